This is an optimization exercise on Yosys and OpenROAD, whose aim is small area, not a production implementation.
RTL that was checked went through simulation tests only; none was proved equivalent to the original.
Order is by start time. A run may have started before the one above it ended, and the first run may already hold edits.
Some runs may be left out. An edit can pass the tests and still lose a function that they never use.
Only the layout flow was run in run 2; the RTL was not checked for function there.
Power and IR drop assume default switching activity.

**flow/config.mk**
```make
export PLATFORM = sky130hd
export DESIGN_NAME = E6_VGA
export DESIGN_NICKNAME = E6_VGA
export VERILOG_FILES = /design/flow/design.v
export SDC_FILE = /design/flow/constraint.sdc
export NUM_CORES = 8
export LEC_CHECK = 0
export CAP_MARGIN = 20
export CORE_MARGIN = 2
export CORE_UTILIZATION = 40
export SLEW_MARGIN = 20
```
**flow/constraint.sdc**
```tcl
create_clock -name core_clock -period 12.0 [get_ports {CLK}]
set_input_delay 2.4000 -clock core_clock [delete_from_list [all_inputs] [get_ports {CLK}]]
set_output_delay 2.4000 -clock core_clock [all_outputs]
set_load 0.01 [all_outputs]
```
**flow/design.v**
```verilog
module E6_VGA (
	input						RST_N					,
	input						CLK						,
	output						VGA_HSYNC				,
	output						VGA_VSYNC				,
	output			[ 7:0]		VGA_R					,
	output			[ 7:0]		VGA_G					,
	output			[ 7:0]		VGA_B					,
	output						VGA_SYNC_N				,
	output						VGA_BLANK_N				,
	input						k						,
	input						k1						,
	input						k2						,
	input						remin					,
	input						rehour					,
	input						key1_N					,
	input						key2_N					,
	input			[ 1:0]		fast					,
	output						LED_hourly				,
	output						LED_alarm				,
	output			[41:0]		DigitalTube_out
);
	function [6:0] inc60;	 
		input [6:0] v;
		begin
			if (v[3:0] == 4'd9) inc60 = {(v[6:4] == 3'd5) ? 3'd0 : v[6:4] + 3'd1, 4'd0};
			else                inc60 = {v[6:4], v[3:0] + 4'd1};
		end
	endfunction
	function [6:0] dec60;
		input [6:0] v;
		begin
			if (v[3:0] == 4'd0) dec60 = {(v[6:4] == 3'd0) ? 3'd5 : v[6:4] - 3'd1, 4'd9};
			else                dec60 = {v[6:4], v[3:0] - 4'd1};
		end
	endfunction
	function [5:0] inc24;	 
		input [5:0] v;
		begin
			if (v == 6'h23)          inc24 = 6'h00;
			else if (v[3:0] == 4'd9) inc24 = {v[5:4] + 2'd1, 4'd0};
			else                     inc24 = {v[5:4], v[3:0] + 4'd1};
		end
	endfunction
	function [5:0] dec24;
		input [5:0] v;
		begin
			if (v == 6'h00)          dec24 = 6'h23;
			else if (v[3:0] == 4'd0) dec24 = {v[5:4] - 2'd1, 4'd9};
			else                     dec24 = {v[5:4], v[3:0] - 4'd1};
		end
	endfunction
	function [6:0] seg7;	 
		input [3:0] n;
		begin
			case (n)
				4'd0:    seg7 = 7'b1000000;
				4'd1:    seg7 = 7'b1111001;
				4'd2:    seg7 = 7'b0100100;
				4'd3:    seg7 = 7'b0110000;
				4'd4:    seg7 = 7'b0011001;
				4'd5:    seg7 = 7'b0010010;
				4'd6:    seg7 = 7'b0000010;
				4'd7:    seg7 = 7'b1111000;
				4'd9:    seg7 = 7'b0010000;
				4'd15:   seg7 = 7'b1111111;
				default: seg7 = 7'b0000000;
			endcase
		end
	endfunction
	function [3:0] c3to4;
		input [2:0] c;
		begin
			c3to4 = (c == 3'd7) ? 4'd15 : (c == 3'd6) ? 4'd8 : {1'b0, c};
		end
	endfunction
	function glyph;
		input [13:0] a;	 
		begin
			case (a)
		14'd85: glyph = 1'b1;
		14'd86: glyph = 1'b1;
		14'd87: glyph = 1'b1;
		14'd88: glyph = 1'b1;
		14'd89: glyph = 1'b1;
		14'd90: glyph = 1'b1;
		14'd91: glyph = 1'b1;
		14'd100: glyph = 1'b1;
		14'd101: glyph = 1'b1;
		14'd102: glyph = 1'b1;
		14'd103: glyph = 1'b1;
		14'd104: glyph = 1'b1;
		14'd105: glyph = 1'b1;
		14'd106: glyph = 1'b1;
		14'd107: glyph = 1'b1;
		14'd108: glyph = 1'b1;
		14'd115: glyph = 1'b1;
		14'd116: glyph = 1'b1;
		14'd117: glyph = 1'b1;
		14'd118: glyph = 1'b1;
		14'd122: glyph = 1'b1;
		14'd123: glyph = 1'b1;
		14'd124: glyph = 1'b1;
		14'd125: glyph = 1'b1;
		14'd131: glyph = 1'b1;
		14'd132: glyph = 1'b1;
		14'd133: glyph = 1'b1;
		14'd139: glyph = 1'b1;
		14'd140: glyph = 1'b1;
		14'd141: glyph = 1'b1;
		14'd146: glyph = 1'b1;
		14'd147: glyph = 1'b1;
		14'd148: glyph = 1'b1;
		14'd156: glyph = 1'b1;
		14'd157: glyph = 1'b1;
		14'd158: glyph = 1'b1;
		14'd162: glyph = 1'b1;
		14'd163: glyph = 1'b1;
		14'd164: glyph = 1'b1;
		14'd172: glyph = 1'b1;
		14'd173: glyph = 1'b1;
		14'd174: glyph = 1'b1;
		14'd178: glyph = 1'b1;
		14'd179: glyph = 1'b1;
		14'd180: glyph = 1'b1;
		14'd189: glyph = 1'b1;
		14'd190: glyph = 1'b1;
		14'd193: glyph = 1'b1;
		14'd194: glyph = 1'b1;
		14'd195: glyph = 1'b1;
		14'd205: glyph = 1'b1;
		14'd206: glyph = 1'b1;
		14'd209: glyph = 1'b1;
		14'd210: glyph = 1'b1;
		14'd211: glyph = 1'b1;
		14'd221: glyph = 1'b1;
		14'd222: glyph = 1'b1;
		14'd223: glyph = 1'b1;
		14'd225: glyph = 1'b1;
		14'd226: glyph = 1'b1;
		14'd227: glyph = 1'b1;
		14'd237: glyph = 1'b1;
		14'd238: glyph = 1'b1;
		14'd239: glyph = 1'b1;
		14'd241: glyph = 1'b1;
		14'd242: glyph = 1'b1;
		14'd243: glyph = 1'b1;
		14'd253: glyph = 1'b1;
		14'd254: glyph = 1'b1;
		14'd255: glyph = 1'b1;
		14'd257: glyph = 1'b1;
		14'd258: glyph = 1'b1;
		14'd259: glyph = 1'b1;
		14'd269: glyph = 1'b1;
		14'd270: glyph = 1'b1;
		14'd271: glyph = 1'b1;
		14'd273: glyph = 1'b1;
		14'd274: glyph = 1'b1;
		14'd275: glyph = 1'b1;
		14'd285: glyph = 1'b1;
		14'd286: glyph = 1'b1;
		14'd287: glyph = 1'b1;
		14'd289: glyph = 1'b1;
		14'd290: glyph = 1'b1;
		14'd291: glyph = 1'b1;
		14'd301: glyph = 1'b1;
		14'd302: glyph = 1'b1;
		14'd303: glyph = 1'b1;
		14'd305: glyph = 1'b1;
		14'd306: glyph = 1'b1;
		14'd307: glyph = 1'b1;
		14'd317: glyph = 1'b1;
		14'd318: glyph = 1'b1;
		14'd319: glyph = 1'b1;
		14'd321: glyph = 1'b1;
		14'd322: glyph = 1'b1;
		14'd323: glyph = 1'b1;
		14'd333: glyph = 1'b1;
		14'd334: glyph = 1'b1;
		14'd338: glyph = 1'b1;
		14'd339: glyph = 1'b1;
		14'd340: glyph = 1'b1;
		14'd349: glyph = 1'b1;
		14'd350: glyph = 1'b1;
		14'd354: glyph = 1'b1;
		14'd355: glyph = 1'b1;
		14'd356: glyph = 1'b1;
		14'd364: glyph = 1'b1;
		14'd365: glyph = 1'b1;
		14'd366: glyph = 1'b1;
		14'd370: glyph = 1'b1;
		14'd371: glyph = 1'b1;
		14'd372: glyph = 1'b1;
		14'd380: glyph = 1'b1;
		14'd381: glyph = 1'b1;
		14'd382: glyph = 1'b1;
		14'd387: glyph = 1'b1;
		14'd388: glyph = 1'b1;
		14'd389: glyph = 1'b1;
		14'd395: glyph = 1'b1;
		14'd396: glyph = 1'b1;
		14'd397: glyph = 1'b1;
		14'd403: glyph = 1'b1;
		14'd404: glyph = 1'b1;
		14'd405: glyph = 1'b1;
		14'd406: glyph = 1'b1;
		14'd410: glyph = 1'b1;
		14'd411: glyph = 1'b1;
		14'd412: glyph = 1'b1;
		14'd413: glyph = 1'b1;
		14'd420: glyph = 1'b1;
		14'd421: glyph = 1'b1;
		14'd422: glyph = 1'b1;
		14'd423: glyph = 1'b1;
		14'd424: glyph = 1'b1;
		14'd425: glyph = 1'b1;
		14'd426: glyph = 1'b1;
		14'd427: glyph = 1'b1;
		14'd428: glyph = 1'b1;
		14'd437: glyph = 1'b1;
		14'd438: glyph = 1'b1;
		14'd439: glyph = 1'b1;
		14'd440: glyph = 1'b1;
		14'd441: glyph = 1'b1;
		14'd442: glyph = 1'b1;
		14'd443: glyph = 1'b1;
		14'd456: glyph = 1'b1;
		14'd457: glyph = 1'b1;
		14'd600: glyph = 1'b1;
		14'd601: glyph = 1'b1;
		14'd615: glyph = 1'b1;
		14'd616: glyph = 1'b1;
		14'd617: glyph = 1'b1;
		14'd630: glyph = 1'b1;
		14'd631: glyph = 1'b1;
		14'd632: glyph = 1'b1;
		14'd633: glyph = 1'b1;
		14'd645: glyph = 1'b1;
		14'd646: glyph = 1'b1;
		14'd647: glyph = 1'b1;
		14'd648: glyph = 1'b1;
		14'd649: glyph = 1'b1;
		14'd660: glyph = 1'b1;
		14'd661: glyph = 1'b1;
		14'd662: glyph = 1'b1;
		14'd664: glyph = 1'b1;
		14'd665: glyph = 1'b1;
		14'd675: glyph = 1'b1;
		14'd676: glyph = 1'b1;
		14'd677: glyph = 1'b1;
		14'd680: glyph = 1'b1;
		14'd681: glyph = 1'b1;
		14'd691: glyph = 1'b1;
		14'd692: glyph = 1'b1;
		14'd696: glyph = 1'b1;
		14'd697: glyph = 1'b1;
		14'd707: glyph = 1'b1;
		14'd712: glyph = 1'b1;
		14'd713: glyph = 1'b1;
		14'd728: glyph = 1'b1;
		14'd729: glyph = 1'b1;
		14'd744: glyph = 1'b1;
		14'd745: glyph = 1'b1;
		14'd760: glyph = 1'b1;
		14'd761: glyph = 1'b1;
		14'd776: glyph = 1'b1;
		14'd777: glyph = 1'b1;
		14'd792: glyph = 1'b1;
		14'd793: glyph = 1'b1;
		14'd808: glyph = 1'b1;
		14'd809: glyph = 1'b1;
		14'd824: glyph = 1'b1;
		14'd825: glyph = 1'b1;
		14'd840: glyph = 1'b1;
		14'd841: glyph = 1'b1;
		14'd856: glyph = 1'b1;
		14'd857: glyph = 1'b1;
		14'd872: glyph = 1'b1;
		14'd873: glyph = 1'b1;
		14'd888: glyph = 1'b1;
		14'd889: glyph = 1'b1;
		14'd904: glyph = 1'b1;
		14'd905: glyph = 1'b1;
		14'd920: glyph = 1'b1;
		14'd921: glyph = 1'b1;
		14'd936: glyph = 1'b1;
		14'd937: glyph = 1'b1;
		14'd952: glyph = 1'b1;
		14'd953: glyph = 1'b1;
		14'd1096: glyph = 1'b1;
		14'd1097: glyph = 1'b1;
		14'd1109: glyph = 1'b1;
		14'd1110: glyph = 1'b1;
		14'd1111: glyph = 1'b1;
		14'd1112: glyph = 1'b1;
		14'd1113: glyph = 1'b1;
		14'd1114: glyph = 1'b1;
		14'd1115: glyph = 1'b1;
		14'd1116: glyph = 1'b1;
		14'd1123: glyph = 1'b1;
		14'd1124: glyph = 1'b1;
		14'd1125: glyph = 1'b1;
		14'd1126: glyph = 1'b1;
		14'd1127: glyph = 1'b1;
		14'd1128: glyph = 1'b1;
		14'd1129: glyph = 1'b1;
		14'd1130: glyph = 1'b1;
		14'd1131: glyph = 1'b1;
		14'd1132: glyph = 1'b1;
		14'd1133: glyph = 1'b1;
		14'd1139: glyph = 1'b1;
		14'd1140: glyph = 1'b1;
		14'd1141: glyph = 1'b1;
		14'd1142: glyph = 1'b1;
		14'd1146: glyph = 1'b1;
		14'd1147: glyph = 1'b1;
		14'd1148: glyph = 1'b1;
		14'd1149: glyph = 1'b1;
		14'd1154: glyph = 1'b1;
		14'd1155: glyph = 1'b1;
		14'd1156: glyph = 1'b1;
		14'd1164: glyph = 1'b1;
		14'd1165: glyph = 1'b1;
		14'd1166: glyph = 1'b1;
		14'd1170: glyph = 1'b1;
		14'd1171: glyph = 1'b1;
		14'd1180: glyph = 1'b1;
		14'd1181: glyph = 1'b1;
		14'd1182: glyph = 1'b1;
		14'd1185: glyph = 1'b1;
		14'd1186: glyph = 1'b1;
		14'd1187: glyph = 1'b1;
		14'd1196: glyph = 1'b1;
		14'd1197: glyph = 1'b1;
		14'd1198: glyph = 1'b1;
		14'd1212: glyph = 1'b1;
		14'd1213: glyph = 1'b1;
		14'd1214: glyph = 1'b1;
		14'd1228: glyph = 1'b1;
		14'd1229: glyph = 1'b1;
		14'd1230: glyph = 1'b1;
		14'd1244: glyph = 1'b1;
		14'd1245: glyph = 1'b1;
		14'd1246: glyph = 1'b1;
		14'd1259: glyph = 1'b1;
		14'd1260: glyph = 1'b1;
		14'd1261: glyph = 1'b1;
		14'd1274: glyph = 1'b1;
		14'd1275: glyph = 1'b1;
		14'd1276: glyph = 1'b1;
		14'd1277: glyph = 1'b1;
		14'd1290: glyph = 1'b1;
		14'd1291: glyph = 1'b1;
		14'd1292: glyph = 1'b1;
		14'd1305: glyph = 1'b1;
		14'd1306: glyph = 1'b1;
		14'd1307: glyph = 1'b1;
		14'd1320: glyph = 1'b1;
		14'd1321: glyph = 1'b1;
		14'd1322: glyph = 1'b1;
		14'd1323: glyph = 1'b1;
		14'd1336: glyph = 1'b1;
		14'd1337: glyph = 1'b1;
		14'd1338: glyph = 1'b1;
		14'd1351: glyph = 1'b1;
		14'd1352: glyph = 1'b1;
		14'd1353: glyph = 1'b1;
		14'd1366: glyph = 1'b1;
		14'd1367: glyph = 1'b1;
		14'd1368: glyph = 1'b1;
		14'd1381: glyph = 1'b1;
		14'd1382: glyph = 1'b1;
		14'd1383: glyph = 1'b1;
		14'd1396: glyph = 1'b1;
		14'd1397: glyph = 1'b1;
		14'd1398: glyph = 1'b1;
		14'd1399: glyph = 1'b1;
		14'd1411: glyph = 1'b1;
		14'd1412: glyph = 1'b1;
		14'd1413: glyph = 1'b1;
		14'd1414: glyph = 1'b1;
		14'd1426: glyph = 1'b1;
		14'd1427: glyph = 1'b1;
		14'd1428: glyph = 1'b1;
		14'd1429: glyph = 1'b1;
		14'd1442: glyph = 1'b1;
		14'd1443: glyph = 1'b1;
		14'd1444: glyph = 1'b1;
		14'd1445: glyph = 1'b1;
		14'd1446: glyph = 1'b1;
		14'd1447: glyph = 1'b1;
		14'd1448: glyph = 1'b1;
		14'd1449: glyph = 1'b1;
		14'd1450: glyph = 1'b1;
		14'd1451: glyph = 1'b1;
		14'd1452: glyph = 1'b1;
		14'd1453: glyph = 1'b1;
		14'd1454: glyph = 1'b1;
		14'd1458: glyph = 1'b1;
		14'd1459: glyph = 1'b1;
		14'd1460: glyph = 1'b1;
		14'd1461: glyph = 1'b1;
		14'd1462: glyph = 1'b1;
		14'd1463: glyph = 1'b1;
		14'd1464: glyph = 1'b1;
		14'd1465: glyph = 1'b1;
		14'd1466: glyph = 1'b1;
		14'd1467: glyph = 1'b1;
		14'd1468: glyph = 1'b1;
		14'd1469: glyph = 1'b1;
		14'd1470: glyph = 1'b1;
		14'd1621: glyph = 1'b1;
		14'd1622: glyph = 1'b1;
		14'd1623: glyph = 1'b1;
		14'd1624: glyph = 1'b1;
		14'd1625: glyph = 1'b1;
		14'd1626: glyph = 1'b1;
		14'd1627: glyph = 1'b1;
		14'd1628: glyph = 1'b1;
		14'd1636: glyph = 1'b1;
		14'd1637: glyph = 1'b1;
		14'd1638: glyph = 1'b1;
		14'd1639: glyph = 1'b1;
		14'd1640: glyph = 1'b1;
		14'd1641: glyph = 1'b1;
		14'd1642: glyph = 1'b1;
		14'd1643: glyph = 1'b1;
		14'd1644: glyph = 1'b1;
		14'd1645: glyph = 1'b1;
		14'd1651: glyph = 1'b1;
		14'd1652: glyph = 1'b1;
		14'd1653: glyph = 1'b1;
		14'd1654: glyph = 1'b1;
		14'd1659: glyph = 1'b1;
		14'd1660: glyph = 1'b1;
		14'd1661: glyph = 1'b1;
		14'd1667: glyph = 1'b1;
		14'd1668: glyph = 1'b1;
		14'd1676: glyph = 1'b1;
		14'd1677: glyph = 1'b1;
		14'd1678: glyph = 1'b1;
		14'd1682: glyph = 1'b1;
		14'd1683: glyph = 1'b1;
		14'd1684: glyph = 1'b1;
		14'd1692: glyph = 1'b1;
		14'd1693: glyph = 1'b1;
		14'd1694: glyph = 1'b1;
		14'd1698: glyph = 1'b1;
		14'd1699: glyph = 1'b1;
		14'd1708: glyph = 1'b1;
		14'd1709: glyph = 1'b1;
		14'd1710: glyph = 1'b1;
		14'd1724: glyph = 1'b1;
		14'd1725: glyph = 1'b1;
		14'd1726: glyph = 1'b1;
		14'd1740: glyph = 1'b1;
		14'd1741: glyph = 1'b1;
		14'd1742: glyph = 1'b1;
		14'd1755: glyph = 1'b1;
		14'd1756: glyph = 1'b1;
		14'd1757: glyph = 1'b1;
		14'd1770: glyph = 1'b1;
		14'd1771: glyph = 1'b1;
		14'd1772: glyph = 1'b1;
		14'd1783: glyph = 1'b1;
		14'd1784: glyph = 1'b1;
		14'd1785: glyph = 1'b1;
		14'd1786: glyph = 1'b1;
		14'd1787: glyph = 1'b1;
		14'd1799: glyph = 1'b1;
		14'd1800: glyph = 1'b1;
		14'd1801: glyph = 1'b1;
		14'd1802: glyph = 1'b1;
		14'd1803: glyph = 1'b1;
		14'd1804: glyph = 1'b1;
		14'd1818: glyph = 1'b1;
		14'd1819: glyph = 1'b1;
		14'd1820: glyph = 1'b1;
		14'd1821: glyph = 1'b1;
		14'd1835: glyph = 1'b1;
		14'd1836: glyph = 1'b1;
		14'd1837: glyph = 1'b1;
		14'd1838: glyph = 1'b1;
		14'd1852: glyph = 1'b1;
		14'd1853: glyph = 1'b1;
		14'd1854: glyph = 1'b1;
		14'd1868: glyph = 1'b1;
		14'd1869: glyph = 1'b1;
		14'd1870: glyph = 1'b1;
		14'd1885: glyph = 1'b1;
		14'd1886: glyph = 1'b1;
		14'd1889: glyph = 1'b1;
		14'd1890: glyph = 1'b1;
		14'd1891: glyph = 1'b1;
		14'd1901: glyph = 1'b1;
		14'd1902: glyph = 1'b1;
		14'd1906: glyph = 1'b1;
		14'd1907: glyph = 1'b1;
		14'd1908: glyph = 1'b1;
		14'd1916: glyph = 1'b1;
		14'd1917: glyph = 1'b1;
		14'd1918: glyph = 1'b1;
		14'd1922: glyph = 1'b1;
		14'd1923: glyph = 1'b1;
		14'd1924: glyph = 1'b1;
		14'd1932: glyph = 1'b1;
		14'd1933: glyph = 1'b1;
		14'd1934: glyph = 1'b1;
		14'd1939: glyph = 1'b1;
		14'd1940: glyph = 1'b1;
		14'd1941: glyph = 1'b1;
		14'd1942: glyph = 1'b1;
		14'd1946: glyph = 1'b1;
		14'd1947: glyph = 1'b1;
		14'd1948: glyph = 1'b1;
		14'd1949: glyph = 1'b1;
		14'd1955: glyph = 1'b1;
		14'd1956: glyph = 1'b1;
		14'd1957: glyph = 1'b1;
		14'd1958: glyph = 1'b1;
		14'd1959: glyph = 1'b1;
		14'd1960: glyph = 1'b1;
		14'd1961: glyph = 1'b1;
		14'd1962: glyph = 1'b1;
		14'd1963: glyph = 1'b1;
		14'd1964: glyph = 1'b1;
		14'd1965: glyph = 1'b1;
		14'd1973: glyph = 1'b1;
		14'd1974: glyph = 1'b1;
		14'd1975: glyph = 1'b1;
		14'd1976: glyph = 1'b1;
		14'd1977: glyph = 1'b1;
		14'd1978: glyph = 1'b1;
		14'd1979: glyph = 1'b1;
		14'd1992: glyph = 1'b1;
		14'd2139: glyph = 1'b1;
		14'd2140: glyph = 1'b1;
		14'd2141: glyph = 1'b1;
		14'd2154: glyph = 1'b1;
		14'd2155: glyph = 1'b1;
		14'd2156: glyph = 1'b1;
		14'd2157: glyph = 1'b1;
		14'd2170: glyph = 1'b1;
		14'd2171: glyph = 1'b1;
		14'd2172: glyph = 1'b1;
		14'd2173: glyph = 1'b1;
		14'd2185: glyph = 1'b1;
		14'd2186: glyph = 1'b1;
		14'd2187: glyph = 1'b1;
		14'd2188: glyph = 1'b1;
		14'd2189: glyph = 1'b1;
		14'd2200: glyph = 1'b1;
		14'd2201: glyph = 1'b1;
		14'd2202: glyph = 1'b1;
		14'd2203: glyph = 1'b1;
		14'd2204: glyph = 1'b1;
		14'd2205: glyph = 1'b1;
		14'd2215: glyph = 1'b1;
		14'd2216: glyph = 1'b1;
		14'd2217: glyph = 1'b1;
		14'd2219: glyph = 1'b1;
		14'd2220: glyph = 1'b1;
		14'd2221: glyph = 1'b1;
		14'd2231: glyph = 1'b1;
		14'd2232: glyph = 1'b1;
		14'd2233: glyph = 1'b1;
		14'd2235: glyph = 1'b1;
		14'd2236: glyph = 1'b1;
		14'd2237: glyph = 1'b1;
		14'd2246: glyph = 1'b1;
		14'd2247: glyph = 1'b1;
		14'd2248: glyph = 1'b1;
		14'd2251: glyph = 1'b1;
		14'd2252: glyph = 1'b1;
		14'd2253: glyph = 1'b1;
		14'd2261: glyph = 1'b1;
		14'd2262: glyph = 1'b1;
		14'd2263: glyph = 1'b1;
		14'd2267: glyph = 1'b1;
		14'd2268: glyph = 1'b1;
		14'd2269: glyph = 1'b1;
		14'd2277: glyph = 1'b1;
		14'd2278: glyph = 1'b1;
		14'd2279: glyph = 1'b1;
		14'd2283: glyph = 1'b1;
		14'd2284: glyph = 1'b1;
		14'd2285: glyph = 1'b1;
		14'd2292: glyph = 1'b1;
		14'd2293: glyph = 1'b1;
		14'd2294: glyph = 1'b1;
		14'd2299: glyph = 1'b1;
		14'd2300: glyph = 1'b1;
		14'd2301: glyph = 1'b1;
		14'd2307: glyph = 1'b1;
		14'd2308: glyph = 1'b1;
		14'd2309: glyph = 1'b1;
		14'd2315: glyph = 1'b1;
		14'd2316: glyph = 1'b1;
		14'd2317: glyph = 1'b1;
		14'd2323: glyph = 1'b1;
		14'd2324: glyph = 1'b1;
		14'd2325: glyph = 1'b1;
		14'd2331: glyph = 1'b1;
		14'd2332: glyph = 1'b1;
		14'd2333: glyph = 1'b1;
		14'd2338: glyph = 1'b1;
		14'd2339: glyph = 1'b1;
		14'd2340: glyph = 1'b1;
		14'd2347: glyph = 1'b1;
		14'd2348: glyph = 1'b1;
		14'd2349: glyph = 1'b1;
		14'd2353: glyph = 1'b1;
		14'd2354: glyph = 1'b1;
		14'd2355: glyph = 1'b1;
		14'd2363: glyph = 1'b1;
		14'd2364: glyph = 1'b1;
		14'd2365: glyph = 1'b1;
		14'd2369: glyph = 1'b1;
		14'd2370: glyph = 1'b1;
		14'd2379: glyph = 1'b1;
		14'd2380: glyph = 1'b1;
		14'd2381: glyph = 1'b1;
		14'd2384: glyph = 1'b1;
		14'd2385: glyph = 1'b1;
		14'd2386: glyph = 1'b1;
		14'd2387: glyph = 1'b1;
		14'd2388: glyph = 1'b1;
		14'd2389: glyph = 1'b1;
		14'd2390: glyph = 1'b1;
		14'd2391: glyph = 1'b1;
		14'd2392: glyph = 1'b1;
		14'd2393: glyph = 1'b1;
		14'd2394: glyph = 1'b1;
		14'd2395: glyph = 1'b1;
		14'd2396: glyph = 1'b1;
		14'd2397: glyph = 1'b1;
		14'd2398: glyph = 1'b1;
		14'd2399: glyph = 1'b1;
		14'd2400: glyph = 1'b1;
		14'd2401: glyph = 1'b1;
		14'd2402: glyph = 1'b1;
		14'd2403: glyph = 1'b1;
		14'd2404: glyph = 1'b1;
		14'd2405: glyph = 1'b1;
		14'd2406: glyph = 1'b1;
		14'd2407: glyph = 1'b1;
		14'd2408: glyph = 1'b1;
		14'd2409: glyph = 1'b1;
		14'd2410: glyph = 1'b1;
		14'd2411: glyph = 1'b1;
		14'd2412: glyph = 1'b1;
		14'd2413: glyph = 1'b1;
		14'd2414: glyph = 1'b1;
		14'd2415: glyph = 1'b1;
		14'd2427: glyph = 1'b1;
		14'd2428: glyph = 1'b1;
		14'd2429: glyph = 1'b1;
		14'd2443: glyph = 1'b1;
		14'd2444: glyph = 1'b1;
		14'd2445: glyph = 1'b1;
		14'd2459: glyph = 1'b1;
		14'd2460: glyph = 1'b1;
		14'd2461: glyph = 1'b1;
		14'd2475: glyph = 1'b1;
		14'd2476: glyph = 1'b1;
		14'd2477: glyph = 1'b1;
		14'd2491: glyph = 1'b1;
		14'd2492: glyph = 1'b1;
		14'd2493: glyph = 1'b1;
		14'd2644: glyph = 1'b1;
		14'd2645: glyph = 1'b1;
		14'd2646: glyph = 1'b1;
		14'd2647: glyph = 1'b1;
		14'd2648: glyph = 1'b1;
		14'd2649: glyph = 1'b1;
		14'd2650: glyph = 1'b1;
		14'd2651: glyph = 1'b1;
		14'd2652: glyph = 1'b1;
		14'd2653: glyph = 1'b1;
		14'd2654: glyph = 1'b1;
		14'd2660: glyph = 1'b1;
		14'd2661: glyph = 1'b1;
		14'd2662: glyph = 1'b1;
		14'd2663: glyph = 1'b1;
		14'd2664: glyph = 1'b1;
		14'd2665: glyph = 1'b1;
		14'd2666: glyph = 1'b1;
		14'd2667: glyph = 1'b1;
		14'd2668: glyph = 1'b1;
		14'd2669: glyph = 1'b1;
		14'd2670: glyph = 1'b1;
		14'd2675: glyph = 1'b1;
		14'd2676: glyph = 1'b1;
		14'd2677: glyph = 1'b1;
		14'd2678: glyph = 1'b1;
		14'd2679: glyph = 1'b1;
		14'd2680: glyph = 1'b1;
		14'd2681: glyph = 1'b1;
		14'd2682: glyph = 1'b1;
		14'd2683: glyph = 1'b1;
		14'd2684: glyph = 1'b1;
		14'd2685: glyph = 1'b1;
		14'd2686: glyph = 1'b1;
		14'd2691: glyph = 1'b1;
		14'd2692: glyph = 1'b1;
		14'd2693: glyph = 1'b1;
		14'd2707: glyph = 1'b1;
		14'd2708: glyph = 1'b1;
		14'd2723: glyph = 1'b1;
		14'd2724: glyph = 1'b1;
		14'd2738: glyph = 1'b1;
		14'd2739: glyph = 1'b1;
		14'd2740: glyph = 1'b1;
		14'd2754: glyph = 1'b1;
		14'd2755: glyph = 1'b1;
		14'd2756: glyph = 1'b1;
		14'd2770: glyph = 1'b1;
		14'd2771: glyph = 1'b1;
		14'd2772: glyph = 1'b1;
		14'd2773: glyph = 1'b1;
		14'd2774: glyph = 1'b1;
		14'd2775: glyph = 1'b1;
		14'd2776: glyph = 1'b1;
		14'd2777: glyph = 1'b1;
		14'd2778: glyph = 1'b1;
		14'd2779: glyph = 1'b1;
		14'd2786: glyph = 1'b1;
		14'd2787: glyph = 1'b1;
		14'd2788: glyph = 1'b1;
		14'd2789: glyph = 1'b1;
		14'd2790: glyph = 1'b1;
		14'd2791: glyph = 1'b1;
		14'd2792: glyph = 1'b1;
		14'd2793: glyph = 1'b1;
		14'd2794: glyph = 1'b1;
		14'd2795: glyph = 1'b1;
		14'd2796: glyph = 1'b1;
		14'd2802: glyph = 1'b1;
		14'd2803: glyph = 1'b1;
		14'd2804: glyph = 1'b1;
		14'd2810: glyph = 1'b1;
		14'd2811: glyph = 1'b1;
		14'd2812: glyph = 1'b1;
		14'd2813: glyph = 1'b1;
		14'd2817: glyph = 1'b1;
		14'd2818: glyph = 1'b1;
		14'd2819: glyph = 1'b1;
		14'd2827: glyph = 1'b1;
		14'd2828: glyph = 1'b1;
		14'd2829: glyph = 1'b1;
		14'd2830: glyph = 1'b1;
		14'd2844: glyph = 1'b1;
		14'd2845: glyph = 1'b1;
		14'd2846: glyph = 1'b1;
		14'd2860: glyph = 1'b1;
		14'd2861: glyph = 1'b1;
		14'd2862: glyph = 1'b1;
		14'd2877: glyph = 1'b1;
		14'd2878: glyph = 1'b1;
		14'd2879: glyph = 1'b1;
		14'd2893: glyph = 1'b1;
		14'd2894: glyph = 1'b1;
		14'd2895: glyph = 1'b1;
		14'd2909: glyph = 1'b1;
		14'd2910: glyph = 1'b1;
		14'd2913: glyph = 1'b1;
		14'd2914: glyph = 1'b1;
		14'd2924: glyph = 1'b1;
		14'd2925: glyph = 1'b1;
		14'd2926: glyph = 1'b1;
		14'd2929: glyph = 1'b1;
		14'd2930: glyph = 1'b1;
		14'd2931: glyph = 1'b1;
		14'd2940: glyph = 1'b1;
		14'd2941: glyph = 1'b1;
		14'd2942: glyph = 1'b1;
		14'd2945: glyph = 1'b1;
		14'd2946: glyph = 1'b1;
		14'd2947: glyph = 1'b1;
		14'd2955: glyph = 1'b1;
		14'd2956: glyph = 1'b1;
		14'd2957: glyph = 1'b1;
		14'd2958: glyph = 1'b1;
		14'd2962: glyph = 1'b1;
		14'd2963: glyph = 1'b1;
		14'd2964: glyph = 1'b1;
		14'd2970: glyph = 1'b1;
		14'd2971: glyph = 1'b1;
		14'd2972: glyph = 1'b1;
		14'd2973: glyph = 1'b1;
		14'd2978: glyph = 1'b1;
		14'd2979: glyph = 1'b1;
		14'd2980: glyph = 1'b1;
		14'd2981: glyph = 1'b1;
		14'd2982: glyph = 1'b1;
		14'd2983: glyph = 1'b1;
		14'd2984: glyph = 1'b1;
		14'd2985: glyph = 1'b1;
		14'd2986: glyph = 1'b1;
		14'd2987: glyph = 1'b1;
		14'd2988: glyph = 1'b1;
		14'd2996: glyph = 1'b1;
		14'd2997: glyph = 1'b1;
		14'd2998: glyph = 1'b1;
		14'd2999: glyph = 1'b1;
		14'd3000: glyph = 1'b1;
		14'd3001: glyph = 1'b1;
		14'd3002: glyph = 1'b1;
		14'd3003: glyph = 1'b1;
		14'd3014: glyph = 1'b1;
		14'd3015: glyph = 1'b1;
		14'd3016: glyph = 1'b1;
		14'd3161: glyph = 1'b1;
		14'd3162: glyph = 1'b1;
		14'd3163: glyph = 1'b1;
		14'd3176: glyph = 1'b1;
		14'd3177: glyph = 1'b1;
		14'd3178: glyph = 1'b1;
		14'd3179: glyph = 1'b1;
		14'd3192: glyph = 1'b1;
		14'd3193: glyph = 1'b1;
		14'd3194: glyph = 1'b1;
		14'd3207: glyph = 1'b1;
		14'd3208: glyph = 1'b1;
		14'd3209: glyph = 1'b1;
		14'd3222: glyph = 1'b1;
		14'd3223: glyph = 1'b1;
		14'd3224: glyph = 1'b1;
		14'd3225: glyph = 1'b1;
		14'd3238: glyph = 1'b1;
		14'd3239: glyph = 1'b1;
		14'd3240: glyph = 1'b1;
		14'd3253: glyph = 1'b1;
		14'd3254: glyph = 1'b1;
		14'd3255: glyph = 1'b1;
		14'd3269: glyph = 1'b1;
		14'd3270: glyph = 1'b1;
		14'd3271: glyph = 1'b1;
		14'd3284: glyph = 1'b1;
		14'd3285: glyph = 1'b1;
		14'd3286: glyph = 1'b1;
		14'd3288: glyph = 1'b1;
		14'd3289: glyph = 1'b1;
		14'd3290: glyph = 1'b1;
		14'd3291: glyph = 1'b1;
		14'd3299: glyph = 1'b1;
		14'd3300: glyph = 1'b1;
		14'd3301: glyph = 1'b1;
		14'd3302: glyph = 1'b1;
		14'd3303: glyph = 1'b1;
		14'd3304: glyph = 1'b1;
		14'd3305: glyph = 1'b1;
		14'd3306: glyph = 1'b1;
		14'd3307: glyph = 1'b1;
		14'd3308: glyph = 1'b1;
		14'd3309: glyph = 1'b1;
		14'd3315: glyph = 1'b1;
		14'd3316: glyph = 1'b1;
		14'd3317: glyph = 1'b1;
		14'd3318: glyph = 1'b1;
		14'd3319: glyph = 1'b1;
		14'd3320: glyph = 1'b1;
		14'd3321: glyph = 1'b1;
		14'd3322: glyph = 1'b1;
		14'd3323: glyph = 1'b1;
		14'd3324: glyph = 1'b1;
		14'd3325: glyph = 1'b1;
		14'd3326: glyph = 1'b1;
		14'd3330: glyph = 1'b1;
		14'd3331: glyph = 1'b1;
		14'd3332: glyph = 1'b1;
		14'd3333: glyph = 1'b1;
		14'd3340: glyph = 1'b1;
		14'd3341: glyph = 1'b1;
		14'd3342: glyph = 1'b1;
		14'd3343: glyph = 1'b1;
		14'd3346: glyph = 1'b1;
		14'd3347: glyph = 1'b1;
		14'd3348: glyph = 1'b1;
		14'd3357: glyph = 1'b1;
		14'd3358: glyph = 1'b1;
		14'd3359: glyph = 1'b1;
		14'd3362: glyph = 1'b1;
		14'd3363: glyph = 1'b1;
		14'd3364: glyph = 1'b1;
		14'd3373: glyph = 1'b1;
		14'd3374: glyph = 1'b1;
		14'd3375: glyph = 1'b1;
		14'd3377: glyph = 1'b1;
		14'd3378: glyph = 1'b1;
		14'd3379: glyph = 1'b1;
		14'd3390: glyph = 1'b1;
		14'd3391: glyph = 1'b1;
		14'd3393: glyph = 1'b1;
		14'd3394: glyph = 1'b1;
		14'd3395: glyph = 1'b1;
		14'd3406: glyph = 1'b1;
		14'd3407: glyph = 1'b1;
		14'd3409: glyph = 1'b1;
		14'd3410: glyph = 1'b1;
		14'd3411: glyph = 1'b1;
		14'd3422: glyph = 1'b1;
		14'd3423: glyph = 1'b1;
		14'd3426: glyph = 1'b1;
		14'd3427: glyph = 1'b1;
		14'd3437: glyph = 1'b1;
		14'd3438: glyph = 1'b1;
		14'd3439: glyph = 1'b1;
		14'd3442: glyph = 1'b1;
		14'd3443: glyph = 1'b1;
		14'd3444: glyph = 1'b1;
		14'd3453: glyph = 1'b1;
		14'd3454: glyph = 1'b1;
		14'd3455: glyph = 1'b1;
		14'd3458: glyph = 1'b1;
		14'd3459: glyph = 1'b1;
		14'd3460: glyph = 1'b1;
		14'd3469: glyph = 1'b1;
		14'd3470: glyph = 1'b1;
		14'd3471: glyph = 1'b1;
		14'd3475: glyph = 1'b1;
		14'd3476: glyph = 1'b1;
		14'd3477: glyph = 1'b1;
		14'd3478: glyph = 1'b1;
		14'd3483: glyph = 1'b1;
		14'd3484: glyph = 1'b1;
		14'd3485: glyph = 1'b1;
		14'd3486: glyph = 1'b1;
		14'd3491: glyph = 1'b1;
		14'd3492: glyph = 1'b1;
		14'd3493: glyph = 1'b1;
		14'd3494: glyph = 1'b1;
		14'd3495: glyph = 1'b1;
		14'd3496: glyph = 1'b1;
		14'd3497: glyph = 1'b1;
		14'd3498: glyph = 1'b1;
		14'd3499: glyph = 1'b1;
		14'd3500: glyph = 1'b1;
		14'd3501: glyph = 1'b1;
		14'd3509: glyph = 1'b1;
		14'd3510: glyph = 1'b1;
		14'd3511: glyph = 1'b1;
		14'd3512: glyph = 1'b1;
		14'd3513: glyph = 1'b1;
		14'd3514: glyph = 1'b1;
		14'd3515: glyph = 1'b1;
		14'd3516: glyph = 1'b1;
		14'd3528: glyph = 1'b1;
		14'd3529: glyph = 1'b1;
		14'd3665: glyph = 1'b1;
		14'd3666: glyph = 1'b1;
		14'd3667: glyph = 1'b1;
		14'd3668: glyph = 1'b1;
		14'd3669: glyph = 1'b1;
		14'd3670: glyph = 1'b1;
		14'd3671: glyph = 1'b1;
		14'd3672: glyph = 1'b1;
		14'd3673: glyph = 1'b1;
		14'd3674: glyph = 1'b1;
		14'd3675: glyph = 1'b1;
		14'd3676: glyph = 1'b1;
		14'd3677: glyph = 1'b1;
		14'd3678: glyph = 1'b1;
		14'd3679: glyph = 1'b1;
		14'd3681: glyph = 1'b1;
		14'd3682: glyph = 1'b1;
		14'd3683: glyph = 1'b1;
		14'd3684: glyph = 1'b1;
		14'd3685: glyph = 1'b1;
		14'd3686: glyph = 1'b1;
		14'd3687: glyph = 1'b1;
		14'd3688: glyph = 1'b1;
		14'd3689: glyph = 1'b1;
		14'd3690: glyph = 1'b1;
		14'd3691: glyph = 1'b1;
		14'd3692: glyph = 1'b1;
		14'd3693: glyph = 1'b1;
		14'd3694: glyph = 1'b1;
		14'd3695: glyph = 1'b1;
		14'd3697: glyph = 1'b1;
		14'd3698: glyph = 1'b1;
		14'd3699: glyph = 1'b1;
		14'd3700: glyph = 1'b1;
		14'd3701: glyph = 1'b1;
		14'd3702: glyph = 1'b1;
		14'd3703: glyph = 1'b1;
		14'd3704: glyph = 1'b1;
		14'd3705: glyph = 1'b1;
		14'd3706: glyph = 1'b1;
		14'd3707: glyph = 1'b1;
		14'd3708: glyph = 1'b1;
		14'd3709: glyph = 1'b1;
		14'd3710: glyph = 1'b1;
		14'd3711: glyph = 1'b1;
		14'd3725: glyph = 1'b1;
		14'd3726: glyph = 1'b1;
		14'd3740: glyph = 1'b1;
		14'd3741: glyph = 1'b1;
		14'd3742: glyph = 1'b1;
		14'd3756: glyph = 1'b1;
		14'd3757: glyph = 1'b1;
		14'd3771: glyph = 1'b1;
		14'd3772: glyph = 1'b1;
		14'd3773: glyph = 1'b1;
		14'd3787: glyph = 1'b1;
		14'd3788: glyph = 1'b1;
		14'd3802: glyph = 1'b1;
		14'd3803: glyph = 1'b1;
		14'd3804: glyph = 1'b1;
		14'd3818: glyph = 1'b1;
		14'd3819: glyph = 1'b1;
		14'd3833: glyph = 1'b1;
		14'd3834: glyph = 1'b1;
		14'd3835: glyph = 1'b1;
		14'd3849: glyph = 1'b1;
		14'd3850: glyph = 1'b1;
		14'd3864: glyph = 1'b1;
		14'd3865: glyph = 1'b1;
		14'd3866: glyph = 1'b1;
		14'd3880: glyph = 1'b1;
		14'd3881: glyph = 1'b1;
		14'd3882: glyph = 1'b1;
		14'd3895: glyph = 1'b1;
		14'd3896: glyph = 1'b1;
		14'd3897: glyph = 1'b1;
		14'd3911: glyph = 1'b1;
		14'd3912: glyph = 1'b1;
		14'd3913: glyph = 1'b1;
		14'd3927: glyph = 1'b1;
		14'd3928: glyph = 1'b1;
		14'd3942: glyph = 1'b1;
		14'd3943: glyph = 1'b1;
		14'd3944: glyph = 1'b1;
		14'd3958: glyph = 1'b1;
		14'd3959: glyph = 1'b1;
		14'd3960: glyph = 1'b1;
		14'd3974: glyph = 1'b1;
		14'd3975: glyph = 1'b1;
		14'd3976: glyph = 1'b1;
		14'd3989: glyph = 1'b1;
		14'd3990: glyph = 1'b1;
		14'd3991: glyph = 1'b1;
		14'd4005: glyph = 1'b1;
		14'd4006: glyph = 1'b1;
		14'd4007: glyph = 1'b1;
		14'd4021: glyph = 1'b1;
		14'd4022: glyph = 1'b1;
		14'd4023: glyph = 1'b1;
		14'd4181: glyph = 1'b1;
		14'd4182: glyph = 1'b1;
		14'd4183: glyph = 1'b1;
		14'd4184: glyph = 1'b1;
		14'd4185: glyph = 1'b1;
		14'd4186: glyph = 1'b1;
		14'd4187: glyph = 1'b1;
		14'd4195: glyph = 1'b1;
		14'd4196: glyph = 1'b1;
		14'd4197: glyph = 1'b1;
		14'd4198: glyph = 1'b1;
		14'd4199: glyph = 1'b1;
		14'd4200: glyph = 1'b1;
		14'd4201: glyph = 1'b1;
		14'd4202: glyph = 1'b1;
		14'd4203: glyph = 1'b1;
		14'd4204: glyph = 1'b1;
		14'd4211: glyph = 1'b1;
		14'd4212: glyph = 1'b1;
		14'd4213: glyph = 1'b1;
		14'd4218: glyph = 1'b1;
		14'd4219: glyph = 1'b1;
		14'd4220: glyph = 1'b1;
		14'd4221: glyph = 1'b1;
		14'd4226: glyph = 1'b1;
		14'd4227: glyph = 1'b1;
		14'd4228: glyph = 1'b1;
		14'd4236: glyph = 1'b1;
		14'd4237: glyph = 1'b1;
		14'd4238: glyph = 1'b1;
		14'd4242: glyph = 1'b1;
		14'd4243: glyph = 1'b1;
		14'd4252: glyph = 1'b1;
		14'd4253: glyph = 1'b1;
		14'd4254: glyph = 1'b1;
		14'd4258: glyph = 1'b1;
		14'd4259: glyph = 1'b1;
		14'd4268: glyph = 1'b1;
		14'd4269: glyph = 1'b1;
		14'd4270: glyph = 1'b1;
		14'd4274: glyph = 1'b1;
		14'd4275: glyph = 1'b1;
		14'd4284: glyph = 1'b1;
		14'd4285: glyph = 1'b1;
		14'd4286: glyph = 1'b1;
		14'd4290: glyph = 1'b1;
		14'd4291: glyph = 1'b1;
		14'd4292: glyph = 1'b1;
		14'd4300: glyph = 1'b1;
		14'd4301: glyph = 1'b1;
		14'd4302: glyph = 1'b1;
		14'd4306: glyph = 1'b1;
		14'd4307: glyph = 1'b1;
		14'd4308: glyph = 1'b1;
		14'd4315: glyph = 1'b1;
		14'd4316: glyph = 1'b1;
		14'd4317: glyph = 1'b1;
		14'd4323: glyph = 1'b1;
		14'd4324: glyph = 1'b1;
		14'd4325: glyph = 1'b1;
		14'd4326: glyph = 1'b1;
		14'd4327: glyph = 1'b1;
		14'd4328: glyph = 1'b1;
		14'd4329: glyph = 1'b1;
		14'd4330: glyph = 1'b1;
		14'd4331: glyph = 1'b1;
		14'd4332: glyph = 1'b1;
		14'd4340: glyph = 1'b1;
		14'd4341: glyph = 1'b1;
		14'd4342: glyph = 1'b1;
		14'd4343: glyph = 1'b1;
		14'd4344: glyph = 1'b1;
		14'd4345: glyph = 1'b1;
		14'd4346: glyph = 1'b1;
		14'd4347: glyph = 1'b1;
		14'd4355: glyph = 1'b1;
		14'd4356: glyph = 1'b1;
		14'd4357: glyph = 1'b1;
		14'd4358: glyph = 1'b1;
		14'd4359: glyph = 1'b1;
		14'd4360: glyph = 1'b1;
		14'd4361: glyph = 1'b1;
		14'd4362: glyph = 1'b1;
		14'd4363: glyph = 1'b1;
		14'd4364: glyph = 1'b1;
		14'd4370: glyph = 1'b1;
		14'd4371: glyph = 1'b1;
		14'd4372: glyph = 1'b1;
		14'd4373: glyph = 1'b1;
		14'd4374: glyph = 1'b1;
		14'd4378: glyph = 1'b1;
		14'd4379: glyph = 1'b1;
		14'd4380: glyph = 1'b1;
		14'd4381: glyph = 1'b1;
		14'd4386: glyph = 1'b1;
		14'd4387: glyph = 1'b1;
		14'd4388: glyph = 1'b1;
		14'd4396: glyph = 1'b1;
		14'd4397: glyph = 1'b1;
		14'd4398: glyph = 1'b1;
		14'd4401: glyph = 1'b1;
		14'd4402: glyph = 1'b1;
		14'd4403: glyph = 1'b1;
		14'd4412: glyph = 1'b1;
		14'd4413: glyph = 1'b1;
		14'd4414: glyph = 1'b1;
		14'd4417: glyph = 1'b1;
		14'd4418: glyph = 1'b1;
		14'd4419: glyph = 1'b1;
		14'd4429: glyph = 1'b1;
		14'd4430: glyph = 1'b1;
		14'd4431: glyph = 1'b1;
		14'd4433: glyph = 1'b1;
		14'd4434: glyph = 1'b1;
		14'd4435: glyph = 1'b1;
		14'd4445: glyph = 1'b1;
		14'd4446: glyph = 1'b1;
		14'd4447: glyph = 1'b1;
		14'd4449: glyph = 1'b1;
		14'd4450: glyph = 1'b1;
		14'd4451: glyph = 1'b1;
		14'd4461: glyph = 1'b1;
		14'd4462: glyph = 1'b1;
		14'd4463: glyph = 1'b1;
		14'd4465: glyph = 1'b1;
		14'd4466: glyph = 1'b1;
		14'd4467: glyph = 1'b1;
		14'd4477: glyph = 1'b1;
		14'd4478: glyph = 1'b1;
		14'd4479: glyph = 1'b1;
		14'd4481: glyph = 1'b1;
		14'd4482: glyph = 1'b1;
		14'd4483: glyph = 1'b1;
		14'd4492: glyph = 1'b1;
		14'd4493: glyph = 1'b1;
		14'd4494: glyph = 1'b1;
		14'd4498: glyph = 1'b1;
		14'd4499: glyph = 1'b1;
		14'd4500: glyph = 1'b1;
		14'd4501: glyph = 1'b1;
		14'd4507: glyph = 1'b1;
		14'd4508: glyph = 1'b1;
		14'd4509: glyph = 1'b1;
		14'd4510: glyph = 1'b1;
		14'd4514: glyph = 1'b1;
		14'd4515: glyph = 1'b1;
		14'd4516: glyph = 1'b1;
		14'd4517: glyph = 1'b1;
		14'd4518: glyph = 1'b1;
		14'd4519: glyph = 1'b1;
		14'd4520: glyph = 1'b1;
		14'd4521: glyph = 1'b1;
		14'd4522: glyph = 1'b1;
		14'd4523: glyph = 1'b1;
		14'd4524: glyph = 1'b1;
		14'd4525: glyph = 1'b1;
		14'd4532: glyph = 1'b1;
		14'd4533: glyph = 1'b1;
		14'd4534: glyph = 1'b1;
		14'd4535: glyph = 1'b1;
		14'd4536: glyph = 1'b1;
		14'd4537: glyph = 1'b1;
		14'd4538: glyph = 1'b1;
		14'd4539: glyph = 1'b1;
		14'd4540: glyph = 1'b1;
		14'd4551: glyph = 1'b1;
		14'd4552: glyph = 1'b1;
		14'd4553: glyph = 1'b1;
		14'd4692: glyph = 1'b1;
		14'd4693: glyph = 1'b1;
		14'd4694: glyph = 1'b1;
		14'd4695: glyph = 1'b1;
		14'd4696: glyph = 1'b1;
		14'd4697: glyph = 1'b1;
		14'd4698: glyph = 1'b1;
		14'd4699: glyph = 1'b1;
		14'd4707: glyph = 1'b1;
		14'd4708: glyph = 1'b1;
		14'd4709: glyph = 1'b1;
		14'd4710: glyph = 1'b1;
		14'd4711: glyph = 1'b1;
		14'd4712: glyph = 1'b1;
		14'd4713: glyph = 1'b1;
		14'd4714: glyph = 1'b1;
		14'd4715: glyph = 1'b1;
		14'd4716: glyph = 1'b1;
		14'd4722: glyph = 1'b1;
		14'd4723: glyph = 1'b1;
		14'd4724: glyph = 1'b1;
		14'd4725: glyph = 1'b1;
		14'd4726: glyph = 1'b1;
		14'd4730: glyph = 1'b1;
		14'd4731: glyph = 1'b1;
		14'd4732: glyph = 1'b1;
		14'd4733: glyph = 1'b1;
		14'd4738: glyph = 1'b1;
		14'd4739: glyph = 1'b1;
		14'd4740: glyph = 1'b1;
		14'd4747: glyph = 1'b1;
		14'd4748: glyph = 1'b1;
		14'd4749: glyph = 1'b1;
		14'd4750: glyph = 1'b1;
		14'd4753: glyph = 1'b1;
		14'd4754: glyph = 1'b1;
		14'd4755: glyph = 1'b1;
		14'd4764: glyph = 1'b1;
		14'd4765: glyph = 1'b1;
		14'd4766: glyph = 1'b1;
		14'd4769: glyph = 1'b1;
		14'd4770: glyph = 1'b1;
		14'd4771: glyph = 1'b1;
		14'd4780: glyph = 1'b1;
		14'd4781: glyph = 1'b1;
		14'd4782: glyph = 1'b1;
		14'd4785: glyph = 1'b1;
		14'd4786: glyph = 1'b1;
		14'd4787: glyph = 1'b1;
		14'd4796: glyph = 1'b1;
		14'd4797: glyph = 1'b1;
		14'd4798: glyph = 1'b1;
		14'd4801: glyph = 1'b1;
		14'd4802: glyph = 1'b1;
		14'd4803: glyph = 1'b1;
		14'd4812: glyph = 1'b1;
		14'd4813: glyph = 1'b1;
		14'd4814: glyph = 1'b1;
		14'd4817: glyph = 1'b1;
		14'd4818: glyph = 1'b1;
		14'd4819: glyph = 1'b1;
		14'd4828: glyph = 1'b1;
		14'd4829: glyph = 1'b1;
		14'd4830: glyph = 1'b1;
		14'd4833: glyph = 1'b1;
		14'd4834: glyph = 1'b1;
		14'd4835: glyph = 1'b1;
		14'd4844: glyph = 1'b1;
		14'd4845: glyph = 1'b1;
		14'd4846: glyph = 1'b1;
		14'd4849: glyph = 1'b1;
		14'd4850: glyph = 1'b1;
		14'd4851: glyph = 1'b1;
		14'd4859: glyph = 1'b1;
		14'd4860: glyph = 1'b1;
		14'd4861: glyph = 1'b1;
		14'd4862: glyph = 1'b1;
		14'd4866: glyph = 1'b1;
		14'd4867: glyph = 1'b1;
		14'd4868: glyph = 1'b1;
		14'd4874: glyph = 1'b1;
		14'd4875: glyph = 1'b1;
		14'd4876: glyph = 1'b1;
		14'd4877: glyph = 1'b1;
		14'd4882: glyph = 1'b1;
		14'd4883: glyph = 1'b1;
		14'd4884: glyph = 1'b1;
		14'd4885: glyph = 1'b1;
		14'd4886: glyph = 1'b1;
		14'd4887: glyph = 1'b1;
		14'd4888: glyph = 1'b1;
		14'd4889: glyph = 1'b1;
		14'd4890: glyph = 1'b1;
		14'd4891: glyph = 1'b1;
		14'd4892: glyph = 1'b1;
		14'd4893: glyph = 1'b1;
		14'd4900: glyph = 1'b1;
		14'd4901: glyph = 1'b1;
		14'd4902: glyph = 1'b1;
		14'd4903: glyph = 1'b1;
		14'd4904: glyph = 1'b1;
		14'd4905: glyph = 1'b1;
		14'd4906: glyph = 1'b1;
		14'd4907: glyph = 1'b1;
		14'd4908: glyph = 1'b1;
		14'd4918: glyph = 1'b1;
		14'd4919: glyph = 1'b1;
		14'd4920: glyph = 1'b1;
		14'd4921: glyph = 1'b1;
		14'd4922: glyph = 1'b1;
		14'd4923: glyph = 1'b1;
		14'd4924: glyph = 1'b1;
		14'd4937: glyph = 1'b1;
		14'd4938: glyph = 1'b1;
		14'd4939: glyph = 1'b1;
		14'd4952: glyph = 1'b1;
		14'd4953: glyph = 1'b1;
		14'd4954: glyph = 1'b1;
		14'd4955: glyph = 1'b1;
		14'd4968: glyph = 1'b1;
		14'd4969: glyph = 1'b1;
		14'd4970: glyph = 1'b1;
		14'd4983: glyph = 1'b1;
		14'd4984: glyph = 1'b1;
		14'd4985: glyph = 1'b1;
		14'd4999: glyph = 1'b1;
		14'd5000: glyph = 1'b1;
		14'd5001: glyph = 1'b1;
		14'd5014: glyph = 1'b1;
		14'd5015: glyph = 1'b1;
		14'd5016: glyph = 1'b1;
		14'd5030: glyph = 1'b1;
		14'd5031: glyph = 1'b1;
		14'd5032: glyph = 1'b1;
		14'd5045: glyph = 1'b1;
		14'd5046: glyph = 1'b1;
		14'd5047: glyph = 1'b1;
		14'd5060: glyph = 1'b1;
		14'd5061: glyph = 1'b1;
		14'd5062: glyph = 1'b1;
		14'd8407: glyph = 1'b1;
		14'd8408: glyph = 1'b1;
		14'd8409: glyph = 1'b1;
		14'd8423: glyph = 1'b1;
		14'd8424: glyph = 1'b1;
		14'd8425: glyph = 1'b1;
		14'd8439: glyph = 1'b1;
		14'd8440: glyph = 1'b1;
		14'd8441: glyph = 1'b1;
		14'd8599: glyph = 1'b1;
		14'd8600: glyph = 1'b1;
		14'd8601: glyph = 1'b1;
		14'd8615: glyph = 1'b1;
		14'd8616: glyph = 1'b1;
		14'd8617: glyph = 1'b1;
		14'd8631: glyph = 1'b1;
		14'd8632: glyph = 1'b1;
		14'd8633: glyph = 1'b1;
		14'd8768: glyph = 1'b1;
		14'd8769: glyph = 1'b1;
		14'd8770: glyph = 1'b1;
		14'd8771: glyph = 1'b1;
		14'd8772: glyph = 1'b1;
		14'd8773: glyph = 1'b1;
		14'd8774: glyph = 1'b1;
		14'd8775: glyph = 1'b1;
		14'd8776: glyph = 1'b1;
		14'd8777: glyph = 1'b1;
		14'd8778: glyph = 1'b1;
		14'd8784: glyph = 1'b1;
		14'd8785: glyph = 1'b1;
		14'd8786: glyph = 1'b1;
		14'd8787: glyph = 1'b1;
		14'd8788: glyph = 1'b1;
		14'd8789: glyph = 1'b1;
		14'd8790: glyph = 1'b1;
		14'd8791: glyph = 1'b1;
		14'd8792: glyph = 1'b1;
		14'd8793: glyph = 1'b1;
		14'd8794: glyph = 1'b1;
		14'd8800: glyph = 1'b1;
		14'd8801: glyph = 1'b1;
		14'd8808: glyph = 1'b1;
		14'd8809: glyph = 1'b1;
		14'd8810: glyph = 1'b1;
		14'd8816: glyph = 1'b1;
		14'd8817: glyph = 1'b1;
		14'd8824: glyph = 1'b1;
		14'd8825: glyph = 1'b1;
		14'd8826: glyph = 1'b1;
		14'd8832: glyph = 1'b1;
		14'd8833: glyph = 1'b1;
		14'd8840: glyph = 1'b1;
		14'd8841: glyph = 1'b1;
		14'd8842: glyph = 1'b1;
		14'd8844: glyph = 1'b1;
		14'd8845: glyph = 1'b1;
		14'd8846: glyph = 1'b1;
		14'd8847: glyph = 1'b1;
		14'd8848: glyph = 1'b1;
		14'd8849: glyph = 1'b1;
		14'd8856: glyph = 1'b1;
		14'd8857: glyph = 1'b1;
		14'd8858: glyph = 1'b1;
		14'd8860: glyph = 1'b1;
		14'd8861: glyph = 1'b1;
		14'd8862: glyph = 1'b1;
		14'd8863: glyph = 1'b1;
		14'd8864: glyph = 1'b1;
		14'd8865: glyph = 1'b1;
		14'd8872: glyph = 1'b1;
		14'd8873: glyph = 1'b1;
		14'd8874: glyph = 1'b1;
		14'd8876: glyph = 1'b1;
		14'd8877: glyph = 1'b1;
		14'd8880: glyph = 1'b1;
		14'd8881: glyph = 1'b1;
		14'd8888: glyph = 1'b1;
		14'd8889: glyph = 1'b1;
		14'd8890: glyph = 1'b1;
		14'd8896: glyph = 1'b1;
		14'd8897: glyph = 1'b1;
		14'd8904: glyph = 1'b1;
		14'd8905: glyph = 1'b1;
		14'd8906: glyph = 1'b1;
		14'd8912: glyph = 1'b1;
		14'd8913: glyph = 1'b1;
		14'd8914: glyph = 1'b1;
		14'd8915: glyph = 1'b1;
		14'd8916: glyph = 1'b1;
		14'd8917: glyph = 1'b1;
		14'd8918: glyph = 1'b1;
		14'd8919: glyph = 1'b1;
		14'd8920: glyph = 1'b1;
		14'd8921: glyph = 1'b1;
		14'd8922: glyph = 1'b1;
		14'd8928: glyph = 1'b1;
		14'd8929: glyph = 1'b1;
		14'd8930: glyph = 1'b1;
		14'd8931: glyph = 1'b1;
		14'd8932: glyph = 1'b1;
		14'd8933: glyph = 1'b1;
		14'd8934: glyph = 1'b1;
		14'd8935: glyph = 1'b1;
		14'd8936: glyph = 1'b1;
		14'd8937: glyph = 1'b1;
		14'd8938: glyph = 1'b1;
		14'd8944: glyph = 1'b1;
		14'd8945: glyph = 1'b1;
		14'd8952: glyph = 1'b1;
		14'd8953: glyph = 1'b1;
		14'd8954: glyph = 1'b1;
		14'd8958: glyph = 1'b1;
		14'd8959: glyph = 1'b1;
		14'd8960: glyph = 1'b1;
		14'd8961: glyph = 1'b1;
		14'd8968: glyph = 1'b1;
		14'd8969: glyph = 1'b1;
		14'd8970: glyph = 1'b1;
		14'd8975: glyph = 1'b1;
		14'd8976: glyph = 1'b1;
		14'd8977: glyph = 1'b1;
		14'd8984: glyph = 1'b1;
		14'd8985: glyph = 1'b1;
		14'd8986: glyph = 1'b1;
		14'd8991: glyph = 1'b1;
		14'd8992: glyph = 1'b1;
		14'd8993: glyph = 1'b1;
		14'd9000: glyph = 1'b1;
		14'd9001: glyph = 1'b1;
		14'd9002: glyph = 1'b1;
		14'd9008: glyph = 1'b1;
		14'd9009: glyph = 1'b1;
		14'd9016: glyph = 1'b1;
		14'd9017: glyph = 1'b1;
		14'd9018: glyph = 1'b1;
		14'd9024: glyph = 1'b1;
		14'd9025: glyph = 1'b1;
		14'd9032: glyph = 1'b1;
		14'd9033: glyph = 1'b1;
		14'd9034: glyph = 1'b1;
		14'd9040: glyph = 1'b1;
		14'd9041: glyph = 1'b1;
		14'd9048: glyph = 1'b1;
		14'd9049: glyph = 1'b1;
		14'd9050: glyph = 1'b1;
		14'd9056: glyph = 1'b1;
		14'd9057: glyph = 1'b1;
		14'd9058: glyph = 1'b1;
		14'd9059: glyph = 1'b1;
		14'd9060: glyph = 1'b1;
		14'd9061: glyph = 1'b1;
		14'd9062: glyph = 1'b1;
		14'd9063: glyph = 1'b1;
		14'd9064: glyph = 1'b1;
		14'd9065: glyph = 1'b1;
		14'd9066: glyph = 1'b1;
		14'd9072: glyph = 1'b1;
		14'd9073: glyph = 1'b1;
		14'd9074: glyph = 1'b1;
		14'd9075: glyph = 1'b1;
		14'd9076: glyph = 1'b1;
		14'd9077: glyph = 1'b1;
		14'd9078: glyph = 1'b1;
		14'd9079: glyph = 1'b1;
		14'd9080: glyph = 1'b1;
		14'd9081: glyph = 1'b1;
		14'd9082: glyph = 1'b1;
		14'd9088: glyph = 1'b1;
		14'd9089: glyph = 1'b1;
		14'd9096: glyph = 1'b1;
		14'd9097: glyph = 1'b1;
		14'd9098: glyph = 1'b1;
		14'd9104: glyph = 1'b1;
		14'd9105: glyph = 1'b1;
		14'd9112: glyph = 1'b1;
		14'd9113: glyph = 1'b1;
		14'd9114: glyph = 1'b1;
		14'd9120: glyph = 1'b1;
		14'd9121: glyph = 1'b1;
		14'd9128: glyph = 1'b1;
		14'd9129: glyph = 1'b1;
		14'd9130: glyph = 1'b1;
		14'd9136: glyph = 1'b1;
		14'd9137: glyph = 1'b1;
		14'd9152: glyph = 1'b1;
		14'd9153: glyph = 1'b1;
		14'd9224: glyph = 1'b1;
		14'd9225: glyph = 1'b1;
		14'd9226: glyph = 1'b1;
		14'd9240: glyph = 1'b1;
		14'd9241: glyph = 1'b1;
		14'd9256: glyph = 1'b1;
		14'd9257: glyph = 1'b1;
		14'd9272: glyph = 1'b1;
		14'd9273: glyph = 1'b1;
		14'd9288: glyph = 1'b1;
		14'd9289: glyph = 1'b1;
		14'd9304: glyph = 1'b1;
		14'd9305: glyph = 1'b1;
		14'd9320: glyph = 1'b1;
		14'd9321: glyph = 1'b1;
		14'd9336: glyph = 1'b1;
		14'd9337: glyph = 1'b1;
		14'd9344: glyph = 1'b1;
		14'd9345: glyph = 1'b1;
		14'd9346: glyph = 1'b1;
		14'd9347: glyph = 1'b1;
		14'd9348: glyph = 1'b1;
		14'd9349: glyph = 1'b1;
		14'd9350: glyph = 1'b1;
		14'd9351: glyph = 1'b1;
		14'd9352: glyph = 1'b1;
		14'd9353: glyph = 1'b1;
		14'd9354: glyph = 1'b1;
		14'd9355: glyph = 1'b1;
		14'd9356: glyph = 1'b1;
		14'd9357: glyph = 1'b1;
		14'd9358: glyph = 1'b1;
		14'd9360: glyph = 1'b1;
		14'd9361: glyph = 1'b1;
		14'd9362: glyph = 1'b1;
		14'd9363: glyph = 1'b1;
		14'd9364: glyph = 1'b1;
		14'd9365: glyph = 1'b1;
		14'd9366: glyph = 1'b1;
		14'd9367: glyph = 1'b1;
		14'd9368: glyph = 1'b1;
		14'd9369: glyph = 1'b1;
		14'd9370: glyph = 1'b1;
		14'd9371: glyph = 1'b1;
		14'd9372: glyph = 1'b1;
		14'd9373: glyph = 1'b1;
		14'd9374: glyph = 1'b1;
		14'd9384: glyph = 1'b1;
		14'd9385: glyph = 1'b1;
		14'd9390: glyph = 1'b1;
		14'd9400: glyph = 1'b1;
		14'd9401: glyph = 1'b1;
		14'd9416: glyph = 1'b1;
		14'd9417: glyph = 1'b1;
		14'd9432: glyph = 1'b1;
		14'd9433: glyph = 1'b1;
		14'd9440: glyph = 1'b1;
		14'd9448: glyph = 1'b1;
		14'd9449: glyph = 1'b1;
		14'd9456: glyph = 1'b1;
		14'd9464: glyph = 1'b1;
		14'd9465: glyph = 1'b1;
		14'd9472: glyph = 1'b1;
		14'd9473: glyph = 1'b1;
		14'd9480: glyph = 1'b1;
		14'd9481: glyph = 1'b1;
		14'd9488: glyph = 1'b1;
		14'd9489: glyph = 1'b1;
		14'd9496: glyph = 1'b1;
		14'd9497: glyph = 1'b1;
		14'd9504: glyph = 1'b1;
		14'd9505: glyph = 1'b1;
		14'd9506: glyph = 1'b1;
		14'd9512: glyph = 1'b1;
		14'd9513: glyph = 1'b1;
		14'd9520: glyph = 1'b1;
		14'd9521: glyph = 1'b1;
		14'd9522: glyph = 1'b1;
		14'd9528: glyph = 1'b1;
		14'd9529: glyph = 1'b1;
		14'd9537: glyph = 1'b1;
		14'd9538: glyph = 1'b1;
		14'd9544: glyph = 1'b1;
		14'd9545: glyph = 1'b1;
		14'd9560: glyph = 1'b1;
		14'd9561: glyph = 1'b1;
		14'd9576: glyph = 1'b1;
		14'd9577: glyph = 1'b1;
		14'd9592: glyph = 1'b1;
		14'd9593: glyph = 1'b1;
		14'd9608: glyph = 1'b1;
		14'd9609: glyph = 1'b1;
		14'd9624: glyph = 1'b1;
		14'd9625: glyph = 1'b1;
		14'd9640: glyph = 1'b1;
		14'd9641: glyph = 1'b1;
		14'd9656: glyph = 1'b1;
		14'd9657: glyph = 1'b1;
		14'd9671: glyph = 1'b1;
		14'd9672: glyph = 1'b1;
		14'd9673: glyph = 1'b1;
		14'd9683: glyph = 1'b1;
		14'd9684: glyph = 1'b1;
		14'd9685: glyph = 1'b1;
		14'd9686: glyph = 1'b1;
		14'd9687: glyph = 1'b1;
		14'd9688: glyph = 1'b1;
		14'd9689: glyph = 1'b1;
		14'd9700: glyph = 1'b1;
		14'd9701: glyph = 1'b1;
		14'd9702: glyph = 1'b1;
		14'd9703: glyph = 1'b1;
		14'd9704: glyph = 1'b1;
		14'd9705: glyph = 1'b1;
		14'd9716: glyph = 1'b1;
		14'd9717: glyph = 1'b1;
		14'd9718: glyph = 1'b1;
		14'd9719: glyph = 1'b1;
		14'd9733: glyph = 1'b1;
		14'd9747: glyph = 1'b1;
		14'd9748: glyph = 1'b1;
		14'd9749: glyph = 1'b1;
		14'd9750: glyph = 1'b1;
		14'd9764: glyph = 1'b1;
		14'd9765: glyph = 1'b1;
		14'd9766: glyph = 1'b1;
		14'd9767: glyph = 1'b1;
		14'd9772: glyph = 1'b1;
		14'd9773: glyph = 1'b1;
		14'd9774: glyph = 1'b1;
		14'd9775: glyph = 1'b1;
		14'd9781: glyph = 1'b1;
		14'd9782: glyph = 1'b1;
		14'd9783: glyph = 1'b1;
		14'd9784: glyph = 1'b1;
		14'd9788: glyph = 1'b1;
		14'd9789: glyph = 1'b1;
		14'd9790: glyph = 1'b1;
		14'd9791: glyph = 1'b1;
		14'd9798: glyph = 1'b1;
		14'd9799: glyph = 1'b1;
		14'd9800: glyph = 1'b1;
		14'd9815: glyph = 1'b1;
		14'd9822: glyph = 1'b1;
		14'd9837: glyph = 1'b1;
		14'd9838: glyph = 1'b1;
		14'd9839: glyph = 1'b1;
		14'd9841: glyph = 1'b1;
		14'd9842: glyph = 1'b1;
		14'd9843: glyph = 1'b1;
		14'd9854: glyph = 1'b1;
		14'd9855: glyph = 1'b1;
		14'd9857: glyph = 1'b1;
		14'd9858: glyph = 1'b1;
		14'd9859: glyph = 1'b1;
		14'd9871: glyph = 1'b1;
		14'd9873: glyph = 1'b1;
		14'd9874: glyph = 1'b1;
		14'd9875: glyph = 1'b1;
		14'd9889: glyph = 1'b1;
		14'd9890: glyph = 1'b1;
		14'd9891: glyph = 1'b1;
		14'd9895: glyph = 1'b1;
		14'd9896: glyph = 1'b1;
		14'd9897: glyph = 1'b1;
		14'd9898: glyph = 1'b1;
		14'd9899: glyph = 1'b1;
		14'd9900: glyph = 1'b1;
		14'd9901: glyph = 1'b1;
		14'd9902: glyph = 1'b1;
		14'd9903: glyph = 1'b1;
		14'd9905: glyph = 1'b1;
		14'd9906: glyph = 1'b1;
		14'd9907: glyph = 1'b1;
		14'd9911: glyph = 1'b1;
		14'd9912: glyph = 1'b1;
		14'd9913: glyph = 1'b1;
		14'd9914: glyph = 1'b1;
		14'd9915: glyph = 1'b1;
		14'd9916: glyph = 1'b1;
		14'd9917: glyph = 1'b1;
		14'd9918: glyph = 1'b1;
		14'd9919: glyph = 1'b1;
		14'd9921: glyph = 1'b1;
		14'd9922: glyph = 1'b1;
		14'd9923: glyph = 1'b1;
		14'd9934: glyph = 1'b1;
		14'd9935: glyph = 1'b1;
		14'd9937: glyph = 1'b1;
		14'd9938: glyph = 1'b1;
		14'd9939: glyph = 1'b1;
		14'd9950: glyph = 1'b1;
		14'd9951: glyph = 1'b1;
		14'd9953: glyph = 1'b1;
		14'd9954: glyph = 1'b1;
		14'd9955: glyph = 1'b1;
		14'd9966: glyph = 1'b1;
		14'd9967: glyph = 1'b1;
		14'd9969: glyph = 1'b1;
		14'd9970: glyph = 1'b1;
		14'd9971: glyph = 1'b1;
		14'd9982: glyph = 1'b1;
		14'd9983: glyph = 1'b1;
		14'd9985: glyph = 1'b1;
		14'd9986: glyph = 1'b1;
		14'd9987: glyph = 1'b1;
		14'd9991: glyph = 1'b1;
		14'd9992: glyph = 1'b1;
		14'd9993: glyph = 1'b1;
		14'd9994: glyph = 1'b1;
		14'd9995: glyph = 1'b1;
		14'd9996: glyph = 1'b1;
		14'd9997: glyph = 1'b1;
		14'd9998: glyph = 1'b1;
		14'd9999: glyph = 1'b1;
		14'd10001: glyph = 1'b1;
		14'd10002: glyph = 1'b1;
		14'd10003: glyph = 1'b1;
		14'd10007: glyph = 1'b1;
		14'd10008: glyph = 1'b1;
		14'd10009: glyph = 1'b1;
		14'd10010: glyph = 1'b1;
		14'd10011: glyph = 1'b1;
		14'd10012: glyph = 1'b1;
		14'd10013: glyph = 1'b1;
		14'd10014: glyph = 1'b1;
		14'd10015: glyph = 1'b1;
		14'd10017: glyph = 1'b1;
		14'd10018: glyph = 1'b1;
		14'd10019: glyph = 1'b1;
		14'd10023: glyph = 1'b1;
		14'd10024: glyph = 1'b1;
		14'd10025: glyph = 1'b1;
		14'd10030: glyph = 1'b1;
		14'd10031: glyph = 1'b1;
		14'd10033: glyph = 1'b1;
		14'd10034: glyph = 1'b1;
		14'd10035: glyph = 1'b1;
		14'd10039: glyph = 1'b1;
		14'd10040: glyph = 1'b1;
		14'd10041: glyph = 1'b1;
		14'd10046: glyph = 1'b1;
		14'd10047: glyph = 1'b1;
		14'd10049: glyph = 1'b1;
		14'd10050: glyph = 1'b1;
		14'd10051: glyph = 1'b1;
		14'd10055: glyph = 1'b1;
		14'd10056: glyph = 1'b1;
		14'd10057: glyph = 1'b1;
		14'd10062: glyph = 1'b1;
		14'd10063: glyph = 1'b1;
		14'd10065: glyph = 1'b1;
		14'd10066: glyph = 1'b1;
		14'd10067: glyph = 1'b1;
		14'd10071: glyph = 1'b1;
		14'd10072: glyph = 1'b1;
		14'd10073: glyph = 1'b1;
		14'd10078: glyph = 1'b1;
		14'd10079: glyph = 1'b1;
		14'd10081: glyph = 1'b1;
		14'd10082: glyph = 1'b1;
		14'd10083: glyph = 1'b1;
		14'd10087: glyph = 1'b1;
		14'd10088: glyph = 1'b1;
		14'd10089: glyph = 1'b1;
		14'd10094: glyph = 1'b1;
		14'd10095: glyph = 1'b1;
		14'd10097: glyph = 1'b1;
		14'd10098: glyph = 1'b1;
		14'd10099: glyph = 1'b1;
		14'd10103: glyph = 1'b1;
		14'd10104: glyph = 1'b1;
		14'd10105: glyph = 1'b1;
		14'd10110: glyph = 1'b1;
		14'd10111: glyph = 1'b1;
		14'd10113: glyph = 1'b1;
		14'd10114: glyph = 1'b1;
		14'd10115: glyph = 1'b1;
		14'd10119: glyph = 1'b1;
		14'd10120: glyph = 1'b1;
		14'd10121: glyph = 1'b1;
		14'd10126: glyph = 1'b1;
		14'd10127: glyph = 1'b1;
		14'd10129: glyph = 1'b1;
		14'd10130: glyph = 1'b1;
		14'd10131: glyph = 1'b1;
		14'd10135: glyph = 1'b1;
		14'd10136: glyph = 1'b1;
		14'd10137: glyph = 1'b1;
		14'd10142: glyph = 1'b1;
		14'd10143: glyph = 1'b1;
		14'd10145: glyph = 1'b1;
		14'd10146: glyph = 1'b1;
		14'd10147: glyph = 1'b1;
		14'd10151: glyph = 1'b1;
		14'd10152: glyph = 1'b1;
		14'd10153: glyph = 1'b1;
		14'd10158: glyph = 1'b1;
		14'd10159: glyph = 1'b1;
		14'd10161: glyph = 1'b1;
		14'd10162: glyph = 1'b1;
		14'd10163: glyph = 1'b1;
		14'd10174: glyph = 1'b1;
		14'd10175: glyph = 1'b1;
		14'd10177: glyph = 1'b1;
		14'd10178: glyph = 1'b1;
		14'd10179: glyph = 1'b1;
		14'd10190: glyph = 1'b1;
		14'd10191: glyph = 1'b1;
		14'd10193: glyph = 1'b1;
		14'd10194: glyph = 1'b1;
		14'd10195: glyph = 1'b1;
		14'd10206: glyph = 1'b1;
		14'd10207: glyph = 1'b1;
		14'd10209: glyph = 1'b1;
		14'd10210: glyph = 1'b1;
		14'd10211: glyph = 1'b1;
		14'd10225: glyph = 1'b1;
		14'd10226: glyph = 1'b1;
		14'd10227: glyph = 1'b1;
		14'd10272: glyph = 1'b1;
		14'd10273: glyph = 1'b1;
		14'd10274: glyph = 1'b1;
		14'd10275: glyph = 1'b1;
		14'd10276: glyph = 1'b1;
		14'd10277: glyph = 1'b1;
		14'd10278: glyph = 1'b1;
		14'd10279: glyph = 1'b1;
		14'd10280: glyph = 1'b1;
		14'd10281: glyph = 1'b1;
		14'd10282: glyph = 1'b1;
		14'd10283: glyph = 1'b1;
		14'd10284: glyph = 1'b1;
		14'd10285: glyph = 1'b1;
		14'd10288: glyph = 1'b1;
		14'd10289: glyph = 1'b1;
		14'd10290: glyph = 1'b1;
		14'd10291: glyph = 1'b1;
		14'd10292: glyph = 1'b1;
		14'd10293: glyph = 1'b1;
		14'd10294: glyph = 1'b1;
		14'd10295: glyph = 1'b1;
		14'd10296: glyph = 1'b1;
		14'd10297: glyph = 1'b1;
		14'd10298: glyph = 1'b1;
		14'd10299: glyph = 1'b1;
		14'd10300: glyph = 1'b1;
		14'd10301: glyph = 1'b1;
		14'd10316: glyph = 1'b1;
		14'd10317: glyph = 1'b1;
		14'd10332: glyph = 1'b1;
		14'd10333: glyph = 1'b1;
		14'd10348: glyph = 1'b1;
		14'd10349: glyph = 1'b1;
		14'd10352: glyph = 1'b1;
		14'd10364: glyph = 1'b1;
		14'd10365: glyph = 1'b1;
		14'd10368: glyph = 1'b1;
		14'd10380: glyph = 1'b1;
		14'd10381: glyph = 1'b1;
		14'd10396: glyph = 1'b1;
		14'd10397: glyph = 1'b1;
		14'd10400: glyph = 1'b1;
		14'd10401: glyph = 1'b1;
		14'd10402: glyph = 1'b1;
		14'd10403: glyph = 1'b1;
		14'd10404: glyph = 1'b1;
		14'd10405: glyph = 1'b1;
		14'd10406: glyph = 1'b1;
		14'd10407: glyph = 1'b1;
		14'd10408: glyph = 1'b1;
		14'd10412: glyph = 1'b1;
		14'd10413: glyph = 1'b1;
		14'd10416: glyph = 1'b1;
		14'd10417: glyph = 1'b1;
		14'd10418: glyph = 1'b1;
		14'd10419: glyph = 1'b1;
		14'd10420: glyph = 1'b1;
		14'd10421: glyph = 1'b1;
		14'd10422: glyph = 1'b1;
		14'd10423: glyph = 1'b1;
		14'd10424: glyph = 1'b1;
		14'd10428: glyph = 1'b1;
		14'd10429: glyph = 1'b1;
		14'd10432: glyph = 1'b1;
		14'd10444: glyph = 1'b1;
		14'd10445: glyph = 1'b1;
		14'd10448: glyph = 1'b1;
		14'd10460: glyph = 1'b1;
		14'd10461: glyph = 1'b1;
		14'd10464: glyph = 1'b1;
		14'd10476: glyph = 1'b1;
		14'd10477: glyph = 1'b1;
		14'd10480: glyph = 1'b1;
		14'd10492: glyph = 1'b1;
		14'd10493: glyph = 1'b1;
		14'd10496: glyph = 1'b1;
		14'd10497: glyph = 1'b1;
		14'd10498: glyph = 1'b1;
		14'd10499: glyph = 1'b1;
		14'd10500: glyph = 1'b1;
		14'd10501: glyph = 1'b1;
		14'd10502: glyph = 1'b1;
		14'd10503: glyph = 1'b1;
		14'd10508: glyph = 1'b1;
		14'd10509: glyph = 1'b1;
		14'd10512: glyph = 1'b1;
		14'd10513: glyph = 1'b1;
		14'd10514: glyph = 1'b1;
		14'd10515: glyph = 1'b1;
		14'd10516: glyph = 1'b1;
		14'd10517: glyph = 1'b1;
		14'd10518: glyph = 1'b1;
		14'd10519: glyph = 1'b1;
		14'd10524: glyph = 1'b1;
		14'd10525: glyph = 1'b1;
		14'd10528: glyph = 1'b1;
		14'd10533: glyph = 1'b1;
		14'd10534: glyph = 1'b1;
		14'd10535: glyph = 1'b1;
		14'd10540: glyph = 1'b1;
		14'd10541: glyph = 1'b1;
		14'd10544: glyph = 1'b1;
		14'd10549: glyph = 1'b1;
		14'd10550: glyph = 1'b1;
		14'd10551: glyph = 1'b1;
		14'd10556: glyph = 1'b1;
		14'd10557: glyph = 1'b1;
		14'd10560: glyph = 1'b1;
		14'd10565: glyph = 1'b1;
		14'd10566: glyph = 1'b1;
		14'd10567: glyph = 1'b1;
		14'd10572: glyph = 1'b1;
		14'd10573: glyph = 1'b1;
		14'd10576: glyph = 1'b1;
		14'd10581: glyph = 1'b1;
		14'd10582: glyph = 1'b1;
		14'd10583: glyph = 1'b1;
		14'd10588: glyph = 1'b1;
		14'd10589: glyph = 1'b1;
		14'd10592: glyph = 1'b1;
		14'd10597: glyph = 1'b1;
		14'd10598: glyph = 1'b1;
		14'd10599: glyph = 1'b1;
		14'd10604: glyph = 1'b1;
		14'd10605: glyph = 1'b1;
		14'd10608: glyph = 1'b1;
		14'd10613: glyph = 1'b1;
		14'd10614: glyph = 1'b1;
		14'd10615: glyph = 1'b1;
		14'd10620: glyph = 1'b1;
		14'd10621: glyph = 1'b1;
		14'd10624: glyph = 1'b1;
		14'd10627: glyph = 1'b1;
		14'd10628: glyph = 1'b1;
		14'd10629: glyph = 1'b1;
		14'd10630: glyph = 1'b1;
		14'd10631: glyph = 1'b1;
		14'd10636: glyph = 1'b1;
		14'd10637: glyph = 1'b1;
		14'd10640: glyph = 1'b1;
		14'd10643: glyph = 1'b1;
		14'd10644: glyph = 1'b1;
		14'd10645: glyph = 1'b1;
		14'd10646: glyph = 1'b1;
		14'd10647: glyph = 1'b1;
		14'd10652: glyph = 1'b1;
		14'd10653: glyph = 1'b1;
		14'd10656: glyph = 1'b1;
		14'd10660: glyph = 1'b1;
		14'd10661: glyph = 1'b1;
		14'd10668: glyph = 1'b1;
		14'd10669: glyph = 1'b1;
		14'd10672: glyph = 1'b1;
		14'd10684: glyph = 1'b1;
		14'd10685: glyph = 1'b1;
		14'd10688: glyph = 1'b1;
		14'd10699: glyph = 1'b1;
		14'd10700: glyph = 1'b1;
		14'd10701: glyph = 1'b1;
		14'd10704: glyph = 1'b1;
		14'd10711: glyph = 1'b1;
		14'd10712: glyph = 1'b1;
		14'd10713: glyph = 1'b1;
		14'd10714: glyph = 1'b1;
		14'd10715: glyph = 1'b1;
		14'd10716: glyph = 1'b1;
		14'd10717: glyph = 1'b1;
		14'd10728: glyph = 1'b1;
		14'd10729: glyph = 1'b1;
		14'd10730: glyph = 1'b1;
		14'd10731: glyph = 1'b1;
		14'd10732: glyph = 1'b1;
		14'd10733: glyph = 1'b1;
		14'd10744: glyph = 1'b1;
		14'd10745: glyph = 1'b1;
		14'd10746: glyph = 1'b1;
		14'd10747: glyph = 1'b1;
		14'd10773: glyph = 1'b1;
		14'd10789: glyph = 1'b1;
		14'd10790: glyph = 1'b1;
		14'd10791: glyph = 1'b1;
		14'd10804: glyph = 1'b1;
		14'd10805: glyph = 1'b1;
		14'd10806: glyph = 1'b1;
		14'd10807: glyph = 1'b1;
		14'd10820: glyph = 1'b1;
		14'd10821: glyph = 1'b1;
		14'd10822: glyph = 1'b1;
		14'd10836: glyph = 1'b1;
		14'd10837: glyph = 1'b1;
		14'd10838: glyph = 1'b1;
		14'd10851: glyph = 1'b1;
		14'd10852: glyph = 1'b1;
		14'd10853: glyph = 1'b1;
		14'd10854: glyph = 1'b1;
		14'd10855: glyph = 1'b1;
		14'd10856: glyph = 1'b1;
		14'd10857: glyph = 1'b1;
		14'd10858: glyph = 1'b1;
		14'd10859: glyph = 1'b1;
		14'd10866: glyph = 1'b1;
		14'd10867: glyph = 1'b1;
		14'd10868: glyph = 1'b1;
		14'd10869: glyph = 1'b1;
		14'd10870: glyph = 1'b1;
		14'd10871: glyph = 1'b1;
		14'd10872: glyph = 1'b1;
		14'd10873: glyph = 1'b1;
		14'd10874: glyph = 1'b1;
		14'd10875: glyph = 1'b1;
		14'd10882: glyph = 1'b1;
		14'd10883: glyph = 1'b1;
		14'd10884: glyph = 1'b1;
		14'd10893: glyph = 1'b1;
		14'd10894: glyph = 1'b1;
		14'd10895: glyph = 1'b1;
		14'd10897: glyph = 1'b1;
		14'd10898: glyph = 1'b1;
		14'd10899: glyph = 1'b1;
		14'd10910: glyph = 1'b1;
		14'd10911: glyph = 1'b1;
		14'd10912: glyph = 1'b1;
		14'd10913: glyph = 1'b1;
		14'd10914: glyph = 1'b1;
		14'd10915: glyph = 1'b1;
		14'd10926: glyph = 1'b1;
		14'd10927: glyph = 1'b1;
		14'd10928: glyph = 1'b1;
		14'd10929: glyph = 1'b1;
		14'd10930: glyph = 1'b1;
		14'd10942: glyph = 1'b1;
		14'd10943: glyph = 1'b1;
		14'd10944: glyph = 1'b1;
		14'd10945: glyph = 1'b1;
		14'd10947: glyph = 1'b1;
		14'd10948: glyph = 1'b1;
		14'd10949: glyph = 1'b1;
		14'd10950: glyph = 1'b1;
		14'd10951: glyph = 1'b1;
		14'd10952: glyph = 1'b1;
		14'd10953: glyph = 1'b1;
		14'd10954: glyph = 1'b1;
		14'd10958: glyph = 1'b1;
		14'd10959: glyph = 1'b1;
		14'd10963: glyph = 1'b1;
		14'd10964: glyph = 1'b1;
		14'd10965: glyph = 1'b1;
		14'd10966: glyph = 1'b1;
		14'd10967: glyph = 1'b1;
		14'd10968: glyph = 1'b1;
		14'd10969: glyph = 1'b1;
		14'd10970: glyph = 1'b1;
		14'd10974: glyph = 1'b1;
		14'd10975: glyph = 1'b1;
		14'd10981: glyph = 1'b1;
		14'd10982: glyph = 1'b1;
		14'd10983: glyph = 1'b1;
		14'd10990: glyph = 1'b1;
		14'd10991: glyph = 1'b1;
		14'd10997: glyph = 1'b1;
		14'd10998: glyph = 1'b1;
		14'd10999: glyph = 1'b1;
		14'd11006: glyph = 1'b1;
		14'd11007: glyph = 1'b1;
		14'd11013: glyph = 1'b1;
		14'd11014: glyph = 1'b1;
		14'd11015: glyph = 1'b1;
		14'd11022: glyph = 1'b1;
		14'd11023: glyph = 1'b1;
		14'd11029: glyph = 1'b1;
		14'd11030: glyph = 1'b1;
		14'd11031: glyph = 1'b1;
		14'd11038: glyph = 1'b1;
		14'd11039: glyph = 1'b1;
		14'd11041: glyph = 1'b1;
		14'd11042: glyph = 1'b1;
		14'd11043: glyph = 1'b1;
		14'd11044: glyph = 1'b1;
		14'd11045: glyph = 1'b1;
		14'd11046: glyph = 1'b1;
		14'd11047: glyph = 1'b1;
		14'd11048: glyph = 1'b1;
		14'd11049: glyph = 1'b1;
		14'd11050: glyph = 1'b1;
		14'd11051: glyph = 1'b1;
		14'd11054: glyph = 1'b1;
		14'd11055: glyph = 1'b1;
		14'd11057: glyph = 1'b1;
		14'd11058: glyph = 1'b1;
		14'd11059: glyph = 1'b1;
		14'd11060: glyph = 1'b1;
		14'd11061: glyph = 1'b1;
		14'd11062: glyph = 1'b1;
		14'd11063: glyph = 1'b1;
		14'd11064: glyph = 1'b1;
		14'd11065: glyph = 1'b1;
		14'd11066: glyph = 1'b1;
		14'd11067: glyph = 1'b1;
		14'd11070: glyph = 1'b1;
		14'd11071: glyph = 1'b1;
		14'd11077: glyph = 1'b1;
		14'd11078: glyph = 1'b1;
		14'd11079: glyph = 1'b1;
		14'd11086: glyph = 1'b1;
		14'd11087: glyph = 1'b1;
		14'd11093: glyph = 1'b1;
		14'd11094: glyph = 1'b1;
		14'd11095: glyph = 1'b1;
		14'd11102: glyph = 1'b1;
		14'd11103: glyph = 1'b1;
		14'd11109: glyph = 1'b1;
		14'd11110: glyph = 1'b1;
		14'd11111: glyph = 1'b1;
		14'd11118: glyph = 1'b1;
		14'd11119: glyph = 1'b1;
		14'd11125: glyph = 1'b1;
		14'd11126: glyph = 1'b1;
		14'd11127: glyph = 1'b1;
		14'd11133: glyph = 1'b1;
		14'd11134: glyph = 1'b1;
		14'd11135: glyph = 1'b1;
		14'd11141: glyph = 1'b1;
		14'd11142: glyph = 1'b1;
		14'd11143: glyph = 1'b1;
		14'd11146: glyph = 1'b1;
		14'd11157: glyph = 1'b1;
		14'd11158: glyph = 1'b1;
		14'd11159: glyph = 1'b1;
		14'd11161: glyph = 1'b1;
		14'd11162: glyph = 1'b1;
		14'd11163: glyph = 1'b1;
		14'd11173: glyph = 1'b1;
		14'd11174: glyph = 1'b1;
		14'd11175: glyph = 1'b1;
		14'd11176: glyph = 1'b1;
		14'd11177: glyph = 1'b1;
		14'd11178: glyph = 1'b1;
		14'd11179: glyph = 1'b1;
		14'd11189: glyph = 1'b1;
		14'd11190: glyph = 1'b1;
		14'd11191: glyph = 1'b1;
		14'd11192: glyph = 1'b1;
		14'd11193: glyph = 1'b1;
		14'd11194: glyph = 1'b1;
		14'd11204: glyph = 1'b1;
		14'd11205: glyph = 1'b1;
		14'd11206: glyph = 1'b1;
		14'd11207: glyph = 1'b1;
		14'd11208: glyph = 1'b1;
		14'd11220: glyph = 1'b1;
		14'd11221: glyph = 1'b1;
		14'd11222: glyph = 1'b1;
		14'd11223: glyph = 1'b1;
		14'd11237: glyph = 1'b1;
		14'd11238: glyph = 1'b1;
		14'd11284: glyph = 1'b1;
		14'd11285: glyph = 1'b1;
		14'd11286: glyph = 1'b1;
		14'd11300: glyph = 1'b1;
		14'd11301: glyph = 1'b1;
		14'd11302: glyph = 1'b1;
		14'd11316: glyph = 1'b1;
		14'd11317: glyph = 1'b1;
		14'd11318: glyph = 1'b1;
		14'd11332: glyph = 1'b1;
		14'd11333: glyph = 1'b1;
		14'd11334: glyph = 1'b1;
		14'd11348: glyph = 1'b1;
		14'd11349: glyph = 1'b1;
		14'd11350: glyph = 1'b1;
		14'd11364: glyph = 1'b1;
		14'd11365: glyph = 1'b1;
		14'd11366: glyph = 1'b1;
		14'd11380: glyph = 1'b1;
		14'd11381: glyph = 1'b1;
		14'd11382: glyph = 1'b1;
		14'd11392: glyph = 1'b1;
		14'd11393: glyph = 1'b1;
		14'd11394: glyph = 1'b1;
		14'd11395: glyph = 1'b1;
		14'd11396: glyph = 1'b1;
		14'd11397: glyph = 1'b1;
		14'd11398: glyph = 1'b1;
		14'd11399: glyph = 1'b1;
		14'd11400: glyph = 1'b1;
		14'd11401: glyph = 1'b1;
		14'd11402: glyph = 1'b1;
		14'd11403: glyph = 1'b1;
		14'd11404: glyph = 1'b1;
		14'd11405: glyph = 1'b1;
		14'd11408: glyph = 1'b1;
		14'd11409: glyph = 1'b1;
		14'd11410: glyph = 1'b1;
		14'd11411: glyph = 1'b1;
		14'd11412: glyph = 1'b1;
		14'd11413: glyph = 1'b1;
		14'd11414: glyph = 1'b1;
		14'd11415: glyph = 1'b1;
		14'd11416: glyph = 1'b1;
		14'd11417: glyph = 1'b1;
		14'd11418: glyph = 1'b1;
		14'd11419: glyph = 1'b1;
		14'd11420: glyph = 1'b1;
		14'd11421: glyph = 1'b1;
		14'd11428: glyph = 1'b1;
		14'd11429: glyph = 1'b1;
		14'd11430: glyph = 1'b1;
		14'd11435: glyph = 1'b1;
		14'd11436: glyph = 1'b1;
		14'd11437: glyph = 1'b1;
		14'd11444: glyph = 1'b1;
		14'd11445: glyph = 1'b1;
		14'd11446: glyph = 1'b1;
		14'd11451: glyph = 1'b1;
		14'd11452: glyph = 1'b1;
		14'd11453: glyph = 1'b1;
		14'd11460: glyph = 1'b1;
		14'd11461: glyph = 1'b1;
		14'd11462: glyph = 1'b1;
		14'd11467: glyph = 1'b1;
		14'd11468: glyph = 1'b1;
		14'd11469: glyph = 1'b1;
		14'd11476: glyph = 1'b1;
		14'd11477: glyph = 1'b1;
		14'd11478: glyph = 1'b1;
		14'd11483: glyph = 1'b1;
		14'd11484: glyph = 1'b1;
		14'd11485: glyph = 1'b1;
		14'd11492: glyph = 1'b1;
		14'd11493: glyph = 1'b1;
		14'd11494: glyph = 1'b1;
		14'd11499: glyph = 1'b1;
		14'd11500: glyph = 1'b1;
		14'd11501: glyph = 1'b1;
		14'd11508: glyph = 1'b1;
		14'd11509: glyph = 1'b1;
		14'd11510: glyph = 1'b1;
		14'd11515: glyph = 1'b1;
		14'd11516: glyph = 1'b1;
		14'd11517: glyph = 1'b1;
		14'd11524: glyph = 1'b1;
		14'd11525: glyph = 1'b1;
		14'd11526: glyph = 1'b1;
		14'd11531: glyph = 1'b1;
		14'd11532: glyph = 1'b1;
		14'd11533: glyph = 1'b1;
		14'd11540: glyph = 1'b1;
		14'd11541: glyph = 1'b1;
		14'd11542: glyph = 1'b1;
		14'd11547: glyph = 1'b1;
		14'd11548: glyph = 1'b1;
		14'd11549: glyph = 1'b1;
		14'd11556: glyph = 1'b1;
		14'd11557: glyph = 1'b1;
		14'd11558: glyph = 1'b1;
		14'd11563: glyph = 1'b1;
		14'd11564: glyph = 1'b1;
		14'd11565: glyph = 1'b1;
		14'd11568: glyph = 1'b1;
		14'd11569: glyph = 1'b1;
		14'd11570: glyph = 1'b1;
		14'd11571: glyph = 1'b1;
		14'd11572: glyph = 1'b1;
		14'd11573: glyph = 1'b1;
		14'd11574: glyph = 1'b1;
		14'd11575: glyph = 1'b1;
		14'd11576: glyph = 1'b1;
		14'd11577: glyph = 1'b1;
		14'd11578: glyph = 1'b1;
		14'd11579: glyph = 1'b1;
		14'd11580: glyph = 1'b1;
		14'd11581: glyph = 1'b1;
		14'd11584: glyph = 1'b1;
		14'd11585: glyph = 1'b1;
		14'd11586: glyph = 1'b1;
		14'd11587: glyph = 1'b1;
		14'd11588: glyph = 1'b1;
		14'd11589: glyph = 1'b1;
		14'd11590: glyph = 1'b1;
		14'd11591: glyph = 1'b1;
		14'd11592: glyph = 1'b1;
		14'd11593: glyph = 1'b1;
		14'd11594: glyph = 1'b1;
		14'd11595: glyph = 1'b1;
		14'd11596: glyph = 1'b1;
		14'd11597: glyph = 1'b1;
		14'd11604: glyph = 1'b1;
		14'd11605: glyph = 1'b1;
		14'd11606: glyph = 1'b1;
		14'd11611: glyph = 1'b1;
		14'd11612: glyph = 1'b1;
		14'd11613: glyph = 1'b1;
		14'd11620: glyph = 1'b1;
		14'd11621: glyph = 1'b1;
		14'd11622: glyph = 1'b1;
		14'd11627: glyph = 1'b1;
		14'd11628: glyph = 1'b1;
		14'd11629: glyph = 1'b1;
		14'd11636: glyph = 1'b1;
		14'd11637: glyph = 1'b1;
		14'd11638: glyph = 1'b1;
		14'd11643: glyph = 1'b1;
		14'd11644: glyph = 1'b1;
		14'd11645: glyph = 1'b1;
		14'd11652: glyph = 1'b1;
		14'd11653: glyph = 1'b1;
		14'd11654: glyph = 1'b1;
		14'd11668: glyph = 1'b1;
		14'd11669: glyph = 1'b1;
		14'd11670: glyph = 1'b1;
		14'd11684: glyph = 1'b1;
		14'd11685: glyph = 1'b1;
		14'd11686: glyph = 1'b1;
		14'd11700: glyph = 1'b1;
		14'd11701: glyph = 1'b1;
		14'd11702: glyph = 1'b1;
		14'd11716: glyph = 1'b1;
		14'd11717: glyph = 1'b1;
		14'd11718: glyph = 1'b1;
		14'd11732: glyph = 1'b1;
		14'd11733: glyph = 1'b1;
		14'd11734: glyph = 1'b1;
		14'd11748: glyph = 1'b1;
		14'd11749: glyph = 1'b1;
		14'd11750: glyph = 1'b1;
		14'd11764: glyph = 1'b1;
		14'd11765: glyph = 1'b1;
		14'd11766: glyph = 1'b1;
				default: glyph = 1'b0;
			endcase
		end
	endfunction
	reg			[14:0]		dcnt;
	reg						dclk;
	wire ge0 = dcnt[14] & dcnt[13] & dcnt[8] & dcnt[7] & dcnt[5] & dcnt[3];
	wire ge1 = (|dcnt[14:9]) | (dcnt[8] & dcnt[7] & (dcnt[6] | dcnt[5]));
	wire ge2 = (|dcnt[14:3]) | (dcnt[2] & dcnt[1]);
	wire ge  = (fast == 2'd0) ? ge0 : (fast == 2'd1) ? ge1 : ge2;
	wire tick = ge & ~dclk;
	always @(posedge CLK or negedge RST_N) begin
		if (!RST_N) begin
			dcnt <= 15'd0;
			dclk <= 1'b0;
		end else if (ge) begin
			dcnt <= 15'd0;
			dclk <= ~dclk;
		end else begin
			dcnt <= dcnt + 15'd1;
		end
	end
	reg			[22:0]		tcnt;
	reg						twk;
	wire tend = tcnt[22] & tcnt[19] & tcnt[18] & tcnt[14] & tcnt[11] & tcnt[9] & tcnt[8] & tcnt[6];
	always @(posedge CLK or negedge RST_N) begin
		if (!RST_N) begin
			tcnt <= 23'd0;
			twk  <= 1'b1;
		end else if (tend) begin
			tcnt <= 23'd0;
			twk  <= ~twk;
		end else begin
			tcnt <= tcnt + 23'd1;
		end
	end
	reg			[7:0]		kc1, kc2;
	reg						p1, p2;
	wire kend1 = kc1[7] & kc1[6] & kc1[3];
	wire kend2 = kc2[7] & kc2[6] & kc2[3];
	always @(posedge CLK or negedge RST_N) begin
		if (!RST_N) begin
			kc1 <= 8'd0; p1 <= 1'b0;
			kc2 <= 8'd0; p2 <= 1'b0;
		end else if (tick) begin
			if (kend1) begin kc1 <= 8'd0; p1 <= 1'b1; end
			else begin p1 <= 1'b0; kc1 <= key1_N ? 8'd0 : kc1 + 8'd1; end
			if (kend2) begin kc2 <= 8'd0; p2 <= 1'b1; end
			else begin p2 <= 1'b0; kc2 <= key2_N ? 8'd0 : kc2 + 8'd1; end
		end
	end
	wire v_sw = k2;
	wire v_al = ~k2 & k;
	wire v_ck = ~k2 & ~k;
	reg			[9:0]		c_ms;
	reg			[6:0]		c_sec, c_min;
	reg			[5:0]		c_hour;
	reg						g_dir, g_h, g_m;
	reg						f_dir, f_h, f_m;
	wire c_norm  = ~g_dir & ~g_h & ~g_m;
	wire c_ms999 = c_ms[9] & c_ms[8] & c_ms[7] & c_ms[6] & c_ms[5] & c_ms[2] & c_ms[1] & c_ms[0];
	wire c_sec59 = c_sec[6] & c_sec[4] & c_sec[3] & c_sec[0];
	wire c_min59 = c_min[6] & c_min[4] & c_min[3] & c_min[0];
	wire c_min0  = (c_min == 7'd0);
	wire c_secinc  = c_norm & c_ms999;
	wire c_mininc  = (c_secinc & c_sec59) | (g_m & ~g_dir);
	wire c_mindec  = g_m & g_dir;
	wire c_hourinc = (c_secinc & c_sec59 & c_min59) | (~g_dir & (g_h | (g_m & c_min59)));
	wire c_hourdec = g_dir & (g_h | (g_m & c_min0));
	wire [9:0] s_ms   = c_norm ? (c_ms999 ? 10'd0 : c_ms + 10'd1) : c_ms;
	wire [6:0] s_sec  = c_secinc ? inc60(c_sec) : c_sec;
	wire [6:0] s_min  = c_mininc ? inc60(c_min) : c_mindec ? dec60(c_min) : c_min;
	wire [5:0] s_hour = c_hourinc ? inc24(c_hour) : c_hourdec ? dec24(c_hour) : c_hour;
	always @(posedge CLK or negedge RST_N) begin
		if (!RST_N) begin
			c_ms <= 10'd0; c_sec <= 7'd0; c_min <= 7'd0; c_hour <= 6'd0;
			g_dir <= 1'b1; g_h <= 1'b0; g_m <= 1'b0;
			f_dir <= 1'b0; f_h <= 1'b0; f_m <= 1'b0;
		end else if (tick) begin
			c_ms <= s_ms; c_sec <= s_sec; c_min <= s_min; c_hour <= s_hour;
			g_dir <= f_dir; g_h <= f_h; g_m <= f_m;
			if (v_ck) begin
				f_dir <= p2 & ~p1 & (rehour | remin);
				f_h   <= (p1 ^ p2) & rehour;
				f_m   <= (p1 ^ p2) & remin;
			end
		end
	end
	wire hourly = (s_min == 7'h59) & (s_sec[6:4] == 3'd5) & (s_sec[3:0] >= 4'd7);
	assign LED_hourly = hourly;
	reg			[6:0]		a_min;
	reg			[5:0]		a_hour;
	wire a_min59 = a_min[6] & a_min[4] & a_min[3] & a_min[0];
	wire a_min0  = (a_min == 7'd0);
	always @(posedge CLK or negedge RST_N) begin
		if (!RST_N) begin
			a_min <= 7'd0; a_hour <= 6'd0;
		end else if (tick & v_al) begin
			if (p1 & ~p2) begin
				if (remin) a_min <= inc60(a_min);
				if (rehour | (remin & a_min59)) a_hour <= inc24(a_hour);
			end else if (p2 & ~p1) begin
				if (remin) a_min <= dec60(a_min);
				if (rehour | (remin & a_min0)) a_hour <= dec24(a_hour);
			end
		end
	end
	wire alarm = k1 & (s_min == a_min) & (s_hour == a_hour);
	assign LED_alarm = alarm;
	reg			[3:0]		w_c2, w_c1, w_c0;
	reg			[6:0]		w_sec, w_min;
	reg			[5:0]		w_hour;
	reg						w_g;
	reg						w_en, w_rstn;
	wire w_c0_9 = w_c0[3] & w_c0[0];
	wire w_c1_9 = w_c1[3] & w_c1[0];
	wire w_c2_9 = w_c2[3] & w_c2[0];
	wire w_ms999 = w_c0_9 & w_c1_9 & w_c2_9;
	wire w_sec59 = w_sec[6] & w_sec[4] & w_sec[3] & w_sec[0];
	wire w_min59 = w_min[6] & w_min[4] & w_min[3] & w_min[0];
	always @(posedge CLK or negedge RST_N) begin
		if (!RST_N) begin
			w_c2 <= 4'd0; w_c1 <= 4'd0; w_c0 <= 4'd0;
			w_sec <= 7'd0; w_min <= 7'd0; w_hour <= 6'd0;
			w_g <= 1'b0;
		end else if (!w_rstn) begin
			w_c2 <= 4'd0; w_c1 <= 4'd0; w_c0 <= 4'd0;
			w_sec <= 7'd0; w_min <= 7'd0; w_hour <= 6'd0;
			w_g <= 1'b0;
		end else if (tick) begin
			w_g <= w_en;
			if (w_g) begin
				w_c0 <= w_c0_9 ? 4'd0 : w_c0 + 4'd1;
				if (w_c0_9) w_c1 <= w_c1_9 ? 4'd0 : w_c1 + 4'd1;
				if (w_c0_9 & w_c1_9) w_c2 <= w_c2_9 ? 4'd0 : w_c2 + 4'd1;
				if (w_ms999) w_sec <= inc60(w_sec);
				if (w_ms999 & w_sec59) w_min <= inc60(w_min);
				if (w_ms999 & w_sec59 & w_min59) w_hour <= inc24(w_hour);
			end
		end
	end
	always @(posedge CLK or negedge RST_N) begin
		if (!RST_N) begin
			w_en <= 1'b0; w_rstn <= 1'b0;
		end else if (tick & v_sw) begin
			case ({p2, p1})
				2'b01:   begin w_en <= ~w_en; w_rstn <= 1'b1; end
				2'b10:   begin w_en <= 1'b0;  w_rstn <= 1'b0; end
				2'b11:   begin w_en <= ~w_en; w_rstn <= 1'b0; end
				default: begin                w_rstn <= 1'b1; end
			endcase
		end
	end
	wire w_hz = (w_hour == 6'd0);
	wire [3:0] d0 = v_ck ? c_sec[3:0]        : v_al ? 4'd0               : w_hz ? w_c1              : w_sec[3:0];
	wire [3:0] d1 = v_ck ? {1'b0,c_sec[6:4]} : v_al ? 4'd0               : w_hz ? w_c2              : {1'b0,w_sec[6:4]};
	wire [3:0] d2 = v_ck ? c_min[3:0]        : v_al ? a_min[3:0]         : w_hz ? w_sec[3:0]        : w_min[3:0];
	wire [2:0] d3 = v_ck ? c_min[6:4]        : v_al ? a_min[6:4]         : w_hz ? w_sec[6:4]        : w_min[6:4];
	wire [3:0] d4 = v_ck ? c_hour[3:0]       : v_al ? a_hour[3:0]        : w_hz ? w_min[3:0]        : w_hour[3:0];
	wire [2:0] d5 = v_ck ? {1'b0,c_hour[5:4]}: v_al ? {1'b0,a_hour[5:4]} : w_hz ? w_min[6:4]        : {1'b0,w_hour[5:4]};
	reg						en01, en23, en45;
	reg			[3:0]		tc0, tc1, tc2, tc4;
	reg			[2:0]		tc3, tc5;
	always @(posedge CLK or negedge RST_N) begin
		if (!RST_N) begin
			en01 <= 1'b1; en23 <= 1'b1; en45 <= 1'b1;
			tc0 <= 4'd8; tc1 <= 4'd8; tc2 <= 4'd8; tc4 <= 4'd8;
			tc3 <= 3'd6; tc5 <= 3'd6;
		end else begin
			en01 <= ~v_al;
			en23 <= ~(~v_sw & remin) | twk;
			en45 <= ~(~v_sw & rehour) | twk;
			tc0 <= en01 ? d0 : 4'd15;
			tc1 <= en01 ? d1 : 4'd15;
			tc2 <= en23 ? d2 : 4'd15;
			tc3 <= en23 ? d3 : 3'd7;
			tc4 <= en45 ? d4 : 4'd15;
			tc5 <= en45 ? d5 : 3'd7;
		end
	end
	assign DigitalTube_out = {seg7(c3to4(tc5)), seg7(tc4), seg7(c3to4(tc3)), seg7(tc2), seg7(tc1), seg7(tc0)};
	reg			[10:0]		hc;
	reg			[9:0]		vc;
	wire hc_end = hc[10] & hc[8] & (&hc[5:0]);				 
	wire hc_v   = (hc == 11'd1048);
	wire vc_end = vc[9] & vc[8] & vc[5] & vc[2] & vc[0];	 
	always @(posedge CLK or negedge RST_N) begin
		if (!RST_N) begin
			hc <= 11'd1048;
			vc <= 10'd786;
		end else begin
			hc <= hc_end ? 11'd0 : hc + 11'd1;
			if (hc_v) vc <= vc_end ? 10'd0 : vc + 10'd1;
		end
	end
	wire hs = ~((hc >= 11'd1049) & (hc <= 11'd1184));
	wire vs = ~((vc >= 10'd787) & (vc <= 10'd792));
	assign VGA_HSYNC   = hs;
	assign VGA_VSYNC   = vs;
	assign VGA_SYNC_N  = 1'b0;
	assign VGA_BLANK_N = hs & vs;
	wire act = (vc >= 10'd16) & (vc <= 10'd783);
	wire pe  = act & (hc >= 11'd1) & (hc <= 11'd1024);
	wire lastpix  = hc[10];
	wire lastline = vc[9] & vc[8] & (&vc[3:0]);				 
	function [10:0] hnext;
		input [10:0] x;
		begin
			if (&x[7:1]) hnext = {(x[10:8] == 3'd5) ? 3'd0 : x[10:8] + 3'd1, 8'd0};
			else         hnext = {x[10:8], x[7:0] + 8'd1};
		end
	endfunction
	reg			[20:0]		cc;
	reg			[10:0]		hu, hu1, hc_c;
	wire cc_end = cc[20] & cc[19] & cc[18] & cc[17] & cc[15] & cc[10] & cc[7];
	always @(posedge CLK or negedge RST_N) begin
		if (!RST_N) begin
			cc <= 21'd0; hu <= 11'd0; hu1 <= 11'd0; hc_c <= 11'd0;
		end else if (pe) begin
			if (cc_end) begin cc <= 21'd0; hu <= hnext(hu); end
			else cc <= cc + 21'd1;
			if (lastpix) begin
				hc_c <= lastline ? hu : hu1;
				if (lastline) hu1 <= hu;
			end else begin
				hc_c <= hnext(hc_c);
			end
		end
	end
	wire [6:0] xb = hc[10:4];
	wire band_d = (vc[9:5] == 5'd12);
	wire band_i = (vc[9:5] == 5'd10);
	reg  [4:0] gid;
	always @* begin
		gid = 5'd31;
		if (band_d) begin
			case (xb)
				7'd36: gid = {1'b0, c3to4(tc5)};
				7'd37: gid = {1'b0, tc4};
				7'd38: gid = 5'd16;
				7'd39: gid = {1'b0, c3to4(tc3)};
				7'd40: gid = {1'b0, tc2};
				7'd41: gid = 5'd16;
				7'd42: gid = {1'b0, tc1};
				7'd43: gid = {1'b0, tc0};
				default: gid = 5'd31;
			endcase
		end else if (band_i) begin
			case (xb)
				7'd35: gid = 5'd17;
				7'd36: gid = 5'd18;
				7'd37: gid = 5'd21;
				7'd38: gid = 5'd22;
				7'd41: gid = 5'd19;
				7'd42: gid = 5'd20;
				7'd43: gid = 5'd21;
				7'd44: gid = 5'd22;
				default: gid = 5'd31;
			endcase
		end
	end
	wire gcov = glyph({gid, vc[4:0], hc[3:0]});
	reg						white, inv, hourly_d, alarm_d;
	wire img_inv = band_i & (((xb <= 7'd38) & hourly_d) | ((xb >= 7'd41) & alarm_d));
	always @(posedge CLK or negedge RST_N) begin
		if (!RST_N) begin
			white <= 1'b0; inv <= 1'b0; hourly_d <= 1'b0; alarm_d <= 1'b0;
		end else begin
			white <= gcov & ~img_inv;
			inv   <= gcov & img_inv;
			hourly_d <= hourly;
			alarm_d  <= alarm;
		end
	end
	wire [2:0] cs = hc_c[10:8];
	wire [7:0] co = hc_c[7:0];
	wire       co0 = (co == 8'd0);
	wire [2:0] cs_p3 = (cs >= 3'd3) ? cs - 3'd3 : cs + 3'd3;
	wire [2:0] cs_p2 = (cs >= 3'd4) ? cs - 3'd4 : cs + 3'd2;
	wire [2:0] qs = inv ? (co0 ? cs_p2 : cs_p3) : cs;
	wire [7:0] qo = inv ? (co0 ? 8'd254 : co - 8'd1) : co;
	reg [7:0] wr, wg, wb;
	always @* begin
		case (qs)
			3'd0:    begin wr = 8'hff; wg = qo;    wb = 8'h00; end
			3'd1:    begin wr = ~qo;   wg = 8'hff; wb = 8'h00; end
			3'd2:    begin wr = 8'h00; wg = 8'hff; wb = qo;    end
			3'd3:    begin wr = 8'h00; wg = ~qo;   wb = 8'hff; end
			3'd4:    begin wr = qo;    wg = 8'h00; wb = 8'hff; end
			default: begin wr = 8'hff; wg = 8'h00; wb = ~qo;   end
		endcase
	end
	assign VGA_R = pe ? (white ? 8'hff : wr) : 8'h00;
	assign VGA_G = pe ? (white ? 8'hff : wg) : 8'h00;
	assign VGA_B = pe ? (white ? 8'hff : wb) : 8'h00;
endmodule
```
**flow/run.sh**
```bash
#!/bin/bash
# synth_recipe.tcl (not shown) runs the flow's synth.tcl, then flattens the netlist and writes it again
# the make line also repeats each setting of config.mk as NAME=value (left out here)
make -C /OpenROAD-flow-scripts/flow DESIGN_CONFIG=/design/flow/config.mk WORK_HOME=/design/flow/orfs CLKGATE_MAP_FILE= SYNTH_SCRIPT=/design/flow/synth_recipe.tcl finish
```
==> flow_summary.yaml, run 1 <==
run_status:
  status: "complete, no violations"
floorplanning:
  die_w_um: 240
  die_h_um: 240
  core_sq_mm: 0.0551
  die_area_sq_mm: 0.0576
  io_pins: 83
  std_cell_rows: 86
  initial_core_util_pct: 40.4
synthesis:
  yosysSeqAreaShare_pct: 27.8
  synth_ff_type: "dfrtp_1"
  synth_edf_count: 0
  synth_cell_types: 101
  synth_warnings: 1
  synthCells: 2987
  avgSynthCellArea_sq_um: 7.45
  synthesis.area_sq_mm: 0.0223
  ys_seq_elements: 246
  synth_nets: 3081
  synthArstFlopShare_pct: 100
global_route:
  grt_pass1_vias: 23559
  grt_util_all_layers_pct: 39.2
  antenna_found_initial: 8
  grt_start_max_net_pins: 170
  grt_first_pass_wirelength_mm: 165
  grt_overflow: 0
detailed_routing:
  drt_pass1_iterations: 9
  vias_per_cell: 6.85
  drtAntennaViolNets: 0
  wl_per_cell_um: 31.0
  wl_mm: 115
  via_count: 25434
  drc: 0
  drt_iter0_markers: 3616
sta:
  max_freq_ghz: 0.144
  rsz0062_at_grt: "no"
  min_period_ns: 6.97
  fin_skew_ns: 0.0241
  relSlewSlack_pct: 8.53
  worst_slew_pin_slew_ns: 1.36
  finalSetupTns_ns: 0
  fin_crit_sh_pct: 58.1
  holdWs_ns: 0.468
  finalHoldViolations: 0
  report.final.slew_viol_count: 0
  worst_slack_ns: 5.03
  finalSetupViolations: 0
clock_network:
  hold_buffers: 0
  cts-resized-gates: 0
  clock-sinks: 246
  path_clk_slew_ns: 0.06
  clk-insertion-delay-late_ns: 0.58
  cts-root-buf: "clkbuf_16"
  clockBufferDepth: 3
  post_cts_buffers: 0
  cts_tree: "yes"
  htreeDepth: 1
  numCtsBuffers: 29
pwr:
  power_density_mw_per_mm2: 105
  peakVddDrop_mv: 0.127
  pwr-share-seq_pct: 40.4
  combPwrFrac_pct: 24.4
  p_int_mw: 1.73
  swShare_pct: 33.3
  p_sw_mw: 0.865
  finalPower_mw: 2.60
  clock_power_share_pct: 35.2
  leakage_nw: 9.83
setup_path:
  crit_required_ns: 9.60
  cp-start-kind: "register"
  crit_path_end_kind: "output port"
  cp_data_arrival_time_ns: 4.57
  crit_chain: "or3_4, nor4_1, o21ai_0, a2111oi_0, o2111ai_1, nor4b_1, clkdlybuf4s50_1"
  critPathKind: "reg2out"
  cp_slowest_stage_delay_ns: 0.74
  crit_path_max_fanout: 6
  crit_slowest_cell: "a2111oi_0"
finish:
  most-common-layout-cells: "363 x nand2_1, 261 x nor2_1, 261 x o21ai_0"
  final_common_cell: "nand2_1"
  layout-drive-gt1-share_pct: 8.59
  final_nets: 3029
  areaGrowthSynthToFinish_pct: 11.2
  final_cell_area_sq_mm: 0.0248
  final_util_pct: 44.9
  fin_cells: 3711
placed_design:
  gp_congestion: 1.10
  placed_cell_area_sq_mm: 0.0237
  hpwl_mm: 79.8
  place_inst: 3651
  port_buffers: 81
  place_ws_ns: 5.24
hold_path:
  hold_path.class: "reg2reg"
run:
  drv_cap: 0
final timing paths:
check | depth (start not counted) | to | start | slack [ns]
min | 2 | vc[9]$_DFFE_PN1N_ | vc[9]$_DFFE_PN1N_ | 0.47
min reg2reg | 2 | vc[9]$_DFFE_PN1N_ | vc[9]$_DFFE_PN1N_ | 0.47
max | 7 | LED_hourly | g_h$_DFFE_PN0P_ | 5.03
min in group asynchronous | 1 | hu[4]$_DFFE_PN0P_ | RST_N | 1.79
max in group asynchronous | 2 | hc[2]$_DFF_PN0_ | RST_N | 8.74
max reg2reg | 11 | white$_DFF_PN0_ | hc[0]$_DFF_PN0_ | 6.68
state kept, by name, summed over array words and instances, names as in the netlist, 8 cells and up:
name and flops:
dcnt 15, kc2 8, cc 21, tcnt 23, vc 10, kc1 8
hc_c 11, hc 11, hu1 11, c_ms 10, hu 11
kinds of logic (layout without fill, tap and decap cells):
logic type	count (synthesis)	in the layout	share of synthesized area, %
DFF	246	246	27.8
other	1	6	0.0168
AOI/OAI and AO/OA	904	904	26.2
buffers and inverters	322	293	5.68
and+or+nand+nor	1274	1274	28.7
adders and majority gates	84	84	4.71
muxes	65	65	3.37
xor gates and xnor gates	91	91	3.58
worst max-delay path, delay by kind of cell (launching register included):
kind	cells	cell delay, ns
AO/OA/AOI/OAI	3	1.10
flip-flops	1	0.44
buffers and inverters	1	0.68
AND/OR/NAND/NOR	3	1.77
cell usage after synthesis, drive strengths merged (16+ instances only):
cell type / instances / area, sq um
nand2: 363 / 1360
nor2: 272 / 1030
o21ai: 263 / 1320
dfrtp: 226 / 5660
a21oi: 203 / 1020
clkbuf: 175 / 657
nand3: 132 / 661
nor3: 99 / 495
ha: 83 / 1040
inv: 82 / 308
buf: 63 / 293
nand4: 55 / 344
xor2: 48 / 420
nor2b: 46 / 288
o22ai: 44 / 282
xnor2: 43 / 377
a31oi: 42 / 263
nand2b: 42 / 263
o31ai: 40 / 300
and2: 36 / 225
and3: 31 / 194
mux2i: 31 / 323
mux2: 30 / 338
nor4: 30 / 200
or3: 30 / 193
a211oi: 26 / 195
o211ai: 24 / 180
a22oi: 23 / 178
a21boi: 21 / 158
a22o: 21 / 185
dfstp: 20 / 526
nand3b: 19 / 146
or2: 19 / 119
a21o: 17 / 135
nor3b: 17 / 128
o2111ai: 17 / 149
a2111oi: 16 / 146
o32ai: 16 / 140
or4: 16 / 124
metal layers:
metal	up-vias	part of all wire, %	GRT usage, %
li1	10867	-	-
met1	12403	39	50.2
met2	1681	42	58.1
met3	473	11	12.4
met4	10	6.8	21.7
met5	-	0.13	1.56
power by group through the flow:
stage	Combinational [mW]	Sequential [mW]	Clock, mW
2_1_floorplan	0.474	0.990	0
3_3_place_gp	0.603	1.05	0
3_5_place_dp	0.623	1.06	0
4_1_cts	0.628	1.05	0.931
5_1_grt	0.708	1.06	0.966
6_report	0.635	1.05	0.914
final cells by class:
cell class | count | area, sq um
Clock inverter | 11 | 174
Fill cell | 5594 | 30300
Multi-Input combinational cell | 2419 | 14900
Clock buffer | 43 | 818
Timing Repair Buffer | 155 | 1430
Tap cell | 748 | 936
Sequential cell | 246 | 6180
Inverter | 84 | 315
Antenna cell | 5 | 12.5
==> run 2: changes to the inputs <==
==> flow/design.v (replaced) <==
module E6_VGA (
	input						RST_N					,
	input						CLK						,
	output						VGA_HSYNC				,
	output						VGA_VSYNC				,
	output			[ 7:0]		VGA_R					,
	output			[ 7:0]		VGA_G					,
	output			[ 7:0]		VGA_B					,
	output						VGA_SYNC_N				,
	output						VGA_BLANK_N				,
	input						k						,
	input						k1						,
	input						k2						,
	input						remin					,
	input						rehour					,
	input						key1_N					,
	input						key2_N					,
	input			[ 1:0]		fast					,
	output						LED_hourly				,
	output						LED_alarm				,
	output			[41:0]		DigitalTube_out
);
	function [6:0] inc60;	 
		input [6:0] v;
		begin
			if (v[3:0] == 4'd9) inc60 = {(v[6:4] == 3'd5) ? 3'd0 : v[6:4] + 3'd1, 4'd0};
			else                inc60 = {v[6:4], v[3:0] + 4'd1};
		end
	endfunction
	function [6:0] dec60;
		input [6:0] v;
		begin
			if (v[3:0] == 4'd0) dec60 = {(v[6:4] == 3'd0) ? 3'd5 : v[6:4] - 3'd1, 4'd9};
			else                dec60 = {v[6:4], v[3:0] - 4'd1};
		end
	endfunction
	function [5:0] inc24;	 
		input [5:0] v;
		begin
			if (v == 6'h23)          inc24 = 6'h00;
			else if (v[3:0] == 4'd9) inc24 = {v[5:4] + 2'd1, 4'd0};
			else                     inc24 = {v[5:4], v[3:0] + 4'd1};
		end
	endfunction
	function [5:0] dec24;
		input [5:0] v;
		begin
			if (v == 6'h00)          dec24 = 6'h23;
			else if (v[3:0] == 4'd0) dec24 = {v[5:4] - 2'd1, 4'd9};
			else                     dec24 = {v[5:4], v[3:0] - 4'd1};
		end
	endfunction
	function [6:0] seg7;	 
		input [3:0] n;
		begin
			case (n)
				4'd0:    seg7 = 7'b1000000;
				4'd1:    seg7 = 7'b1111001;
				4'd2:    seg7 = 7'b0100100;
				4'd3:    seg7 = 7'b0110000;
				4'd4:    seg7 = 7'b0011001;
				4'd5:    seg7 = 7'b0010010;
				4'd6:    seg7 = 7'b0000010;
				4'd7:    seg7 = 7'b1111000;
				4'd9:    seg7 = 7'b0010000;
				4'd15:   seg7 = 7'b1111111;
				default: seg7 = 7'b0000000;
			endcase
		end
	endfunction
	function [3:0] c3to4;
		input [2:0] c;
		begin
			c3to4 = (c == 3'd7) ? 4'd15 : (c == 3'd6) ? 4'd8 : {1'b0, c};
		end
	endfunction
	reg			[14:0]		dcnt;
	reg						dclk;
	wire ge0 = dcnt[14] & dcnt[13] & dcnt[8] & dcnt[7] & dcnt[5] & dcnt[3];
	wire ge1 = (|dcnt[14:9]) | (dcnt[8] & dcnt[7] & (dcnt[6] | dcnt[5]));
	wire ge2 = (|dcnt[14:3]) | (dcnt[2] & dcnt[1]);
	wire ge  = (fast == 2'd0) ? ge0 : (fast == 2'd1) ? ge1 : ge2;
	wire tick = ge & ~dclk;
	always @(posedge CLK or negedge RST_N) begin
		if (!RST_N) begin
			dcnt <= 15'd0;
			dclk <= 1'b0;
		end else if (ge) begin
			dcnt <= 15'd0;
			dclk <= ~dclk;
		end else begin
			dcnt <= dcnt + 15'd1;
		end
	end
	reg			[22:0]		tcnt;
	reg						twk;
	wire tend = tcnt[22] & tcnt[19] & tcnt[18] & tcnt[14] & tcnt[11] & tcnt[9] & tcnt[8] & tcnt[6];
	always @(posedge CLK or negedge RST_N) begin
		if (!RST_N) begin
			tcnt <= 23'd0;
			twk  <= 1'b1;
		end else if (tend) begin
			tcnt <= 23'd0;
			twk  <= ~twk;
		end else begin
			tcnt <= tcnt + 23'd1;
		end
	end
	reg			[7:0]		kc1, kc2;
	reg						p1, p2;
	wire kend1 = kc1[7] & kc1[6] & kc1[3];
	wire kend2 = kc2[7] & kc2[6] & kc2[3];
	always @(posedge CLK or negedge RST_N) begin
		if (!RST_N) begin
			kc1 <= 8'd0; p1 <= 1'b0;
			kc2 <= 8'd0; p2 <= 1'b0;
		end else if (tick) begin
			if (kend1) begin kc1 <= 8'd0; p1 <= 1'b1; end
			else begin p1 <= 1'b0; kc1 <= key1_N ? 8'd0 : kc1 + 8'd1; end
			if (kend2) begin kc2 <= 8'd0; p2 <= 1'b1; end
			else begin p2 <= 1'b0; kc2 <= key2_N ? 8'd0 : kc2 + 8'd1; end
		end
	end
	wire v_sw = k2;
	wire v_al = ~k2 & k;
	wire v_ck = ~k2 & ~k;
	reg			[9:0]		c_ms;
	reg			[6:0]		c_sec, c_min;
	reg			[5:0]		c_hour;
	reg						g_dir, g_h, g_m;
	reg						f_dir, f_h, f_m;
	wire c_norm  = ~g_dir & ~g_h & ~g_m;
	wire c_ms999 = c_ms[9] & c_ms[8] & c_ms[7] & c_ms[6] & c_ms[5] & c_ms[2] & c_ms[1] & c_ms[0];
	wire c_sec59 = c_sec[6] & c_sec[4] & c_sec[3] & c_sec[0];
	wire c_min59 = c_min[6] & c_min[4] & c_min[3] & c_min[0];
	wire c_min0  = (c_min == 7'd0);
	wire c_secinc  = c_norm & c_ms999;
	wire c_mininc  = (c_secinc & c_sec59) | (g_m & ~g_dir);
	wire c_mindec  = g_m & g_dir;
	wire c_hourinc = (c_secinc & c_sec59 & c_min59) | (~g_dir & (g_h | (g_m & c_min59)));
	wire c_hourdec = g_dir & (g_h | (g_m & c_min0));
	wire [9:0] s_ms   = c_norm ? (c_ms999 ? 10'd0 : c_ms + 10'd1) : c_ms;
	wire [6:0] s_sec  = c_secinc ? inc60(c_sec) : c_sec;
	wire [6:0] s_min  = c_mininc ? inc60(c_min) : c_mindec ? dec60(c_min) : c_min;
	wire [5:0] s_hour = c_hourinc ? inc24(c_hour) : c_hourdec ? dec24(c_hour) : c_hour;
	always @(posedge CLK or negedge RST_N) begin
		if (!RST_N) begin
			c_ms <= 10'd0; c_sec <= 7'd0; c_min <= 7'd0; c_hour <= 6'd0;
			g_dir <= 1'b1; g_h <= 1'b0; g_m <= 1'b0;
			f_dir <= 1'b0; f_h <= 1'b0; f_m <= 1'b0;
		end else if (tick) begin
			c_ms <= s_ms; c_sec <= s_sec; c_min <= s_min; c_hour <= s_hour;
			g_dir <= f_dir; g_h <= f_h; g_m <= f_m;
			if (v_ck) begin
				f_dir <= p2 & ~p1 & (rehour | remin);
				f_h   <= (p1 ^ p2) & rehour;
				f_m   <= (p1 ^ p2) & remin;
			end
		end
	end
	wire hourly = (s_min == 7'h59) & (s_sec[6:4] == 3'd5) & (s_sec[3:0] >= 4'd7);
	assign LED_hourly = hourly;
	reg			[6:0]		a_min;
	reg			[5:0]		a_hour;
	wire a_min59 = a_min[6] & a_min[4] & a_min[3] & a_min[0];
	wire a_min0  = (a_min == 7'd0);
	always @(posedge CLK or negedge RST_N) begin
		if (!RST_N) begin
			a_min <= 7'd0; a_hour <= 6'd0;
		end else if (tick & v_al) begin
			if (p1 & ~p2) begin
				if (remin) a_min <= inc60(a_min);
				if (rehour | (remin & a_min59)) a_hour <= inc24(a_hour);
			end else if (p2 & ~p1) begin
				if (remin) a_min <= dec60(a_min);
				if (rehour | (remin & a_min0)) a_hour <= dec24(a_hour);
			end
		end
	end
	wire alarm = k1 & (s_min == a_min) & (s_hour == a_hour);
	assign LED_alarm = alarm;
	reg			[3:0]		w_c2, w_c1, w_c0;
	reg			[6:0]		w_sec, w_min;
	reg			[5:0]		w_hour;
	reg						w_g;
	reg						w_en, w_rstn;
	wire w_c0_9 = w_c0[3] & w_c0[0];
	wire w_c1_9 = w_c1[3] & w_c1[0];
	wire w_c2_9 = w_c2[3] & w_c2[0];
	wire w_ms999 = w_c0_9 & w_c1_9 & w_c2_9;
	wire w_sec59 = w_sec[6] & w_sec[4] & w_sec[3] & w_sec[0];
	wire w_min59 = w_min[6] & w_min[4] & w_min[3] & w_min[0];
	always @(posedge CLK or negedge RST_N) begin
		if (!RST_N) begin
			w_c2 <= 4'd0; w_c1 <= 4'd0; w_c0 <= 4'd0;
			w_sec <= 7'd0; w_min <= 7'd0; w_hour <= 6'd0;
			w_g <= 1'b0;
		end else if (!w_rstn) begin
			w_c2 <= 4'd0; w_c1 <= 4'd0; w_c0 <= 4'd0;
			w_sec <= 7'd0; w_min <= 7'd0; w_hour <= 6'd0;
			w_g <= 1'b0;
		end else if (tick) begin
			w_g <= w_en;
			if (w_g) begin
				w_c0 <= w_c0_9 ? 4'd0 : w_c0 + 4'd1;
				if (w_c0_9) w_c1 <= w_c1_9 ? 4'd0 : w_c1 + 4'd1;
				if (w_c0_9 & w_c1_9) w_c2 <= w_c2_9 ? 4'd0 : w_c2 + 4'd1;
				if (w_ms999) w_sec <= inc60(w_sec);
				if (w_ms999 & w_sec59) w_min <= inc60(w_min);
				if (w_ms999 & w_sec59 & w_min59) w_hour <= inc24(w_hour);
			end
		end
	end
	always @(posedge CLK or negedge RST_N) begin
		if (!RST_N) begin
			w_en <= 1'b0; w_rstn <= 1'b0;
		end else if (tick & v_sw) begin
			case ({p2, p1})
				2'b01:   begin w_en <= ~w_en; w_rstn <= 1'b1; end
				2'b10:   begin w_en <= 1'b0;  w_rstn <= 1'b0; end
				2'b11:   begin w_en <= ~w_en; w_rstn <= 1'b0; end
				default: begin                w_rstn <= 1'b1; end
			endcase
		end
	end
	wire w_hz = (w_hour == 6'd0);
	wire [3:0] d0 = v_ck ? c_sec[3:0]        : v_al ? 4'd0               : w_hz ? w_c1              : w_sec[3:0];
	wire [3:0] d1 = v_ck ? {1'b0,c_sec[6:4]} : v_al ? 4'd0               : w_hz ? w_c2              : {1'b0,w_sec[6:4]};
	wire [3:0] d2 = v_ck ? c_min[3:0]        : v_al ? a_min[3:0]         : w_hz ? w_sec[3:0]        : w_min[3:0];
	wire [2:0] d3 = v_ck ? c_min[6:4]        : v_al ? a_min[6:4]         : w_hz ? w_sec[6:4]        : w_min[6:4];
	wire [3:0] d4 = v_ck ? c_hour[3:0]       : v_al ? a_hour[3:0]        : w_hz ? w_min[3:0]        : w_hour[3:0];
	wire [2:0] d5 = v_ck ? {1'b0,c_hour[5:4]}: v_al ? {1'b0,a_hour[5:4]} : w_hz ? w_min[6:4]        : {1'b0,w_hour[5:4]};
	reg						en01, en23, en45;
	reg			[3:0]		tc0, tc1, tc2, tc4;
	reg			[2:0]		tc3, tc5;
	always @(posedge CLK or negedge RST_N) begin
		if (!RST_N) begin
			en01 <= 1'b1; en23 <= 1'b1; en45 <= 1'b1;
			tc0 <= 4'd8; tc1 <= 4'd8; tc2 <= 4'd8; tc4 <= 4'd8;
			tc3 <= 3'd6; tc5 <= 3'd6;
		end else begin
			en01 <= ~v_al;
			en23 <= ~(~v_sw & remin) | twk;
			en45 <= ~(~v_sw & rehour) | twk;
			tc0 <= en01 ? d0 : 4'd15;
			tc1 <= en01 ? d1 : 4'd15;
			tc2 <= en23 ? d2 : 4'd15;
			tc3 <= en23 ? d3 : 3'd7;
			tc4 <= en45 ? d4 : 4'd15;
			tc5 <= en45 ? d5 : 3'd7;
		end
	end
	assign DigitalTube_out = {seg7(c3to4(tc5)), seg7(tc4), seg7(c3to4(tc3)), seg7(tc2), seg7(tc1), seg7(tc0)};
	reg			[10:0]		hc;
	reg			[9:0]		vc;
	wire hc_end = hc[10] & hc[8] & (&hc[5:0]);				 
	wire hc_v   = (hc == 11'd1048);
	wire vc_end = vc[9] & vc[8] & vc[5] & vc[2] & vc[0];	 
	always @(posedge CLK or negedge RST_N) begin
		if (!RST_N) begin
			hc <= 11'd1048;
			vc <= 10'd786;
		end else begin
			hc <= hc_end ? 11'd0 : hc + 11'd1;
			if (hc_v) vc <= vc_end ? 10'd0 : vc + 10'd1;
		end
	end
	wire hs = ~((hc >= 11'd1049) & (hc <= 11'd1184));
	wire vs = ~((vc >= 10'd787) & (vc <= 10'd792));
	assign VGA_HSYNC   = hs;
	assign VGA_VSYNC   = vs;
	assign VGA_SYNC_N  = 1'b0;
	assign VGA_BLANK_N = hs & vs;
	wire act = (vc >= 10'd16) & (vc <= 10'd783);
	wire pe  = act & (hc >= 11'd1) & (hc <= 11'd1024);
	wire lastpix  = hc[10];
	wire lastline = vc[9] & vc[8] & (&vc[3:0]);				 
	function [10:0] hnext;
		input [10:0] x;
		begin
			if (&x[7:1]) hnext = {(x[10:8] == 3'd5) ? 3'd0 : x[10:8] + 3'd1, 8'd0};
			else         hnext = {x[10:8], x[7:0] + 8'd1};
		end
	endfunction
	reg			[20:0]		cc;
	reg			[10:0]		hu, hu1, hc_c;
	wire cc_end = cc[20] & cc[19] & cc[18] & cc[17] & cc[15] & cc[10] & cc[7];
	always @(posedge CLK or negedge RST_N) begin
		if (!RST_N) begin
			cc <= 21'd0; hu <= 11'd0; hu1 <= 11'd0; hc_c <= 11'd0;
		end else if (pe) begin
			if (cc_end) begin cc <= 21'd0; hu <= hnext(hu); end
			else cc <= cc + 21'd1;
			if (lastpix) begin
				hc_c <= lastline ? hu : hu1;
				if (lastline) hu1 <= hu;
			end else begin
				hc_c <= hnext(hc_c);
			end
		end
	end
	wire [6:0] xb = hc[10:4];
	wire band_d = (vc[9:5] == 5'd12);
	wire band_i = (vc[9:5] == 5'd10);
	function [15:0] wgl;
		input [9:0] a;
		begin
			case (a)
				10'd5: wgl = 16'b0000111111100000;
				10'd6: wgl = 16'b0001111111110000;
				10'd7: wgl = 16'b0011110001111000;
				10'd8: wgl = 16'b0011100000111000;
				10'd9: wgl = 16'b0111000000011100;
				10'd10: wgl = 16'b0111000000011100;
				10'd11: wgl = 16'b0110000000011100;
				10'd12: wgl = 16'b0110000000001110;
				10'd13: wgl = 16'b1110000000001110;
				10'd14: wgl = 16'b1110000000001110;
				10'd15: wgl = 16'b1110000000001110;
				10'd16: wgl = 16'b1110000000001110;
				10'd17: wgl = 16'b1110000000001110;
				10'd18: wgl = 16'b1110000000001110;
				10'd19: wgl = 16'b1110000000001110;
				10'd20: wgl = 16'b0110000000001110;
				10'd21: wgl = 16'b0110000000011100;
				10'd22: wgl = 16'b0111000000011100;
				10'd23: wgl = 16'b0111000000011100;
				10'd24: wgl = 16'b0011100000111000;
				10'd25: wgl = 16'b0011110001111000;
				10'd26: wgl = 16'b0001111111110000;
				10'd27: wgl = 16'b0000111111100000;
				10'd28: wgl = 16'b0000001100000000;
				10'd37: wgl = 16'b0000001100000000;
				10'd38: wgl = 16'b0000001110000000;
				10'd39: wgl = 16'b0000001111000000;
				10'd40: wgl = 16'b0000001111100000;
				10'd41: wgl = 16'b0000001101110000;
				10'd42: wgl = 16'b0000001100111000;
				10'd43: wgl = 16'b0000001100011000;
				10'd44: wgl = 16'b0000001100001000;
				10'd45: wgl = 16'b0000001100000000;
				10'd46: wgl = 16'b0000001100000000;
				10'd47: wgl = 16'b0000001100000000;
				10'd48: wgl = 16'b0000001100000000;
				10'd49: wgl = 16'b0000001100000000;
				10'd50: wgl = 16'b0000001100000000;
				10'd51: wgl = 16'b0000001100000000;
				10'd52: wgl = 16'b0000001100000000;
				10'd53: wgl = 16'b0000001100000000;
				10'd54: wgl = 16'b0000001100000000;
				10'd55: wgl = 16'b0000001100000000;
				10'd56: wgl = 16'b0000001100000000;
				10'd57: wgl = 16'b0000001100000000;
				10'd58: wgl = 16'b0000001100000000;
				10'd59: wgl = 16'b0000001100000000;
				10'd68: wgl = 16'b0000001100000000;
				10'd69: wgl = 16'b0001111111100000;
				10'd70: wgl = 16'b0011111111111000;
				10'd71: wgl = 16'b0011110001111000;
				10'd72: wgl = 16'b0111000000011100;
				10'd73: wgl = 16'b0111000000001100;
				10'd74: wgl = 16'b0111000000001110;
				10'd75: wgl = 16'b0111000000000000;
				10'd76: wgl = 16'b0111000000000000;
				10'd77: wgl = 16'b0111000000000000;
				10'd78: wgl = 16'b0011100000000000;
				10'd79: wgl = 16'b0011110000000000;
				10'd80: wgl = 16'b0001110000000000;
				10'd81: wgl = 16'b0000111000000000;
				10'd82: wgl = 16'b0000111100000000;
				10'd83: wgl = 16'b0000011100000000;
				10'd84: wgl = 16'b0000001110000000;
				10'd85: wgl = 16'b0000000111000000;
				10'd86: wgl = 16'b0000000011100000;
				10'd87: wgl = 16'b0000000011110000;
				10'd88: wgl = 16'b0000000001111000;
				10'd89: wgl = 16'b0000000000111100;
				10'd90: wgl = 16'b0111111111111100;
				10'd91: wgl = 16'b0111111111111100;
				10'd101: wgl = 16'b0001111111100000;
				10'd102: wgl = 16'b0011111111110000;
				10'd103: wgl = 16'b0011100001111000;
				10'd104: wgl = 16'b0111000000011000;
				10'd105: wgl = 16'b0111000000011100;
				10'd106: wgl = 16'b0111000000001100;
				10'd107: wgl = 16'b0111000000000000;
				10'd108: wgl = 16'b0111000000000000;
				10'd109: wgl = 16'b0011100000000000;
				10'd110: wgl = 16'b0001110000000000;
				10'd111: wgl = 16'b0000111110000000;
				10'd112: wgl = 16'b0001111110000000;
				10'd113: wgl = 16'b0011110000000000;
				10'd114: wgl = 16'b0111100000000000;
				10'd115: wgl = 16'b0111000000000000;
				10'd116: wgl = 16'b0111000000000000;
				10'd117: wgl = 16'b0110000000000000;
				10'd118: wgl = 16'b0110000000001110;
				10'd119: wgl = 16'b0111000000011100;
				10'd120: wgl = 16'b0111000000011100;
				10'd121: wgl = 16'b0011110001111000;
				10'd122: wgl = 16'b0011111111111000;
				10'd123: wgl = 16'b0000111111100000;
				10'd124: wgl = 16'b0000000100000000;
				10'd133: wgl = 16'b0011100000000000;
				10'd134: wgl = 16'b0011110000000000;
				10'd135: wgl = 16'b0011110000000000;
				10'd136: wgl = 16'b0011111000000000;
				10'd137: wgl = 16'b0011111100000000;
				10'd138: wgl = 16'b0011101110000000;
				10'd139: wgl = 16'b0011101110000000;
				10'd140: wgl = 16'b0011100111000000;
				10'd141: wgl = 16'b0011100011100000;
				10'd142: wgl = 16'b0011100011100000;
				10'd143: wgl = 16'b0011100001110000;
				10'd144: wgl = 16'b0011100000111000;
				10'd145: wgl = 16'b0011100000111000;
				10'd146: wgl = 16'b0011100000011100;
				10'd147: wgl = 16'b0011100000001110;
				10'd148: wgl = 16'b0011100000000110;
				10'd149: wgl = 16'b1111111111111111;
				10'd150: wgl = 16'b1111111111111111;
				10'd151: wgl = 16'b0011100000000000;
				10'd152: wgl = 16'b0011100000000000;
				10'd153: wgl = 16'b0011100000000000;
				10'd154: wgl = 16'b0011100000000000;
				10'd155: wgl = 16'b0011100000000000;
				10'd165: wgl = 16'b0111111111110000;
				10'd166: wgl = 16'b0111111111110000;
				10'd167: wgl = 16'b0111111111111000;
				10'd168: wgl = 16'b0000000000111000;
				10'd169: wgl = 16'b0000000000011000;
				10'd170: wgl = 16'b0000000000011000;
				10'd171: wgl = 16'b0000000000011100;
				10'd172: wgl = 16'b0000000000011100;
				10'd173: wgl = 16'b0000111111111100;
				10'd174: wgl = 16'b0001111111111100;
				10'd175: wgl = 16'b0011110000011100;
				10'd176: wgl = 16'b0111100000001110;
				10'd177: wgl = 16'b0111000000000000;
				10'd178: wgl = 16'b0111000000000000;
				10'd179: wgl = 16'b1110000000000000;
				10'd180: wgl = 16'b1110000000000000;
				10'd181: wgl = 16'b0110000000000000;
				10'd182: wgl = 16'b0111000000000110;
				10'd183: wgl = 16'b0111000000001110;
				10'd184: wgl = 16'b0111100000001110;
				10'd185: wgl = 16'b0011110000011100;
				10'd186: wgl = 16'b0001111111111100;
				10'd187: wgl = 16'b0000111111110000;
				10'd188: wgl = 16'b0000000111000000;
				10'd197: wgl = 16'b0000111000000000;
				10'd198: wgl = 16'b0000111100000000;
				10'd199: wgl = 16'b0000011100000000;
				10'd200: wgl = 16'b0000001110000000;
				10'd201: wgl = 16'b0000001111000000;
				10'd202: wgl = 16'b0000000111000000;
				10'd203: wgl = 16'b0000000011100000;
				10'd204: wgl = 16'b0000000011100000;
				10'd205: wgl = 16'b0000111101110000;
				10'd206: wgl = 16'b0011111111111000;
				10'd207: wgl = 16'b0111111111111000;
				10'd208: wgl = 16'b1111000000111100;
				10'd209: wgl = 16'b1110000000011100;
				10'd210: wgl = 16'b1110000000011100;
				10'd211: wgl = 16'b1100000000001110;
				10'd212: wgl = 16'b1100000000001110;
				10'd213: wgl = 16'b1100000000001110;
				10'd214: wgl = 16'b1110000000001100;
				10'd215: wgl = 16'b1110000000011100;
				10'd216: wgl = 16'b1110000000011100;
				10'd217: wgl = 16'b0111100001111000;
				10'd218: wgl = 16'b0011111111111000;
				10'd219: wgl = 16'b0001111111100000;
				10'd220: wgl = 16'b0000001100000000;
				10'd229: wgl = 16'b1111111111111110;
				10'd230: wgl = 16'b1111111111111110;
				10'd231: wgl = 16'b1111111111111110;
				10'd232: wgl = 16'b0110000000000000;
				10'd233: wgl = 16'b0111000000000000;
				10'd234: wgl = 16'b0011000000000000;
				10'd235: wgl = 16'b0011100000000000;
				10'd236: wgl = 16'b0001100000000000;
				10'd237: wgl = 16'b0001110000000000;
				10'd238: wgl = 16'b0000110000000000;
				10'd239: wgl = 16'b0000111000000000;
				10'd240: wgl = 16'b0000011000000000;
				10'd241: wgl = 16'b0000011100000000;
				10'd242: wgl = 16'b0000011100000000;
				10'd243: wgl = 16'b0000001110000000;
				10'd244: wgl = 16'b0000001110000000;
				10'd245: wgl = 16'b0000000110000000;
				10'd246: wgl = 16'b0000000111000000;
				10'd247: wgl = 16'b0000000111000000;
				10'd248: wgl = 16'b0000000111000000;
				10'd249: wgl = 16'b0000000011100000;
				10'd250: wgl = 16'b0000000011100000;
				10'd251: wgl = 16'b0000000011100000;
				10'd261: wgl = 16'b0000111111100000;
				10'd262: wgl = 16'b0001111111111000;
				10'd263: wgl = 16'b0011110000111000;
				10'd264: wgl = 16'b0111000000011100;
				10'd265: wgl = 16'b0111000000001100;
				10'd266: wgl = 16'b0111000000001100;
				10'd267: wgl = 16'b0111000000001100;
				10'd268: wgl = 16'b0111000000011100;
				10'd269: wgl = 16'b0011100000011100;
				10'd270: wgl = 16'b0001111111111000;
				10'd271: wgl = 16'b0000111111110000;
				10'd272: wgl = 16'b0001111111111000;
				10'd273: wgl = 16'b0011110001111100;
				10'd274: wgl = 16'b0111000000011100;
				10'd275: wgl = 16'b0111000000001110;
				10'd276: wgl = 16'b1110000000001110;
				10'd277: wgl = 16'b1110000000001110;
				10'd278: wgl = 16'b1110000000001110;
				10'd279: wgl = 16'b1110000000001110;
				10'd280: wgl = 16'b0111000000001110;
				10'd281: wgl = 16'b0111100000111100;
				10'd282: wgl = 16'b0011111111111100;
				10'd283: wgl = 16'b0001111111110000;
				10'd284: wgl = 16'b0000001110000000;
				10'd293: wgl = 16'b0000111111110000;
				10'd294: wgl = 16'b0001111111111000;
				10'd295: wgl = 16'b0011110001111100;
				10'd296: wgl = 16'b0111100000011100;
				10'd297: wgl = 16'b0111000000001110;
				10'd298: wgl = 16'b0111000000001110;
				10'd299: wgl = 16'b0111000000001110;
				10'd300: wgl = 16'b0111000000001110;
				10'd301: wgl = 16'b0111000000001110;
				10'd302: wgl = 16'b0111000000001110;
				10'd303: wgl = 16'b0111100000001110;
				10'd304: wgl = 16'b0011110000011100;
				10'd305: wgl = 16'b0011111111111100;
				10'd306: wgl = 16'b0001111111110000;
				10'd307: wgl = 16'b0001111111000000;
				10'd308: wgl = 16'b0000111000000000;
				10'd309: wgl = 16'b0000111100000000;
				10'd310: wgl = 16'b0000011100000000;
				10'd311: wgl = 16'b0000001110000000;
				10'd312: wgl = 16'b0000001110000000;
				10'd313: wgl = 16'b0000000111000000;
				10'd314: wgl = 16'b0000000111000000;
				10'd315: wgl = 16'b0000000011100000;
				10'd316: wgl = 16'b0000000001110000;
				10'd525: wgl = 16'b0000001110000000;
				10'd526: wgl = 16'b0000001110000000;
				10'd527: wgl = 16'b0000001110000000;
				10'd537: wgl = 16'b0000001110000000;
				10'd538: wgl = 16'b0000001110000000;
				10'd539: wgl = 16'b0000001110000000;
				10'd548: wgl = 16'b0000011111111111;
				10'd549: wgl = 16'b0000011111111111;
				10'd550: wgl = 16'b0000011100000011;
				10'd551: wgl = 16'b0000011100000011;
				10'd552: wgl = 16'b1111011100000011;
				10'd553: wgl = 16'b1111011100000011;
				10'd554: wgl = 16'b0011011100000011;
				10'd555: wgl = 16'b0000011100000011;
				10'd556: wgl = 16'b0000011100000011;
				10'd557: wgl = 16'b0000011111111111;
				10'd558: wgl = 16'b0000011111111111;
				10'd559: wgl = 16'b1100011100000011;
				10'd560: wgl = 16'b1000011100000011;
				10'd561: wgl = 16'b1000011100000011;
				10'd562: wgl = 16'b0000011100000011;
				10'd563: wgl = 16'b0000011100000011;
				10'd564: wgl = 16'b0000011100000011;
				10'd565: wgl = 16'b0000011100000011;
				10'd566: wgl = 16'b0000011111111111;
				10'd567: wgl = 16'b0000011111111111;
				10'd568: wgl = 16'b0000011100000011;
				10'd569: wgl = 16'b0000011100000011;
				10'd570: wgl = 16'b0000011100000011;
				10'd571: wgl = 16'b0000000000000011;
				10'd572: wgl = 16'b0000000000000011;
				10'd576: wgl = 16'b0000011100000000;
				10'd577: wgl = 16'b0000001100000000;
				10'd578: wgl = 16'b0000001100000000;
				10'd579: wgl = 16'b0000001100000000;
				10'd580: wgl = 16'b0000001100000000;
				10'd581: wgl = 16'b0000001100000000;
				10'd582: wgl = 16'b0000001100000000;
				10'd583: wgl = 16'b0000001100000000;
				10'd584: wgl = 16'b0111111111111111;
				10'd585: wgl = 16'b0111111111111111;
				10'd586: wgl = 16'b0100001100000000;
				10'd587: wgl = 16'b0000001100000000;
				10'd588: wgl = 16'b0000001100000000;
				10'd589: wgl = 16'b0000001100000000;
				10'd590: wgl = 16'b0000001100000001;
				10'd591: wgl = 16'b0000001100000001;
				10'd592: wgl = 16'b0000001100000011;
				10'd593: wgl = 16'b0000001100000011;
				10'd594: wgl = 16'b0000001100000111;
				10'd595: wgl = 16'b0000001100000111;
				10'd596: wgl = 16'b0000001100000110;
				10'd597: wgl = 16'b0000001100000000;
				10'd598: wgl = 16'b0000001100000000;
				10'd599: wgl = 16'b0000001100000000;
				10'd600: wgl = 16'b0000001100000000;
				10'd601: wgl = 16'b0000001100000000;
				10'd602: wgl = 16'b0000001100000000;
				10'd603: wgl = 16'b0000001100000000;
				10'd604: wgl = 16'b0000001110000000;
				10'd605: wgl = 16'b0000001111111000;
				10'd606: wgl = 16'b0000001111110000;
				10'd607: wgl = 16'b0000000011110000;
				10'd608: wgl = 16'b0000000000100000;
				10'd609: wgl = 16'b0000000001111000;
				10'd610: wgl = 16'b1111000011110000;
				10'd611: wgl = 16'b1111000111100000;
				10'd612: wgl = 16'b0000000111000000;
				10'd613: wgl = 16'b0100000010000000;
				10'd614: wgl = 16'b1110000000000000;
				10'd615: wgl = 16'b1100000000001110;
				10'd616: wgl = 16'b1000000000001110;
				10'd617: wgl = 16'b0000000000001110;
				10'd618: wgl = 16'b1111111110001110;
				10'd619: wgl = 16'b1111111110001110;
				10'd620: wgl = 16'b1100000000001110;
				10'd621: wgl = 16'b1100000000001110;
				10'd622: wgl = 16'b1100000000001110;
				10'd623: wgl = 16'b1100000000001110;
				10'd624: wgl = 16'b1111111110001110;
				10'd625: wgl = 16'b1111111110001110;
				10'd626: wgl = 16'b1100001110001110;
				10'd627: wgl = 16'b1100001110001110;
				10'd628: wgl = 16'b1100001110001110;
				10'd629: wgl = 16'b1100001110001110;
				10'd630: wgl = 16'b1100001110001110;
				10'd631: wgl = 16'b1100001110001110;
				10'd632: wgl = 16'b1100001110001110;
				10'd633: wgl = 16'b1100001110001110;
				10'd634: wgl = 16'b1100001110001110;
				10'd635: wgl = 16'b1100000000001110;
				10'd636: wgl = 16'b1100000000001110;
				10'd637: wgl = 16'b1100000000001110;
				10'd638: wgl = 16'b0000000000001110;
				10'd639: wgl = 16'b0000000000001110;
				10'd642: wgl = 16'b0011111111111111;
				10'd643: wgl = 16'b0011111111111111;
				10'd644: wgl = 16'b0011000000000000;
				10'd645: wgl = 16'b0011000000000000;
				10'd646: wgl = 16'b0011000000000000;
				10'd647: wgl = 16'b0011000000000001;
				10'd648: wgl = 16'b0011000000000001;
				10'd649: wgl = 16'b0011000000000000;
				10'd650: wgl = 16'b0011000111111111;
				10'd651: wgl = 16'b0011000111111111;
				10'd652: wgl = 16'b0011000000000001;
				10'd653: wgl = 16'b0011000000000001;
				10'd654: wgl = 16'b0011000000000001;
				10'd655: wgl = 16'b0011000000000001;
				10'd656: wgl = 16'b0011000011111111;
				10'd657: wgl = 16'b0011000011111111;
				10'd658: wgl = 16'b0011000011100001;
				10'd659: wgl = 16'b0011000011100001;
				10'd660: wgl = 16'b0011000011100001;
				10'd661: wgl = 16'b0011000011100001;
				10'd662: wgl = 16'b0011000011100001;
				10'd663: wgl = 16'b0011000011100001;
				10'd664: wgl = 16'b0011000011111001;
				10'd665: wgl = 16'b0011000011111001;
				10'd666: wgl = 16'b0011000000110001;
				10'd667: wgl = 16'b0011000000000001;
				10'd668: wgl = 16'b0011100000000001;
				10'd669: wgl = 16'b0011111110000001;
				10'd670: wgl = 16'b0011111100000000;
				10'd671: wgl = 16'b0000111100000000;
				10'd673: wgl = 16'b0000000000100000;
				10'd674: wgl = 16'b0000000011100000;
				10'd675: wgl = 16'b0000000011110000;
				10'd676: wgl = 16'b0000000001110000;
				10'd677: wgl = 16'b0000000001110000;
				10'd678: wgl = 16'b0000111111111000;
				10'd679: wgl = 16'b0000111111111100;
				10'd680: wgl = 16'b1110000000011100;
				10'd681: wgl = 16'b1100000000001110;
				10'd682: wgl = 16'b1100000000001111;
				10'd683: wgl = 16'b1100000000000111;
				10'd684: wgl = 16'b1100011111111011;
				10'd685: wgl = 16'b1100011111111000;
				10'd686: wgl = 16'b1100000011100000;
				10'd687: wgl = 16'b1100000011100000;
				10'd688: wgl = 16'b1100000011100000;
				10'd689: wgl = 16'b1100000011100000;
				10'd690: wgl = 16'b1100111111111110;
				10'd691: wgl = 16'b1100111111111110;
				10'd692: wgl = 16'b1100000011100000;
				10'd693: wgl = 16'b1100000011100000;
				10'd694: wgl = 16'b1100000011100000;
				10'd695: wgl = 16'b1110000011100000;
				10'd696: wgl = 16'b0000010011100000;
				10'd697: wgl = 16'b0000111011100000;
				10'd698: wgl = 16'b0000111111100000;
				10'd699: wgl = 16'b0000011111100000;
				10'd700: wgl = 16'b0000000111110000;
				10'd701: wgl = 16'b0000000011110000;
				10'd702: wgl = 16'b0000000001100000;
				10'd705: wgl = 16'b0000000001110000;
				10'd706: wgl = 16'b0000000001110000;
				10'd707: wgl = 16'b0000000001110000;
				10'd708: wgl = 16'b0000000001110000;
				10'd709: wgl = 16'b0000000001110000;
				10'd710: wgl = 16'b0000000001110000;
				10'd711: wgl = 16'b0000000001110000;
				10'd712: wgl = 16'b0011111111111111;
				10'd713: wgl = 16'b0011111111111111;
				10'd714: wgl = 16'b0011100001110000;
				10'd715: wgl = 16'b0011100001110000;
				10'd716: wgl = 16'b0011100001110000;
				10'd717: wgl = 16'b0011100001110000;
				10'd718: wgl = 16'b0011100001110000;
				10'd719: wgl = 16'b0011100001110000;
				10'd720: wgl = 16'b0011100001110000;
				10'd721: wgl = 16'b0011100001110000;
				10'd722: wgl = 16'b0011100001110000;
				10'd723: wgl = 16'b0011111111111111;
				10'd724: wgl = 16'b0011111111111111;
				10'd725: wgl = 16'b0011100001110000;
				10'd726: wgl = 16'b0011100001110000;
				10'd727: wgl = 16'b0011100001110000;
				10'd728: wgl = 16'b0000000001110000;
				10'd729: wgl = 16'b0000000001110000;
				10'd730: wgl = 16'b0000000001110000;
				10'd731: wgl = 16'b0000000001110000;
				10'd732: wgl = 16'b0000000001110000;
				10'd733: wgl = 16'b0000000001110000;
				10'd734: wgl = 16'b0000000001110000;
				10'd735: wgl = 16'b0000000001110000;
				default: wgl = 16'd0;
			endcase
		end
	endfunction
	reg  [3:0] dsel;
	always @* begin
		case (xb[2:0])
			3'd4:    dsel = c3to4(tc5);
			3'd5:    dsel = tc4;
			3'd7:    dsel = c3to4(tc3);
			3'd0:    dsel = tc2;
			3'd2:    dsel = tc1;
			3'd3:    dsel = tc0;
			default: dsel = 4'd15;
		endcase
	end
	wire in_d = band_d & (xb >= 7'd36) & (xb <= 7'd43);
	wire is_colon = (xb == 7'd38) | (xb == 7'd41);
	wire in_i = band_i & (((xb >= 7'd35) & (xb <= 7'd38)) | ((xb >= 7'd41) & (xb <= 7'd44)));
	reg  [2:0] isel;
	always @* begin
		case (xb[3:0])
			4'd3:    isel = 3'd0;
			4'd4:    isel = 3'd1;
			4'd9:    isel = 3'd2;
			4'd10:   isel = 3'd3;
			4'd5:    isel = 3'd4;
			4'd11:   isel = 3'd4;
			default: isel = 3'd5;
		endcase
	end
	wire [4:0] gid = in_d ? (is_colon ? 5'd16 : {1'b0, dsel}) : in_i ? 5'd17 + {2'b00, isel} : 5'd31;
	wire [15:0] gw = wgl({gid, vc[4:0]});
	wire gcov = gw[hc[3:0]];
	reg						white, inv, hourly_d, alarm_d;
	wire img_inv = band_i & (((xb <= 7'd38) & hourly_d) | ((xb >= 7'd41) & alarm_d));
	always @(posedge CLK or negedge RST_N) begin
		if (!RST_N) begin
			white <= 1'b0; inv <= 1'b0; hourly_d <= 1'b0; alarm_d <= 1'b0;
		end else begin
			white <= gcov & ~img_inv;
			inv   <= gcov & img_inv;
			hourly_d <= hourly;
			alarm_d  <= alarm;
		end
	end
	wire [2:0] cs = hc_c[10:8];
	wire [7:0] co = hc_c[7:0];
	wire       co0 = (co == 8'd0);
	wire [2:0] cs_p3 = (cs >= 3'd3) ? cs - 3'd3 : cs + 3'd3;
	wire [2:0] cs_p2 = (cs >= 3'd4) ? cs - 3'd4 : cs + 3'd2;
	wire [2:0] qs = inv ? (co0 ? cs_p2 : cs_p3) : cs;
	wire [7:0] qo = inv ? (co0 ? 8'd254 : co - 8'd1) : co;
	reg [7:0] wr, wg, wb;
	always @* begin
		case (qs)
			3'd0:    begin wr = 8'hff; wg = qo;    wb = 8'h00; end
			3'd1:    begin wr = ~qo;   wg = 8'hff; wb = 8'h00; end
			3'd2:    begin wr = 8'h00; wg = 8'hff; wb = qo;    end
			3'd3:    begin wr = 8'h00; wg = ~qo;   wb = 8'hff; end
			3'd4:    begin wr = qo;    wg = 8'h00; wb = 8'hff; end
			default: begin wr = 8'hff; wg = 8'h00; wb = ~qo;   end
		endcase
	end
	assign VGA_R = pe ? (white ? 8'hff : wr) : 8'h00;
	assign VGA_G = pe ? (white ? 8'hff : wg) : 8'h00;
	assign VGA_B = pe ? (white ? 8'hff : wb) : 8'h00;
endmodule
==> flow/flow/run.sh (new file) <==
#!/bin/bash
# Layout flow: the standard synthesis, then the combinational logic of its
# netlist is re-mapped with an area-oriented ABC script (registers, their
# names and cell types are kept as the standard synthesis made them), checked
# for equivalence with the standard netlist, and the rest of the standard flow
# (floorplan to finish) lays it out. Each tool's output goes to its own log.
set -uo pipefail
W=$PWD
F=$W/flow
R=$W/orfs/results/${FLOW_PLATFORM}/E6_VGA/base
LIB=$FLOW_HOME/platforms/${FLOW_PLATFORM}/lib/sky130_fd_sc_hd__tt_025C_1v80.lib

YOSYS=yosys
command -v yosys > /dev/null 2>&1 || YOSYS=$FLOW_HOME/../tools/install/yosys/bin/yosys
ABC=yosys-abc
command -v yosys-abc > /dev/null 2>&1 || ABC=$FLOW_HOME/../tools/install/yosys/bin/yosys-abc

# 1. standard synthesis
bash standard.sh synth > $W/log_synth.txt 2>&1 || { echo "standard synthesis failed"; exit 1; }
cp $R/1_2_yosys.v $W/std_1_2_yosys.v

# 2. re-map the combinational logic
export REMAP_IN=$W/std_1_2_yosys.v
export REMAP_OUT=$W/remapped.v
export REMAP_LIB=$LIB
export REMAP_ABC=$F/area.abc
export REMAP_TMP=$W
export REMAP_SEQ="$(grep -oE 'sky130_fd_sc_hd__(df|edf|sdf|dl|sdl)[a-z0-9_]*' $REMAP_IN | sort -u | tr '\n' ' ')"
export REMAP_DONTUSE="$(sed -n '/DONT_USE_CELLS += /,/^#/p' $FLOW_HOME/platforms/${FLOW_PLATFORM}/config.mk | grep -oE 'sky130_fd_sc_hd__[a-z0-9_]+' | tr '\n' ' ')"

ok=0
if $YOSYS -c $F/remap.tcl > $W/log_remap.txt 2>&1 && [[ -s $REMAP_OUT ]]; then
  if $YOSYS -c $F/eqcheck.tcl > $W/log_eqcheck.txt 2>&1; then
    $ABC -c "cec -n $W/gold.blif $W/gate.blif" > $W/log_cec.txt 2>&1
    if grep -q "Networks are equivalent" $W/log_cec.txt; then
      ok=1
    fi
  fi
fi

if [[ $ok == 1 ]]; then
  echo "re-mapped netlist is equivalent; using it"
  cp $REMAP_OUT $R/1_2_yosys.v
  rm -f $R/1_synth.odb $R/1_synth.sdc
else
  echo "re-mapping failed or not proven equivalent; keeping the standard netlist"
fi

# 3. the rest of the standard flow
bash standard.sh BUFFER_PORTS_ARGS="-buffer_cell sky130_fd_sc_hd__buf_1" finish > $W/log_finish.txt 2>&1 || { echo "layout failed"; tail -30 $W/log_finish.txt; exit 1; }
echo "done"
==> flow/flow/area.abc (new file) <==
strash
dc2
balance -l; resub -K 6 -l; rewrite -l; resub -K 6 -N 2 -l; refactor -l; resub -K 8 -l; balance -l; resub -K 8 -N 2 -l; rewrite -l; resub -K 10 -l; rewrite -z -l; resub -K 10 -N 2 -l; balance -l; resub -K 12 -l; refactor -z -l; resub -K 12 -N 2 -l; rewrite -z -l; balance -l
balance -l; resub -K 6 -l; rewrite -l; resub -K 6 -N 2 -l; refactor -l; resub -K 8 -l; balance -l; resub -K 8 -N 2 -l; rewrite -l; resub -K 10 -l; rewrite -z -l; resub -K 10 -N 2 -l; balance -l; resub -K 12 -l; refactor -z -l; resub -K 12 -N 2 -l; rewrite -z -l; balance -l
dch -f
amap
topo
==> flow/flow/eqcheck.tcl (new file) <==
# Check that the re-mapped netlist is equivalent to the standard synthesis
# netlist, registers paired by name (ABC cec on the flattened netlists).
yosys -import
set lib $::env(REMAP_LIB)
set tmp $::env(REMAP_TMP)
foreach {which file} [list gold $::env(REMAP_IN) gate $::env(REMAP_OUT)] {
  design -reset
  read_liberty -overwrite -ignore_miss_func -ignore_miss_data_latch $lib
  read_verilog $file
  hierarchy -top E6_VGA
  flatten
  yosys rename -hide w:* x:* %d
  opt_clean -purge
  async2sync
  dffunmap
  opt_clean -purge
  write_blif -gates $tmp/$which.blif
}
==> flow/flow/remap.tcl (new file) <==
# Re-map the combinational logic of the standard synthesis netlist with a
# stronger area-oriented ABC script. Registers (their instances, names and
# cell types) are kept exactly as the standard synthesis made them.
# env: REMAP_IN, REMAP_OUT, REMAP_LIB, REMAP_ABC, REMAP_DONTUSE
yosys -import
set lib $::env(REMAP_LIB)
set du {}
foreach c $::env(REMAP_DONTUSE) { lappend du -dont_use $c }
read_liberty -overwrite -ignore_miss_func -ignore_miss_data_latch $lib
read_verilog $::env(REMAP_IN)
hierarchy -top E6_VGA
# keep every sequential cell as an instance
setattr -mod -set keep_hierarchy 1 {*}$::env(REMAP_SEQ)
flatten
opt_clean -purge
select -module E6_VGA
opt -full
abc -liberty $lib {*}$du -script $::env(REMAP_ABC)
opt_clean -purge
hilomap -singleton -hicell sky130_fd_sc_hd__conb_1 HI -locell sky130_fd_sc_hd__conb_1 LO
splitnets
opt_clean -purge
insbuf -buf sky130_fd_sc_hd__buf_4 A X
opt_clean -purge
select -clear
read_liberty -lib -overwrite -ignore_miss_func -ignore_miss_data_latch $lib
tee -o $::env(REMAP_OUT).stat stat -top E6_VGA -liberty $lib
write_verilog -noattr -noexpr -nohex -nodec -selected $::env(REMAP_OUT)
==> flow/standard.sh (new file) <==
#!/bin/bash
# synth_recipe.tcl (not shown) runs the flow's synth.tcl, then flattens the netlist and writes it again
# the make line also repeats each setting of config.mk as NAME=value (left out here)
make -C /OpenROAD-flow-scripts/flow DESIGN_CONFIG=/design/flow/config.mk WORK_HOME=/design/flow/orfs CLKGATE_MAP_FILE= SYNTH_SCRIPT=/design/flow/synth_recipe.tcl "${@:-finish}"
--- a/flow/config.mk
+++ b/flow/config.mk
@@ -10,2 +10,4 @@
 export CORE_UTILIZATION = 40
+export CTS_BUF_LIST = sky130_fd_sc_hd__clkbuf_4
 export SLEW_MARGIN = 20
+export SYNTH_MEMORY_MAX_BITS = 65536
removed: flow/run.sh
==> run 2 against run 1 <==
Against the previous run: still clean on timing, DRC and antenna; combinational power is 7.1% lower; fmax is 17% lower; count of clock-buffer cells in the layout is 57 higher; flip-flop and latch count stayed put; sequential power hardly changed; power is 7.5% lower; clock power is 13% lower; critical path depth is 9 higher; register-to-register slack worse by 1.8 ns; critical path type unchanged; critical endpoint is now LED_alarm.
==> flow_summary.yaml, run 2 <==
clock_network:
  cts_tree: "yes"
  cts-resized-gates: 0
  path_clk_slew_ns: 0.06
  cts-root-buf: "clkbuf_4"
  htreeDepth: 3
  numCtsBuffers: 71
  hold_buffers: 0
  clockBufferDepth: 3
  clock-sinks: 246
  clk-insertion-delay-late_ns: 0.76
  post_cts_buffers: 0
setup_path:
  cpMostUsedCell: "nor2_1"
  critPathKind: "reg2out"
  crit_path_end_kind: "output port"
  rrSetupSlack_ns: 4.92
  cp-start-kind: "register"
  crit_required_ns: 9.60
  crit_path_max_fanout: 6
  r2r_end: "white$_DFF_PN0_"
  cp-startpoint: "g_m$_DFFE_PN0P_"
  cp_slowest_stage_delay_ns: 0.81
  r2r-start: "hc[6]$_DFF_PN0_"
  crit_chain: "clkinv_1, nand3_1, or2_0, or4_1, nor2_1, a31oi_1, nor2_1, nand3_1, o32ai_1, clkinv_1, nor2_1, a31oi_1, a221o_1, or4_1, nor4_1, buf_1"
  cp_data_arrival_time_ns: 6.01
  r2r_cells: 20
  crit_slowest_cell: "o32ai_1"
finish:
  largest_reg_flops: 23
  largestRegisters: "tcnt x23, cc x21, dcnt x15"
  areaGrowthSynthToFinish_pct: 13.4
  final_cell_area_sq_mm: 0.0180
  final_common_cell: "nor2_1"
  final_nets: 2371
  layout-drive-gt1-share_pct: 7.01
  most-common-layout-cells: "541 x nor2_1, 296 x clkinv_1, 226 x dfrtp_1"
  largest-register: "tcnt"
sta:
  finalHoldViolations: 0
  worst_slew_pin_slew_ns: 1.11
  rsz0062_at_grt: "no"
  min_period_ns: 8.41
  finalSetupViolations: 0
  fin_skew_ns: 0.0515
  finalSetupTns_ns: 0
  fin_crit_sh_pct: 70.1
  max_freq_ghz: 0.119
  relSlewSlack_pct: 25.5
  holdWs_ns: 0.478
  report.final.slew_viol_count: 0
detailed_routing:
  via_count: 17540
  vias_per_cell: 5.99
  drt_iter0_markers: 1747
  wl_per_cell_um: 21.6
  drt_pass1_iterations: 8
  wl_mm: 63.3
  drtAntennaViolNets: 0
  drc: 0
global_route:
  grt_overflow: 0
  grt_first_pass_wirelength_mm: 97.9
  grt_pass1_vias: 16944
  grt_util_all_layers_pct: 30.9
  antenna_found_initial: 2
  grt_start_max_net_pins: 78
pwr:
  p_sw_mw: 0.860
  p_int_mw: 1.54
  pwr-share-seq_pct: 42.5
  clock_power_share_pct: 33.0
  power_density_mw_per_mm2: 134
  leakage_nw: 6.93
  swShare_pct: 35.8
  peakVddDrop_mv: 0.140
  combPwrFrac_pct: 24.5
floorplanning:
  die_h_um: 203
  io_pins: 83
  die_area_sq_mm: 0.0412
  std_cell_rows: 72
  die_w_um: 203
  initial_core_util_pct: 40.7
  core_sq_mm: 0.0389
hold_path:
  whs_path_depth: 1
  hp-start: "dcnt[0]$_DFF_PN0_"
  hold_path.class: "reg2reg"
  holdPathEnd: "dcnt[0]$_DFF_PN0_"
synthesis:
  synth_warnings: 1
  synth_nets: 2187
  synthesis.area_sq_mm: 0.0158
  avgSynthCellArea_sq_um: 7.28
  synthCells: 2176
placed_design:
  gp_congestion: 1.04
  hpwl_mm: 48.2
  placed_cell_area_sq_mm: 0.0171
  port_buffers: 81
run:
  drv_cap: 0
run_status:
  status: "complete, no violations"
[run 2: power groups by stage]
stage | Sequential (mW) | Clock, mW | Combinational [mW]
after floorplan | 1.00 | 0 | 0.408
after global placement | 1.03 | 0 | 0.587
after detailed placement | 1.03 | 0 | 0.590
after CTS | 1.02 | 0.827 | 0.591
after global routing | 1.03 | 0.876 | 0.666
final | 1.02 | 0.793 | 0.590
[run 2: routing by layer]
layer	wire, um	track usage [%]	up-vias
met1	26700	40.0	8312
met5	13	0	-
met2	28800	48.5	776
met3	4660	6.68	190
li1	-	-	8260
met4	3150	16.2	2
[run 2: per-stage QoR]
step / worst slack (ns) / util (%) / std cells / power, mW
2_1_floorplan: 4.67 / - / 2176 / 1.41
3_3_place_gp: 4.52 / 43.8 / 2805 / 1.62
3_5_place_dp: 4.41 / 43.8 / 2805 / 1.62
4_1_cts: 3.56 / 46.1 / 2929 / 2.44
5_1_grt: 3.12 / 46.2 / 2930 / 2.58
6_report: 3.59 / 46.2 / 2930 / 2.40
[run 2: cell type report]
| class | count | area (sq um) |
|---|---|---|
| fillers | 4058 | 20900 |
| multi-input cells | 1646 | 8630 |
| repair buffers | 113 | 548 |
| diodes | 1 | 2.50 |
| clock buffers | 100 | 751 |
| clock inverters | 24 | 153 |
| inverters | 282 | 1060 |
| well taps | 518 | 648 |
| flip-flops and latches | 246 | 6180 |
[run 2: worst max-delay path by stage]
stage | endpoint | slack (ns) | cells after the start
after floorplan | w_hour[5]$_DFFE_PN0P_ | 4.67 | 21
after CTS | LED_alarm | 3.56 | 16
after global placement | LED_alarm | 4.52 | 16
after global routing | LED_alarm | 3.12 | 16
after detailed placement | LED_alarm | 4.41 | 16
final | LED_alarm | 3.59 | 16
[run 2: worst max-delay path: cells and delay by family, from the launching register on]
family                 cells  cell delay [ns]
DFF                        1             0.40
buffers and inverters      3             0.71
AOI/OAI and AO/OA          4             1.47
and+or+nand+nor            9             2.69
==> run 3: changes to the inputs <==
--- a/flow/design.v
+++ b/flow/design.v
@@ -96,3 +96,3 @@
 	reg						twk;
-	wire tend = tcnt[22] & tcnt[19] & tcnt[18] & tcnt[14] & tcnt[11] & tcnt[9] & tcnt[8] & tcnt[6];
+	wire tend = (tcnt == 23'd4272211);
 	always @(posedge CLK or negedge RST_N) begin
@@ -105,3 +105,3 @@
 		end else begin
-			tcnt <= tcnt + 23'd1;
+			tcnt <= {tcnt[21:0], ~(tcnt[22] ^ tcnt[17])};
 		end
@@ -110,4 +110,4 @@
 	reg						p1, p2;
-	wire kend1 = kc1[7] & kc1[6] & kc1[3];
-	wire kend2 = kc2[7] & kc2[6] & kc2[3];
+	wire kend1 = (kc1 == 8'd11);
+	wire kend2 = (kc2 == 8'd11);
 	always @(posedge CLK or negedge RST_N) begin
@@ -118,5 +118,5 @@
 			if (kend1) begin kc1 <= 8'd0; p1 <= 1'b1; end
-			else begin p1 <= 1'b0; kc1 <= key1_N ? 8'd0 : kc1 + 8'd1; end
+			else begin p1 <= 1'b0; kc1 <= key1_N ? 8'd0 : {kc1[6:0], ~(kc1[7] ^ kc1[5] ^ kc1[4] ^ kc1[3])}; end
 			if (kend2) begin kc2 <= 8'd0; p2 <= 1'b1; end
-			else begin p2 <= 1'b0; kc2 <= key2_N ? 8'd0 : kc2 + 8'd1; end
+			else begin p2 <= 1'b0; kc2 <= key2_N ? 8'd0 : {kc2[6:0], ~(kc2[7] ^ kc2[5] ^ kc2[4] ^ kc2[3])}; end
 		end
@@ -132,3 +132,3 @@
 	wire c_norm  = ~g_dir & ~g_h & ~g_m;
-	wire c_ms999 = c_ms[9] & c_ms[8] & c_ms[7] & c_ms[6] & c_ms[5] & c_ms[2] & c_ms[1] & c_ms[0];
+	wire c_ms999 = (c_ms == 10'd690);
 	wire c_sec59 = c_sec[6] & c_sec[4] & c_sec[3] & c_sec[0];
@@ -141,3 +141,3 @@
 	wire c_hourdec = g_dir & (g_h | (g_m & c_min0));
-	wire [9:0] s_ms   = c_norm ? (c_ms999 ? 10'd0 : c_ms + 10'd1) : c_ms;
+	wire [9:0] s_ms   = c_norm ? (c_ms999 ? 10'd0 : {c_ms[8:0], ~(c_ms[9] ^ c_ms[6])}) : c_ms;
 	wire [6:0] s_sec  = c_secinc ? inc60(c_sec) : c_sec;
@@ -285,3 +285,4 @@
 	reg			[20:0]		cc;
-	reg			[10:0]		hu, hu1, hc_c;
+	reg			[10:0]		hu, hu1;
+	reg			[10:0]		hc_c;	 
 	wire cc_end = cc[20] & cc[19] & cc[18] & cc[17] & cc[15] & cc[10] & cc[7];
@@ -289,3 +290,3 @@
 		if (!RST_N) begin
-			cc <= 21'd0; hu <= 11'd0; hu1 <= 11'd0; hc_c <= 11'd0;
+			cc <= 21'd0; hu <= 11'd0; hu1 <= 11'd0;
 		end else if (pe) begin
@@ -293,10 +294,9 @@
 			else cc <= cc + 21'd1;
-			if (lastpix) begin
-				hc_c <= lastline ? hu : hu1;
-				if (lastline) hu1 <= hu;
-			end else begin
-				hc_c <= hnext(hc_c);
-			end
+			if (lastpix & lastline) hu1 <= hu;
 		end
 	end
+	always @(posedge CLK) begin
+		if (hc == 11'd0) hc_c <= hu1;
+		else if (pe) hc_c <= hnext(hc_c);
+	end
 	wire [6:0] xb = hc[10:4];
@@ -767,11 +767,7 @@
 	wire img_inv = band_i & (((xb <= 7'd38) & hourly_d) | ((xb >= 7'd41) & alarm_d));
-	always @(posedge CLK or negedge RST_N) begin
-		if (!RST_N) begin
-			white <= 1'b0; inv <= 1'b0; hourly_d <= 1'b0; alarm_d <= 1'b0;
-		end else begin
-			white <= gcov & ~img_inv;
-			inv   <= gcov & img_inv;
-			hourly_d <= hourly;
-			alarm_d  <= alarm;
-		end
+	always @(posedge CLK) begin
+		white <= gcov & ~img_inv;
+		inv   <= gcov & img_inv;
+		hourly_d <= hourly;
+		alarm_d  <= alarm;
 	end
--- a/flow/flow/run.sh
+++ b/flow/flow/run.sh
@@ -48,4 +48,11 @@
 
-# 3. the rest of the standard flow
-bash standard.sh BUFFER_PORTS_ARGS="-buffer_cell sky130_fd_sc_hd__buf_1" finish > $W/log_finish.txt 2>&1 || { echo "layout failed"; tail -30 $W/log_finish.txt; exit 1; }
+# 3. the rest of the standard flow, with the make settings listed in
+#    flow/make_args (one VAR=value per line)
+ARGS=()
+if [[ -f $F/make_args ]]; then
+  while IFS= read -r line; do
+    [[ -n "$line" && "${line:0:1}" != "#" ]] && ARGS+=("$line")
+  done < $F/make_args
+fi
+bash standard.sh "${ARGS[@]}" finish > $W/log_finish.txt 2>&1 || { echo "layout failed"; tail -30 $W/log_finish.txt; exit 1; }
 echo "done"
==> flow/flow/make_args (new file) <==
BUFFER_PORTS_ARGS=-buffer_cell sky130_fd_sc_hd__buf_1
CTS_ARGS=-sink_clustering_enable -repair_clock_nets -buf_list sky130_fd_sc_hd__clkbuf_8 -sink_clustering_size 15 -sink_clustering_max_diameter 60 -dont_use_dummy_load
--- a/flow/config.mk
+++ b/flow/config.mk
@@ -7,7 +7,7 @@
 export LEC_CHECK = 0
-export CAP_MARGIN = 20
+export CAP_MARGIN = 0
 export CORE_MARGIN = 2
 export CORE_UTILIZATION = 40
-export CTS_BUF_LIST = sky130_fd_sc_hd__clkbuf_4
-export SLEW_MARGIN = 20
+export GPL_TIMING_DRIVEN = 0
+export SLEW_MARGIN = 0
 export SYNTH_MEMORY_MAX_BITS = 65536
==> run 3 against run 2 <==
Against the previous run: die area down 2.2%; fmax decreased by 6.6%; synthesized cell count fell by 4.0%; register-to-register slack worse by 1.0 ns; combinational power grew 21%; final cell count fell by 6.8%; clock power fell by about 40%; largest power group unchanged.
==> flow_summary.yaml, run 3 <==
detailed_routing:
  via_count: 16456
  drtAntennaViolNets: 0
  vias_per_cell: 6.03
  drt_pass1_iterations: 5
  wl_per_cell_um: 22.0
  wl_mm: 60.2
  drt_iter0_markers: 1386
  drc: 0
placed_design:
  gp_congestion: 0.992
  place_inst: 2701
  port_buffers: 81
  hpwl_mm: 46.3
  placed_cell_area_sq_mm: 0.0167
clock_network:
  hold_buffers: 0
  clk-insertion-delay-late_ns: 0.60
  clock-sinks: 246
  cts_tree: "yes"
  numCtsBuffers: 27
  path_clk_slew_ns: 0.09
  cts-root-buf: "clkbuf_8"
  htreeDepth: 1
  cts-resized-gates: 0
  clockBufferDepth: 3
  post_cts_buffers: 0
finish:
  final_nets: 2224
  final_common_cell: "nor2_1"
  areaGrowthSynthToFinish_pct: 10.4
  most-common-layout-cells: "487 x nor2_1, 295 x clkinv_1, 211 x dfrtp_1"
  largest_reg_flops: 23
  final_cell_area_sq_mm: 0.0171
  largest-register: "tcnt"
  largestRegisters: "tcnt x23, cc x21, dcnt x15"
  fin_cells: 2730
  layout-drive-gt1-share_pct: 3.17
  final_util_pct: 44.5
setup_path:
  cp-start-kind: "register"
  worst-path-stages: 18
  rrSetupSlack_ns: 3.87
  r2r_cells: 22
  cp-startpoint: "c_ms[5]$_DFFE_PN0P_"
  crit_required_ns: 9.60
  endpoint: "LED_alarm"
  crit_path_end_kind: "output port"
  crit_chain: "clkinv_1, or4_1, or4_1, or3_1, o41ai_1, nand2_1, nor2_1, clkinv_1, o22ai_1, a211oi_1, nor3_1, clkinv_1, a21oi_1, o221ai_1, a2111oi_0, o211ai_1, nor4_1, buf_1"
  critPathKind: "reg2out"
  critical-path-top-delay-family: "simple AND/OR/NAND/NOR gates"
  crit_buf_inv: 4
  cp_slowest_stage_delay_ns: 0.70
  r2r_end: "white$_DFF_P_"
  cp_data_arrival_time_ns: 6.61
  r2r-start: "hc[8]$_DFF_PN0_"
  crit_slowest_cell: "nor4_1"
  cpMostUsedCell: "clkinv_1"
  crit_path_max_fanout: 7
synthesis:
  avgSynthCellArea_sq_um: 7.42
  synthCells: 2090
  synth_warnings: 1
  synth_nets: 2101
  synthesis.area_sq_mm: 0.0155
sta:
  finalSetupTns_ns: 0
  max_freq_ghz: 0.111
  worst_slew_pin_slew_ns: 1.39
  rsz0062_at_grt: "no"
  fin_crit_sh_pct: 75.1
  fin_skew_ns: 0.0845
  finalSetupViolations: 0
  finalHoldViolations: 0
  relSlewSlack_pct: 7.04
  report.final.slew_viol_count: 0
  min_period_ns: 9.01
floorplanning:
  die_w_um: 201
  core_sq_mm: 0.0385
  initial_core_util_pct: 40.3
  die_area_sq_mm: 0.0403
  std_cell_rows: 72
  io_pins: 83
  die_h_um: 201
pwr:
  peakVddDrop_mv: 0.122
  leakage_nw: 6.24
  finalPower_mw: 2.27
  power_density_mw_per_mm2: 133
global_route:
  grt_first_pass_wirelength_mm: 92.9
  grt_overflow: 0
  grt_util_all_layers_pct: 29.6
  antenna_found_initial: 1
  grt_start_max_net_pins: 52
  grt_pass1_vias: 15903
run:
  drv_cap: 0
hold_path:
  hold_path.class: "reg2reg"
run_status:
  status: "complete, no violations"
run 3: worst reg2reg max path, stage by stage (launching register included):
cell and delay, ns:
dfrtp_1 0.43, clkinv_1 0.10, nand3_1 0.16, or4_1 0.44, nor4_1 0.84, clkinv_1 0.28
o21ai_0 0.33, clkinv_1 0.21, nor3_2 0.65, clkinv_1 0.86, nor2_1 0.68, clkinv_1 0.40
a21oi_1 0.38, o21ai_0 0.16, a21oi_1 0.16, nor3_1 0.07, a2111oi_0 0.65, a21oi_1 0.23
nor4b_1 0.47, nor2_1 0.09, or2_0 0.21, nand2b_1 0.10, nor2b_1 0.08
run 3: worst min path at each step:
| stage | from | end | slack, ns | cells after the start |
|---|---|---|---|---|
| after global routing | tcnt[9]$_DFF_PN0_ | tcnt[10]$_DFF_PN0_ | 0.40 | 0 |
| after floorplan | tcnt[3]$_DFF_PN0_ | tcnt[4]$_DFF_PN0_ | 0.35 | 0 |
| final | tcnt[20]$_DFF_PN0_ | tcnt[21]$_DFF_PN0_ | 0.38 | 0 |
| after global placement | tcnt[7]$_DFF_PN0_ | tcnt[8]$_DFF_PN0_ | 0.35 | 0 |
| after detailed placement | tcnt[20]$_DFF_PN0_ | tcnt[21]$_DFF_PN0_ | 0.35 | 0 |
| after CTS | tcnt[20]$_DFF_PN0_ | tcnt[21]$_DFF_PN0_ | 0.38 | 0 |
run 3: power by group:
| part | switching, mW | total, mW | leakage, nW | internal, mW |
|---|---|---|---|---|
| Sequential | 0.125 | 1.08 | 3.01 | 0.955 |
| Combinational | 0.473 | 0.711 | 3.03 | 0.238 |
| Clock | 0.279 | 0.477 | 0.194 | 0.198 |
run 3: layout make-up:
| cell class | instances | area, sq um |
|---|---|---|
| Antenna cell | 1 | 2.50 |
| Buffer | 2 | 7.51 |
| Clock buffer | 27 | 372 |
| Fill cell | 3980 | 21400 |
| Inverter | 296 | 1110 |
| Multi-Input combinational cell | 1546 | 8220 |
| Sequential cell | 246 | 6220 |
| Tap cell | 518 | 648 |
| Timing Repair Buffer | 94 | 542 |
run 3: metal layers:
layer	track usage, %	vias to the layer above	share of wire (%)
met3	5.44	164	7.4
met5	0	-	0.022
met2	47.8	678	45
met1	38.3	7835	42
met4	14.3	2	5.2
li1	-	7777	-
run 3: per-stage QoR:
step                setup slack, ns  hold WS (ns)
floorplan                      4.87         0.345
global placement              -3.09         0.355
detailed placement             3.90         0.352
CTS                            3.15         0.376
global route                   2.59         0.399
finish                         2.99         0.380
==> run 4: changes to the inputs <==
==> flow/design.v (replaced) <==
module E6_glyph_rom (
	input  [4:0]  g,
	input  [4:0]  r,
	output [15:0] w
);
wire new_n27, new_n28, new_n29, new_n30, new_n31, new_n32, new_n33,
    new_n34, new_n35, new_n36, new_n37, new_n38, new_n39, new_n40, new_n41,
    new_n42, new_n43, new_n44, new_n45, new_n46, new_n47, new_n48, new_n49,
    new_n50, new_n51, new_n52, new_n53, new_n54, new_n55, new_n56, new_n57,
    new_n58, new_n59, new_n60, new_n61, new_n62, new_n63, new_n64, new_n65,
    new_n66, new_n67, new_n68, new_n69, new_n70, new_n71, new_n72, new_n73,
    new_n74, new_n75, new_n76, new_n77, new_n78, new_n79, new_n80, new_n81,
    new_n82, new_n83, new_n84, new_n85, new_n86, new_n87, new_n88, new_n89,
    new_n90, new_n92, new_n93, new_n94, new_n95, new_n96, new_n97, new_n98,
    new_n99, new_n100, new_n101, new_n102, new_n103, new_n104, new_n105,
    new_n106, new_n107, new_n108, new_n109, new_n110, new_n111, new_n112,
    new_n113, new_n114, new_n115, new_n116, new_n117, new_n118, new_n119,
    new_n120, new_n121, new_n122, new_n123, new_n124, new_n125, new_n126,
    new_n127, new_n128, new_n129, new_n130, new_n131, new_n132, new_n133,
    new_n134, new_n135, new_n136, new_n137, new_n138, new_n139, new_n140,
    new_n141, new_n142, new_n143, new_n144, new_n145, new_n146, new_n147,
    new_n148, new_n149, new_n150, new_n151, new_n152, new_n153, new_n154,
    new_n155, new_n156, new_n157, new_n158, new_n159, new_n160, new_n161,
    new_n162, new_n163, new_n164, new_n165, new_n166, new_n167, new_n168,
    new_n169, new_n170, new_n171, new_n172, new_n173, new_n174, new_n175,
    new_n176, new_n177, new_n178, new_n179, new_n180, new_n181, new_n182,
    new_n184, new_n185, new_n186, new_n187, new_n188, new_n189, new_n190,
    new_n191, new_n192, new_n193, new_n194, new_n195, new_n196, new_n197,
    new_n198, new_n199, new_n200, new_n201, new_n202, new_n203, new_n204,
    new_n205, new_n206, new_n207, new_n208, new_n209, new_n210, new_n211,
    new_n212, new_n213, new_n214, new_n215, new_n216, new_n217, new_n218,
    new_n219, new_n220, new_n221, new_n222, new_n223, new_n224, new_n225,
    new_n226, new_n227, new_n228, new_n229, new_n230, new_n231, new_n232,
    new_n233, new_n234, new_n235, new_n236, new_n237, new_n238, new_n239,
    new_n240, new_n241, new_n242, new_n243, new_n244, new_n245, new_n246,
    new_n247, new_n248, new_n249, new_n250, new_n251, new_n252, new_n253,
    new_n254, new_n255, new_n256, new_n257, new_n258, new_n259, new_n260,
    new_n261, new_n262, new_n263, new_n264, new_n265, new_n266, new_n267,
    new_n268, new_n269, new_n270, new_n271, new_n273, new_n274, new_n275,
    new_n276, new_n277, new_n278, new_n279, new_n280, new_n281, new_n282,
    new_n283, new_n284, new_n285, new_n286, new_n287, new_n288, new_n289,
    new_n290, new_n291, new_n292, new_n293, new_n294, new_n295, new_n296,
    new_n297, new_n298, new_n299, new_n300, new_n301, new_n302, new_n303,
    new_n304, new_n305, new_n307, new_n308, new_n309, new_n310, new_n311,
    new_n312, new_n313, new_n314, new_n315, new_n316, new_n317, new_n318,
    new_n319, new_n320, new_n321, new_n322, new_n323, new_n324, new_n325,
    new_n326, new_n327, new_n328, new_n329, new_n330, new_n331, new_n332,
    new_n333, new_n334, new_n335, new_n336, new_n337, new_n338, new_n339,
    new_n340, new_n341, new_n342, new_n343, new_n344, new_n345, new_n346,
    new_n347, new_n348, new_n349, new_n350, new_n351, new_n352, new_n353,
    new_n354, new_n355, new_n356, new_n357, new_n358, new_n359, new_n360,
    new_n361, new_n362, new_n363, new_n364, new_n365, new_n366, new_n367,
    new_n368, new_n369, new_n370, new_n371, new_n372, new_n373, new_n374,
    new_n375, new_n376, new_n377, new_n379, new_n380, new_n381, new_n382,
    new_n383, new_n384, new_n385, new_n386, new_n387, new_n388, new_n389,
    new_n390, new_n391, new_n392, new_n393, new_n394, new_n395, new_n396,
    new_n397, new_n398, new_n399, new_n400, new_n401, new_n402, new_n403,
    new_n404, new_n405, new_n406, new_n407, new_n408, new_n409, new_n410,
    new_n411, new_n413, new_n414, new_n415, new_n416, new_n417, new_n418,
    new_n419, new_n420, new_n421, new_n422, new_n423, new_n424, new_n425,
    new_n426, new_n427, new_n428, new_n429, new_n430, new_n431, new_n432,
    new_n433, new_n434, new_n435, new_n436, new_n437, new_n438, new_n439,
    new_n440, new_n441, new_n442, new_n443, new_n444, new_n445, new_n446,
    new_n447, new_n448, new_n449, new_n450, new_n452, new_n453, new_n454,
    new_n455, new_n456, new_n457, new_n458, new_n459, new_n460, new_n461,
    new_n462, new_n463, new_n464, new_n465, new_n466, new_n467, new_n468,
    new_n469, new_n470, new_n471, new_n472, new_n473, new_n474, new_n475,
    new_n476, new_n477, new_n478, new_n479, new_n480, new_n481, new_n482,
    new_n483, new_n484, new_n485, new_n486, new_n487, new_n488, new_n489,
    new_n490, new_n491, new_n492, new_n493, new_n494, new_n495, new_n496,
    new_n497, new_n498, new_n499, new_n500, new_n501, new_n502, new_n503,
    new_n504, new_n505, new_n506, new_n507, new_n508, new_n509, new_n510,
    new_n511, new_n512, new_n513, new_n514, new_n516, new_n517, new_n518,
    new_n519, new_n520, new_n521, new_n522, new_n523, new_n524, new_n525,
    new_n526, new_n527, new_n528, new_n529, new_n530, new_n531, new_n532,
    new_n533, new_n534, new_n535, new_n536, new_n537, new_n538, new_n539,
    new_n540, new_n541, new_n542, new_n543, new_n544, new_n545, new_n546,
    new_n547, new_n548, new_n550, new_n551, new_n552, new_n553, new_n554,
    new_n555, new_n556, new_n557, new_n558, new_n559, new_n560, new_n561,
    new_n562, new_n563, new_n564, new_n565, new_n566, new_n567, new_n568,
    new_n569, new_n570, new_n572, new_n573, new_n574, new_n575, new_n576,
    new_n577, new_n578, new_n579, new_n580, new_n581, new_n582, new_n583,
    new_n584, new_n585, new_n586, new_n587, new_n588, new_n589, new_n590,
    new_n591, new_n592, new_n593, new_n594, new_n595, new_n596, new_n597,
    new_n598, new_n599, new_n600, new_n601, new_n602, new_n603, new_n604,
    new_n605, new_n606, new_n607, new_n608, new_n609, new_n610, new_n611,
    new_n612, new_n613, new_n614, new_n615, new_n616, new_n617, new_n618,
    new_n619, new_n620, new_n621, new_n622, new_n624, new_n625, new_n626,
    new_n627, new_n628, new_n629, new_n630, new_n631, new_n632, new_n633,
    new_n634, new_n635, new_n636, new_n637, new_n638, new_n640, new_n641,
    new_n642, new_n643, new_n644, new_n645, new_n646, new_n647, new_n648,
    new_n649, new_n650, new_n651, new_n652, new_n653, new_n654, new_n655,
    new_n656, new_n657, new_n658, new_n659, new_n660, new_n661, new_n662,
    new_n663, new_n664, new_n665, new_n666, new_n667, new_n668, new_n670,
    new_n671, new_n672, new_n673, new_n674, new_n675, new_n676, new_n677,
    new_n678, new_n679, new_n680, new_n681, new_n682, new_n683, new_n684,
    new_n685, new_n686, new_n687, new_n688, new_n690, new_n691, new_n692,
    new_n693, new_n694, new_n695, new_n696, new_n697, new_n698, new_n699,
    new_n700, new_n701, new_n702, new_n703, new_n704, new_n705, new_n706,
    new_n707, new_n708, new_n709, new_n710, new_n711, new_n712, new_n713,
    new_n714, new_n715, new_n717, new_n718, new_n719, new_n720, new_n721,
    new_n722, new_n723, new_n724, new_n725, new_n726, new_n727, new_n728,
    new_n729, new_n730, new_n731, new_n732, new_n733, new_n734, new_n735,
    new_n736, new_n737, new_n738, new_n739, new_n740, new_n741;
  assign new_n27 = ~g[1] & g[2];
  assign new_n28 = ~r[1] & ~r[2];
  assign new_n29 = ~r[0] & ~r[1];
  assign new_n30 = r[2] & ~new_n29;
  assign new_n31 = r[3] & ~r[4];
  assign new_n32 = ~new_n30 & new_n31;
  assign new_n33 = ~new_n28 & new_n32;
  assign new_n34 = r[0] & r[1];
  assign new_n35 = r[2] & ~new_n34;
  assign new_n36 = r[2] & r[4];
  assign new_n37 = ~g[0] & r[1];
  assign new_n38 = ~new_n36 & new_n37;
  assign new_n39 = ~new_n35 & new_n38;
  assign new_n40 = ~g[0] & r[4];
  assign new_n41 = r[1] & r[3];
  assign new_n42 = new_n40 & ~new_n41;
  assign new_n43 = ~new_n39 & ~new_n42;
  assign new_n44 = ~g[0] & new_n31;
  assign new_n45 = r[2] & new_n44;
  assign new_n46 = ~r[0] & new_n44;
  assign new_n47 = ~new_n45 & ~new_n46;
  assign new_n48 = new_n43 & new_n47;
  assign new_n49 = ~new_n33 & new_n48;
  assign new_n50 = new_n27 & new_n49;
  assign new_n51 = ~new_n29 & ~new_n34;
  assign new_n52 = new_n36 & new_n51;
  assign new_n53 = ~g[0] & ~r[3];
  assign new_n54 = new_n52 & new_n53;
  assign new_n55 = ~g[4] & ~new_n54;
  assign new_n56 = ~r[2] & ~r[4];
  assign new_n57 = ~r[3] & new_n56;
  assign new_n58 = r[3] & new_n36;
  assign new_n59 = ~new_n57 & ~new_n58;
  assign new_n60 = g[0] & ~g[1];
  assign new_n61 = new_n59 & new_n60;
  assign new_n62 = ~g[1] & ~g[2];
  assign new_n63 = g[0] & r[3];
  assign new_n64 = new_n29 & new_n63;
  assign new_n65 = new_n36 & new_n64;
  assign new_n66 = new_n62 & ~new_n65;
  assign new_n67 = ~new_n61 & new_n66;
  assign new_n68 = ~g[3] & ~new_n67;
  assign new_n69 = ~new_n55 & new_n68;
  assign new_n70 = g[1] & ~g[2];
  assign new_n71 = ~r[3] & ~r[4];
  assign new_n72 = r[1] & r[2];
  assign new_n73 = ~new_n28 & ~new_n72;
  assign new_n74 = ~r[4] & ~new_n73;
  assign new_n75 = ~r[2] & ~r[3];
  assign new_n76 = ~new_n74 & ~new_n75;
  assign new_n77 = ~new_n71 & ~new_n76;
  assign new_n78 = new_n70 & ~new_n77;
  assign new_n79 = g[0] & g[1];
  assign new_n80 = ~r[3] & r[4];
  assign new_n81 = ~r[2] & ~new_n34;
  assign new_n82 = ~new_n30 & ~new_n81;
  assign new_n83 = new_n80 & new_n82;
  assign new_n84 = g[1] & g[2];
  assign new_n85 = new_n28 & new_n31;
  assign new_n86 = new_n84 & ~new_n85;
  assign new_n87 = ~new_n83 & new_n86;
  assign new_n88 = ~new_n79 & ~new_n87;
  assign new_n89 = ~new_n78 & new_n88;
  assign new_n90 = new_n69 & new_n89;
  assign w[0] = ~new_n50 & new_n90;
  assign new_n92 = ~g[3] & g[4];
  assign new_n93 = g[2] & ~new_n88;
  assign new_n94 = new_n92 & ~new_n93;
  assign new_n95 = r[4] & new_n28;
  assign new_n96 = ~g[0] & ~g[1];
  assign new_n97 = r[1] & new_n56;
  assign new_n98 = new_n96 & ~new_n97;
  assign new_n99 = ~new_n95 & new_n98;
  assign new_n100 = new_n94 & ~new_n99;
  assign new_n101 = ~r[3] & new_n40;
  assign new_n102 = ~new_n30 & new_n101;
  assign new_n103 = r[2] & new_n34;
  assign new_n104 = new_n71 & ~new_n103;
  assign new_n105 = ~g[0] & ~new_n85;
  assign new_n106 = ~new_n104 & ~new_n105;
  assign new_n107 = new_n70 & ~new_n106;
  assign new_n108 = ~new_n40 & ~new_n107;
  assign new_n109 = ~new_n102 & ~new_n108;
  assign new_n110 = new_n36 & new_n53;
  assign new_n111 = ~new_n32 & ~new_n110;
  assign new_n112 = ~new_n29 & ~new_n111;
  assign new_n113 = r[1] & new_n80;
  assign new_n114 = ~r[2] & new_n113;
  assign new_n115 = g[2] & ~new_n114;
  assign new_n116 = ~new_n112 & new_n115;
  assign new_n117 = new_n49 & new_n116;
  assign new_n118 = ~new_n67 & ~new_n117;
  assign new_n119 = ~new_n109 & new_n118;
  assign new_n120 = new_n100 & new_n119;
  assign new_n121 = ~r[2] & new_n29;
  assign new_n122 = ~r[4] & new_n63;
  assign new_n123 = ~new_n121 & new_n122;
  assign new_n124 = new_n40 & new_n121;
  assign new_n125 = ~new_n123 & ~new_n124;
  assign new_n126 = ~new_n101 & new_n125;
  assign new_n127 = new_n80 & new_n81;
  assign new_n128 = g[3] & ~g[4];
  assign new_n129 = new_n62 & new_n128;
  assign new_n130 = ~new_n127 & new_n129;
  assign new_n131 = ~new_n126 & new_n130;
  assign new_n132 = ~new_n120 & ~new_n131;
  assign new_n133 = ~g[3] & ~g[4];
  assign new_n134 = ~r[3] & new_n72;
  assign new_n135 = r[3] & r[4];
  assign new_n136 = ~r[2] & new_n135;
  assign new_n137 = ~r[4] & new_n30;
  assign new_n138 = ~r[3] & new_n137;
  assign new_n139 = ~new_n136 & ~new_n138;
  assign new_n140 = ~new_n134 & new_n139;
  assign new_n141 = g[0] & ~new_n140;
  assign new_n142 = ~r[2] & ~new_n29;
  assign new_n143 = ~g[0] & r[3];
  assign new_n144 = new_n142 & new_n143;
  assign new_n145 = ~new_n141 & ~new_n144;
  assign new_n146 = g[1] & ~new_n145;
  assign new_n147 = ~new_n45 & ~new_n146;
  assign new_n148 = g[0] & ~r[3];
  assign new_n149 = new_n137 & new_n148;
  assign new_n150 = g[2] & ~new_n149;
  assign new_n151 = ~new_n102 & ~new_n150;
  assign new_n152 = new_n147 & new_n151;
  assign new_n153 = new_n133 & ~new_n152;
  assign new_n154 = ~new_n28 & ~new_n103;
  assign new_n155 = new_n101 & new_n154;
  assign new_n156 = r[3] & new_n81;
  assign new_n157 = ~new_n134 & ~new_n156;
  assign new_n158 = r[4] & new_n121;
  assign new_n159 = ~new_n31 & ~new_n158;
  assign new_n160 = new_n157 & new_n159;
  assign new_n161 = ~r[4] & ~new_n157;
  assign new_n162 = new_n60 & ~new_n161;
  assign new_n163 = ~new_n160 & new_n162;
  assign new_n164 = ~new_n155 & ~new_n163;
  assign new_n165 = g[1] & r[1];
  assign new_n166 = new_n36 & ~new_n165;
  assign new_n167 = ~r[2] & r[4];
  assign new_n168 = g[0] & new_n167;
  assign new_n169 = ~new_n29 & new_n168;
  assign new_n170 = r[3] & new_n169;
  assign new_n171 = new_n51 & new_n101;
  assign new_n172 = ~new_n122 & ~new_n171;
  assign new_n173 = ~new_n170 & new_n172;
  assign new_n174 = ~new_n166 & ~new_n173;
  assign new_n175 = ~new_n164 & ~new_n174;
  assign new_n176 = new_n150 & ~new_n175;
  assign new_n177 = ~new_n36 & ~new_n56;
  assign new_n178 = ~r[0] & r[1];
  assign new_n179 = ~new_n177 & new_n178;
  assign new_n180 = new_n70 & ~new_n179;
  assign new_n181 = ~new_n176 & ~new_n180;
  assign new_n182 = new_n153 & new_n181;
  assign w[1] = ~new_n132 | new_n182;
  assign new_n184 = g[0] & g[2];
  assign new_n185 = ~g[0] & ~g[2];
  assign new_n186 = ~new_n184 & ~new_n185;
  assign new_n187 = ~r[2] & ~new_n31;
  assign new_n188 = ~new_n113 & new_n187;
  assign new_n189 = ~new_n186 & new_n188;
  assign new_n190 = ~new_n34 & new_n137;
  assign new_n191 = r[3] & new_n190;
  assign new_n192 = g[0] & r[2];
  assign new_n193 = ~r[1] & new_n71;
  assign new_n194 = ~new_n113 & ~new_n193;
  assign new_n195 = new_n192 & ~new_n194;
  assign new_n196 = new_n62 & ~new_n195;
  assign new_n197 = ~new_n191 & new_n196;
  assign new_n198 = ~new_n189 & ~new_n197;
  assign new_n199 = new_n100 & new_n198;
  assign new_n200 = ~new_n109 & new_n199;
  assign new_n201 = r[4] & ~new_n28;
  assign new_n202 = new_n29 & new_n56;
  assign new_n203 = ~new_n71 & ~new_n135;
  assign new_n204 = ~g[1] & new_n203;
  assign new_n205 = ~g[0] & new_n204;
  assign new_n206 = ~new_n202 & new_n205;
  assign new_n207 = ~g[2] & ~new_n206;
  assign new_n208 = g[1] & new_n56;
  assign new_n209 = new_n29 & ~new_n143;
  assign new_n210 = r[0] & ~r[1];
  assign new_n211 = new_n143 & new_n210;
  assign new_n212 = ~new_n209 & ~new_n211;
  assign new_n213 = new_n208 & new_n212;
  assign new_n214 = ~new_n146 & ~new_n213;
  assign new_n215 = ~new_n40 & ~new_n113;
  assign new_n216 = r[3] & new_n29;
  assign new_n217 = new_n31 & ~new_n34;
  assign new_n218 = ~new_n216 & ~new_n217;
  assign new_n219 = new_n215 & new_n218;
  assign new_n220 = ~new_n214 & ~new_n219;
  assign new_n221 = new_n207 & ~new_n220;
  assign new_n222 = g[0] & ~new_n34;
  assign new_n223 = new_n71 & new_n72;
  assign new_n224 = ~new_n222 & new_n223;
  assign new_n225 = ~new_n156 & ~new_n224;
  assign new_n226 = new_n221 & new_n225;
  assign new_n227 = new_n201 & new_n226;
  assign new_n228 = ~new_n56 & ~new_n82;
  assign new_n229 = g[1] & ~new_n58;
  assign new_n230 = ~new_n52 & new_n229;
  assign new_n231 = r[2] & new_n71;
  assign new_n232 = g[0] & ~new_n231;
  assign new_n233 = new_n230 & ~new_n232;
  assign new_n234 = new_n228 & new_n233;
  assign new_n235 = ~new_n71 & new_n234;
  assign new_n236 = new_n44 & new_n103;
  assign new_n237 = ~new_n235 & ~new_n236;
  assign new_n238 = r[4] & new_n63;
  assign new_n239 = new_n71 & ~new_n72;
  assign new_n240 = new_n129 & ~new_n239;
  assign new_n241 = ~new_n238 & new_n240;
  assign new_n242 = new_n237 & new_n241;
  assign new_n243 = ~new_n227 & new_n242;
  assign new_n244 = g[0] & new_n80;
  assign new_n245 = ~r[2] & new_n143;
  assign new_n246 = ~new_n244 & ~new_n245;
  assign new_n247 = ~new_n223 & new_n246;
  assign new_n248 = ~r[1] & r[3];
  assign new_n249 = r[1] & new_n148;
  assign new_n250 = ~new_n248 & ~new_n249;
  assign new_n251 = ~new_n45 & ~new_n95;
  assign new_n252 = new_n250 & ~new_n251;
  assign new_n253 = new_n247 & new_n252;
  assign new_n254 = ~new_n71 & ~new_n253;
  assign new_n255 = ~r[0] & ~new_n254;
  assign new_n256 = new_n243 & ~new_n255;
  assign new_n257 = ~g[0] & new_n71;
  assign new_n258 = new_n256 & ~new_n257;
  assign new_n259 = ~new_n200 & ~new_n258;
  assign new_n260 = g[2] & new_n192;
  assign new_n261 = ~new_n224 & new_n260;
  assign new_n262 = ~new_n259 & ~new_n261;
  assign new_n263 = ~new_n54 & new_n150;
  assign new_n264 = ~new_n80 & ~new_n158;
  assign new_n265 = ~new_n79 & ~new_n96;
  assign new_n266 = ~new_n264 & new_n265;
  assign new_n267 = new_n263 & ~new_n266;
  assign new_n268 = ~new_n60 & ~new_n267;
  assign new_n269 = new_n164 & ~new_n268;
  assign new_n270 = new_n133 & ~new_n269;
  assign new_n271 = ~new_n221 & new_n270;
  assign w[2] = new_n262 | new_n271;
  assign new_n273 = ~new_n35 & ~new_n157;
  assign new_n274 = new_n159 & ~new_n273;
  assign new_n275 = new_n60 & ~new_n274;
  assign new_n276 = ~g[2] & new_n49;
  assign new_n277 = new_n275 & ~new_n276;
  assign new_n278 = ~new_n139 & new_n154;
  assign new_n279 = ~new_n192 & new_n216;
  assign new_n280 = new_n36 & new_n279;
  assign new_n281 = ~new_n244 & ~new_n280;
  assign new_n282 = ~new_n278 & new_n281;
  assign new_n283 = ~new_n275 & new_n282;
  assign new_n284 = ~g[1] & ~new_n283;
  assign new_n285 = ~r[4] & ~new_n41;
  assign new_n286 = new_n234 & ~new_n285;
  assign new_n287 = new_n40 & new_n75;
  assign new_n288 = new_n267 & ~new_n287;
  assign new_n289 = ~new_n286 & new_n288;
  assign new_n290 = ~new_n284 & ~new_n289;
  assign new_n291 = ~new_n226 & new_n290;
  assign new_n292 = ~new_n277 & ~new_n291;
  assign new_n293 = new_n133 & ~new_n292;
  assign new_n294 = ~new_n59 & new_n210;
  assign new_n295 = new_n107 & ~new_n294;
  assign new_n296 = g[0] & ~new_n177;
  assign new_n297 = ~new_n53 & ~new_n135;
  assign new_n298 = new_n250 & new_n297;
  assign new_n299 = ~new_n296 & ~new_n298;
  assign new_n300 = ~new_n95 & new_n299;
  assign new_n301 = new_n184 & ~new_n300;
  assign new_n302 = ~new_n81 & new_n301;
  assign new_n303 = ~new_n295 & ~new_n302;
  assign new_n304 = new_n199 & new_n303;
  assign new_n305 = ~new_n243 & ~new_n304;
  assign w[3] = new_n293 | ~new_n305;
  assign new_n307 = ~new_n57 & new_n79;
  assign new_n308 = new_n30 & new_n135;
  assign new_n309 = new_n105 & ~new_n308;
  assign new_n310 = ~g[2] & new_n92;
  assign new_n311 = ~new_n309 & new_n310;
  assign new_n312 = ~new_n197 & new_n311;
  assign new_n313 = ~new_n307 & new_n312;
  assign new_n314 = new_n142 & ~new_n201;
  assign new_n315 = ~new_n34 & ~new_n208;
  assign new_n316 = new_n314 & new_n315;
  assign new_n317 = new_n34 & new_n208;
  assign new_n318 = ~new_n316 & ~new_n317;
  assign new_n319 = ~new_n214 & new_n318;
  assign new_n320 = ~r[4] & new_n29;
  assign new_n321 = g[1] & new_n320;
  assign new_n322 = ~new_n121 & ~new_n321;
  assign new_n323 = new_n214 & new_n322;
  assign new_n324 = ~new_n319 & ~new_n323;
  assign new_n325 = new_n313 & ~new_n324;
  assign new_n326 = new_n273 & ~new_n314;
  assign new_n327 = new_n28 & new_n63;
  assign new_n328 = new_n143 & new_n167;
  assign new_n329 = ~new_n223 & ~new_n328;
  assign new_n330 = ~new_n327 & new_n329;
  assign new_n331 = ~new_n326 & new_n330;
  assign new_n332 = g[1] & ~new_n331;
  assign new_n333 = ~g[1] & new_n112;
  assign new_n334 = new_n96 & ~new_n157;
  assign new_n335 = ~g[2] & ~new_n334;
  assign new_n336 = ~new_n333 & new_n335;
  assign new_n337 = ~new_n332 & new_n336;
  assign new_n338 = ~g[1] & ~new_n173;
  assign new_n339 = new_n80 & new_n121;
  assign new_n340 = ~g[0] & new_n339;
  assign new_n341 = new_n150 & ~new_n340;
  assign new_n342 = ~new_n338 & new_n341;
  assign new_n343 = new_n237 & new_n342;
  assign new_n344 = new_n133 & ~new_n343;
  assign new_n345 = ~new_n337 & new_n344;
  assign new_n346 = new_n71 & new_n121;
  assign new_n347 = g[2] & ~new_n79;
  assign new_n348 = new_n92 & new_n347;
  assign new_n349 = ~new_n346 & new_n348;
  assign new_n350 = ~new_n75 & ~new_n248;
  assign new_n351 = ~new_n81 & ~new_n350;
  assign new_n352 = new_n232 & ~new_n320;
  assign new_n353 = ~new_n351 & new_n352;
  assign new_n354 = ~new_n99 & ~new_n353;
  assign new_n355 = ~new_n29 & ~new_n139;
  assign new_n356 = ~r[0] & new_n168;
  assign new_n357 = ~new_n65 & ~new_n356;
  assign new_n358 = ~new_n252 & new_n357;
  assign new_n359 = ~new_n355 & new_n358;
  assign new_n360 = ~r[0] & ~r[2];
  assign new_n361 = new_n349 & new_n360;
  assign new_n362 = ~new_n129 & ~new_n361;
  assign new_n363 = ~new_n163 & ~new_n362;
  assign new_n364 = ~new_n359 & new_n363;
  assign new_n365 = ~new_n354 & ~new_n364;
  assign new_n366 = new_n349 & ~new_n365;
  assign new_n367 = ~new_n45 & ~new_n127;
  assign new_n368 = ~new_n29 & new_n328;
  assign new_n369 = r[3] & new_n202;
  assign new_n370 = ~new_n368 & ~new_n369;
  assign new_n371 = new_n367 & new_n370;
  assign new_n372 = ~new_n65 & ~new_n223;
  assign new_n373 = ~new_n149 & new_n372;
  assign new_n374 = new_n371 & new_n373;
  assign new_n375 = new_n129 & ~new_n374;
  assign new_n376 = ~new_n366 & ~new_n375;
  assign new_n377 = ~new_n345 & new_n376;
  assign w[4] = new_n325 | ~new_n377;
  assign new_n379 = new_n63 & new_n202;
  assign new_n380 = new_n41 & new_n168;
  assign new_n381 = ~new_n379 & ~new_n380;
  assign new_n382 = ~new_n191 & new_n381;
  assign new_n383 = new_n263 & new_n382;
  assign new_n384 = ~new_n253 & new_n383;
  assign new_n385 = new_n139 & ~new_n369;
  assign new_n386 = new_n96 & ~new_n385;
  assign new_n387 = new_n31 & new_n81;
  assign new_n388 = new_n60 & new_n387;
  assign new_n389 = ~new_n27 & ~new_n388;
  assign new_n390 = ~new_n386 & new_n389;
  assign new_n391 = ~new_n384 & ~new_n390;
  assign new_n392 = ~g[0] & g[2];
  assign new_n393 = new_n140 & ~new_n392;
  assign new_n394 = new_n31 & ~new_n81;
  assign new_n395 = ~new_n29 & new_n135;
  assign new_n396 = g[0] & ~r[4];
  assign new_n397 = ~new_n185 & ~new_n396;
  assign new_n398 = ~new_n395 & new_n397;
  assign new_n399 = ~new_n394 & new_n398;
  assign new_n400 = ~new_n340 & new_n399;
  assign new_n401 = new_n229 & ~new_n400;
  assign new_n402 = ~new_n393 & new_n401;
  assign new_n403 = ~new_n391 & ~new_n402;
  assign new_n404 = new_n133 & ~new_n403;
  assign new_n405 = ~new_n80 & new_n99;
  assign new_n406 = ~new_n35 & ~new_n177;
  assign new_n407 = new_n63 & new_n406;
  assign new_n408 = new_n349 & ~new_n407;
  assign new_n409 = ~new_n405 & new_n408;
  assign new_n410 = ~new_n313 & ~new_n409;
  assign new_n411 = ~new_n364 & new_n410;
  assign w[5] = new_n404 | ~new_n411;
  assign new_n413 = ~g[1] & new_n383;
  assign new_n414 = g[0] & ~new_n137;
  assign new_n415 = ~new_n105 & ~new_n414;
  assign new_n416 = new_n27 & ~new_n223;
  assign new_n417 = ~new_n54 & new_n416;
  assign new_n418 = ~new_n170 & new_n417;
  assign new_n419 = ~new_n415 & new_n418;
  assign new_n420 = ~new_n413 & ~new_n419;
  assign new_n421 = ~new_n65 & ~new_n420;
  assign new_n422 = ~new_n84 & ~new_n421;
  assign new_n423 = new_n147 & ~new_n422;
  assign new_n424 = g[1] & new_n34;
  assign new_n425 = ~new_n265 & ~new_n424;
  assign new_n426 = new_n355 & new_n425;
  assign new_n427 = ~g[2] & ~new_n426;
  assign new_n428 = r[2] & new_n53;
  assign new_n429 = ~new_n136 & ~new_n428;
  assign new_n430 = g[1] & ~new_n429;
  assign new_n431 = ~new_n224 & ~new_n430;
  assign new_n432 = new_n212 & ~new_n431;
  assign new_n433 = new_n60 & new_n85;
  assign new_n434 = ~new_n432 & ~new_n433;
  assign new_n435 = new_n427 & new_n434;
  assign new_n436 = new_n133 & ~new_n435;
  assign new_n437 = ~new_n423 & new_n436;
  assign new_n438 = ~new_n30 & new_n71;
  assign new_n439 = ~new_n121 & new_n438;
  assign new_n440 = new_n79 & ~new_n439;
  assign new_n441 = new_n312 & ~new_n440;
  assign new_n442 = new_n28 & new_n396;
  assign new_n443 = ~new_n65 & ~new_n169;
  assign new_n444 = ~new_n149 & new_n443;
  assign new_n445 = ~new_n253 & new_n444;
  assign new_n446 = ~new_n278 & new_n445;
  assign new_n447 = new_n129 & ~new_n446;
  assign new_n448 = ~new_n409 & ~new_n447;
  assign new_n449 = ~new_n442 & ~new_n448;
  assign new_n450 = ~new_n441 & ~new_n449;
  assign w[6] = new_n437 | ~new_n450;
  assign new_n452 = g[0] & new_n127;
  assign new_n453 = ~new_n396 & ~new_n452;
  assign new_n454 = ~r[1] & new_n453;
  assign new_n455 = new_n234 & new_n454;
  assign new_n456 = ~new_n234 & ~new_n453;
  assign new_n457 = ~r[4] & new_n154;
  assign new_n458 = ~g[1] & ~new_n457;
  assign new_n459 = ~new_n53 & new_n59;
  assign new_n460 = ~new_n458 & new_n459;
  assign new_n461 = ~new_n456 & new_n460;
  assign new_n462 = ~new_n455 & new_n461;
  assign new_n463 = ~new_n422 & ~new_n462;
  assign new_n464 = new_n63 & ~new_n154;
  assign new_n465 = ~new_n158 & ~new_n464;
  assign new_n466 = ~new_n137 & ~new_n452;
  assign new_n467 = ~new_n465 & ~new_n466;
  assign new_n468 = ~new_n278 & ~new_n467;
  assign new_n469 = g[1] & new_n110;
  assign new_n470 = new_n34 & new_n135;
  assign new_n471 = new_n61 & ~new_n470;
  assign new_n472 = ~g[2] & ~new_n471;
  assign new_n473 = ~new_n469 & new_n472;
  assign new_n474 = new_n468 & new_n473;
  assign new_n475 = ~g[2] & new_n60;
  assign new_n476 = ~new_n223 & new_n475;
  assign new_n477 = ~new_n202 & new_n476;
  assign new_n478 = new_n133 & ~new_n477;
  assign new_n479 = ~new_n474 & new_n478;
  assign new_n480 = ~new_n463 & new_n479;
  assign new_n481 = g[2] & ~new_n299;
  assign new_n482 = g[2] & new_n98;
  assign new_n483 = ~new_n308 & new_n482;
  assign new_n484 = new_n94 & ~new_n483;
  assign new_n485 = ~new_n481 & new_n484;
  assign new_n486 = ~new_n29 & new_n143;
  assign new_n487 = new_n177 & new_n486;
  assign new_n488 = new_n197 & ~new_n487;
  assign new_n489 = r[2] & r[3];
  assign new_n490 = ~new_n470 & ~new_n489;
  assign new_n491 = ~new_n105 & new_n490;
  assign new_n492 = new_n36 & new_n41;
  assign new_n493 = ~g[1] & new_n492;
  assign new_n494 = ~new_n79 & ~new_n229;
  assign new_n495 = ~new_n493 & new_n494;
  assign new_n496 = ~new_n491 & ~new_n495;
  assign new_n497 = new_n74 & new_n79;
  assign new_n498 = ~new_n496 & ~new_n497;
  assign new_n499 = ~new_n488 & new_n498;
  assign new_n500 = new_n485 & new_n499;
  assign new_n501 = r[1] & new_n135;
  assign new_n502 = ~new_n193 & ~new_n501;
  assign new_n503 = new_n409 & new_n502;
  assign new_n504 = new_n94 & new_n503;
  assign new_n505 = new_n29 & new_n148;
  assign new_n506 = r[1] & new_n45;
  assign new_n507 = ~new_n168 & ~new_n339;
  assign new_n508 = ~new_n506 & new_n507;
  assign new_n509 = new_n282 & new_n508;
  assign new_n510 = new_n129 & ~new_n509;
  assign new_n511 = ~new_n505 & new_n510;
  assign new_n512 = ~new_n52 & new_n511;
  assign new_n513 = ~new_n504 & ~new_n512;
  assign new_n514 = ~new_n500 & new_n513;
  assign w[7] = new_n480 | ~new_n514;
  assign new_n516 = ~new_n65 & new_n301;
  assign new_n517 = new_n484 & ~new_n516;
  assign new_n518 = ~new_n511 & ~new_n517;
  assign new_n519 = ~new_n285 & ~new_n489;
  assign new_n520 = g[0] & ~new_n519;
  assign new_n521 = ~g[1] & ~new_n129;
  assign new_n522 = ~new_n470 & ~new_n521;
  assign new_n523 = ~new_n520 & new_n522;
  assign new_n524 = ~new_n487 & ~new_n523;
  assign new_n525 = new_n472 & new_n524;
  assign new_n526 = g[1] & ~r[3];
  assign new_n527 = new_n82 & new_n526;
  assign new_n528 = new_n525 & ~new_n527;
  assign new_n529 = ~new_n518 & ~new_n528;
  assign new_n530 = ~g[1] & ~new_n31;
  assign new_n531 = g[1] & new_n44;
  assign new_n532 = ~new_n279 & ~new_n531;
  assign new_n533 = ~new_n149 & new_n532;
  assign new_n534 = new_n247 & new_n533;
  assign new_n535 = ~new_n530 & ~new_n534;
  assign new_n536 = ~new_n324 & new_n535;
  assign new_n537 = ~new_n422 & ~new_n536;
  assign new_n538 = new_n29 & new_n428;
  assign new_n539 = new_n37 & new_n167;
  assign new_n540 = new_n70 & ~new_n539;
  assign new_n541 = ~new_n538 & new_n540;
  assign new_n542 = new_n468 & new_n541;
  assign new_n543 = ~new_n65 & new_n542;
  assign new_n544 = ~new_n175 & new_n543;
  assign new_n545 = new_n62 & new_n283;
  assign new_n546 = new_n133 & ~new_n545;
  assign new_n547 = ~new_n544 & new_n546;
  assign new_n548 = ~new_n537 & new_n547;
  assign w[8] = new_n529 | new_n548;
  assign new_n550 = new_n360 & new_n518;
  assign new_n551 = new_n173 & new_n510;
  assign new_n552 = ~new_n485 & ~new_n551;
  assign new_n553 = ~new_n525 & ~new_n552;
  assign new_n554 = ~new_n550 & new_n553;
  assign new_n555 = new_n101 & new_n142;
  assign new_n556 = new_n542 & ~new_n555;
  assign new_n557 = new_n546 & ~new_n556;
  assign new_n558 = ~r[3] & ~new_n36;
  assign new_n559 = ~new_n29 & ~new_n558;
  assign new_n560 = ~new_n283 & ~new_n559;
  assign new_n561 = ~new_n85 & ~new_n137;
  assign new_n562 = ~new_n222 & ~new_n561;
  assign new_n563 = r[3] & new_n539;
  assign new_n564 = new_n84 & ~new_n563;
  assign new_n565 = ~new_n562 & new_n564;
  assign new_n566 = ~new_n560 & new_n565;
  assign new_n567 = new_n56 & new_n143;
  assign new_n568 = ~new_n420 & ~new_n567;
  assign new_n569 = ~new_n566 & ~new_n568;
  assign new_n570 = new_n557 & new_n569;
  assign w[9] = new_n554 | new_n570;
  assign new_n572 = new_n51 & new_n135;
  assign new_n573 = new_n184 & ~new_n572;
  assign new_n574 = new_n35 & new_n63;
  assign new_n575 = ~new_n573 & ~new_n574;
  assign new_n576 = ~new_n304 & ~new_n575;
  assign new_n577 = ~new_n56 & ~new_n175;
  assign new_n578 = ~new_n29 & ~new_n577;
  assign new_n579 = new_n29 & ~new_n80;
  assign new_n580 = ~new_n63 & ~new_n579;
  assign new_n581 = ~new_n122 & ~new_n580;
  assign new_n582 = ~g[0] & new_n113;
  assign new_n583 = new_n36 & new_n185;
  assign new_n584 = new_n129 & ~new_n583;
  assign new_n585 = ~new_n582 & new_n584;
  assign new_n586 = ~new_n581 & new_n585;
  assign new_n587 = ~new_n578 & new_n586;
  assign new_n588 = new_n133 & new_n386;
  assign new_n589 = g[1] & ~new_n203;
  assign new_n590 = ~new_n193 & ~new_n204;
  assign new_n591 = ~new_n589 & new_n590;
  assign new_n592 = ~new_n244 & ~new_n591;
  assign new_n593 = new_n56 & ~new_n442;
  assign new_n594 = ~r[1] & new_n168;
  assign new_n595 = ~new_n593 & ~new_n594;
  assign new_n596 = g[1] & ~new_n37;
  assign new_n597 = ~new_n595 & new_n596;
  assign new_n598 = ~g[2] & ~new_n597;
  assign new_n599 = new_n92 & ~new_n598;
  assign new_n600 = ~new_n592 & new_n599;
  assign new_n601 = ~new_n386 & new_n600;
  assign new_n602 = ~new_n588 & ~new_n601;
  assign new_n603 = ~new_n587 & new_n602;
  assign new_n604 = ~new_n576 & ~new_n603;
  assign new_n605 = new_n321 & new_n593;
  assign new_n606 = new_n472 & ~new_n605;
  assign new_n607 = ~new_n604 & new_n606;
  assign new_n608 = new_n485 & ~new_n607;
  assign new_n609 = g[1] & new_n177;
  assign new_n610 = ~new_n579 & new_n609;
  assign new_n611 = ~new_n46 & new_n250;
  assign new_n612 = new_n610 & new_n611;
  assign new_n613 = new_n427 & ~new_n612;
  assign new_n614 = new_n466 & new_n564;
  assign new_n615 = new_n133 & ~new_n614;
  assign new_n616 = ~new_n419 & new_n615;
  assign new_n617 = ~new_n613 & new_n616;
  assign new_n618 = ~r[1] & new_n143;
  assign new_n619 = ~new_n406 & ~new_n618;
  assign new_n620 = new_n580 & new_n619;
  assign new_n621 = new_n585 & new_n620;
  assign new_n622 = ~new_n617 & ~new_n621;
  assign w[10] = new_n608 | ~new_n622;
  assign new_n624 = ~new_n205 & ~new_n368;
  assign new_n625 = ~new_n506 & new_n624;
  assign new_n626 = new_n150 & new_n625;
  assign new_n627 = ~new_n136 & ~new_n158;
  assign new_n628 = ~g[1] & ~new_n627;
  assign new_n629 = ~new_n79 & ~new_n103;
  assign new_n630 = new_n394 & ~new_n629;
  assign new_n631 = ~new_n190 & ~new_n630;
  assign new_n632 = ~new_n628 & new_n631;
  assign new_n633 = new_n626 & new_n632;
  assign new_n634 = ~new_n83 & ~new_n618;
  assign new_n635 = new_n610 & new_n634;
  assign new_n636 = ~g[2] & ~new_n635;
  assign new_n637 = new_n133 & ~new_n636;
  assign new_n638 = ~new_n633 & new_n637;
  assign w[11] = new_n604 | new_n638;
  assign new_n640 = ~new_n77 & new_n140;
  assign new_n641 = new_n228 & ~new_n640;
  assign new_n642 = g[1] & ~new_n125;
  assign new_n643 = ~new_n641 & new_n642;
  assign new_n644 = ~g[1] & new_n641;
  assign new_n645 = ~new_n340 & new_n626;
  assign new_n646 = ~new_n644 & new_n645;
  assign new_n647 = ~new_n643 & new_n646;
  assign new_n648 = ~new_n42 & ~new_n438;
  assign new_n649 = ~new_n339 & ~new_n648;
  assign new_n650 = g[0] & new_n41;
  assign new_n651 = ~new_n490 & new_n650;
  assign new_n652 = r[0] & new_n651;
  assign new_n653 = new_n230 & ~new_n652;
  assign new_n654 = ~new_n649 & new_n653;
  assign new_n655 = new_n335 & ~new_n654;
  assign new_n656 = new_n133 & ~new_n655;
  assign new_n657 = ~new_n647 & new_n656;
  assign new_n658 = ~new_n36 & new_n242;
  assign new_n659 = ~new_n388 & new_n598;
  assign new_n660 = ~g[1] & ~new_n103;
  assign new_n661 = new_n135 & ~new_n660;
  assign new_n662 = ~new_n28 & ~new_n84;
  assign new_n663 = new_n71 & ~new_n662;
  assign new_n664 = new_n92 & ~new_n184;
  assign new_n665 = ~new_n663 & new_n664;
  assign new_n666 = ~new_n661 & new_n665;
  assign new_n667 = ~new_n659 & new_n666;
  assign new_n668 = ~new_n658 & ~new_n667;
  assign w[12] = new_n657 | ~new_n668;
  assign new_n670 = ~new_n184 & ~new_n464;
  assign new_n671 = new_n204 & ~new_n670;
  assign new_n672 = r[1] & ~new_n229;
  assign new_n673 = g[0] & ~new_n193;
  assign new_n674 = ~g[1] & ~new_n75;
  assign new_n675 = new_n56 & new_n210;
  assign new_n676 = ~new_n674 & ~new_n675;
  assign new_n677 = new_n673 & new_n676;
  assign new_n678 = ~new_n672 & new_n677;
  assign new_n679 = ~new_n671 & ~new_n678;
  assign new_n680 = new_n94 & ~new_n679;
  assign new_n681 = ~new_n153 & ~new_n583;
  assign new_n682 = new_n60 & new_n83;
  assign new_n683 = ~new_n70 & new_n268;
  assign new_n684 = ~new_n682 & ~new_n683;
  assign new_n685 = r[2] & new_n488;
  assign new_n686 = new_n132 & new_n685;
  assign new_n687 = ~new_n684 & ~new_n686;
  assign new_n688 = ~new_n681 & new_n687;
  assign w[15] = new_n680 | new_n688;
  assign new_n690 = ~new_n120 & ~new_n331;
  assign new_n691 = w[15] & new_n690;
  assign new_n692 = new_n103 & new_n284;
  assign new_n693 = ~g[1] & ~new_n122;
  assign new_n694 = new_n29 & new_n71;
  assign new_n695 = ~new_n650 & ~new_n694;
  assign new_n696 = new_n693 & new_n695;
  assign new_n697 = ~g[2] & ~new_n42;
  assign new_n698 = ~new_n193 & new_n697;
  assign new_n699 = ~new_n339 & new_n698;
  assign new_n700 = ~new_n651 & new_n699;
  assign new_n701 = ~new_n696 & ~new_n700;
  assign new_n702 = new_n59 & ~new_n701;
  assign new_n703 = new_n72 & new_n101;
  assign new_n704 = new_n63 & new_n208;
  assign new_n705 = ~new_n703 & ~new_n704;
  assign new_n706 = ~new_n149 & new_n705;
  assign new_n707 = ~new_n286 & new_n706;
  assign new_n708 = ~new_n702 & new_n707;
  assign new_n709 = ~new_n692 & new_n708;
  assign new_n710 = g[2] & ~new_n709;
  assign new_n711 = ~new_n284 & new_n702;
  assign new_n712 = ~new_n710 & ~new_n711;
  assign new_n713 = new_n133 & ~new_n712;
  assign new_n714 = ~new_n667 & ~new_n713;
  assign new_n715 = ~new_n256 & new_n714;
  assign w[13] = new_n691 | ~new_n715;
  assign new_n717 = ~g[0] & new_n137;
  assign new_n718 = ~new_n621 & ~new_n717;
  assign new_n719 = new_n243 & new_n718;
  assign new_n720 = r[0] & new_n286;
  assign new_n721 = new_n79 & new_n85;
  assign new_n722 = new_n267 & ~new_n721;
  assign new_n723 = ~new_n720 & new_n722;
  assign new_n724 = ~new_n28 & ~new_n246;
  assign new_n725 = ~r[4] & new_n618;
  assign new_n726 = ~r[2] & new_n64;
  assign new_n727 = ~new_n32 & ~new_n726;
  assign new_n728 = ~new_n725 & new_n727;
  assign new_n729 = ~new_n724 & new_n728;
  assign new_n730 = g[1] & ~new_n729;
  assign new_n731 = new_n207 & ~new_n730;
  assign new_n732 = new_n133 & ~new_n731;
  assign new_n733 = ~new_n723 & new_n732;
  assign new_n734 = ~g[0] & ~new_n387;
  assign new_n735 = new_n70 & ~new_n442;
  assign new_n736 = ~new_n492 & ~new_n694;
  assign new_n737 = new_n735 & new_n736;
  assign new_n738 = ~new_n734 & new_n737;
  assign new_n739 = ~new_n671 & ~new_n738;
  assign new_n740 = new_n92 & ~new_n739;
  assign new_n741 = ~new_n733 & ~new_n740;
  assign w[14] = new_n719 | ~new_n741;
endmodule
module E6_VGA (
	input						RST_N					,
	input						CLK						,
	output						VGA_HSYNC				,
	output						VGA_VSYNC				,
	output			[ 7:0]		VGA_R					,
	output			[ 7:0]		VGA_G					,
	output			[ 7:0]		VGA_B					,
	output						VGA_SYNC_N				,
	output						VGA_BLANK_N				,
	input						k						,
	input						k1						,
	input						k2						,
	input						remin					,
	input						rehour					,
	input						key1_N					,
	input						key2_N					,
	input			[ 1:0]		fast					,
	output						LED_hourly				,
	output						LED_alarm				,
	output			[41:0]		DigitalTube_out
);
	function [6:0] inc60;	 
		input [6:0] v;
		begin
			if (v[3:0] == 4'd9) inc60 = {(v[6:4] == 3'd5) ? 3'd0 : v[6:4] + 3'd1, 4'd0};
			else                inc60 = {v[6:4], v[3:0] + 4'd1};
		end
	endfunction
	function [6:0] dec60;
		input [6:0] v;
		begin
			if (v[3:0] == 4'd0) dec60 = {(v[6:4] == 3'd0) ? 3'd5 : v[6:4] - 3'd1, 4'd9};
			else                dec60 = {v[6:4], v[3:0] - 4'd1};
		end
	endfunction
	function [5:0] inc24;	 
		input [5:0] v;
		begin
			if (v == 6'h23)          inc24 = 6'h00;
			else if (v[3:0] == 4'd9) inc24 = {v[5:4] + 2'd1, 4'd0};
			else                     inc24 = {v[5:4], v[3:0] + 4'd1};
		end
	endfunction
	function [5:0] dec24;
		input [5:0] v;
		begin
			if (v == 6'h00)          dec24 = 6'h23;
			else if (v[3:0] == 4'd0) dec24 = {v[5:4] - 2'd1, 4'd9};
			else                     dec24 = {v[5:4], v[3:0] - 4'd1};
		end
	endfunction
	function [6:0] seg7;	 
		input [3:0] n;
		begin
			case (n)
				4'd0:    seg7 = 7'b1000000;
				4'd1:    seg7 = 7'b1111001;
				4'd2:    seg7 = 7'b0100100;
				4'd3:    seg7 = 7'b0110000;
				4'd4:    seg7 = 7'b0011001;
				4'd5:    seg7 = 7'b0010010;
				4'd6:    seg7 = 7'b0000010;
				4'd7:    seg7 = 7'b1111000;
				4'd9:    seg7 = 7'b0010000;
				4'd15:   seg7 = 7'b1111111;
				default: seg7 = 7'b0000000;
			endcase
		end
	endfunction
	function [3:0] c3to4;
		input [2:0] c;
		begin
			c3to4 = (c == 3'd7) ? 4'd15 : (c == 3'd6) ? 4'd8 : {1'b0, c};
		end
	endfunction
	reg			[14:0]		dcnt;
	reg						dclk;
	wire ge0 = dcnt[14] & dcnt[13] & dcnt[8] & dcnt[7] & dcnt[5] & dcnt[3];
	wire ge1 = (|dcnt[14:9]) | (dcnt[8] & dcnt[7] & (dcnt[6] | dcnt[5]));
	wire ge2 = (|dcnt[14:3]) | (dcnt[2] & dcnt[1]);
	wire ge  = (fast == 2'd0) ? ge0 : (fast == 2'd1) ? ge1 : ge2;
	wire tick = ge & ~dclk;
	always @(posedge CLK or negedge RST_N) begin
		if (!RST_N) begin
			dcnt <= 15'd0;
			dclk <= 1'b0;
		end else if (ge) begin
			dcnt <= 15'd0;
			dclk <= ~dclk;
		end else begin
			dcnt <= dcnt + 15'd1;
		end
	end
	reg			[22:0]		tcnt;
	reg						twk;
	wire tend = (tcnt == 23'd4272211);
	always @(posedge CLK or negedge RST_N) begin
		if (!RST_N) begin
			tcnt <= 23'd0;
			twk  <= 1'b1;
		end else if (tend) begin
			tcnt <= 23'd0;
			twk  <= ~twk;
		end else begin
			tcnt <= {tcnt[21:0], ~(tcnt[22] ^ tcnt[17])};
		end
	end
	reg			[7:0]		kc1, kc2;
	reg						p1, p2;
	wire kend1 = (kc1 == 8'd11);
	wire kend2 = (kc2 == 8'd11);
	always @(posedge CLK or negedge RST_N) begin
		if (!RST_N) begin
			kc1 <= 8'd0; p1 <= 1'b0;
			kc2 <= 8'd0; p2 <= 1'b0;
		end else if (tick) begin
			if (kend1) begin kc1 <= 8'd0; p1 <= 1'b1; end
			else begin p1 <= 1'b0; kc1 <= key1_N ? 8'd0 : {kc1[6:0], ~(kc1[7] ^ kc1[5] ^ kc1[4] ^ kc1[3])}; end
			if (kend2) begin kc2 <= 8'd0; p2 <= 1'b1; end
			else begin p2 <= 1'b0; kc2 <= key2_N ? 8'd0 : {kc2[6:0], ~(kc2[7] ^ kc2[5] ^ kc2[4] ^ kc2[3])}; end
		end
	end
	wire v_sw = k2;
	wire v_al = ~k2 & k;
	wire v_ck = ~k2 & ~k;
	reg			[9:0]		c_ms;
	reg			[6:0]		c_sec, c_min;
	reg			[5:0]		c_hour;
	reg						g_dir, g_h, g_m;
	reg						f_dir, f_h, f_m;
	wire c_norm  = ~g_dir & ~g_h & ~g_m;
	wire c_ms999 = (c_ms == 10'd690);
	wire c_sec59 = c_sec[6] & c_sec[4] & c_sec[3] & c_sec[0];
	wire c_min59 = c_min[6] & c_min[4] & c_min[3] & c_min[0];
	wire c_min0  = (c_min == 7'd0);
	wire c_secinc  = c_norm & c_ms999;
	wire c_mininc  = (c_secinc & c_sec59) | (g_m & ~g_dir);
	wire c_mindec  = g_m & g_dir;
	wire c_hourinc = (c_secinc & c_sec59 & c_min59) | (~g_dir & (g_h | (g_m & c_min59)));
	wire c_hourdec = g_dir & (g_h | (g_m & c_min0));
	wire [9:0] s_ms   = c_norm ? (c_ms999 ? 10'd0 : {c_ms[8:0], ~(c_ms[9] ^ c_ms[6])}) : c_ms;
	wire [6:0] s_sec  = c_secinc ? inc60(c_sec) : c_sec;
	wire [6:0] s_min  = c_mininc ? inc60(c_min) : c_mindec ? dec60(c_min) : c_min;
	wire [5:0] s_hour = c_hourinc ? inc24(c_hour) : c_hourdec ? dec24(c_hour) : c_hour;
	always @(posedge CLK or negedge RST_N) begin
		if (!RST_N) begin
			c_ms <= 10'd0; c_sec <= 7'd0; c_min <= 7'd0; c_hour <= 6'd0;
			g_dir <= 1'b1; g_h <= 1'b0; g_m <= 1'b0;
			f_dir <= 1'b0; f_h <= 1'b0; f_m <= 1'b0;
		end else if (tick) begin
			c_ms <= s_ms; c_sec <= s_sec; c_min <= s_min; c_hour <= s_hour;
			g_dir <= f_dir; g_h <= f_h; g_m <= f_m;
			if (v_ck) begin
				f_dir <= p2 & ~p1 & (rehour | remin);
				f_h   <= (p1 ^ p2) & rehour;
				f_m   <= (p1 ^ p2) & remin;
			end
		end
	end
	wire hourly = (s_min == 7'h59) & (s_sec[6:4] == 3'd5) & (s_sec[3:0] >= 4'd7);
	assign LED_hourly = hourly;
	reg			[6:0]		a_min;
	reg			[5:0]		a_hour;
	wire a_min59 = a_min[6] & a_min[4] & a_min[3] & a_min[0];
	wire a_min0  = (a_min == 7'd0);
	always @(posedge CLK or negedge RST_N) begin
		if (!RST_N) begin
			a_min <= 7'd0; a_hour <= 6'd0;
		end else if (tick & v_al) begin
			if (p1 & ~p2) begin
				if (remin) a_min <= inc60(a_min);
				if (rehour | (remin & a_min59)) a_hour <= inc24(a_hour);
			end else if (p2 & ~p1) begin
				if (remin) a_min <= dec60(a_min);
				if (rehour | (remin & a_min0)) a_hour <= dec24(a_hour);
			end
		end
	end
	wire alarm = k1 & (s_min == a_min) & (s_hour == a_hour);
	assign LED_alarm = alarm;
	reg			[3:0]		w_c2, w_c1, w_c0;
	reg			[6:0]		w_sec, w_min;
	reg			[5:0]		w_hour;
	reg						w_g;
	reg						w_en, w_rstn;
	wire w_c0_9 = w_c0[3] & w_c0[0];
	wire w_c1_9 = w_c1[3] & w_c1[0];
	wire w_c2_9 = w_c2[3] & w_c2[0];
	wire w_ms999 = w_c0_9 & w_c1_9 & w_c2_9;
	wire w_sec59 = w_sec[6] & w_sec[4] & w_sec[3] & w_sec[0];
	wire w_min59 = w_min[6] & w_min[4] & w_min[3] & w_min[0];
	always @(posedge CLK or negedge RST_N) begin
		if (!RST_N) begin
			w_c2 <= 4'd0; w_c1 <= 4'd0; w_c0 <= 4'd0;
			w_sec <= 7'd0; w_min <= 7'd0; w_hour <= 6'd0;
			w_g <= 1'b0;
		end else if (!w_rstn) begin
			w_c2 <= 4'd0; w_c1 <= 4'd0; w_c0 <= 4'd0;
			w_sec <= 7'd0; w_min <= 7'd0; w_hour <= 6'd0;
			w_g <= 1'b0;
		end else if (tick) begin
			w_g <= w_en;
			if (w_g) begin
				w_c0 <= w_c0_9 ? 4'd0 : w_c0 + 4'd1;
				if (w_c0_9) w_c1 <= w_c1_9 ? 4'd0 : w_c1 + 4'd1;
				if (w_c0_9 & w_c1_9) w_c2 <= w_c2_9 ? 4'd0 : w_c2 + 4'd1;
				if (w_ms999) w_sec <= inc60(w_sec);
				if (w_ms999 & w_sec59) w_min <= inc60(w_min);
				if (w_ms999 & w_sec59 & w_min59) w_hour <= inc24(w_hour);
			end
		end
	end
	always @(posedge CLK or negedge RST_N) begin
		if (!RST_N) begin
			w_en <= 1'b0; w_rstn <= 1'b0;
		end else if (tick & v_sw) begin
			case ({p2, p1})
				2'b01:   begin w_en <= ~w_en; w_rstn <= 1'b1; end
				2'b10:   begin w_en <= 1'b0;  w_rstn <= 1'b0; end
				2'b11:   begin w_en <= ~w_en; w_rstn <= 1'b0; end
				default: begin                w_rstn <= 1'b1; end
			endcase
		end
	end
	wire w_hz = (w_hour == 6'd0);
	wire [3:0] d0 = v_ck ? c_sec[3:0]        : v_al ? 4'd0               : w_hz ? w_c1              : w_sec[3:0];
	wire [3:0] d1 = v_ck ? {1'b0,c_sec[6:4]} : v_al ? 4'd0               : w_hz ? w_c2              : {1'b0,w_sec[6:4]};
	wire [3:0] d2 = v_ck ? c_min[3:0]        : v_al ? a_min[3:0]         : w_hz ? w_sec[3:0]        : w_min[3:0];
	wire [2:0] d3 = v_ck ? c_min[6:4]        : v_al ? a_min[6:4]         : w_hz ? w_sec[6:4]        : w_min[6:4];
	wire [3:0] d4 = v_ck ? c_hour[3:0]       : v_al ? a_hour[3:0]        : w_hz ? w_min[3:0]        : w_hour[3:0];
	wire [2:0] d5 = v_ck ? {1'b0,c_hour[5:4]}: v_al ? {1'b0,a_hour[5:4]} : w_hz ? w_min[6:4]        : {1'b0,w_hour[5:4]};
	reg						en01, en23, en45;
	reg			[3:0]		tc0, tc1, tc2, tc4;
	reg			[2:0]		tc3, tc5;
	always @(posedge CLK or negedge RST_N) begin
		if (!RST_N) begin
			en01 <= 1'b1; en23 <= 1'b1; en45 <= 1'b1;
			tc0 <= 4'd8; tc1 <= 4'd8; tc2 <= 4'd8; tc4 <= 4'd8;
			tc3 <= 3'd6; tc5 <= 3'd6;
		end else begin
			en01 <= ~v_al;
			en23 <= ~(~v_sw & remin) | twk;
			en45 <= ~(~v_sw & rehour) | twk;
			tc0 <= en01 ? d0 : 4'd15;
			tc1 <= en01 ? d1 : 4'd15;
			tc2 <= en23 ? d2 : 4'd15;
			tc3 <= en23 ? d3 : 3'd7;
			tc4 <= en45 ? d4 : 4'd15;
			tc5 <= en45 ? d5 : 3'd7;
		end
	end
	assign DigitalTube_out = {seg7(c3to4(tc5)), seg7(tc4), seg7(c3to4(tc3)), seg7(tc2), seg7(tc1), seg7(tc0)};
	reg			[10:0]		hc;
	reg			[9:0]		vc;
	wire hc_end = hc[10] & hc[8] & (&hc[5:0]);				 
	wire hc_v   = (hc == 11'd1048);
	wire vc_end = vc[9] & vc[8] & vc[5] & vc[2] & vc[0];	 
	always @(posedge CLK or negedge RST_N) begin
		if (!RST_N) begin
			hc <= 11'd1048;
			vc <= 10'd786;
		end else begin
			hc <= hc_end ? 11'd0 : hc + 11'd1;
			if (hc_v) vc <= vc_end ? 10'd0 : vc + 10'd1;
		end
	end
	wire hs = ~((hc >= 11'd1049) & (hc <= 11'd1184));
	wire vs = ~((vc >= 10'd787) & (vc <= 10'd792));
	assign VGA_HSYNC   = hs;
	assign VGA_VSYNC   = vs;
	assign VGA_SYNC_N  = 1'b0;
	assign VGA_BLANK_N = hs & vs;
	wire act = (vc >= 10'd16) & (vc <= 10'd783);
	wire pe  = act & (hc >= 11'd1) & (hc <= 11'd1024);
	wire lastpix  = hc[10];
	wire lastline = vc[9] & vc[8] & (&vc[3:0]);				 
	function [10:0] hnext;
		input [10:0] x;
		begin
			if (&x[7:1]) hnext = {(x[10:8] == 3'd5) ? 3'd0 : x[10:8] + 3'd1, 8'd0};
			else         hnext = {x[10:8], x[7:0] + 8'd1};
		end
	endfunction
	reg			[20:0]		cc;
	reg			[10:0]		hu, hu1;
	reg			[10:0]		hc_c;	 
	wire cc_end = cc[20] & cc[19] & cc[18] & cc[17] & cc[15] & cc[10] & cc[7];
	always @(posedge CLK or negedge RST_N) begin
		if (!RST_N) begin
			cc <= 21'd0; hu <= 11'd0; hu1 <= 11'd0;
		end else if (pe) begin
			if (cc_end) begin cc <= 21'd0; hu <= hnext(hu); end
			else cc <= cc + 21'd1;
			if (lastpix & lastline) hu1 <= hu;
		end
	end
	always @(posedge CLK) begin
		if (hc == 11'd0) hc_c <= hu1;
		else if (pe) hc_c <= hnext(hc_c);
	end
	wire [6:0] xb = hc[10:4];
	wire band_d = (vc[9:5] == 5'd12);
	wire band_i = (vc[9:5] == 5'd10);
	reg  [3:0] dsel;
	always @* begin
		case (xb[2:0])
			3'd4:    dsel = c3to4(tc5);
			3'd5:    dsel = tc4;
			3'd7:    dsel = c3to4(tc3);
			3'd0:    dsel = tc2;
			3'd2:    dsel = tc1;
			3'd3:    dsel = tc0;
			default: dsel = 4'd15;
		endcase
	end
	wire in_d = band_d & (xb >= 7'd36) & (xb <= 7'd43);
	wire is_colon = (xb == 7'd38) | (xb == 7'd41);
	wire in_i = band_i & (((xb >= 7'd35) & (xb <= 7'd38)) | ((xb >= 7'd41) & (xb <= 7'd44)));
	reg  [2:0] isel;
	always @* begin
		case (xb[3:0])
			4'd3:    isel = 3'd0;
			4'd4:    isel = 3'd1;
			4'd9:    isel = 3'd2;
			4'd10:   isel = 3'd3;
			4'd5:    isel = 3'd4;
			4'd11:   isel = 3'd4;
			default: isel = 3'd5;
		endcase
	end
	wire [4:0] gid = in_d ? (is_colon ? 5'd16 : {1'b0, dsel}) : in_i ? 5'd17 + {2'b00, isel} : 5'd31;
	wire [15:0] gw;
	E6_glyph_rom u_glyph (.g(gid), .r(vc[4:0]), .w(gw));
	wire gcov = gw[hc[3:0]];
	reg						white, inv, hourly_d, alarm_d;
	wire img_inv = band_i & (((xb <= 7'd38) & hourly_d) | ((xb >= 7'd41) & alarm_d));
	always @(posedge CLK) begin
		white <= gcov & ~img_inv;
		inv   <= gcov & img_inv;
		hourly_d <= hourly;
		alarm_d  <= alarm;
	end
	wire [2:0] cs = hc_c[10:8];
	wire [7:0] co = hc_c[7:0];
	wire       co0 = (co == 8'd0);
	wire [2:0] cs_p3 = (cs >= 3'd3) ? cs - 3'd3 : cs + 3'd3;
	wire [2:0] cs_p2 = (cs >= 3'd4) ? cs - 3'd4 : cs + 3'd2;
	wire [2:0] qs = inv ? (co0 ? cs_p2 : cs_p3) : cs;
	wire [7:0] qo = inv ? (co0 ? 8'd254 : co - 8'd1) : co;
	reg [7:0] wr, wg, wb;
	always @* begin
		case (qs)
			3'd0:    begin wr = 8'hff; wg = qo;    wb = 8'h00; end
			3'd1:    begin wr = ~qo;   wg = 8'hff; wb = 8'h00; end
			3'd2:    begin wr = 8'h00; wg = 8'hff; wb = qo;    end
			3'd3:    begin wr = 8'h00; wg = ~qo;   wb = 8'hff; end
			3'd4:    begin wr = qo;    wg = 8'h00; wb = 8'hff; end
			default: begin wr = 8'hff; wg = 8'h00; wb = ~qo;   end
		endcase
	end
	assign VGA_R = pe ? (white ? 8'hff : wr) : 8'h00;
	assign VGA_G = pe ? (white ? 8'hff : wg) : 8'h00;
	assign VGA_B = pe ? (white ? 8'hff : wb) : 8'h00;
endmodule
--- a/flow/flow/area.abc
+++ b/flow/flow/area.abc
@@ -5,3 +5,3 @@
 dch -f
-amap
+amap -F 20 -A 40
 topo
==> run 4 against run 3 <==
Against the previous run: sequential share of layout area increased by 1.4 points; critical path depth is 6 higher; via count down 3.4%; global-route usage decreased by 0.98 points; flip-flop and latch count unchanged; final cell count down 5.3%; first-iteration DRC count grew 5.9%; clock power down 6.1%; wire length fell by 7.3%; sequential power hardly changed; utilization shrank 0.33 points; the layout now fails its checks (max-capacitance violations); highest routed layer unchanged; design area fell by 3.7%.
==> flow_summary.yaml, run 4 <==
run_status:
  status: "complete, but fails checks"
  so.violations: "max-capacitance violations"
sta:
  worst_slew_pin_slew_ns: 1.59
  holdWs_ns: 0.378
  max_freq_ghz: 0.108
  rsz0062_at_grt: "no"
  finalSetupTns_ns: 0
  fin_skew_ns: 0.0765
  finalSetupViolations: 0
  finalHoldViolations: 0
  relSlewSlack_pct: -6.09
  fin_crit_sh_pct: 76.9
  min_period_ns: 9.23
  report.final.slew_viol_count: 4
detailed_routing:
  drtAntennaViolNets: 0
  via_count: 15892
  drc: 0
  drt_pass1_iterations: 6
  wl_mm: 55.8
  vias_per_cell: 6.15
  drt_iter0_markers: 1468
  wl_per_cell_um: 21.6
run:
  drv_cap: 1
setup_path:
  crit_path_max_fanout: 19
  crit_path_end_kind: "register"
  cp-start-kind: "register"
  critPathKind: "reg2reg"
  cp_data_arrival_time_ns: 9.64
  crit_required_ns: 12.42
floorplanning:
  io_pins: 83
  core_sq_mm: 0.0373
  initial_core_util_pct: 40.3
  die_w_um: 198
  std_cell_rows: 71
  die_area_sq_mm: 0.0392
  die_h_um: 198
pwr:
  p_int_mw: 1.38
  p_sw_mw: 0.870
  finalPower_mw: 2.25
  peakVddDrop_mv: 0.118
  swShare_pct: 38.6
  clock_power_share_pct: 19.9
  leakage_nw: 6.03
  power_density_mw_per_mm2: 137
  pwr-share-seq_pct: 48.1
  combPwrFrac_pct: 32.1
clock_network:
  path_clk_slew_ns: 0.09
  clockBufferDepth: 3
  post_cts_buffers: 0
  htreeDepth: 1
  cts-root-buf: "clkbuf_8"
  cts_tree: "yes"
  numCtsBuffers: 24
  clock-sinks: 246
  clk-insertion-delay-late_ns: 0.58
  hold_buffers: 0
  cts-resized-gates: 0
global_route:
  grt_util_all_layers_pct: 28.6
  grt_pass1_vias: 15190
  grt_start_max_net_pins: 42
  antenna_found_initial: 2
  grt_first_pass_wirelength_mm: 86.7
  grt_overflow: 0
placed_design:
  hpwl_mm: 42.0
  place_inst: 2561
  port_buffers: 81
  gp_congestion: 1.04
finish:
  areaGrowthSynthToFinish_pct: 9.56
  largest_reg_flops: 23
  antenna_cells: 0
  largest-register: "tcnt"
  layout-drive-gt1-share_pct: 2.98
  largestRegisters: "tcnt x23, cc x21, dcnt x15"
  final_nets: 2124
  fin_cells: 2585
  final_common_cell: "nor2_1"
  fillers: 3847
  most-common-layout-cells: "358 x nor2_1, 310 x clkinv_1, 232 x o21ai_0"
synthesis:
  synth_nets: 2006
  synthCells: 1995
  avgSynthCellArea_sq_um: 7.54
  synthesis.area_sq_mm: 0.0150
  synth_warnings: 1
hold_path:
  hold_path.class: "reg2reg"
## run 4: metal layers
| layer | up-vias | share of wire, % | global-route usage (%) |
|---|---|---|---|
| met1 | 7418 | 41 | 37.3 |
| met5 | - | 0.014 | 0 |
| met3 | 212 | 8.6 | 4.51 |
| li1 | 7464 | - | - |
| met4 | 2 | 5.9 | 15.2 |
| met2 | 796 | 45 | 45.7 |
## run 4: layout make-up
type,count,area (sq um),share of cell area [%]
multi-input cells,1437,7690,46.6
repair buffers,92,482,2.92
inverters,310,1160,7.06
well taps,474,593,3.60
clock buffers,24,330,2.00
flip-flops and latches,246,6220,37.7
plain buffers,2,7.51,0.0456
## run 4: worst paths after layout
kind                       slack [ns]  cells after the start                    end          startpoint
max reg2reg                      2.77                     24            inv$_DFF_P_     hc[6]$_DFF_PN0_
min reg2reg                      0.38                      0     tcnt[20]$_DFF_PN0_  tcnt[19]$_DFF_PN0_
max in group asynchronous        8.80                      5  w_hour[0]$_DFFE_PN0P_               RST_N
min                              0.38                      0     tcnt[20]$_DFF_PN0_  tcnt[19]$_DFF_PN0_
max                              2.77                     24            inv$_DFF_P_     hc[6]$_DFF_PN0_
min in group asynchronous        1.79                      1     cc[19]$_DFFE_PN0P_               RST_N
## run 4: power by group through the flow
stage | Sequential (mW) | Combinational (mW) | Clock, mW
6_report | 1.08 | 0.723 | 0.448
4_1_cts | 1.08 | 0.721 | 0.470
5_1_grt | 1.10 | 0.812 | 0.501
3_5_place_dp | 1.10 | 0.718 | 0
3_3_place_gp | 1.10 | 0.695 | 0
2_1_floorplan | 1.06 | 0.514 | 0
## run 4: critical path, stage by stage (launching register included)
cell	delay (ns)
dfrtp_1	0.60
clkinv_1	0.44
nor2_1	0.40
nor3_1	0.11
o2111ai_1	0.21
nor2_1	0.17
a21oi_1	1.09
clkinv_1	0.83
nor2_2	0.47
buf_8	0.23
clkinv_1	0.52
nor2_1	0.88
nand2_1	0.46
o21ai_0	0.57
clkinv_1	0.18
o21ai_0	0.28
clkinv_1	0.31
o22ai_1	0.25
o21ai_0	0.13
a31oi_1	0.21
o311ai_0	0.15
o32ai_1	0.12
nor2b_1	0.14
nor2b_1	0.18
nor3_1	0.09
## run 4: per-stage QoR
stage / cell area [sq um] / util [%] / setup slack [ns]
final: 16500 / 44.2 / 2.77
after detailed placement: 16100 / 43.3 / 3.47
after floorplan: 15000 / - / 4.34
after global routing: 16500 / 44.2 / 2.34
after global placement: 15900 / 42.7 / -2.92
after CTS: 16500 / 44.2 / 3.37
==> run 5: changes to the inputs <==
--- a/flow/flow/run.sh
+++ b/flow/flow/run.sh
@@ -21,7 +21,7 @@
 
-# 2. re-map the combinational logic
+# 2. re-map the combinational logic: several ABC runs with different seeds for
+#    its &deepsyn search run side by side; the smallest result that is proven
+#    equivalent to the standard netlist is used
 export REMAP_IN=$W/std_1_2_yosys.v
-export REMAP_OUT=$W/remapped.v
 export REMAP_LIB=$LIB
-export REMAP_ABC=$F/area.abc
 export REMAP_TMP=$W
@@ -29,15 +29,26 @@
 export REMAP_DONTUSE="$(sed -n '/DONT_USE_CELLS += /,/^#/p' $FLOW_HOME/platforms/${FLOW_PLATFORM}/config.mk | grep -oE 'sky130_fd_sc_hd__[a-z0-9_]+' | tr '\n' ' ')"
+SEEDS=$(cat $F/remap_seeds 2>/dev/null || echo "1")
+DEEP_T=$(cat $F/remap_seconds 2>/dev/null || echo "600")
+for S in $SEEDS; do
+  sed -e "s/@SEED@/$S/" -e "s/@TIME@/$DEEP_T/" $F/area.abc > $W/area_$S.abc
+  REMAP_ABC=$W/area_$S.abc REMAP_OUT=$W/remapped_$S.v $YOSYS -c $F/remap.tcl > $W/log_remap_$S.txt 2>&1 &
+done
+wait
 
 ok=0
-if $YOSYS -c $F/remap.tcl > $W/log_remap.txt 2>&1 && [[ -s $REMAP_OUT ]]; then
-  if $YOSYS -c $F/eqcheck.tcl > $W/log_eqcheck.txt 2>&1; then
-    $ABC -c "cec -n $W/gold.blif $W/gate.blif" > $W/log_cec.txt 2>&1
-    if grep -q "Networks are equivalent" $W/log_cec.txt; then
+for S in $(for S in $SEEDS; do a=$(grep -s "Chip area" $W/remapped_$S.v.stat | awk '{print $NF}'); [[ -n "$a" ]] && echo "$a $S"; done | sort -g | awk '{print $2}'); do
+  echo "seed $S: area $(grep "Chip area" $W/remapped_$S.v.stat | awk '{print $NF}')"
+  export REMAP_OUT=$W/remapped_$S.v
+  if $YOSYS -c $F/eqcheck.tcl > $W/log_eqcheck_$S.txt 2>&1; then
+    $ABC -c "cec -n $W/gold.blif $W/gate.blif" > $W/log_cec_$S.txt 2>&1
+    if grep -q "Networks are equivalent" $W/log_cec_$S.txt; then
       ok=1
+      break
     fi
   fi
-fi
+  echo "seed $S: not proven equivalent"
+done
 
 if [[ $ok == 1 ]]; then
-  echo "re-mapped netlist is equivalent; using it"
+  echo "re-mapped netlist (seed $S) is equivalent; using it"
   cp $REMAP_OUT $R/1_2_yosys.v
--- a/flow/flow/area.abc
+++ b/flow/flow/area.abc
@@ -4,2 +4,5 @@
 balance -l; resub -K 6 -l; rewrite -l; resub -K 6 -N 2 -l; refactor -l; resub -K 8 -l; balance -l; resub -K 8 -N 2 -l; rewrite -l; resub -K 10 -l; rewrite -z -l; resub -K 10 -N 2 -l; balance -l; resub -K 12 -l; refactor -z -l; resub -K 12 -N 2 -l; rewrite -z -l; balance -l
+&get -n
+&deepsyn -T @TIME@ -S @SEED@
+&put
 dch -f
==> flow/flow/remap_seconds (new file) <==
1200
==> flow/flow/remap_seeds (new file) <==
1 2 3 4 5 6
==> run 5 against run 4 <==
Against the previous run: now clean on timing, DRC and antenna; critical path depth shrank 1; synthesized cell count shrank 6.5%; die area shrank 3.7%; global-route usage shrank 0.66 points; register-to-register slack gained 0.02 ns; first-iteration DRC count shrank 9.6%; final cell count shrank 5.6%; power shrank 11%; critical endpoint is now white$_DFF_P_.
==> flow_summary.yaml, run 5 <==
run_status:
  status: "complete, no violations"
sta:
  finalSetupViolations: 0
  max_freq_ghz: 0.109
  finalHoldViolations: 0
  fin_crit_sh_pct: 76.7
  relSlewSlack_pct: 13.9
  worst_slew_pin_slew_ns: 1.28
  worst_slack_ns: 2.79
  finalSetupTns_ns: 0
  rsz0062_at_grt: "no"
  min_period_ns: 9.21
  fin_skew_ns: 0.0397
  report.final.slew_viol_count: 0
setup_path:
  crit_slowest_cell: "nor2_1"
  cp_data_arrival_time_ns: 9.64
  crit_path_end_kind: "register"
  critPathKind: "reg2reg"
  crit_buf_inv: 5
  crit_required_ns: 12.44
  critical-path-top-delay-family: "simple AND/OR/NAND/NOR gates"
  crit_path_max_fanout: 12
  crit_chain: "clkinv_1, nor2_1, clkinv_1, o22ai_1, nor2_1, clkinv_1, o22ai_1, o21ai_1, clkinv_1, nor2_1, clkinv_1, nor2_1, o21ai_0, nand2_1, a21oi_1, nor3_1, o21ai_0, o21bai_1, o2111a_1, or4_1, o221ai_1, nor2_1, nor2b_1"
  cp_slowest_stage_delay_ns: 1.07
  cp-start-kind: "register"
synthesis:
  synth_warnings: 1
  synth_nets: 1876
  synthesis.area_sq_mm: 0.0145
  avgSynthCellArea_sq_um: 7.76
  synthCells: 1865
detailed_routing:
  drc: 0
  wl_per_cell_um: 21.7
  drt_iter0_markers: 1327
  wl_mm: 53.1
  drt_pass1_iterations: 6
  via_count: 14841
  drtAntennaViolNets: 0
  vias_per_cell: 6.08
pwr:
  pwr-share-seq_pct: 52.5
  peakVddDrop_mv: 0.170
  swShare_pct: 35.7
  p_sw_mw: 0.717
  combPwrFrac_pct: 26.5
  power_density_mw_per_mm2: 126
  clock_power_share_pct: 21.0
  leakage_nw: 5.85
  p_int_mw: 1.29
floorplanning:
  initial_core_util_pct: 40.7
  io_pins: 83
  std_cell_rows: 69
  die_w_um: 194
  core_sq_mm: 0.0356
  die_area_sq_mm: 0.0377
  die_h_um: 194
finish:
  largest-register: "tcnt"
  largestRegisters: "tcnt x23, cc x21, dcnt x15"
  final_common_cell: "nor2_1"
  final_cell_area_sq_mm: 0.0159
  fin_cells: 2441
  final_util_pct: 44.6
  most-common-layout-cells: "354 x nor2_1, 305 x clkinv_1, 211 x dfrtp_1"
  largest_reg_flops: 23
  layout-drive-gt1-share_pct: 3.03
  final_nets: 1993
  areaGrowthSynthToFinish_pct: 9.63
  antenna_cells: 0
placed_design:
  gp_congestion: 0.989
  hpwl_mm: 41.5
  place_inst: 2419
  place_ws_ns: 3.33
  port_buffers: 81
  placed_cell_area_sq_mm: 0.0156
global_route:
  grt_start_max_net_pins: 42
  antenna_found_initial: 1
  grt_util_all_layers_pct: 27.9
  grt_pass1_vias: 14133
  grt_overflow: 0
  grt_first_pass_wirelength_mm: 82.7
clock_network:
  clock-sinks: 246
  post_cts_buffers: 0
  clk-insertion-delay-late_ns: 0.55
  hold_buffers: 0
  cts-root-buf: "clkbuf_8"
  cts_tree: "yes"
  cts-resized-gates: 0
  path_clk_slew_ns: 0.09
  numCtsBuffers: 22
  clockBufferDepth: 3
  htreeDepth: 1
hold_path:
  hold_path.class: "reg2reg"
run:
  drv_cap: 0
[run 5: power by group through the flow]
stage,clock network (mW),registers (mW),logic [mW]
6_report,0.421,1.05,0.531
5_1_grt,0.473,1.07,0.601
4_1_cts,0.444,1.05,0.530
3_5_place_dp,0,1.07,0.527
3_3_place_gp,0,1.06,0.511
2_1_floorplan,0,1.03,0.382
[run 5: stage by stage]
| step | power (mW) | hold WS, ns |
|---|---|---|
| finish | 2.01 | 0.373 |
| global route | 2.14 | 0.385 |
| CTS | 2.02 | 0.378 |
| detailed placement | 1.59 | 0.357 |
| global placement | 1.58 | 0.351 |
| floorplan | 1.41 | 0.346 |
[run 5: final timing paths]
check	from	end	slack, ns	cells past startpoint
worst max-delay path	hc[4]$_DFF_PN1_	white$_DFF_P_	2.79	23
worst max register to register	hc[4]$_DFF_PN1_	white$_DFF_P_	2.79	23
max in group asynchronous	RST_N	hc[3]$_DFF_PN1_	9.35	3
worst min register to register	tcnt[15]$_DFF_PN0_	tcnt[16]$_DFF_PN0_	0.37	0
worst min-delay path	tcnt[15]$_DFF_PN0_	tcnt[16]$_DFF_PN0_	0.37	0
min in group asynchronous	RST_N	kc1[1]$_DFFE_PN0P_	1.75	1
[run 5: layer usage]
layer  vias up  part of all wire, %  track usage, %
met4         0                  5.2            12.6
met1      7056                   41            35.8
li1       6994                    -               -
met5         -                    0               0
met3       159                  7.0            4.07
met2       632                   47            46.8
[run 5: worst register-to-register path, delay by kind of cell (launching register included)]
kind | cells | cell delay [ns]
flops | 1 | 0.69
buf+inv | 5 | 2.00
simple gates | 9 | 3.84
compound gates | 9 | 2.56
[run 5: layout make-up]
type	count	area, sq um
timing repair buffer	93	487
clock buffer	22	303
sequential	246	6220
inverter	305	1140
multi-input combinational	1312	7130
buffer	2	7.51
fill	3638	19700
tap	461	577
==> run 6: changes to the inputs <==
--- a/flow/flow/run.sh
+++ b/flow/flow/run.sh
@@ -21,7 +21,7 @@
 
-# 2. re-map the combinational logic: several ABC runs with different seeds for
-#    its &deepsyn search run side by side; the smallest result that is proven
-#    equivalent to the standard netlist is used
+# 2. re-map the combinational logic
 export REMAP_IN=$W/std_1_2_yosys.v
+export REMAP_OUT=$W/remapped.v
 export REMAP_LIB=$LIB
+export REMAP_ABC=$F/area.abc
 export REMAP_TMP=$W
@@ -29,26 +29,15 @@
 export REMAP_DONTUSE="$(sed -n '/DONT_USE_CELLS += /,/^#/p' $FLOW_HOME/platforms/${FLOW_PLATFORM}/config.mk | grep -oE 'sky130_fd_sc_hd__[a-z0-9_]+' | tr '\n' ' ')"
-SEEDS=$(cat $F/remap_seeds 2>/dev/null || echo "1")
-DEEP_T=$(cat $F/remap_seconds 2>/dev/null || echo "600")
-for S in $SEEDS; do
-  sed -e "s/@SEED@/$S/" -e "s/@TIME@/$DEEP_T/" $F/area.abc > $W/area_$S.abc
-  REMAP_ABC=$W/area_$S.abc REMAP_OUT=$W/remapped_$S.v $YOSYS -c $F/remap.tcl > $W/log_remap_$S.txt 2>&1 &
-done
-wait
 
 ok=0
-for S in $(for S in $SEEDS; do a=$(grep -s "Chip area" $W/remapped_$S.v.stat | awk '{print $NF}'); [[ -n "$a" ]] && echo "$a $S"; done | sort -g | awk '{print $2}'); do
-  echo "seed $S: area $(grep "Chip area" $W/remapped_$S.v.stat | awk '{print $NF}')"
-  export REMAP_OUT=$W/remapped_$S.v
-  if $YOSYS -c $F/eqcheck.tcl > $W/log_eqcheck_$S.txt 2>&1; then
-    $ABC -c "cec -n $W/gold.blif $W/gate.blif" > $W/log_cec_$S.txt 2>&1
-    if grep -q "Networks are equivalent" $W/log_cec_$S.txt; then
+if $YOSYS -c $F/remap.tcl > $W/log_remap.txt 2>&1 && [[ -s $REMAP_OUT ]]; then
+  if $YOSYS -c $F/eqcheck.tcl > $W/log_eqcheck.txt 2>&1; then
+    $ABC -c "cec -n $W/gold.blif $W/gate.blif" > $W/log_cec.txt 2>&1
+    if grep -q "Networks are equivalent" $W/log_cec.txt; then
       ok=1
-      break
     fi
   fi
-  echo "seed $S: not proven equivalent"
-done
+fi
 
 if [[ $ok == 1 ]]; then
-  echo "re-mapped netlist (seed $S) is equivalent; using it"
+  echo "re-mapped netlist is equivalent; using it"
   cp $REMAP_OUT $R/1_2_yosys.v
--- a/flow/flow/area.abc
+++ b/flow/flow/area.abc
@@ -4,5 +4,2 @@
 balance -l; resub -K 6 -l; rewrite -l; resub -K 6 -N 2 -l; refactor -l; resub -K 8 -l; balance -l; resub -K 8 -N 2 -l; rewrite -l; resub -K 10 -l; rewrite -z -l; resub -K 10 -N 2 -l; balance -l; resub -K 12 -l; refactor -z -l; resub -K 12 -N 2 -l; rewrite -z -l; balance -l
-&get -n
-&deepsyn -T @TIME@ -S @SEED@
-&put
 dch -f
--- a/flow/config.mk
+++ b/flow/config.mk
@@ -7,3 +7,3 @@
 export LEC_CHECK = 0
-export CAP_MARGIN = 0
+export CAP_MARGIN = 20
 export CORE_MARGIN = 2
@@ -11,3 +11,3 @@
 export GPL_TIMING_DRIVEN = 0
-export SLEW_MARGIN = 0
+export SLEW_MARGIN = 20
 export SYNTH_MEMORY_MAX_BITS = 65536
removed: flow/flow/remap_seconds
removed: flow/flow/remap_seeds
==> run 6 against run 5 <==
Against the previous run: still clean on timing, DRC and antenna; wire length rose by 5.3%; area after synthesis grew 4.0%; global-route usage rose by 0.68 points; fmax increased by 5.5%; critical path depth grew 1; first-iteration DRC count grew 7.8%; clock skew up 0.059 ns; final cell count increased by 6.2%; non-clock buffer count is 6 higher; sequential share of layout area down 1.8 points; die area is 3.9% higher; synthesized cell count up 7.0%; largest cell class unchanged; highest routed layer is now met5.
==> flow_summary.yaml, run 6 <==
run_status:
  status: "complete, no violations"
clock_network:
  cts-root-buf: "clkbuf_8"
  htreeDepth: 1
  clockBufferDepth: 3
  clock-sinks: 246
  cts-resized-gates: 0
  cts_tree: "yes"
  post_cts_buffers: 0
  clk-insertion-delay-late_ns: 0.59
  numCtsBuffers: 23
  hold_buffers: 0
  path_clk_slew_ns: 0.09
sta:
  worst_slew_pin_slew_ns: 1.18
  fin_skew_ns: 0.0986
  finalHoldViolations: 0
  max_freq_ghz: 0.115
  relSlewSlack_pct: 19.0
  holdWs_ns: 0.371
  report.final.slew_viol_count: 0
  finalSetupTns_ns: 0
  fin_crit_sh_pct: 72.7
  rsz0062_at_grt: "no"
  min_period_ns: 8.73
  finalSetupViolations: 0
pwr:
  finalPower_mw: 2.25
  power_density_mw_per_mm2: 136
  leakage_nw: 6.08
  peakVddDrop_mv: 0.122
detailed_routing:
  drtAntennaViolNets: 0
  wl_per_cell_um: 21.6
  drc: 0
  drt_pass1_iterations: 6
  vias_per_cell: 6.14
  drt_iter0_markers: 1430
  via_count: 15924
  wl_mm: 55.9
floorplanning:
  io_pins: 83
  die_w_um: 198
  die_area_sq_mm: 0.0392
  initial_core_util_pct: 40.3
  std_cell_rows: 71
  core_sq_mm: 0.0373
  die_h_um: 198
finish:
  final_common_cell: "nor2_1"
  largestRegisters: "tcnt x23, cc x21, dcnt x15"
  largest-register: "tcnt"
  final_util_pct: 44.5
  areaGrowthSynthToFinish_pct: 10.4
  most-common-layout-cells: "356 x nor2_1, 310 x clkinv_1, 231 x o21ai_0"
  largest_reg_flops: 23
  fin_cells: 2592
  final_nets: 2130
  layout-drive-gt1-share_pct: 3.50
global_route:
  grt_util_all_layers_pct: 28.6
  grt_pass1_vias: 15226
  antenna_found_initial: 2
  grt_first_pass_wirelength_mm: 86.6
  grt_start_max_net_pins: 35
  grt_overflow: 0
setup_path:
  crit_path_max_fanout: 15
  cp_slowest_stage_delay_ns: 0.89
  critical-path-top-delay-family: "simple AND/OR/NAND/NOR gates"
  crit_buf_inv: 6
  crit_path_end_kind: "register"
  cpMostUsedCell: "clkinv_1"
  critPathKind: "reg2reg"
  cp_data_arrival_time_ns: 9.19
  cp-start-kind: "register"
  crit_required_ns: 12.46
  crit_slowest_cell: "nor2_1"
  crit_chain: "clkinv_1, nor2_1, nor3_1, o2111ai_1, nor2_1, a21oi_2, clkinv_1, nor2_2, buf_8, clkinv_1, nor2_1, nand2_1, o21ai_0, clkinv_1, o21ai_0, clkinv_1, o22ai_1, o21ai_0, a31oi_1, o311ai_0, o32ai_1, nor2b_1, nor2b_1, nor3_1"
placed_design:
  port_buffers: 81
  hpwl_mm: 42.3
  place_inst: 2568
  gp_congestion: 1.04
hold_path:
  hold_path.class: "reg2reg"
synthesis:
  synth_nets: 2006
  synth_warnings: 1
  synthCells: 1995
  synthesis.area_sq_mm: 0.0150
  avgSynthCellArea_sq_um: 7.54
run:
  drv_cap: 0
==> run 6: worst reg2reg max path, delay by kind of cell, from the launching register on <==
family,cells,cell delay [ns]
compound gates,9,2.68
buf+inv,6,2.30
flops,1,0.59
simple gates,9,3.04
==> run 6: layer usage <==
layer  track usage [%]  wire (um)  share of wire (%)  vias to the layer above
met5                 0         11              0.020                        -
met4              13.2       2720                4.9                        2
met3              4.67       4460                8.0                      181
met2              47.0      25600                 46                      699
met1              37.0      23100                 41                     7565
li1                  -          -                  -                     7477
==> run 6: where the power goes <==
part / switching, mW / leakage, nW / internal [mW]
registers: 0.127 / 3.01 / 0.958
clock network: 0.268 / 0.165 / 0.171
logic: 0.477 / 2.90 / 0.253
total: 0.872 / 6.08 / 1.38
==> run 6: worst paths after layout <==
path / startpoint / end / slack, ns / cells past startpoint
setup / recovery: hc[6]$_DFF_PN0_ / inv$_DFF_P_ / 3.27 / 24
hold / removal: tcnt[3]$_DFF_PN0_ / tcnt[4]$_DFF_PN0_ / 0.37 / 0
setup reg to reg: hc[6]$_DFF_PN0_ / inv$_DFF_P_ / 3.27 / 24
hold reg to reg: tcnt[3]$_DFF_PN0_ / tcnt[4]$_DFF_PN0_ / 0.37 / 0
max in group asynchronous: RST_N / tcnt[20]$_DFF_PN0_ / 8.87 / 6
min in group asynchronous: RST_N / cc[17]$_DFFE_PN0P_ / 1.70 / 1
==> run 6: layout make-up <==
cell class                      count  area [sq um]
Antenna cell                        1          2.50
Buffer                              2          7.51
Clock buffer                       23           317
Fill cell                        3806         20700
Inverter                          310          1160
Multi-Input combinational cell   1437          7700
Sequential cell                   246          6220
Tap cell                          474           593
Timing Repair Buffer               99           601
==> run 6: metrics by stage <==
stage	setup slack [ns]	instance area, sq um
final	3.27	16600
after CTS	3.73	16600
after global placement	-2.92	15900
after detailed placement	3.77	16300
after global routing	2.91	16600
after floorplan	4.34	15000
==> run 7: changes to the inputs <==
--- a/flow/flow/run.sh
+++ b/flow/flow/run.sh
@@ -21,7 +21,7 @@
 
-# 2. re-map the combinational logic
+# 2. re-map the combinational logic: several ABC runs with different seeds for
+#    its &deepsyn search run side by side; the smallest result that is proven
+#    equivalent to the standard netlist is used
 export REMAP_IN=$W/std_1_2_yosys.v
-export REMAP_OUT=$W/remapped.v
 export REMAP_LIB=$LIB
-export REMAP_ABC=$F/area.abc
 export REMAP_TMP=$W
@@ -29,15 +29,26 @@
 export REMAP_DONTUSE="$(sed -n '/DONT_USE_CELLS += /,/^#/p' $FLOW_HOME/platforms/${FLOW_PLATFORM}/config.mk | grep -oE 'sky130_fd_sc_hd__[a-z0-9_]+' | tr '\n' ' ')"
+SEEDS=$(cat $F/remap_seeds 2>/dev/null || echo "1")
+DEEP_T=$(cat $F/remap_seconds 2>/dev/null || echo "600")
+for S in $SEEDS; do
+  sed -e "s/@SEED@/$S/" -e "s/@TIME@/$DEEP_T/" $F/area.abc > $W/area_$S.abc
+  REMAP_ABC=$W/area_$S.abc REMAP_OUT=$W/remapped_$S.v $YOSYS -c $F/remap.tcl > $W/log_remap_$S.txt 2>&1 &
+done
+wait
 
 ok=0
-if $YOSYS -c $F/remap.tcl > $W/log_remap.txt 2>&1 && [[ -s $REMAP_OUT ]]; then
-  if $YOSYS -c $F/eqcheck.tcl > $W/log_eqcheck.txt 2>&1; then
-    $ABC -c "cec -n $W/gold.blif $W/gate.blif" > $W/log_cec.txt 2>&1
-    if grep -q "Networks are equivalent" $W/log_cec.txt; then
+for S in $(for S in $SEEDS; do a=$(grep -s "Chip area" $W/remapped_$S.v.stat | awk '{print $NF}'); [[ -n "$a" ]] && echo "$a $S"; done | sort -g | awk '{print $2}'); do
+  echo "seed $S: area $(grep "Chip area" $W/remapped_$S.v.stat | awk '{print $NF}')"
+  export REMAP_OUT=$W/remapped_$S.v
+  if $YOSYS -c $F/eqcheck.tcl > $W/log_eqcheck_$S.txt 2>&1; then
+    $ABC -c "cec -n $W/gold.blif $W/gate.blif" > $W/log_cec_$S.txt 2>&1
+    if grep -q "Networks are equivalent" $W/log_cec_$S.txt; then
       ok=1
+      break
     fi
   fi
-fi
+  echo "seed $S: not proven equivalent"
+done
 
 if [[ $ok == 1 ]]; then
-  echo "re-mapped netlist is equivalent; using it"
+  echo "re-mapped netlist (seed $S) is equivalent; using it"
   cp $REMAP_OUT $R/1_2_yosys.v
--- a/flow/flow/area.abc
+++ b/flow/flow/area.abc
@@ -4,2 +4,5 @@
 balance -l; resub -K 6 -l; rewrite -l; resub -K 6 -N 2 -l; refactor -l; resub -K 8 -l; balance -l; resub -K 8 -N 2 -l; rewrite -l; resub -K 10 -l; rewrite -z -l; resub -K 10 -N 2 -l; balance -l; resub -K 12 -l; refactor -z -l; resub -K 12 -N 2 -l; rewrite -z -l; balance -l
+&get -n
+&deepsyn -T @TIME@ -S @SEED@
+&put
 dch -f
==> flow/flow/remap_seconds (new file) <==
1200
==> flow/flow/remap_seeds (new file) <==
1 2 3 4
==> run 7 against run 6 <==
Against the previous run: still clean on timing, DRC and antenna; setup slack better by 0.10 ns; worst hold slack better by 0.0025 ns; combinational power down 27%; highest routed layer is now met4; wire length down 5.4%.
==> flow_summary.yaml, run 7 <==
setup_path:
  critPathKind: "reg2reg"
  crit_required_ns: 12.44
  cp_slowest_stage_delay_ns: 1.03
  crit_chain: "clkinv_1, nor2_1, clkinv_1, o22ai_1, nor2_1, clkinv_1, o22ai_1, o21ai_1, buf_4, clkinv_1, nor2_1, clkinv_1, nor2_1, o21ai_0, nand2_1, a21oi_1, nor3_1, o21ai_0, o21bai_1, o2111a_1, or4_1, o221ai_1, nor2_1, nor2b_1"
  crit_path_end_kind: "register"
  cp-start-kind: "register"
  crit_path_max_fanout: 12
  crit_slowest_cell: "nor2_1"
  cp_data_arrival_time_ns: 9.07
clock_network:
  cts-resized-gates: 0
  path_clk_slew_ns: 0.09
  clk-insertion-delay-late_ns: 0.57
  cts_tree: "yes"
  post_cts_buffers: 0
  clock-sinks: 246
  hold_buffers: 0
  htreeDepth: 1
  clockBufferDepth: 3
  cts-root-buf: "clkbuf_8"
  numCtsBuffers: 24
pwr:
  leakage_nw: 5.88
  p_sw_mw: 0.725
  power_density_mw_per_mm2: 127
  finalPower_mw: 2.03
  clock_power_share_pct: 21.7
  swShare_pct: 35.7
  p_int_mw: 1.30
  combPwrFrac_pct: 26.3
  pwr-share-seq_pct: 52.0
  peakVddDrop_mv: 0.137
finish:
  largestRegisters: "tcnt x23, cc x21, dcnt x15"
  layout-drive-gt1-share_pct: 3.38
  areaGrowthSynthToFinish_pct: 10.1
  antenna_cells: 0
  final_util_pct: 44.8
  final_common_cell: "nor2_1"
  largest-register: "tcnt"
  most-common-layout-cells: "353 x nor2_1, 305 x clkinv_1, 211 x dfrtp_1"
  largest_reg_flops: 23
  final_nets: 1997
  final_cell_area_sq_mm: 0.0159
synthesis:
  synth_warnings: 1
  synth_nets: 1876
  synthCells: 1865
  avgSynthCellArea_sq_um: 7.76
  synthesis.area_sq_mm: 0.0145
sta:
  relSlewSlack_pct: 19.5
  finalSetupTns_ns: 0
  worst_slew_pin_slew_ns: 1.20
  rsz0062_at_grt: "no"
  fin_skew_ns: 0.0414
  fin_crit_sh_pct: 71.9
  worst_slack_ns: 3.37
  finalSetupViolations: 0
  finalHoldViolations: 0
  max_freq_ghz: 0.116
  min_period_ns: 8.63
  report.final.slew_viol_count: 0
detailed_routing:
  drc: 0
  drt_pass1_iterations: 6
  via_count: 14800
  drtAntennaViolNets: 0
  wl_mm: 52.9
  wl_per_cell_um: 21.6
  vias_per_cell: 6.05
  drt_iter0_markers: 1286
placed_design:
  placed_cell_area_sq_mm: 0.0156
  port_buffers: 81
  gp_congestion: 0.989
  hpwl_mm: 41.4
  place_ws_ns: 3.53
global_route:
  grt_start_max_net_pins: 36
  grt_pass1_vias: 14292
  grt_overflow: 0
  grt_first_pass_wirelength_mm: 82.7
  antenna_found_initial: 0
  grt_util_all_layers_pct: 27.9
run_status:
  status: "complete, no violations"
run:
  drv_cap: 0
floorplanning:
  initial_core_util_pct: 40.7
  die_w_um: 194
  die_area_sq_mm: 0.0377
  core_sq_mm: 0.0356
  io_pins: 83
  std_cell_rows: 69
  die_h_um: 194
hold_path:
  hold_path.class: "reg2reg"
run 7: area by class of cell:
class | instances | area (sq um)
multi-input cells | 1312 | 7140
repair buffers | 95 | 514
fillers | 3646 | 19600
flip-flops and latches | 246 | 6220
plain buffers | 2 | 7.51
well taps | 461 | 577
inverters | 305 | 1140
clock buffers | 24 | 330
run 7: routing by layer:
metal | part of all wire, % | vias to the layer above | global-route usage (%)
met3 | 6.5 | 169 | 3.25
met2 | 47 | 603 | 46.6
met1 | 41 | 7029 | 35.7
met5 | 0 | - | 0
met4 | 6.0 | 0 | 14.5
li1 | - | 6999 | -
run 7: path summary, 6_finish.rpt:
| kind | end | start | slack (ns) | depth (start not counted) |
|---|---|---|---|---|
| hold reg to reg | tcnt[16]$_DFF_PN0_ | tcnt[15]$_DFF_PN0_ | 0.37 | 0 |
| max in group asynchronous | vc[1]$_DFFE_PN1N_ | RST_N | 9.28 | 4 |
| min in group asynchronous | kc1[0]$_DFFE_PN0P_ | RST_N | 1.72 | 1 |
| setup / recovery | white$_DFF_P_ | hc[4]$_DFF_PN1_ | 3.37 | 24 |
| hold / removal | tcnt[16]$_DFF_PN0_ | tcnt[15]$_DFF_PN0_ | 0.37 | 0 |
| setup reg to reg | white$_DFF_P_ | hc[4]$_DFF_PN1_ | 3.37 | 24 |
run 7: worst max-delay path: cells and delay by family, from the launching register on:
kind | cells | cell delay, ns
compound gates | 9 | 2.16
buf+inv | 6 | 1.89
flops | 1 | 0.66
simple gates | 9 | 3.79
run 7: stage by stage:
stage	std cells	hold slack, ns
after floorplan	1865	0.346
after global placement	2407	0.351
after detailed placement	2420	0.355
after CTS	2444	0.378
after global routing	2445	0.389
final	2445	0.374
run 7: power groups by stage:
| stage | logic, mW | registers, mW | clock network, mW |
|---|---|---|---|
| after floorplan | 0.382 | 1.03 | 0 |
| final | 0.533 | 1.06 | 0.440 |
| after global placement | 0.511 | 1.06 | 0 |
| after global routing | 0.606 | 1.07 | 0.493 |
| after CTS | 0.530 | 1.05 | 0.462 |
| after detailed placement | 0.527 | 1.07 | 0 |
==> run 8: changes to the inputs <==
--- a/flow/design.v
+++ b/flow/design.v
@@ -1106,3 +1106,4 @@
 	reg			[20:0]		cc;
-	reg			[10:0]		hu, hu1;
+	reg			[10:0]		hu1;
+	reg						hw;
 	reg			[10:0]		hc_c;	 
@@ -1111,7 +1112,12 @@
 		if (!RST_N) begin
-			cc <= 21'd0; hu <= 11'd0; hu1 <= 11'd0;
+			cc <= 21'd0; hu1 <= 11'd0; hw <= 1'b0;
 		end else if (pe) begin
-			if (cc_end) begin cc <= 21'd0; hu <= hnext(hu); end
-			else cc <= cc + 21'd1;
-			if (lastpix & lastline) hu1 <= hu;
+			if (cc_end) cc <= 21'd0;
+			else        cc <= cc + 21'd1;
+			if (lastpix & lastline) begin
+				if (hw) hu1 <= hnext(hu1);
+				hw <= cc_end;
+			end else if (cc_end) begin
+				hw <= 1'b1;
+			end
 		end
==> run 8 against run 7 <==
Against the previous run: via count is 0.22% higher; synthesized cell count fell by 0.27%; clock skew is 0.047 ns higher; highest routed layer unchanged.
==> flow_summary.yaml, run 8 <==
clock_network:
  clock-sinks: 236
  path_clk_slew_ns: 0.10
  clk-insertion-delay-late_ns: 0.57
  cts_tree: "yes"
  clockBufferDepth: 3
  cts-root-buf: "clkbuf_8"
  numCtsBuffers: 23
  htreeDepth: 1
  cts-resized-gates: 0
  hold_buffers: 0
  post_cts_buffers: 0
finish:
  antenna_cells: 0
  final_common_cell: "nor2_1"
  largest_reg_flops: 23
  most-common-layout-cells: "368 x nor2_1, 294 x clkinv_1, 201 x dfrtp_1"
  largestRegisters: "tcnt x23, cc x21, dcnt x15"
  final_nets: 1989
  areaGrowthSynthToFinish_pct: 10.4
  largest-register: "tcnt"
  layout-drive-gt1-share_pct: 3.29
  fillers: 3659
sta:
  min_period_ns: 8.00
  finalHoldViolations: 0
  rsz0062_at_grt: "no"
  relSlewSlack_pct: 21.7
  max_freq_ghz: 0.125
  fin_skew_ns: 0.0889
  holdWs_ns: 0.369
  finalSetupViolations: 0
  fin_crit_sh_pct: 66.7
  report.final.slew_viol_count: 0
  worst_slew_pin_slew_ns: 1.16
placed_design:
  hpwl_mm: 43.1
  gp_congestion: 1.02
  port_buffers: 81
detailed_routing:
  drt_iter0_markers: 1242
  wl_mm: 55.8
  drt_pass1_iterations: 6
  drtAntennaViolNets: 0
  vias_per_cell: 6.09
  drc: 0
  via_count: 14833
  wl_per_cell_um: 22.9
setup_path:
  crit_path_max_fanout: 15
  cp_data_arrival_time_ns: 8.48
  cp-start-kind: "register"
  crit_path_end_kind: "register"
  critPathKind: "reg2reg"
  crit_required_ns: 12.47
floorplanning:
  die_h_um: 193
  die_w_um: 193
  die_area_sq_mm: 0.0371
  core_sq_mm: 0.0353
  initial_core_util_pct: 40.3
  std_cell_rows: 69
  io_pins: 83
synthesis:
  avgSynthCellArea_sq_um: 7.64
  synth_warnings: 1
  synthesis.area_sq_mm: 0.0142
  synthCells: 1860
  synth_nets: 1871
global_route:
  grt_busiest_layer: "met2"
  grt_util_all_layers_pct: 30.0
  grt_overflow: 0
  met1_usage_pct: 37.7
  met3_usage_pct: 4.56
  grt_first_pass_wirelength_mm: 83.7
  antenna_found_initial: 0
  grt_start_max_net_pins: 35
  grt_pass1_vias: 13959
  grt_use_met2_pct: 50.2
hold_path:
  hold_path.class: "reg2reg"
pwr:
  peakVddDrop_mv: 0.127
  leakage_nw: 5.80
  power_density_mw_per_mm2: 136
  finalPower_mw: 2.13
run_status:
  status: "complete, no violations"
run:
  drv_cap: 0
## run 8: path summary, 6_finish.rpt
| path | startpoint | to | slack (ns) | depth (start not counted) |
|---|---|---|---|---|
| worst max-delay path | vc[2]$_DFFE_PN0N_ | white$_DFF_P_ | 4.00 | 20 |
| worst min-delay path | tcnt[21]$_DFF_PN0_ | tcnt[22]$_DFF_PN0_ | 0.37 | 0 |
| worst max register to register | vc[2]$_DFFE_PN0N_ | white$_DFF_P_ | 4.00 | 20 |
| worst min register to register | tcnt[21]$_DFF_PN0_ | tcnt[22]$_DFF_PN0_ | 0.37 | 0 |
| max in group asynchronous | RST_N | en23$_DFF_PN1_ | 8.92 | 5 |
| min in group asynchronous | RST_N | hu1[4]$_DFFE_PN0P_ | 1.75 | 1 |
## run 8: layout make-up
class / count / area, sq um / area share (%)
Multi-Input combinational cell: 1328 / 7220 / 46.0
Tap cell: 461 / 577 / 3.67
Inverter: 294 / 1100 / 7.03
Clock buffer: 23 / 317 / 2.02
Timing Repair Buffer: 93 / 510 / 3.25
Sequential cell: 236 / 5970 / 38.0
Buffer: 2 / 7.51 / 0.0478
## run 8: power by group
part,leakage [nW],internal [mW],switching (mW),total [mW]
logic,2.75,0.224,0.425,0.649
registers,2.89,0.917,0.139,1.06
clock network,0.165,0.171,0.258,0.429
## run 8: metal layers
metal | wire [um] | part of all wire (%)
met2 | 26100 | 47
met3 | 3510 | 6.3
met1 | 23100 | 41
met4 | 3150 | 5.6
met5 | 0 | 0
## run 8: per-stage QoR
step                      worst slack, ns  setup TNS [ns]  util [%]  std cells  cell area [sq um]
after global placement              -2.22         -441.95      42.8       2402              15100
after floorplan                      4.77               0         -       1860              14200
final                                4.00               0      44.5       2437              15700
after CTS                            4.05               0      44.4       2437              15700
after global routing                 3.46               0      44.5       2437              15700
after detailed placement             4.20               0      43.5       2414              15400
## run 8: critical path, cell delays in order, from the launching register on
cell	delay [ns]
dfrtp_1	0.81
clkinv_1	0.77
nor2_1	0.43
clkinv_1	0.49
nor2_1	0.67
clkinv_1	0.45
o21ai_0	1.01
clkinv_1	0.30
o21ai_0	0.23
a21boi_0	0.50
nor2_1	0.11
o21ai_0	0.50
o221ai_1	0.18
a222oi_1	0.42
clkinv_1	0.13
a31oi_1	0.33
nor2_1	0.06
o21bai_1	0.16
nand3_1	0.08
nand2b_1	0.12
nor2b_1	0.14
==> run 9: changes to the inputs <==
==> flow/flow/remap_seconds (replaced) <==
5400
==> flow/flow/remap_seeds (replaced) <==
1 2 3 4 5 6
==> run 9 against run 8 <==
Against the previous run: largest cell class unchanged; count of clock-buffer cells in the layout decreased by 1; combinational power decreased by 0.6%; flip-flop and latch count unchanged; sequential share of layout area increased by 0.17 points; worst hold slack about the same; register-to-register slack improved by 0.24 ns; global-route usage decreased by 2.6 points.
==> flow_summary.yaml, run 9 <==
run_status:
  status: "complete, no violations"
setup_path:
  critPathKind: "reg2out"
  cp-start-kind: "register"
  crit_path_end_kind: "output port"
  crit_path_max_fanout: 5
  cp_data_arrival_time_ns: 5.87
  crit_required_ns: 9.60
finish:
  final_common_cell: "nor2_1"
  most-common-layout-cells: "344 x nor2_1, 308 x clkinv_1, 201 x dfrtp_1"
  largest-register: "tcnt"
  layout-drive-gt1-share_pct: 2.92
  final_nets: 1965
  largest_reg_flops: 23
  areaGrowthSynthToFinish_pct: 10.1
  largestRegisters: "tcnt x23, cc x21, dcnt x15"
global_route:
  grt_overflow: 0
  grt_start_max_net_pins: 33
  grt_util_all_layers_pct: 27.4
  antenna_found_initial: 0
  grt_pass1_vias: 13851
  grt_first_pass_wirelength_mm: 78.4
clock_network:
  path_clk_slew_ns: 0.10
  hold_buffers: 0
  clk-insertion-delay-late_ns: 0.58
  cts-resized-gates: 0
  htreeDepth: 1
  cts-root-buf: "clkbuf_8"
  numCtsBuffers: 22
  clock-sinks: 236
  clockBufferDepth: 3
  cts_tree: "yes"
  post_cts_buffers: 0
sta:
  min_period_ns: 8.27
  fin_crit_sh_pct: 68.9
  finalSetupTns_ns: 0
  finalSetupViolations: 0
  max_freq_ghz: 0.121
  report.final.slew_viol_count: 0
  worst_slack_ns: 3.73
  relSlewSlack_pct: 24.1
  finalHoldViolations: 0
  fin_skew_ns: 0.0743
  worst_slew_pin_slew_ns: 1.14
  rsz0062_at_grt: "no"
  holdWs_ns: 0.368
detailed_routing:
  drt_iter0_markers: 1395
  wl_mm: 50.9
  drc: 0
  via_count: 14635
  vias_per_cell: 6.08
  wl_per_cell_um: 21.1
  drt_pass1_iterations: 9
  drtAntennaViolNets: 0
pwr:
  finalPower_mw: 2.12
  peakVddDrop_mv: 0.122
  combPwrFrac_pct: 30.5
  leakage_nw: 5.71
  pwr-share-seq_pct: 49.9
  clock_power_share_pct: 19.6
  p_sw_mw: 0.802
  swShare_pct: 37.9
  power_density_mw_per_mm2: 135
  p_int_mw: 1.31
floorplanning:
  core_sq_mm: 0.0347
  die_h_um: 192
  io_pins: 83
  die_area_sq_mm: 0.0370
  std_cell_rows: 68
  die_w_um: 192
  initial_core_util_pct: 40.9
synthesis:
  synthesis.area_sq_mm: 0.0142
  synth_nets: 1850
  synth_warnings: 1
  avgSynthCellArea_sq_um: 7.72
  synthCells: 1839
placed_design:
  port_buffers: 81
  hpwl_mm: 39.9
  gp_congestion: 1.05
  place_ws_ns: 4.31
hold_path:
  hold_path.class: "reg2reg"
run:
  drv_cap: 0
-- run 9: power by group through the flow --
| stage | Sequential (mW) | Clock, mW | Combinational (mW) |
|---|---|---|---|
| detailed placement | 1.07 | 0 | 0.640 |
| global placement | 1.07 | 0 | 0.621 |
| finish | 1.06 | 0.414 | 0.645 |
| global route | 1.07 | 0.462 | 0.718 |
| floorplan | 1.02 | 0 | 0.459 |
| CTS | 1.05 | 0.433 | 0.642 |
-- run 9: layout make-up --
| cell class | count | area (sq um) |
|---|---|---|
| fillers | 3575 | 19100 |
| multi-input cells | 1293 | 7110 |
| flip-flops and latches | 236 | 5970 |
| inverters | 308 | 1160 |
| well taps | 455 | 569 |
| repair buffers | 91 | 512 |
| clock buffers | 22 | 303 |
| plain buffers | 2 | 7.51 |
| diodes | 1 | 2.50 |
-- run 9: critical path, cell delays in order (launching register included) --
cell and delay (ns):
dfrtp_1 0.42, or4b_1 0.53, nor4_1 0.46, nand2b_1 0.13
nor2_1 0.20, a31oi_1 0.17, nor3_1 0.46, clkinv_1 0.16
o21a_1 0.26, nor3_1 0.32, nor2_1 0.12, or2_0 0.33
nor2_1 0.13, a21oi_1 0.05, nor3_1 0.18, o211ai_1 0.12
a21o_1 0.17, o21bai_1 0.14, a2111oi_1 0.75, buf_1 0.25
-- run 9: path summary, 6_finish.rpt --
kind | from | to | slack (ns) | cells after the start
hold / removal | tcnt[10]$_DFF_PN0_ | tcnt[11]$_DFF_PN0_ | 0.37 | 0
min in group asynchronous | RST_N | kc2[2]$_DFFE_PN0P_ | 1.77 | 1
hold reg to reg | tcnt[10]$_DFF_PN0_ | tcnt[11]$_DFF_PN0_ | 0.37 | 0
setup reg to reg | hc[4]$_DFF_PN1_ | white$_DFF_P_ | 4.24 | 22
max in group asynchronous | RST_N | tc0[3]$_DFF_PN1_ | 9.15 | 4
setup / recovery | c_ms[8]$_DFFE_PN0P_ | LED_alarm | 3.73 | 19
-- run 9: metal layers --
metal / part of all wire, % / vias to the layer above / GRT usage [%]
met4: 5.3 / 0 / 13.5
met1: 41 / 6907 / 34.9
met2: 47 / 627 / 45.8
met5: 0 / - / 0
li1: - / 6928 / -
met3: 7.2 / 173 / 3.89
-- run 9: through the flow --
step | instance area [sq um] | instances | util [%]
2_1_floorplan | 14200 | 1839 | -
4_1_cts | 15600 | 2407 | 45.0
3_5_place_dp | 15300 | 2385 | 44.1
3_3_place_gp | 15100 | 2375 | 43.4
5_1_grt | 15600 | 2407 | 45.0
6_report | 15600 | 2408 | 45.0
==> run 10: changes to the inputs <==
==> flow/design.v (replaced) <==
module E6_glyph_rom (
	input  [4:0]  g,
	input  [4:0]  r,
	output [15:0] w
);
wire new_n27, new_n28, new_n29, new_n30, new_n31, new_n32, new_n33,
    new_n34, new_n35, new_n36, new_n37, new_n38, new_n39, new_n40, new_n41,
    new_n42, new_n43, new_n44, new_n45, new_n46, new_n47, new_n48, new_n49,
    new_n50, new_n51, new_n52, new_n53, new_n54, new_n55, new_n56, new_n57,
    new_n58, new_n59, new_n60, new_n61, new_n62, new_n63, new_n64, new_n65,
    new_n66, new_n67, new_n68, new_n69, new_n70, new_n71, new_n72, new_n73,
    new_n74, new_n75, new_n76, new_n77, new_n78, new_n79, new_n80, new_n81,
    new_n82, new_n83, new_n84, new_n85, new_n86, new_n87, new_n88, new_n89,
    new_n90, new_n91, new_n92, new_n94, new_n95, new_n96, new_n97, new_n98,
    new_n99, new_n100, new_n101, new_n102, new_n103, new_n104, new_n105,
    new_n106, new_n107, new_n108, new_n109, new_n110, new_n111, new_n112,
    new_n113, new_n114, new_n115, new_n116, new_n117, new_n118, new_n119,
    new_n120, new_n121, new_n122, new_n123, new_n124, new_n125, new_n126,
    new_n127, new_n128, new_n129, new_n130, new_n131, new_n132, new_n133,
    new_n134, new_n135, new_n136, new_n137, new_n138, new_n139, new_n140,
    new_n141, new_n142, new_n143, new_n144, new_n145, new_n146, new_n147,
    new_n148, new_n149, new_n150, new_n151, new_n152, new_n153, new_n154,
    new_n155, new_n156, new_n157, new_n158, new_n159, new_n160, new_n161,
    new_n162, new_n163, new_n164, new_n165, new_n166, new_n167, new_n168,
    new_n169, new_n170, new_n171, new_n172, new_n173, new_n174, new_n175,
    new_n176, new_n177, new_n178, new_n179, new_n180, new_n181, new_n182,
    new_n183, new_n184, new_n185, new_n186, new_n187, new_n188, new_n189,
    new_n190, new_n191, new_n192, new_n193, new_n194, new_n195, new_n196,
    new_n197, new_n198, new_n199, new_n200, new_n201, new_n202, new_n203,
    new_n204, new_n205, new_n206, new_n207, new_n208, new_n209, new_n210,
    new_n211, new_n212, new_n213, new_n214, new_n215, new_n216, new_n217,
    new_n218, new_n219, new_n220, new_n221, new_n222, new_n223, new_n224,
    new_n225, new_n226, new_n227, new_n228, new_n229, new_n230, new_n231,
    new_n232, new_n233, new_n234, new_n235, new_n236, new_n238, new_n239,
    new_n240, new_n241, new_n242, new_n243, new_n244, new_n245, new_n246,
    new_n247, new_n248, new_n249, new_n250, new_n251, new_n252, new_n253,
    new_n254, new_n255, new_n256, new_n257, new_n258, new_n259, new_n260,
    new_n261, new_n262, new_n263, new_n264, new_n265, new_n266, new_n267,
    new_n268, new_n269, new_n270, new_n271, new_n272, new_n273, new_n274,
    new_n275, new_n276, new_n277, new_n278, new_n280, new_n281, new_n282,
    new_n283, new_n284, new_n285, new_n286, new_n287, new_n288, new_n289,
    new_n290, new_n291, new_n292, new_n293, new_n294, new_n295, new_n296,
    new_n297, new_n298, new_n299, new_n300, new_n301, new_n302, new_n303,
    new_n304, new_n305, new_n306, new_n307, new_n309, new_n310, new_n311,
    new_n312, new_n313, new_n314, new_n315, new_n316, new_n317, new_n318,
    new_n319, new_n320, new_n321, new_n322, new_n323, new_n324, new_n325,
    new_n326, new_n327, new_n328, new_n329, new_n330, new_n331, new_n332,
    new_n333, new_n334, new_n335, new_n336, new_n337, new_n338, new_n339,
    new_n340, new_n341, new_n342, new_n343, new_n344, new_n345, new_n346,
    new_n347, new_n348, new_n349, new_n350, new_n351, new_n352, new_n353,
    new_n354, new_n355, new_n356, new_n357, new_n358, new_n360, new_n361,
    new_n362, new_n363, new_n364, new_n365, new_n366, new_n367, new_n368,
    new_n369, new_n370, new_n371, new_n372, new_n373, new_n374, new_n375,
    new_n376, new_n377, new_n378, new_n379, new_n380, new_n381, new_n382,
    new_n383, new_n384, new_n385, new_n386, new_n387, new_n388, new_n389,
    new_n390, new_n391, new_n392, new_n393, new_n394, new_n395, new_n396,
    new_n397, new_n398, new_n399, new_n400, new_n401, new_n402, new_n403,
    new_n404, new_n405, new_n406, new_n407, new_n408, new_n409, new_n410,
    new_n411, new_n412, new_n413, new_n414, new_n415, new_n416, new_n417,
    new_n419, new_n420, new_n421, new_n422, new_n423, new_n424, new_n425,
    new_n426, new_n427, new_n428, new_n429, new_n430, new_n431, new_n432,
    new_n433, new_n434, new_n435, new_n436, new_n437, new_n438, new_n439,
    new_n440, new_n441, new_n443, new_n444, new_n445, new_n446, new_n447,
    new_n448, new_n449, new_n450, new_n451, new_n452, new_n453, new_n454,
    new_n455, new_n456, new_n457, new_n458, new_n459, new_n460, new_n461,
    new_n462, new_n463, new_n464, new_n465, new_n466, new_n467, new_n468,
    new_n469, new_n470, new_n471, new_n472, new_n473, new_n474, new_n475,
    new_n476, new_n477, new_n478, new_n479, new_n480, new_n481, new_n482,
    new_n483, new_n484, new_n486, new_n487, new_n488, new_n489, new_n490,
    new_n491, new_n492, new_n493, new_n494, new_n495, new_n496, new_n497,
    new_n498, new_n499, new_n500, new_n501, new_n502, new_n503, new_n504,
    new_n505, new_n506, new_n507, new_n508, new_n509, new_n510, new_n511,
    new_n512, new_n513, new_n514, new_n515, new_n516, new_n517, new_n518,
    new_n519, new_n520, new_n522, new_n523, new_n524, new_n525, new_n526,
    new_n527, new_n528, new_n529, new_n530, new_n531, new_n532, new_n533,
    new_n534, new_n535, new_n536, new_n537, new_n539, new_n540, new_n541,
    new_n542, new_n543, new_n544, new_n545, new_n546, new_n547, new_n548,
    new_n549, new_n550, new_n551, new_n552, new_n553, new_n554, new_n555,
    new_n556, new_n557, new_n558, new_n559, new_n560, new_n561, new_n562,
    new_n563, new_n564, new_n565, new_n566, new_n567, new_n568, new_n569,
    new_n570, new_n571, new_n572, new_n573, new_n574, new_n575, new_n576,
    new_n577, new_n578, new_n579, new_n580, new_n581, new_n582, new_n583,
    new_n584, new_n585, new_n586, new_n587, new_n588, new_n589, new_n590,
    new_n592, new_n593, new_n594, new_n595, new_n596, new_n597, new_n598,
    new_n599, new_n601, new_n602, new_n603, new_n604, new_n605, new_n606,
    new_n607, new_n608, new_n609, new_n610, new_n611, new_n612, new_n613,
    new_n614, new_n615, new_n616, new_n617, new_n618, new_n619, new_n620,
    new_n621, new_n622, new_n624, new_n625, new_n626, new_n627, new_n628,
    new_n629, new_n630, new_n631, new_n632, new_n633, new_n634, new_n635,
    new_n636, new_n637, new_n638, new_n639, new_n640, new_n641, new_n642,
    new_n643, new_n644, new_n645, new_n646, new_n647, new_n648, new_n649,
    new_n650, new_n651, new_n652, new_n653, new_n654, new_n655, new_n656,
    new_n658, new_n659, new_n660, new_n661, new_n662, new_n664, new_n665,
    new_n666, new_n667, new_n668, new_n669, new_n670, new_n671, new_n672,
    new_n673, new_n674, new_n675, new_n676, new_n677, new_n678, new_n679,
    new_n680, new_n681, new_n682, new_n683;
  assign new_n27 = ~g[1] & g[2];
  assign new_n28 = ~r[1] & ~r[2];
  assign new_n29 = ~r[4] & ~new_n28;
  assign new_n30 = ~r[0] & ~r[1];
  assign new_n31 = r[2] & ~new_n30;
  assign new_n32 = r[3] & ~new_n31;
  assign new_n33 = new_n29 & new_n32;
  assign new_n34 = ~g[0] & r[1];
  assign new_n35 = r[1] & r[2];
  assign new_n36 = r[0] & ~r[4];
  assign new_n37 = new_n35 & ~new_n36;
  assign new_n38 = new_n34 & ~new_n37;
  assign new_n39 = ~g[0] & r[4];
  assign new_n40 = r[3] & r[4];
  assign new_n41 = r[1] & new_n40;
  assign new_n42 = new_n39 & ~new_n41;
  assign new_n43 = ~g[0] & r[3];
  assign new_n44 = ~r[0] & ~r[4];
  assign new_n45 = new_n43 & new_n44;
  assign new_n46 = r[3] & ~r[4];
  assign new_n47 = ~g[0] & r[2];
  assign new_n48 = new_n46 & new_n47;
  assign new_n49 = ~new_n45 & ~new_n48;
  assign new_n50 = ~new_n42 & new_n49;
  assign new_n51 = ~new_n38 & new_n50;
  assign new_n52 = ~new_n33 & new_n51;
  assign new_n53 = new_n27 & new_n52;
  assign new_n54 = g[1] & ~g[2];
  assign new_n55 = ~r[3] & r[4];
  assign new_n56 = ~r[2] & new_n55;
  assign new_n57 = ~new_n28 & ~new_n35;
  assign new_n58 = new_n46 & ~new_n57;
  assign new_n59 = ~new_n56 & ~new_n58;
  assign new_n60 = new_n54 & new_n59;
  assign new_n61 = r[0] & r[1];
  assign new_n62 = ~new_n30 & ~new_n61;
  assign new_n63 = new_n47 & new_n55;
  assign new_n64 = new_n62 & new_n63;
  assign new_n65 = ~g[3] & new_n64;
  assign new_n66 = g[0] & g[1];
  assign new_n67 = ~g[3] & g[4];
  assign new_n68 = ~new_n66 & new_n67;
  assign new_n69 = ~new_n65 & ~new_n68;
  assign new_n70 = ~new_n60 & ~new_n69;
  assign new_n71 = ~g[1] & ~g[2];
  assign new_n72 = g[0] & ~g[1];
  assign new_n73 = ~r[3] & ~r[4];
  assign new_n74 = ~r[2] & new_n73;
  assign new_n75 = new_n72 & ~new_n74;
  assign new_n76 = new_n31 & new_n40;
  assign new_n77 = new_n75 & ~new_n76;
  assign new_n78 = new_n71 & ~new_n77;
  assign new_n79 = ~r[3] & new_n39;
  assign new_n80 = ~new_n31 & new_n79;
  assign new_n81 = ~r[2] & ~new_n61;
  assign new_n82 = new_n80 & ~new_n81;
  assign new_n83 = g[1] & g[2];
  assign new_n84 = ~r[1] & new_n46;
  assign new_n85 = ~g[0] & ~r[4];
  assign new_n86 = ~r[2] & r[3];
  assign new_n87 = new_n85 & new_n86;
  assign new_n88 = new_n84 & new_n87;
  assign new_n89 = new_n83 & ~new_n88;
  assign new_n90 = ~new_n82 & new_n89;
  assign new_n91 = ~new_n78 & ~new_n90;
  assign new_n92 = new_n70 & new_n91;
  assign w[0] = ~new_n53 & new_n92;
  assign new_n94 = ~g[0] & g[1];
  assign new_n95 = new_n46 & ~new_n81;
  assign new_n96 = ~new_n31 & ~new_n66;
  assign new_n97 = new_n95 & ~new_n96;
  assign new_n98 = r[0] & new_n35;
  assign new_n99 = ~r[3] & new_n98;
  assign new_n100 = ~new_n81 & ~new_n99;
  assign new_n101 = r[4] & ~new_n100;
  assign new_n102 = ~new_n97 & ~new_n101;
  assign new_n103 = new_n94 & ~new_n102;
  assign new_n104 = ~g[0] & new_n46;
  assign new_n105 = new_n98 & new_n104;
  assign new_n106 = ~new_n103 & ~new_n105;
  assign new_n107 = g[3] & ~g[4];
  assign new_n108 = new_n71 & new_n107;
  assign new_n109 = ~new_n40 & ~new_n73;
  assign new_n110 = ~new_n35 & ~new_n39;
  assign new_n111 = ~new_n109 & new_n110;
  assign new_n112 = new_n108 & ~new_n111;
  assign new_n113 = new_n106 & new_n112;
  assign new_n114 = g[0] & new_n55;
  assign new_n115 = ~new_n81 & new_n114;
  assign new_n116 = r[2] & ~r[3];
  assign new_n117 = g[0] & new_n116;
  assign new_n118 = ~new_n30 & new_n117;
  assign new_n119 = ~r[2] & new_n40;
  assign new_n120 = ~new_n104 & ~new_n119;
  assign new_n121 = ~new_n118 & new_n120;
  assign new_n122 = ~new_n115 & new_n121;
  assign new_n123 = ~g[0] & new_n30;
  assign new_n124 = g[1] & ~new_n123;
  assign new_n125 = ~new_n47 & ~new_n124;
  assign new_n126 = ~new_n35 & new_n55;
  assign new_n127 = ~new_n125 & ~new_n126;
  assign new_n128 = ~new_n122 & new_n127;
  assign new_n129 = ~r[2] & ~new_n30;
  assign new_n130 = g[0] & new_n129;
  assign new_n131 = r[4] & ~new_n130;
  assign new_n132 = new_n128 & new_n131;
  assign new_n133 = g[0] & new_n30;
  assign new_n134 = g[1] & ~r[4];
  assign new_n135 = r[3] & new_n81;
  assign new_n136 = new_n134 & new_n135;
  assign new_n137 = ~new_n133 & new_n136;
  assign new_n138 = ~new_n132 & ~new_n137;
  assign new_n139 = g[0] & r[3];
  assign new_n140 = ~r[1] & r[3];
  assign new_n141 = ~r[0] & new_n140;
  assign new_n142 = ~new_n139 & ~new_n141;
  assign new_n143 = new_n28 & ~new_n142;
  assign new_n144 = g[0] & r[0];
  assign new_n145 = new_n119 & ~new_n144;
  assign new_n146 = ~new_n143 & ~new_n145;
  assign new_n147 = ~g[0] & ~g[1];
  assign new_n148 = new_n109 & new_n147;
  assign new_n149 = new_n146 & new_n148;
  assign new_n150 = ~g[2] & ~new_n149;
  assign new_n151 = new_n138 & new_n150;
  assign new_n152 = r[4] & ~new_n28;
  assign new_n153 = ~new_n135 & new_n152;
  assign new_n154 = new_n151 & new_n153;
  assign new_n155 = new_n113 & ~new_n154;
  assign new_n156 = new_n119 & new_n142;
  assign new_n157 = ~r[0] & new_n28;
  assign new_n158 = r[3] & ~new_n157;
  assign new_n159 = new_n81 & new_n109;
  assign new_n160 = ~new_n158 & new_n159;
  assign new_n161 = r[2] & new_n40;
  assign new_n162 = new_n133 & new_n161;
  assign new_n163 = new_n35 & new_n73;
  assign new_n164 = ~new_n48 & ~new_n163;
  assign new_n165 = ~new_n162 & new_n164;
  assign new_n166 = ~new_n160 & new_n165;
  assign new_n167 = ~new_n156 & new_n166;
  assign new_n168 = ~new_n85 & new_n167;
  assign new_n169 = new_n155 & new_n168;
  assign new_n170 = g[1] & r[1];
  assign new_n171 = new_n116 & ~new_n170;
  assign new_n172 = new_n62 & new_n79;
  assign new_n173 = ~new_n131 & new_n139;
  assign new_n174 = ~new_n172 & ~new_n173;
  assign new_n175 = ~new_n171 & ~new_n174;
  assign new_n176 = ~new_n28 & new_n79;
  assign new_n177 = ~new_n98 & new_n176;
  assign new_n178 = new_n55 & new_n157;
  assign new_n179 = ~new_n95 & ~new_n178;
  assign new_n180 = new_n72 & ~new_n179;
  assign new_n181 = ~new_n177 & ~new_n180;
  assign new_n182 = new_n40 & ~new_n81;
  assign new_n183 = new_n75 & ~new_n182;
  assign new_n184 = r[4] & ~new_n126;
  assign new_n185 = new_n183 & new_n184;
  assign new_n186 = new_n181 & ~new_n185;
  assign new_n187 = ~new_n175 & ~new_n186;
  assign new_n188 = ~r[2] & ~r[4];
  assign new_n189 = r[2] & r[4];
  assign new_n190 = ~new_n188 & ~new_n189;
  assign new_n191 = ~r[0] & ~new_n190;
  assign new_n192 = ~new_n187 & new_n191;
  assign new_n193 = new_n54 & ~new_n192;
  assign new_n194 = ~g[3] & ~g[4];
  assign new_n195 = ~r[4] & new_n118;
  assign new_n196 = g[2] & ~new_n195;
  assign new_n197 = ~new_n80 & ~new_n196;
  assign new_n198 = ~new_n128 & new_n197;
  assign new_n199 = new_n194 & ~new_n198;
  assign new_n200 = ~new_n187 & new_n196;
  assign new_n201 = new_n199 & ~new_n200;
  assign new_n202 = ~new_n193 & new_n201;
  assign new_n203 = ~g[0] & ~new_n28;
  assign new_n204 = ~new_n73 & ~new_n203;
  assign new_n205 = g[0] & new_n98;
  assign new_n206 = new_n54 & ~new_n205;
  assign new_n207 = ~new_n204 & new_n206;
  assign new_n208 = ~new_n39 & ~new_n207;
  assign new_n209 = ~new_n80 & ~new_n208;
  assign new_n210 = r[4] & new_n28;
  assign new_n211 = r[1] & new_n188;
  assign new_n212 = ~new_n210 & ~new_n211;
  assign new_n213 = new_n147 & new_n212;
  assign new_n214 = ~new_n57 & ~new_n86;
  assign new_n215 = new_n109 & ~new_n214;
  assign new_n216 = ~new_n66 & ~new_n147;
  assign new_n217 = ~r[2] & new_n216;
  assign new_n218 = ~new_n215 & new_n217;
  assign new_n219 = ~new_n213 & ~new_n218;
  assign new_n220 = ~r[1] & new_n29;
  assign new_n221 = ~new_n32 & new_n220;
  assign new_n222 = new_n37 & new_n109;
  assign new_n223 = new_n71 & ~new_n222;
  assign new_n224 = ~new_n221 & new_n223;
  assign new_n225 = new_n67 & ~new_n90;
  assign new_n226 = ~new_n224 & new_n225;
  assign new_n227 = new_n219 & new_n226;
  assign new_n228 = ~new_n209 & new_n227;
  assign new_n229 = new_n52 & ~new_n129;
  assign new_n230 = new_n228 & ~new_n229;
  assign new_n231 = ~g[2] & new_n67;
  assign new_n232 = ~new_n43 & new_n231;
  assign new_n233 = ~new_n78 & new_n232;
  assign new_n234 = ~new_n207 & new_n233;
  assign new_n235 = ~new_n230 & ~new_n234;
  assign new_n236 = ~new_n202 & new_n235;
  assign w[1] = new_n169 | ~new_n236;
  assign new_n238 = ~new_n34 & ~new_n61;
  assign new_n239 = new_n116 & ~new_n238;
  assign new_n240 = ~new_n135 & ~new_n239;
  assign new_n241 = new_n181 & new_n240;
  assign new_n242 = new_n72 & ~new_n241;
  assign new_n243 = ~new_n30 & new_n116;
  assign new_n244 = ~new_n86 & ~new_n243;
  assign new_n245 = ~new_n211 & ~new_n244;
  assign new_n246 = new_n29 & ~new_n98;
  assign new_n247 = ~new_n41 & ~new_n246;
  assign new_n248 = new_n245 & ~new_n247;
  assign new_n249 = ~new_n114 & ~new_n144;
  assign new_n250 = ~new_n129 & ~new_n249;
  assign new_n251 = ~new_n59 & new_n250;
  assign new_n252 = ~new_n248 & ~new_n251;
  assign new_n253 = ~new_n242 & new_n252;
  assign new_n254 = new_n40 & new_n203;
  assign new_n255 = ~new_n114 & ~new_n254;
  assign new_n256 = ~new_n31 & ~new_n255;
  assign new_n257 = ~new_n114 & ~new_n256;
  assign new_n258 = new_n253 & new_n257;
  assign new_n259 = ~g[1] & ~new_n258;
  assign new_n260 = ~new_n64 & new_n196;
  assign new_n261 = r[4] & new_n216;
  assign new_n262 = ~new_n158 & new_n261;
  assign new_n263 = new_n260 & ~new_n262;
  assign new_n264 = ~new_n259 & ~new_n263;
  assign new_n265 = new_n186 & ~new_n264;
  assign new_n266 = ~new_n151 & new_n194;
  assign new_n267 = ~new_n265 & new_n266;
  assign new_n268 = ~r[0] & new_n214;
  assign new_n269 = new_n186 & new_n268;
  assign new_n270 = new_n155 & ~new_n269;
  assign new_n271 = ~g[0] & new_n73;
  assign new_n272 = new_n270 & ~new_n271;
  assign new_n273 = r[0] & new_n163;
  assign new_n274 = g[0] & g[2];
  assign new_n275 = r[2] & new_n274;
  assign new_n276 = ~new_n273 & new_n275;
  assign new_n277 = new_n228 & ~new_n276;
  assign new_n278 = ~new_n272 & ~new_n277;
  assign w[2] = new_n267 | ~new_n278;
  assign new_n280 = ~g[2] & new_n52;
  assign new_n281 = new_n242 & ~new_n280;
  assign new_n282 = ~new_n55 & ~new_n240;
  assign new_n283 = new_n151 & ~new_n282;
  assign new_n284 = ~r[1] & ~r[4];
  assign new_n285 = new_n103 & ~new_n284;
  assign new_n286 = ~r[2] & new_n79;
  assign new_n287 = ~new_n285 & ~new_n286;
  assign new_n288 = ~new_n264 & new_n287;
  assign new_n289 = ~new_n283 & ~new_n288;
  assign new_n290 = ~new_n281 & ~new_n289;
  assign new_n291 = new_n194 & ~new_n290;
  assign new_n292 = ~r[4] & new_n31;
  assign new_n293 = ~new_n126 & ~new_n292;
  assign new_n294 = r[0] & ~r[1];
  assign new_n295 = new_n293 & new_n294;
  assign new_n296 = new_n207 & ~new_n295;
  assign new_n297 = g[0] & ~new_n190;
  assign new_n298 = r[1] & ~r[3];
  assign new_n299 = ~new_n140 & ~new_n298;
  assign new_n300 = ~new_n152 & new_n299;
  assign new_n301 = ~new_n297 & ~new_n300;
  assign new_n302 = ~new_n28 & new_n301;
  assign new_n303 = new_n274 & ~new_n302;
  assign new_n304 = ~new_n81 & new_n303;
  assign new_n305 = ~new_n296 & ~new_n304;
  assign new_n306 = new_n227 & new_n305;
  assign new_n307 = ~new_n155 & ~new_n306;
  assign w[3] = new_n291 | ~new_n307;
  assign new_n309 = g[2] & ~new_n301;
  assign new_n310 = ~g[0] & ~new_n76;
  assign new_n311 = new_n27 & ~new_n211;
  assign new_n312 = new_n310 & new_n311;
  assign new_n313 = new_n225 & ~new_n312;
  assign new_n314 = ~new_n309 & new_n313;
  assign new_n315 = g[1] & ~new_n310;
  assign new_n316 = ~new_n306 & ~new_n315;
  assign new_n317 = new_n314 & ~new_n316;
  assign new_n318 = new_n66 & ~new_n74;
  assign new_n319 = new_n317 & ~new_n318;
  assign new_n320 = ~new_n28 & ~new_n134;
  assign new_n321 = ~new_n35 & ~new_n62;
  assign new_n322 = ~new_n320 & new_n321;
  assign new_n323 = new_n138 & new_n322;
  assign new_n324 = new_n319 & ~new_n323;
  assign new_n325 = new_n28 & new_n79;
  assign new_n326 = new_n106 & ~new_n325;
  assign new_n327 = ~g[1] & ~new_n174;
  assign new_n328 = new_n196 & ~new_n327;
  assign new_n329 = new_n326 & new_n328;
  assign new_n330 = ~g[0] & ~new_n240;
  assign new_n331 = new_n71 & ~new_n330;
  assign new_n332 = new_n46 & new_n129;
  assign new_n333 = new_n31 & new_n79;
  assign new_n334 = ~new_n332 & ~new_n333;
  assign new_n335 = new_n331 & new_n334;
  assign new_n336 = new_n54 & ~new_n163;
  assign new_n337 = ~new_n99 & new_n336;
  assign new_n338 = new_n146 & new_n337;
  assign new_n339 = new_n194 & ~new_n338;
  assign new_n340 = ~new_n335 & new_n339;
  assign new_n341 = ~new_n329 & new_n340;
  assign new_n342 = ~new_n324 & ~new_n341;
  assign new_n343 = new_n167 & ~new_n195;
  assign new_n344 = new_n108 & ~new_n343;
  assign new_n345 = r[2] & r[3];
  assign new_n346 = ~new_n44 & ~new_n345;
  assign new_n347 = ~r[1] & ~new_n346;
  assign new_n348 = ~new_n147 & ~new_n347;
  assign new_n349 = ~new_n219 & ~new_n348;
  assign new_n350 = r[1] & new_n135;
  assign new_n351 = new_n349 & ~new_n350;
  assign new_n352 = new_n73 & ~new_n81;
  assign new_n353 = g[0] & ~new_n347;
  assign new_n354 = ~new_n352 & new_n353;
  assign new_n355 = g[2] & new_n68;
  assign new_n356 = ~new_n354 & new_n355;
  assign new_n357 = ~new_n351 & new_n356;
  assign new_n358 = ~new_n344 & ~new_n357;
  assign w[4] = ~new_n342 | ~new_n358;
  assign new_n360 = ~r[4] & new_n242;
  assign new_n361 = ~new_n167 & new_n360;
  assign new_n362 = new_n62 & new_n95;
  assign new_n363 = new_n41 & new_n110;
  assign new_n364 = ~g[1] & ~new_n363;
  assign new_n365 = ~new_n362 & new_n364;
  assign new_n366 = new_n260 & new_n365;
  assign new_n367 = new_n326 & new_n366;
  assign new_n368 = ~new_n361 & new_n367;
  assign new_n369 = new_n219 & ~new_n292;
  assign new_n370 = ~new_n253 & ~new_n369;
  assign new_n371 = new_n27 & ~new_n64;
  assign new_n372 = ~new_n370 & new_n371;
  assign new_n373 = ~new_n368 & ~new_n372;
  assign new_n374 = ~new_n162 & ~new_n373;
  assign new_n375 = ~new_n83 & ~new_n374;
  assign new_n376 = ~r[1] & new_n103;
  assign new_n377 = ~g[1] & ~new_n246;
  assign new_n378 = ~new_n122 & ~new_n377;
  assign new_n379 = ~new_n376 & new_n378;
  assign new_n380 = ~new_n375 & ~new_n379;
  assign new_n381 = g[1] & new_n190;
  assign new_n382 = ~new_n347 & new_n381;
  assign new_n383 = ~new_n170 & ~new_n382;
  assign new_n384 = new_n245 & ~new_n383;
  assign new_n385 = ~new_n132 & new_n384;
  assign new_n386 = ~new_n380 & new_n385;
  assign new_n387 = new_n81 & new_n360;
  assign new_n388 = ~g[0] & ~new_n179;
  assign new_n389 = g[1] & ~new_n388;
  assign new_n390 = g[2] & ~new_n389;
  assign new_n391 = ~new_n30 & new_n190;
  assign new_n392 = ~g[0] & new_n391;
  assign new_n393 = ~g[1] & ~new_n109;
  assign new_n394 = new_n392 & new_n393;
  assign new_n395 = ~new_n147 & ~new_n392;
  assign new_n396 = ~new_n146 & ~new_n395;
  assign new_n397 = ~new_n394 & ~new_n396;
  assign new_n398 = ~new_n390 & new_n397;
  assign new_n399 = ~new_n387 & new_n398;
  assign new_n400 = ~new_n386 & new_n399;
  assign new_n401 = new_n194 & ~new_n368;
  assign new_n402 = ~new_n400 & new_n401;
  assign new_n403 = new_n357 & new_n368;
  assign new_n404 = ~new_n55 & new_n349;
  assign new_n405 = r[4] & ~new_n61;
  assign new_n406 = ~new_n190 & ~new_n405;
  assign new_n407 = new_n139 & new_n406;
  assign new_n408 = new_n355 & ~new_n407;
  assign new_n409 = ~new_n404 & new_n408;
  assign new_n410 = ~new_n55 & new_n391;
  assign new_n411 = new_n167 & ~new_n410;
  assign new_n412 = ~new_n84 & new_n108;
  assign new_n413 = new_n186 & new_n412;
  assign new_n414 = ~new_n411 & new_n413;
  assign new_n415 = ~new_n409 & ~new_n414;
  assign new_n416 = ~new_n319 & new_n415;
  assign new_n417 = ~new_n403 & new_n416;
  assign w[5] = new_n402 | ~new_n417;
  assign new_n419 = ~new_n128 & ~new_n375;
  assign new_n420 = ~g[2] & ~new_n394;
  assign new_n421 = ~new_n132 & new_n382;
  assign new_n422 = ~new_n207 & ~new_n421;
  assign new_n423 = ~new_n360 & new_n422;
  assign new_n424 = new_n245 & ~new_n423;
  assign new_n425 = new_n420 & ~new_n424;
  assign new_n426 = new_n194 & ~new_n425;
  assign new_n427 = ~new_n419 & new_n426;
  assign new_n428 = ~new_n31 & ~new_n81;
  assign new_n429 = new_n207 & new_n428;
  assign new_n430 = new_n342 & ~new_n429;
  assign new_n431 = new_n317 & ~new_n430;
  assign new_n432 = new_n108 & new_n391;
  assign new_n433 = ~new_n270 & new_n432;
  assign new_n434 = ~g[0] & ~new_n152;
  assign new_n435 = new_n151 & new_n434;
  assign new_n436 = g[0] & ~r[2];
  assign new_n437 = new_n284 & new_n436;
  assign new_n438 = ~new_n415 & ~new_n437;
  assign new_n439 = ~new_n435 & new_n438;
  assign new_n440 = ~new_n433 & ~new_n439;
  assign new_n441 = ~new_n431 & new_n440;
  assign w[6] = new_n427 | ~new_n441;
  assign new_n443 = new_n72 & ~new_n298;
  assign new_n444 = ~new_n252 & ~new_n443;
  assign new_n445 = g[1] & new_n63;
  assign new_n446 = ~g[2] & ~new_n445;
  assign new_n447 = ~new_n444 & new_n446;
  assign new_n448 = ~new_n361 & new_n447;
  assign new_n449 = new_n194 & ~new_n448;
  assign new_n450 = ~new_n380 & new_n449;
  assign new_n451 = ~r[3] & new_n133;
  assign new_n452 = new_n179 & ~new_n332;
  assign new_n453 = ~new_n183 & new_n452;
  assign new_n454 = r[4] & new_n81;
  assign new_n455 = ~new_n35 & ~new_n454;
  assign new_n456 = new_n66 & ~new_n455;
  assign new_n457 = ~new_n66 & new_n455;
  assign new_n458 = ~new_n456 & ~new_n457;
  assign new_n459 = ~new_n453 & new_n458;
  assign new_n460 = new_n258 & ~new_n459;
  assign new_n461 = new_n108 & ~new_n360;
  assign new_n462 = ~new_n460 & new_n461;
  assign new_n463 = ~new_n451 & new_n462;
  assign new_n464 = new_n31 & new_n405;
  assign new_n465 = new_n463 & ~new_n464;
  assign new_n466 = ~new_n41 & ~new_n284;
  assign new_n467 = new_n225 & new_n466;
  assign new_n468 = new_n409 & new_n467;
  assign new_n469 = new_n224 & ~new_n392;
  assign new_n470 = ~new_n182 & ~new_n345;
  assign new_n471 = ~r[4] & ~new_n57;
  assign new_n472 = new_n470 & ~new_n471;
  assign new_n473 = g[0] & new_n472;
  assign new_n474 = new_n35 & new_n40;
  assign new_n475 = ~g[1] & r[3];
  assign new_n476 = ~new_n474 & new_n475;
  assign new_n477 = ~new_n88 & ~new_n161;
  assign new_n478 = new_n94 & ~new_n477;
  assign new_n479 = ~new_n476 & ~new_n478;
  assign new_n480 = ~new_n473 & new_n479;
  assign new_n481 = ~new_n469 & ~new_n480;
  assign new_n482 = new_n314 & new_n481;
  assign new_n483 = ~new_n468 & ~new_n482;
  assign new_n484 = ~new_n465 & new_n483;
  assign w[7] = new_n450 | ~new_n484;
  assign new_n486 = ~new_n162 & new_n303;
  assign new_n487 = new_n313 & ~new_n486;
  assign new_n488 = ~new_n463 & ~new_n487;
  assign new_n489 = ~g[2] & ~new_n183;
  assign new_n490 = ~new_n73 & new_n472;
  assign new_n491 = g[0] & ~new_n490;
  assign new_n492 = r[3] & new_n98;
  assign new_n493 = g[1] & ~new_n492;
  assign new_n494 = r[3] & new_n391;
  assign new_n495 = ~new_n108 & ~new_n494;
  assign new_n496 = ~new_n493 & new_n495;
  assign new_n497 = ~new_n491 & ~new_n496;
  assign new_n498 = new_n489 & ~new_n497;
  assign new_n499 = ~new_n429 & new_n498;
  assign new_n500 = ~new_n488 & ~new_n499;
  assign new_n501 = ~new_n87 & ~new_n373;
  assign new_n502 = ~r[0] & new_n84;
  assign new_n503 = new_n501 & ~new_n502;
  assign new_n504 = ~new_n104 & ~new_n117;
  assign new_n505 = ~new_n157 & ~new_n163;
  assign new_n506 = new_n504 & new_n505;
  assign new_n507 = new_n257 & new_n506;
  assign new_n508 = ~new_n323 & ~new_n507;
  assign new_n509 = ~new_n503 & new_n508;
  assign new_n510 = ~new_n375 & ~new_n509;
  assign new_n511 = new_n71 & new_n258;
  assign new_n512 = new_n194 & ~new_n511;
  assign new_n513 = new_n116 & new_n123;
  assign new_n514 = new_n54 & ~new_n513;
  assign new_n515 = new_n252 & new_n514;
  assign new_n516 = new_n57 & new_n79;
  assign new_n517 = ~new_n162 & ~new_n516;
  assign new_n518 = new_n515 & new_n517;
  assign new_n519 = new_n512 & ~new_n518;
  assign new_n520 = ~new_n510 & new_n519;
  assign w[8] = new_n500 | new_n520;
  assign new_n522 = ~r[0] & ~r[2];
  assign new_n523 = new_n488 & new_n522;
  assign new_n524 = new_n174 & new_n462;
  assign new_n525 = ~new_n314 & ~new_n524;
  assign new_n526 = ~new_n498 & ~new_n525;
  assign new_n527 = ~new_n523 & new_n526;
  assign new_n528 = new_n139 & new_n253;
  assign new_n529 = new_n83 & ~new_n292;
  assign new_n530 = ~new_n88 & new_n529;
  assign new_n531 = ~new_n256 & new_n530;
  assign new_n532 = new_n79 & new_n129;
  assign new_n533 = new_n515 & ~new_n532;
  assign new_n534 = ~new_n531 & ~new_n533;
  assign new_n535 = ~new_n528 & new_n534;
  assign new_n536 = new_n512 & new_n535;
  assign new_n537 = ~new_n501 & new_n536;
  assign w[9] = new_n527 | new_n537;
  assign new_n539 = new_n108 & ~new_n176;
  assign new_n540 = new_n293 & new_n425;
  assign new_n541 = new_n539 & ~new_n540;
  assign new_n542 = new_n42 & new_n54;
  assign new_n543 = new_n194 & ~new_n542;
  assign new_n544 = ~new_n397 & new_n543;
  assign new_n545 = ~new_n541 & ~new_n544;
  assign new_n546 = new_n66 & ~new_n212;
  assign new_n547 = new_n28 & ~new_n39;
  assign new_n548 = new_n94 & new_n547;
  assign new_n549 = ~g[2] & ~new_n548;
  assign new_n550 = ~new_n546 & new_n549;
  assign new_n551 = ~new_n387 & new_n550;
  assign new_n552 = new_n67 & ~new_n551;
  assign new_n553 = ~new_n284 & new_n393;
  assign new_n554 = g[1] & new_n109;
  assign new_n555 = ~new_n114 & ~new_n554;
  assign new_n556 = ~new_n553 & new_n555;
  assign new_n557 = new_n397 & ~new_n556;
  assign new_n558 = new_n552 & new_n557;
  assign new_n559 = new_n545 & ~new_n558;
  assign new_n560 = new_n62 & new_n242;
  assign new_n561 = new_n274 & new_n560;
  assign new_n562 = ~new_n274 & ~new_n560;
  assign new_n563 = ~new_n306 & ~new_n562;
  assign new_n564 = ~new_n561 & new_n563;
  assign new_n565 = ~new_n559 & ~new_n564;
  assign new_n566 = g[1] & new_n349;
  assign new_n567 = new_n489 & ~new_n566;
  assign new_n568 = ~new_n565 & new_n567;
  assign new_n569 = new_n314 & ~new_n568;
  assign new_n570 = ~new_n167 & ~new_n258;
  assign new_n571 = new_n529 & ~new_n570;
  assign new_n572 = ~new_n249 & new_n298;
  assign new_n573 = new_n140 & ~new_n144;
  assign new_n574 = ~new_n45 & ~new_n573;
  assign new_n575 = new_n382 & new_n574;
  assign new_n576 = ~new_n572 & new_n575;
  assign new_n577 = new_n420 & ~new_n576;
  assign new_n578 = g[0] & new_n410;
  assign new_n579 = ~new_n88 & ~new_n578;
  assign new_n580 = ~new_n163 & new_n371;
  assign new_n581 = new_n579 & new_n580;
  assign new_n582 = new_n194 & ~new_n581;
  assign new_n583 = ~new_n577 & new_n582;
  assign new_n584 = ~new_n571 & new_n583;
  assign new_n585 = new_n167 & new_n258;
  assign new_n586 = r[3] & ~new_n34;
  assign new_n587 = ~new_n406 & ~new_n586;
  assign new_n588 = new_n539 & new_n587;
  assign new_n589 = ~new_n585 & new_n588;
  assign new_n590 = ~new_n584 & ~new_n589;
  assign w[10] = new_n569 | ~new_n590;
  assign new_n592 = ~new_n97 & ~new_n148;
  assign new_n593 = new_n196 & new_n592;
  assign new_n594 = ~new_n370 & new_n593;
  assign new_n595 = new_n194 & ~new_n331;
  assign new_n596 = ~new_n411 & ~new_n573;
  assign new_n597 = ~g[2] & ~new_n596;
  assign new_n598 = new_n595 & ~new_n597;
  assign new_n599 = ~new_n594 & new_n598;
  assign w[11] = new_n565 | new_n599;
  assign new_n601 = ~new_n39 & ~new_n196;
  assign new_n602 = ~new_n148 & ~new_n601;
  assign new_n603 = ~new_n459 & new_n602;
  assign new_n604 = new_n545 & new_n603;
  assign new_n605 = new_n84 & new_n274;
  assign new_n606 = ~new_n109 & ~new_n245;
  assign new_n607 = ~new_n605 & ~new_n606;
  assign new_n608 = g[0] & new_n61;
  assign new_n609 = ~new_n470 & new_n608;
  assign new_n610 = ~new_n464 & ~new_n609;
  assign new_n611 = new_n607 & new_n610;
  assign new_n612 = new_n54 & ~new_n611;
  assign new_n613 = new_n595 & ~new_n612;
  assign new_n614 = ~new_n604 & new_n613;
  assign new_n615 = new_n113 & ~new_n189;
  assign new_n616 = new_n39 & new_n98;
  assign new_n617 = ~new_n83 & ~new_n547;
  assign new_n618 = ~new_n616 & new_n617;
  assign new_n619 = ~new_n109 & ~new_n618;
  assign new_n620 = ~new_n274 & ~new_n619;
  assign new_n621 = new_n552 & new_n620;
  assign new_n622 = ~new_n615 & ~new_n621;
  assign w[12] = new_n614 | ~new_n622;
  assign new_n624 = ~r[4] & new_n66;
  assign new_n625 = new_n86 & new_n624;
  assign new_n626 = ~new_n285 & ~new_n625;
  assign new_n627 = r[1] & ~new_n98;
  assign new_n628 = ~new_n174 & new_n627;
  assign new_n629 = ~new_n289 & new_n628;
  assign new_n630 = new_n83 & ~new_n628;
  assign new_n631 = new_n607 & ~new_n630;
  assign new_n632 = ~new_n629 & new_n631;
  assign new_n633 = new_n626 & ~new_n632;
  assign new_n634 = g[1] & ~new_n36;
  assign new_n635 = ~new_n157 & new_n634;
  assign new_n636 = ~g[2] & ~new_n635;
  assign new_n637 = ~new_n258 & new_n636;
  assign new_n638 = new_n543 & ~new_n637;
  assign new_n639 = ~new_n633 & new_n638;
  assign new_n640 = r[3] & new_n138;
  assign new_n641 = new_n284 & ~new_n640;
  assign new_n642 = ~new_n28 & new_n71;
  assign new_n643 = ~new_n492 & new_n642;
  assign new_n644 = ~new_n393 & ~new_n474;
  assign new_n645 = ~new_n643 & new_n644;
  assign new_n646 = new_n225 & new_n645;
  assign new_n647 = g[0] & new_n646;
  assign new_n648 = ~new_n641 & new_n647;
  assign new_n649 = new_n63 & new_n108;
  assign new_n650 = new_n72 & ~new_n428;
  assign new_n651 = new_n30 & new_n642;
  assign new_n652 = ~new_n54 & ~new_n651;
  assign new_n653 = ~new_n650 & new_n652;
  assign new_n654 = ~new_n263 & new_n653;
  assign new_n655 = new_n199 & new_n654;
  assign new_n656 = ~new_n649 & ~new_n655;
  assign w[15] = new_n648 | ~new_n656;
  assign new_n658 = new_n109 & ~new_n406;
  assign new_n659 = new_n235 & ~new_n658;
  assign new_n660 = w[15] & new_n659;
  assign new_n661 = ~new_n270 & ~new_n621;
  assign new_n662 = ~new_n660 & new_n661;
  assign w[13] = new_n639 | ~new_n662;
  assign new_n664 = ~new_n72 & new_n97;
  assign new_n665 = ~new_n588 & ~new_n664;
  assign new_n666 = new_n155 & new_n665;
  assign new_n667 = ~new_n626 & ~new_n627;
  assign new_n668 = new_n263 & ~new_n667;
  assign new_n669 = g[1] & new_n215;
  assign new_n670 = new_n579 & new_n669;
  assign new_n671 = new_n151 & ~new_n670;
  assign new_n672 = new_n543 & ~new_n671;
  assign new_n673 = ~new_n668 & new_n672;
  assign new_n674 = new_n30 & new_n73;
  assign new_n675 = ~g[2] & ~new_n437;
  assign new_n676 = ~new_n674 & new_n675;
  assign new_n677 = ~new_n72 & ~new_n676;
  assign new_n678 = r[4] & new_n71;
  assign new_n679 = g[0] & ~new_n678;
  assign new_n680 = ~new_n136 & ~new_n679;
  assign new_n681 = ~new_n677 & ~new_n680;
  assign new_n682 = new_n646 & new_n681;
  assign new_n683 = ~new_n673 & ~new_n682;
  assign w[14] = new_n666 | ~new_n683;
endmodule
module E6_VGA (
	input						RST_N					,
	input						CLK						,
	output						VGA_HSYNC				,
	output						VGA_VSYNC				,
	output			[ 7:0]		VGA_R					,
	output			[ 7:0]		VGA_G					,
	output			[ 7:0]		VGA_B					,
	output						VGA_SYNC_N				,
	output						VGA_BLANK_N				,
	input						k						,
	input						k1						,
	input						k2						,
	input						remin					,
	input						rehour					,
	input						key1_N					,
	input						key2_N					,
	input			[ 1:0]		fast					,
	output						LED_hourly				,
	output						LED_alarm				,
	output			[41:0]		DigitalTube_out
);
	function [6:0] inc60;	 
		input [6:0] v;
		begin
			if (v[3:0] == 4'd9) inc60 = {(v[6:4] == 3'd5) ? 3'd0 : v[6:4] + 3'd1, 4'd0};
			else                inc60 = {v[6:4], v[3:0] + 4'd1};
		end
	endfunction
	function [6:0] dec60;
		input [6:0] v;
		begin
			if (v[3:0] == 4'd0) dec60 = {(v[6:4] == 3'd0) ? 3'd5 : v[6:4] - 3'd1, 4'd9};
			else                dec60 = {v[6:4], v[3:0] - 4'd1};
		end
	endfunction
	function [5:0] inc24;	 
		input [5:0] v;
		begin
			if (v == 6'h23)          inc24 = 6'h00;
			else if (v[3:0] == 4'd9) inc24 = {v[5:4] + 2'd1, 4'd0};
			else                     inc24 = {v[5:4], v[3:0] + 4'd1};
		end
	endfunction
	function [5:0] dec24;
		input [5:0] v;
		begin
			if (v == 6'h00)          dec24 = 6'h23;
			else if (v[3:0] == 4'd0) dec24 = {v[5:4] - 2'd1, 4'd9};
			else                     dec24 = {v[5:4], v[3:0] - 4'd1};
		end
	endfunction
	function [6:0] seg7;	 
		input [3:0] n;
		begin
			case (n)
				4'd0:    seg7 = 7'b1000000;
				4'd1:    seg7 = 7'b1111001;
				4'd2:    seg7 = 7'b0100100;
				4'd3:    seg7 = 7'b0110000;
				4'd4:    seg7 = 7'b0011001;
				4'd5:    seg7 = 7'b0010010;
				4'd6:    seg7 = 7'b0000010;
				4'd7:    seg7 = 7'b1111000;
				4'd9:    seg7 = 7'b0010000;
				4'd15:   seg7 = 7'b1111111;
				default: seg7 = 7'b0000000;
			endcase
		end
	endfunction
	function [3:0] c3to4;
		input [2:0] c;
		begin
			c3to4 = (c == 3'd7) ? 4'd15 : (c == 3'd6) ? 4'd8 : {1'b0, c};
		end
	endfunction
	reg			[14:0]		dcnt;
	reg						dclk;
	wire ge0 = dcnt[14] & dcnt[13] & dcnt[8] & dcnt[7] & dcnt[5] & dcnt[3];
	wire ge1 = (|dcnt[14:9]) | (dcnt[8] & dcnt[7] & (dcnt[6] | dcnt[5]));
	wire ge2 = (|dcnt[14:3]) | (dcnt[2] & dcnt[1]);
	wire ge  = (fast == 2'd0) ? ge0 : (fast == 2'd1) ? ge1 : ge2;
	wire tick = ge & ~dclk;
	always @(posedge CLK or negedge RST_N) begin
		if (!RST_N) begin
			dcnt <= 15'd0;
			dclk <= 1'b0;
		end else if (ge) begin
			dcnt <= 15'd0;
			dclk <= ~dclk;
		end else begin
			dcnt <= dcnt + 15'd1;
		end
	end
	reg			[22:0]		tcnt;
	reg						twk;
	wire tend = (tcnt == 23'd4272211);
	always @(posedge CLK or negedge RST_N) begin
		if (!RST_N) begin
			tcnt <= 23'd0;
			twk  <= 1'b1;
		end else if (tend) begin
			tcnt <= 23'd0;
			twk  <= ~twk;
		end else begin
			tcnt <= {tcnt[21:0], ~(tcnt[22] ^ tcnt[17])};
		end
	end
	reg			[7:0]		kc1, kc2;
	reg						p1, p2;
	wire kend1 = (kc1 == 8'd11);
	wire kend2 = (kc2 == 8'd11);
	always @(posedge CLK or negedge RST_N) begin
		if (!RST_N) begin
			kc1 <= 8'd0; p1 <= 1'b0;
			kc2 <= 8'd0; p2 <= 1'b0;
		end else if (tick) begin
			if (kend1) begin kc1 <= 8'd0; p1 <= 1'b1; end
			else begin p1 <= 1'b0; kc1 <= key1_N ? 8'd0 : {kc1[6:0], ~(kc1[7] ^ kc1[5] ^ kc1[4] ^ kc1[3])}; end
			if (kend2) begin kc2 <= 8'd0; p2 <= 1'b1; end
			else begin p2 <= 1'b0; kc2 <= key2_N ? 8'd0 : {kc2[6:0], ~(kc2[7] ^ kc2[5] ^ kc2[4] ^ kc2[3])}; end
		end
	end
	wire v_sw = k2;
	wire v_al = ~k2 & k;
	wire v_ck = ~k2 & ~k;
	reg			[9:0]		c_ms;
	reg			[6:0]		c_sec, c_min;
	reg			[5:0]		c_hour;
	reg						g_dir, g_h, g_m;
	reg						f_dir, f_h, f_m;
	wire c_norm  = ~g_dir & ~g_h & ~g_m;
	wire c_ms999 = (c_ms == 10'd690);
	wire c_sec59 = c_sec[6] & c_sec[4] & c_sec[3] & c_sec[0];
	wire c_min59 = c_min[6] & c_min[4] & c_min[3] & c_min[0];
	wire c_min0  = (c_min == 7'd0);
	wire c_secinc  = c_norm & c_ms999;
	wire c_mininc  = (c_secinc & c_sec59) | (g_m & ~g_dir);
	wire c_mindec  = g_m & g_dir;
	wire c_hourinc = (c_secinc & c_sec59 & c_min59) | (~g_dir & (g_h | (g_m & c_min59)));
	wire c_hourdec = g_dir & (g_h | (g_m & c_min0));
	wire [9:0] s_ms   = c_norm ? (c_ms999 ? 10'd0 : {c_ms[8:0], ~(c_ms[9] ^ c_ms[6])}) : c_ms;
	wire [6:0] s_sec  = c_secinc ? inc60(c_sec) : c_sec;
	wire [6:0] s_min  = c_mininc ? inc60(c_min) : c_mindec ? dec60(c_min) : c_min;
	wire [5:0] s_hour = c_hourinc ? inc24(c_hour) : c_hourdec ? dec24(c_hour) : c_hour;
	always @(posedge CLK or negedge RST_N) begin
		if (!RST_N) begin
			c_ms <= 10'd0; c_sec <= 7'd0; c_min <= 7'd0; c_hour <= 6'd0;
			g_dir <= 1'b1; g_h <= 1'b0; g_m <= 1'b0;
			f_dir <= 1'b0; f_h <= 1'b0; f_m <= 1'b0;
		end else if (tick) begin
			c_ms <= s_ms; c_sec <= s_sec; c_min <= s_min; c_hour <= s_hour;
			g_dir <= f_dir; g_h <= f_h; g_m <= f_m;
			if (v_ck) begin
				f_dir <= p2 & ~p1 & (rehour | remin);
				f_h   <= (p1 ^ p2) & rehour;
				f_m   <= (p1 ^ p2) & remin;
			end
		end
	end
	wire hourly = (s_min == 7'h59) & (s_sec[6:4] == 3'd5) & (s_sec[3:0] >= 4'd7);
	assign LED_hourly = hourly;
	reg			[6:0]		a_min;
	reg			[5:0]		a_hour;
	wire a_min59 = a_min[6] & a_min[4] & a_min[3] & a_min[0];
	wire a_min0  = (a_min == 7'd0);
	always @(posedge CLK or negedge RST_N) begin
		if (!RST_N) begin
			a_min <= 7'd0; a_hour <= 6'd0;
		end else if (tick & v_al) begin
			if (p1 & ~p2) begin
				if (remin) a_min <= inc60(a_min);
				if (rehour | (remin & a_min59)) a_hour <= inc24(a_hour);
			end else if (p2 & ~p1) begin
				if (remin) a_min <= dec60(a_min);
				if (rehour | (remin & a_min0)) a_hour <= dec24(a_hour);
			end
		end
	end
	wire alarm = k1 & (s_min == a_min) & (s_hour == a_hour);
	assign LED_alarm = alarm;
	reg			[3:0]		w_c2, w_c1, w_c0;
	reg			[6:0]		w_sec, w_min;
	reg			[5:0]		w_hour;
	reg						w_g;
	reg						w_en, w_rstn;
	wire w_c0_9 = w_c0[3] & w_c0[0];
	wire w_c1_9 = w_c1[3] & w_c1[0];
	wire w_c2_9 = w_c2[3] & w_c2[0];
	wire w_ms999 = w_c0_9 & w_c1_9 & w_c2_9;
	wire w_sec59 = w_sec[6] & w_sec[4] & w_sec[3] & w_sec[0];
	wire w_min59 = w_min[6] & w_min[4] & w_min[3] & w_min[0];
	always @(posedge CLK or negedge RST_N) begin
		if (!RST_N) begin
			w_c2 <= 4'd0; w_c1 <= 4'd0; w_c0 <= 4'd0;
			w_sec <= 7'd0; w_min <= 7'd0; w_hour <= 6'd0;
			w_g <= 1'b0;
		end else if (!w_rstn) begin
			w_c2 <= 4'd0; w_c1 <= 4'd0; w_c0 <= 4'd0;
			w_sec <= 7'd0; w_min <= 7'd0; w_hour <= 6'd0;
			w_g <= 1'b0;
		end else if (tick) begin
			w_g <= w_en;
			if (w_g) begin
				w_c0 <= w_c0_9 ? 4'd0 : w_c0 + 4'd1;
				if (w_c0_9) w_c1 <= w_c1_9 ? 4'd0 : w_c1 + 4'd1;
				if (w_c0_9 & w_c1_9) w_c2 <= w_c2_9 ? 4'd0 : w_c2 + 4'd1;
				if (w_ms999) w_sec <= inc60(w_sec);
				if (w_ms999 & w_sec59) w_min <= inc60(w_min);
				if (w_ms999 & w_sec59 & w_min59) w_hour <= inc24(w_hour);
			end
		end
	end
	always @(posedge CLK or negedge RST_N) begin
		if (!RST_N) begin
			w_en <= 1'b0; w_rstn <= 1'b0;
		end else if (tick & v_sw) begin
			case ({p2, p1})
				2'b01:   begin w_en <= ~w_en; w_rstn <= 1'b1; end
				2'b10:   begin w_en <= 1'b0;  w_rstn <= 1'b0; end
				2'b11:   begin w_en <= ~w_en; w_rstn <= 1'b0; end
				default: begin                w_rstn <= 1'b1; end
			endcase
		end
	end
	wire w_hz = (w_hour == 6'd0);
	wire [3:0] d0 = v_ck ? c_sec[3:0]        : v_al ? 4'd0               : w_hz ? w_c1              : w_sec[3:0];
	wire [3:0] d1 = v_ck ? {1'b0,c_sec[6:4]} : v_al ? 4'd0               : w_hz ? w_c2              : {1'b0,w_sec[6:4]};
	wire [3:0] d2 = v_ck ? c_min[3:0]        : v_al ? a_min[3:0]         : w_hz ? w_sec[3:0]        : w_min[3:0];
	wire [2:0] d3 = v_ck ? c_min[6:4]        : v_al ? a_min[6:4]         : w_hz ? w_sec[6:4]        : w_min[6:4];
	wire [3:0] d4 = v_ck ? c_hour[3:0]       : v_al ? a_hour[3:0]        : w_hz ? w_min[3:0]        : w_hour[3:0];
	wire [2:0] d5 = v_ck ? {1'b0,c_hour[5:4]}: v_al ? {1'b0,a_hour[5:4]} : w_hz ? w_min[6:4]        : {1'b0,w_hour[5:4]};
	reg						en01, en23, en45;
	reg			[3:0]		tc0, tc1, tc2, tc4;
	reg			[2:0]		tc3, tc5;
	always @(posedge CLK or negedge RST_N) begin
		if (!RST_N) begin
			en01 <= 1'b1; en23 <= 1'b1; en45 <= 1'b1;
			tc0 <= 4'd8; tc1 <= 4'd8; tc2 <= 4'd8; tc4 <= 4'd8;
			tc3 <= 3'd6; tc5 <= 3'd6;
		end else begin
			en01 <= ~v_al;
			en23 <= ~(~v_sw & remin) | twk;
			en45 <= ~(~v_sw & rehour) | twk;
			tc0 <= en01 ? d0 : 4'd15;
			tc1 <= en01 ? d1 : 4'd15;
			tc2 <= en23 ? d2 : 4'd15;
			tc3 <= en23 ? d3 : 3'd7;
			tc4 <= en45 ? d4 : 4'd15;
			tc5 <= en45 ? d5 : 3'd7;
		end
	end
	assign DigitalTube_out = {seg7(c3to4(tc5)), seg7(tc4), seg7(c3to4(tc3)), seg7(tc2), seg7(tc1), seg7(tc0)};
	reg			[10:0]		hc;
	reg			[9:0]		vc;
	wire hc_end = hc[10] & hc[8] & (&hc[5:0]);				 
	wire hc_v   = (hc == 11'd1048);
	wire vc_end = vc[9] & vc[8] & vc[5] & vc[2] & vc[0];	 
	always @(posedge CLK or negedge RST_N) begin
		if (!RST_N) begin
			hc <= 11'd1048;
			vc <= 10'd786;
		end else begin
			hc <= hc_end ? 11'd0 : hc + 11'd1;
			if (hc_v) vc <= vc_end ? 10'd0 : vc + 10'd1;
		end
	end
	wire hs = ~((hc >= 11'd1049) & (hc <= 11'd1184));
	wire vs = ~((vc >= 10'd787) & (vc <= 10'd792));
	assign VGA_HSYNC   = hs;
	assign VGA_VSYNC   = vs;
	assign VGA_SYNC_N  = 1'b0;
	assign VGA_BLANK_N = hs & vs;
	wire act = (vc >= 10'd16) & (vc <= 10'd783);
	wire pe  = act & (hc >= 11'd1) & (hc <= 11'd1024);
	wire lastpix  = hc[10];
	wire lastline = vc[9] & vc[8] & (&vc[3:0]);				 
	function [10:0] hnext;
		input [10:0] x;
		begin
			if (&x[7:1]) hnext = {(x[10:8] == 3'd5) ? 3'd0 : x[10:8] + 3'd1, 8'd0};
			else         hnext = {x[10:8], x[7:0] + 8'd1};
		end
	endfunction
	reg			[20:0]		cc;
	reg			[10:0]		hu1;
	reg						hw;
	reg			[10:0]		hc_c;	 
	wire cc_end = cc[20] & cc[19] & cc[18] & cc[17] & cc[15] & cc[10] & cc[7];
	always @(posedge CLK or negedge RST_N) begin
		if (!RST_N) begin
			cc <= 21'd0; hu1 <= 11'd0; hw <= 1'b0;
		end else if (pe) begin
			if (cc_end) cc <= 21'd0;
			else        cc <= cc + 21'd1;
			if (lastpix & lastline) begin
				if (hw) hu1 <= hnext(hu1);
				hw <= cc_end;
			end else if (cc_end) begin
				hw <= 1'b1;
			end
		end
	end
	always @(posedge CLK) begin
		if (hc == 11'd0) hc_c <= hu1;
		else if (pe) hc_c <= hnext(hc_c);
	end
	wire [6:0] xb = hc[10:4];
	wire band_d = (vc[9:5] == 5'd12);
	wire band_i = (vc[9:5] == 5'd10);
	reg  [3:0] dsel;
	always @* begin
		case (xb[2:0])
			3'd4:    dsel = c3to4(tc5);
			3'd5:    dsel = tc4;
			3'd7:    dsel = c3to4(tc3);
			3'd0:    dsel = tc2;
			3'd2:    dsel = tc1;
			3'd3:    dsel = tc0;
			default: dsel = 4'd15;
		endcase
	end
	wire in_d = band_d & (xb >= 7'd36) & (xb <= 7'd43);
	wire is_colon = (xb == 7'd38) | (xb == 7'd41);
	wire in_i = band_i & (((xb >= 7'd35) & (xb <= 7'd38)) | ((xb >= 7'd41) & (xb <= 7'd44)));
	reg  [2:0] isel;
	always @* begin
		case (xb[3:0])
			4'd3:    isel = 3'd0;
			4'd4:    isel = 3'd1;
			4'd9:    isel = 3'd2;
			4'd10:   isel = 3'd3;
			4'd5:    isel = 3'd4;
			4'd11:   isel = 3'd4;
			default: isel = 3'd5;
		endcase
	end
	wire [4:0] gid = in_d ? (is_colon ? 5'd16 : {1'b0, dsel}) : in_i ? 5'd17 + {2'b00, isel} : 5'd31;
	wire [15:0] gw;
	E6_glyph_rom u_glyph (.g(gid), .r(vc[4:0]), .w(gw));
	wire gcov = gw[hc[3:0]];
	reg						white, inv, hourly_d, alarm_d;
	wire img_inv = band_i & (((xb <= 7'd38) & hourly_d) | ((xb >= 7'd41) & alarm_d));
	always @(posedge CLK) begin
		white <= gcov & ~img_inv;
		inv   <= gcov & img_inv;
		hourly_d <= hourly;
		alarm_d  <= alarm;
	end
	wire [2:0] cs = hc_c[10:8];
	wire [7:0] co = hc_c[7:0];
	wire       co0 = (co == 8'd0);
	wire [2:0] cs_p3 = (cs >= 3'd3) ? cs - 3'd3 : cs + 3'd3;
	wire [2:0] cs_p2 = (cs >= 3'd4) ? cs - 3'd4 : cs + 3'd2;
	wire [2:0] qs = inv ? (co0 ? cs_p2 : cs_p3) : cs;
	wire [7:0] qo = inv ? (co0 ? 8'd254 : co - 8'd1) : co;
	reg [7:0] wr, wg, wb;
	always @* begin
		case (qs)
			3'd0:    begin wr = 8'hff; wg = qo;    wb = 8'h00; end
			3'd1:    begin wr = ~qo;   wg = 8'hff; wb = 8'h00; end
			3'd2:    begin wr = 8'h00; wg = 8'hff; wb = qo;    end
			3'd3:    begin wr = 8'h00; wg = ~qo;   wb = 8'hff; end
			3'd4:    begin wr = qo;    wg = 8'h00; wb = 8'hff; end
			default: begin wr = 8'hff; wg = 8'h00; wb = ~qo;   end
		endcase
	end
	assign VGA_R = pe ? (white ? 8'hff : wr) : 8'h00;
	assign VGA_G = pe ? (white ? 8'hff : wg) : 8'h00;
	assign VGA_B = pe ? (white ? 8'hff : wb) : 8'h00;
endmodule
==> run 10 against run 9 <==
Against the previous run: area after synthesis is 0.99% lower; register-to-register slack worse by 2.5 ns; count of clock-buffer cells in the layout up 1; fmax shrank 19%; design area down 0.76%; sequential power about the same; setup slack worse by 2.0 ns; clock power up 4%; clock skew up 0.0030 ns; largest power group unchanged; sequential share of layout area rose by 0.29 points.
==> flow_summary.yaml, run 10 <==
clock_network:
  clock-sinks: 236
  cts_tree: "yes"
  cts-root-buf: "clkbuf_8"
  cts-resized-gates: 0
  path_clk_slew_ns: 0.09
  clk-insertion-delay-late_ns: 0.58
  hold_buffers: 0
  clockBufferDepth: 3
  post_cts_buffers: 0
  htreeDepth: 1
  numCtsBuffers: 23
sta:
  worst_slew_pin_slew_ns: 1.26
  worst_slack_ns: 1.78
  relSlewSlack_pct: 15.8
  rsz0062_at_grt: "no"
  min_period_ns: 10.22
  finalSetupViolations: 0
  report.final.slew_viol_count: 0
  holdWs_ns: 0.371
  max_freq_ghz: 0.0978
  fin_skew_ns: 0.0773
  finalHoldViolations: 0
  finalSetupTns_ns: 0
  fin_crit_sh_pct: 85.2
pwr:
  power_density_mw_per_mm2: 133
  clock_power_share_pct: 20.8
  finalPower_mw: 2.06
  p_sw_mw: 0.775
  combPwrFrac_pct: 28.1
  peakVddDrop_mv: 0.132
  pwr-share-seq_pct: 51.0
  p_int_mw: 1.29
  leakage_nw: 5.67
  swShare_pct: 37.6
setup_path:
  crit_path_end_kind: "register"
  critPathKind: "reg2reg"
  cp_slowest_stage_delay_ns: 0.90
  cp-startpoint: "hc[4]$_DFF_PN1_"
  r2r-start: "hc[4]$_DFF_PN1_"
  crit_required_ns: 12.47
  rrSetupSlack_ns: 1.78
  r2r_cells: 32
  cp-start-kind: "register"
  crit_path_max_fanout: 14
  r2r_end: "white$_DFF_P_"
  cp_data_arrival_time_ns: 10.69
  cpMostUsedCell: "clkinv_1"
  crit_slowest_cell: "o22ai_1"
floorplanning:
  std_cell_rows: 68
  initial_core_util_pct: 40.7
  core_sq_mm: 0.0345
  die_area_sq_mm: 0.0366
  die_w_um: 191
  io_pins: 83
  die_h_um: 191
synthesis:
  synthesis.area_sq_mm: 0.0141
  synthCells: 1810
  avgSynthCellArea_sq_um: 7.76
  synth_nets: 1821
  synth_warnings: 1
detailed_routing:
  wl_per_cell_um: 21.9
  drt_iter0_markers: 1264
  via_count: 14512
  drc: 0
  drt_pass1_iterations: 5
  wl_mm: 52.1
  vias_per_cell: 6.10
  drtAntennaViolNets: 0
finish:
  final_nets: 1937
  antenna_cells: 0
  final_common_cell: "nor2_1"
  layout-drive-gt1-share_pct: 3.17
  largestRegisters: "tcnt x23, cc x21, dcnt x15"
  multi_input_comb_area_sq_mm: 0.00704
  areaGrowthSynthToFinish_pct: 10.4
  largest_reg_flops: 23
  largest-register: "tcnt"
  final-seq-area_sq_mm: 0.00597
  fin_cells: 2379
  most-common-layout-cells: "295 x nor2_1, 287 x clkinv_1, 201 x dfrtp_1"
  fillers: 3571
placed_design:
  hpwl_mm: 40.2
  port_buffers: 81
  place_inst: 2356
  gp_congestion: 1.00
  place_ws_ns: 2.34
hold_path:
  hold_path.class: "reg2reg"
  holdPathEnd: "tcnt[16]$_DFF_PN0_"
  hp-start: "tcnt[15]$_DFF_PN0_"
  whs_path_depth: 0
global_route:
  antenna_found_initial: 0
  grt_start_max_net_pins: 32
  grt_overflow: 0
  grt_pass1_vias: 13728
  grt_first_pass_wirelength_mm: 80.3
  grt_util_all_layers_pct: 28.5
run_status:
  status: "complete, no violations"
run:
  drv_cap: 0
==> run 10: per-layer routing <==
metal,wire [um],GRT usage (%),vias to the layer above
li1,-,-,6857
met1,22200,36.8,7002
met2,24200,47.1,515
met3,3130,4.59,138
met4,2510,12.6,0
met5,0,0,-
==> run 10: worst max-delay path by stage <==
stage / cells after the start / slack (ns) / to
after floorplan: 24 / 4.13 / a_hour[3]$_DFFE_PN0P_
after global placement: 1 / -2.26 / w_c0[2]$_DFFE_PN0P_
after detailed placement: 32 / 2.34 / white$_DFF_P_
after CTS: 32 / 2.33 / white$_DFF_P_
after global routing: 32 / 1.70 / white$_DFF_P_
final: 32 / 1.78 / white$_DFF_P_
==> run 10: final cells by class <==
cell class / count / share of cell area [%]
Multi-Input combinational cell: 1285 / 45.4
Tap cell: 455 / 3.67
Sequential cell: 236 / 38.5
Timing Repair Buffer: 91 / 3.42
Clock buffer: 23 / 2.04
Buffer: 2 / 0.0484
Inverter: 287 / 6.95
==> run 10: power by group through the flow <==
stage,combinational [mW],clock (mW),sequential (mW)
global route,0.655,0.474,1.07
floorplan,0.417,0,1.02
finish,0.580,0.430,1.05
global placement,0.565,0,1.06
detailed placement,0.578,0,1.06
CTS,0.580,0.449,1.05
==> run 10: through the flow <==
step	utilization (%)	instance area, sq um
after detailed placement	44.0	15200
after global routing	44.9	15500
after floorplan	-	14100
after CTS	44.9	15500
final	44.9	15500
after global placement	43.2	14900
==> run 10: worst max-delay path: cells and delay by family (launching register included) <==
kind | cells | cell delay, ns
flops | 1 | 0.76
compound gates | 15 | 4.77
buf+inv | 6 | 1.96
simple gates | 11 | 2.64
==> run 11: changes to the inputs <==
--- a/flow/flow/run.sh
+++ b/flow/flow/run.sh
@@ -32,3 +32,5 @@
 for S in $SEEDS; do
-  sed -e "s/@SEED@/$S/" -e "s/@TIME@/$DEEP_T/" $F/area.abc > $W/area_$S.abc
+  # a seed is a number and a letter naming the script that prepares the
+  # logic for &deepsyn (flow/area_<letter>.abc)
+  sed -e "s/@SEED@/${S%[a-z]}/" -e "s/@TIME@/$DEEP_T/" $F/area_${S: -1}.abc > $W/area_$S.abc
   REMAP_ABC=$W/area_$S.abc REMAP_OUT=$W/remapped_$S.v $YOSYS -c $F/remap.tcl > $W/log_remap_$S.txt 2>&1 &
==> flow/flow/area_a.abc (new file) <==
strash
dc2
balance -l; resub -K 6 -l; rewrite -l; resub -K 6 -N 2 -l; refactor -l; resub -K 8 -l; balance -l; resub -K 8 -N 2 -l; rewrite -l; resub -K 10 -l; rewrite -z -l; resub -K 10 -N 2 -l; balance -l; resub -K 12 -l; refactor -z -l; resub -K 12 -N 2 -l; rewrite -z -l; balance -l
balance -l; resub -K 6 -l; rewrite -l; resub -K 6 -N 2 -l; refactor -l; resub -K 8 -l; balance -l; resub -K 8 -N 2 -l; rewrite -l; resub -K 10 -l; rewrite -z -l; resub -K 10 -N 2 -l; balance -l; resub -K 12 -l; refactor -z -l; resub -K 12 -N 2 -l; rewrite -z -l; balance -l
&get -n
&deepsyn -T @TIME@ -S @SEED@
&put
dch -f
amap -F 20 -A 40
topo
==> flow/flow/area_b.abc (new file) <==
strash
dch -f
map -a
strash
balance -l; resub -K 6 -l; rewrite -l; resub -K 6 -N 2 -l; refactor -l; resub -K 8 -l; balance -l; resub -K 8 -N 2 -l; rewrite -l; resub -K 10 -l; rewrite -z -l; resub -K 10 -N 2 -l; balance -l; resub -K 12 -l; refactor -z -l; resub -K 12 -N 2 -l; rewrite -z -l; balance -l
&get -n
&deepsyn -T @TIME@ -S @SEED@
&put
dch -f
amap -F 20 -A 40
topo
==> flow/flow/area_c.abc (new file) <==
strash
&get -n
&deepsyn -T @TIME@ -S @SEED@
&put
dch -f
amap -F 20 -A 40
topo
==> flow/flow/remap_seconds (replaced) <==
900
==> flow/flow/remap_seeds (replaced) <==
1a 2a 3a 4a 1b 2b 3b 4b 1c 2c 3c 4c
removed: flow/flow/area.abc
==> run 11 against run 10 <==
Against the previous run: via count shrank 1.4%; sequential power is essentially flat; non-clock buffer count increased by 4; setup slack improved by 2.2 ns; clock power is 2% lower; utilization decreased by 0.054 points.
==> flow_summary.yaml, run 11 <==
detailed_routing:
  drt_pass1_iterations: 7
  wl_mm: 52.0
  drtAntennaViolNets: 0
  via_count: 14304
  vias_per_cell: 6.03
  drc: 0
  wl_per_cell_um: 21.9
  drt_iter0_markers: 1184
synthesis:
  synthCells: 1799
  synthesis.area_sq_mm: 0.0140
  synth_nets: 1810
  avgSynthCellArea_sq_um: 7.81
  synth_warnings: 1
clock_network:
  hold_buffers: 0
  htreeDepth: 1
  clk-insertion-delay-late_ns: 0.56
  cts-resized-gates: 0
  clock-sinks: 236
  path_clk_slew_ns: 0.09
  cts_tree: "yes"
  post_cts_buffers: 0
  clockBufferDepth: 3
  cts-root-buf: "clkbuf_8"
  numCtsBuffers: 23
placed_design:
  gp_congestion: 1.04
  hpwl_mm: 41.0
  placed_cell_area_sq_mm: 0.0152
  port_buffers: 81
setup_path:
  crit_path_max_fanout: 5
  endpoint: "LED_alarm"
  r2r_end: "inv$_DFF_P_"
  cp_data_arrival_time_ns: 5.63
  r2r_cells: 21
  crit_required_ns: 9.60
  r2r-start: "vc[4]$_DFFE_PN1N_"
  crit_path_end_kind: "output port"
  cp-startpoint: "c_ms[4]$_DFFE_PN0P_"
  cp-start-kind: "register"
  critPathKind: "reg2out"
  rrSetupSlack_ns: 4.33
floorplanning:
  std_cell_rows: 68
  die_w_um: 191
  core_sq_mm: 0.0345
  die_h_um: 191
  initial_core_util_pct: 40.7
  die_area_sq_mm: 0.0366
  io_pins: 83
sta:
  min_period_ns: 8.03
  fin_crit_sh_pct: 66.9
  finalHoldViolations: 0
  holdWs_ns: 0.360
  worst_slew_pin_slew_ns: 1.02
  rsz0062_at_grt: "no"
  report.final.slew_viol_count: 0
  fin_skew_ns: 0.0640
  max_freq_ghz: 0.124
  relSlewSlack_pct: 31.5
  finalSetupViolations: 0
pwr:
  power_density_mw_per_mm2: 133
  peakVddDrop_mv: 0.112
  leakage_nw: 5.66
  p_int_mw: 1.30
  p_sw_mw: 0.758
  pwr-share-seq_pct: 51.3
  swShare_pct: 36.9
  combPwrFrac_pct: 28.2
  finalPower_mw: 2.06
  clock_power_share_pct: 20.5
finish:
  largest_reg_flops: 23
  layout-drive-gt1-share_pct: 3.29
  final_common_cell: "clkinv_1"
  areaGrowthSynthToFinish_pct: 10.3
  antenna_cells: 0
  final_cell_area_sq_mm: 0.0155
  final_nets: 1930
  largest-register: "tcnt"
  largestRegisters: "tcnt x23, cc x21, dcnt x15"
  most-common-layout-cells: "297 x clkinv_1, 296 x nor2_1, 201 x dfrtp_1"
global_route:
  grt_pass1_vias: 13829
  antenna_found_initial: 0
  grt_first_pass_wirelength_mm: 80.0
  grt_overflow: 0
  grt_util_all_layers_pct: 28.5
  grt_start_max_net_pins: 35
run_status:
  status: "complete, no violations"
hold_path:
  hold_path.class: "reg2reg"
run:
  drv_cap: 0
## run 11: changes by cell type in the layout (fill, tap and decap cells not counted), sizes merged, moves of 5 or more
cell,before,now
a222oi,4,10
a31oi,36,23
and3,7,12
clkinv,287,297
nand2,129,115
nand4,11,17
nor3,67,77
o21ai,165,145
o221a,8,2
o22ai,112,106
o32ai,11,19
## run 11: metal layers
| metal | GRT usage (%) | wire length [um] |
|---|---|---|
| met1 | 35.7 | 21400 |
| met2 | 47.6 | 24400 |
| met3 | 4.59 | 3320 |
| met4 | 14.3 | 2890 |
| met5 | 0 | 0 |
## run 11: final cells by class
type                       instances  area [sq um]
buffer                             2          7.51
clock buffer                      23           317
fill                            3555         19100
inverter                         297          1110
multi-input combinational       1264          6980
sequential                       236          5970
tap                              455           569
timing repair buffer              95           533
## run 11: worst min path at each step
stage	endpoint	slack, ns	start	cells past startpoint
floorplan	tcnt[11]$_DFF_PN0_	0.35	tcnt[10]$_DFF_PN0_	0
global placement	tcnt[8]$_DFF_PN0_	0.35	tcnt[7]$_DFF_PN0_	0
detailed placement	tcnt[8]$_DFF_PN0_	0.35	tcnt[7]$_DFF_PN0_	0
CTS	tcnt[15]$_DFF_PN0_	0.36	tcnt[14]$_DFF_PN0_	0
global route	tcnt[15]$_DFF_PN0_	0.37	tcnt[14]$_DFF_PN0_	0
finish	tcnt[15]$_DFF_PN0_	0.36	tcnt[14]$_DFF_PN0_	0
## run 11: per-stage QoR
step / utilization (%) / instances / worst slack [ns] / TNS [ns]
after global routing: 44.8 / 2372 / 3.55 / 0
after CTS: 44.8 / 2372 / 3.93 / 0
after detailed placement: 43.9 / 2349 / 4.58 / 0
after global placement: 43.2 / 2335 / -2.58 / -511.17
final: 44.8 / 2372 / 3.97 / 0
after floorplan: - / 1799 / 5.04 / 0
## run 11: power by group through the flow
stage                     Combinational (mW)  Clock [mW]  Sequential [mW]
after floorplan                        0.423           0             1.02
after global placement                 0.560           0             1.07
after detailed placement               0.580           0             1.07
after CTS                              0.582       0.442             1.05
after global routing                   0.659       0.472             1.07
final                                  0.580       0.423             1.05
## run 11: worst max-delay path: stages, from the launching register on
cell and delay, ns:
dfrtp_1 0.34, clkinv_1 0.10, or4_1 0.53, nor4_1 0.32, nor2b_1 0.23, nand2_1 0.08
nor4_1 0.21, nor2_1 0.12, nor4_1 0.68, o22ai_1 0.18, a31oi_1 0.32, nand2_1 0.08
o21ai_0 0.07, o21ai_0 0.08, or4_1 0.44, or3_1 0.35, nor4_1 0.72, buf_1 0.22

==> what the ideal ports hide <==
How much do the figures lean on ideal ports? The routed layouts below were timed once more, with nothing changed but the port constraints. Step 1 (the two cells are an assumption about what drives the block):
set clk [get_ports {CLK}]
set_driving_cell -lib_cell sky130_fd_sc_hd__clkbuf_16 $clk
set_driving_cell -lib_cell sky130_fd_sc_hd__buf_2 [delete_from_list [all_inputs] $clk]
Step 2, shift: input delay + t, output delay - t, t = (earliest + latest rising clock arrival at the registers) / 2. This alone moves slack from input paths to output paths. Slacks: ideal ports / drivers / drivers and shift; pairs: ideal ports / drivers.
| run | shift t [ns] | setup slack, ns | slew at the worst register clock pin (ns) | worst data-port slew with drivers (ns) | pins driven straight from the clock port |
|---|---|---|---|---|---|
| run 1 | 0.634 | 5.033 / 4.972 / 5.217 | 0.06 / 0.06 | 0.05 | 1 |
| run 2 | 0.788 | 3.586 / 3.532 / 4.320 | 0.07 / 0.07 | 0.05 | 1 |
| run 3 | 0.612 | 2.990 / 2.941 / 3.553 | 0.11 / 0.11 | 0.04 | 1 |
| run 4 | 0.594 | 2.772 / 2.772 / 2.772 | 0.10 / 0.10 | 0.03 | 1 |
| run 5 | 0.582 | 2.793 / 2.793 / 2.793 | 0.09 / 0.09 | 0.06 | 1 |
| run 6 | 0.594 | 3.270 / 3.270 / 3.270 | 0.10 / 0.10 | 0.03 | 1 |
| run 7 | 0.602 | 3.371 / 3.371 / 3.371 | 0.10 / 0.10 | 0.07 | 1 |
| run 8 | 0.579 | 3.997 / 3.987 / 3.997 | 0.10 / 0.10 | 0.04 | 1 |
| run 9 | 0.580 | 3.729 / 3.686 / 4.241 | 0.10 / 0.10 | 0.03 | 1 |
| run 10 | 0.588 | 1.778 / 1.778 / 1.778 | 0.10 / 0.10 | 0.03 | 1 |
| run 11 | 0.576 | 3.967 / 3.919 / 4.332 | 0.10 / 0.10 | 0.06 | 1 |
